Context: an optimization exercise on an open-source flow, tuned for small area. The choices shown serve that exercise and are no tape-out recipe.
Function was checked by simulation only, so behaviour that the tests miss may differ from the original.
Order is by start time. A run may have started before the one above it ended, and the first run may already hold edits.
Some runs may be left out. An edit can pass the tests and still lose a function that they never use.

[design.v]
module sine_generator #(
    parameter DATA_WIDTH = 16,
    parameter PHASE_WIDTH = 32,
    parameter LUT_ADDR_WIDTH = 8             
)(
    input  wire                         clk,
    input  wire                         rst_n,
    input  wire                         enable,
    input  wire [PHASE_WIDTH-1:0]       freq_increment,
    input  wire [DATA_WIDTH-1:0]        modulation_index,
    output reg  signed [DATA_WIDTH-1:0] sine_out,
    output wire [LUT_ADDR_WIDTH-1:0]    phase
);
    reg [PHASE_WIDTH-1:0] phase_acc;
    assign phase = phase_acc[PHASE_WIDTH-1:PHASE_WIDTH-LUT_ADDR_WIDTH];
    reg signed [DATA_WIDTH-1:0] sine_lut [0:(1<<LUT_ADDR_WIDTH)-1];
    wire signed [2*DATA_WIDTH-1:0] sine_scaled;
    initial begin
        $readmemh("sine_lut.hex", sine_lut);
    end
    assign sine_scaled = sine_lut[phase] * $signed(modulation_index);
    always @(posedge clk or negedge rst_n) begin
        if (!rst_n) begin
            phase_acc <= 0;
            sine_out <= 0;
        end else begin
            if (enable) begin
                phase_acc <= phase_acc + freq_increment;
                sine_out <= sine_scaled >>> (DATA_WIDTH - 1);
            end else begin
                phase_acc <= 0;
                sine_out <= 0;
            end
        end
    end
endmodule
module carrier_generator #(
    parameter CARRIER_WIDTH = 16,            
    parameter COUNTER_WIDTH = 16             
)(
    input  wire                         clk,
    input  wire                         rst_n,
    input  wire                         enable,
    input  wire [COUNTER_WIDTH-1:0]     freq_div,       
    output reg  signed [CARRIER_WIDTH-1:0]  carrier1,       
    output reg  signed [CARRIER_WIDTH-1:0]  carrier2,       
    output reg                          sync_pulse      
);
    localparam signed CARRIER_MAX = (1 << (CARRIER_WIDTH-1)) - 1;   
    localparam signed CARRIER_MIN = -(1 << (CARRIER_WIDTH-1));      
    localparam signed CARRIER_MID = 0;
    reg [COUNTER_WIDTH-1:0] counter;
    reg counter_dir;                         
    reg prev_dir;                            
    reg [CARRIER_WIDTH-1:0] carrier_unsigned;
    always @(posedge clk or negedge rst_n) begin
        if (!rst_n) begin
            counter <= 0;
            counter_dir <= 0;
            prev_dir <= 0;
            carrier_unsigned <= 0;
            carrier1 <= CARRIER_MIN;
            carrier2 <= CARRIER_MID;
            sync_pulse <= 0;
        end else begin
            if (enable) begin
                if (counter >= freq_div - 1) begin
                    counter <= 0;
                    if (counter_dir == 0) begin
                        counter_dir <= 1;
                        carrier_unsigned <= (1 << (CARRIER_WIDTH-1)) - 1;   
                    end else begin
                        counter_dir <= 0;
                        carrier_unsigned <= 0;   
                    end
                end else begin
                    counter <= counter + 1;
                    if (counter_dir == 0) begin
                        carrier_unsigned <= carrier_unsigned + 1;
                    end else begin
                        carrier_unsigned <= carrier_unsigned - 1;
                    end
                end
                carrier1 <= $signed(carrier_unsigned) + CARRIER_MIN;
                carrier2 <= $signed(carrier_unsigned);
                prev_dir <= counter_dir;
                sync_pulse <= (prev_dir == 0) && (counter_dir == 1);
            end else begin
                counter <= 0;
                counter_dir <= 0;
                carrier_unsigned <= 0;
                carrier1 <= CARRIER_MIN;
                carrier2 <= CARRIER_MID;
                sync_pulse <= 0;
            end
        end
    end
endmodule
module pwm_comparator #(
    parameter DATA_WIDTH = 16,               
    parameter DEADTIME_WIDTH = 8             
)(
    input  wire                         clk,
    input  wire                         rst_n,
    input  wire                         enable,
    input  wire signed [DATA_WIDTH-1:0] reference,
    input  wire signed [DATA_WIDTH-1:0] carrier,
    input  wire [DEADTIME_WIDTH-1:0]    deadtime,
    output reg                          pwm_high,
    output reg                          pwm_low
);
    reg pwm_raw;                             
    reg pwm_raw_prev;                        
    reg [DEADTIME_WIDTH-1:0] deadtime_counter;
    reg deadtime_active;                     
    wire rising_edge;
    wire falling_edge;
    assign rising_edge = pwm_raw && !pwm_raw_prev;
    assign falling_edge = !pwm_raw && pwm_raw_prev;
    always @(posedge clk or negedge rst_n) begin
        if (!rst_n) begin
            pwm_raw <= 0;
            pwm_raw_prev <= 0;
            deadtime_counter <= 0;
            deadtime_active <= 0;
            pwm_high <= 0;
            pwm_low <= 0;
        end else begin
            if (enable) begin
                pwm_raw <= (reference > carrier) ? 1'b1 : 1'b0;
                pwm_raw_prev <= pwm_raw;
                if (rising_edge || falling_edge) begin
                    deadtime_active <= 1;
                    deadtime_counter <= deadtime;
                    pwm_high <= 0;
                    pwm_low <= 0;
                end else if (deadtime_active) begin
                    if (deadtime_counter > 0) begin
                        deadtime_counter <= deadtime_counter - 1;
                        pwm_high <= 0;
                        pwm_low <= 0;
                    end else begin
                        deadtime_active <= 0;
                        pwm_high <= pwm_raw;
                        pwm_low <= ~pwm_raw;
                    end
                end else begin
                    pwm_high <= pwm_raw;
                    pwm_low <= ~pwm_raw;
                end
            end else begin
                pwm_raw <= 0;
                pwm_raw_prev <= 0;
                deadtime_counter <= 0;
                deadtime_active <= 0;
                pwm_high <= 0;
                pwm_low <= 0;
            end
        end
    end
endmodule
module inverter_5level_top #(
    parameter DATA_WIDTH = 16,
    parameter PHASE_WIDTH = 32,
    parameter DEADTIME_WIDTH = 8,
    parameter CARRIER_DIV_WIDTH = 16
)(
    input  wire                         clk,
    input  wire                         rst_n,
    input  wire                         enable,
    input  wire [PHASE_WIDTH-1:0]       freq_50hz,           
    input  wire [DATA_WIDTH-1:0]        modulation_index,    
    input  wire [DEADTIME_WIDTH-1:0]    deadtime_cycles,     
    input  wire [CARRIER_DIV_WIDTH-1:0] carrier_freq_div,    
    output wire                         pwm1_ch1_high,       
    output wire                         pwm1_ch1_low,        
    output wire                         pwm1_ch2_high,       
    output wire                         pwm1_ch2_low,        
    output wire                         pwm2_ch1_high,       
    output wire                         pwm2_ch1_low,        
    output wire                         pwm2_ch2_high,       
    output wire                         pwm2_ch2_low,        
    output wire                         sync_pulse,
    output wire                         fault
);
    wire signed [DATA_WIDTH-1:0] sine_ref;
    wire signed [DATA_WIDTH-1:0] carrier1;
    wire signed [DATA_WIDTH-1:0] carrier2;
    sine_generator #(
        .DATA_WIDTH     (DATA_WIDTH),
        .PHASE_WIDTH    (PHASE_WIDTH)
    ) sine_gen (
        .clk                (clk),
        .rst_n              (rst_n),
        .enable             (enable),
        .freq_increment     (freq_50hz),
        .modulation_index   (modulation_index),
        .sine_out           (sine_ref),
        .phase              ()                   
    );
    carrier_generator #(
        .CARRIER_WIDTH  (DATA_WIDTH),
        .COUNTER_WIDTH  (CARRIER_DIV_WIDTH)
    ) carrier_gen (
        .clk            (clk),
        .rst_n          (rst_n),
        .enable         (enable),
        .freq_div       (carrier_freq_div),
        .carrier1       (carrier1),
        .carrier2       (carrier2),
        .sync_pulse     (sync_pulse)
    );
    pwm_comparator #(
        .DATA_WIDTH         (DATA_WIDTH),
        .DEADTIME_WIDTH     (DEADTIME_WIDTH)
    ) pwm1_ch1 (
        .clk        (clk),
        .rst_n      (rst_n),
        .enable     (enable),
        .reference  (sine_ref),
        .carrier    (carrier1),
        .deadtime   (deadtime_cycles),
        .pwm_high   (pwm1_ch1_high),
        .pwm_low    (pwm1_ch1_low)
    );
    pwm_comparator #(
        .DATA_WIDTH         (DATA_WIDTH),
        .DEADTIME_WIDTH     (DEADTIME_WIDTH)
    ) pwm1_ch2 (
        .clk        (clk),
        .rst_n      (rst_n),
        .enable     (enable),
        .reference  (sine_ref),
        .carrier    (carrier1),
        .deadtime   (deadtime_cycles),
        .pwm_high   (pwm1_ch2_high),
        .pwm_low    (pwm1_ch2_low)
    );
    pwm_comparator #(
        .DATA_WIDTH         (DATA_WIDTH),
        .DEADTIME_WIDTH     (DEADTIME_WIDTH)
    ) pwm2_ch1 (
        .clk        (clk),
        .rst_n      (rst_n),
        .enable     (enable),
        .reference  (sine_ref),
        .carrier    (carrier2),
        .deadtime   (deadtime_cycles),
        .pwm_high   (pwm2_ch1_high),
        .pwm_low    (pwm2_ch1_low)
    );
    pwm_comparator #(
        .DATA_WIDTH         (DATA_WIDTH),
        .DEADTIME_WIDTH     (DEADTIME_WIDTH)
    ) pwm2_ch2 (
        .clk        (clk),
        .rst_n      (rst_n),
        .enable     (enable),
        .reference  (sine_ref),
        .carrier    (carrier2),
        .deadtime   (deadtime_cycles),
        .pwm_high   (pwm2_ch2_high),
        .pwm_low    (pwm2_ch2_low)
    );
    assign fault = 1'b0;
endmodule
[sine_lut.hex]
0000
0324
0647
096a
0c8b
0fab
12c7
15e1
18f8
1c0b
1f19
2223
2527
2826
2b1e
2e10
30fb
33de
36b9
398c
3c56
3f16
41cd
447a
471c
49b3
4c3f
4ebf
5133
539a
55f4
5842
5a81
5cb3
5ed6
60eb
62f1
64e7
66ce
68a5
6a6c
6c23
6dc9
6f5e
70e1
7254
73b5
7503
7640
776b
7883
7989
7a7c
7b5c
7c29
7ce2
7d89
7e1c
7e9c
7f08
7f61
7fa6
7fd7
7ff5
7fff
7ff5
7fd7
7fa6
7f61
7f08
7e9c
7e1c
7d89
7ce2
7c29
7b5c
7a7c
7989
7883
776b
7640
7503
73b5
7254
70e1
6f5e
6dc9
6c23
6a6c
68a5
66ce
64e7
62f1
60eb
5ed6
5cb3
5a81
5842
55f4
539a
5133
4ebf
4c3f
49b3
471c
447a
41cd
3f16
3c56
398c
36b9
33de
30fb
2e10
2b1e
2826
2527
2223
1f19
1c0b
18f8
15e1
12c7
0fab
0c8b
096a
0647
0324
0000
fcdc
f9b9
f696
f375
f055
ed39
ea1f
e708
e3f5
e0e7
dddd
dad9
d7da
d4e2
d1f0
cf05
cc22
c947
c674
c3aa
c0ea
be33
bb86
b8e4
b64d
b3c1
b141
aecd
ac66
aa0c
a7be
a57f
a34d
a12a
9f15
9d0f
9b19
9932
975b
9594
93dd
9237
90a2
8f1f
8dac
8c4b
8afd
89c0
8895
877d
8677
8584
84a4
83d7
831e
8277
81e4
8164
80f8
809f
805a
8029
800b
8001
800b
8029
805a
809f
80f8
8164
81e4
8277
831e
83d7
84a4
8584
8677
877d
8895
89c0
8afd
8c4b
8dac
8f1f
90a2
9237
93dd
9594
975b
9932
9b19
9d0f
9f15
a12a
a34d
a57f
a7be
aa0c
ac66
aecd
b141
b3c1
b64d
b8e4
bb86
be33
c0ea
c3aa
c674
c947
cc22
cf05
d1f0
d4e2
d7da
dad9
dddd
e0e7
e3f5
e708
ea1f
ed39
f055
f375
f696
f9b9
fcdc
[run.sh]
#!/bin/bash
# synth_recipe.tcl (not shown) runs the flow's synth.tcl, then flattens the netlist and writes it again
# the make line also repeats each setting of config.mk as NAME=value (left out here)
make -C /OpenROAD-flow-scripts/flow DESIGN_CONFIG=/design/flow/config.mk WORK_HOME=/design/flow/orfs CLKGATE_MAP_FILE= SYNTH_SCRIPT=/design/flow/synth_recipe.tcl finish
[config.mk]
export PLATFORM = sky130hd
export DESIGN_NAME = inverter_5level_top
export DESIGN_NICKNAME = inverter_5level_top
export VERILOG_FILES = /design/flow/design.v
export SDC_FILE = /design/flow/constraint.sdc
export NUM_CORES = 4
export LEC_CHECK = 0
export CAP_MARGIN = 20
export CORE_MARGIN = 2
export CORE_UTILIZATION = 40
export SLEW_MARGIN = 20
[constraint.sdc]
create_clock -name core_clock -period 10.0 [get_ports {clk}]
set_input_delay 2.0000 -clock core_clock [delete_from_list [all_inputs] [get_ports {clk}]]
set_output_delay 2.0000 -clock core_clock [all_outputs]
set_load 0.01 [all_outputs]
==> results of run 1 <==
[worst max-delay path: cells and delay by family, from the launching register on]
| kind | cells | cell delay, ps |
|---|---|---|
| flip-flops | 1 | 400 |
| buffers and inverters | 8 | 1080 |
| AND/OR/NAND/NOR | 5 | 1220 |
| AO/OA/AOI/OAI | 12 | 2320 |
| adder cells (fa/ha/maj) | 9 | 4300 |
[cell families after synthesis]
family	count (synthesis)	synth area share [%]
AO/OA/AOI/OAI	588	16.9
multiplexers	14	0.978
XOR/XNOR	114	4.51
other	1	0.0169
flip-flops	148	16.7
adder cells (fa/ha/maj)	439	33.5
AND/OR/NAND/NOR	851	18.5
buffers and inverters	494	8.73
[metal layers]
| metal | part of all wire (%) | global-route usage, % | up-vias |
|---|---|---|---|
| li1 | - | - | 8853 |
| met1 | 42 | 31.7 | 9487 |
| met2 | 48 | 40.8 | 677 |
| met3 | 5.6 | 2.86 | 171 |
| met4 | 4.6 | 10.4 | 0 |
| met5 | 0 | 0 | - |
[area by class of cell]
cell class / instances / area share [%]
antenna: 1 / 0.0103
clock buffer: 20 / 1.80
clock inverter: 12 / 0.546
inverter: 357 / 5.51
multi-input combinational: 2007 / 67.9
sequential: 148 / 15.3
tap: 704 / 3.63
timing repair buffer: 145 / 5.32
[Yosys cell counts (15+ instances only)]
library cell               count
sky130_fd_sc_hd__and2_1      133
sky130_fd_sc_hd__o31ai_1      16
sky130_fd_sc_hd__ha_1        182
sky130_fd_sc_hd__o21ai_0     127
sky130_fd_sc_hd__a21oi_1     199
sky130_fd_sc_hd__o211ai_1     20
sky130_fd_sc_hd__clkbuf_1     81
sky130_fd_sc_hd__nor2_1      189
sky130_fd_sc_hd__nand2_1     280
sky130_fd_sc_hd__buf_2        38
sky130_fd_sc_hd__inv_1       353
sky130_fd_sc_hd__nor2b_1      29
sky130_fd_sc_hd__fa_1        257
sky130_fd_sc_hd__a211oi_1     32
sky130_fd_sc_hd__a21o_1       37
sky130_fd_sc_hd__nand3_1      41
sky130_fd_sc_hd__and3_1       15
sky130_fd_sc_hd__xor2_1       36
sky130_fd_sc_hd__dfrtp_1     147
sky130_fd_sc_hd__nand2b_1     39
sky130_fd_sc_hd__xnor2_1      78
sky130_fd_sc_hd__a31oi_1      20
sky130_fd_sc_hd__nor3_1       49
[flip-flops by register name, summed over array words and instances, names as in the netlist, 8 cells and up]
signal and count:
carrier_gen.carrier1 16, carrier_gen.carrier_unsigned 16, carrier_gen.counter 16, pwm1_ch1.deadtime_counter 8, pwm1_ch2.deadtime_counter 8, pwm2_ch1.deadtime_counter 8
pwm2_ch2.deadtime_counter 8, sine_gen.phase_acc 32, sine_gen.sine_out 16
[how the worst max path moves through the flow]
stage                       endpoint  cells after the start
2_1_floorplan  sine_gen.sine_out[15]                     36
3_3_place_gp   sine_gen.sine_out[15]                     32
3_5_place_dp   sine_gen.sine_out[15]                     32
4_1_cts        sine_gen.sine_out[15]                     32
5_1_grt        sine_gen.sine_out[15]                     34
6_report       sine_gen.sine_out[15]                     34
[metrics by stage]
step	util [%]	hold WS (ps)
floorplan	-	402
global placement	43.2	417
detailed placement	43.2	417
CTS	44.3	442
global route	44.3	458
finish	44.3	439
[what timing repair did]
action | CTS | global route
resized for setup | 0 | 1
endpoints found under the setup margin | 0 | 1
setup buffers | 0 | 0
==> results_dict.tcl, run 1 <==
set metrics [dict create \
    status "finished clean" \
    startpoint "sine_gen.phase_acc[25]" \
    syn-instance-count 2649 \
    hold_bufs_at_cts 0 \
    detail_route.vias_per_cell 5.65 \
    antenna_violations_before_repair 1 \
    dpl_worst_slack_ps 621 \
    final_area_um2 24300 \
    mostFrequentLayoutCell "sky130_fd_sc_hd__inv_1" \
    fill_cells 5544 \
    worst-setup-path-type "register to register" \
    yosys_register_bits 148 \
    chipHeight_um 239 \
    regArea_um2 3710 \
    grt_max_degree 86 \
    path_clk_slew_ps 60 \
    finalCriticalPeriod_ps 9410 \
    floorplan.die.width_um 239 \
    hold_start "carrier_gen.prev_dir" \
    whs_endpoint "carrier_gen.sync_pulse" \
    average_cell_area_after_synthesis_um2 8.36 \
    number_of_enable_type_register_cells_in_the_synthesized_netlist 0 \
    relSlewSlack_pct 26.2 \
    critical-path-slowest-cell "sky130_fd_sc_hd__ha_1" \
    synthesized_net_count 3163 \
    final-max-slew-violation-count 0 \
    critical_path.reg2reg.startpoint "sine_gen.phase_acc[25]" \
    crit-reg2reg-capture "sine_gen.sine_out[15]" \
    layout_setup_ws_ps 591 \
    cts_h_tree_lvls 4 \
    synth.distinct_cells 92 \
    yosys_warnings 3 \
    synthToLayoutAreaGrowth_pct 9.77 \
    holdPathStages 1 \
    worst_setup_path_start_kind "register" \
    routed-via-count 19188 \
    post-place-cells 3361 \
    initialDrtViolationCount 1598 \
    max-clock-path-buffers 2 \
    skew_ps 8.98 \
    floorplan.io_pins 85 \
    floorplan.core_area_um2 54900 \
    gp_congestion 1.03 \
    post_route_cells_drive_above_1_share_pct 5.17 \
    grt_setup_unrepaired "no" \
    tightest_slew_ps 1090 \
    grt_first_pass_wirelength_mm 109 \
    clock_tree.root_cell "sky130_fd_sc_hd__clkbuf_16" \
    grt_usage_pct 24.3 \
    post_synth_instance_area_um2 22100 \
    route.detailed.wl_per_inst_um 19.9 \
    dp_hpwl_mm 51.8 \
    total_number_of_clock_tree_sinks 148 \
    grt_overflow 0 \
    fin_tns_setup_ps 0 \
    maxCapViolations 0 \
    postRouteAntennaNets 0 \
    finalNetCount 3190 \
    cts_made_buffers 17 \
    finalHoldViolations 0 \
    number_of_input_and_output_port_buffers_inserted 83 \
    grt_pass1_vias 19557 \
    fp-row-count 86 \
    initial_core_util_pct 40.3 \
    fin_crit_sh_pct 94.1 \
    cp_data_arrival_time_ps 9750 \
    die_area_um2 57200 \
    multi_input_comb_area_um2 16500 \
    required_time_reported_for_the_critical_path_endpoint_ps 10340 \
    reg2reg_setup_slack_ps 590 \
    finalNonFillerCells 3394 \
    insertion_delay_ps 430 \
    critical_path.endpoint_type "register" \
    postSynth.asyncResetShare_pct 100 \
    wirelength_mm 67.6 \
    fmax_mhz 106 \
    synth_top_flop_cell "sky130_fd_sc_hd__dfrtp_1" \
    drc_errors 0 \
    worst-r2r-cell-count 34 \
    yosys.area.top_type "sky130_fd_sc_hd__fa_1" \
    crit_path_max_fanout 15 \
    yosys.area.top_type_share_pct 23.2 \
    worstHoldPathType "register to register" \
    drt_pre_antenna_iters 5 \
    tritoncts "built" \
    synth_sequential_area_ratio_pct 16.7 \
    commonest_cells_after_routing_fill_and_taps_aside "sky130_fd_sc_hd__inv_1 (353), sky130_fd_sc_hd__nand2_1 (280), sky130_fd_sc_hd__fa_1 (257), sky130_fd_sc_hd__a21oi_1 (199), sky130_fd_sc_hd__nor2_1 (189)" \
    max_stage_delay_ps 600 \
    synthTopCellsByArea "sky130_fd_sc_hd__fa_1 (23%), sky130_fd_sc_hd__dfrtp_1 (17%), sky130_fd_sc_hd__ha_1 (10%)" \
    placed_cell_area_um2 23700 \
    setup_viol 0 \
]
Power of run 1 is not shown: default switching activity piles up to over one toggle a cycle in this logic, so the estimate is an artifact.
==> inputs of run 2 (changes only) <==
==> design.v (replaced) <==
module sine_generator (
    input  wire               clk,
    input  wire               rst_n,
    input  wire               enable,
    input  wire        [31:0] freq_increment,
    input  wire        [15:0] modulation_index,
    output wire signed [15:0] t_out,
    output wire               s_out
);
    reg [31:0] phase_acc;
    always @(posedge clk or negedge rst_n) begin
        if (!rst_n)
            phase_acc <= 32'd0;
        else if (enable)
            phase_acc <= phase_acc + freq_increment;
        else
            phase_acc <= 32'd0;
    end
    wire [7:0] p = phase_acc[31:24];
    wire [6:0] idx = p[6] ? (7'd64 - {1'b0, p[5:0]}) : {1'b0, p[5:0]};
    reg [14:0] quarter;
    always @(*) begin
        case (idx)
            7'd0: quarter = 15'd0;
            7'd1: quarter = 15'd804;
            7'd2: quarter = 15'd1607;
            7'd3: quarter = 15'd2410;
            7'd4: quarter = 15'd3211;
            7'd5: quarter = 15'd4011;
            7'd6: quarter = 15'd4807;
            7'd7: quarter = 15'd5601;
            7'd8: quarter = 15'd6392;
            7'd9: quarter = 15'd7179;
            7'd10: quarter = 15'd7961;
            7'd11: quarter = 15'd8739;
            7'd12: quarter = 15'd9511;
            7'd13: quarter = 15'd10278;
            7'd14: quarter = 15'd11038;
            7'd15: quarter = 15'd11792;
            7'd16: quarter = 15'd12539;
            7'd17: quarter = 15'd13278;
            7'd18: quarter = 15'd14009;
            7'd19: quarter = 15'd14732;
            7'd20: quarter = 15'd15446;
            7'd21: quarter = 15'd16150;
            7'd22: quarter = 15'd16845;
            7'd23: quarter = 15'd17530;
            7'd24: quarter = 15'd18204;
            7'd25: quarter = 15'd18867;
            7'd26: quarter = 15'd19519;
            7'd27: quarter = 15'd20159;
            7'd28: quarter = 15'd20787;
            7'd29: quarter = 15'd21402;
            7'd30: quarter = 15'd22004;
            7'd31: quarter = 15'd22594;
            7'd32: quarter = 15'd23169;
            7'd33: quarter = 15'd23731;
            7'd34: quarter = 15'd24278;
            7'd35: quarter = 15'd24811;
            7'd36: quarter = 15'd25329;
            7'd37: quarter = 15'd25831;
            7'd38: quarter = 15'd26318;
            7'd39: quarter = 15'd26789;
            7'd40: quarter = 15'd27244;
            7'd41: quarter = 15'd27683;
            7'd42: quarter = 15'd28105;
            7'd43: quarter = 15'd28510;
            7'd44: quarter = 15'd28897;
            7'd45: quarter = 15'd29268;
            7'd46: quarter = 15'd29621;
            7'd47: quarter = 15'd29955;
            7'd48: quarter = 15'd30272;
            7'd49: quarter = 15'd30571;
            7'd50: quarter = 15'd30851;
            7'd51: quarter = 15'd31113;
            7'd52: quarter = 15'd31356;
            7'd53: quarter = 15'd31580;
            7'd54: quarter = 15'd31785;
            7'd55: quarter = 15'd31970;
            7'd56: quarter = 15'd32137;
            7'd57: quarter = 15'd32284;
            7'd58: quarter = 15'd32412;
            7'd59: quarter = 15'd32520;
            7'd60: quarter = 15'd32609;
            7'd61: quarter = 15'd32678;
            7'd62: quarter = 15'd32727;
            7'd63: quarter = 15'd32757;
            7'd64: quarter = 15'd32767;
            default: quarter = 15'd0;
        endcase
    end
    wire signed [31:0] m = $signed({1'b0, quarter}) * $signed(modulation_index)
                         + $signed({17'd0, {15{p[7]}}});
    assign t_out = m[30:15];
    assign s_out = p[7];
endmodule
module carrier_generator (
    input  wire        clk,
    input  wire        rst_n,
    input  wire        enable,
    input  wire [15:0] freq_div,
    output wire [15:0] cu,
    output reg         sync_pulse
);
    reg [15:0] counter;
    reg        counter_dir;
    reg        prev_dir;
    wire wrap = (freq_div != 16'd0) && (counter >= freq_div - 16'd1);
    always @(posedge clk or negedge rst_n) begin
        if (!rst_n) begin
            counter     <= 16'd0;
            counter_dir <= 1'b0;
            prev_dir    <= 1'b0;
            sync_pulse  <= 1'b0;
        end else if (enable) begin
            if (wrap) begin
                counter     <= 16'd0;
                counter_dir <= ~counter_dir;
            end else begin
                counter     <= counter + 16'd1;
            end
            prev_dir   <= counter_dir;
            sync_pulse <= ~prev_dir & counter_dir;
        end else begin
            counter     <= 16'd0;
            counter_dir <= 1'b0;
            sync_pulse  <= 1'b0;
        end
    end
    assign cu = counter_dir ? {counter[15], ~counter[14:0]} : counter;
endmodule
module pwm_comparator #(
    parameter RESET_CMP = 1'b0
)(
    input  wire       clk,
    input  wire       rst_n,
    input  wire       enable,
    input  wire       cmp_next,
    input  wire [7:0] deadtime,
    output wire       pwm_high,
    output wire       pwm_low
);
    reg       cmp;
    reg       pwm_raw;
    reg       pwm_raw_prev;
    reg [7:0] deadtime_counter;
    reg       out_en;
    always @(posedge clk or negedge rst_n) begin
        if (!rst_n) begin
            cmp              <= RESET_CMP;
            pwm_raw          <= 1'b0;
            pwm_raw_prev     <= 1'b0;
            deadtime_counter <= 8'd0;
            out_en           <= 1'b0;
        end else if (enable) begin
            cmp          <= cmp_next;
            pwm_raw      <= cmp;
            pwm_raw_prev <= pwm_raw;
            if (pwm_raw != pwm_raw_prev) begin
                deadtime_counter <= deadtime;
                out_en           <= 1'b0;
            end else if (deadtime_counter != 8'd0) begin
                deadtime_counter <= deadtime_counter - 8'd1;
                out_en           <= 1'b0;
            end else begin
                out_en           <= 1'b1;
            end
        end else begin
            cmp              <= RESET_CMP;
            pwm_raw          <= 1'b0;
            pwm_raw_prev     <= 1'b0;
            deadtime_counter <= 8'd0;
            out_en           <= 1'b0;
        end
    end
    assign pwm_high = out_en & pwm_raw_prev;
    assign pwm_low  = out_en & ~pwm_raw_prev;
endmodule
module inverter_5level_top #(
    parameter DATA_WIDTH = 16,
    parameter PHASE_WIDTH = 32,
    parameter DEADTIME_WIDTH = 8,
    parameter CARRIER_DIV_WIDTH = 16
)(
    input  wire                         clk,
    input  wire                         rst_n,
    input  wire                         enable,
    input  wire [PHASE_WIDTH-1:0]       freq_50hz,
    input  wire [DATA_WIDTH-1:0]        modulation_index,
    input  wire [DEADTIME_WIDTH-1:0]    deadtime_cycles,
    input  wire [CARRIER_DIV_WIDTH-1:0] carrier_freq_div,
    output wire                         pwm1_ch1_high,
    output wire                         pwm1_ch1_low,
    output wire                         pwm1_ch2_high,
    output wire                         pwm1_ch2_low,
    output wire                         pwm2_ch1_high,
    output wire                         pwm2_ch1_low,
    output wire                         pwm2_ch2_high,
    output wire                         pwm2_ch2_low,
    output wire                         sync_pulse,
    output wire                         fault
);
    wire signed [15:0] t;
    wire               s;
    wire        [15:0] cu;
    sine_generator sine_gen (
        .clk            (clk),
        .rst_n          (rst_n),
        .enable         (enable),
        .freq_increment (freq_50hz),
        .modulation_index (modulation_index),
        .t_out          (t),
        .s_out          (s)
    );
    carrier_generator carrier_gen (
        .clk        (clk),
        .rst_n      (rst_n),
        .enable     (enable),
        .freq_div   (carrier_freq_div),
        .cu         (cu),
        .sync_pulse (sync_pulse)
    );
    wire signed [15:0] c2 = cu ^ {16{s}};
    wire signed [15:0] c1 = c2 ^ 16'h8000;
    wire cmp1 = s ^ (t > c1);
    wire cmp2 = s ^ (t > c2);
    wire h1, l1, h2, l2;
    pwm_comparator #(.RESET_CMP(1'b1)) pwm1 (
        .clk (clk), .rst_n (rst_n), .enable (enable),
        .cmp_next (cmp1), .deadtime (deadtime_cycles),
        .pwm_high (h1), .pwm_low (l1)
    );
    pwm_comparator #(.RESET_CMP(1'b0)) pwm2 (
        .clk (clk), .rst_n (rst_n), .enable (enable),
        .cmp_next (cmp2), .deadtime (deadtime_cycles),
        .pwm_high (h2), .pwm_low (l2)
    );
    assign pwm1_ch1_high = h1;
    assign pwm1_ch1_low  = l1;
    assign pwm1_ch2_high = h1;
    assign pwm1_ch2_low  = l1;
    assign pwm2_ch1_high = h2;
    assign pwm2_ch1_low  = l2;
    assign pwm2_ch2_high = h2;
    assign pwm2_ch2_low  = l2;
    assign fault = 1'b0;
endmodule
removed: sine_lut.hex
==> run 2 against run 1 <==
  * Still clean
  * Core utilization grew 4.7 points
  * Synthesized area shrank 29%
  * Wire length shrank 39%
  * Sequential share of layout area shrank 5.3 points
  * Global-route usage shrank 3.2 points
  * Synthesized cell count shrank 30%
  * Fmax shrank 2.8%
  * Critical path depth grew 8
  * Hold slack gained 3.3 ps
  * Sequential cell count shrank 73
  * Clock skew shrank 1.6 ps
  * Critical endpoint is now pwm1.cmp
==> results_dict.tcl, run 2 <==
set metrics [dict create \
    finalHoldViolations 0 \
    antenna_violations_before_repair 0 \
    synth_xor_xnor_area_share_pct 5.77 \
    yosys_warnings 4 \
    grt_pass1_vias 14462 \
    grt_max_degree 76 \
    holdPathStages 1 \
    max_stage_delay_ps 550 \
    critical-path-slowest-cell "sky130_fd_sc_hd__fa_1" \
    fill_cells 3794 \
    initial_core_util_pct 40.5 \
    finalNetCount 2495 \
    synth_adder_area_share_pct 39.7 \
    crit_path_frequent_cell "sky130_fd_sc_hd__buf_4" \
    tightest_slew_ps 935 \
    final-max-slew-violation-count 0 \
    initialDrtViolationCount 605 \
    grt_setup_unrepaired "yes" \
    worstHoldPathType "register to register" \
    syn-instance-count 1842 \
    detail_route.vias_per_cell 5.23 \
    relSlewSlack_pct 37.6 \
    maxCapViolations 0 \
    chipHeight_um 202 \
    insertion_delay_ps 340 \
    netlist_top_cells_count "sky130_fd_sc_hd__inv_1 (273), sky130_fd_sc_hd__fa_1 (194), sky130_fd_sc_hd__ha_1 (185)" \
    synthToLayoutAreaGrowth_pct 21.0 \
    grt_overflow 0 \
    drc_errors 0 \
    post_synth_instance_area_um2 15600 \
    area_fraction_in_and_or_nand_and_nor_cells_after_synthesis_pct 19.1 \
    diodes 0 \
    tritoncts "built" \
    synthesized_net_count 2296 \
    cts_h_tree_lvls 3 \
    yosys.area.top_type "sky130_fd_sc_hd__fa_1" \
    die_area_um2 40600 \
    fin_tns_setup_ps 0 \
    placed_cell_area_um2 18100 \
    mostFrequentLayoutCell "sky130_fd_sc_hd__inv_1" \
    floorplan.die.width_um 202 \
    grt_usage_pct 21.1 \
    number_of_input_and_output_port_buffers_inserted 83 \
    synth_top_flop_cell "sky130_fd_sc_hd__dfrtp_1" \
    floorplan.io_pins 85 \
    status "finished clean" \
    worst_setup_path_start_kind "register" \
    synth_sequential_area_ratio_pct 12.0 \
    total_number_of_clock_tree_sinks 75 \
    max-clock-path-buffers 2 \
    floorplan.core_area_um2 38600 \
    grt_first_pass_wirelength_mm 70.3 \
    cp_data_arrival_time_ps 9950 \
    fin_crit_sh_pct 96.8 \
    dp_hpwl_mm 34.2 \
    top_register "sine_gen.phase_acc" \
    reg2reg_setup_slack_ps 320 \
    skew_ps 7.42 \
    yosys.area.top_type_share_pct 24.9 \
    route.detailed.wl_per_inst_um 16.2 \
    postRouteAntennaNets 0 \
    hold_ws_ps 442 \
    synthTopCellsByArea "sky130_fd_sc_hd__fa_1 (25%), sky130_fd_sc_hd__ha_1 (15%), sky130_fd_sc_hd__dfrtp_1 (12%)" \
    gp_congestion 0.889 \
    post_route_cells_drive_above_1_share_pct 14.0 \
    commonest_cells_after_routing_fill_and_taps_aside "sky130_fd_sc_hd__inv_1 (269), sky130_fd_sc_hd__fa_1 (193), sky130_fd_sc_hd__ha_1 (180), sky130_fd_sc_hd__buf_4 (173), sky130_fd_sc_hd__nor2_1 (159)" \
    average_cell_area_after_synthesis_um2 8.47 \
    drt_pre_antenna_iters 6 \
    routed-via-count 13403 \
    postSynth.asyncResetShare_pct 100 \
    fmax_mhz 103 \
    wirelength_mm 41.5 \
    clock_tree.root_cell "sky130_fd_sc_hd__clkbuf_16" \
    critical_path.endpoint_type "register" \
    synth_top_family_by_area "adder cells" \
    final_area_um2 18900 \
    area_fraction_in_compound_gates_after_synthesis_pct 13.6 \
    top_regs "sine_gen.phase_acc x32, carrier_gen.counter x16" \
    largest_register_ffs 32 \
    finalCriticalPeriod_ps 9680 \
    required_time_reported_for_the_critical_path_endpoint_ps 10270 \
    cts_made_buffers 9 \
    yosys_register_bits 75 \
    path_clk_slew_ps 60 \
    post_synth_mux_area_share_pct 0.802 \
    worst-setup-path-type "register to register" \
    yosys.cell_count.top_type "sky130_fd_sc_hd__inv_1" \
    fp-row-count 72 \
    worst-r2r-cell-count 42 \
    setup_viol 0 \
    number_of_enable_type_register_cells_in_the_synthesized_netlist 0 \
    crit_path_max_fanout 7 \
    synth.distinct_cells 82 \
]
run 2: changes by cell type in the layout (fill, tap and decap cells not counted), sizes merged, moves of 63 or more:
cell   before  now
fa        257  194
buf        64  186
dfrtp     147   74
o21ai     128   65
nand2     281  154
a21oi     201   74
inv       356  276
run 2: metrics by stage:
stage	std cells	setup slack, ps	util, %
2_1_floorplan	1842	12.8	-
3_3_place_gp	2533	-473	47.0
3_5_place_dp	2533	-482	47.0
4_1_cts	2552	32.7	48.0
5_1_grt	2564	-80.7	49.0
6_report	2564	317	49.0
run 2: kinds of logic (layout without fill, tap and decap cells):
| family | Yosys count | after routing |
|---|---|---|
| buf+inv | 355 | 559 |
| compound gates | 313 | 313 |
| fa+ha+maj | 379 | 379 |
| xor+xnor | 99 | 99 |
| mux | 11 | 11 |
| other cells | 1 | 1 |
| simple gates | 609 | 609 |
| flops | 75 | 75 |
run 2: worst paths after layout:
kind                                        startpoint                      end
max in group asynchronous                        rst_n   sine_gen.phase_acc[13]
worst max register to register  sine_gen.phase_acc[24]                 pwm1.cmp
worst min-delay path              carrier_gen.prev_dir   carrier_gen.sync_pulse
worst max-delay path            sine_gen.phase_acc[24]                 pwm1.cmp
min in group asynchronous                        rst_n  carrier_gen.counter_dir
worst min register to register    carrier_gen.prev_dir   carrier_gen.sync_pulse
run 2: what timing repair did:
action | 4_1_cts | 5_1_grt
hold endpoints to repair | 0 | 0
buffers inserted | 3 | 12
pin swaps | 6 | 35
setup endpoints to repair | 2 | 2
hold buffers | 0 | 0
resized for setup | 13 | 61
run 2: critical path, delay by kind of cell (launching register included):
| family | cells | cell delay (ps) |
|---|---|---|
| AO/OA/AOI/OAI | 14 | 2740 |
| adder cells (fa/ha/maj) | 9 | 3380 |
| buffers and inverters | 11 | 1190 |
| multiplexers | 1 | 220 |
| flip-flops | 1 | 430 |
| AND/OR/NAND/NOR | 7 | 1630 |
run 2: per-layer routing:
| layer | vias up | routed length (um) | share of wire, % | GRT usage (%) |
|---|---|---|---|---|
| li1 | 6464 | - | - | - |
| met1 | 6569 | 17900 | 43 | 26.4 |
| met2 | 302 | 20900 | 50 | 38.3 |
| met3 | 68 | 1620 | 3.9 | 1.73 |
| met4 | 0 | 1120 | 2.7 | 6.70 |
| met5 | - | 0 | 0 | 0 |
run 2: area by class of cell:
| class | count | area (um2) | area share, % |
|---|---|---|---|
| well taps | 518 | 648 | 3.43 |
| repair buffers | 268 | 2360 | 12.5 |
| clock buffers | 11 | 243 | 1.29 |
| flip-flops and latches | 75 | 1880 | 9.95 |
| inverters | 275 | 1030 | 5.48 |
| clock inverters | 5 | 85.1 | 0.451 |
| multi-input cells | 1412 | 12600 | 66.9 |
Power of run 2 is left out for the same reason.
==> inputs of run 3 (changes only) <==
--- a/design.v
+++ b/design.v
@@ -1,10 +1,11 @@
 module sine_generator (
-    input  wire               clk,
-    input  wire               rst_n,
-    input  wire               enable,
-    input  wire        [31:0] freq_increment,
-    input  wire        [15:0] modulation_index,
-    output wire signed [15:0] t_out,
-    output wire               s_out
+    input  wire        clk,
+    input  wire        rst_n,
+    input  wire        enable,
+    input  wire [31:0] freq_increment,
+    input  wire [15:0] modulation_index,
+    input  wire [15:0] cu,
+    output wire        cmp1,
+    output wire        cmp2
 );
     reg [31:0] phase_acc;
@@ -18,80 +19,516 @@
     end
     wire [7:0] p = phase_acc[31:24];
+    wire       s = p[7];
     wire [6:0] idx = p[6] ? (7'd64 - {1'b0, p[5:0]}) : {1'b0, p[5:0]};
-    reg [14:0] quarter;
+    reg [23:0] dg;
     always @(*) begin
         case (idx)
-            7'd0: quarter = 15'd0;
-            7'd1: quarter = 15'd804;
-            7'd2: quarter = 15'd1607;
-            7'd3: quarter = 15'd2410;
-            7'd4: quarter = 15'd3211;
-            7'd5: quarter = 15'd4011;
-            7'd6: quarter = 15'd4807;
-            7'd7: quarter = 15'd5601;
-            7'd8: quarter = 15'd6392;
-            7'd9: quarter = 15'd7179;
-            7'd10: quarter = 15'd7961;
-            7'd11: quarter = 15'd8739;
-            7'd12: quarter = 15'd9511;
-            7'd13: quarter = 15'd10278;
-            7'd14: quarter = 15'd11038;
-            7'd15: quarter = 15'd11792;
-            7'd16: quarter = 15'd12539;
-            7'd17: quarter = 15'd13278;
-            7'd18: quarter = 15'd14009;
-            7'd19: quarter = 15'd14732;
-            7'd20: quarter = 15'd15446;
-            7'd21: quarter = 15'd16150;
-            7'd22: quarter = 15'd16845;
-            7'd23: quarter = 15'd17530;
-            7'd24: quarter = 15'd18204;
-            7'd25: quarter = 15'd18867;
-            7'd26: quarter = 15'd19519;
-            7'd27: quarter = 15'd20159;
-            7'd28: quarter = 15'd20787;
-            7'd29: quarter = 15'd21402;
-            7'd30: quarter = 15'd22004;
-            7'd31: quarter = 15'd22594;
-            7'd32: quarter = 15'd23169;
-            7'd33: quarter = 15'd23731;
-            7'd34: quarter = 15'd24278;
-            7'd35: quarter = 15'd24811;
-            7'd36: quarter = 15'd25329;
-            7'd37: quarter = 15'd25831;
-            7'd38: quarter = 15'd26318;
-            7'd39: quarter = 15'd26789;
-            7'd40: quarter = 15'd27244;
-            7'd41: quarter = 15'd27683;
-            7'd42: quarter = 15'd28105;
-            7'd43: quarter = 15'd28510;
-            7'd44: quarter = 15'd28897;
-            7'd45: quarter = 15'd29268;
-            7'd46: quarter = 15'd29621;
-            7'd47: quarter = 15'd29955;
-            7'd48: quarter = 15'd30272;
-            7'd49: quarter = 15'd30571;
-            7'd50: quarter = 15'd30851;
-            7'd51: quarter = 15'd31113;
-            7'd52: quarter = 15'd31356;
-            7'd53: quarter = 15'd31580;
-            7'd54: quarter = 15'd31785;
-            7'd55: quarter = 15'd31970;
-            7'd56: quarter = 15'd32137;
-            7'd57: quarter = 15'd32284;
-            7'd58: quarter = 15'd32412;
-            7'd59: quarter = 15'd32520;
-            7'd60: quarter = 15'd32609;
-            7'd61: quarter = 15'd32678;
-            7'd62: quarter = 15'd32727;
-            7'd63: quarter = 15'd32757;
-            7'd64: quarter = 15'd32767;
-            default: quarter = 15'd0;
+            7'd0: dg = 24'h000000;
+            7'd1: dg = 24'h221004;
+            7'd2: dg = 24'h280112;
+            7'd3: dg = 24'h180027;
+            7'd4: dg = 24'h442308;
+            7'd5: dg = 24'h400f00;
+            7'd6: dg = 24'h601902;
+            7'd7: dg = 24'h610814;
+            7'd8: dg = 24'h500422;
+            7'd9: dg = 24'h042340;
+            7'd10: dg = 24'h051042;
+            7'd11: dg = 24'h020154;
+            7'd12: dg = 24'h300146;
+            7'd13: dg = 24'h020065;
+            7'd14: dg = 24'h807205;
+            7'd15: dg = 24'h846010;
+            7'd16: dg = 24'h904300;
+            7'd17: dg = 24'ha04a05;
+            7'd18: dg = 24'h815c22;
+            7'd19: dg = 24'h944228;
+            7'd20: dg = 24'h8e2001;
+            7'd21: dg = 24'h861001;
+            7'd22: dg = 24'h850a10;
+            7'd23: dg = 24'ha0040b;
+            7'd24: dg = 24'h801224;
+            7'd25: dg = 24'h820d30;
+            7'd26: dg = 24'hc82100;
+            7'd27: dg = 24'hc01900;
+            7'd28: dg = 24'hda0500;
+            7'd29: dg = 24'he4100b;
+            7'd30: dg = 24'he20410;
+            7'd31: dg = 24'hc80021;
+            7'd32: dg = 24'hc10038;
+            7'd33: dg = 24'h922d40;
+            7'd34: dg = 24'h861841;
+            7'd35: dg = 24'h900740;
+            7'd36: dg = 24'ha11440;
+            7'd37: dg = 24'hb00946;
+            7'd38: dg = 24'h841a61;
+            7'd39: dg = 24'h83006c;
+            7'd40: dg = 24'h800678;
+            7'd41: dg = 24'h026184;
+            7'd42: dg = 24'h016892;
+            7'd43: dg = 24'h085285;
+            7'd44: dg = 24'h114884;
+            7'd45: dg = 24'h0e4090;
+            7'd46: dg = 24'h234c80;
+            7'd47: dg = 24'h324180;
+            7'd48: dg = 24'h284090;
+            7'd49: dg = 24'h0057a8;
+            7'd50: dg = 24'h0241a8;
+            7'd51: dg = 24'h1140aa;
+            7'd52: dg = 24'h0042b8;
+            7'd53: dg = 24'h083284;
+            7'd54: dg = 24'h012086;
+            7'd55: dg = 24'h102885;
+            7'd56: dg = 24'h11208a;
+            7'd57: dg = 24'h002294;
+            7'd58: dg = 24'h00229c;
+            7'd59: dg = 24'h001082;
+            7'd60: dg = 24'h091084;
+            7'd61: dg = 24'h02108d;
+            7'd62: dg = 24'h040982;
+            7'd63: dg = 24'h030480;
+            7'd64: dg = 24'h000180;
+            default: dg = 24'h000000;
         endcase
     end
-    wire signed [31:0] m = $signed({1'b0, quarter}) * $signed(modulation_index)
-                         + $signed({17'd0, {15{p[7]}}});
-    assign t_out = m[30:15];
-    assign s_out = p[7];
+    wire [7:0] dg_p1 = dg[23:16];
+    wire [7:0] dg_n1 = dg[15:8];
+    wire [7:0] dg_p2 = dg[7:0];
+    wire [15:0] m = modulation_index;
+    wire [15:0] nc = ~(cu ^ {16{s}});
+    wire pp0_0 = (dg_p1[0] & m[0]) | (dg_n1[0] & ~m[0]);
+    wire pp0_1 = (dg_p1[0] & m[1]) | (dg_n1[0] & ~m[1]) | (dg_p2[0] & m[0]);
+    wire pp0_2 = (dg_p1[0] & m[2]) | (dg_n1[0] & ~m[2]) | (dg_p2[0] & m[1]);
+    wire pp0_3 = (dg_p1[0] & m[3]) | (dg_n1[0] & ~m[3]) | (dg_p2[0] & m[2]);
+    wire pp0_4 = (dg_p1[0] & m[4]) | (dg_n1[0] & ~m[4]) | (dg_p2[0] & m[3]);
+    wire pp0_5 = (dg_p1[0] & m[5]) | (dg_n1[0] & ~m[5]) | (dg_p2[0] & m[4]);
+    wire pp0_6 = (dg_p1[0] & m[6]) | (dg_n1[0] & ~m[6]) | (dg_p2[0] & m[5]);
+    wire pp0_7 = (dg_p1[0] & m[7]) | (dg_n1[0] & ~m[7]) | (dg_p2[0] & m[6]);
+    wire pp0_8 = (dg_p1[0] & m[8]) | (dg_n1[0] & ~m[8]) | (dg_p2[0] & m[7]);
+    wire pp0_9 = (dg_p1[0] & m[9]) | (dg_n1[0] & ~m[9]) | (dg_p2[0] & m[8]);
+    wire pp0_10 = (dg_p1[0] & m[10]) | (dg_n1[0] & ~m[10]) | (dg_p2[0] & m[9]);
+    wire pp0_11 = (dg_p1[0] & m[11]) | (dg_n1[0] & ~m[11]) | (dg_p2[0] & m[10]);
+    wire pp0_12 = (dg_p1[0] & m[12]) | (dg_n1[0] & ~m[12]) | (dg_p2[0] & m[11]);
+    wire pp0_13 = (dg_p1[0] & m[13]) | (dg_n1[0] & ~m[13]) | (dg_p2[0] & m[12]);
+    wire pp0_14 = (dg_p1[0] & m[14]) | (dg_n1[0] & ~m[14]) | (dg_p2[0] & m[13]);
+    wire pp0_15 = (dg_p1[0] & m[15]) | (dg_n1[0] & ~m[15]) | (dg_p2[0] & m[14]);
+    wire pp0_16 = (dg_p1[0] & m[15]) | (dg_n1[0] & ~m[15]) | (dg_p2[0] & m[15]);
+    wire pp1_0 = (dg_p1[1] & m[0]) | (dg_n1[1] & ~m[0]);
+    wire pp1_1 = (dg_p1[1] & m[1]) | (dg_n1[1] & ~m[1]) | (dg_p2[1] & m[0]);
+    wire pp1_2 = (dg_p1[1] & m[2]) | (dg_n1[1] & ~m[2]) | (dg_p2[1] & m[1]);
+    wire pp1_3 = (dg_p1[1] & m[3]) | (dg_n1[1] & ~m[3]) | (dg_p2[1] & m[2]);
+    wire pp1_4 = (dg_p1[1] & m[4]) | (dg_n1[1] & ~m[4]) | (dg_p2[1] & m[3]);
+    wire pp1_5 = (dg_p1[1] & m[5]) | (dg_n1[1] & ~m[5]) | (dg_p2[1] & m[4]);
+    wire pp1_6 = (dg_p1[1] & m[6]) | (dg_n1[1] & ~m[6]) | (dg_p2[1] & m[5]);
+    wire pp1_7 = (dg_p1[1] & m[7]) | (dg_n1[1] & ~m[7]) | (dg_p2[1] & m[6]);
+    wire pp1_8 = (dg_p1[1] & m[8]) | (dg_n1[1] & ~m[8]) | (dg_p2[1] & m[7]);
+    wire pp1_9 = (dg_p1[1] & m[9]) | (dg_n1[1] & ~m[9]) | (dg_p2[1] & m[8]);
+    wire pp1_10 = (dg_p1[1] & m[10]) | (dg_n1[1] & ~m[10]) | (dg_p2[1] & m[9]);
+    wire pp1_11 = (dg_p1[1] & m[11]) | (dg_n1[1] & ~m[11]) | (dg_p2[1] & m[10]);
+    wire pp1_12 = (dg_p1[1] & m[12]) | (dg_n1[1] & ~m[12]) | (dg_p2[1] & m[11]);
+    wire pp1_13 = (dg_p1[1] & m[13]) | (dg_n1[1] & ~m[13]) | (dg_p2[1] & m[12]);
+    wire pp1_14 = (dg_p1[1] & m[14]) | (dg_n1[1] & ~m[14]) | (dg_p2[1] & m[13]);
+    wire pp1_15 = (dg_p1[1] & m[15]) | (dg_n1[1] & ~m[15]) | (dg_p2[1] & m[14]);
+    wire pp1_16 = (dg_p1[1] & m[15]) | (dg_n1[1] & ~m[15]) | (dg_p2[1] & m[15]);
+    wire pp2_0 = (dg_p1[2] & m[0]) | (dg_n1[2] & ~m[0]);
+    wire pp2_1 = (dg_p1[2] & m[1]) | (dg_n1[2] & ~m[1]) | (dg_p2[2] & m[0]);
+    wire pp2_2 = (dg_p1[2] & m[2]) | (dg_n1[2] & ~m[2]) | (dg_p2[2] & m[1]);
+    wire pp2_3 = (dg_p1[2] & m[3]) | (dg_n1[2] & ~m[3]) | (dg_p2[2] & m[2]);
+    wire pp2_4 = (dg_p1[2] & m[4]) | (dg_n1[2] & ~m[4]) | (dg_p2[2] & m[3]);
+    wire pp2_5 = (dg_p1[2] & m[5]) | (dg_n1[2] & ~m[5]) | (dg_p2[2] & m[4]);
+    wire pp2_6 = (dg_p1[2] & m[6]) | (dg_n1[2] & ~m[6]) | (dg_p2[2] & m[5]);
+    wire pp2_7 = (dg_p1[2] & m[7]) | (dg_n1[2] & ~m[7]) | (dg_p2[2] & m[6]);
+    wire pp2_8 = (dg_p1[2] & m[8]) | (dg_n1[2] & ~m[8]) | (dg_p2[2] & m[7]);
+    wire pp2_9 = (dg_p1[2] & m[9]) | (dg_n1[2] & ~m[9]) | (dg_p2[2] & m[8]);
+    wire pp2_10 = (dg_p1[2] & m[10]) | (dg_n1[2] & ~m[10]) | (dg_p2[2] & m[9]);
+    wire pp2_11 = (dg_p1[2] & m[11]) | (dg_n1[2] & ~m[11]) | (dg_p2[2] & m[10]);
+    wire pp2_12 = (dg_p1[2] & m[12]) | (dg_n1[2] & ~m[12]) | (dg_p2[2] & m[11]);
+    wire pp2_13 = (dg_p1[2] & m[13]) | (dg_n1[2] & ~m[13]) | (dg_p2[2] & m[12]);
+    wire pp2_14 = (dg_p1[2] & m[14]) | (dg_n1[2] & ~m[14]) | (dg_p2[2] & m[13]);
+    wire pp2_15 = (dg_p1[2] & m[15]) | (dg_n1[2] & ~m[15]) | (dg_p2[2] & m[14]);
+    wire pp2_16 = (dg_p1[2] & m[15]) | (dg_n1[2] & ~m[15]) | (dg_p2[2] & m[15]);
+    wire pp3_0 = (dg_p1[3] & m[0]) | (dg_n1[3] & ~m[0]);
+    wire pp3_1 = (dg_p1[3] & m[1]) | (dg_n1[3] & ~m[1]) | (dg_p2[3] & m[0]);
+    wire pp3_2 = (dg_p1[3] & m[2]) | (dg_n1[3] & ~m[2]) | (dg_p2[3] & m[1]);
+    wire pp3_3 = (dg_p1[3] & m[3]) | (dg_n1[3] & ~m[3]) | (dg_p2[3] & m[2]);
+    wire pp3_4 = (dg_p1[3] & m[4]) | (dg_n1[3] & ~m[4]) | (dg_p2[3] & m[3]);
+    wire pp3_5 = (dg_p1[3] & m[5]) | (dg_n1[3] & ~m[5]) | (dg_p2[3] & m[4]);
+    wire pp3_6 = (dg_p1[3] & m[6]) | (dg_n1[3] & ~m[6]) | (dg_p2[3] & m[5]);
+    wire pp3_7 = (dg_p1[3] & m[7]) | (dg_n1[3] & ~m[7]) | (dg_p2[3] & m[6]);
+    wire pp3_8 = (dg_p1[3] & m[8]) | (dg_n1[3] & ~m[8]) | (dg_p2[3] & m[7]);
+    wire pp3_9 = (dg_p1[3] & m[9]) | (dg_n1[3] & ~m[9]) | (dg_p2[3] & m[8]);
+    wire pp3_10 = (dg_p1[3] & m[10]) | (dg_n1[3] & ~m[10]) | (dg_p2[3] & m[9]);
+    wire pp3_11 = (dg_p1[3] & m[11]) | (dg_n1[3] & ~m[11]) | (dg_p2[3] & m[10]);
+    wire pp3_12 = (dg_p1[3] & m[12]) | (dg_n1[3] & ~m[12]) | (dg_p2[3] & m[11]);
+    wire pp3_13 = (dg_p1[3] & m[13]) | (dg_n1[3] & ~m[13]) | (dg_p2[3] & m[12]);
+    wire pp3_14 = (dg_p1[3] & m[14]) | (dg_n1[3] & ~m[14]) | (dg_p2[3] & m[13]);
+    wire pp3_15 = (dg_p1[3] & m[15]) | (dg_n1[3] & ~m[15]) | (dg_p2[3] & m[14]);
+    wire pp3_16 = (dg_p1[3] & m[15]) | (dg_n1[3] & ~m[15]) | (dg_p2[3] & m[15]);
+    wire pp4_0 = (dg_p1[4] & m[0]) | (dg_n1[4] & ~m[0]);
+    wire pp4_1 = (dg_p1[4] & m[1]) | (dg_n1[4] & ~m[1]) | (dg_p2[4] & m[0]);
+    wire pp4_2 = (dg_p1[4] & m[2]) | (dg_n1[4] & ~m[2]) | (dg_p2[4] & m[1]);
+    wire pp4_3 = (dg_p1[4] & m[3]) | (dg_n1[4] & ~m[3]) | (dg_p2[4] & m[2]);
+    wire pp4_4 = (dg_p1[4] & m[4]) | (dg_n1[4] & ~m[4]) | (dg_p2[4] & m[3]);
+    wire pp4_5 = (dg_p1[4] & m[5]) | (dg_n1[4] & ~m[5]) | (dg_p2[4] & m[4]);
+    wire pp4_6 = (dg_p1[4] & m[6]) | (dg_n1[4] & ~m[6]) | (dg_p2[4] & m[5]);
+    wire pp4_7 = (dg_p1[4] & m[7]) | (dg_n1[4] & ~m[7]) | (dg_p2[4] & m[6]);
+    wire pp4_8 = (dg_p1[4] & m[8]) | (dg_n1[4] & ~m[8]) | (dg_p2[4] & m[7]);
+    wire pp4_9 = (dg_p1[4] & m[9]) | (dg_n1[4] & ~m[9]) | (dg_p2[4] & m[8]);
+    wire pp4_10 = (dg_p1[4] & m[10]) | (dg_n1[4] & ~m[10]) | (dg_p2[4] & m[9]);
+    wire pp4_11 = (dg_p1[4] & m[11]) | (dg_n1[4] & ~m[11]) | (dg_p2[4] & m[10]);
+    wire pp4_12 = (dg_p1[4] & m[12]) | (dg_n1[4] & ~m[12]) | (dg_p2[4] & m[11]);
+    wire pp4_13 = (dg_p1[4] & m[13]) | (dg_n1[4] & ~m[13]) | (dg_p2[4] & m[12]);
+    wire pp4_14 = (dg_p1[4] & m[14]) | (dg_n1[4] & ~m[14]) | (dg_p2[4] & m[13]);
+    wire pp4_15 = (dg_p1[4] & m[15]) | (dg_n1[4] & ~m[15]) | (dg_p2[4] & m[14]);
+    wire pp4_16 = (dg_p1[4] & m[15]) | (dg_n1[4] & ~m[15]) | (dg_p2[4] & m[15]);
+    wire pp5_0 = (dg_p1[5] & m[0]) | (dg_n1[5] & ~m[0]);
+    wire pp5_1 = (dg_p1[5] & m[1]) | (dg_n1[5] & ~m[1]) | (dg_p2[5] & m[0]);
+    wire pp5_2 = (dg_p1[5] & m[2]) | (dg_n1[5] & ~m[2]) | (dg_p2[5] & m[1]);
+    wire pp5_3 = (dg_p1[5] & m[3]) | (dg_n1[5] & ~m[3]) | (dg_p2[5] & m[2]);
+    wire pp5_4 = (dg_p1[5] & m[4]) | (dg_n1[5] & ~m[4]) | (dg_p2[5] & m[3]);
+    wire pp5_5 = (dg_p1[5] & m[5]) | (dg_n1[5] & ~m[5]) | (dg_p2[5] & m[4]);
+    wire pp5_6 = (dg_p1[5] & m[6]) | (dg_n1[5] & ~m[6]) | (dg_p2[5] & m[5]);
+    wire pp5_7 = (dg_p1[5] & m[7]) | (dg_n1[5] & ~m[7]) | (dg_p2[5] & m[6]);
+    wire pp5_8 = (dg_p1[5] & m[8]) | (dg_n1[5] & ~m[8]) | (dg_p2[5] & m[7]);
+    wire pp5_9 = (dg_p1[5] & m[9]) | (dg_n1[5] & ~m[9]) | (dg_p2[5] & m[8]);
+    wire pp5_10 = (dg_p1[5] & m[10]) | (dg_n1[5] & ~m[10]) | (dg_p2[5] & m[9]);
+    wire pp5_11 = (dg_p1[5] & m[11]) | (dg_n1[5] & ~m[11]) | (dg_p2[5] & m[10]);
+    wire pp5_12 = (dg_p1[5] & m[12]) | (dg_n1[5] & ~m[12]) | (dg_p2[5] & m[11]);
+    wire pp5_13 = (dg_p1[5] & m[13]) | (dg_n1[5] & ~m[13]) | (dg_p2[5] & m[12]);
+    wire pp5_14 = (dg_p1[5] & m[14]) | (dg_n1[5] & ~m[14]) | (dg_p2[5] & m[13]);
+    wire pp5_15 = (dg_p1[5] & m[15]) | (dg_n1[5] & ~m[15]) | (dg_p2[5] & m[14]);
+    wire pp5_16 = (dg_p1[5] & m[15]) | (dg_n1[5] & ~m[15]) | (dg_p2[5] & m[15]);
+    wire pp6_0 = (dg_p1[6] & m[0]) | (dg_n1[6] & ~m[0]);
+    wire pp6_1 = (dg_p1[6] & m[1]) | (dg_n1[6] & ~m[1]) | (dg_p2[6] & m[0]);
+    wire pp6_2 = (dg_p1[6] & m[2]) | (dg_n1[6] & ~m[2]) | (dg_p2[6] & m[1]);
+    wire pp6_3 = (dg_p1[6] & m[3]) | (dg_n1[6] & ~m[3]) | (dg_p2[6] & m[2]);
+    wire pp6_4 = (dg_p1[6] & m[4]) | (dg_n1[6] & ~m[4]) | (dg_p2[6] & m[3]);
+    wire pp6_5 = (dg_p1[6] & m[5]) | (dg_n1[6] & ~m[5]) | (dg_p2[6] & m[4]);
+    wire pp6_6 = (dg_p1[6] & m[6]) | (dg_n1[6] & ~m[6]) | (dg_p2[6] & m[5]);
+    wire pp6_7 = (dg_p1[6] & m[7]) | (dg_n1[6] & ~m[7]) | (dg_p2[6] & m[6]);
+    wire pp6_8 = (dg_p1[6] & m[8]) | (dg_n1[6] & ~m[8]) | (dg_p2[6] & m[7]);
+    wire pp6_9 = (dg_p1[6] & m[9]) | (dg_n1[6] & ~m[9]) | (dg_p2[6] & m[8]);
+    wire pp6_10 = (dg_p1[6] & m[10]) | (dg_n1[6] & ~m[10]) | (dg_p2[6] & m[9]);
+    wire pp6_11 = (dg_p1[6] & m[11]) | (dg_n1[6] & ~m[11]) | (dg_p2[6] & m[10]);
+    wire pp6_12 = (dg_p1[6] & m[12]) | (dg_n1[6] & ~m[12]) | (dg_p2[6] & m[11]);
+    wire pp6_13 = (dg_p1[6] & m[13]) | (dg_n1[6] & ~m[13]) | (dg_p2[6] & m[12]);
+    wire pp6_14 = (dg_p1[6] & m[14]) | (dg_n1[6] & ~m[14]) | (dg_p2[6] & m[13]);
+    wire pp6_15 = (dg_p1[6] & m[15]) | (dg_n1[6] & ~m[15]) | (dg_p2[6] & m[14]);
+    wire pp6_16 = (dg_p1[6] & m[15]) | (dg_n1[6] & ~m[15]) | (dg_p2[6] & m[15]);
+    wire pp7_0 = (dg_p1[7] & m[0]) | (dg_n1[7] & ~m[0]);
+    wire pp7_1 = (dg_p1[7] & m[1]) | (dg_n1[7] & ~m[1]) | (dg_p2[7] & m[0]);
+    wire pp7_2 = (dg_p1[7] & m[2]) | (dg_n1[7] & ~m[2]) | (dg_p2[7] & m[1]);
+    wire pp7_3 = (dg_p1[7] & m[3]) | (dg_n1[7] & ~m[3]) | (dg_p2[7] & m[2]);
+    wire pp7_4 = (dg_p1[7] & m[4]) | (dg_n1[7] & ~m[4]) | (dg_p2[7] & m[3]);
+    wire pp7_5 = (dg_p1[7] & m[5]) | (dg_n1[7] & ~m[5]) | (dg_p2[7] & m[4]);
+    wire pp7_6 = (dg_p1[7] & m[6]) | (dg_n1[7] & ~m[6]) | (dg_p2[7] & m[5]);
+    wire pp7_7 = (dg_p1[7] & m[7]) | (dg_n1[7] & ~m[7]) | (dg_p2[7] & m[6]);
+    wire pp7_8 = (dg_p1[7] & m[8]) | (dg_n1[7] & ~m[8]) | (dg_p2[7] & m[7]);
+    wire pp7_9 = (dg_p1[7] & m[9]) | (dg_n1[7] & ~m[9]) | (dg_p2[7] & m[8]);
+    wire pp7_10 = (dg_p1[7] & m[10]) | (dg_n1[7] & ~m[10]) | (dg_p2[7] & m[9]);
+    wire pp7_11 = (dg_p1[7] & m[11]) | (dg_n1[7] & ~m[11]) | (dg_p2[7] & m[10]);
+    wire pp7_12 = (dg_p1[7] & m[12]) | (dg_n1[7] & ~m[12]) | (dg_p2[7] & m[11]);
+    wire pp7_13 = (dg_p1[7] & m[13]) | (dg_n1[7] & ~m[13]) | (dg_p2[7] & m[12]);
+    wire pp7_14 = (dg_p1[7] & m[14]) | (dg_n1[7] & ~m[14]) | (dg_p2[7] & m[13]);
+    wire pp7_15 = (dg_p1[7] & m[15]) | (dg_n1[7] & ~m[15]) | (dg_p2[7] & m[14]);
+    wire pp7_16 = (dg_p1[7] & m[15]) | (dg_n1[7] & ~m[15]) | (dg_p2[7] & m[15]);
+    wire hs1 = pp0_14 ^ pp1_12;
+    wire hc2 = pp0_14 & pp1_12;
+    wire hs3 = pp0_15 ^ pp1_13;
+    wire hc4 = pp0_15 & pp1_13;
+    wire fs5 = ~pp0_16 ^ pp1_14 ^ pp2_12;
+    wire fc6 = (~pp0_16 & pp1_14) | (~pp0_16 & pp2_12) | (pp1_14 & pp2_12);
+    wire hs7 = pp1_15 ^ pp2_13;
+    wire hc8 = pp1_15 & pp2_13;
+    wire hs9 = pp0_8 ^ pp1_6;
+    wire hc10 = pp0_8 & pp1_6;
+    wire hs11 = pp0_9 ^ pp1_7;
+    wire hc12 = pp0_9 & pp1_7;
+    wire fs13 = pp0_10 ^ pp1_8 ^ pp2_6;
+    wire fc14 = (pp0_10 & pp1_8) | (pp0_10 & pp2_6) | (pp1_8 & pp2_6);
+    wire hs15 = pp3_4 ^ pp4_2;
+    wire hc16 = pp3_4 & pp4_2;
+    wire fs17 = pp0_11 ^ pp1_9 ^ pp2_7;
+    wire fc18 = (pp0_11 & pp1_9) | (pp0_11 & pp2_7) | (pp1_9 & pp2_7);
+    wire hs19 = pp3_5 ^ pp4_3;
+    wire hc20 = pp3_5 & pp4_3;
+    wire fs21 = pp0_12 ^ pp1_10 ^ pp2_8;
+    wire fc22 = (pp0_12 & pp1_10) | (pp0_12 & pp2_8) | (pp1_10 & pp2_8);
+    wire fs23 = pp3_6 ^ pp4_4 ^ pp5_2;
+    wire fc24 = (pp3_6 & pp4_4) | (pp3_6 & pp5_2) | (pp4_4 & pp5_2);
+    wire hs25 = pp6_0 ^ dg_n1[6];
+    wire hc26 = pp6_0 & dg_n1[6];
+    wire fs27 = pp0_13 ^ pp1_11 ^ pp2_9;
+    wire fc28 = (pp0_13 & pp1_11) | (pp0_13 & pp2_9) | (pp1_11 & pp2_9);
+    wire fs29 = pp3_7 ^ pp4_5 ^ pp5_3;
+    wire fc30 = (pp3_7 & pp4_5) | (pp3_7 & pp5_3) | (pp4_5 & pp5_3);
+    wire hs31 = pp6_1 ^ s;
+    wire hc32 = pp6_1 & s;
+    wire fs33 = hs1 ^ pp2_10 ^ pp3_8;
+    wire fc34 = (hs1 & pp2_10) | (hs1 & pp3_8) | (pp2_10 & pp3_8);
+    wire fs35 = pp4_6 ^ pp5_4 ^ pp6_2;
+    wire fc36 = (pp4_6 & pp5_4) | (pp4_6 & pp6_2) | (pp5_4 & pp6_2);
+    wire fs37 = pp7_0 ^ dg_n1[7] ^ s;
+    wire fc38 = (pp7_0 & dg_n1[7]) | (pp7_0 & s) | (dg_n1[7] & s);
+    wire fs39 = hc2 ^ hs3 ^ pp2_11;
+    wire fc40 = (hc2 & hs3) | (hc2 & pp2_11) | (hs3 & pp2_11);
+    wire fs41 = pp3_9 ^ pp4_7 ^ pp5_5;
+    wire fc42 = (pp3_9 & pp4_7) | (pp3_9 & pp5_5) | (pp4_7 & pp5_5);
+    wire fs43 = pp6_3 ^ pp7_1 ^ nc[0];
+    wire fc44 = (pp6_3 & pp7_1) | (pp6_3 & nc[0]) | (pp7_1 & nc[0]);
+    wire fs45 = hc4 ^ fs5 ^ pp3_10;
+    wire fc46 = (hc4 & fs5) | (hc4 & pp3_10) | (fs5 & pp3_10);
+    wire fs47 = pp4_8 ^ pp5_6 ^ pp6_4;
+    wire fc48 = (pp4_8 & pp5_6) | (pp4_8 & pp6_4) | (pp5_6 & pp6_4);
+    wire fs49 = pp7_2 ^ nc[1] ^ 1'b1;
+    wire fc50 = (pp7_2 & nc[1]) | (pp7_2 & 1'b1) | (nc[1] & 1'b1);
+    wire fs51 = fc6 ^ hs7 ^ pp3_11;
+    wire fc52 = (fc6 & hs7) | (fc6 & pp3_11) | (hs7 & pp3_11);
+    wire fs53 = pp4_9 ^ pp5_7 ^ pp6_5;
+    wire fc54 = (pp4_9 & pp5_7) | (pp4_9 & pp6_5) | (pp5_7 & pp6_5);
+    wire fs55 = pp7_3 ^ nc[2] ^ 1'b1;
+    wire fc56 = (pp7_3 & nc[2]) | (pp7_3 & 1'b1) | (nc[2] & 1'b1);
+    wire fs57 = hc8 ^ ~pp1_16 ^ pp2_14;
+    wire fc58 = (hc8 & ~pp1_16) | (hc8 & pp2_14) | (~pp1_16 & pp2_14);
+    wire fs59 = pp3_12 ^ pp4_10 ^ pp5_8;
+    wire fc60 = (pp3_12 & pp4_10) | (pp3_12 & pp5_8) | (pp4_10 & pp5_8);
+    wire fs61 = pp6_6 ^ pp7_4 ^ nc[3];
+    wire fc62 = (pp6_6 & pp7_4) | (pp6_6 & nc[3]) | (pp7_4 & nc[3]);
+    wire fs63 = pp2_15 ^ pp3_13 ^ pp4_11;
+    wire fc64 = (pp2_15 & pp3_13) | (pp2_15 & pp4_11) | (pp3_13 & pp4_11);
+    wire fs65 = pp5_9 ^ pp6_7 ^ pp7_5;
+    wire fc66 = (pp5_9 & pp6_7) | (pp5_9 & pp7_5) | (pp6_7 & pp7_5);
+    wire hs67 = nc[4] ^ 1'b1;
+    wire hc68 = nc[4] & 1'b1;
+    wire fs69 = ~pp2_16 ^ pp3_14 ^ pp4_12;
+    wire fc70 = (~pp2_16 & pp3_14) | (~pp2_16 & pp4_12) | (pp3_14 & pp4_12);
+    wire fs71 = pp5_10 ^ pp6_8 ^ pp7_6;
+    wire fc72 = (pp5_10 & pp6_8) | (pp5_10 & pp7_6) | (pp6_8 & pp7_6);
+    wire fs73 = pp3_15 ^ pp4_13 ^ pp5_11;
+    wire fc74 = (pp3_15 & pp4_13) | (pp3_15 & pp5_11) | (pp4_13 & pp5_11);
+    wire hs75 = pp6_9 ^ pp7_7;
+    wire hc76 = pp6_9 & pp7_7;
+    wire fs77 = ~pp3_16 ^ pp4_14 ^ pp5_12;
+    wire fc78 = (~pp3_16 & pp4_14) | (~pp3_16 & pp5_12) | (pp4_14 & pp5_12);
+    wire hs79 = pp4_15 ^ pp5_13;
+    wire hc80 = pp4_15 & pp5_13;
+    wire hs81 = pp0_4 ^ pp1_2;
+    wire hc82 = pp0_4 & pp1_2;
+    wire hs83 = pp0_5 ^ pp1_3;
+    wire hc84 = pp0_5 & pp1_3;
+    wire fs85 = pp0_6 ^ pp1_4 ^ pp2_2;
+    wire fc86 = (pp0_6 & pp1_4) | (pp0_6 & pp2_2) | (pp1_4 & pp2_2);
+    wire hs87 = pp3_0 ^ dg_n1[3];
+    wire hc88 = pp3_0 & dg_n1[3];
+    wire fs89 = pp0_7 ^ pp1_5 ^ pp2_3;
+    wire fc90 = (pp0_7 & pp1_5) | (pp0_7 & pp2_3) | (pp1_5 & pp2_3);
+    wire hs91 = pp3_1 ^ s;
+    wire hc92 = pp3_1 & s;
+    wire fs93 = hs9 ^ pp2_4 ^ pp3_2;
+    wire fc94 = (hs9 & pp2_4) | (hs9 & pp3_2) | (pp2_4 & pp3_2);
+    wire fs95 = pp4_0 ^ dg_n1[4] ^ s;
+    wire fc96 = (pp4_0 & dg_n1[4]) | (pp4_0 & s) | (dg_n1[4] & s);
+    wire fs97 = hc10 ^ hs11 ^ pp2_5;
+    wire fc98 = (hc10 & hs11) | (hc10 & pp2_5) | (hs11 & pp2_5);
+    wire fs99 = pp3_3 ^ pp4_1 ^ s;
+    wire fc100 = (pp3_3 & pp4_1) | (pp3_3 & s) | (pp4_1 & s);
+    wire fs101 = hc12 ^ fs13 ^ hs15;
+    wire fc102 = (hc12 & fs13) | (hc12 & hs15) | (fs13 & hs15);
+    wire fs103 = pp5_0 ^ dg_n1[5] ^ s;
+    wire fc104 = (pp5_0 & dg_n1[5]) | (pp5_0 & s) | (dg_n1[5] & s);
+    wire fs105 = fc14 ^ hc16 ^ fs17;
+    wire fc106 = (fc14 & hc16) | (fc14 & fs17) | (hc16 & fs17);
+    wire fs107 = hs19 ^ pp5_1 ^ s;
+    wire fc108 = (hs19 & pp5_1) | (hs19 & s) | (pp5_1 & s);
+    wire fs109 = fc18 ^ hc20 ^ fs21;
+    wire fc110 = (fc18 & hc20) | (fc18 & fs21) | (hc20 & fs21);
+    wire fs111 = fs23 ^ hs25 ^ s;
+    wire fc112 = (fs23 & hs25) | (fs23 & s) | (hs25 & s);
+    wire fs113 = fc22 ^ fc24 ^ hc26;
+    wire fc114 = (fc22 & fc24) | (fc22 & hc26) | (fc24 & hc26);
+    wire fs115 = fs27 ^ fs29 ^ hs31;
+    wire fc116 = (fs27 & fs29) | (fs27 & hs31) | (fs29 & hs31);
+    wire fs117 = fc28 ^ fc30 ^ hc32;
+    wire fc118 = (fc28 & fc30) | (fc28 & hc32) | (fc30 & hc32);
+    wire fs119 = fs33 ^ fs35 ^ fs37;
+    wire fc120 = (fs33 & fs35) | (fs33 & fs37) | (fs35 & fs37);
+    wire fs121 = fc34 ^ fc36 ^ fc38;
+    wire fc122 = (fc34 & fc36) | (fc34 & fc38) | (fc36 & fc38);
+    wire fs123 = fs39 ^ fs41 ^ fs43;
+    wire fc124 = (fs39 & fs41) | (fs39 & fs43) | (fs41 & fs43);
+    wire fs125 = fc40 ^ fc42 ^ fc44;
+    wire fc126 = (fc40 & fc42) | (fc40 & fc44) | (fc42 & fc44);
+    wire fs127 = fs45 ^ fs47 ^ fs49;
+    wire fc128 = (fs45 & fs47) | (fs45 & fs49) | (fs47 & fs49);
+    wire fs129 = fc46 ^ fc48 ^ fc50;
+    wire fc130 = (fc46 & fc48) | (fc46 & fc50) | (fc48 & fc50);
+    wire fs131 = fs51 ^ fs53 ^ fs55;
+    wire fc132 = (fs51 & fs53) | (fs51 & fs55) | (fs53 & fs55);
+    wire fs133 = fc52 ^ fc54 ^ fc56;
+    wire fc134 = (fc52 & fc54) | (fc52 & fc56) | (fc54 & fc56);
+    wire fs135 = fs57 ^ fs59 ^ fs61;
+    wire fc136 = (fs57 & fs59) | (fs57 & fs61) | (fs59 & fs61);
+    wire fs137 = fc58 ^ fc60 ^ fc62;
+    wire fc138 = (fc58 & fc60) | (fc58 & fc62) | (fc60 & fc62);
+    wire fs139 = fs63 ^ fs65 ^ hs67;
+    wire fc140 = (fs63 & fs65) | (fs63 & hs67) | (fs65 & hs67);
+    wire fs141 = fc64 ^ fc66 ^ hc68;
+    wire fc142 = (fc64 & fc66) | (fc64 & hc68) | (fc66 & hc68);
+    wire fs143 = fs69 ^ fs71 ^ nc[5];
+    wire fc144 = (fs69 & fs71) | (fs69 & nc[5]) | (fs71 & nc[5]);
+    wire fs145 = fc70 ^ fc72 ^ fs73;
+    wire fc146 = (fc70 & fc72) | (fc70 & fs73) | (fc72 & fs73);
+    wire fs147 = hs75 ^ nc[6] ^ 1'b1;
+    wire fc148 = (hs75 & nc[6]) | (hs75 & 1'b1) | (nc[6] & 1'b1);
+    wire fs149 = fc74 ^ hc76 ^ fs77;
+    wire fc150 = (fc74 & hc76) | (fc74 & fs77) | (hc76 & fs77);
+    wire fs151 = pp6_10 ^ pp7_8 ^ nc[7];
+    wire fc152 = (pp6_10 & pp7_8) | (pp6_10 & nc[7]) | (pp7_8 & nc[7]);
+    wire fs153 = fc78 ^ hs79 ^ pp6_11;
+    wire fc154 = (fc78 & hs79) | (fc78 & pp6_11) | (hs79 & pp6_11);
+    wire fs155 = pp7_9 ^ nc[8] ^ 1'b1;
+    wire fc156 = (pp7_9 & nc[8]) | (pp7_9 & 1'b1) | (nc[8] & 1'b1);
+    wire fs157 = hc80 ^ ~pp4_16 ^ pp5_14;
+    wire fc158 = (hc80 & ~pp4_16) | (hc80 & pp5_14) | (~pp4_16 & pp5_14);
+    wire fs159 = pp6_12 ^ pp7_10 ^ nc[9];
+    wire fc160 = (pp6_12 & pp7_10) | (pp6_12 & nc[9]) | (pp7_10 & nc[9]);
+    wire fs161 = pp5_15 ^ pp6_13 ^ pp7_11;
+    wire fc162 = (pp5_15 & pp6_13) | (pp5_15 & pp7_11) | (pp6_13 & pp7_11);
+    wire hs163 = nc[10] ^ 1'b1;
+    wire hc164 = nc[10] & 1'b1;
+    wire fs165 = ~pp5_16 ^ pp6_14 ^ pp7_12;
+    wire fc166 = (~pp5_16 & pp6_14) | (~pp5_16 & pp7_12) | (pp6_14 & pp7_12);
+    wire hs167 = pp6_15 ^ pp7_13;
+    wire hc168 = pp6_15 & pp7_13;
+    wire hs169 = pp0_2 ^ pp1_0;
+    wire hc170 = pp0_2 & pp1_0;
+    wire hs171 = pp0_3 ^ pp1_1;
+    wire hc172 = pp0_3 & pp1_1;
+    wire fs173 = hs81 ^ pp2_0 ^ dg_n1[2];
+    wire fc174 = (hs81 & pp2_0) | (hs81 & dg_n1[2]) | (pp2_0 & dg_n1[2]);
+    wire fs175 = hc82 ^ hs83 ^ pp2_1;
+    wire fc176 = (hc82 & hs83) | (hc82 & pp2_1) | (hs83 & pp2_1);
+    wire fs177 = hc84 ^ fs85 ^ hs87;
+    wire fc178 = (hc84 & fs85) | (hc84 & hs87) | (fs85 & hs87);
+    wire fs179 = fc86 ^ hc88 ^ fs89;
+    wire fc180 = (fc86 & hc88) | (fc86 & fs89) | (hc88 & fs89);
+    wire fs181 = fc90 ^ hc92 ^ fs93;
+    wire fc182 = (fc90 & hc92) | (fc90 & fs93) | (hc92 & fs93);
+    wire fs183 = fc94 ^ fc96 ^ fs97;
+    wire fc184 = (fc94 & fc96) | (fc94 & fs97) | (fc96 & fs97);
+    wire fs185 = fc98 ^ fc100 ^ fs101;
+    wire fc186 = (fc98 & fc100) | (fc98 & fs101) | (fc100 & fs101);
+    wire fs187 = fc102 ^ fc104 ^ fs105;
+    wire fc188 = (fc102 & fc104) | (fc102 & fs105) | (fc104 & fs105);
+    wire fs189 = fc106 ^ fc108 ^ fs109;
+    wire fc190 = (fc106 & fc108) | (fc106 & fs109) | (fc108 & fs109);
+    wire fs191 = fc110 ^ fc112 ^ fs113;
+    wire fc192 = (fc110 & fc112) | (fc110 & fs113) | (fc112 & fs113);
+    wire fs193 = fc114 ^ fc116 ^ fs117;
+    wire fc194 = (fc114 & fc116) | (fc114 & fs117) | (fc116 & fs117);
+    wire fs195 = fc118 ^ fc120 ^ fs121;
+    wire fc196 = (fc118 & fc120) | (fc118 & fs121) | (fc120 & fs121);
+    wire fs197 = fc122 ^ fc124 ^ fs125;
+    wire fc198 = (fc122 & fc124) | (fc122 & fs125) | (fc124 & fs125);
+    wire fs199 = fc126 ^ fc128 ^ fs129;
+    wire fc200 = (fc126 & fc128) | (fc126 & fs129) | (fc128 & fs129);
+    wire fs201 = fc130 ^ fc132 ^ fs133;
+    wire fc202 = (fc130 & fc132) | (fc130 & fs133) | (fc132 & fs133);
+    wire fs203 = fc134 ^ fc136 ^ fs137;
+    wire fc204 = (fc134 & fc136) | (fc134 & fs137) | (fc136 & fs137);
+    wire fs205 = fc138 ^ fc140 ^ fs141;
+    wire fc206 = (fc138 & fc140) | (fc138 & fs141) | (fc140 & fs141);
+    wire fs207 = fc142 ^ fc144 ^ fs145;
+    wire fc208 = (fc142 & fc144) | (fc142 & fs145) | (fc144 & fs145);
+    wire fs209 = fc146 ^ fc148 ^ fs149;
+    wire fc210 = (fc146 & fc148) | (fc146 & fs149) | (fc148 & fs149);
+    wire fs211 = fc150 ^ fc152 ^ fs153;
+    wire fc212 = (fc150 & fc152) | (fc150 & fs153) | (fc152 & fs153);
+    wire fs213 = fc154 ^ fc156 ^ fs157;
+    wire fc214 = (fc154 & fc156) | (fc154 & fs157) | (fc156 & fs157);
+    wire fs215 = fc158 ^ fc160 ^ fs161;
+    wire fc216 = (fc158 & fc160) | (fc158 & fs161) | (fc160 & fs161);
+    wire fs217 = fc162 ^ hc164 ^ fs165;
+    wire fc218 = (fc162 & hc164) | (fc162 & fs165) | (hc164 & fs165);
+    wire fs219 = fc166 ^ hs167 ^ nc[12];
+    wire fc220 = (fc166 & hs167) | (fc166 & nc[12]) | (hs167 & nc[12]);
+    wire fs221 = hc168 ^ ~pp6_16 ^ pp7_14;
+    wire fc222 = (hc168 & ~pp6_16) | (hc168 & pp7_14) | (~pp6_16 & pp7_14);
+    wire hs223 = pp7_15 ^ nc[14];
+    wire hc224 = pp7_15 & nc[14];
+    wire hs225 = pp0_0 ^ dg_n1[0];
+    wire hc226 = pp0_0 & dg_n1[0];
+    wire hs227 = pp0_1 ^ s;
+    wire hc228 = pp0_1 & s;
+    wire fs229 = hs169 ^ dg_n1[1] ^ s;
+    wire fc230 = (hs169 & dg_n1[1]) | (hs169 & s) | (dg_n1[1] & s);
+    wire fs231 = hc170 ^ hs171 ^ s;
+    wire fc232 = (hc170 & hs171) | (hc170 & s) | (hs171 & s);
+    wire fs233 = hc172 ^ fs173 ^ s;
+    wire fc234 = (hc172 & fs173) | (hc172 & s) | (fs173 & s);
+    wire fs235 = fc174 ^ fs175 ^ s;
+    wire fc236 = (fc174 & fs175) | (fc174 & s) | (fs175 & s);
+    wire fs237 = fc176 ^ fs177 ^ s;
+    wire fc238 = (fc176 & fs177) | (fc176 & s) | (fs177 & s);
+    wire fs239 = fc178 ^ fs179 ^ hs91;
+    wire fc240 = (fc178 & fs179) | (fc178 & hs91) | (fs179 & hs91);
+    wire fs241 = fc180 ^ fs181 ^ fs95;
+    wire fc242 = (fc180 & fs181) | (fc180 & fs95) | (fs181 & fs95);
+    wire fs243 = fc182 ^ fs183 ^ fs99;
+    wire fc244 = (fc182 & fs183) | (fc182 & fs99) | (fs183 & fs99);
+    wire fs245 = fc184 ^ fs185 ^ fs103;
+    wire fc246 = (fc184 & fs185) | (fc184 & fs103) | (fs185 & fs103);
+    wire fs247 = fc186 ^ fs187 ^ fs107;
+    wire fc248 = (fc186 & fs187) | (fc186 & fs107) | (fs187 & fs107);
+    wire fs249 = fc188 ^ fs189 ^ fs111;
+    wire fc250 = (fc188 & fs189) | (fc188 & fs111) | (fs189 & fs111);
+    wire fs251 = fc190 ^ fs191 ^ fs115;
+    wire fc252 = (fc190 & fs191) | (fc190 & fs115) | (fs191 & fs115);
+    wire fs253 = fc192 ^ fs193 ^ fs119;
+    wire fc254 = (fc192 & fs193) | (fc192 & fs119) | (fs193 & fs119);
+    wire fs255 = fc194 ^ fs195 ^ fs123;
+    wire fc256 = (fc194 & fs195) | (fc194 & fs123) | (fs195 & fs123);
+    wire fs257 = fc196 ^ fs197 ^ fs127;
+    wire fc258 = (fc196 & fs197) | (fc196 & fs127) | (fs197 & fs127);
+    wire fs259 = fc198 ^ fs199 ^ fs131;
+    wire fc260 = (fc198 & fs199) | (fc198 & fs131) | (fs199 & fs131);
+    wire fs261 = fc200 ^ fs201 ^ fs135;
+    wire fc262 = (fc200 & fs201) | (fc200 & fs135) | (fs201 & fs135);
+    wire fs263 = fc202 ^ fs203 ^ fs139;
+    wire fc264 = (fc202 & fs203) | (fc202 & fs139) | (fs203 & fs139);
+    wire fs265 = fc204 ^ fs205 ^ fs143;
+    wire fc266 = (fc204 & fs205) | (fc204 & fs143) | (fs205 & fs143);
+    wire fs267 = fc206 ^ fs207 ^ fs147;
+    wire fc268 = (fc206 & fs207) | (fc206 & fs147) | (fs207 & fs147);
+    wire fs269 = fc208 ^ fs209 ^ fs151;
+    wire fc270 = (fc208 & fs209) | (fc208 & fs151) | (fs209 & fs151);
+    wire fs271 = fc210 ^ fs211 ^ fs155;
+    wire fc272 = (fc210 & fs211) | (fc210 & fs155) | (fs211 & fs155);
+    wire fs273 = fc212 ^ fs213 ^ fs159;
+    wire fc274 = (fc212 & fs213) | (fc212 & fs159) | (fs213 & fs159);
+    wire fs275 = fc214 ^ fs215 ^ hs163;
+    wire fc276 = (fc214 & fs215) | (fc214 & hs163) | (fs215 & hs163);
+    wire fs277 = fc216 ^ fs217 ^ nc[11];
+    wire fc278 = (fc216 & fs217) | (fc216 & nc[11]) | (fs217 & nc[11]);
+    wire fs279 = fc218 ^ fs219 ^ 1'b1;
+    wire fc280 = (fc218 & fs219) | (fc218 & 1'b1) | (fs219 & 1'b1);
+    wire fs281 = fc220 ^ fs221 ^ nc[13];
+    wire fc282 = (fc220 & fs221) | (fc220 & nc[13]) | (fs221 & nc[13]);
+    wire fs283 = fc222 ^ hs223 ^ 1'b1;
+    wire fc284 = (fc222 & hs223) | (fc222 & 1'b1) | (hs223 & 1'b1);
+    wire fs285 = hc224 ^ ~pp7_16 ^ 1'b1;
+    wire fc286 = (hc224 & ~pp7_16) | (hc224 & 1'b1) | (~pp7_16 & 1'b1);
+    wire [31:0] ra = {fc286, fc284, fc282, fc280, fc278, fc276, fc274, fc272, fc270, fc268, fc266, fc264, fc262, fc260, fc258, fc256, fc254, fc252, fc250, fc248, fc246, fc244, fc242, fc240, fc238, fc236, fc234, fc232, fc230, hc228, hc226, hs225};
+    wire [31:0] rb = {1'b0, fs285, fs283, fs281, fs279, fs277, fs275, fs273, fs271, fs269, fs267, fs265, fs263, fs261, fs259, fs257, fs255, fs253, fs251, fs249, fs247, fs245, fs243, fs241, fs239, fs237, fs235, fs233, fs231, fs229, hs227, s};
+    wire [30:0] low = {1'b0, ra[29:0]} + {1'b0, rb[29:0]};
+    wire        k30 = low[30];
+    wire        e2 = ~nc[15];
+    wire        e1 = nc[15];
+    wire [1:0]  t2 = ra[30] + rb[30] + e2 + k30;
+    wire [1:0]  t1 = ra[30] + rb[30] + e1 + k30;
+    wire        d31_2 = ra[31] ^ rb[31] ^ t2[1];
+    wire        d31_1 = ra[31] ^ rb[31] ^ t1[1];
+    assign cmp2 = ~(s ^ d31_2);
+    assign cmp1 = ~(s ^ d31_1);
 endmodule
 module carrier_generator (
@@ -201,16 +638,6 @@
     output wire                         fault
 );
-    wire signed [15:0] t;
-    wire               s;
-    wire        [15:0] cu;
-    sine_generator sine_gen (
-        .clk            (clk),
-        .rst_n          (rst_n),
-        .enable         (enable),
-        .freq_increment (freq_50hz),
-        .modulation_index (modulation_index),
-        .t_out          (t),
-        .s_out          (s)
-    );
+    wire [15:0] cu;
+    wire        cmp1, cmp2;
     carrier_generator carrier_gen (
         .clk        (clk),
@@ -221,8 +648,14 @@
         .sync_pulse (sync_pulse)
     );
-    wire signed [15:0] c2 = cu ^ {16{s}};
-    wire signed [15:0] c1 = c2 ^ 16'h8000;
-    wire cmp1 = s ^ (t > c1);
-    wire cmp2 = s ^ (t > c2);
+    sine_generator sine_gen (
+        .clk              (clk),
+        .rst_n            (rst_n),
+        .enable           (enable),
+        .freq_increment   (freq_50hz),
+        .modulation_index (modulation_index),
+        .cu               (cu),
+        .cmp1             (cmp1),
+        .cmp2             (cmp2)
+    );
     wire h1, l1, h2, l2;
     pwm_comparator #(.RESET_CMP(1'b1)) pwm1 (
==> run 3 against run 2 <==
  * Non-clock buffer count fell by 142
  * Core utilization fell by 3.3 points
  * Die area fell by 18%
  * Sequential share of layout area rose by 3.1 points
  * Cell count fell by 21%
  * Hold slack got worse by 7.4 ps
  * Largest cell class unchanged
  * Setup slack improved by 880 ps
  * Wire length fell by 13%
  * First-iteration DRC count rose by 49%
==> results_dict.tcl, run 3 <==
set metrics [dict create \
    cts_h_tree_lvls 3 \
    critical_path.reg2reg.startpoint "sine_gen.phase_acc[24]" \
    skew_ps 8.88 \
    synth_sequential_area_ratio_pct 14.7 \
    fp-row-count 65 \
    average_cell_area_after_synthesis_um2 8.14 \
    tightest_slew_ps 986 \
    finalHoldViolations 0 \
    yosys_warnings 4 \
    synthToLayoutAreaGrowth_pct 12.4 \
    fin_tns_setup_ps 0 \
    dpl_worst_slack_ps 1100 \
    syn-instance-count 1571 \
    finalNetCount 1913 \
    grt_max_degree 76 \
    top_register "sine_gen.phase_acc" \
    number_of_enable_type_register_cells_in_the_synthesized_netlist 0 \
    yosys.area.top_type "sky130_fd_sc_hd__fa_1" \
    yosys.cell_count.top_type "sky130_fd_sc_hd__nor2_1" \
    initialDrtViolationCount 900 \
    maxCapViolations 0 \
    finalNonFillerCells 2013 \
    worst-setup-path-type "register to register" \
    total_number_of_clock_tree_sinks 75 \
    critical-path-slowest-cell "sky130_fd_sc_hd__fa_1" \
    finalCriticalPeriod_ps 8810 \
    whs_endpoint "carrier_gen.sync_pulse" \
    wirelength_mm 36.2 \
    antenna_violations_before_repair 0 \
    post_route_cells_drive_above_1_share_pct 5.90 \
    synth_top_flop_cell "sky130_fd_sc_hd__dfrtp_1" \
    final-max-slew-violation-count 0 \
    max-clock-path-buffers 2 \
    postRouteAntennaNets 0 \
    insertion_delay_ps 340 \
    hold_bufs_at_cts 0 \
    gp_congestion 0.897 \
    drt_pre_antenna_iters 7 \
    grt_setup_unrepaired "no" \
    tritoncts "built" \
    drc_errors 0 \
    crit_path_frequent_cell "sky130_fd_sc_hd__inv_1" \
    die_area_um2 33400 \
    relSlewSlack_pct 34.1 \
    synthesized_net_count 1878 \
    status "finished clean" \
    grt_pass1_vias 11315 \
    diodes 0 \
    post_cts.resized_instances 0 \
    grt_usage_pct 22.5 \
    floorplan.io_pins 85 \
    fmax_mhz 114 \
    floorplan.die.width_um 183 \
    commonest_cells_after_routing_fill_and_taps_aside "sky130_fd_sc_hd__nor2_1 (192), sky130_fd_sc_hd__inv_1 (174), sky130_fd_sc_hd__ha_1 (119), sky130_fd_sc_hd__fa_1 (113), sky130_fd_sc_hd__nand2_1 (111)" \
    post_synth_instance_area_um2 12800 \
    detail_route.vias_per_cell 5.74 \
    dp_hpwl_mm 27.5 \
    synth.distinct_cells 74 \
    number_of_input_and_output_port_buffers_inserted 83 \
    placed_cell_area_um2 14000 \
    mostFrequentLayoutCell "sky130_fd_sc_hd__nor2_1" \
    synthTopCellsByArea "sky130_fd_sc_hd__fa_1 (18%), sky130_fd_sc_hd__dfrtp_1 (14%), sky130_fd_sc_hd__ha_1 (12%)" \
    postSynth.asyncResetShare_pct 100 \
    chipHeight_um 183 \
    grt_first_pass_wirelength_mm 60.6 \
    worst-r2r-cell-count 35 \
    hold_start "carrier_gen.prev_dir" \
    max_stage_delay_ps 520 \
    grt_overflow 0 \
    floorplan.core_area_um2 31500 \
    reg2reg_setup_slack_ps 1190 \
    worst_setup_path_start_kind "register" \
    final_area_um2 14400 \
    routed-via-count 11548 \
    layout_setup_ws_ps 1190 \
    setup_viol 0 \
    critical_path.endpoint_type "register" \
    cp_data_arrival_time_ps 9020 \
    holdPathStages 1 \
    post-place-cells 1996 \
    largest_register_ffs 32 \
    yosys_register_bits 75 \
    top_regs "sine_gen.phase_acc x32, carrier_gen.counter x16" \
    fin_crit_sh_pct 88.1 \
    required_time_reported_for_the_critical_path_endpoint_ps 10220 \
    worstHoldPathType "register to register" \
    path_clk_slew_ps 70 \
    crit-reg2reg-capture "pwm2.cmp" \
    netlist_top_cells_count "sky130_fd_sc_hd__nor2_1 (192), sky130_fd_sc_hd__inv_1 (174), sky130_fd_sc_hd__ha_1 (119)" \
    route.detailed.wl_per_inst_um 18.0 \
    crit_path_max_fanout 16 \
    initial_core_util_pct 40.6 \
    cts_made_buffers 9 \
    yosys.area.top_type_share_pct 17.7 \
    postCtsSetupRepairBufs 0 \
    clock_tree.root_cell "sky130_fd_sc_hd__clkbuf_16" \
]
==> run 3: cell count changes after synthesis, moves of 33 or more <==
cell and delta:
sky130_fd_sc_hd__nand2_1 -41, sky130_fd_sc_hd__inv_1 -99, sky130_fd_sc_hd__and2_1 -77, sky130_fd_sc_hd__a221oi_1 +33, sky130_fd_sc_hd__fa_1 -81, sky130_fd_sc_hd__o21ai_0 +34
sky130_fd_sc_hd__ha_1 -66, sky130_fd_sc_hd__a221o_1 +50
==> run 3: cells by family (layout without fill, tap and decap cells) <==
family                     Yosys count  after routing  synth area share, %
xor gates and xnor gates            95             95                 6.63
DFF                                 75             75                 14.7
adders and majority gates          232            232                 29.3
buffers and inverters              277            317                 8.58
AOI/OAI and AO/OA                  432            432                 24.1
muxes                                5              5                0.401
other                                1              1               0.0293
and+or+nand+nor                    454            454                 16.2
==> run 3: worst max-delay path: cells and delay by family (launching register included) <==
family | cells | cell delay, ps
flops | 1 | 320
fa+ha+maj | 9 | 3740
xor+xnor | 1 | 150
buf+inv | 8 | 1200
simple gates | 8 | 1210
compound gates | 9 | 2030
==> run 3: area by class of cell <==
type,instances,area (um2)
fillers,3158,17100
multi-input cells,1219,9860
flip-flops and latches,75,1880
repair buffers,126,1170
inverters,175,657
well taps,402,503
clock buffers,9,225
clock inverters,7,73.8
==> run 3: stage by stage <==
stage                     hold WS [ps]  util (%)
final                              434      45.6
after global routing               443      45.6
after CTS                          428      45.5
after detailed placement           414      44.6
after global placement             416      44.6
after floorplan                    402         -
==> run 3: routing by layer <==
| layer | part of all wire [%] | vias to the layer above | GRT usage (%) |
|---|---|---|---|
| li1 | - | 5563 | - |
| met1 | 46 | 5546 | 32.7 |
| met2 | 46 | 383 | 36.1 |
| met3 | 5.7 | 56 | 1.81 |
| met4 | 2.3 | 0 | 6.23 |
| met5 | 0 | - | 0 |
==> run 3: worst max path at each step <==
stage	startpoint	end	slack, ps
4_1_cts	sine_gen.phase_acc[24]	pwm2.cmp	1120
3_5_place_dp	sine_gen.phase_acc[24]	pwm2.cmp	1100
6_report	sine_gen.phase_acc[24]	pwm2.cmp	1190
3_3_place_gp	sine_gen.phase_acc[24]	pwm2.cmp	1350
2_1_floorplan	sine_gen.phase_acc[24]	pwm2.cmp	2020
5_1_grt	sine_gen.phase_acc[24]	pwm2.cmp	520
Power of run 3 is left out for the same reason.
==> inputs of run 4 (changes only) <==
==> design.v (replaced) <==
module sine_generator (
    input  wire        clk,
    input  wire        rst_n,
    input  wire        enable,
    input  wire [31:0] freq_increment,
    input  wire [15:0] modulation_index,
    input  wire [15:0] cu,
    output wire        cmp1,
    output wire        cmp2
);
    reg [11:0] ph_low;
    reg [11:0] ph_mid;
    reg        ph_cy;
    reg [7:0]  ph_top;
    wire [11:0] f0 = freq_increment[11:0];
    wire [11:0] f1 = freq_increment[23:12];
    wire [7:0]  f2 = freq_increment[31:24];
    wire [12:0] c0;
    wire [11:0] s0;
    wire [12:0] c1;
    wire [11:0] s1;
    wire [8:0]  c2;
    wire [7:0]  s2;
    assign c0[0] = 1'b0;
    assign c1[0] = ph_cy;
    assign c2[0] = 1'b0;
    genvar gi;
    generate
        for (gi = 0; gi < 12; gi = gi + 1) begin : g_low
            assign s0[gi]   = ph_low[gi] ^ f0[gi] ^ c0[gi];
            assign c0[gi+1] = (ph_low[gi] & f0[gi]) | (ph_low[gi] & c0[gi]) | (f0[gi] & c0[gi]);
            assign s1[gi]   = ph_mid[gi] ^ f1[gi] ^ c1[gi];
            assign c1[gi+1] = (ph_mid[gi] & f1[gi]) | (ph_mid[gi] & c1[gi]) | (f1[gi] & c1[gi]);
        end
        for (gi = 0; gi < 8; gi = gi + 1) begin : g_top
            assign s2[gi]   = ph_top[gi] ^ f2[gi] ^ c2[gi];
            assign c2[gi+1] = (ph_top[gi] & f2[gi]) | (ph_top[gi] & c2[gi]) | (f2[gi] & c2[gi]);
        end
    endgenerate
    wire k_now  = ph_cy & (&ph_mid);
    wire k_next = c0[12] & (&s1);
    wire inc    = k_now ? k_next : (c1[12] | k_next);
    wire [7:0] run;
    assign run[0] = inc;
    generate
        for (gi = 1; gi < 8; gi = gi + 1) begin : g_inc
            assign run[gi] = run[gi-1] & s2[gi-1];
        end
    endgenerate
    wire [7:0] top_next = s2 ^ run;
    always @(posedge clk or negedge rst_n) begin
        if (!rst_n) begin
            ph_low <= 12'd0;
            ph_mid <= 12'd0;
            ph_cy  <= 1'b0;
            ph_top <= 8'd0;
        end else if (enable) begin
            ph_low <= s0;
            ph_mid <= s1;
            ph_cy  <= c0[12];
            ph_top <= top_next;
        end else begin
            ph_low <= 12'd0;
            ph_mid <= 12'd0;
            ph_cy  <= 1'b0;
            ph_top <= 8'd0;
        end
    end
    wire [7:0] p = ph_top;
    wire       s = p[7];
    wire [6:0] idx = p[6] ? (7'd64 - {1'b0, p[5:0]}) : {1'b0, p[5:0]};
    reg [23:0] dg;
    reg [6:0]  zt;
    always @(*) begin
        case (idx)
            7'd0: {zt, dg} = 31'h7f000000;
            7'd1: {zt, dg} = 31'h06221004;
            7'd2: {zt, dg} = 31'h00280112;
            7'd3: {zt, dg} = 31'h02180027;
            7'd4: {zt, dg} = 31'h00442308;
            7'd5: {zt, dg} = 31'h00400f00;
            7'd6: {zt, dg} = 31'h00601902;
            7'd7: {zt, dg} = 31'h00610814;
            7'd8: {zt, dg} = 31'h0e500422;
            7'd9: {zt, dg} = 31'h00042340;
            7'd10: {zt, dg} = 31'h00051042;
            7'd11: {zt, dg} = 31'h00020154;
            7'd12: {zt, dg} = 31'h00300146;
            7'd13: {zt, dg} = 31'h02020065;
            7'd14: {zt, dg} = 31'h02807205;
            7'd15: {zt, dg} = 31'h1e846010;
            7'd16: {zt, dg} = 31'h00904300;
            7'd17: {zt, dg} = 31'h02a04a05;
            7'd18: {zt, dg} = 31'h00815c22;
            7'd19: {zt, dg} = 31'h06944228;
            7'd20: {zt, dg} = 31'h028e2001;
            7'd21: {zt, dg} = 31'h02861001;
            7'd22: {zt, dg} = 31'h00850a10;
            7'd23: {zt, dg} = 31'h02a0040b;
            7'd24: {zt, dg} = 31'h06801224;
            7'd25: {zt, dg} = 31'h00820d30;
            7'd26: {zt, dg} = 31'h00c82100;
            7'd27: {zt, dg} = 31'h00c01900;
            7'd28: {zt, dg} = 31'h00da0500;
            7'd29: {zt, dg} = 31'h02e4100b;
            7'd30: {zt, dg} = 31'h06e20410;
            7'd31: {zt, dg} = 31'h02c80021;
            7'd32: {zt, dg} = 31'h00c10038;
            7'd33: {zt, dg} = 31'h00922d40;
            7'd34: {zt, dg} = 31'h02861841;
            7'd35: {zt, dg} = 31'h00900740;
            7'd36: {zt, dg} = 31'h00a11440;
            7'd37: {zt, dg} = 31'h00b00946;
            7'd38: {zt, dg} = 31'h02841a61;
            7'd39: {zt, dg} = 31'h0083006c;
            7'd40: {zt, dg} = 31'h06800678;
            7'd41: {zt, dg} = 31'h00026184;
            7'd42: {zt, dg} = 31'h00016892;
            7'd43: {zt, dg} = 31'h02085285;
            7'd44: {zt, dg} = 31'h00114884;
            7'd45: {zt, dg} = 31'h060e4090;
            7'd46: {zt, dg} = 31'h00234c80;
            7'd47: {zt, dg} = 31'h00324180;
            7'd48: {zt, dg} = 31'h7e284090;
            7'd49: {zt, dg} = 31'h000057a8;
            7'd50: {zt, dg} = 31'h000241a8;
            7'd51: {zt, dg} = 31'h001140aa;
            7'd52: {zt, dg} = 31'h060042b8;
            7'd53: {zt, dg} = 31'h06083284;
            7'd54: {zt, dg} = 31'h00012086;
            7'd55: {zt, dg} = 31'h02102885;
            7'd56: {zt, dg} = 31'h0011208a;
            7'd57: {zt, dg} = 31'h06002294;
            7'd58: {zt, dg} = 31'h0600229c;
            7'd59: {zt, dg} = 31'h0e001082;
            7'd60: {zt, dg} = 31'h00091084;
            7'd61: {zt, dg} = 31'h0202108d;
            7'd62: {zt, dg} = 31'h00040982;
            7'd63: {zt, dg} = 31'h00030480;
            7'd64: {zt, dg} = 31'h00000180;
            default: {zt, dg} = 31'h00000000;
        endcase
    end
    wire [7:0] dg_p1 = dg[23:16];
    wire [7:0] dg_n1 = dg[15:8];
    wire [7:0] dg_p2 = dg[7:0];
    wire [15:0] m = modulation_index;
    wire [15:0] cx = cu ^ {16{s}};
    wire [7:0]  dn1n = ~dg_n1;
    wire z = zt[0] | (m[14:0] == 15'd0) |
             (zt[1] & (m[13:0] == 14'd0)) |
             (zt[2] & (m[12:0] == 13'd0)) |
             (zt[3] & (m[11:0] == 12'd0)) |
             (zt[4] & (m[10:0] == 11'd0)) |
             (zt[5] & (m[9:0] == 10'd0)) |
             (zt[6] & (m[8:0] == 9'd0));
    wire szn = ~(s & ~z);
    wire pn0_0 = ~((dg_p1[0] & m[0]) | (dg_n1[0] & ~m[0]));
    wire pn0_1 = ~((dg_p1[0] & m[1]) | (dg_n1[0] & ~m[1]) | (dg_p2[0] & m[0]));
    wire pn0_2 = ~((dg_p1[0] & m[2]) | (dg_n1[0] & ~m[2]) | (dg_p2[0] & m[1]));
    wire pn0_3 = ~((dg_p1[0] & m[3]) | (dg_n1[0] & ~m[3]) | (dg_p2[0] & m[2]));
    wire pn0_4 = ~((dg_p1[0] & m[4]) | (dg_n1[0] & ~m[4]) | (dg_p2[0] & m[3]));
    wire pn0_5 = ~((dg_p1[0] & m[5]) | (dg_n1[0] & ~m[5]) | (dg_p2[0] & m[4]));
    wire pn0_6 = ~((dg_p1[0] & m[6]) | (dg_n1[0] & ~m[6]) | (dg_p2[0] & m[5]));
    wire pn0_7 = ~((dg_p1[0] & m[7]) | (dg_n1[0] & ~m[7]) | (dg_p2[0] & m[6]));
    wire pn0_8 = ~((dg_p1[0] & m[8]) | (dg_n1[0] & ~m[8]) | (dg_p2[0] & m[7]));
    wire pn0_9 = ~((dg_p1[0] & m[9]) | (dg_n1[0] & ~m[9]) | (dg_p2[0] & m[8]));
    wire pn0_10 = ~((dg_p1[0] & m[10]) | (dg_n1[0] & ~m[10]) | (dg_p2[0] & m[9]));
    wire pn0_11 = ~((dg_p1[0] & m[11]) | (dg_n1[0] & ~m[11]) | (dg_p2[0] & m[10]));
    wire pn0_12 = ~((dg_p1[0] & m[12]) | (dg_n1[0] & ~m[12]) | (dg_p2[0] & m[11]));
    wire pn0_13 = ~((dg_p1[0] & m[13]) | (dg_n1[0] & ~m[13]) | (dg_p2[0] & m[12]));
    wire pn0_14 = ~((dg_p1[0] & m[14]) | (dg_n1[0] & ~m[14]) | (dg_p2[0] & m[13]));
    wire pn0_15 = ~((dg_p1[0] & m[15]) | (dg_n1[0] & ~m[15]) | (dg_p2[0] & m[14]));
    wire pt0 = (dg_p1[0] & m[15]) | (dg_n1[0] & ~m[15]) | (dg_p2[0] & m[15]);
    wire pn1_0 = ~((dg_p1[1] & m[0]) | (dg_n1[1] & ~m[0]));
    wire pn1_1 = ~((dg_p1[1] & m[1]) | (dg_n1[1] & ~m[1]) | (dg_p2[1] & m[0]));
    wire pn1_2 = ~((dg_p1[1] & m[2]) | (dg_n1[1] & ~m[2]) | (dg_p2[1] & m[1]));
    wire pn1_3 = ~((dg_p1[1] & m[3]) | (dg_n1[1] & ~m[3]) | (dg_p2[1] & m[2]));
    wire pn1_4 = ~((dg_p1[1] & m[4]) | (dg_n1[1] & ~m[4]) | (dg_p2[1] & m[3]));
    wire pn1_5 = ~((dg_p1[1] & m[5]) | (dg_n1[1] & ~m[5]) | (dg_p2[1] & m[4]));
    wire pn1_6 = ~((dg_p1[1] & m[6]) | (dg_n1[1] & ~m[6]) | (dg_p2[1] & m[5]));
    wire pn1_7 = ~((dg_p1[1] & m[7]) | (dg_n1[1] & ~m[7]) | (dg_p2[1] & m[6]));
    wire pn1_8 = ~((dg_p1[1] & m[8]) | (dg_n1[1] & ~m[8]) | (dg_p2[1] & m[7]));
    wire pn1_9 = ~((dg_p1[1] & m[9]) | (dg_n1[1] & ~m[9]) | (dg_p2[1] & m[8]));
    wire pn1_10 = ~((dg_p1[1] & m[10]) | (dg_n1[1] & ~m[10]) | (dg_p2[1] & m[9]));
    wire pn1_11 = ~((dg_p1[1] & m[11]) | (dg_n1[1] & ~m[11]) | (dg_p2[1] & m[10]));
    wire pn1_12 = ~((dg_p1[1] & m[12]) | (dg_n1[1] & ~m[12]) | (dg_p2[1] & m[11]));
    wire pn1_13 = ~((dg_p1[1] & m[13]) | (dg_n1[1] & ~m[13]) | (dg_p2[1] & m[12]));
    wire pn1_14 = ~((dg_p1[1] & m[14]) | (dg_n1[1] & ~m[14]) | (dg_p2[1] & m[13]));
    wire pn1_15 = ~((dg_p1[1] & m[15]) | (dg_n1[1] & ~m[15]) | (dg_p2[1] & m[14]));
    wire pt1 = (dg_p1[1] & m[15]) | (dg_n1[1] & ~m[15]) | (dg_p2[1] & m[15]);
    wire pn2_0 = ~((dg_p1[2] & m[0]) | (dg_n1[2] & ~m[0]));
    wire pn2_1 = ~((dg_p1[2] & m[1]) | (dg_n1[2] & ~m[1]) | (dg_p2[2] & m[0]));
    wire pn2_2 = ~((dg_p1[2] & m[2]) | (dg_n1[2] & ~m[2]) | (dg_p2[2] & m[1]));
    wire pn2_3 = ~((dg_p1[2] & m[3]) | (dg_n1[2] & ~m[3]) | (dg_p2[2] & m[2]));
    wire pn2_4 = ~((dg_p1[2] & m[4]) | (dg_n1[2] & ~m[4]) | (dg_p2[2] & m[3]));
    wire pn2_5 = ~((dg_p1[2] & m[5]) | (dg_n1[2] & ~m[5]) | (dg_p2[2] & m[4]));
    wire pn2_6 = ~((dg_p1[2] & m[6]) | (dg_n1[2] & ~m[6]) | (dg_p2[2] & m[5]));
    wire pn2_7 = ~((dg_p1[2] & m[7]) | (dg_n1[2] & ~m[7]) | (dg_p2[2] & m[6]));
    wire pn2_8 = ~((dg_p1[2] & m[8]) | (dg_n1[2] & ~m[8]) | (dg_p2[2] & m[7]));
    wire pn2_9 = ~((dg_p1[2] & m[9]) | (dg_n1[2] & ~m[9]) | (dg_p2[2] & m[8]));
    wire pn2_10 = ~((dg_p1[2] & m[10]) | (dg_n1[2] & ~m[10]) | (dg_p2[2] & m[9]));
    wire pn2_11 = ~((dg_p1[2] & m[11]) | (dg_n1[2] & ~m[11]) | (dg_p2[2] & m[10]));
    wire pn2_12 = ~((dg_p1[2] & m[12]) | (dg_n1[2] & ~m[12]) | (dg_p2[2] & m[11]));
    wire pn2_13 = ~((dg_p1[2] & m[13]) | (dg_n1[2] & ~m[13]) | (dg_p2[2] & m[12]));
    wire pn2_14 = ~((dg_p1[2] & m[14]) | (dg_n1[2] & ~m[14]) | (dg_p2[2] & m[13]));
    wire pn2_15 = ~((dg_p1[2] & m[15]) | (dg_n1[2] & ~m[15]) | (dg_p2[2] & m[14]));
    wire pt2 = (dg_p1[2] & m[15]) | (dg_n1[2] & ~m[15]) | (dg_p2[2] & m[15]);
    wire pn3_0 = ~((dg_p1[3] & m[0]) | (dg_n1[3] & ~m[0]));
    wire pn3_1 = ~((dg_p1[3] & m[1]) | (dg_n1[3] & ~m[1]) | (dg_p2[3] & m[0]));
    wire pn3_2 = ~((dg_p1[3] & m[2]) | (dg_n1[3] & ~m[2]) | (dg_p2[3] & m[1]));
    wire pn3_3 = ~((dg_p1[3] & m[3]) | (dg_n1[3] & ~m[3]) | (dg_p2[3] & m[2]));
    wire pn3_4 = ~((dg_p1[3] & m[4]) | (dg_n1[3] & ~m[4]) | (dg_p2[3] & m[3]));
    wire pn3_5 = ~((dg_p1[3] & m[5]) | (dg_n1[3] & ~m[5]) | (dg_p2[3] & m[4]));
    wire pn3_6 = ~((dg_p1[3] & m[6]) | (dg_n1[3] & ~m[6]) | (dg_p2[3] & m[5]));
    wire pn3_7 = ~((dg_p1[3] & m[7]) | (dg_n1[3] & ~m[7]) | (dg_p2[3] & m[6]));
    wire pn3_8 = ~((dg_p1[3] & m[8]) | (dg_n1[3] & ~m[8]) | (dg_p2[3] & m[7]));
    wire pn3_9 = ~((dg_p1[3] & m[9]) | (dg_n1[3] & ~m[9]) | (dg_p2[3] & m[8]));
    wire pn3_10 = ~((dg_p1[3] & m[10]) | (dg_n1[3] & ~m[10]) | (dg_p2[3] & m[9]));
    wire pn3_11 = ~((dg_p1[3] & m[11]) | (dg_n1[3] & ~m[11]) | (dg_p2[3] & m[10]));
    wire pn3_12 = ~((dg_p1[3] & m[12]) | (dg_n1[3] & ~m[12]) | (dg_p2[3] & m[11]));
    wire pn3_13 = ~((dg_p1[3] & m[13]) | (dg_n1[3] & ~m[13]) | (dg_p2[3] & m[12]));
    wire pn3_14 = ~((dg_p1[3] & m[14]) | (dg_n1[3] & ~m[14]) | (dg_p2[3] & m[13]));
    wire pn3_15 = ~((dg_p1[3] & m[15]) | (dg_n1[3] & ~m[15]) | (dg_p2[3] & m[14]));
    wire pt3 = (dg_p1[3] & m[15]) | (dg_n1[3] & ~m[15]) | (dg_p2[3] & m[15]);
    wire pn4_0 = ~((dg_p1[4] & m[0]) | (dg_n1[4] & ~m[0]));
    wire pn4_1 = ~((dg_p1[4] & m[1]) | (dg_n1[4] & ~m[1]) | (dg_p2[4] & m[0]));
    wire pn4_2 = ~((dg_p1[4] & m[2]) | (dg_n1[4] & ~m[2]) | (dg_p2[4] & m[1]));
    wire pn4_3 = ~((dg_p1[4] & m[3]) | (dg_n1[4] & ~m[3]) | (dg_p2[4] & m[2]));
    wire pn4_4 = ~((dg_p1[4] & m[4]) | (dg_n1[4] & ~m[4]) | (dg_p2[4] & m[3]));
    wire pn4_5 = ~((dg_p1[4] & m[5]) | (dg_n1[4] & ~m[5]) | (dg_p2[4] & m[4]));
    wire pn4_6 = ~((dg_p1[4] & m[6]) | (dg_n1[4] & ~m[6]) | (dg_p2[4] & m[5]));
    wire pn4_7 = ~((dg_p1[4] & m[7]) | (dg_n1[4] & ~m[7]) | (dg_p2[4] & m[6]));
    wire pn4_8 = ~((dg_p1[4] & m[8]) | (dg_n1[4] & ~m[8]) | (dg_p2[4] & m[7]));
    wire pn4_9 = ~((dg_p1[4] & m[9]) | (dg_n1[4] & ~m[9]) | (dg_p2[4] & m[8]));
    wire pn4_10 = ~((dg_p1[4] & m[10]) | (dg_n1[4] & ~m[10]) | (dg_p2[4] & m[9]));
    wire pn4_11 = ~((dg_p1[4] & m[11]) | (dg_n1[4] & ~m[11]) | (dg_p2[4] & m[10]));
    wire pn4_12 = ~((dg_p1[4] & m[12]) | (dg_n1[4] & ~m[12]) | (dg_p2[4] & m[11]));
    wire pn4_13 = ~((dg_p1[4] & m[13]) | (dg_n1[4] & ~m[13]) | (dg_p2[4] & m[12]));
    wire pn4_14 = ~((dg_p1[4] & m[14]) | (dg_n1[4] & ~m[14]) | (dg_p2[4] & m[13]));
    wire pn4_15 = ~((dg_p1[4] & m[15]) | (dg_n1[4] & ~m[15]) | (dg_p2[4] & m[14]));
    wire pt4 = (dg_p1[4] & m[15]) | (dg_n1[4] & ~m[15]) | (dg_p2[4] & m[15]);
    wire pn5_0 = ~((dg_p1[5] & m[0]) | (dg_n1[5] & ~m[0]));
    wire pn5_1 = ~((dg_p1[5] & m[1]) | (dg_n1[5] & ~m[1]) | (dg_p2[5] & m[0]));
    wire pn5_2 = ~((dg_p1[5] & m[2]) | (dg_n1[5] & ~m[2]) | (dg_p2[5] & m[1]));
    wire pn5_3 = ~((dg_p1[5] & m[3]) | (dg_n1[5] & ~m[3]) | (dg_p2[5] & m[2]));
    wire pn5_4 = ~((dg_p1[5] & m[4]) | (dg_n1[5] & ~m[4]) | (dg_p2[5] & m[3]));
    wire pn5_5 = ~((dg_p1[5] & m[5]) | (dg_n1[5] & ~m[5]) | (dg_p2[5] & m[4]));
    wire pn5_6 = ~((dg_p1[5] & m[6]) | (dg_n1[5] & ~m[6]) | (dg_p2[5] & m[5]));
    wire pn5_7 = ~((dg_p1[5] & m[7]) | (dg_n1[5] & ~m[7]) | (dg_p2[5] & m[6]));
    wire pn5_8 = ~((dg_p1[5] & m[8]) | (dg_n1[5] & ~m[8]) | (dg_p2[5] & m[7]));
    wire pn5_9 = ~((dg_p1[5] & m[9]) | (dg_n1[5] & ~m[9]) | (dg_p2[5] & m[8]));
    wire pn5_10 = ~((dg_p1[5] & m[10]) | (dg_n1[5] & ~m[10]) | (dg_p2[5] & m[9]));
    wire pn5_11 = ~((dg_p1[5] & m[11]) | (dg_n1[5] & ~m[11]) | (dg_p2[5] & m[10]));
    wire pn5_12 = ~((dg_p1[5] & m[12]) | (dg_n1[5] & ~m[12]) | (dg_p2[5] & m[11]));
    wire pn5_13 = ~((dg_p1[5] & m[13]) | (dg_n1[5] & ~m[13]) | (dg_p2[5] & m[12]));
    wire pn5_14 = ~((dg_p1[5] & m[14]) | (dg_n1[5] & ~m[14]) | (dg_p2[5] & m[13]));
    wire pn5_15 = ~((dg_p1[5] & m[15]) | (dg_n1[5] & ~m[15]) | (dg_p2[5] & m[14]));
    wire pt5 = (dg_p1[5] & m[15]) | (dg_n1[5] & ~m[15]) | (dg_p2[5] & m[15]);
    wire pn6_0 = ~((dg_p1[6] & m[0]) | (dg_n1[6] & ~m[0]));
    wire pn6_1 = ~((dg_p1[6] & m[1]) | (dg_n1[6] & ~m[1]) | (dg_p2[6] & m[0]));
    wire pn6_2 = ~((dg_p1[6] & m[2]) | (dg_n1[6] & ~m[2]) | (dg_p2[6] & m[1]));
    wire pn6_3 = ~((dg_p1[6] & m[3]) | (dg_n1[6] & ~m[3]) | (dg_p2[6] & m[2]));
    wire pn6_4 = ~((dg_p1[6] & m[4]) | (dg_n1[6] & ~m[4]) | (dg_p2[6] & m[3]));
    wire pn6_5 = ~((dg_p1[6] & m[5]) | (dg_n1[6] & ~m[5]) | (dg_p2[6] & m[4]));
    wire pn6_6 = ~((dg_p1[6] & m[6]) | (dg_n1[6] & ~m[6]) | (dg_p2[6] & m[5]));
    wire pn6_7 = ~((dg_p1[6] & m[7]) | (dg_n1[6] & ~m[7]) | (dg_p2[6] & m[6]));
    wire pn6_8 = ~((dg_p1[6] & m[8]) | (dg_n1[6] & ~m[8]) | (dg_p2[6] & m[7]));
    wire pn6_9 = ~((dg_p1[6] & m[9]) | (dg_n1[6] & ~m[9]) | (dg_p2[6] & m[8]));
    wire pn6_10 = ~((dg_p1[6] & m[10]) | (dg_n1[6] & ~m[10]) | (dg_p2[6] & m[9]));
    wire pn6_11 = ~((dg_p1[6] & m[11]) | (dg_n1[6] & ~m[11]) | (dg_p2[6] & m[10]));
    wire pn6_12 = ~((dg_p1[6] & m[12]) | (dg_n1[6] & ~m[12]) | (dg_p2[6] & m[11]));
    wire pn6_13 = ~((dg_p1[6] & m[13]) | (dg_n1[6] & ~m[13]) | (dg_p2[6] & m[12]));
    wire pn6_14 = ~((dg_p1[6] & m[14]) | (dg_n1[6] & ~m[14]) | (dg_p2[6] & m[13]));
    wire pn6_15 = ~((dg_p1[6] & m[15]) | (dg_n1[6] & ~m[15]) | (dg_p2[6] & m[14]));
    wire pt6 = (dg_p1[6] & m[15]) | (dg_n1[6] & ~m[15]) | (dg_p2[6] & m[15]);
    wire pn7_0 = ~((dg_p1[7] & m[0]) | (dg_n1[7] & ~m[0]));
    wire pn7_1 = ~((dg_p1[7] & m[1]) | (dg_n1[7] & ~m[1]) | (dg_p2[7] & m[0]));
    wire pn7_2 = ~((dg_p1[7] & m[2]) | (dg_n1[7] & ~m[2]) | (dg_p2[7] & m[1]));
    wire pn7_3 = ~((dg_p1[7] & m[3]) | (dg_n1[7] & ~m[3]) | (dg_p2[7] & m[2]));
    wire pn7_4 = ~((dg_p1[7] & m[4]) | (dg_n1[7] & ~m[4]) | (dg_p2[7] & m[3]));
    wire pn7_5 = ~((dg_p1[7] & m[5]) | (dg_n1[7] & ~m[5]) | (dg_p2[7] & m[4]));
    wire pn7_6 = ~((dg_p1[7] & m[6]) | (dg_n1[7] & ~m[6]) | (dg_p2[7] & m[5]));
    wire pn7_7 = ~((dg_p1[7] & m[7]) | (dg_n1[7] & ~m[7]) | (dg_p2[7] & m[6]));
    wire pn7_8 = ~((dg_p1[7] & m[8]) | (dg_n1[7] & ~m[8]) | (dg_p2[7] & m[7]));
    wire pn7_9 = ~((dg_p1[7] & m[9]) | (dg_n1[7] & ~m[9]) | (dg_p2[7] & m[8]));
    wire pn7_10 = ~((dg_p1[7] & m[10]) | (dg_n1[7] & ~m[10]) | (dg_p2[7] & m[9]));
    wire pn7_11 = ~((dg_p1[7] & m[11]) | (dg_n1[7] & ~m[11]) | (dg_p2[7] & m[10]));
    wire pn7_12 = ~((dg_p1[7] & m[12]) | (dg_n1[7] & ~m[12]) | (dg_p2[7] & m[11]));
    wire pn7_13 = ~((dg_p1[7] & m[13]) | (dg_n1[7] & ~m[13]) | (dg_p2[7] & m[12]));
    wire pn7_14 = ~((dg_p1[7] & m[14]) | (dg_n1[7] & ~m[14]) | (dg_p2[7] & m[13]));
    wire pn7_15 = ~((dg_p1[7] & m[15]) | (dg_n1[7] & ~m[15]) | (dg_p2[7] & m[14]));
    wire pt7 = (dg_p1[7] & m[15]) | (dg_n1[7] & ~m[15]) | (dg_p2[7] & m[15]);
    wire hs1 = ~(pn0_15 ^ pn1_13);
    wire hc2 = pn0_15 | pn1_13;
    wire fs3 = pt0 ^ pn1_14 ^ pn2_12;
    wire fc4 = (pt0 & pn1_14) | (pt0 & pn2_12) | (pn1_14 & pn2_12);
    wire hs5 = ~(pn1_15 ^ pn2_13);
    wire hc6 = pn1_15 | pn2_13;
    wire hs7 = ~(pn0_10 ^ pn1_8);
    wire hc8 = pn0_10 | pn1_8;
    wire hs9 = ~(pn0_11 ^ pn1_9);
    wire hc10 = pn0_11 | pn1_9;
    wire fs11 = pn0_12 ^ pn1_10 ^ pn2_8;
    wire fc12 = (pn0_12 & pn1_10) | (pn0_12 & pn2_8) | (pn1_10 & pn2_8);
    wire hs13 = ~(pn3_6 ^ pn4_4);
    wire hc14 = pn3_6 | pn4_4;
    wire fs15 = pn0_13 ^ pn1_11 ^ pn2_9;
    wire fc16 = (pn0_13 & pn1_11) | (pn0_13 & pn2_9) | (pn1_11 & pn2_9);
    wire hs17 = ~(pn3_7 ^ pn4_5);
    wire hc18 = pn3_7 | pn4_5;
    wire fs19 = pn0_14 ^ pn1_12 ^ pn2_10;
    wire fc20 = (pn0_14 & pn1_12) | (pn0_14 & pn2_10) | (pn1_12 & pn2_10);
    wire fs21 = pn3_8 ^ pn4_6 ^ pn5_4;
    wire fc22 = (pn3_8 & pn4_6) | (pn3_8 & pn5_4) | (pn4_6 & pn5_4);
    wire hs23 = ~(pn6_2 ^ pn7_0);
    wire hc24 = pn6_2 | pn7_0;
    wire fs25 = hs1 ^ pn2_11 ^ pn3_9;
    wire fc26 = (hs1 & pn2_11) | (hs1 & pn3_9) | (pn2_11 & pn3_9);
    wire fs27 = pn4_7 ^ pn5_5 ^ pn6_3;
    wire fc28 = (pn4_7 & pn5_5) | (pn4_7 & pn6_3) | (pn5_5 & pn6_3);
    wire fs29 = pn7_1 ^ szn ^ cx[0];
    wire fc30 = (pn7_1 & szn) | (pn7_1 & cx[0]) | (szn & cx[0]);
    wire fs31 = hc2 ^ fs3 ^ pn3_10;
    wire fc32 = (hc2 & fs3) | (hc2 & pn3_10) | (fs3 & pn3_10);
    wire fs33 = pn4_8 ^ pn5_6 ^ pn6_4;
    wire fc34 = (pn4_8 & pn5_6) | (pn4_8 & pn6_4) | (pn5_6 & pn6_4);
    wire fs35 = pn7_2 ^ cx[1] ^ 1'b0;
    wire fc36 = (pn7_2 & cx[1]) | (pn7_2 & 1'b0) | (cx[1] & 1'b0);
    wire fs37 = fc4 ^ hs5 ^ pn3_11;
    wire fc38 = (fc4 & hs5) | (fc4 & pn3_11) | (hs5 & pn3_11);
    wire fs39 = pn4_9 ^ pn5_7 ^ pn6_5;
    wire fc40 = (pn4_9 & pn5_7) | (pn4_9 & pn6_5) | (pn5_7 & pn6_5);
    wire fs41 = pn7_3 ^ cx[2] ^ 1'b0;
    wire fc42 = (pn7_3 & cx[2]) | (pn7_3 & 1'b0) | (cx[2] & 1'b0);
    wire fs43 = hc6 ^ pt1 ^ pn2_14;
    wire fc44 = (hc6 & pt1) | (hc6 & pn2_14) | (pt1 & pn2_14);
    wire fs45 = pn3_12 ^ pn4_10 ^ pn5_8;
    wire fc46 = (pn3_12 & pn4_10) | (pn3_12 & pn5_8) | (pn4_10 & pn5_8);
    wire fs47 = pn6_6 ^ pn7_4 ^ cx[3];
    wire fc48 = (pn6_6 & pn7_4) | (pn6_6 & cx[3]) | (pn7_4 & cx[3]);
    wire fs49 = pn2_15 ^ pn3_13 ^ pn4_11;
    wire fc50 = (pn2_15 & pn3_13) | (pn2_15 & pn4_11) | (pn3_13 & pn4_11);
    wire fs51 = pn5_9 ^ pn6_7 ^ pn7_5;
    wire fc52 = (pn5_9 & pn6_7) | (pn5_9 & pn7_5) | (pn6_7 & pn7_5);
    wire hs53 = ~(cx[4] ^ 1'b0);
    wire hc54 = cx[4] | 1'b0;
    wire fs55 = pt2 ^ pn3_14 ^ pn4_12;
    wire fc56 = (pt2 & pn3_14) | (pt2 & pn4_12) | (pn3_14 & pn4_12);
    wire fs57 = pn5_10 ^ pn6_8 ^ pn7_6;
    wire fc58 = (pn5_10 & pn6_8) | (pn5_10 & pn7_6) | (pn6_8 & pn7_6);
    wire fs59 = pn3_15 ^ pn4_13 ^ pn5_11;
    wire fc60 = (pn3_15 & pn4_13) | (pn3_15 & pn5_11) | (pn4_13 & pn5_11);
    wire hs61 = ~(pn6_9 ^ pn7_7);
    wire hc62 = pn6_9 | pn7_7;
    wire fs63 = pt3 ^ pn4_14 ^ pn5_12;
    wire fc64 = (pt3 & pn4_14) | (pt3 & pn5_12) | (pn4_14 & pn5_12);
    wire hs65 = ~(pn4_15 ^ pn5_13);
    wire hc66 = pn4_15 | pn5_13;
    wire hs67 = ~(pn0_6 ^ pn1_4);
    wire hc68 = pn0_6 | pn1_4;
    wire hs69 = ~(pn0_7 ^ pn1_5);
    wire hc70 = pn0_7 | pn1_5;
    wire fs71 = pn0_8 ^ pn1_6 ^ pn2_4;
    wire fc72 = (pn0_8 & pn1_6) | (pn0_8 & pn2_4) | (pn1_6 & pn2_4);
    wire hs73 = ~(pn3_2 ^ pn4_0);
    wire hc74 = pn3_2 | pn4_0;
    wire fs75 = pn0_9 ^ pn1_7 ^ pn2_5;
    wire fc76 = (pn0_9 & pn1_7) | (pn0_9 & pn2_5) | (pn1_7 & pn2_5);
    wire hs77 = ~(pn3_3 ^ pn4_1);
    wire hc78 = pn3_3 | pn4_1;
    wire fs79 = hs7 ^ pn2_6 ^ pn3_4;
    wire fc80 = (hs7 & pn2_6) | (hs7 & pn3_4) | (pn2_6 & pn3_4);
    wire fs81 = pn4_2 ^ pn5_0 ^ dn1n[5];
    wire fc82 = (pn4_2 & pn5_0) | (pn4_2 & dn1n[5]) | (pn5_0 & dn1n[5]);
    wire fs83 = hc8 ^ hs9 ^ pn2_7;
    wire fc84 = (hc8 & hs9) | (hc8 & pn2_7) | (hs9 & pn2_7);
    wire fs85 = pn3_5 ^ pn4_3 ^ pn5_1;
    wire fc86 = (pn3_5 & pn4_3) | (pn3_5 & pn5_1) | (pn4_3 & pn5_1);
    wire fs87 = hc10 ^ fs11 ^ hs13;
    wire fc88 = (hc10 & fs11) | (hc10 & hs13) | (fs11 & hs13);
    wire fs89 = pn5_2 ^ pn6_0 ^ dn1n[6];
    wire fc90 = (pn5_2 & pn6_0) | (pn5_2 & dn1n[6]) | (pn6_0 & dn1n[6]);
    wire fs91 = fc12 ^ hc14 ^ fs15;
    wire fc92 = (fc12 & hc14) | (fc12 & fs15) | (hc14 & fs15);
    wire fs93 = hs17 ^ pn5_3 ^ pn6_1;
    wire fc94 = (hs17 & pn5_3) | (hs17 & pn6_1) | (pn5_3 & pn6_1);
    wire fs95 = fc16 ^ hc18 ^ fs19;
    wire fc96 = (fc16 & hc18) | (fc16 & fs19) | (hc18 & fs19);
    wire fs97 = fs21 ^ hs23 ^ dn1n[7];
    wire fc98 = (fs21 & hs23) | (fs21 & dn1n[7]) | (hs23 & dn1n[7]);
    wire fs99 = fc20 ^ fc22 ^ hc24;
    wire fc100 = (fc20 & fc22) | (fc20 & hc24) | (fc22 & hc24);
    wire fs101 = fs25 ^ fs27 ^ fs29;
    wire fc102 = (fs25 & fs27) | (fs25 & fs29) | (fs27 & fs29);
    wire fs103 = fc26 ^ fc28 ^ fc30;
    wire fc104 = (fc26 & fc28) | (fc26 & fc30) | (fc28 & fc30);
    wire fs105 = fs31 ^ fs33 ^ fs35;
    wire fc106 = (fs31 & fs33) | (fs31 & fs35) | (fs33 & fs35);
    wire fs107 = fc32 ^ fc34 ^ fc36;
    wire fc108 = (fc32 & fc34) | (fc32 & fc36) | (fc34 & fc36);
    wire fs109 = fs37 ^ fs39 ^ fs41;
    wire fc110 = (fs37 & fs39) | (fs37 & fs41) | (fs39 & fs41);
    wire fs111 = fc38 ^ fc40 ^ fc42;
    wire fc112 = (fc38 & fc40) | (fc38 & fc42) | (fc40 & fc42);
    wire fs113 = fs43 ^ fs45 ^ fs47;
    wire fc114 = (fs43 & fs45) | (fs43 & fs47) | (fs45 & fs47);
    wire fs115 = fc44 ^ fc46 ^ fc48;
    wire fc116 = (fc44 & fc46) | (fc44 & fc48) | (fc46 & fc48);
    wire fs117 = fs49 ^ fs51 ^ hs53;
    wire fc118 = (fs49 & fs51) | (fs49 & hs53) | (fs51 & hs53);
    wire fs119 = fc50 ^ fc52 ^ hc54;
    wire fc120 = (fc50 & fc52) | (fc50 & hc54) | (fc52 & hc54);
    wire fs121 = fs55 ^ fs57 ^ cx[5];
    wire fc122 = (fs55 & fs57) | (fs55 & cx[5]) | (fs57 & cx[5]);
    wire fs123 = fc56 ^ fc58 ^ fs59;
    wire fc124 = (fc56 & fc58) | (fc56 & fs59) | (fc58 & fs59);
    wire fs125 = hs61 ^ cx[6] ^ 1'b0;
    wire fc126 = (hs61 & cx[6]) | (hs61 & 1'b0) | (cx[6] & 1'b0);
    wire fs127 = fc60 ^ hc62 ^ fs63;
    wire fc128 = (fc60 & hc62) | (fc60 & fs63) | (hc62 & fs63);
    wire fs129 = pn6_10 ^ pn7_8 ^ cx[7];
    wire fc130 = (pn6_10 & pn7_8) | (pn6_10 & cx[7]) | (pn7_8 & cx[7]);
    wire fs131 = fc64 ^ hs65 ^ pn6_11;
    wire fc132 = (fc64 & hs65) | (fc64 & pn6_11) | (hs65 & pn6_11);
    wire fs133 = pn7_9 ^ cx[8] ^ 1'b0;
    wire fc134 = (pn7_9 & cx[8]) | (pn7_9 & 1'b0) | (cx[8] & 1'b0);
    wire fs135 = hc66 ^ pt4 ^ pn5_14;
    wire fc136 = (hc66 & pt4) | (hc66 & pn5_14) | (pt4 & pn5_14);
    wire fs137 = pn6_12 ^ pn7_10 ^ cx[9];
    wire fc138 = (pn6_12 & pn7_10) | (pn6_12 & cx[9]) | (pn7_10 & cx[9]);
    wire fs139 = pn5_15 ^ pn6_13 ^ pn7_11;
    wire fc140 = (pn5_15 & pn6_13) | (pn5_15 & pn7_11) | (pn6_13 & pn7_11);
    wire hs141 = ~(cx[10] ^ 1'b0);
    wire hc142 = cx[10] | 1'b0;
    wire fs143 = pt5 ^ pn6_14 ^ pn7_12;
    wire fc144 = (pt5 & pn6_14) | (pt5 & pn7_12) | (pn6_14 & pn7_12);
    wire hs145 = ~(pn6_15 ^ pn7_13);
    wire hc146 = pn6_15 | pn7_13;
    wire hs147 = ~(pn0_4 ^ pn1_2);
    wire hc148 = pn0_4 | pn1_2;
    wire hs149 = ~(pn0_5 ^ pn1_3);
    wire hc150 = pn0_5 | pn1_3;
    wire fs151 = hs67 ^ pn2_2 ^ pn3_0;
    wire fc152 = (hs67 & pn2_2) | (hs67 & pn3_0) | (pn2_2 & pn3_0);
    wire fs153 = hc68 ^ hs69 ^ pn2_3;
    wire fc154 = (hc68 & hs69) | (hc68 & pn2_3) | (hs69 & pn2_3);
    wire fs155 = hc70 ^ fs71 ^ hs73;
    wire fc156 = (hc70 & fs71) | (hc70 & hs73) | (fs71 & hs73);
    wire fs157 = fc72 ^ hc74 ^ fs75;
    wire fc158 = (fc72 & hc74) | (fc72 & fs75) | (hc74 & fs75);
    wire fs159 = fc76 ^ hc78 ^ fs79;
    wire fc160 = (fc76 & hc78) | (fc76 & fs79) | (hc78 & fs79);
    wire fs161 = fc80 ^ fc82 ^ fs83;
    wire fc162 = (fc80 & fc82) | (fc80 & fs83) | (fc82 & fs83);
    wire fs163 = fc84 ^ fc86 ^ fs87;
    wire fc164 = (fc84 & fc86) | (fc84 & fs87) | (fc86 & fs87);
    wire fs165 = fc88 ^ fc90 ^ fs91;
    wire fc166 = (fc88 & fc90) | (fc88 & fs91) | (fc90 & fs91);
    wire fs167 = fc92 ^ fc94 ^ fs95;
    wire fc168 = (fc92 & fc94) | (fc92 & fs95) | (fc94 & fs95);
    wire fs169 = fc96 ^ fc98 ^ fs99;
    wire fc170 = (fc96 & fc98) | (fc96 & fs99) | (fc98 & fs99);
    wire fs171 = fc100 ^ fc102 ^ fs103;
    wire fc172 = (fc100 & fc102) | (fc100 & fs103) | (fc102 & fs103);
    wire fs173 = fc104 ^ fc106 ^ fs107;
    wire fc174 = (fc104 & fc106) | (fc104 & fs107) | (fc106 & fs107);
    wire fs175 = fc108 ^ fc110 ^ fs111;
    wire fc176 = (fc108 & fc110) | (fc108 & fs111) | (fc110 & fs111);
    wire fs177 = fc112 ^ fc114 ^ fs115;
    wire fc178 = (fc112 & fc114) | (fc112 & fs115) | (fc114 & fs115);
    wire fs179 = fc116 ^ fc118 ^ fs119;
    wire fc180 = (fc116 & fc118) | (fc116 & fs119) | (fc118 & fs119);
    wire fs181 = fc120 ^ fc122 ^ fs123;
    wire fc182 = (fc120 & fc122) | (fc120 & fs123) | (fc122 & fs123);
    wire fs183 = fc124 ^ fc126 ^ fs127;
    wire fc184 = (fc124 & fc126) | (fc124 & fs127) | (fc126 & fs127);
    wire fs185 = fc128 ^ fc130 ^ fs131;
    wire fc186 = (fc128 & fc130) | (fc128 & fs131) | (fc130 & fs131);
    wire fs187 = fc132 ^ fc134 ^ fs135;
    wire fc188 = (fc132 & fc134) | (fc132 & fs135) | (fc134 & fs135);
    wire fs189 = fc136 ^ fc138 ^ fs139;
    wire fc190 = (fc136 & fc138) | (fc136 & fs139) | (fc138 & fs139);
    wire fs191 = fc140 ^ hc142 ^ fs143;
    wire fc192 = (fc140 & hc142) | (fc140 & fs143) | (hc142 & fs143);
    wire fs193 = fc144 ^ hs145 ^ cx[12];
    wire fc194 = (fc144 & hs145) | (fc144 & cx[12]) | (hs145 & cx[12]);
    wire fs195 = hc146 ^ pt6 ^ pn7_14;
    wire fc196 = (hc146 & pt6) | (hc146 & pn7_14) | (pt6 & pn7_14);
    wire hs197 = ~(pn7_15 ^ cx[14]);
    wire hc198 = pn7_15 | cx[14];
    wire hs199 = ~(pn0_2 ^ pn1_0);
    wire hc200 = pn0_2 | pn1_0;
    wire hs201 = ~(pn0_3 ^ pn1_1);
    wire hc202 = pn0_3 | pn1_1;
    wire fs203 = hs147 ^ pn2_0 ^ dn1n[2];
    wire fc204 = (hs147 & pn2_0) | (hs147 & dn1n[2]) | (pn2_0 & dn1n[2]);
    wire fs205 = hc148 ^ hs149 ^ pn2_1;
    wire fc206 = (hc148 & hs149) | (hc148 & pn2_1) | (hs149 & pn2_1);
    wire fs207 = hc150 ^ fs151 ^ dn1n[3];
    wire fc208 = (hc150 & fs151) | (hc150 & dn1n[3]) | (fs151 & dn1n[3]);
    wire fs209 = fc152 ^ fs153 ^ pn3_1;
    wire fc210 = (fc152 & fs153) | (fc152 & pn3_1) | (fs153 & pn3_1);
    wire fs211 = fc154 ^ fs155 ^ dn1n[4];
    wire fc212 = (fc154 & fs155) | (fc154 & dn1n[4]) | (fs155 & dn1n[4]);
    wire fs213 = fc156 ^ fs157 ^ hs77;
    wire fc214 = (fc156 & fs157) | (fc156 & hs77) | (fs157 & hs77);
    wire fs215 = fc158 ^ fs159 ^ fs81;
    wire fc216 = (fc158 & fs159) | (fc158 & fs81) | (fs159 & fs81);
    wire fs217 = fc160 ^ fs161 ^ fs85;
    wire fc218 = (fc160 & fs161) | (fc160 & fs85) | (fs161 & fs85);
    wire fs219 = fc162 ^ fs163 ^ fs89;
    wire fc220 = (fc162 & fs163) | (fc162 & fs89) | (fs163 & fs89);
    wire fs221 = fc164 ^ fs165 ^ fs93;
    wire fc222 = (fc164 & fs165) | (fc164 & fs93) | (fs165 & fs93);
    wire fs223 = fc166 ^ fs167 ^ fs97;
    wire fc224 = (fc166 & fs167) | (fc166 & fs97) | (fs167 & fs97);
    wire fs225 = fc168 ^ fs169 ^ fs101;
    wire fc226 = (fc168 & fs169) | (fc168 & fs101) | (fs169 & fs101);
    wire fs227 = fc170 ^ fs171 ^ fs105;
    wire fc228 = (fc170 & fs171) | (fc170 & fs105) | (fs171 & fs105);
    wire fs229 = fc172 ^ fs173 ^ fs109;
    wire fc230 = (fc172 & fs173) | (fc172 & fs109) | (fs173 & fs109);
    wire fs231 = fc174 ^ fs175 ^ fs113;
    wire fc232 = (fc174 & fs175) | (fc174 & fs113) | (fs175 & fs113);
    wire fs233 = fc176 ^ fs177 ^ fs117;
    wire fc234 = (fc176 & fs177) | (fc176 & fs117) | (fs177 & fs117);
    wire fs235 = fc178 ^ fs179 ^ fs121;
    wire fc236 = (fc178 & fs179) | (fc178 & fs121) | (fs179 & fs121);
    wire fs237 = fc180 ^ fs181 ^ fs125;
    wire fc238 = (fc180 & fs181) | (fc180 & fs125) | (fs181 & fs125);
    wire fs239 = fc182 ^ fs183 ^ fs129;
    wire fc240 = (fc182 & fs183) | (fc182 & fs129) | (fs183 & fs129);
    wire fs241 = fc184 ^ fs185 ^ fs133;
    wire fc242 = (fc184 & fs185) | (fc184 & fs133) | (fs185 & fs133);
    wire fs243 = fc186 ^ fs187 ^ fs137;
    wire fc244 = (fc186 & fs187) | (fc186 & fs137) | (fs187 & fs137);
    wire fs245 = fc188 ^ fs189 ^ hs141;
    wire fc246 = (fc188 & fs189) | (fc188 & hs141) | (fs189 & hs141);
    wire fs247 = fc190 ^ fs191 ^ cx[11];
    wire fc248 = (fc190 & fs191) | (fc190 & cx[11]) | (fs191 & cx[11]);
    wire fs249 = fc192 ^ fs193 ^ 1'b0;
    wire fc250 = (fc192 & fs193) | (fc192 & 1'b0) | (fs193 & 1'b0);
    wire fs251 = fc194 ^ fs195 ^ cx[13];
    wire fc252 = (fc194 & fs195) | (fc194 & cx[13]) | (fs195 & cx[13]);
    wire fs253 = fc196 ^ hs197 ^ 1'b0;
    wire fc254 = (fc196 & hs197) | (fc196 & 1'b0) | (hs197 & 1'b0);
    wire fs255 = hc198 ^ pt7 ^ 1'b0;
    wire fc256 = (hc198 & pt7) | (hc198 & 1'b0) | (pt7 & 1'b0);
    wire [31:0] ra = {fc256, fc254, fc252, fc250, fc248, fc246, fc244, fc242, fc240, fc238, fc236, fc234, fc232, fc230, fc228, fc226, fc224, fc222, fc220, fc218, fc216, fc214, fc212, fc210, fc208, fc206, fc204, hc202, hc200, hs199, pn0_1, pn0_0};
    wire [31:0] rb = {1'b1, fs255, fs253, fs251, fs249, fs247, fs245, fs243, fs241, fs239, fs237, fs235, fs233, fs231, fs229, fs227, fs225, fs223, fs221, fs219, fs217, fs215, fs213, fs211, fs209, fs207, fs205, fs203, hs201, dn1n[1], 1'b1, dn1n[0]};
    wire [29:0] cg = ~(ra[29:0] | rb[29:0]);
    wire [29:0] cp = ~(ra[29:0] & rb[29:0]);
    wire tg0_0 = cg[1] | (cp[1] & cg[0]);
    wire tg0_1 = cg[3] | (cp[3] & cg[2]);
    wire tp0_1 = cp[3] & cp[2];
    wire tg0_2 = cg[5] | (cp[5] & cg[4]);
    wire tp0_2 = cp[5] & cp[4];
    wire tg0_3 = cg[7] | (cp[7] & cg[6]);
    wire tp0_3 = cp[7] & cp[6];
    wire tg0_4 = cg[9] | (cp[9] & cg[8]);
    wire tp0_4 = cp[9] & cp[8];
    wire tg0_5 = cg[11] | (cp[11] & cg[10]);
    wire tp0_5 = cp[11] & cp[10];
    wire tg0_6 = cg[13] | (cp[13] & cg[12]);
    wire tp0_6 = cp[13] & cp[12];
    wire tg0_7 = cg[15] | (cp[15] & cg[14]);
    wire tp0_7 = cp[15] & cp[14];
    wire tg0_8 = cg[17] | (cp[17] & cg[16]);
    wire tp0_8 = cp[17] & cp[16];
    wire tg0_9 = cg[19] | (cp[19] & cg[18]);
    wire tp0_9 = cp[19] & cp[18];
    wire tg0_10 = cg[21] | (cp[21] & cg[20]);
    wire tp0_10 = cp[21] & cp[20];
    wire tg0_11 = cg[23] | (cp[23] & cg[22]);
    wire tp0_11 = cp[23] & cp[22];
    wire tg0_12 = cg[25] | (cp[25] & cg[24]);
    wire tp0_12 = cp[25] & cp[24];
    wire tg0_13 = cg[27] | (cp[27] & cg[26]);
    wire tp0_13 = cp[27] & cp[26];
    wire tg0_14 = cg[29] | (cp[29] & cg[28]);
    wire tp0_14 = cp[29] & cp[28];
    wire tg1_0 = tg0_1 | (tp0_1 & tg0_0);
    wire tg1_1 = tg0_3 | (tp0_3 & tg0_2);
    wire tp1_1 = tp0_3 & tp0_2;
    wire tg1_2 = tg0_5 | (tp0_5 & tg0_4);
    wire tp1_2 = tp0_5 & tp0_4;
    wire tg1_3 = tg0_7 | (tp0_7 & tg0_6);
    wire tp1_3 = tp0_7 & tp0_6;
    wire tg1_4 = tg0_9 | (tp0_9 & tg0_8);
    wire tp1_4 = tp0_9 & tp0_8;
    wire tg1_5 = tg0_11 | (tp0_11 & tg0_10);
    wire tp1_5 = tp0_11 & tp0_10;
    wire tg1_6 = tg0_13 | (tp0_13 & tg0_12);
    wire tp1_6 = tp0_13 & tp0_12;
    wire tg2_0 = tg1_1 | (tp1_1 & tg1_0);
    wire tg2_1 = tg1_3 | (tp1_3 & tg1_2);
    wire tp2_1 = tp1_3 & tp1_2;
    wire tg2_2 = tg1_5 | (tp1_5 & tg1_4);
    wire tp2_2 = tp1_5 & tp1_4;
    wire tg2_3 = tg0_14 | (tp0_14 & tg1_6);
    wire tp2_3 = tp0_14 & tp1_6;
    wire tg3_0 = tg2_1 | (tp2_1 & tg2_0);
    wire tg3_1 = tg2_3 | (tp2_3 & tg2_2);
    wire tp3_1 = tp2_3 & tp2_2;
    wire tg4_0 = tg3_1 | (tp3_1 & tg3_0);
    wire        k30 = tg4_0;
    wire        e2 = cx[15];
    wire        e1 = ~cx[15];
    wire [1:0]  t2 = (~ra[30]) + (~rb[30]) + e2 + k30;
    wire [1:0]  t1 = (~ra[30]) + (~rb[30]) + e1 + k30;
    wire        d31_2 = ra[31] ^ rb[31] ^ t2[1];
    wire        d31_1 = ra[31] ^ rb[31] ^ t1[1];
    assign cmp2 = ~(s ^ d31_2);
    assign cmp1 = ~(s ^ d31_1);
endmodule
module carrier_generator (
    input  wire        clk,
    input  wire        rst_n,
    input  wire        enable,
    input  wire [15:0] freq_div,
    output wire [15:0] cu,
    output reg         sync_pulse
);
    reg [15:0] counter;
    reg        counter_dir;
    reg        prev_dir;
    wire [16:0] cnt_inc;
    assign cnt_inc[0] = 1'b1;
    wire [15:0] cnt_plus1;
    genvar gi;
    generate
        for (gi = 0; gi < 16; gi = gi + 1) begin : g_inc
            assign cnt_plus1[gi]  = counter[gi] ^ cnt_inc[gi];
            assign cnt_inc[gi+1]  = counter[gi] & cnt_inc[gi];
        end
    endgenerate
    wire wrap = (|freq_div) && (cnt_inc[16] || (cnt_plus1 >= freq_div));
    always @(posedge clk or negedge rst_n) begin
        if (!rst_n) begin
            counter     <= 16'd0;
            counter_dir <= 1'b0;
            prev_dir    <= 1'b0;
            sync_pulse  <= 1'b0;
        end else if (enable) begin
            if (wrap) begin
                counter     <= 16'd0;
                counter_dir <= ~counter_dir;
            end else begin
                counter     <= cnt_plus1;
            end
            prev_dir   <= counter_dir;
            sync_pulse <= ~prev_dir & counter_dir;
        end else begin
            counter     <= 16'd0;
            counter_dir <= 1'b0;
            sync_pulse  <= 1'b0;
        end
    end
    assign cu = counter_dir ? {counter[15], ~counter[14:0]} : counter;
endmodule
module pwm_comparator #(
    parameter RESET_CMP = 1'b0
)(
    input  wire       clk,
    input  wire       rst_n,
    input  wire       enable,
    input  wire       cmp_next,
    input  wire [7:0] deadtime,
    output wire       pwm_high,
    output wire       pwm_low
);
    reg       cmp;
    reg       pwm_raw;
    reg       pwm_raw_prev;
    reg [7:0] deadtime_counter;
    reg       out_en;
    always @(posedge clk or negedge rst_n) begin
        if (!rst_n) begin
            cmp              <= RESET_CMP;
            pwm_raw          <= 1'b0;
            pwm_raw_prev     <= 1'b0;
            deadtime_counter <= 8'd0;
            out_en           <= 1'b0;
        end else if (enable) begin
            cmp          <= cmp_next;
            pwm_raw      <= cmp;
            pwm_raw_prev <= pwm_raw;
            if (pwm_raw != pwm_raw_prev) begin
                deadtime_counter <= deadtime;
                out_en           <= 1'b0;
            end else if (deadtime_counter != 8'd0) begin
                deadtime_counter <= deadtime_counter - 8'd1;
                out_en           <= 1'b0;
            end else begin
                out_en           <= 1'b1;
            end
        end else begin
            cmp              <= RESET_CMP;
            pwm_raw          <= 1'b0;
            pwm_raw_prev     <= 1'b0;
            deadtime_counter <= 8'd0;
            out_en           <= 1'b0;
        end
    end
    assign pwm_high = out_en & pwm_raw_prev;
    assign pwm_low  = out_en & ~pwm_raw_prev;
endmodule
module inverter_5level_top #(
    parameter DATA_WIDTH = 16,
    parameter PHASE_WIDTH = 32,
    parameter DEADTIME_WIDTH = 8,
    parameter CARRIER_DIV_WIDTH = 16
)(
    input  wire                         clk,
    input  wire                         rst_n,
    input  wire                         enable,
    input  wire [PHASE_WIDTH-1:0]       freq_50hz,
    input  wire [DATA_WIDTH-1:0]        modulation_index,
    input  wire [DEADTIME_WIDTH-1:0]    deadtime_cycles,
    input  wire [CARRIER_DIV_WIDTH-1:0] carrier_freq_div,
    output wire                         pwm1_ch1_high,
    output wire                         pwm1_ch1_low,
    output wire                         pwm1_ch2_high,
    output wire                         pwm1_ch2_low,
    output wire                         pwm2_ch1_high,
    output wire                         pwm2_ch1_low,
    output wire                         pwm2_ch2_high,
    output wire                         pwm2_ch2_low,
    output wire                         sync_pulse,
    output wire                         fault
);
    wire [15:0] cu;
    wire        cmp1, cmp2;
    carrier_generator carrier_gen (
        .clk        (clk),
        .rst_n      (rst_n),
        .enable     (enable),
        .freq_div   (carrier_freq_div),
        .cu         (cu),
        .sync_pulse (sync_pulse)
    );
    sine_generator sine_gen (
        .clk              (clk),
        .rst_n            (rst_n),
        .enable           (enable),
        .freq_increment   (freq_50hz),
        .modulation_index (modulation_index),
        .cu               (cu),
        .cmp1             (cmp1),
        .cmp2             (cmp2)
    );
    wire h1, l1, h2, l2;
    pwm_comparator #(.RESET_CMP(1'b1)) pwm1 (
        .clk (clk), .rst_n (rst_n), .enable (enable),
        .cmp_next (cmp1), .deadtime (deadtime_cycles),
        .pwm_high (h1), .pwm_low (l1)
    );
    pwm_comparator #(.RESET_CMP(1'b0)) pwm2 (
        .clk (clk), .rst_n (rst_n), .enable (enable),
        .cmp_next (cmp2), .deadtime (deadtime_cycles),
        .pwm_high (h2), .pwm_low (l2)
    );
    assign pwm1_ch1_high = h1;
    assign pwm1_ch1_low  = l1;
    assign pwm1_ch2_high = h1;
    assign pwm1_ch2_low  = l1;
    assign pwm2_ch1_high = h2;
    assign pwm2_ch1_low  = l2;
    assign pwm2_ch2_high = h2;
    assign pwm2_ch2_low  = l2;
    assign fault = 1'b0;
endmodule
==> run 4 against run 3 <==
  * Still clean
  * Synthesized cell count fell by 7.1%
  * Non-clock buffer count grew 17
  * Core utilization decreased by 0.26 points
  * Count of clock-buffer cells in the layout is the same
  * Fmax decreased by 8.1%
  * Global-route usage shrank 0.074 points
  * Clock skew grew 0.70 ps
==> results_dict.tcl, run 4 <==
set metrics [dict create \
    area_fraction_in_and_or_nand_and_nor_cells_after_synthesis_pct 15.5 \
    post-route-util_pct 45.4 \
    post_cts.resized_instances 0 \
    worst_setup_path_start_kind "input port" \
    max_stage_delay_ps 490 \
    crit_path_max_fanout 2 \
    worstHoldPathType "register to register" \
    synth_adder_area_share_pct 29.1 \
    grt_pass1_vias 11203 \
    post_synth_instance_area_um2 12300 \
    crit-reg2reg-capture "pwm2.cmp" \
    detail_route.vias_per_cell 5.92 \
    total_number_of_clock_tree_sinks 76 \
    cp_data_arrival_time_ps 9760 \
    synthTopCellsByArea "sky130_fd_sc_hd__fa_1 (21%), sky130_fd_sc_hd__dfrtp_1 (15%), sky130_fd_sc_hd__ha_1 (8.1%)" \
    area_fraction_in_compound_gates_after_synthesis_pct 24.8 \
    initial_core_util_pct 40.4 \
    top_register "carrier_gen.counter" \
    relSlewSlack_pct 34.2 \
    synth_sequential_area_ratio_pct 15.4 \
    required_time_reported_for_the_critical_path_endpoint_ps 10180 \
    synth.distinct_cells 88 \
    initialDrtViolationCount 1302 \
    tritoncts "built" \
    clock_tree.root_cell "sky130_fd_sc_hd__clkbuf_16" \
    dp_hpwl_mm 27.3 \
    synthesized_net_count 1743 \
    mostFrequentLayoutCell "sky130_fd_sc_hd__nor2_1" \
    worst-path-stages 27 \
    wirelength_mm 36.0 \
    diodes 0 \
    grt_setup_unrepaired "no" \
    fill_cells 2955 \
    crit_path_frequent_cell "sky130_fd_sc_hd__fa_1" \
    post_synth_mux_area_share_pct 0.852 \
    routed-via-count 11211 \
    synth_xor_xnor_area_share_pct 3.63 \
    floorplan.io_pins 85 \
    synth_top_flop_cell "sky130_fd_sc_hd__dfrtp_1" \
    synth_top_family_by_area "adder cells" \
    synthToLayoutAreaGrowth_pct 12.2 \
    tightest_slew_ps 988 \
    grt_usage_pct 22.4 \
    finalHoldViolations 0 \
    grt_max_degree 77 \
    path_clk_slew_ps 60 \
    reg2reg_setup_slack_ps 1250 \
    floorplan.core_area_um2 30500 \
    worst-r2r-cell-count 33 \
    hold_bufs_at_cts 0 \
    skew_ps 9.58 \
    cts_h_tree_lvls 3 \
    finalNetCount 1776 \
    worst-setup-path-type "input port to register" \
    grt_util_met2_pct 37.1 \
    grt_first_pass_wirelength_mm 59.7 \
    yosys_register_bits 76 \
    average_cell_area_after_synthesis_um2 8.45 \
    status "finished clean" \
    postSynth.asyncResetShare_pct 100 \
    yosys.area.top_type "sky130_fd_sc_hd__fa_1" \
    postCtsSetupRepairBufs 0 \
    grt_overflow 0 \
    largest_register_ffs 16 \
    fmax_mhz 104 \
    fp-row-count 64 \
    chipHeight_um 180 \
    floorplan.die.width_um 180 \
    drc_errors 0 \
    finalCriticalPeriod_ps 9580 \
    setup_viol 0 \
    post_route_cells_drive_above_1_share_pct 7.95 \
    critical_path.endpoint_type "register" \
    yosys.cell_count.top_type "sky130_fd_sc_hd__nor2_1" \
    antenna_violations_before_repair 0 \
    fin_crit_sh_pct 95.8 \
    holdPathStages 1 \
    startpoint "freq_50hz[12]" \
    syn-instance-count 1460 \
    top_regs "carrier_gen.counter x16, sine_gen.ph_low x12, sine_gen.ph_mid x12" \
    maxCapViolations 0 \
    yosys_warnings 4 \
    number_of_enable_type_register_cells_in_the_synthesized_netlist 0 \
    yosys.area.top_type_share_pct 20.8 \
    worstSetupEndpoint "sine_gen.ph_top[7]" \
    drt_pre_antenna_iters 6 \
    number_of_input_and_output_port_buffers_inserted 83 \
    globalRouteMet1Util_pct 31.1 \
    max-clock-path-buffers 2 \
    critical-path-slowest-cell "sky130_fd_sc_hd__clkdlybuf4s50_1" \
    critical_path.reg2reg.startpoint "sine_gen.ph_top[1]" \
    cts_made_buffers 9 \
    die_area_um2 32300 \
    final-max-slew-violation-count 0 \
    postRouteAntennaNets 0 \
    route.detailed.wl_per_inst_um 19.0 \
    top_usage_layer "met2" \
    use_met3_pct 2.07 \
    critical_path_buf_inv_count 3 \
    insertion_delay_ps 340 \
    worst_path_dominant_cell_family "adder cells" \
    commonest_cells_after_routing_fill_and_taps_aside "sky130_fd_sc_hd__nor2_1 (195), sky130_fd_sc_hd__inv_1 (185), sky130_fd_sc_hd__fa_1 (124), sky130_fd_sc_hd__nand2_1 (86), sky130_fd_sc_hd__clkdlybuf4s50_1 (81)" \
    gp_congestion 0.956 \
    netlist_top_cells_count "sky130_fd_sc_hd__nor2_1 (195), sky130_fd_sc_hd__inv_1 (185), sky130_fd_sc_hd__fa_1 (128)" \
]
run 4: cell types whose count changed in the layout (fill, tap and decap cells not counted), moves of 15 or more:
| cell | delta |
|---|---|
| sky130_fd_sc_hd__xnor2_1 | -23 |
| sky130_fd_sc_hd__ha_1 | -39 |
| sky130_fd_sc_hd__o21ai_0 | -51 |
| sky130_fd_sc_hd__xor2_1 | -28 |
| sky130_fd_sc_hd__buf_4 | +17 |
| sky130_fd_sc_hd__nand2_1 | -25 |
| sky130_fd_sc_hd__a22oi_1 | -15 |
| sky130_fd_sc_hd__a21oi_1 | -17 |
run 4: per-layer routing:
metal,vias to the layer above,share of wire [%],wire [um]
li1,5199,-,-
met5,-,0,0
met3,68,5.4,1940
met4,0,2.4,859
met2,465,48,17200
met1,5479,44,16000
run 4: worst register-to-register path: cells and delay by family, from the launching register on:
family	cells	cell delay (ps)
buffers and inverters	6	720
multiplexers	1	410
AND/OR/NAND/NOR	5	480
XOR/XNOR	1	170
adder cells (fa/ha/maj)	7	3120
AO/OA/AOI/OAI	13	3150
flip-flops	1	530
run 4: layout make-up:
class	instances	area, um2	area share [%]
repair buffers	143	1280	9.23
well taps	396	495	3.58
clock buffers	9	225	1.63
clock inverters	6	65.1	0.470
flip-flops and latches	76	1900	13.7
multi-input cells	1075	9170	66.3
inverters	188	706	5.10
run 4: worst min path at each step:
stage	endpoint	start	slack, ps
finish	pwm2.pwm_raw	pwm2.cmp	460
global route	pwm2.pwm_raw	pwm2.cmp	510
CTS	pwm2.pwm_raw	pwm2.cmp	470
detailed placement	pwm2.pwm_raw	pwm2.cmp	450
global placement	pwm2.pwm_raw	pwm2.cmp	470
floorplan	pwm2.pwm_raw	pwm2.cmp	430
run 4: cell families after synthesis:
| logic type | count (synthesis) |
|---|---|
| buf+inv | 309 |
| simple gates | 420 |
| mux | 10 |
| xor+xnor | 43 |
| other cells | 1 |
| compound gates | 390 |
| flops | 76 |
| fa+ha+maj | 211 |
run 4: through the flow:
| stage | std cells | instance area, um2 | TNS (ps) | hold slack, ps | worst slack [ps] |
|---|---|---|---|---|---|
| after floorplan | 1460 | 12300 | 0 | 434 | 709 |
| final | 1893 | 13800 | 0 | 462 | 417 |
| after global routing | 1893 | 13800 | 0 | 512 | 40.6 |
| after detailed placement | 1877 | 13500 | -280 | 453 | -236 |
| after global placement | 1877 | 13500 | -119 | 473 | -119 |
| after CTS | 1892 | 13800 | 0 | 471 | 109 |
Power of run 4 is left out for the same reason.
==> inputs of run 5 (changes only) <==
==> flow/run.sh (new file) <==
#!/bin/bash
# Own layout flow: the standard flow (standard.sh) with two changes:
#  - synthesis maps logic with an area-oriented ABC script (flow/abc_area.script)
#    instead of ORFS's speed script; registers are mapped as before (dfflibmap
#    runs before ABC), so their names and cells match the standard synthesis;
#  - port buffers are sky130_fd_sc_hd__buf_1 (every port still gets one).
# Each tool's output is in orfs/logs/...; make's own output goes to flow_make.log.
set -euo pipefail
here=$(pwd)
rm -rf "$here/scripts_area"
cp -r "$FLOW_HOME/scripts" "$here/scripts_area"
cp "$here/flow/abc_area.script" "$here/scripts_area/abc_area.script"
bash standard.sh \
  SCRIPTS_DIR="$here/scripts_area" \
  ABC_AREA=1 \
  BUFFER_PORTS_ARGS="-buffer_cell sky130_fd_sc_hd__buf_1" \
  finish > "$here/flow_make.log" 2>&1
==> flow/abc_area.script (new file) <==
strash
&get -n
&deepsyn -T 60
&put
dch
map -a
topo
stime -c
==> standard.sh (new file) <==
#!/bin/bash
# synth_recipe.tcl (not shown) runs the flow's synth.tcl, then flattens the netlist and writes it again
# the make line also repeats each setting of config.mk as NAME=value (left out here)
make -C /OpenROAD-flow-scripts/flow DESIGN_CONFIG=/design/flow/config.mk WORK_HOME=/design/flow/orfs CLKGATE_MAP_FILE= SYNTH_SCRIPT=/design/flow/synth_recipe.tcl "${@:-finish}"
removed: run.sh
==> run 5 against run 4 <==
  * Setup slack gained 360 ps
  * Still clean on timing, DRC and antenna
  * Via count shrank 8.7%
  * Critical endpoint is now pwm2.cmp
  * First-iteration DRC count shrank 20%
==> results_dict.tcl, run 5 <==
set metrics [dict create \
    drt_pre_antenna_iters 16 \
    route.detailed.wl_per_inst_um 18.1 \
    yosys.area.top_type "sky130_fd_sc_hd__fa_1" \
    number_of_enable_type_register_cells_in_the_synthesized_netlist 0 \
    fp-row-count 59 \
    chipHeight_um 167 \
    max-clock-path-buffers 2 \
    critical_path.reg2reg.startpoint "sine_gen.ph_top[0]" \
    crit_path_frequent_cell "sky130_fd_sc_hd__clkinv_1" \
    finalCriticalPeriod_ps 9230 \
    floorplan.die.width_um 167 \
    postSynth.asyncResetShare_pct 100 \
    postRouteAntennaNets 0 \
    clock_tree.root_cell "sky130_fd_sc_hd__clkbuf_16" \
    post_route_cells_drive_above_1_share_pct 5.25 \
    fin_crit_sh_pct 92.3 \
    tightest_slew_ps 961 \
    gp_congestion 0.988 \
    worst-setup-path-type "register to register" \
    synthToLayoutAreaGrowth_pct 13.3 \
    insertion_delay_ps 340 \
    max_stage_delay_ps 540 \
    tritoncts "built" \
    finalHoldViolations 0 \
    synth_sequential_area_ratio_pct 17.8 \
    final-max-slew-violation-count 0 \
    average_cell_area_after_synthesis_um2 7.96 \
    yosys.cell_count.top_type "sky130_fd_sc_hd__clkinv_1" \
    floorplan.core_area_um2 26100 \
    top_register "carrier_gen.counter" \
    syn-instance-count 1342 \
    critical-path-slowest-cell "sky130_fd_sc_hd__fa_1" \
    cts_made_buffers 9 \
    synth_top_flop_cell "sky130_fd_sc_hd__dfrtp_1" \
    floorplan.io_pins 85 \
    worst_setup_path_start_kind "register" \
    hold_start "carrier_gen.prev_dir" \
    whs_endpoint "carrier_gen.sync_pulse" \
    critical_path_buf_inv_count 11 \
    layout_setup_ws_ps 772 \
    synthesized_net_count 1625 \
    detail_route.vias_per_cell 5.61 \
    holdPathStages 1 \
    yosys.area.top_type_share_pct 24.0 \
    required_time_reported_for_the_critical_path_endpoint_ps 10240 \
    dpl_worst_slack_ps 434 \
    total_number_of_clock_tree_sinks 76 \
    initialDrtViolationCount 1044 \
    yosys_register_bits 76 \
    post_synth_instance_area_um2 10700 \
    crit_path_max_fanout 9 \
    finalNetCount 1765 \
    top_regs "carrier_gen.counter x16, sine_gen.ph_low x12, sine_gen.ph_mid x12" \
    grt_overflow 0 \
    skew_ps 6.34 \
    wirelength_mm 33.0 \
    post-place-cells 1804 \
    worst-r2r-cell-count 42 \
    synthTopCellsByArea "sky130_fd_sc_hd__fa_1 (24%), sky130_fd_sc_hd__dfrtp_1 (18%), sky130_fd_sc_hd__clkinv_1 (11%)" \
    grt_usage_pct 24.5 \
    setup_viol 0 \
    dp_hpwl_mm 26.6 \
    status "finished clean" \
    initial_core_util_pct 40.9 \
    mostFrequentLayoutCell "sky130_fd_sc_hd__clkinv_1" \
    routed-via-count 10235 \
    relSlewSlack_pct 36.0 \
    reg2reg_setup_slack_ps 770 \
    grt_first_pass_wirelength_mm 55.0 \
    maxCapViolations 0 \
    largest_register_ffs 16 \
    hold_ws_ps 425 \
    path_clk_slew_ps 60 \
    die_area_um2 28000 \
    yosys_warnings 4 \
    critical_path.endpoint_type "register" \
    number_of_input_and_output_port_buffers_inserted 83 \
    commonest_cells_after_routing_fill_and_taps_aside "sky130_fd_sc_hd__clkinv_1 (312), sky130_fd_sc_hd__nor2_1 (170), sky130_fd_sc_hd__nand2_1 (146), sky130_fd_sc_hd__fa_1 (128), sky130_fd_sc_hd__buf_1 (82)" \
    fill_cells 2669 \
    finalNonFillerCells 1823 \
    grt_pass1_vias 10584 \
    worstHoldPathType "register to register" \
    grt_max_degree 77 \
    synth.distinct_cells 38 \
    fmax_mhz 108 \
    cts_h_tree_lvls 3 \
    antenna_violations_before_repair 0 \
    crit-reg2reg-capture "pwm2.cmp" \
    hold_bufs_at_cts 0 \
    cp_data_arrival_time_ps 9470 \
    worst_path_dominant_cell_family "adder cells" \
    netlist_top_cells_count "sky130_fd_sc_hd__clkinv_1 (312), sky130_fd_sc_hd__nor2_1 (170), sky130_fd_sc_hd__nand2_1 (146)" \
    post-route-util_pct 46.3 \
    drc_errors 0 \
]
-- run 5: cell count changes in the layout (fill, tap and decap cells not counted), moves of 21 or more --
cell | previous run | this run
sky130_fd_sc_hd__o22ai_1 | 15 | 49
sky130_fd_sc_hd__inv_1 | 185 | 0
sky130_fd_sc_hd__a221o_1 | 65 | 0
sky130_fd_sc_hd__o221ai_1 | 9 | 54
sky130_fd_sc_hd__clkdlybuf4s50_1 | 81 | 0
sky130_fd_sc_hd__nand2_1 | 86 | 146
sky130_fd_sc_hd__a211oi_1 | 21 | 0
sky130_fd_sc_hd__nor2_1 | 195 | 170
sky130_fd_sc_hd__clkinv_1 | 1 | 312
sky130_fd_sc_hd__o21ai_0 | 44 | 69
sky130_fd_sc_hd__a221oi_1 | 47 | 21
sky130_fd_sc_hd__buf_1 | 0 | 82
-- run 5: logic make-up after synthesis --
family,Yosys count,share of synthesized area [%]
other cells,1,0.0351
xor+xnor,27,2.21
buf+inv,317,11.3
fa+ha+maj,208,33.3
simple gates,383,14.6
compound gates,330,20.7
flops,76,17.8
-- run 5: worst max path at each step --
| stage | startpoint | to | cells past startpoint |
|---|---|---|---|
| 5_1_grt | sine_gen.ph_top[0] | pwm2.cmp | 42 |
| 6_report | sine_gen.ph_top[0] | pwm2.cmp | 42 |
| 3_5_place_dp | freq_50hz[12] | sine_gen.ph_top[7] | 29 |
| 4_1_cts | sine_gen.ph_top[0] | pwm2.cmp | 40 |
| 3_3_place_gp | freq_50hz[12] | sine_gen.ph_top[7] | 29 |
| 2_1_floorplan | freq_50hz[12] | sine_gen.ph_top[7] | 28 |
-- run 5: layer usage --
layer / global-route usage (%) / wire (um) / up-vias
li1: - / - / 4811
met1: 32.0 / 13800 / 4880
met2: 40.3 / 15300 / 442
met3: 3.17 / 2440 / 102
met4: 12.2 / 1440 / 0
met5: 0 / 0 / -
-- run 5: repair_timing --
item	4_1_cts	5_1_grt
endpoints found under the setup margin	0	2
endpoints found under the hold margin	0	0
gates resized for setup	0	1
setup buffers	0	2
-- run 5: layout make-up --
cell class	instances	area [um2]	share of cell area, %
clock buffers	9	225	1.86
flip-flops and latches	76	1900	15.7
repair buffers	134	698	5.76
diodes	1	2.50	0.0207
inverters	312	1170	9.67
clock inverters	7	91.3	0.754
multi-input cells	949	7600	62.8
well taps	335	419	3.46
-- run 5: per-stage QoR --
stage,setup TNS [ps],instance area [um2]
CTS,0,12100
finish,0,12100
global route,-31.5,12100
detailed placement,0,11800
global placement,0,11800
floorplan,0,10700
Power of run 5 is left out for the same reason.
==> inputs of run 6 (changes only) <==
--- a/design.v
+++ b/design.v
@@ -636,5 +636,12 @@
         end
     endgenerate
-    wire wrap = (|freq_div) && (cnt_inc[16] || (cnt_plus1 >= freq_div));
+    wire [16:0] ge;
+    assign ge[0] = 1'b1;
+    generate
+        for (gi = 0; gi < 16; gi = gi + 1) begin : g_ge
+            assign ge[gi+1] = (cnt_plus1[gi] & ~freq_div[gi]) | (ge[gi] & (cnt_plus1[gi] | ~freq_div[gi]));
+        end
+    endgenerate
+    wire wrap = (|freq_div) && (cnt_inc[16] || ge[16]);
     always @(posedge clk or negedge rst_n) begin
         if (!rst_n) begin
@@ -676,4 +683,17 @@
     reg [7:0] deadtime_counter;
     reg       out_en;
+    wire       edge_seen = pwm_raw ^ pwm_raw_prev;
+    wire       dt_zero   = ~|deadtime_counter;
+    wire [8:0] borrow;
+    wire [7:0] dt_dec;
+    assign borrow[0] = 1'b1;
+    genvar gi;
+    generate
+        for (gi = 0; gi < 8; gi = gi + 1) begin : g_dec
+            assign dt_dec[gi]   = deadtime_counter[gi] ^ borrow[gi];
+            assign borrow[gi+1] = borrow[gi] & ~deadtime_counter[gi];
+        end
+    endgenerate
+    wire [7:0] dt_next = edge_seen ? deadtime : (dt_zero ? 8'd0 : dt_dec);
     always @(posedge clk or negedge rst_n) begin
         if (!rst_n) begin
@@ -683,23 +703,10 @@
             deadtime_counter <= 8'd0;
             out_en           <= 1'b0;
-        end else if (enable) begin
-            cmp          <= cmp_next;
-            pwm_raw      <= cmp;
-            pwm_raw_prev <= pwm_raw;
-            if (pwm_raw != pwm_raw_prev) begin
-                deadtime_counter <= deadtime;
-                out_en           <= 1'b0;
-            end else if (deadtime_counter != 8'd0) begin
-                deadtime_counter <= deadtime_counter - 8'd1;
-                out_en           <= 1'b0;
-            end else begin
-                out_en           <= 1'b1;
-            end
         end else begin
-            cmp              <= RESET_CMP;
-            pwm_raw          <= 1'b0;
-            pwm_raw_prev     <= 1'b0;
-            deadtime_counter <= 8'd0;
-            out_en           <= 1'b0;
+            cmp              <= enable ? cmp_next : RESET_CMP;
+            pwm_raw          <= enable & cmp;
+            pwm_raw_prev     <= enable & pwm_raw;
+            deadtime_counter <= enable ? dt_next : 8'd0;
+            out_en           <= enable & ~edge_seen & dt_zero;
         end
     end
--- a/config.mk
+++ b/config.mk
@@ -9,3 +9,4 @@
 export CORE_MARGIN = 2
 export CORE_UTILIZATION = 40
+export CTS_BUF_LIST = sky130_fd_sc_hd__clkbuf_8
 export SLEW_MARGIN = 20
==> run 6 against run 5 <==
  * Setup slack improved by 20 ps
  * Register-to-register slack better by 150 ps
  * Die area down 1.5%
  * Via count is 0.21% higher
  * Synthesized cell count down 0.97%
  * Still clean on timing, DRC and antenna
  * Count of clock-buffer cells in the layout rose by 2
  * Sequential cell count did not move
  * Sequential share of layout area up 0.16 points
  * Core utilization is essentially flat
  * Critical path depth fell by 15
  * Cell area decreased by 0.94%
==> results_dict.tcl, run 6 <==
set metrics [dict create \
    status "finished clean" \
    die_area_um2 27600 \
    synth_top_flop_cell "sky130_fd_sc_hd__dfrtp_1" \
    cts_h_tree_lvls 3 \
    syn-instance-count 1329 \
    synthToLayoutAreaGrowth_pct 14.0 \
    finalCriticalPeriod_ps 9210 \
    grt_pass1_vias 10603 \
    dp_hpwl_mm 26.8 \
    grt_overflow 0 \
    skew_ps 5.48 \
    chipHeight_um 166 \
    synth.distinct_cells 38 \
    largest_register_ffs 16 \
    average_cell_area_after_synthesis_um2 7.92 \
    layout_setup_ws_ps 792 \
    fp-row-count 59 \
    synth_top_family_by_area "adder cells" \
    path_clk_slew_ps 80 \
    worst-setup-path-type "input port to register" \
    netlist_top_cells_count "sky130_fd_sc_hd__clkinv_1 (309), sky130_fd_sc_hd__nor2_1 (181), sky130_fd_sc_hd__nand2_1 (164)" \
    yosys.area.top_type_share_pct 24.3 \
    synth_xor_xnor_area_share_pct 1.66 \
    number_of_input_and_output_port_buffers_inserted 83 \
    mostFrequentLayoutCell "sky130_fd_sc_hd__clkinv_1" \
    routed-via-count 10256 \
    post_synth_mux_area_share_pct 0 \
    postSynth.asyncResetShare_pct 100 \
    diodes 0 \
    clock_tree.root_cell "sky130_fd_sc_hd__clkbuf_8" \
    postRouteAntennaNets 0 \
    grt_setup_unrepaired "no" \
    drc_errors 0 \
    fill_cells 2624 \
    tritoncts "built" \
    grt_usage_pct 24.8 \
    worst_setup_path_start_kind "input port" \
    initialDrtViolationCount 955 \
    drt_pre_antenna_iters 7 \
    setup_viol 0 \
    synth_sequential_area_ratio_pct 18.1 \
    yosys_register_bits 76 \
    floorplan.core_area_um2 25900 \
    post_synth_instance_area_um2 10500 \
    grt_first_pass_wirelength_mm 55.5 \
    area_fraction_in_and_or_nand_and_nor_cells_after_synthesis_pct 16.0 \
    floorplan.die.width_um 166 \
    final-max-slew-violation-count 0 \
    synthesized_net_count 1605 \
    tightest_slew_ps 957 \
    fmax_mhz 109 \
    cp_data_arrival_time_ps 9480 \
    route.detailed.wl_per_inst_um 18.1 \
    yosys.area.top_type "sky130_fd_sc_hd__fa_1" \
    area_fraction_in_compound_gates_after_synthesis_pct 19.8 \
    fin_crit_sh_pct 92.1 \
    total_number_of_clock_tree_sinks 76 \
    yosys_warnings 4 \
    cts_made_buffers 9 \
    gp_congestion 1.02 \
    top_register "carrier_gen.counter" \
    dpl_worst_slack_ps 367 \
    detail_route.vias_per_cell 5.60 \
    number_of_enable_type_register_cells_in_the_synthesized_netlist 0 \
    grt_max_degree 77 \
    initial_core_util_pct 40.6 \
    required_time_reported_for_the_critical_path_endpoint_ps 10280 \
    insertion_delay_ps 350 \
    critical_path.endpoint_type "register" \
    antenna_violations_before_repair 0 \
    synth_adder_area_share_pct 33.0 \
    max-clock-path-buffers 2 \
    maxCapViolations 0 \
    synthTopCellsByArea "sky130_fd_sc_hd__fa_1 (24%), sky130_fd_sc_hd__dfrtp_1 (18%), sky130_fd_sc_hd__clkinv_1 (11%)" \
    worstHoldPathType "register to register" \
    finalHoldViolations 0 \
    floorplan.io_pins 85 \
    multi_input_comb_area_um2 7430 \
    relSlewSlack_pct 36.2 \
    yosys.cell_count.top_type "sky130_fd_sc_hd__clkinv_1" \
    commonest_cells_after_routing_fill_and_taps_aside "sky130_fd_sc_hd__clkinv_1 (307), sky130_fd_sc_hd__nor2_1 (181), sky130_fd_sc_hd__nand2_1 (164), sky130_fd_sc_hd__fa_1 (128), sky130_fd_sc_hd__buf_1 (82)" \
    regArea_um2 1900 \
    post_route_cells_drive_above_1_share_pct 6.88 \
    top_regs "carrier_gen.counter x16, sine_gen.ph_low x12, sine_gen.ph_mid x12" \
    crit_path_max_fanout 2 \
    wirelength_mm 33.3 \
    finalNetCount 1769 \
    hold_bufs_at_cts 0 \
    fin_tns_setup_ps 0 \
]
run 6: changes by cell type in the layout (fill, tap and decap cells not counted), moves of 5 or more:
cell / change
sky130_fd_sc_hd__o21ai_0: -15
sky130_fd_sc_hd__clkbuf_16: -9
sky130_fd_sc_hd__buf_4: +24
sky130_fd_sc_hd__o221ai_1: +16
sky130_fd_sc_hd__ha_1: -7
sky130_fd_sc_hd__a221oi_1: +6
sky130_fd_sc_hd__o21a_1: -17
sky130_fd_sc_hd__clkbuf_8: +11
sky130_fd_sc_hd__clkinv_1: -5
sky130_fd_sc_hd__nand2_1: +18
sky130_fd_sc_hd__nor2_1: +11
sky130_fd_sc_hd__a22oi_1: -10
run 6: final cells by class:
class,instances,share of cell area [%]
Tap cell,335,3.49
Multi-Input combinational cell,939,61.9
Clock buffer,11,1.26
Timing Repair Buffer,158,7.32
Sequential cell,76,15.9
Inverter,309,9.70
Clock inverter,5,0.417
run 6: kinds of logic after synthesis:
family | count (synthesis)
buf+inv | 314
fa+ha+maj | 201
flops | 76
xor+xnor | 20
simple gates | 415
compound gates | 302
other cells | 1
run 6: worst max-delay path, cell delays in order:
cell and delay, ps:
sky130_fd_sc_hd__buf_1 70, sky130_fd_sc_hd__ha_1 140, sky130_fd_sc_hd__clkinv_1 80, sky130_fd_sc_hd__fa_1 450
sky130_fd_sc_hd__fa_1 460, sky130_fd_sc_hd__fa_1 460, sky130_fd_sc_hd__fa_1 470, sky130_fd_sc_hd__fa_1 460
sky130_fd_sc_hd__fa_1 460, sky130_fd_sc_hd__fa_1 470, sky130_fd_sc_hd__fa_1 460, sky130_fd_sc_hd__fa_1 460
sky130_fd_sc_hd__fa_1 450, sky130_fd_sc_hd__fa_1 460, sky130_fd_sc_hd__nor4_1 180, sky130_fd_sc_hd__nand4_1 130
sky130_fd_sc_hd__o41ai_1 300, sky130_fd_sc_hd__ha_1 210, sky130_fd_sc_hd__ha_1 150, sky130_fd_sc_hd__ha_1 150
sky130_fd_sc_hd__ha_1 150, sky130_fd_sc_hd__ha_1 150, sky130_fd_sc_hd__ha_1 150, sky130_fd_sc_hd__ha_1 150
sky130_fd_sc_hd__xnor2_1 130, sky130_fd_sc_hd__o21ai_0 110, sky130_fd_sc_hd__a21oi_1 140
run 6: per-stage QoR:
stage          std cells  area (um2)  util [%]  hold slack (ps)
6_report            1833       12000      46.3              443
5_1_grt             1833       12000      46.3              469
4_1_cts             1833       12000      46.3              449
3_5_place_dp        1817       11800      45.5              434
3_3_place_gp        1817       11800      45.5              434
2_1_floorplan       1329       10500         -              402
run 6: path summary, 6_finish.rpt:
kind                                            from                  endpoint  slack [ps]  cells past startpoint
worst max-delay path                    freq_50hz[0]        sine_gen.ph_top[7]         790                     27
worst min-delay path            carrier_gen.prev_dir    carrier_gen.sync_pulse         440                      1
worst max register to register    sine_gen.ph_top[0]                  pwm2.cmp         920                     45
worst min register to register  carrier_gen.prev_dir    carrier_gen.sync_pulse         440                      1
max in group asynchronous                      rst_n        sine_gen.ph_top[0]        7420                      2
min in group asynchronous                      rst_n  pwm1.deadtime_counter[0]        1900                      2
run 6: metal layers:
layer	wire length (um)	part of all wire [%]	global-route usage, %
met3	2620	7.9	4.58
met5	0	0	0
met1	14100	42	32.8
met2	15400	46	40.3
met4	1110	3.3	9.68
run 6: timing repair:
action                     4_1_cts  5_1_grt
gates resized for setup          0        2
setup buffers                    0        0
setup endpoints to repair        0        2
Power of run 6 is left out for the same reason.
==> inputs of run 7 (changes only) <==
--- a/config.mk
+++ b/config.mk
@@ -10,3 +10,4 @@
 export CORE_UTILIZATION = 40
 export CTS_BUF_LIST = sky130_fd_sc_hd__clkbuf_8
+export GPL_TIMING_DRIVEN = 0
 export SLEW_MARGIN = 20
==> run 7 against run 6 <==
  * Still clean on timing, DRC and antenna
  * Sequential cell count did not move
  * Die area did not move
  * Synthesized area did not move
  * Wire length fell by 2.2%
  * Clock skew rose by 3.3 ps
  * Synthesized cell count did not move
  * Critical endpoint unchanged
  * Highest routed layer unchanged
==> results_dict.tcl, run 7 <==
set metrics [dict create \
    fin_crit_sh_pct 93.8 \
    commonest_cells_after_routing_fill_and_taps_aside "sky130_fd_sc_hd__clkinv_1 (298), sky130_fd_sc_hd__nor2_1 (169), sky130_fd_sc_hd__nand2_1 (162), sky130_fd_sc_hd__fa_1 (128), sky130_fd_sc_hd__buf_1 (82)" \
    grt_pass1_vias 10054 \
    initialDrtViolationCount 956 \
    postSynth.asyncResetShare_pct 100 \
    critical_path.reg2reg.startpoint "sine_gen.ph_top[0]" \
    yosys_warnings 4 \
    wirelength_mm 32.5 \
    placed_cell_area_um2 11400 \
    grt_util_met2_pct 40.0 \
    worstHoldPathType "register to register" \
    postRouteAntennaNets 0 \
    floorplan.io_pins 85 \
    maxCapViolations 0 \
    finalHoldViolations 0 \
    grt_usage_pct 23.9 \
    critical_path.endpoint_type "register" \
    dp_hpwl_mm 25.6 \
    required_time_reported_for_the_critical_path_endpoint_ps 10260 \
    final-max-slew-violation-count 0 \
    drt_pre_antenna_iters 5 \
    syn-instance-count 1329 \
    route.detailed.wl_per_inst_um 18.3 \
    use_met3_pct 3.24 \
    grt_max_degree 33 \
    post_synth_instance_area_um2 10500 \
    synth_top_flop_cell "sky130_fd_sc_hd__dfrtp_1" \
    hold_bufs_at_cts 0 \
    fmax_mhz 107 \
    finalNetCount 1708 \
    hold_start "carrier_gen.prev_dir" \
    clock_tree.root_cell "sky130_fd_sc_hd__clkbuf_8" \
    tritoncts "built" \
    whs_endpoint "carrier_gen.sync_pulse" \
    chipHeight_um 166 \
    initial_core_util_pct 40.6 \
    yosys.area.top_type "sky130_fd_sc_hd__fa_1" \
    crit-reg2reg-capture "pwm2.cmp" \
    synth_sequential_area_ratio_pct 18.1 \
    finalCriticalPeriod_ps 9380 \
    floorplan.core_area_um2 25900 \
    setup_viol 0 \
    worst_setup_path_start_kind "input port" \
    post-route-util_pct 45.3 \
    synth.distinct_cells 38 \
    top_usage_layer "met2" \
    gp_congestion 0.980 \
    reg2reg_setup_slack_ps 820 \
    number_of_input_and_output_port_buffers_inserted 83 \
    cts_h_tree_lvls 3 \
    routed-via-count 10061 \
    grt_setup_unrepaired "no" \
    yosys_register_bits 76 \
    tightest_slew_ps 1020 \
    worst-r2r-cell-count 40 \
    dpl_worst_slack_ps -379 \
    netlist_top_cells_count "sky130_fd_sc_hd__clkinv_1 (309), sky130_fd_sc_hd__nor2_1 (181), sky130_fd_sc_hd__nand2_1 (164)" \
    total_number_of_clock_tree_sinks 76 \
    mostFrequentLayoutCell "sky130_fd_sc_hd__clkinv_1" \
    floorplan.die.width_um 166 \
    post_route_cells_drive_above_1_share_pct 4.94 \
    cts_made_buffers 9 \
    yosys.cell_count.top_type "sky130_fd_sc_hd__clkinv_1" \
    skew_ps 8.79 \
    layout_setup_ws_ps 621 \
    antenna_violations_before_repair 0 \
    synthToLayoutAreaGrowth_pct 11.6 \
    holdPathStages 1 \
    crit_path_max_fanout 2 \
    path_clk_slew_ps 80 \
    synthTopCellsByArea "sky130_fd_sc_hd__fa_1 (24%), sky130_fd_sc_hd__dfrtp_1 (18%), sky130_fd_sc_hd__clkinv_1 (11%)" \
    insertion_delay_ps 350 \
    largest_register_ffs 16 \
    fp-row-count 59 \
    diodes 0 \
    average_cell_area_after_synthesis_um2 7.92 \
    top_register "carrier_gen.counter" \
    detail_route.vias_per_cell 5.68 \
    worst-setup-path-type "input port to register" \
    yosys.area.top_type_share_pct 24.3 \
    hold_ws_ps 432 \
    status "finished clean" \
    die_area_um2 27600 \
    max-clock-path-buffers 2 \
    globalRouteMet1Util_pct 32.5 \
    relSlewSlack_pct 31.9 \
    drc_errors 0 \
    cp_data_arrival_time_ps 9640 \
    final_area_um2 11700 \
    top_regs "carrier_gen.counter x16, sine_gen.ph_low x12, sine_gen.ph_mid x12" \
    synthesized_net_count 1605 \
    grt_first_pass_wirelength_mm 53.3 \
    grt_overflow 0 \
    number_of_enable_type_register_cells_in_the_synthesized_netlist 0 \
]
==> run 7: worst max-delay path by stage <==
stage                            start                 end  slack (ps)
floorplan                freq_50hz[12]  sine_gen.ph_top[7]         870
global placement    sine_gen.ph_top[0]            pwm2.cmp       -1310
detailed placement  sine_gen.ph_top[0]            pwm2.cmp        -380
CTS                 sine_gen.ph_top[0]            pwm2.cmp           3
global route        sine_gen.ph_top[0]            pwm2.cmp          30
finish                   freq_50hz[12]  sine_gen.ph_top[7]         620
==> run 7: kinds of logic after synthesis <==
group           share of synthesized area [%]
compound gates                           19.8
xor+xnor                                 1.66
fa+ha+maj                                33.0
buf+inv                                  11.4
flops                                    18.1
other cells                            0.0356
simple gates                             16.0
==> run 7: what timing repair did <==
| item | in CTS | in global routing |
|---|---|---|
| setup endpoints to repair | 2 | 2 |
| buffers inserted | 0 | 3 |
| cloned | 0 | 0 |
| resized for setup | 9 | 29 |
| pin swaps | 0 | 0 |
==> run 7: critical path: stages <==
cell and delay (ps):
sky130_fd_sc_hd__buf_1 120, sky130_fd_sc_hd__fa_1 190, sky130_fd_sc_hd__clkinv_1 90, sky130_fd_sc_hd__fa_1 470
sky130_fd_sc_hd__fa_1 490, sky130_fd_sc_hd__fa_1 480, sky130_fd_sc_hd__fa_1 470, sky130_fd_sc_hd__fa_1 460
sky130_fd_sc_hd__fa_1 480, sky130_fd_sc_hd__fa_1 480, sky130_fd_sc_hd__fa_1 470, sky130_fd_sc_hd__fa_1 460
sky130_fd_sc_hd__fa_1 440, sky130_fd_sc_hd__clkinv_1 80, sky130_fd_sc_hd__fa_1 420, sky130_fd_sc_hd__nand4_1 130
sky130_fd_sc_hd__o41ai_1 80, sky130_fd_sc_hd__ha_1 230, sky130_fd_sc_hd__ha_1 200, sky130_fd_sc_hd__ha_1 200
sky130_fd_sc_hd__ha_1 200, sky130_fd_sc_hd__ha_1 200, sky130_fd_sc_hd__ha_1 200, sky130_fd_sc_hd__ha_1 190
sky130_fd_sc_hd__xnor2_1 170, sky130_fd_sc_hd__o21ai_0 110, sky130_fd_sc_hd__a21oi_1 150
==> run 7: metal layers <==
layer | wire, um | share of wire, %
met4 | 780 | 2.4
met1 | 13900 | 43
met5 | 0 | 0
met3 | 2550 | 7.8
met2 | 15300 | 47
==> run 7: per-stage QoR <==
step | setup TNS (ps) | std cells
2_1_floorplan | 0 | 1329
3_3_place_gp | -2560 | 1747
3_5_place_dp | -683 | 1753
4_1_cts | 0 | 1769
5_1_grt | 0 | 1772
6_report | 0 | 1772
==> run 7: layout make-up <==
cell class / count / area [um2]
plain buffers: 5 / 37.5
fillers: 2664 / 14200
inverters: 309 / 1210
flip-flops and latches: 76 / 1900
repair buffers: 92 / 440
clock inverters: 6 / 65.1
well taps: 335 / 419
clock buffers: 10 / 138
multi-input cells: 939 / 7530
Power of run 7 is left out for the same reason.
==> inputs of run 8 (changes only) <==
==> design.v (replaced) <==
module sine_generator (
    input  wire        clk,
    input  wire        rst_n,
    input  wire        enable,
    input  wire [31:0] freq_increment,
    input  wire [15:0] modulation_index,
    input  wire [15:0] cu,
    output wire        cmp1,
    output wire        cmp2
);
    reg [11:0] ph_low;
    reg [11:0] ph_mid;
    reg        ph_cy;
    reg [7:0]  ph_top;
    wire [11:0] f0 = freq_increment[11:0];
    wire [11:0] f1 = freq_increment[23:12];
    wire [7:0]  f2 = freq_increment[31:24];
    wire [12:0] c0;
    wire [11:0] s0;
    wire [12:0] c1;
    wire [11:0] s1;
    wire [8:0]  c2;
    wire [7:0]  s2;
    assign c0[0] = 1'b0;
    assign c1[0] = ph_cy;
    assign c2[0] = 1'b0;
    genvar gi;
    generate
        for (gi = 0; gi < 12; gi = gi + 1) begin : g_low
            assign s0[gi]   = ph_low[gi] ^ f0[gi] ^ c0[gi];
            assign c0[gi+1] = (ph_low[gi] & f0[gi]) | (ph_low[gi] & c0[gi]) | (f0[gi] & c0[gi]);
            assign s1[gi]   = ph_mid[gi] ^ f1[gi] ^ c1[gi];
            assign c1[gi+1] = (ph_mid[gi] & f1[gi]) | (ph_mid[gi] & c1[gi]) | (f1[gi] & c1[gi]);
        end
        for (gi = 0; gi < 8; gi = gi + 1) begin : g_top
            assign s2[gi]   = ph_top[gi] ^ f2[gi] ^ c2[gi];
            assign c2[gi+1] = (ph_top[gi] & f2[gi]) | (ph_top[gi] & c2[gi]) | (f2[gi] & c2[gi]);
        end
    endgenerate
    wire k_now  = ph_cy & (&ph_mid);
    wire k_next = c0[12] & (&s1);
    wire inc    = k_now ? k_next : (c1[12] | k_next);
    wire [7:0] run;
    assign run[0] = inc;
    generate
        for (gi = 1; gi < 8; gi = gi + 1) begin : g_inc
            assign run[gi] = run[gi-1] & s2[gi-1];
        end
    endgenerate
    wire [7:0] top_next = s2 ^ run;
    always @(posedge clk or negedge rst_n) begin
        if (!rst_n) begin
            ph_low <= 12'd0;
            ph_mid <= 12'd0;
            ph_cy  <= 1'b0;
            ph_top <= 8'd0;
        end else if (enable) begin
            ph_low <= s0;
            ph_mid <= s1;
            ph_cy  <= c0[12];
            ph_top <= top_next;
        end else begin
            ph_low <= 12'd0;
            ph_mid <= 12'd0;
            ph_cy  <= 1'b0;
            ph_top <= 8'd0;
        end
    end
    wire [7:0] p = ph_top;
    wire       s = p[7];
    wire [6:0] idx = p[6] ? (7'd64 - {1'b0, p[5:0]}) : {1'b0, p[5:0]};
    reg [23:0] dg;
    reg [6:0]  zt;
    always @(*) begin
        case (idx)
            7'd0: {zt, dg} = 31'h7f000000;
            7'd1: {zt, dg} = 31'h06221004;
            7'd2: {zt, dg} = 31'h00280112;
            7'd3: {zt, dg} = 31'h02180027;
            7'd4: {zt, dg} = 31'h00442308;
            7'd5: {zt, dg} = 31'h00400f00;
            7'd6: {zt, dg} = 31'h00601902;
            7'd7: {zt, dg} = 31'h00610814;
            7'd8: {zt, dg} = 31'h0e500422;
            7'd9: {zt, dg} = 31'h00042340;
            7'd10: {zt, dg} = 31'h00051042;
            7'd11: {zt, dg} = 31'h00020154;
            7'd12: {zt, dg} = 31'h00300146;
            7'd13: {zt, dg} = 31'h02020065;
            7'd14: {zt, dg} = 31'h02807205;
            7'd15: {zt, dg} = 31'h1e846010;
            7'd16: {zt, dg} = 31'h00904300;
            7'd17: {zt, dg} = 31'h02a04a05;
            7'd18: {zt, dg} = 31'h00815c22;
            7'd19: {zt, dg} = 31'h06944228;
            7'd20: {zt, dg} = 31'h028e2001;
            7'd21: {zt, dg} = 31'h02861001;
            7'd22: {zt, dg} = 31'h00850a10;
            7'd23: {zt, dg} = 31'h02a0040b;
            7'd24: {zt, dg} = 31'h06801224;
            7'd25: {zt, dg} = 31'h00820d30;
            7'd26: {zt, dg} = 31'h00c82100;
            7'd27: {zt, dg} = 31'h00c01900;
            7'd28: {zt, dg} = 31'h00da0500;
            7'd29: {zt, dg} = 31'h02e4100b;
            7'd30: {zt, dg} = 31'h06e20410;
            7'd31: {zt, dg} = 31'h02c80021;
            7'd32: {zt, dg} = 31'h00c10038;
            7'd33: {zt, dg} = 31'h00922d40;
            7'd34: {zt, dg} = 31'h02861841;
            7'd35: {zt, dg} = 31'h00900740;
            7'd36: {zt, dg} = 31'h00a11440;
            7'd37: {zt, dg} = 31'h00b00946;
            7'd38: {zt, dg} = 31'h02841a61;
            7'd39: {zt, dg} = 31'h0083006c;
            7'd40: {zt, dg} = 31'h06800678;
            7'd41: {zt, dg} = 31'h00026184;
            7'd42: {zt, dg} = 31'h00016892;
            7'd43: {zt, dg} = 31'h02085285;
            7'd44: {zt, dg} = 31'h00114884;
            7'd45: {zt, dg} = 31'h060e4090;
            7'd46: {zt, dg} = 31'h00234c80;
            7'd47: {zt, dg} = 31'h00324180;
            7'd48: {zt, dg} = 31'h7e284090;
            7'd49: {zt, dg} = 31'h000057a8;
            7'd50: {zt, dg} = 31'h000241a8;
            7'd51: {zt, dg} = 31'h001140aa;
            7'd52: {zt, dg} = 31'h060042b8;
            7'd53: {zt, dg} = 31'h06083284;
            7'd54: {zt, dg} = 31'h00012086;
            7'd55: {zt, dg} = 31'h02102885;
            7'd56: {zt, dg} = 31'h0011208a;
            7'd57: {zt, dg} = 31'h06002294;
            7'd58: {zt, dg} = 31'h0600229c;
            7'd59: {zt, dg} = 31'h0e001082;
            7'd60: {zt, dg} = 31'h00091084;
            7'd61: {zt, dg} = 31'h0202108d;
            7'd62: {zt, dg} = 31'h00040982;
            7'd63: {zt, dg} = 31'h00030480;
            7'd64: {zt, dg} = 31'h00000180;
            default: {zt, dg} = 31'h00000000;
        endcase
    end
    wire [7:0] dg_p1 = dg[23:16];
    wire [7:0] dg_n1 = dg[15:8];
    wire [7:0] dg_p2 = dg[7:0];
    wire [15:0] m = modulation_index;
    wire [15:0] cx = cu ^ {16{s}};
    wire [15:0] ncx = ~cx;
    wire [7:0]  dn1n = dg_n1;
    wire z = zt[0] | (m[14:0] == 15'd0) |
             (zt[1] & (m[13:0] == 14'd0)) |
             (zt[2] & (m[12:0] == 13'd0)) |
             (zt[3] & (m[11:0] == 12'd0)) |
             (zt[4] & (m[10:0] == 11'd0)) |
             (zt[5] & (m[9:0] == 10'd0)) |
             (zt[6] & (m[8:0] == 9'd0));
    wire szn = (s & ~z);
    wire pn0_0 = ((dg_p1[0] & m[0]) | (dg_n1[0] & ~m[0]));
    wire pn0_1 = ((dg_p1[0] & m[1]) | (dg_n1[0] & ~m[1]) | (dg_p2[0] & m[0]));
    wire pn0_2 = ((dg_p1[0] & m[2]) | (dg_n1[0] & ~m[2]) | (dg_p2[0] & m[1]));
    wire pn0_3 = ((dg_p1[0] & m[3]) | (dg_n1[0] & ~m[3]) | (dg_p2[0] & m[2]));
    wire pn0_4 = ((dg_p1[0] & m[4]) | (dg_n1[0] & ~m[4]) | (dg_p2[0] & m[3]));
    wire pn0_5 = ((dg_p1[0] & m[5]) | (dg_n1[0] & ~m[5]) | (dg_p2[0] & m[4]));
    wire pn0_6 = ((dg_p1[0] & m[6]) | (dg_n1[0] & ~m[6]) | (dg_p2[0] & m[5]));
    wire pn0_7 = ((dg_p1[0] & m[7]) | (dg_n1[0] & ~m[7]) | (dg_p2[0] & m[6]));
    wire pn0_8 = ((dg_p1[0] & m[8]) | (dg_n1[0] & ~m[8]) | (dg_p2[0] & m[7]));
    wire pn0_9 = ((dg_p1[0] & m[9]) | (dg_n1[0] & ~m[9]) | (dg_p2[0] & m[8]));
    wire pn0_10 = ((dg_p1[0] & m[10]) | (dg_n1[0] & ~m[10]) | (dg_p2[0] & m[9]));
    wire pn0_11 = ((dg_p1[0] & m[11]) | (dg_n1[0] & ~m[11]) | (dg_p2[0] & m[10]));
    wire pn0_12 = ((dg_p1[0] & m[12]) | (dg_n1[0] & ~m[12]) | (dg_p2[0] & m[11]));
    wire pn0_13 = ((dg_p1[0] & m[13]) | (dg_n1[0] & ~m[13]) | (dg_p2[0] & m[12]));
    wire pn0_14 = ((dg_p1[0] & m[14]) | (dg_n1[0] & ~m[14]) | (dg_p2[0] & m[13]));
    wire pn0_15 = ((dg_p1[0] & m[15]) | (dg_n1[0] & ~m[15]) | (dg_p2[0] & m[14]));
    wire pt0 = ~((dg_p1[0] & m[15]) | (dg_n1[0] & ~m[15]) | (dg_p2[0] & m[15]));
    wire pn1_0 = ((dg_p1[1] & m[0]) | (dg_n1[1] & ~m[0]));
    wire pn1_1 = ((dg_p1[1] & m[1]) | (dg_n1[1] & ~m[1]) | (dg_p2[1] & m[0]));
    wire pn1_2 = ((dg_p1[1] & m[2]) | (dg_n1[1] & ~m[2]) | (dg_p2[1] & m[1]));
    wire pn1_3 = ((dg_p1[1] & m[3]) | (dg_n1[1] & ~m[3]) | (dg_p2[1] & m[2]));
    wire pn1_4 = ((dg_p1[1] & m[4]) | (dg_n1[1] & ~m[4]) | (dg_p2[1] & m[3]));
    wire pn1_5 = ((dg_p1[1] & m[5]) | (dg_n1[1] & ~m[5]) | (dg_p2[1] & m[4]));
    wire pn1_6 = ((dg_p1[1] & m[6]) | (dg_n1[1] & ~m[6]) | (dg_p2[1] & m[5]));
    wire pn1_7 = ((dg_p1[1] & m[7]) | (dg_n1[1] & ~m[7]) | (dg_p2[1] & m[6]));
    wire pn1_8 = ((dg_p1[1] & m[8]) | (dg_n1[1] & ~m[8]) | (dg_p2[1] & m[7]));
    wire pn1_9 = ((dg_p1[1] & m[9]) | (dg_n1[1] & ~m[9]) | (dg_p2[1] & m[8]));
    wire pn1_10 = ((dg_p1[1] & m[10]) | (dg_n1[1] & ~m[10]) | (dg_p2[1] & m[9]));
    wire pn1_11 = ((dg_p1[1] & m[11]) | (dg_n1[1] & ~m[11]) | (dg_p2[1] & m[10]));
    wire pn1_12 = ((dg_p1[1] & m[12]) | (dg_n1[1] & ~m[12]) | (dg_p2[1] & m[11]));
    wire pn1_13 = ((dg_p1[1] & m[13]) | (dg_n1[1] & ~m[13]) | (dg_p2[1] & m[12]));
    wire pn1_14 = ((dg_p1[1] & m[14]) | (dg_n1[1] & ~m[14]) | (dg_p2[1] & m[13]));
    wire pn1_15 = ((dg_p1[1] & m[15]) | (dg_n1[1] & ~m[15]) | (dg_p2[1] & m[14]));
    wire pt1 = ~((dg_p1[1] & m[15]) | (dg_n1[1] & ~m[15]) | (dg_p2[1] & m[15]));
    wire pn2_0 = ((dg_p1[2] & m[0]) | (dg_n1[2] & ~m[0]));
    wire pn2_1 = ((dg_p1[2] & m[1]) | (dg_n1[2] & ~m[1]) | (dg_p2[2] & m[0]));
    wire pn2_2 = ((dg_p1[2] & m[2]) | (dg_n1[2] & ~m[2]) | (dg_p2[2] & m[1]));
    wire pn2_3 = ((dg_p1[2] & m[3]) | (dg_n1[2] & ~m[3]) | (dg_p2[2] & m[2]));
    wire pn2_4 = ((dg_p1[2] & m[4]) | (dg_n1[2] & ~m[4]) | (dg_p2[2] & m[3]));
    wire pn2_5 = ((dg_p1[2] & m[5]) | (dg_n1[2] & ~m[5]) | (dg_p2[2] & m[4]));
    wire pn2_6 = ((dg_p1[2] & m[6]) | (dg_n1[2] & ~m[6]) | (dg_p2[2] & m[5]));
    wire pn2_7 = ((dg_p1[2] & m[7]) | (dg_n1[2] & ~m[7]) | (dg_p2[2] & m[6]));
    wire pn2_8 = ((dg_p1[2] & m[8]) | (dg_n1[2] & ~m[8]) | (dg_p2[2] & m[7]));
    wire pn2_9 = ((dg_p1[2] & m[9]) | (dg_n1[2] & ~m[9]) | (dg_p2[2] & m[8]));
    wire pn2_10 = ((dg_p1[2] & m[10]) | (dg_n1[2] & ~m[10]) | (dg_p2[2] & m[9]));
    wire pn2_11 = ((dg_p1[2] & m[11]) | (dg_n1[2] & ~m[11]) | (dg_p2[2] & m[10]));
    wire pn2_12 = ((dg_p1[2] & m[12]) | (dg_n1[2] & ~m[12]) | (dg_p2[2] & m[11]));
    wire pn2_13 = ((dg_p1[2] & m[13]) | (dg_n1[2] & ~m[13]) | (dg_p2[2] & m[12]));
    wire pn2_14 = ((dg_p1[2] & m[14]) | (dg_n1[2] & ~m[14]) | (dg_p2[2] & m[13]));
    wire pn2_15 = ((dg_p1[2] & m[15]) | (dg_n1[2] & ~m[15]) | (dg_p2[2] & m[14]));
    wire pt2 = ~((dg_p1[2] & m[15]) | (dg_n1[2] & ~m[15]) | (dg_p2[2] & m[15]));
    wire pn3_0 = ((dg_p1[3] & m[0]) | (dg_n1[3] & ~m[0]));
    wire pn3_1 = ((dg_p1[3] & m[1]) | (dg_n1[3] & ~m[1]) | (dg_p2[3] & m[0]));
    wire pn3_2 = ((dg_p1[3] & m[2]) | (dg_n1[3] & ~m[2]) | (dg_p2[3] & m[1]));
    wire pn3_3 = ((dg_p1[3] & m[3]) | (dg_n1[3] & ~m[3]) | (dg_p2[3] & m[2]));
    wire pn3_4 = ((dg_p1[3] & m[4]) | (dg_n1[3] & ~m[4]) | (dg_p2[3] & m[3]));
    wire pn3_5 = ((dg_p1[3] & m[5]) | (dg_n1[3] & ~m[5]) | (dg_p2[3] & m[4]));
    wire pn3_6 = ((dg_p1[3] & m[6]) | (dg_n1[3] & ~m[6]) | (dg_p2[3] & m[5]));
    wire pn3_7 = ((dg_p1[3] & m[7]) | (dg_n1[3] & ~m[7]) | (dg_p2[3] & m[6]));
    wire pn3_8 = ((dg_p1[3] & m[8]) | (dg_n1[3] & ~m[8]) | (dg_p2[3] & m[7]));
    wire pn3_9 = ((dg_p1[3] & m[9]) | (dg_n1[3] & ~m[9]) | (dg_p2[3] & m[8]));
    wire pn3_10 = ((dg_p1[3] & m[10]) | (dg_n1[3] & ~m[10]) | (dg_p2[3] & m[9]));
    wire pn3_11 = ((dg_p1[3] & m[11]) | (dg_n1[3] & ~m[11]) | (dg_p2[3] & m[10]));
    wire pn3_12 = ((dg_p1[3] & m[12]) | (dg_n1[3] & ~m[12]) | (dg_p2[3] & m[11]));
    wire pn3_13 = ((dg_p1[3] & m[13]) | (dg_n1[3] & ~m[13]) | (dg_p2[3] & m[12]));
    wire pn3_14 = ((dg_p1[3] & m[14]) | (dg_n1[3] & ~m[14]) | (dg_p2[3] & m[13]));
    wire pn3_15 = ((dg_p1[3] & m[15]) | (dg_n1[3] & ~m[15]) | (dg_p2[3] & m[14]));
    wire pt3 = ~((dg_p1[3] & m[15]) | (dg_n1[3] & ~m[15]) | (dg_p2[3] & m[15]));
    wire pn4_0 = ((dg_p1[4] & m[0]) | (dg_n1[4] & ~m[0]));
    wire pn4_1 = ((dg_p1[4] & m[1]) | (dg_n1[4] & ~m[1]) | (dg_p2[4] & m[0]));
    wire pn4_2 = ((dg_p1[4] & m[2]) | (dg_n1[4] & ~m[2]) | (dg_p2[4] & m[1]));
    wire pn4_3 = ((dg_p1[4] & m[3]) | (dg_n1[4] & ~m[3]) | (dg_p2[4] & m[2]));
    wire pn4_4 = ((dg_p1[4] & m[4]) | (dg_n1[4] & ~m[4]) | (dg_p2[4] & m[3]));
    wire pn4_5 = ((dg_p1[4] & m[5]) | (dg_n1[4] & ~m[5]) | (dg_p2[4] & m[4]));
    wire pn4_6 = ((dg_p1[4] & m[6]) | (dg_n1[4] & ~m[6]) | (dg_p2[4] & m[5]));
    wire pn4_7 = ((dg_p1[4] & m[7]) | (dg_n1[4] & ~m[7]) | (dg_p2[4] & m[6]));
    wire pn4_8 = ((dg_p1[4] & m[8]) | (dg_n1[4] & ~m[8]) | (dg_p2[4] & m[7]));
    wire pn4_9 = ((dg_p1[4] & m[9]) | (dg_n1[4] & ~m[9]) | (dg_p2[4] & m[8]));
    wire pn4_10 = ((dg_p1[4] & m[10]) | (dg_n1[4] & ~m[10]) | (dg_p2[4] & m[9]));
    wire pn4_11 = ((dg_p1[4] & m[11]) | (dg_n1[4] & ~m[11]) | (dg_p2[4] & m[10]));
    wire pn4_12 = ((dg_p1[4] & m[12]) | (dg_n1[4] & ~m[12]) | (dg_p2[4] & m[11]));
    wire pn4_13 = ((dg_p1[4] & m[13]) | (dg_n1[4] & ~m[13]) | (dg_p2[4] & m[12]));
    wire pn4_14 = ((dg_p1[4] & m[14]) | (dg_n1[4] & ~m[14]) | (dg_p2[4] & m[13]));
    wire pn4_15 = ((dg_p1[4] & m[15]) | (dg_n1[4] & ~m[15]) | (dg_p2[4] & m[14]));
    wire pt4 = ~((dg_p1[4] & m[15]) | (dg_n1[4] & ~m[15]) | (dg_p2[4] & m[15]));
    wire pn5_0 = ((dg_p1[5] & m[0]) | (dg_n1[5] & ~m[0]));
    wire pn5_1 = ((dg_p1[5] & m[1]) | (dg_n1[5] & ~m[1]) | (dg_p2[5] & m[0]));
    wire pn5_2 = ((dg_p1[5] & m[2]) | (dg_n1[5] & ~m[2]) | (dg_p2[5] & m[1]));
    wire pn5_3 = ((dg_p1[5] & m[3]) | (dg_n1[5] & ~m[3]) | (dg_p2[5] & m[2]));
    wire pn5_4 = ((dg_p1[5] & m[4]) | (dg_n1[5] & ~m[4]) | (dg_p2[5] & m[3]));
    wire pn5_5 = ((dg_p1[5] & m[5]) | (dg_n1[5] & ~m[5]) | (dg_p2[5] & m[4]));
    wire pn5_6 = ((dg_p1[5] & m[6]) | (dg_n1[5] & ~m[6]) | (dg_p2[5] & m[5]));
    wire pn5_7 = ((dg_p1[5] & m[7]) | (dg_n1[5] & ~m[7]) | (dg_p2[5] & m[6]));
    wire pn5_8 = ((dg_p1[5] & m[8]) | (dg_n1[5] & ~m[8]) | (dg_p2[5] & m[7]));
    wire pn5_9 = ((dg_p1[5] & m[9]) | (dg_n1[5] & ~m[9]) | (dg_p2[5] & m[8]));
    wire pn5_10 = ((dg_p1[5] & m[10]) | (dg_n1[5] & ~m[10]) | (dg_p2[5] & m[9]));
    wire pn5_11 = ((dg_p1[5] & m[11]) | (dg_n1[5] & ~m[11]) | (dg_p2[5] & m[10]));
    wire pn5_12 = ((dg_p1[5] & m[12]) | (dg_n1[5] & ~m[12]) | (dg_p2[5] & m[11]));
    wire pn5_13 = ((dg_p1[5] & m[13]) | (dg_n1[5] & ~m[13]) | (dg_p2[5] & m[12]));
    wire pn5_14 = ((dg_p1[5] & m[14]) | (dg_n1[5] & ~m[14]) | (dg_p2[5] & m[13]));
    wire pn5_15 = ((dg_p1[5] & m[15]) | (dg_n1[5] & ~m[15]) | (dg_p2[5] & m[14]));
    wire pt5 = ~((dg_p1[5] & m[15]) | (dg_n1[5] & ~m[15]) | (dg_p2[5] & m[15]));
    wire pn6_0 = ((dg_p1[6] & m[0]) | (dg_n1[6] & ~m[0]));
    wire pn6_1 = ((dg_p1[6] & m[1]) | (dg_n1[6] & ~m[1]) | (dg_p2[6] & m[0]));
    wire pn6_2 = ((dg_p1[6] & m[2]) | (dg_n1[6] & ~m[2]) | (dg_p2[6] & m[1]));
    wire pn6_3 = ((dg_p1[6] & m[3]) | (dg_n1[6] & ~m[3]) | (dg_p2[6] & m[2]));
    wire pn6_4 = ((dg_p1[6] & m[4]) | (dg_n1[6] & ~m[4]) | (dg_p2[6] & m[3]));
    wire pn6_5 = ((dg_p1[6] & m[5]) | (dg_n1[6] & ~m[5]) | (dg_p2[6] & m[4]));
    wire pn6_6 = ((dg_p1[6] & m[6]) | (dg_n1[6] & ~m[6]) | (dg_p2[6] & m[5]));
    wire pn6_7 = ((dg_p1[6] & m[7]) | (dg_n1[6] & ~m[7]) | (dg_p2[6] & m[6]));
    wire pn6_8 = ((dg_p1[6] & m[8]) | (dg_n1[6] & ~m[8]) | (dg_p2[6] & m[7]));
    wire pn6_9 = ((dg_p1[6] & m[9]) | (dg_n1[6] & ~m[9]) | (dg_p2[6] & m[8]));
    wire pn6_10 = ((dg_p1[6] & m[10]) | (dg_n1[6] & ~m[10]) | (dg_p2[6] & m[9]));
    wire pn6_11 = ((dg_p1[6] & m[11]) | (dg_n1[6] & ~m[11]) | (dg_p2[6] & m[10]));
    wire pn6_12 = ((dg_p1[6] & m[12]) | (dg_n1[6] & ~m[12]) | (dg_p2[6] & m[11]));
    wire pn6_13 = ((dg_p1[6] & m[13]) | (dg_n1[6] & ~m[13]) | (dg_p2[6] & m[12]));
    wire pn6_14 = ((dg_p1[6] & m[14]) | (dg_n1[6] & ~m[14]) | (dg_p2[6] & m[13]));
    wire pn6_15 = ((dg_p1[6] & m[15]) | (dg_n1[6] & ~m[15]) | (dg_p2[6] & m[14]));
    wire pt6 = ~((dg_p1[6] & m[15]) | (dg_n1[6] & ~m[15]) | (dg_p2[6] & m[15]));
    wire pn7_0 = ((dg_p1[7] & m[0]) | (dg_n1[7] & ~m[0]));
    wire pn7_1 = ((dg_p1[7] & m[1]) | (dg_n1[7] & ~m[1]) | (dg_p2[7] & m[0]));
    wire pn7_2 = ((dg_p1[7] & m[2]) | (dg_n1[7] & ~m[2]) | (dg_p2[7] & m[1]));
    wire pn7_3 = ((dg_p1[7] & m[3]) | (dg_n1[7] & ~m[3]) | (dg_p2[7] & m[2]));
    wire pn7_4 = ((dg_p1[7] & m[4]) | (dg_n1[7] & ~m[4]) | (dg_p2[7] & m[3]));
    wire pn7_5 = ((dg_p1[7] & m[5]) | (dg_n1[7] & ~m[5]) | (dg_p2[7] & m[4]));
    wire pn7_6 = ((dg_p1[7] & m[6]) | (dg_n1[7] & ~m[6]) | (dg_p2[7] & m[5]));
    wire pn7_7 = ((dg_p1[7] & m[7]) | (dg_n1[7] & ~m[7]) | (dg_p2[7] & m[6]));
    wire pn7_8 = ((dg_p1[7] & m[8]) | (dg_n1[7] & ~m[8]) | (dg_p2[7] & m[7]));
    wire pn7_9 = ((dg_p1[7] & m[9]) | (dg_n1[7] & ~m[9]) | (dg_p2[7] & m[8]));
    wire pn7_10 = ((dg_p1[7] & m[10]) | (dg_n1[7] & ~m[10]) | (dg_p2[7] & m[9]));
    wire pn7_11 = ((dg_p1[7] & m[11]) | (dg_n1[7] & ~m[11]) | (dg_p2[7] & m[10]));
    wire pn7_12 = ((dg_p1[7] & m[12]) | (dg_n1[7] & ~m[12]) | (dg_p2[7] & m[11]));
    wire pn7_13 = ((dg_p1[7] & m[13]) | (dg_n1[7] & ~m[13]) | (dg_p2[7] & m[12]));
    wire pn7_14 = ((dg_p1[7] & m[14]) | (dg_n1[7] & ~m[14]) | (dg_p2[7] & m[13]));
    wire pn7_15 = ((dg_p1[7] & m[15]) | (dg_n1[7] & ~m[15]) | (dg_p2[7] & m[14]));
    wire pt7 = ~((dg_p1[7] & m[15]) | (dg_n1[7] & ~m[15]) | (dg_p2[7] & m[15]));
    wire hs1, hc2;
    assign {hc2, hs1} = pn0_15 + pn1_13;
    wire fs3, fc4;
    assign {fc4, fs3} = 1'b1 + pt0 + pn1_14;
    wire hs5, hc6;
    assign {hc6, hs5} = 1'b1 + pn1_15;
    wire hs7, hc8;
    assign {hc8, hs7} = pn0_10 + pn1_8;
    wire hs9, hc10;
    assign {hc10, hs9} = pn0_11 + pn1_9;
    wire fs11, fc12;
    assign {fc12, fs11} = pn0_12 + pn1_10 + pn2_8;
    wire hs13, hc14;
    assign {hc14, hs13} = pn3_6 + pn4_4;
    wire fs15, fc16;
    assign {fc16, fs15} = pn0_13 + pn1_11 + pn2_9;
    wire hs17, hc18;
    assign {hc18, hs17} = pn3_7 + pn4_5;
    wire fs19, fc20;
    assign {fc20, fs19} = pn0_14 + pn1_12 + pn2_10;
    wire fs21, fc22;
    assign {fc22, fs21} = pn3_8 + pn4_6 + pn5_4;
    wire hs23, hc24;
    assign {hc24, hs23} = pn6_2 + pn7_0;
    wire fs25, fc26;
    assign {fc26, fs25} = hs1 + pn2_11 + pn3_9;
    wire fs27, fc28;
    assign {fc28, fs27} = pn4_7 + pn5_5 + pn6_3;
    wire fs29, fc30;
    assign {fc30, fs29} = pn7_1 + szn + ncx[0];
    wire fs31, fc32;
    assign {fc32, fs31} = hc2 + fs3 + pn2_12;
    wire fs33, fc34;
    assign {fc34, fs33} = pn3_10 + pn4_8 + pn5_6;
    wire fs35, fc36;
    assign {fc36, fs35} = pn6_4 + pn7_2 + ncx[1];
    wire fs37, fc38;
    assign {fc38, fs37} = fc4 + hs5 + pn2_13;
    wire fs39, fc40;
    assign {fc40, fs39} = pn3_11 + pn4_9 + pn5_7;
    wire fs41, fc42;
    assign {fc42, fs41} = pn6_5 + pn7_3 + ncx[2];
    wire fs43, fc44;
    assign {fc44, fs43} = hc6 + pt1 + pn2_14;
    wire fs45, fc46;
    assign {fc46, fs45} = pn3_12 + pn4_10 + pn5_8;
    wire fs47, fc48;
    assign {fc48, fs47} = pn6_6 + pn7_4 + ncx[3];
    wire fs49, fc50;
    assign {fc50, fs49} = 1'b1 + pn2_15 + pn3_13;
    wire fs51, fc52;
    assign {fc52, fs51} = pn4_11 + pn5_9 + pn6_7;
    wire hs53, hc54;
    assign {hc54, hs53} = pn7_5 + ncx[4];
    wire fs55, fc56;
    assign {fc56, fs55} = pt2 + pn3_14 + pn4_12;
    wire fs57, fc58;
    assign {fc58, fs57} = pn5_10 + pn6_8 + pn7_6;
    wire fs59, fc60;
    assign {fc60, fs59} = 1'b1 + pn3_15 + pn4_13;
    wire hs61, hc62;
    assign {hc62, hs61} = pn5_11 + pn6_9;
    wire fs63, fc64;
    assign {fc64, fs63} = pt3 + pn4_14 + pn5_12;
    wire hs65, hc66;
    assign {hc66, hs65} = 1'b1 + pn4_15;
    wire hs67, hc68;
    assign {hc68, hs67} = pn0_6 + pn1_4;
    wire hs69, hc70;
    assign {hc70, hs69} = pn0_7 + pn1_5;
    wire fs71, fc72;
    assign {fc72, fs71} = pn0_8 + pn1_6 + pn2_4;
    wire hs73, hc74;
    assign {hc74, hs73} = pn3_2 + pn4_0;
    wire fs75, fc76;
    assign {fc76, fs75} = pn0_9 + pn1_7 + pn2_5;
    wire hs77, hc78;
    assign {hc78, hs77} = pn3_3 + pn4_1;
    wire fs79, fc80;
    assign {fc80, fs79} = hs7 + pn2_6 + pn3_4;
    wire fs81, fc82;
    assign {fc82, fs81} = pn4_2 + pn5_0 + dn1n[5];
    wire fs83, fc84;
    assign {fc84, fs83} = hc8 + hs9 + pn2_7;
    wire fs85, fc86;
    assign {fc86, fs85} = pn3_5 + pn4_3 + pn5_1;
    wire fs87, fc88;
    assign {fc88, fs87} = hc10 + fs11 + hs13;
    wire fs89, fc90;
    assign {fc90, fs89} = pn5_2 + pn6_0 + dn1n[6];
    wire fs91, fc92;
    assign {fc92, fs91} = fc12 + hc14 + fs15;
    wire fs93, fc94;
    assign {fc94, fs93} = hs17 + pn5_3 + pn6_1;
    wire fs95, fc96;
    assign {fc96, fs95} = fc16 + hc18 + fs19;
    wire fs97, fc98;
    assign {fc98, fs97} = fs21 + hs23 + dn1n[7];
    wire fs99, fc100;
    assign {fc100, fs99} = fc20 + fc22 + hc24;
    wire fs101, fc102;
    assign {fc102, fs101} = fs25 + fs27 + fs29;
    wire fs103, fc104;
    assign {fc104, fs103} = fc26 + fc28 + fc30;
    wire fs105, fc106;
    assign {fc106, fs105} = fs31 + fs33 + fs35;
    wire fs107, fc108;
    assign {fc108, fs107} = fc32 + fc34 + fc36;
    wire fs109, fc110;
    assign {fc110, fs109} = fs37 + fs39 + fs41;
    wire fs111, fc112;
    assign {fc112, fs111} = fc38 + fc40 + fc42;
    wire fs113, fc114;
    assign {fc114, fs113} = fs43 + fs45 + fs47;
    wire fs115, fc116;
    assign {fc116, fs115} = fc44 + fc46 + fc48;
    wire fs117, fc118;
    assign {fc118, fs117} = fs49 + fs51 + hs53;
    wire fs119, fc120;
    assign {fc120, fs119} = fc50 + fc52 + hc54;
    wire fs121, fc122;
    assign {fc122, fs121} = fs55 + fs57 + ncx[5];
    wire fs123, fc124;
    assign {fc124, fs123} = fc56 + fc58 + fs59;
    wire fs125, fc126;
    assign {fc126, fs125} = hs61 + pn7_7 + ncx[6];
    wire fs127, fc128;
    assign {fc128, fs127} = fc60 + hc62 + fs63;
    wire fs129, fc130;
    assign {fc130, fs129} = pn6_10 + pn7_8 + ncx[7];
    wire fs131, fc132;
    assign {fc132, fs131} = fc64 + hs65 + pn5_13;
    wire fs133, fc134;
    assign {fc134, fs133} = pn6_11 + pn7_9 + ncx[8];
    wire fs135, fc136;
    assign {fc136, fs135} = hc66 + pt4 + pn5_14;
    wire fs137, fc138;
    assign {fc138, fs137} = pn6_12 + pn7_10 + ncx[9];
    wire fs139, fc140;
    assign {fc140, fs139} = 1'b1 + pn5_15 + pn6_13;
    wire hs141, hc142;
    assign {hc142, hs141} = pn7_11 + ncx[10];
    wire fs143, fc144;
    assign {fc144, fs143} = pt5 + pn6_14 + pn7_12;
    wire hs145, hc146;
    assign {hc146, hs145} = 1'b1 + pn6_15;
    wire hs147, hc148;
    assign {hc148, hs147} = pn0_4 + pn1_2;
    wire hs149, hc150;
    assign {hc150, hs149} = pn0_5 + pn1_3;
    wire fs151, fc152;
    assign {fc152, fs151} = hs67 + pn2_2 + pn3_0;
    wire fs153, fc154;
    assign {fc154, fs153} = hc68 + hs69 + pn2_3;
    wire fs155, fc156;
    assign {fc156, fs155} = hc70 + fs71 + hs73;
    wire fs157, fc158;
    assign {fc158, fs157} = fc72 + hc74 + fs75;
    wire fs159, fc160;
    assign {fc160, fs159} = fc76 + hc78 + fs79;
    wire fs161, fc162;
    assign {fc162, fs161} = fc80 + fc82 + fs83;
    wire fs163, fc164;
    assign {fc164, fs163} = fc84 + fc86 + fs87;
    wire fs165, fc166;
    assign {fc166, fs165} = fc88 + fc90 + fs91;
    wire fs167, fc168;
    assign {fc168, fs167} = fc92 + fc94 + fs95;
    wire fs169, fc170;
    assign {fc170, fs169} = fc96 + fc98 + fs99;
    wire fs171, fc172;
    assign {fc172, fs171} = fc100 + fc102 + fs103;
    wire fs173, fc174;
    assign {fc174, fs173} = fc104 + fc106 + fs107;
    wire fs175, fc176;
    assign {fc176, fs175} = fc108 + fc110 + fs111;
    wire fs177, fc178;
    assign {fc178, fs177} = fc112 + fc114 + fs115;
    wire fs179, fc180;
    assign {fc180, fs179} = fc116 + fc118 + fs119;
    wire fs181, fc182;
    assign {fc182, fs181} = fc120 + fc122 + fs123;
    wire fs183, fc184;
    assign {fc184, fs183} = fc124 + fc126 + fs127;
    wire fs185, fc186;
    assign {fc186, fs185} = fc128 + fc130 + fs131;
    wire fs187, fc188;
    assign {fc188, fs187} = fc132 + fc134 + fs135;
    wire fs189, fc190;
    assign {fc190, fs189} = fc136 + fc138 + fs139;
    wire fs191, fc192;
    assign {fc192, fs191} = fc140 + hc142 + fs143;
    wire fs193, fc194;
    assign {fc194, fs193} = fc144 + hs145 + pn7_13;
    wire fs195, fc196;
    assign {fc196, fs195} = hc146 + pt6 + pn7_14;
    wire hs197, hc198;
    assign {hc198, hs197} = 1'b1 + pn7_15;
    wire hs199, hc200;
    assign {hc200, hs199} = pn0_2 + pn1_0;
    wire hs201, hc202;
    assign {hc202, hs201} = pn0_3 + pn1_1;
    wire fs203, fc204;
    assign {fc204, fs203} = hs147 + pn2_0 + dn1n[2];
    wire fs205, fc206;
    assign {fc206, fs205} = hc148 + hs149 + pn2_1;
    wire fs207, fc208;
    assign {fc208, fs207} = hc150 + fs151 + dn1n[3];
    wire fs209, fc210;
    assign {fc210, fs209} = fc152 + fs153 + pn3_1;
    wire fs211, fc212;
    assign {fc212, fs211} = fc154 + fs155 + dn1n[4];
    wire fs213, fc214;
    assign {fc214, fs213} = fc156 + fs157 + hs77;
    wire fs215, fc216;
    assign {fc216, fs215} = fc158 + fs159 + fs81;
    wire fs217, fc218;
    assign {fc218, fs217} = fc160 + fs161 + fs85;
    wire fs219, fc220;
    assign {fc220, fs219} = fc162 + fs163 + fs89;
    wire fs221, fc222;
    assign {fc222, fs221} = fc164 + fs165 + fs93;
    wire fs223, fc224;
    assign {fc224, fs223} = fc166 + fs167 + fs97;
    wire fs225, fc226;
    assign {fc226, fs225} = fc168 + fs169 + fs101;
    wire fs227, fc228;
    assign {fc228, fs227} = fc170 + fs171 + fs105;
    wire fs229, fc230;
    assign {fc230, fs229} = fc172 + fs173 + fs109;
    wire fs231, fc232;
    assign {fc232, fs231} = fc174 + fs175 + fs113;
    wire fs233, fc234;
    assign {fc234, fs233} = fc176 + fs177 + fs117;
    wire fs235, fc236;
    assign {fc236, fs235} = fc178 + fs179 + fs121;
    wire fs237, fc238;
    assign {fc238, fs237} = fc180 + fs181 + fs125;
    wire fs239, fc240;
    assign {fc240, fs239} = fc182 + fs183 + fs129;
    wire fs241, fc242;
    assign {fc242, fs241} = fc184 + fs185 + fs133;
    wire fs243, fc244;
    assign {fc244, fs243} = fc186 + fs187 + fs137;
    wire fs245, fc246;
    assign {fc246, fs245} = fc188 + fs189 + hs141;
    wire fs247, fc248;
    assign {fc248, fs247} = fc190 + fs191 + ncx[11];
    wire fs249, fc250;
    assign {fc250, fs249} = fc192 + fs193 + ncx[12];
    wire fs251, fc252;
    assign {fc252, fs251} = fc194 + fs195 + ncx[13];
    wire fs253, fc254;
    assign {fc254, fs253} = fc196 + hs197 + ncx[14];
    wire fs255, fc256;
    assign {fc256, fs255} = hc198 + 1'b1 + pt7;
    wire [31:0] ra = {fc256, fc254, fc252, fc250, fc248, fc246, fc244, fc242, fc240, fc238, fc236, fc234, fc232, fc230, fc228, fc226, fc224, fc222, fc220, fc218, fc216, fc214, fc212, fc210, fc208, fc206, fc204, hc202, hc200, hs199, pn0_1, pn0_0};
    wire [31:0] rb = {1'b0, fs255, fs253, fs251, fs249, fs247, fs245, fs243, fs241, fs239, fs237, fs235, fs233, fs231, fs229, fs227, fs225, fs223, fs221, fs219, fs217, fs215, fs213, fs211, fs209, fs207, fs205, fs203, hs201, dn1n[1], 1'b0, dn1n[0]};
    wire [29:0] cg = ra[29:0] & rb[29:0];
    wire [29:0] cp = ra[29:0] | rb[29:0];
    wire tg0_0 = cg[1] | (cp[1] & cg[0]);
    wire tg0_1 = cg[3] | (cp[3] & cg[2]);
    wire tp0_1 = cp[3] & cp[2];
    wire tg0_2 = cg[5] | (cp[5] & cg[4]);
    wire tp0_2 = cp[5] & cp[4];
    wire tg0_3 = cg[7] | (cp[7] & cg[6]);
    wire tp0_3 = cp[7] & cp[6];
    wire tg0_4 = cg[9] | (cp[9] & cg[8]);
    wire tp0_4 = cp[9] & cp[8];
    wire tg0_5 = cg[11] | (cp[11] & cg[10]);
    wire tp0_5 = cp[11] & cp[10];
    wire tg0_6 = cg[13] | (cp[13] & cg[12]);
    wire tp0_6 = cp[13] & cp[12];
    wire tg0_7 = cg[15] | (cp[15] & cg[14]);
    wire tp0_7 = cp[15] & cp[14];
    wire tg0_8 = cg[17] | (cp[17] & cg[16]);
    wire tp0_8 = cp[17] & cp[16];
    wire tg0_9 = cg[19] | (cp[19] & cg[18]);
    wire tp0_9 = cp[19] & cp[18];
    wire tg0_10 = cg[21] | (cp[21] & cg[20]);
    wire tp0_10 = cp[21] & cp[20];
    wire tg0_11 = cg[23] | (cp[23] & cg[22]);
    wire tp0_11 = cp[23] & cp[22];
    wire tg0_12 = cg[25] | (cp[25] & cg[24]);
    wire tp0_12 = cp[25] & cp[24];
    wire tg0_13 = cg[27] | (cp[27] & cg[26]);
    wire tp0_13 = cp[27] & cp[26];
    wire tg0_14 = cg[29] | (cp[29] & cg[28]);
    wire tp0_14 = cp[29] & cp[28];
    wire tg1_0 = tg0_1 | (tp0_1 & tg0_0);
    wire tg1_1 = tg0_3 | (tp0_3 & tg0_2);
    wire tp1_1 = tp0_3 & tp0_2;
    wire tg1_2 = tg0_5 | (tp0_5 & tg0_4);
    wire tp1_2 = tp0_5 & tp0_4;
    wire tg1_3 = tg0_7 | (tp0_7 & tg0_6);
    wire tp1_3 = tp0_7 & tp0_6;
    wire tg1_4 = tg0_9 | (tp0_9 & tg0_8);
    wire tp1_4 = tp0_9 & tp0_8;
    wire tg1_5 = tg0_11 | (tp0_11 & tg0_10);
    wire tp1_5 = tp0_11 & tp0_10;
    wire tg1_6 = tg0_13 | (tp0_13 & tg0_12);
    wire tp1_6 = tp0_13 & tp0_12;
    wire tg2_0 = tg1_1 | (tp1_1 & tg1_0);
    wire tg2_1 = tg1_3 | (tp1_3 & tg1_2);
    wire tp2_1 = tp1_3 & tp1_2;
    wire tg2_2 = tg1_5 | (tp1_5 & tg1_4);
    wire tp2_2 = tp1_5 & tp1_4;
    wire tg2_3 = tg0_14 | (tp0_14 & tg1_6);
    wire tp2_3 = tp0_14 & tp1_6;
    wire tg3_0 = tg2_1 | (tp2_1 & tg2_0);
    wire tg3_1 = tg2_3 | (tp2_3 & tg2_2);
    wire tp3_1 = tp2_3 & tp2_2;
    wire tg4_0 = tg3_1 | (tp3_1 & tg3_0);
    wire        k30 = tg4_0;
    wire        e2 = cx[15];
    wire        e1 = ~cx[15];
    wire        a30 = ra[30];
    wire        b30 = rb[30];
    wire [1:0]  t2 = a30 + b30 + e2 + k30;
    wire [1:0]  t1 = a30 + b30 + e1 + k30;
    wire        d31_2 = ra[31] ^ rb[31] ^ t2[1];
    wire        d31_1 = ra[31] ^ rb[31] ^ t1[1];
    assign cmp2 = ~(s ^ d31_2);
    assign cmp1 = ~(s ^ d31_1);
endmodule
module carrier_generator (
    input  wire        clk,
    input  wire        rst_n,
    input  wire        enable,
    input  wire [15:0] freq_div,
    output wire [15:0] cu,
    output reg         sync_pulse
);
    reg [15:0] counter;
    reg        counter_dir;
    reg        prev_dir;
    wire [16:0] cnt_inc;
    assign cnt_inc[0] = 1'b1;
    wire [15:0] cnt_plus1;
    genvar gi;
    generate
        for (gi = 0; gi < 16; gi = gi + 1) begin : g_inc
            assign cnt_plus1[gi]  = counter[gi] ^ cnt_inc[gi];
            assign cnt_inc[gi+1]  = counter[gi] & cnt_inc[gi];
        end
    endgenerate
    wire [16:0] ge;
    assign ge[0] = 1'b1;
    generate
        for (gi = 0; gi < 16; gi = gi + 1) begin : g_ge
            assign ge[gi+1] = (cnt_plus1[gi] & ~freq_div[gi]) | (ge[gi] & (cnt_plus1[gi] | ~freq_div[gi]));
        end
    endgenerate
    wire wrap = (|freq_div) && (cnt_inc[16] || ge[16]);
    always @(posedge clk or negedge rst_n) begin
        if (!rst_n) begin
            counter     <= 16'd0;
            counter_dir <= 1'b0;
            prev_dir    <= 1'b0;
            sync_pulse  <= 1'b0;
        end else if (enable) begin
            if (wrap) begin
                counter     <= 16'd0;
                counter_dir <= ~counter_dir;
            end else begin
                counter     <= cnt_plus1;
            end
            prev_dir   <= counter_dir;
            sync_pulse <= ~prev_dir & counter_dir;
        end else begin
            counter     <= 16'd0;
            counter_dir <= 1'b0;
            sync_pulse  <= 1'b0;
        end
    end
    assign cu = counter_dir ? {counter[15], ~counter[14:0]} : counter;
endmodule
module pwm_comparator #(
    parameter RESET_CMP = 1'b0
)(
    input  wire       clk,
    input  wire       rst_n,
    input  wire       enable,
    input  wire       cmp_next,
    input  wire [7:0] deadtime,
    output wire       pwm_high,
    output wire       pwm_low
);
    reg       cmp;
    reg       pwm_raw;
    reg       pwm_raw_prev;
    reg [7:0] deadtime_counter;
    reg       out_en;
    wire       edge_seen = pwm_raw ^ pwm_raw_prev;
    wire       dt_zero   = ~|deadtime_counter;
    wire [8:0] borrow;
    wire [7:0] dt_dec;
    assign borrow[0] = 1'b1;
    genvar gi;
    generate
        for (gi = 0; gi < 8; gi = gi + 1) begin : g_dec
            assign dt_dec[gi]   = deadtime_counter[gi] ^ borrow[gi];
            assign borrow[gi+1] = borrow[gi] & ~deadtime_counter[gi];
        end
    endgenerate
    wire [7:0] dt_next = edge_seen ? deadtime : (dt_zero ? 8'd0 : dt_dec);
    always @(posedge clk or negedge rst_n) begin
        if (!rst_n) begin
            cmp              <= RESET_CMP;
            pwm_raw          <= 1'b0;
            pwm_raw_prev     <= 1'b0;
            deadtime_counter <= 8'd0;
            out_en           <= 1'b0;
        end else begin
            cmp              <= enable ? cmp_next : RESET_CMP;
            pwm_raw          <= enable & cmp;
            pwm_raw_prev     <= enable & pwm_raw;
            deadtime_counter <= enable ? dt_next : 8'd0;
            out_en           <= enable & ~edge_seen & dt_zero;
        end
    end
    assign pwm_high = out_en & pwm_raw_prev;
    assign pwm_low  = out_en & ~pwm_raw_prev;
endmodule
module inverter_5level_top #(
    parameter DATA_WIDTH = 16,
    parameter PHASE_WIDTH = 32,
    parameter DEADTIME_WIDTH = 8,
    parameter CARRIER_DIV_WIDTH = 16
)(
    input  wire                         clk,
    input  wire                         rst_n,
    input  wire                         enable,
    input  wire [PHASE_WIDTH-1:0]       freq_50hz,
    input  wire [DATA_WIDTH-1:0]        modulation_index,
    input  wire [DEADTIME_WIDTH-1:0]    deadtime_cycles,
    input  wire [CARRIER_DIV_WIDTH-1:0] carrier_freq_div,
    output wire                         pwm1_ch1_high,
    output wire                         pwm1_ch1_low,
    output wire                         pwm1_ch2_high,
    output wire                         pwm1_ch2_low,
    output wire                         pwm2_ch1_high,
    output wire                         pwm2_ch1_low,
    output wire                         pwm2_ch2_high,
    output wire                         pwm2_ch2_low,
    output wire                         sync_pulse,
    output wire                         fault
);
    wire [15:0] cu;
    wire        cmp1, cmp2;
    carrier_generator carrier_gen (
        .clk        (clk),
        .rst_n      (rst_n),
        .enable     (enable),
        .freq_div   (carrier_freq_div),
        .cu         (cu),
        .sync_pulse (sync_pulse)
    );
    sine_generator sine_gen (
        .clk              (clk),
        .rst_n            (rst_n),
        .enable           (enable),
        .freq_increment   (freq_50hz),
        .modulation_index (modulation_index),
        .cu               (cu),
        .cmp1             (cmp1),
        .cmp2             (cmp2)
    );
    wire h1, l1, h2, l2;
    pwm_comparator #(.RESET_CMP(1'b1)) pwm1 (
        .clk (clk), .rst_n (rst_n), .enable (enable),
        .cmp_next (cmp1), .deadtime (deadtime_cycles),
        .pwm_high (h1), .pwm_low (l1)
    );
    pwm_comparator #(.RESET_CMP(1'b0)) pwm2 (
        .clk (clk), .rst_n (rst_n), .enable (enable),
        .cmp_next (cmp2), .deadtime (deadtime_cycles),
        .pwm_high (h2), .pwm_low (l2)
    );
    assign pwm1_ch1_high = h1;
    assign pwm1_ch1_low  = l1;
    assign pwm1_ch2_high = h1;
    assign pwm1_ch2_low  = l1;
    assign pwm2_ch1_high = h2;
    assign pwm2_ch1_low  = l2;
    assign pwm2_ch2_high = h2;
    assign pwm2_ch2_low  = l2;
    assign fault = 1'b0;
endmodule
--- a/flow/run.sh
+++ b/flow/run.sh
@@ -1,7 +1,9 @@
 #!/bin/bash
-# Own layout flow: the standard flow (standard.sh) with two changes:
+# Own layout flow: the standard flow (standard.sh) with these changes:
 #  - synthesis maps logic with an area-oriented ABC script (flow/abc_area.script)
 #    instead of ORFS's speed script; registers are mapped as before (dfflibmap
 #    runs before ABC), so their names and cells match the standard synthesis;
+#  - Yosys's synth runs without its internal ABC pass (SYNTH_ARGS=-noabc), so
+#    the adders written in the RTL reach extract_fa as written;
 #  - port buffers are sky130_fd_sc_hd__buf_1 (every port still gets one).
 # Each tool's output is in orfs/logs/...; make's own output goes to flow_make.log.
@@ -14,4 +16,5 @@
   SCRIPTS_DIR="$here/scripts_area" \
   ABC_AREA=1 \
+  SYNTH_ARGS=-noabc \
   BUFFER_PORTS_ARGS="-buffer_cell sky130_fd_sc_hd__buf_1" \
   finish > "$here/flow_make.log" 2>&1
==> run 8 against run 7 <==
  * Count of clock-buffer cells in the layout increased by 1
  * Cell count decreased by 5.1%
  * Cell area decreased by 0.92%
  * Clock skew increased by 4.5 ps
  * Setup slack got worse by 140 ps
==> results_dict.tcl, run 8 <==
set metrics [dict create \
    status "finished clean" \
    hold_start "carrier_gen.prev_dir" \
    die_area_um2 26600 \
    netlist_top_cells_count "sky130_fd_sc_hd__clkinv_1 (219), sky130_fd_sc_hd__nor2_1 (168), sky130_fd_sc_hd__nand2_1 (142)" \
    antenna_violations_before_repair 0 \
    worst-r2r-cell-count 42 \
    floorplan.core_area_um2 25000 \
    post-route-util_pct 46.5 \
    gp_congestion 0.958 \
    yosys.area.top_type_share_pct 25.7 \
    total_number_of_clock_tree_sinks 76 \
    top_usage_layer "met2" \
    worst_path_dominant_cell_family "compound AO/OA/AOI/OAI gates" \
    number_of_input_and_output_port_buffers_inserted 83 \
    clock_tree.root_cell "sky130_fd_sc_hd__clkbuf_8" \
    yosys.area.top_type "sky130_fd_sc_hd__fa_1" \
    worst_setup_path_start_kind "register" \
    fmax_mhz 105 \
    grt_pass1_vias 9852 \
    syn-instance-count 1224 \
    dp_hpwl_mm 24.1 \
    crit_path_max_fanout 13 \
    drt_pre_antenna_iters 8 \
    synthesized_net_count 1494 \
    path_clk_slew_ps 90 \
    tritoncts "built" \
    commonest_cells_after_routing_fill_and_taps_aside "sky130_fd_sc_hd__clkinv_1 (206), sky130_fd_sc_hd__nor2_1 (155), sky130_fd_sc_hd__nand2_1 (136), sky130_fd_sc_hd__fa_1 (130), sky130_fd_sc_hd__buf_1 (82)" \
    cts_made_buffers 9 \
    average_cell_area_after_synthesis_um2 8.27 \
    use_met3_pct 3.50 \
    post_route_cells_drive_above_1_share_pct 7.85 \
    cp_data_arrival_time_ps 9770 \
    grt_overflow 0 \
    worstHoldPathType "register to register" \
    finalCriticalPeriod_ps 9520 \
    tightest_slew_ps 1010 \
    insertion_delay_ps 360 \
    skew_ps 13.3 \
    crit_path_frequent_cell "sky130_fd_sc_hd__fa_1" \
    critical_path.endpoint_type "register" \
    reg2reg_setup_slack_ps 480 \
    wirelength_mm 31.2 \
    synthToLayoutAreaGrowth_pct 14.9 \
    number_of_enable_type_register_cells_in_the_synthesized_netlist 0 \
    max_stage_delay_ps 520 \
    relSlewSlack_pct 32.4 \
    finalNetCount 1616 \
    globalRouteMet1Util_pct 32.5 \
    cts_h_tree_lvls 3 \
    yosys_register_bits 76 \
    synthTopCellsByArea "sky130_fd_sc_hd__fa_1 (26%), sky130_fd_sc_hd__dfrtp_1 (19%), sky130_fd_sc_hd__clkinv_1 (8.1%)" \
    worst-setup-path-type "register to register" \
    synth_top_flop_cell "sky130_fd_sc_hd__dfrtp_1" \
    setup_viol 0 \
    postRouteAntennaNets 0 \
    initialDrtViolationCount 793 \
    grt_first_pass_wirelength_mm 51.6 \
    postSynth.asyncResetShare_pct 100 \
    critical_path.reg2reg.startpoint "sine_gen.ph_top[0]" \
    max-clock-path-buffers 2 \
    route.detailed.wl_per_inst_um 18.5 \
    hold_bufs_at_cts 0 \
    maxCapViolations 0 \
    top_regs "carrier_gen.counter x16, sine_gen.ph_low x12, sine_gen.ph_mid x12" \
    critical-path-slowest-cell "sky130_fd_sc_hd__fa_1" \
    whs_endpoint "carrier_gen.sync_pulse" \
    chipHeight_um 163 \
    fin_crit_sh_pct 95.2 \
    crit-reg2reg-capture "pwm1.cmp" \
    top_register "carrier_gen.counter" \
    final-max-slew-violation-count 0 \
    finalHoldViolations 0 \
    largest_register_ffs 16 \
    grt_util_met2_pct 39.7 \
    holdPathStages 1 \
    grt_max_degree 30 \
    required_time_reported_for_the_critical_path_endpoint_ps 10250 \
    synth_sequential_area_ratio_pct 18.8 \
    synth.distinct_cells 39 \
    critical_path_buf_inv_count 8 \
    floorplan.io_pins 85 \
    detail_route.vias_per_cell 5.79 \
    floorplan.die.width_um 163 \
    initial_core_util_pct 40.4 \
    yosys_warnings 4 \
    yosys.cell_count.top_type "sky130_fd_sc_hd__clkinv_1" \
    drc_errors 0 \
    diodes 0 \
    post_synth_instance_area_um2 10100 \
    mostFrequentLayoutCell "sky130_fd_sc_hd__clkinv_1" \
    grt_usage_pct 24.3 \
    fp-row-count 58 \
    routed-via-count 9734 \
    worst-path-stages 42 \
]
==> run 8: worst max-delay path by stage <==
stage	from	endpoint	slack [ps]
CTS	sine_gen.ph_top[0]	pwm1.cmp	50
floorplan	sine_gen.ph_top[0]	pwm1.cmp	100
finish	sine_gen.ph_top[0]	pwm1.cmp	480
global placement	sine_gen.ph_top[0]	pwm1.cmp	-4200
global route	sine_gen.ph_top[0]	pwm1.cmp	-60
detailed placement	sine_gen.ph_top[0]	pwm1.cmp	-1770
==> run 8: kinds of logic (layout without fill, tap and decap cells) <==
kind of cell	Yosys count	count (layout)	share of synthesized area, %
and+or+nand+nor	374	374	14.9
AOI/OAI and AO/OA	334	334	22.3
buffers and inverters	224	351	8.49
adders and majority gates	195	195	33.7
DFF	76	76	18.8
xor gates and xnor gates	20	20	1.73
other	1	1	0.0370
==> run 8: cell type report <==
type	count	area [um2]
Inverter	219	861
Clock inverter	5	83.8
Clock buffer	11	151
Sequential cell	76	1900
Timing Repair Buffer	111	592
Fill cell	2497	13400
Multi-Input combinational cell	924	7600
Buffer	5	37.5
Tap cell	330	413
==> run 8: metrics by stage <==
stage	hold WS (ps)	instance area, um2	worst slack (ps)	setup TNS (ps)	instances
5_1_grt	498	11600	-59.2	-69.7	1681
4_1_cts	475	11500	45.5	0	1670
2_1_floorplan	410	10100	96.0	0	1224
3_3_place_gp	427	10900	-4200	-8330	1637
6_report	460	11600	482	0	1681
3_5_place_dp	431	11100	-1770	-3470	1648
==> run 8: timing repair <==
item | CTS | global route
endpoints found under the setup margin | 2 | 2
gates resized for setup | 31 | 27
pin swaps | 5 | 5
endpoints found under the hold margin | 0 | 0
buffers inserted | 6 | 11
==> run 8: layer usage <==
layer,routed length (um),vias up
met5,0,-
met2,14500,473
met3,2320,84
met4,1200,0
met1,13100,4647
li1,-,4530
==> run 8: worst reg2reg max path: cells and delay by family (launching register included) <==
| family | cells | cell delay, ps |
|---|---|---|
| simple gates | 8 | 1510 |
| flops | 1 | 490 |
| fa+ha+maj | 6 | 2640 |
| buf+inv | 8 | 1430 |
| compound gates | 20 | 3340 |
Power of run 8 is left out for the same reason.
==> inputs of run 9 (changes only) <==
==> flow/abc_area.script (replaced) <==
strash
&get -n
&deepsyn -T 60
&b
&put
dch
map -a
topo
stime -c
--- a/config.mk
+++ b/config.mk
@@ -8,5 +8,5 @@
 export CAP_MARGIN = 20
 export CORE_MARGIN = 2
-export CORE_UTILIZATION = 40
+export CORE_UTILIZATION = 55
 export CTS_BUF_LIST = sky130_fd_sc_hd__clkbuf_8
 export GPL_TIMING_DRIVEN = 0
==> run 9 against run 8 <==
  * Still clean on timing, DRC and antenna
  * Register-to-register slack better by 330 ps
  * Core utilization grew 16 points
  * Wire length barely moved
  * Setup slack improved by 38 ps
  * Fmax up 0.40%
  * First-iteration DRC count grew 9.5%
  * Hold slack got worse by 29 ps
  * Non-clock buffer count shrank 7
  * Highest routed layer unchanged
==> results_dict.tcl, run 9 <==
set metrics [dict create \
    status "finished clean" \
    synth_top_flop_cell "sky130_fd_sc_hd__dfrtp_1" \
    yosys.area.top_type "sky130_fd_sc_hd__fa_1" \
    syn-instance-count 1265 \
    wirelength_mm 31.1 \
    total_number_of_clock_tree_sinks 76 \
    post_route_cells_drive_above_1_share_pct 6.86 \
    postSynth.asyncResetShare_pct 100 \
    yosys_register_bits 76 \
    dr.max_layer_used "met4" \
    initial_core_util_pct 56.3 \
    yosys.area.top_type_share_pct 25.6 \
    postRouteAntennaNets 0 \
    antenna_violations_before_repair 0 \
    wl_met3_mm 2.84 \
    crit_path_max_fanout 2 \
    synthTopCellsByArea "sky130_fd_sc_hd__fa_1 (26%), sky130_fd_sc_hd__dfrtp_1 (18%), sky130_fd_sc_hd__clkinv_1 (8.0%)" \
    worstHoldPathType "register to register" \
    route.detailed.wl_per_inst_um 19.3 \
    worst_setup_path_start_kind "input port" \
    setup_viol 0 \
    drc_errors 0 \
    dp_hpwl_mm 24.3 \
    fp-row-count 49 \
    yosys.cell_count.top_type "sky130_fd_sc_hd__clkinv_1" \
    chipHeight_um 140 \
    fin_crit_sh_pct 94.8 \
    finalCriticalPeriod_ps 9480 \
    top_register "carrier_gen.counter" \
    top_regs "carrier_gen.counter x16, sine_gen.ph_low x12, sine_gen.ph_mid x12" \
    routed-via-count 10003 \
    clock_tree.root_cell "sky130_fd_sc_hd__clkbuf_8" \
    post-place-cells 1590 \
    worst-setup-path-type "input port to register" \
    finalNonFillerCells 1614 \
    grt_max_degree 31 \
    cts_h_tree_lvls 3 \
    die_area_um2 19600 \
    yosys_warnings 4 \
    relSlewSlack_pct 35.8 \
    initialDrtViolationCount 868 \
    number_of_enable_type_register_cells_in_the_synthesized_netlist 0 \
    post_synth_instance_area_um2 10200 \
    mostFrequentLayoutCell "sky130_fd_sc_hd__clkinv_1" \
    cts_made_buffers 9 \
    grt_pass1_vias 10108 \
    max-clock-path-buffers 2 \
    grt_usage_pct 32.9 \
    finalHoldViolations 0 \
    detail_route.wirelength.met1_mm 12.2 \
    cp_data_arrival_time_ps 9760 \
    grt_overflow 0 \
    tritoncts "built" \
    average_cell_area_after_synthesis_um2 8.04 \
    synth.distinct_cells 38 \
    floorplan.die.width_um 140 \
    floorplan.core_area_um2 18100 \
    tightest_slew_ps 963 \
    gp_congestion 0.987 \
    final-max-slew-violation-count 0 \
    hold_ws_ps 431 \
    drt_pre_antenna_iters 23 \
    required_time_reported_for_the_critical_path_endpoint_ps 10280 \
    number_of_input_and_output_port_buffers_inserted 83 \
    grt_first_pass_wirelength_mm 51.5 \
    critical_path.endpoint_type "register" \
    skew_ps 6.00 \
    detail_route.vias_per_cell 6.20 \
    synthesized_net_count 1535 \
    netlist_top_cells_count "sky130_fd_sc_hd__clkinv_1 (218), sky130_fd_sc_hd__nor2_1 (201), sky130_fd_sc_hd__nand2_1 (136)" \
    synth_sequential_area_ratio_pct 18.7 \
    commonest_cells_after_routing_fill_and_taps_aside "sky130_fd_sc_hd__clkinv_1 (206), sky130_fd_sc_hd__nor2_1 (188), sky130_fd_sc_hd__fa_1 (130), sky130_fd_sc_hd__nand2_1 (129), sky130_fd_sc_hd__o21ai_0 (115)" \
    met2RoutedLength_mm 14.6 \
    path_clk_slew_ps 70 \
    largest_register_ffs 16 \
    finalNetCount 1650 \
    maxCapViolations 0 \
    synthToLayoutAreaGrowth_pct 11.7 \
    insertion_delay_ps 350 \
    fmax_mhz 105 \
    diodes 0 \
    floorplan.io_pins 85 \
]
==> run 9: cell count changes in the layout (fill, tap and decap cells not counted), sizes merged, moves of 7 or more <==
cell	change
buf	-7
o21ai	+41
o22ai	+16
o221ai	-22
nor2	+33
a22oi	-11
==> run 9: what timing repair did <==
item                                    in CTS  in global routing
resized for setup                           17                 26
endpoints found under the setup margin       2                  3
setup buffers                                0                  8
pin swaps                                    1                  3
hold buffers                                 0                  0
==> run 9: final timing paths <==
kind                                       from                  endpoint  slack, ps  depth (start not counted)
setup / recovery                  freq_50hz[12]        sine_gen.ph_top[7]        520                         27
hold / removal             carrier_gen.prev_dir    carrier_gen.sync_pulse        430                          1
setup reg to reg             sine_gen.ph_top[0]                  pwm2.cmp        810                         42
hold reg to reg            carrier_gen.prev_dir    carrier_gen.sync_pulse        430                          1
max in group asynchronous                 rst_n        sine_gen.ph_top[0]       7630                          3
min in group asynchronous                 rst_n  pwm1.deadtime_counter[7]       1600                          1
==> run 9: layout make-up <==
type,instances,area (um2)
repair buffers,104,548
multi-input cells,966,7560
clock inverters,6,63.8
well taps,229,287
clock buffers,10,138
plain buffers,5,37.5
inverters,218,837
fillers,1618,6720
flip-flops and latches,76,1900
==> run 9: layer usage <==
| layer | vias up | global-route usage (%) |
|---|---|---|
| met3 | 106 | 6.05 |
| li1 | 4581 | - |
| met4 | 0 | 14.9 |
| met1 | 4769 | 42.9 |
| met2 | 547 | 53.9 |
| met5 | - | 0 |
==> run 9: logic make-up (layout without fill, tap and decap cells) <==
group           count (synthesis)  in the layout  share of synthesized area, %
other cells                     1              1                        0.0369
buf+inv                       223            343                          8.41
xor+xnor                       22             22                          1.89
flops                          76             76                          18.7
fa+ha+maj                     195            195                          33.6
simple gates                  405            405                          16.1
compound gates                343            343                          21.3
==> run 9: critical path, cell delays in order <==
cell,delay (ps)
sky130_fd_sc_hd__buf_1,90
sky130_fd_sc_hd__fa_1,470
sky130_fd_sc_hd__fa_1,440
sky130_fd_sc_hd__fa_1,430
sky130_fd_sc_hd__fa_1,430
sky130_fd_sc_hd__fa_1,430
sky130_fd_sc_hd__fa_1,430
sky130_fd_sc_hd__fa_1,440
sky130_fd_sc_hd__fa_1,440
sky130_fd_sc_hd__fa_1,440
sky130_fd_sc_hd__fa_1,420
sky130_fd_sc_hd__fa_1,420
sky130_fd_sc_hd__fa_1,530
sky130_fd_sc_hd__clkinv_1,80
sky130_fd_sc_hd__nor4_1,300
sky130_fd_sc_hd__nand4_1,150
sky130_fd_sc_hd__o41ai_2,280
sky130_fd_sc_hd__ha_1,210
sky130_fd_sc_hd__ha_1,160
sky130_fd_sc_hd__ha_1,150
sky130_fd_sc_hd__ha_1,150
sky130_fd_sc_hd__ha_1,150
sky130_fd_sc_hd__ha_1,160
sky130_fd_sc_hd__ha_1,160
sky130_fd_sc_hd__xnor2_1,140
sky130_fd_sc_hd__o21ai_0,110
sky130_fd_sc_hd__a21oi_1,140
==> run 9: through the flow <==
stage | setup slack, ps | instance area [um2] | util [%] | setup TNS (ps)
finish | 520 | 11400 | 62.9 | 0
global route | -12.0 | 11400 | 62.9 | -12.0
CTS | 17.1 | 11200 | 62.0 | 0
detailed placement | -1300 | 11000 | 60.6 | -2510
global placement | -3310 | 10800 | 59.6 | -6540
floorplan | 548 | 10200 | - | 0
Power of run 9 is left out for the same reason.
==> inputs of run 10 (changes only) <==
--- a/config.mk
+++ b/config.mk
@@ -8,5 +8,5 @@
 export CAP_MARGIN = 20
 export CORE_MARGIN = 2
-export CORE_UTILIZATION = 55
+export CORE_UTILIZATION = 40
 export CTS_BUF_LIST = sky130_fd_sc_hd__clkbuf_8
 export GPL_TIMING_DRIVEN = 0
==> run 10 against run 9 <==
  * Core utilization shrank 17 points
  * First-iteration DRC count grew 2.2%
  * Setup slack lost 42 ps
==> results_dict.tcl, run 10 <==
set metrics [dict create \
    routed-via-count 9819 \
    fmax_mhz 105 \
    startpoint "freq_50hz[12]" \
    required_time_reported_for_the_critical_path_endpoint_ps 10270 \
    initial_core_util_pct 40.4 \
    cts_h_tree_lvls 3 \
    worst-setup-path-type "input port to register" \
    die_area_um2 26600 \
    floorplan.die.width_um 163 \
    fp-row-count 58 \
    critical_path.reg2reg.startpoint "sine_gen.ph_top[0]" \
    number_of_input_and_output_port_buffers_inserted 83 \
    hold_bufs_at_cts 0 \
    max-clock-path-buffers 2 \
    synthTopCellsByArea "sky130_fd_sc_hd__fa_1 (26%), sky130_fd_sc_hd__dfrtp_1 (19%), sky130_fd_sc_hd__ha_1 (8.0%)" \
    post_synth_instance_area_um2 10100 \
    number_of_enable_type_register_cells_in_the_synthesized_netlist 0 \
    path_clk_slew_ps 70 \
    critical_path.endpoint_type "register" \
    synth_adder_area_share_pct 33.8 \
    synth_xor_xnor_area_share_pct 1.90 \
    antenna_violations_before_repair 0 \
    fin_crit_sh_pct 95.2 \
    drt_pre_antenna_iters 5 \
    worstHoldPathType "register to register" \
    area_fraction_in_and_or_nand_and_nor_cells_after_synthesis_pct 16.4 \
    netlist_top_cells_count "sky130_fd_sc_hd__clkinv_1 (200), sky130_fd_sc_hd__nand2_1 (171), sky130_fd_sc_hd__nor2_1 (160)" \
    maxCapViolations 0 \
    syn-instance-count 1224 \
    yosys_register_bits 76 \
    tightest_slew_ps 1030 \
    clock_tree.root_cell "sky130_fd_sc_hd__clkbuf_8" \
    critical-path-slowest-cell "sky130_fd_sc_hd__fa_1" \
    synth.distinct_cells 41 \
    yosys.area.top_type "sky130_fd_sc_hd__fa_1" \
    post_synth_mux_area_share_pct 0 \
    crit-reg2reg-capture "pwm2.cmp" \
    detail_route.vias_per_cell 5.87 \
    grt_overflow 0 \
    grt_first_pass_wirelength_mm 51.0 \
    placed_cell_area_um2 11000 \
    worst-r2r-cell-count 40 \
    total_number_of_clock_tree_sinks 76 \
    synth_top_family_by_area "adder cells" \
    grt_setup_unrepaired "yes" \
    diodes 0 \
    synth_top_flop_cell "sky130_fd_sc_hd__dfrtp_1" \
    average_cell_area_after_synthesis_um2 8.27 \
    largest_register_ffs 16 \
    postSynth.asyncResetShare_pct 100 \
    finalNonFillerCells 1673 \
    max_stage_delay_ps 530 \
    dp_hpwl_mm 24.1 \
    yosys_warnings 4 \
    commonest_cells_after_routing_fill_and_taps_aside "sky130_fd_sc_hd__clkinv_1 (190), sky130_fd_sc_hd__nand2_1 (168), sky130_fd_sc_hd__nor2_1 (152), sky130_fd_sc_hd__fa_1 (130), sky130_fd_sc_hd__buf_1 (82)" \
    final_area_um2 11400 \
    synthesized_net_count 1494 \
    relSlewSlack_pct 31.2 \
    mostFrequentLayoutCell "sky130_fd_sc_hd__clkinv_1" \
    top_regs "carrier_gen.counter x16, sine_gen.ph_low x12, sine_gen.ph_mid x12" \
    tritoncts "built" \
    post_route_cells_drive_above_1_share_pct 6.25 \
    crit_path_max_fanout 2 \
    area_fraction_in_compound_gates_after_synthesis_pct 21.3 \
    insertion_delay_ps 350 \
    grt_max_degree 42 \
    route.detailed.wl_per_inst_um 18.5 \
    skew_ps 8.22 \
    finalHoldViolations 0 \
    synthToLayoutAreaGrowth_pct 12.4 \
    yosys.cell_count.top_type "sky130_fd_sc_hd__clkinv_1" \
    floorplan.core_area_um2 25000 \
    drc_errors 0 \
    chipHeight_um 163 \
    wirelength_mm 30.9 \
    cp_data_arrival_time_ps 9790 \
    post-place-cells 1645 \
    status "finished clean" \
    finalCriticalPeriod_ps 9520 \
    final-max-slew-violation-count 0 \
    reg2reg_setup_slack_ps 670 \
    worstSetupEndpoint "sine_gen.ph_top[7]" \
    gp_congestion 1.05 \
    hold_ws_ps 432 \
    fin_tns_setup_ps 0 \
    top_register "carrier_gen.counter" \
    cts_made_buffers 9 \
    crit_path_frequent_cell "sky130_fd_sc_hd__fa_1" \
    finalNetCount 1609 \
    fill_cells 2501 \
    yosys.area.top_type_share_pct 25.7 \
    synth_sequential_area_ratio_pct 18.8 \
    worst_setup_path_start_kind "input port" \
    postRouteAntennaNets 0 \
    setup_viol 0 \
    grt_usage_pct 24.1 \
    grt_pass1_vias 9916 \
    initialDrtViolationCount 887 \
    floorplan.io_pins 85 \
]
run 10: area by class of cell:
cell class,instances,area (um2),area share (%)
Buffer,5,37.5,0.330
Clock buffer,10,138,1.21
Clock inverter,5,52.6,0.462
Inverter,200,771,6.78
Multi-Input combinational cell,943,7540,66.3
Sequential cell,76,1900,16.7
Tap cell,330,413,3.63
Timing Repair Buffer,104,520,4.58
run 10: layer usage:
metal / global-route usage [%] / share of wire, %
met3: 4.09 / 8.1
met2: 40.7 / 47
met4: 9.33 / 3.2
met5: 0 / 0
met1: 31.0 / 42
run 10: logic make-up after synthesis:
logic type / after synthesis
AND/OR/NAND/NOR: 406
AO/OA/AOI/OAI: 319
buffers and inverters: 205
adder cells (fa/ha/maj): 195
flip-flops: 76
XOR/XNOR: 22
other: 1
run 10: metrics by stage:
stage | util, % | worst slack, ps
6_report | 45.4 | 478
5_1_grt | 45.4 | -70.5
4_1_cts | 44.7 | 107
3_5_place_dp | 43.8 | -828
3_3_place_gp | 43.3 | -2870
2_1_floorplan | - | 742
run 10: what timing repair did:
action,in CTS,in global routing
endpoints found under the setup margin,2,3
resized for setup,12,19
buffers inserted,0,13
endpoints found under the hold margin,0,0
pin swaps,0,3
run 10: how the worst min path moves through the flow:
stage / start / endpoint / slack [ps] / depth (start not counted)
6_report: carrier_gen.prev_dir / carrier_gen.sync_pulse / 430 / 1
3_5_place_dp: carrier_gen.prev_dir / carrier_gen.sync_pulse / 430 / 1
4_1_cts: carrier_gen.prev_dir / carrier_gen.sync_pulse / 440 / 1
3_3_place_gp: carrier_gen.prev_dir / carrier_gen.sync_pulse / 420 / 1
2_1_floorplan: carrier_gen.prev_dir / carrier_gen.sync_pulse / 410 / 1
5_1_grt: carrier_gen.prev_dir / carrier_gen.sync_pulse / 450 / 1
run 10: worst max-delay path: cells and delay by family:
kind            cells  cell delay, ps
buf+inv             2             170
simple gates        2             460
compound gates      3             530
xor+xnor            1             210
fa+ha+maj          19            6400
Power of run 10 is left out for the same reason.
==> inputs of run 11 (changes only) <==
--- a/config.mk
+++ b/config.mk
@@ -10,4 +10,6 @@
 export CORE_UTILIZATION = 40
 export CTS_BUF_LIST = sky130_fd_sc_hd__clkbuf_8
+export CTS_CLUSTER_DIAMETER = 100
+export CTS_CLUSTER_SIZE = 30
 export GPL_TIMING_DRIVEN = 0
 export SLEW_MARGIN = 20
==> run 11 against run 10 <==
  * Still clean on timing, DRC and antenna
  * Register-to-register slack worse by 30 ps
  * Wire length grew 3.1%
  * Setup slack better by 27 ps
  * Via count about the same
  * First-iteration DRC count down 6.5%
  * Critical path type unchanged
  * Critical endpoint unchanged
==> results_dict.tcl, run 11 <==
set metrics [dict create \
    status "finished clean" \
    antenna_violations_before_repair 0 \
    drt_pre_antenna_iters 5 \
    required_time_reported_for_the_critical_path_endpoint_ps 10270 \
    finalNetCount 1652 \
    average_cell_area_after_synthesis_um2 8.04 \
    crit-reg2reg-capture "pwm2.cmp" \
    tritoncts "built" \
    initial_core_util_pct 40.5 \
    fp-row-count 58 \
    synthTopCellsByArea "sky130_fd_sc_hd__fa_1 (26%), sky130_fd_sc_hd__dfrtp_1 (18%), sky130_fd_sc_hd__clkinv_1 (8.0%)" \
    finalCriticalPeriod_ps 9490 \
    post-place-cells 1689 \
    syn-instance-count 1265 \
    detail_route.vias_per_cell 5.72 \
    max_stage_delay_ps 520 \
    dp_hpwl_mm 24.9 \
    worstHoldPathType "register to register" \
    final-max-slew-violation-count 0 \
    clock_tree.root_cell "sky130_fd_sc_hd__clkbuf_8" \
    post_synth_instance_area_um2 10200 \
    worst_setup_path_start_kind "input port" \
    critical-path-slowest-cell "sky130_fd_sc_hd__fa_1" \
    whs_endpoint "carrier_gen.sync_pulse" \
    postRouteAntennaNets 0 \
    maxCapViolations 0 \
    netlist_top_cells_count "sky130_fd_sc_hd__clkinv_1 (218), sky130_fd_sc_hd__nor2_1 (201), sky130_fd_sc_hd__nand2_1 (136)" \
    drc_errors 0 \
    wirelength_mm 31.9 \
    chipHeight_um 164 \
    synthesized_net_count 1535 \
    critical_path.reg2reg.startpoint "sine_gen.ph_top[0]" \
    setup_viol 0 \
    gp_congestion 0.985 \
    synth.distinct_cells 38 \
    floorplan.die.width_um 164 \
    yosys_register_bits 76 \
    yosys.area.top_type "sky130_fd_sc_hd__fa_1" \
    fmax_mhz 105 \
    yosys.area.top_type_share_pct 25.6 \
    grt_first_pass_wirelength_mm 52.1 \
    crit_path_frequent_cell "sky130_fd_sc_hd__fa_1" \
    grt_pass1_vias 9829 \
    grt_overflow 0 \
    reg2reg_setup_slack_ps 640 \
    hold_bufs_at_cts 0 \
    max-clock-path-buffers 2 \
    yosys.cell_count.top_type "sky130_fd_sc_hd__clkinv_1" \
    critical_path.endpoint_type "register" \
    routed-via-count 9822 \
    post_route_cells_drive_above_1_share_pct 6.49 \
    mostFrequentLayoutCell "sky130_fd_sc_hd__clkinv_1" \
    holdPathStages 1 \
    floorplan.io_pins 85 \
    relSlewSlack_pct 36.6 \
    fin_crit_sh_pct 94.9 \
    number_of_input_and_output_port_buffers_inserted 83 \
    cp_data_arrival_time_ps 9770 \
    commonest_cells_after_routing_fill_and_taps_aside "sky130_fd_sc_hd__clkinv_1 (206), sky130_fd_sc_hd__nor2_1 (192), sky130_fd_sc_hd__fa_1 (130), sky130_fd_sc_hd__nand2_1 (129), sky130_fd_sc_hd__o21ai_0 (115)" \
    number_of_enable_type_register_cells_in_the_synthesized_netlist 0 \
    floorplan.core_area_um2 25100 \
    cts_made_buffers 9 \
    die_area_um2 26700 \
    fin_tns_setup_ps 0 \
    synth_top_flop_cell "sky130_fd_sc_hd__dfrtp_1" \
    yosys_warnings 4 \
    hold_start "carrier_gen.prev_dir" \
    top_regs "carrier_gen.counter x16, sine_gen.ph_low x12, sine_gen.ph_mid x12" \
    cts_h_tree_lvls 3 \
    skew_ps 8.74 \
    top_register "carrier_gen.counter" \
    finalNonFillerCells 1716 \
    synthToLayoutAreaGrowth_pct 13.0 \
    postSynth.asyncResetShare_pct 100 \
    synth_sequential_area_ratio_pct 18.7 \
    initialDrtViolationCount 829 \
    largest_register_ffs 16 \
    insertion_delay_ps 340 \
    total_number_of_clock_tree_sinks 76 \
    path_clk_slew_ps 70 \
    grt_max_degree 29 \
    finalHoldViolations 0 \
    fill_cells 2626 \
    grt_setup_unrepaired "no" \
    worst-r2r-cell-count 47 \
    diodes 0 \
    grt_usage_pct 24.7 \
    route.detailed.wl_per_inst_um 18.6 \
    tightest_slew_ps 951 \
    worst-setup-path-type "input port to register" \
    crit_path_max_fanout 2 \
]
run 11: cell types whose count changed in the layout (fill, tap and decap cells not counted), sizes merged, moves of 5 or more:
| cell | delta |
|---|---|
| clkinv | +13 |
| o21ai | +41 |
| nand2 | -35 |
| a22oi | +13 |
| o221ai | -36 |
| a31oi | -6 |
| nor2 | +41 |
| o22ai | +15 |
| o2111ai | -5 |
run 11: cells by family (layout without fill, tap and decap cells):
logic type,Yosys count,count (layout),synth area share (%)
flip-flops,76,76,18.7
other,1,1,0.0369
AO/OA/AOI/OAI,343,343,21.3
buffers and inverters,223,344,8.41
adder cells (fa/ha/maj),195,195,33.6
XOR/XNOR,22,22,1.89
AND/OR/NAND/NOR,405,405,16.1
run 11: worst max-delay path: cells and delay by family:
kind	cells	cell delay, ps
AOI/OAI and AO/OA	3	550
xor gates and xnor gates	1	150
adders and majority gates	19	6400
buffers and inverters	2	170
and+or+nand+nor	2	490
run 11: worst max path at each step:
stage	to	start	cells past startpoint	slack, ps
after floorplan	pwm2.cmp	sine_gen.ph_top[0]	35	550
after global placement	pwm2.cmp	sine_gen.ph_top[0]	43	-4040
after detailed placement	pwm2.cmp	sine_gen.ph_top[0]	45	-1340
after CTS	pwm2.cmp	sine_gen.ph_top[0]	42	60
after global routing	pwm2.cmp	sine_gen.ph_top[0]	45	8
final	sine_gen.ph_top[7]	freq_50hz[12]	27	510
run 11: metal layers:
layer  part of all wire (%)  GRT usage (%)  routed length [um]
met1                     42           33.0               13400
met2                     47           40.7               14900
met3                    7.2           3.50                2300
met4                    4.1           9.13                1300
met5                      0              0                   0
run 11: what timing repair did:
item / CTS / global route
pin swaps: 1 / 4
buffers inserted: 0 / 12
setup endpoints to repair: 2 / 3
resized for setup: 17 / 23
run 11: layout make-up:
| class | count | area, um2 | area share, % |
|---|---|---|---|
| flip-flops and latches | 76 | 1900 | 16.6 |
| repair buffers | 106 | 547 | 4.75 |
| clock buffers | 12 | 165 | 1.44 |
| multi-input cells | 966 | 7550 | 65.7 |
| clock inverters | 3 | 37.5 | 0.326 |
| well taps | 330 | 413 | 3.59 |
| inverters | 218 | 845 | 7.34 |
| plain buffers | 5 | 37.5 | 0.326 |
run 11: through the flow:
| step | utilization (%) | area [um2] | hold WS (ps) | worst slack (ps) |
|---|---|---|---|---|
| 2_1_floorplan | - | 10200 | 410 | 548 |
| 4_1_cts | 45.2 | 11300 | 443 | 60.0 |
| 6_report | 45.8 | 11500 | 442 | 505 |
| 5_1_grt | 45.8 | 11500 | 465 | 8.17 |
| 3_5_place_dp | 44.2 | 11100 | 433 | -1340 |
| 3_3_place_gp | 43.4 | 10900 | 417 | -4040 |
Power of run 11 is left out for the same reason.
==> inputs of run 12 (changes only) <==
--- a/config.mk
+++ b/config.mk
@@ -6,10 +6,8 @@
 export NUM_CORES = 4
 export LEC_CHECK = 0
-export CAP_MARGIN = 20
+export CAP_MARGIN = 0
 export CORE_MARGIN = 2
 export CORE_UTILIZATION = 40
 export CTS_BUF_LIST = sky130_fd_sc_hd__clkbuf_8
-export CTS_CLUSTER_DIAMETER = 100
-export CTS_CLUSTER_SIZE = 30
 export GPL_TIMING_DRIVEN = 0
-export SLEW_MARGIN = 20
+export SLEW_MARGIN = 0
==> run 12 against run 11 <==
  * Cell area decreased by 0.62%
  * Via count decreased by 0.63%
  * Global-route usage increased by 0.087 points
  * First-iteration DRC count increased by 6.9%
  * Cell count decreased by 0.35%
  * Register-to-register slack improved by 90 ps
  * Wire length decreased by 0.38%
==> results_dict.tcl, run 12 <==
set metrics [dict create \
    commonest_cells_after_routing_fill_and_taps_aside "sky130_fd_sc_hd__clkinv_1 (209), sky130_fd_sc_hd__nor2_1 (193), sky130_fd_sc_hd__fa_1 (130), sky130_fd_sc_hd__nand2_1 (129), sky130_fd_sc_hd__o21ai_0 (115)" \
    netlist_top_cells_count "sky130_fd_sc_hd__clkinv_1 (218), sky130_fd_sc_hd__nor2_1 (201), sky130_fd_sc_hd__nand2_1 (136)" \
    grt_overflow 0 \
    clock_tree.root_cell "sky130_fd_sc_hd__clkbuf_8" \
    cts_h_tree_lvls 3 \
    floorplan.core_area_um2 25100 \
    use_met3_pct 3.43 \
    fp-row-count 58 \
    yosys.area.top_type "sky130_fd_sc_hd__fa_1" \
    globalRouteMet1Util_pct 32.8 \
    chipHeight_um 164 \
    cts_made_buffers 9 \
    cp_data_arrival_time_ps 9750 \
    regArea_um2 1900 \
    max-clock-path-buffers 2 \
    critical_path.endpoint_type "register" \
    yosys.cell_count.top_type "sky130_fd_sc_hd__clkinv_1" \
    die_area_um2 26700 \
    gp_congestion 0.985 \
    synthesized_net_count 1535 \
    finalNetCount 1646 \
    worstHoldPathType "register to register" \
    hold_bufs_at_cts 0 \
    synthToLayoutAreaGrowth_pct 12.3 \
    synth_top_flop_cell "sky130_fd_sc_hd__dfrtp_1" \
    grt_first_pass_wirelength_mm 52.1 \
    status "finished clean" \
    finalCriticalPeriod_ps 9480 \
    top_usage_layer "met2" \
    post_route_cells_drive_above_1_share_pct 5.72 \
    fill_cells 2592 \
    skew_ps 9.86 \
    drc_errors 0 \
    setup_viol 0 \
    number_of_enable_type_register_cells_in_the_synthesized_netlist 0 \
    multi_input_comb_area_um2 7570 \
    total_number_of_clock_tree_sinks 76 \
    antenna_violations_before_repair 0 \
    route.detailed.wl_per_inst_um 18.6 \
    grt_usage_pct 24.7 \
    synthTopCellsByArea "sky130_fd_sc_hd__fa_1 (26%), sky130_fd_sc_hd__dfrtp_1 (18%), sky130_fd_sc_hd__clkinv_1 (8.0%)" \
    fmax_mhz 105 \
    largest_register_ffs 16 \
    reg2reg_setup_slack_ps 730 \
    tritoncts "built" \
    finalHoldViolations 0 \
    relSlewSlack_pct 14.8 \
    postSynth.asyncResetShare_pct 100 \
    wirelength_mm 31.7 \
    drt_pre_antenna_iters 6 \
    yosys.area.top_type_share_pct 25.6 \
    floorplan.io_pins 85 \
    path_clk_slew_ps 70 \
    syn-instance-count 1265 \
    floorplan.die.width_um 164 \
    crit_path_max_fanout 2 \
    grt_max_degree 42 \
    routed-via-count 9760 \
    dp_hpwl_mm 24.9 \
    worst_setup_path_start_kind "input port" \
    top_register "carrier_gen.counter" \
    post_synth_instance_area_um2 10200 \
    grt_pass1_vias 9887 \
    initialDrtViolationCount 886 \
    average_cell_area_after_synthesis_um2 8.04 \
    diodes 0 \
    mostFrequentLayoutCell "sky130_fd_sc_hd__clkinv_1" \
    insertion_delay_ps 350 \
    detail_route.vias_per_cell 5.71 \
    grt_util_met2_pct 41.7 \
    number_of_input_and_output_port_buffers_inserted 83 \
    top_regs "carrier_gen.counter x16, sine_gen.ph_low x12, sine_gen.ph_mid x12" \
    yosys_register_bits 76 \
    fin_crit_sh_pct 94.8 \
    maxCapViolations 0 \
    postRouteAntennaNets 0 \
    hold_ws_ps 439 \
    final-max-slew-violation-count 0 \
    synth.distinct_cells 38 \
    yosys_warnings 4 \
    tightest_slew_ps 1270 \
    worst-setup-path-type "input port to register" \
    required_time_reported_for_the_critical_path_endpoint_ps 10270 \
    initial_core_util_pct 40.5 \
    synth_sequential_area_ratio_pct 18.7 \
]
[run 12: worst paths after layout]
check	from	depth (start not counted)	endpoint
min in group asynchronous	rst_n	1	pwm2.deadtime_counter[6]
max in group asynchronous	rst_n	3	pwm1.cmp
hold reg to reg	carrier_gen.prev_dir	1	carrier_gen.sync_pulse
hold / removal	carrier_gen.prev_dir	1	carrier_gen.sync_pulse
setup reg to reg	sine_gen.ph_top[0]	43	pwm2.cmp
setup / recovery	freq_50hz[12]	27	sine_gen.ph_top[7]
[run 12: critical path: stages]
cell	delay, ps
sky130_fd_sc_hd__buf_1	90
sky130_fd_sc_hd__fa_1	440
sky130_fd_sc_hd__fa_1	430
sky130_fd_sc_hd__fa_1	430
sky130_fd_sc_hd__fa_1	420
sky130_fd_sc_hd__fa_1	420
sky130_fd_sc_hd__fa_1	440
sky130_fd_sc_hd__fa_1	440
sky130_fd_sc_hd__fa_1	440
sky130_fd_sc_hd__fa_1	430
sky130_fd_sc_hd__fa_1	450
sky130_fd_sc_hd__fa_1	430
sky130_fd_sc_hd__fa_1	510
sky130_fd_sc_hd__clkinv_1	80
sky130_fd_sc_hd__nor4_1	330
sky130_fd_sc_hd__nand4_1	170
sky130_fd_sc_hd__o41ai_2	300
sky130_fd_sc_hd__ha_1	210
sky130_fd_sc_hd__ha_1	140
sky130_fd_sc_hd__ha_1	150
sky130_fd_sc_hd__ha_1	150
sky130_fd_sc_hd__ha_1	150
sky130_fd_sc_hd__ha_1	150
sky130_fd_sc_hd__ha_1	160
sky130_fd_sc_hd__xnor2_1	140
sky130_fd_sc_hd__o21ai_0	120
sky130_fd_sc_hd__a21oi_1	130
[run 12: metrics by stage]
stage | cell area, um2 | setup WS (ps) | cells | TNS, ps | utilization (%)
after global routing | 11400 | -1.15 | 1710 | -1.15 | 45.5
after floorplan | 10200 | 548 | 1265 | 0 | -
after global placement | 10900 | -4040 | 1678 | -8020 | 43.4
after detailed placement | 11000 | -2290 | 1686 | -4560 | 43.8
final | 11400 | 518 | 1710 | 0 | 45.5
after CTS | 11300 | 55.9 | 1704 | 0 | 45.1
[run 12: logic make-up (layout without fill, tap and decap cells)]
family,after synthesis,after routing,share of synthesized area [%]
simple gates,405,405,16.1
compound gates,343,343,21.3
fa+ha+maj,195,195,33.6
xor+xnor,22,22,1.89
other cells,1,1,0.0369
flops,76,76,18.7
buf+inv,223,338,8.41
[run 12: what timing repair did]
action                                  CTS  global route
gates resized for setup                  25            20
buffers inserted                          3             6
pin swaps                                 2             2
endpoints found under the setup margin    2             3
[run 12: routing by layer]
layer / up-vias / share of wire, %
li1: 4575 / -
met1: 4629 / 42
met2: 481 / 47
met3: 75 / 7.5
met4: 0 / 3.2
met5: - / 0
[run 12: final cells by class]
cell class                      instances  share of cell area, %
Multi-Input combinational cell        966                   66.2
Sequential cell                        76                   16.7
Inverter                              218                   7.29
Timing Repair Buffer                  100                   4.11
Tap cell                              330                   3.61
Clock buffer                           12                   1.44
Clock inverter                          3                  0.328
Buffer                                  5                  0.328
Power of run 12 is left out for the same reason.
==> inputs of run 13 (changes only) <==
--- a/config.mk
+++ b/config.mk
@@ -9,5 +9,5 @@
 export CORE_MARGIN = 2
 export CORE_UTILIZATION = 40
-export CTS_BUF_LIST = sky130_fd_sc_hd__clkbuf_8
+export CTS_BUF_LIST = sky130_fd_sc_hd__clkbuf_4 sky130_fd_sc_hd__clkbuf_8
 export GPL_TIMING_DRIVEN = 0
 export SLEW_MARGIN = 0
==> run 13 against run 12 <==
  * Still clean on timing, DRC and antenna
  * Hold slack barely moved
  * Core utilization barely moved
  * Synthesized cell count did not move
  * Sequential share of layout area barely moved
  * Via count rose by 0.26%
  * Wire length barely moved
  * Cell count did not move
  * Critical endpoint unchanged
  * Largest cell class unchanged
==> results_dict.tcl, run 13 <==
set metrics [dict create \
    largest_register_ffs 16 \
    tightest_slew_ps 1270 \
    hold_bufs_at_cts 0 \
    chipHeight_um 164 \
    finalNetCount 1646 \
    route.detailed.wl_per_inst_um 18.5 \
    fin_crit_sh_pct 94.8 \
    grt_first_pass_wirelength_mm 52.2 \
    floorplan.io_pins 85 \
    finalNonFillerCells 1710 \
    top_register "carrier_gen.counter" \
    floorplan.die.width_um 164 \
    drc_errors 0 \
    number_of_enable_type_register_cells_in_the_synthesized_netlist 0 \
    clock_tree.root_cell "sky130_fd_sc_hd__clkbuf_8" \
    fill_cells 2593 \
    initial_core_util_pct 40.5 \
    diodes 0 \
    critical_path.endpoint_type "register" \
    synth_top_flop_cell "sky130_fd_sc_hd__dfrtp_1" \
    tritoncts "built" \
    worst_setup_path_start_kind "input port" \
    path_clk_slew_ps 70 \
    synth.distinct_cells 38 \
    total_number_of_clock_tree_sinks 76 \
    critical-path-slowest-cell "sky130_fd_sc_hd__fa_1" \
    antenna_violations_before_repair 0 \
    synthTopCellsByArea "sky130_fd_sc_hd__fa_1 (26%), sky130_fd_sc_hd__dfrtp_1 (18%), sky130_fd_sc_hd__clkinv_1 (8.0%)" \
    drt_pre_antenna_iters 6 \
    postSynth.asyncResetShare_pct 100 \
    status "finished clean" \
    detail_route.vias_per_cell 5.72 \
    worstHoldPathType "register to register" \
    setup_viol 0 \
    netlist_top_cells_count "sky130_fd_sc_hd__clkinv_1 (218), sky130_fd_sc_hd__nor2_1 (201), sky130_fd_sc_hd__nand2_1 (136)" \
    floorplan.core_area_um2 25100 \
    relSlewSlack_pct 15.0 \
    synthToLayoutAreaGrowth_pct 12.4 \
    grt_pass1_vias 9889 \
    finalCriticalPeriod_ps 9480 \
    post_route_cells_drive_above_1_share_pct 5.87 \
    syn-instance-count 1265 \
    finalHoldViolations 0 \
    worst-setup-path-type "input port to register" \
    insertion_delay_ps 340 \
    crit_path_max_fanout 2 \
    dp_hpwl_mm 24.9 \
    hold_ws_ps 439 \
    required_time_reported_for_the_critical_path_endpoint_ps 10270 \
    post_synth_instance_area_um2 10200 \
    grt_max_degree 42 \
    yosys_register_bits 76 \
    skew_ps 9.78 \
    fmax_mhz 105 \
    fin_tns_setup_ps 0 \
    wirelength_mm 31.7 \
    cp_data_arrival_time_ps 9750 \
    multi_input_comb_area_um2 7570 \
    die_area_um2 26700 \
    cts_h_tree_lvls 3 \
    maxCapViolations 0 \
    grt_overflow 0 \
    yosys.area.top_type "sky130_fd_sc_hd__fa_1" \
    final-max-slew-violation-count 0 \
    initialDrtViolationCount 779 \
    gp_congestion 0.985 \
    fp-row-count 58 \
    yosys.cell_count.top_type "sky130_fd_sc_hd__clkinv_1" \
    yosys.area.top_type_share_pct 25.6 \
    postRouteAntennaNets 0 \
    grt_usage_pct 24.7 \
    cts_made_buffers 9 \
    commonest_cells_after_routing_fill_and_taps_aside "sky130_fd_sc_hd__clkinv_1 (209), sky130_fd_sc_hd__nor2_1 (193), sky130_fd_sc_hd__fa_1 (130), sky130_fd_sc_hd__nand2_1 (129), sky130_fd_sc_hd__o21ai_0 (115)" \
    max_stage_delay_ps 510 \
    mostFrequentLayoutCell "sky130_fd_sc_hd__clkinv_1" \
    number_of_input_and_output_port_buffers_inserted 83 \
    regArea_um2 1900 \
    average_cell_area_after_synthesis_um2 8.04 \
    top_regs "carrier_gen.counter x16, sine_gen.ph_low x12, sine_gen.ph_mid x12" \
    synth_sequential_area_ratio_pct 18.7 \
    crit_path_frequent_cell "sky130_fd_sc_hd__fa_1" \
    max-clock-path-buffers 2 \
    yosys_warnings 4 \
    synthesized_net_count 1535 \
    post-place-cells 1686 \
    routed-via-count 9785 \
]
run 13: final cells by class:
cell class / count / share of cell area [%]
multi-input cells: 966 / 66.2
plain buffers: 5 / 0.328
well taps: 330 / 3.61
inverters: 218 / 7.29
clock buffers: 14 / 1.58
clock inverters: 1 / 0.263
flip-flops and latches: 76 / 16.7
repair buffers: 100 / 4.10
run 13: path summary, 6_finish.rpt:
path                                      start                       end  slack, ps  cells past startpoint
max                               freq_50hz[12]        sine_gen.ph_top[7]        520                     27
min reg2reg                carrier_gen.prev_dir    carrier_gen.sync_pulse        440                      1
min                        carrier_gen.prev_dir    carrier_gen.sync_pulse        440                      1
max reg2reg                  sine_gen.ph_top[0]                  pwm2.cmp        730                     43
max in group asynchronous                 rst_n                  pwm1.cmp       7580                      3
min in group asynchronous                 rst_n  pwm2.deadtime_counter[6]       1600                      1
run 13: through the flow:
| stage | setup slack (ps) | utilization [%] | instance area, um2 |
|---|---|---|---|
| 3_3_place_gp | -4040 | 43.4 | 10900 |
| 3_5_place_dp | -2290 | 43.8 | 11000 |
| 5_1_grt | -1.15 | 45.6 | 11400 |
| 4_1_cts | 55.9 | 45.1 | 11300 |
| 2_1_floorplan | 548 | - | 10200 |
| 6_report | 516 | 45.6 | 11400 |
run 13: cell families (layout without fill, tap and decap cells):
group           Yosys count  in the layout  share of synthesized area, %
simple gates            405            405                          16.1
compound gates          343            343                          21.3
buf+inv                 223            338                          8.41
fa+ha+maj               195            195                          33.6
flops                    76             76                          18.7
xor+xnor                 22             22                          1.89
other cells               1              1                        0.0369
run 13: worst max-delay path: cells and delay by family:
| kind | cells | cell delay (ps) |
|---|---|---|
| compound gates | 3 | 550 |
| xor+xnor | 1 | 140 |
| fa+ha+maj | 19 | 6390 |
| buf+inv | 2 | 170 |
| simple gates | 2 | 500 |
run 13: per-layer routing:
layer	routed length, um	track usage [%]	up-vias
met2	15100	41.7	432
li1	-	-	4578
met4	1030	8.33	0
met5	0	0	-
met3	2090	3.43	80
met1	13500	32.8	4695
run 13: what timing repair did:
item / CTS / global route
pin swaps: 2 / 2
setup buffers: 3 / 6
setup endpoints to repair: 2 / 3
gates resized for setup: 25 / 20
Power of run 13 is left out for the same reason.
==> inputs of run 14 (changes only) <==
--- a/design.v
+++ b/design.v
@@ -294,17 +294,17 @@
     wire pt7 = ~((dg_p1[7] & m[15]) | (dg_n1[7] & ~m[15]) | (dg_p2[7] & m[15]));
     wire hs1, hc2;
-    assign {hc2, hs1} = pn0_15 + pn1_13;
+    assign {hc2, hs1} = ncx[0] + szn;
     wire fs3, fc4;
-    assign {fc4, fs3} = 1'b1 + pt0 + pn1_14;
+    assign {fc4, fs3} = 1'b1 + ncx[1] + pt0;
     wire hs5, hc6;
-    assign {hc6, hs5} = 1'b1 + pn1_15;
+    assign {hc6, hs5} = 1'b1 + ncx[2];
     wire hs7, hc8;
-    assign {hc8, hs7} = pn0_10 + pn1_8;
+    assign {hc8, hs7} = dn1n[5] + pn0_10;
     wire hs9, hc10;
     assign {hc10, hs9} = pn0_11 + pn1_9;
     wire fs11, fc12;
-    assign {fc12, fs11} = pn0_12 + pn1_10 + pn2_8;
+    assign {fc12, fs11} = dn1n[6] + pn0_12 + pn1_10;
     wire hs13, hc14;
-    assign {hc14, hs13} = pn3_6 + pn4_4;
+    assign {hc14, hs13} = pn2_8 + pn3_6;
     wire fs15, fc16;
     assign {fc16, fs15} = pn0_13 + pn1_11 + pn2_9;
@@ -312,59 +312,59 @@
     assign {hc18, hs17} = pn3_7 + pn4_5;
     wire fs19, fc20;
-    assign {fc20, fs19} = pn0_14 + pn1_12 + pn2_10;
+    assign {fc20, fs19} = dn1n[7] + pn0_14 + pn1_12;
     wire fs21, fc22;
-    assign {fc22, fs21} = pn3_8 + pn4_6 + pn5_4;
+    assign {fc22, fs21} = pn2_10 + pn3_8 + pn4_6;
     wire hs23, hc24;
-    assign {hc24, hs23} = pn6_2 + pn7_0;
+    assign {hc24, hs23} = pn5_4 + pn6_2;
     wire fs25, fc26;
-    assign {fc26, fs25} = hs1 + pn2_11 + pn3_9;
+    assign {fc26, fs25} = hs1 + pn0_15 + pn1_13;
     wire fs27, fc28;
-    assign {fc28, fs27} = pn4_7 + pn5_5 + pn6_3;
+    assign {fc28, fs27} = pn2_11 + pn3_9 + pn4_7;
     wire fs29, fc30;
-    assign {fc30, fs29} = pn7_1 + szn + ncx[0];
+    assign {fc30, fs29} = pn5_5 + pn6_3 + pn7_1;
     wire fs31, fc32;
-    assign {fc32, fs31} = hc2 + fs3 + pn2_12;
+    assign {fc32, fs31} = hc2 + pn1_14 + pn2_12;
     wire fs33, fc34;
     assign {fc34, fs33} = pn3_10 + pn4_8 + pn5_6;
     wire fs35, fc36;
-    assign {fc36, fs35} = pn6_4 + pn7_2 + ncx[1];
+    assign {fc36, fs35} = pn6_4 + pn7_2 + fs3;
     wire fs37, fc38;
-    assign {fc38, fs37} = fc4 + hs5 + pn2_13;
+    assign {fc38, fs37} = hs5 + pn1_15 + pn2_13;
     wire fs39, fc40;
     assign {fc40, fs39} = pn3_11 + pn4_9 + pn5_7;
     wire fs41, fc42;
-    assign {fc42, fs41} = pn6_5 + pn7_3 + ncx[2];
+    assign {fc42, fs41} = pn6_5 + pn7_3 + fc4;
     wire fs43, fc44;
-    assign {fc44, fs43} = hc6 + pt1 + pn2_14;
+    assign {fc44, fs43} = ncx[3] + hc6 + pt1;
     wire fs45, fc46;
-    assign {fc46, fs45} = pn3_12 + pn4_10 + pn5_8;
+    assign {fc46, fs45} = pn2_14 + pn3_12 + pn4_10;
     wire fs47, fc48;
-    assign {fc48, fs47} = pn6_6 + pn7_4 + ncx[3];
+    assign {fc48, fs47} = pn5_8 + pn6_6 + pn7_4;
     wire fs49, fc50;
-    assign {fc50, fs49} = 1'b1 + pn2_15 + pn3_13;
+    assign {fc50, fs49} = 1'b1 + ncx[4] + pn2_15;
     wire fs51, fc52;
-    assign {fc52, fs51} = pn4_11 + pn5_9 + pn6_7;
+    assign {fc52, fs51} = pn3_13 + pn4_11 + pn5_9;
     wire hs53, hc54;
-    assign {hc54, hs53} = pn7_5 + ncx[4];
+    assign {hc54, hs53} = pn6_7 + pn7_5;
     wire fs55, fc56;
-    assign {fc56, fs55} = pt2 + pn3_14 + pn4_12;
+    assign {fc56, fs55} = ncx[5] + pt2 + pn3_14;
     wire fs57, fc58;
-    assign {fc58, fs57} = pn5_10 + pn6_8 + pn7_6;
+    assign {fc58, fs57} = pn4_12 + pn5_10 + pn6_8;
     wire fs59, fc60;
-    assign {fc60, fs59} = 1'b1 + pn3_15 + pn4_13;
+    assign {fc60, fs59} = 1'b1 + ncx[6] + pn3_15;
     wire hs61, hc62;
-    assign {hc62, hs61} = pn5_11 + pn6_9;
+    assign {hc62, hs61} = pn4_13 + pn5_11;
     wire fs63, fc64;
-    assign {fc64, fs63} = pt3 + pn4_14 + pn5_12;
+    assign {fc64, fs63} = ncx[7] + pt3 + pn4_14;
     wire hs65, hc66;
-    assign {hc66, hs65} = 1'b1 + pn4_15;
+    assign {hc66, hs65} = 1'b1 + ncx[8];
     wire hs67, hc68;
-    assign {hc68, hs67} = pn0_6 + pn1_4;
+    assign {hc68, hs67} = dn1n[3] + pn0_6;
     wire hs69, hc70;
     assign {hc70, hs69} = pn0_7 + pn1_5;
     wire fs71, fc72;
-    assign {fc72, fs71} = pn0_8 + pn1_6 + pn2_4;
+    assign {fc72, fs71} = dn1n[4] + pn0_8 + pn1_6;
     wire hs73, hc74;
-    assign {hc74, hs73} = pn3_2 + pn4_0;
+    assign {hc74, hs73} = pn2_4 + pn3_2;
     wire fs75, fc76;
     assign {fc76, fs75} = pn0_9 + pn1_7 + pn2_5;
@@ -372,25 +372,25 @@
     assign {hc78, hs77} = pn3_3 + pn4_1;
     wire fs79, fc80;
-    assign {fc80, fs79} = hs7 + pn2_6 + pn3_4;
+    assign {fc80, fs79} = pn1_8 + pn2_6 + pn3_4;
     wire fs81, fc82;
-    assign {fc82, fs81} = pn4_2 + pn5_0 + dn1n[5];
+    assign {fc82, fs81} = pn4_2 + pn5_0 + hs7;
     wire fs83, fc84;
-    assign {fc84, fs83} = hc8 + hs9 + pn2_7;
+    assign {fc84, fs83} = pn2_7 + pn3_5 + pn4_3;
     wire fs85, fc86;
-    assign {fc86, fs85} = pn3_5 + pn4_3 + pn5_1;
+    assign {fc86, fs85} = pn5_1 + hc8 + hs9;
     wire fs87, fc88;
-    assign {fc88, fs87} = hc10 + fs11 + hs13;
+    assign {fc88, fs87} = pn4_4 + pn5_2 + pn6_0;
     wire fs89, fc90;
-    assign {fc90, fs89} = pn5_2 + pn6_0 + dn1n[6];
+    assign {fc90, fs89} = hc10 + hs13 + fs11;
     wire fs91, fc92;
-    assign {fc92, fs91} = fc12 + hc14 + fs15;
+    assign {fc92, fs91} = pn5_3 + pn6_1 + hc14;
     wire fs93, fc94;
-    assign {fc94, fs93} = hs17 + pn5_3 + pn6_1;
+    assign {fc94, fs93} = hs17 + fc12 + fs15;
     wire fs95, fc96;
-    assign {fc96, fs95} = fc16 + hc18 + fs19;
+    assign {fc96, fs95} = pn7_0 + hc18 + hs23;
     wire fs97, fc98;
-    assign {fc98, fs97} = fs21 + hs23 + dn1n[7];
+    assign {fc98, fs97} = fc16 + fs19 + fs21;
     wire fs99, fc100;
-    assign {fc100, fs99} = fc20 + fc22 + hc24;
+    assign {fc100, fs99} = hc24 + fc20 + fc22;
     wire fs101, fc102;
     assign {fc102, fs101} = fs25 + fs27 + fs29;
@@ -400,65 +400,65 @@
     assign {fc106, fs105} = fs31 + fs33 + fs35;
     wire fs107, fc108;
-    assign {fc108, fs107} = fc32 + fc34 + fc36;
+    assign {fc108, fs107} = fc32 + fc34 + fs37;
     wire fs109, fc110;
-    assign {fc110, fs109} = fs37 + fs39 + fs41;
+    assign {fc110, fs109} = fs39 + fc36 + fs41;
     wire fs111, fc112;
-    assign {fc112, fs111} = fc38 + fc40 + fc42;
+    assign {fc112, fs111} = fc38 + fc40 + fs43;
     wire fs113, fc114;
-    assign {fc114, fs113} = fs43 + fs45 + fs47;
+    assign {fc114, fs113} = fs45 + fs47 + fc42;
     wire fs115, fc116;
-    assign {fc116, fs115} = fc44 + fc46 + fc48;
+    assign {fc116, fs115} = hs53 + fc44 + fc46;
     wire fs117, fc118;
-    assign {fc118, fs117} = fs49 + fs51 + hs53;
+    assign {fc118, fs117} = fc48 + fs49 + fs51;
     wire fs119, fc120;
-    assign {fc120, fs119} = fc50 + fc52 + hc54;
+    assign {fc120, fs119} = pn7_6 + hc54 + fc50;
     wire fs121, fc122;
-    assign {fc122, fs121} = fs55 + fs57 + ncx[5];
+    assign {fc122, fs121} = fc52 + fs55 + fs57;
     wire fs123, fc124;
-    assign {fc124, fs123} = fc56 + fc58 + fs59;
+    assign {fc124, fs123} = pn6_9 + pn7_7 + hs61;
     wire fs125, fc126;
-    assign {fc126, fs125} = hs61 + pn7_7 + ncx[6];
+    assign {fc126, fs125} = fc56 + fc58 + fs59;
     wire fs127, fc128;
-    assign {fc128, fs127} = fc60 + hc62 + fs63;
+    assign {fc128, fs127} = pn5_12 + pn6_10 + pn7_8;
     wire fs129, fc130;
-    assign {fc130, fs129} = pn6_10 + pn7_8 + ncx[7];
+    assign {fc130, fs129} = hc62 + fc60 + fs63;
     wire fs131, fc132;
-    assign {fc132, fs131} = fc64 + hs65 + pn5_13;
+    assign {fc132, fs131} = hs65 + pn4_15 + pn5_13;
     wire fs133, fc134;
-    assign {fc134, fs133} = pn6_11 + pn7_9 + ncx[8];
+    assign {fc134, fs133} = pn6_11 + pn7_9 + fc64;
     wire fs135, fc136;
-    assign {fc136, fs135} = hc66 + pt4 + pn5_14;
+    assign {fc136, fs135} = ncx[9] + hc66 + pt4;
     wire fs137, fc138;
-    assign {fc138, fs137} = pn6_12 + pn7_10 + ncx[9];
+    assign {fc138, fs137} = pn5_14 + pn6_12 + pn7_10;
     wire fs139, fc140;
-    assign {fc140, fs139} = 1'b1 + pn5_15 + pn6_13;
+    assign {fc140, fs139} = 1'b1 + ncx[10] + pn5_15;
     wire hs141, hc142;
-    assign {hc142, hs141} = pn7_11 + ncx[10];
+    assign {hc142, hs141} = pn6_13 + pn7_11;
     wire fs143, fc144;
-    assign {fc144, fs143} = pt5 + pn6_14 + pn7_12;
+    assign {fc144, fs143} = ncx[11] + pt5 + pn6_14;
     wire hs145, hc146;
-    assign {hc146, hs145} = 1'b1 + pn6_15;
+    assign {hc146, hs145} = 1'b1 + ncx[12];
     wire hs147, hc148;
-    assign {hc148, hs147} = pn0_4 + pn1_2;
+    assign {hc148, hs147} = dn1n[2] + pn0_4;
     wire hs149, hc150;
     assign {hc150, hs149} = pn0_5 + pn1_3;
     wire fs151, fc152;
-    assign {fc152, fs151} = hs67 + pn2_2 + pn3_0;
+    assign {fc152, fs151} = pn1_4 + pn2_2 + pn3_0;
     wire fs153, fc154;
-    assign {fc154, fs153} = hc68 + hs69 + pn2_3;
+    assign {fc154, fs153} = pn2_3 + pn3_1 + hc68;
     wire fs155, fc156;
-    assign {fc156, fs155} = hc70 + fs71 + hs73;
+    assign {fc156, fs155} = pn4_0 + hc70 + hs73;
     wire fs157, fc158;
-    assign {fc158, fs157} = fc72 + hc74 + fs75;
+    assign {fc158, fs157} = hc74 + hs77 + fc72;
     wire fs159, fc160;
-    assign {fc160, fs159} = fc76 + hc78 + fs79;
+    assign {fc160, fs159} = hc78 + fc76 + fs79;
     wire fs161, fc162;
-    assign {fc162, fs161} = fc80 + fc82 + fs83;
+    assign {fc162, fs161} = fc80 + fs83 + fc82;
     wire fs163, fc164;
-    assign {fc164, fs163} = fc84 + fc86 + fs87;
+    assign {fc164, fs163} = fc84 + fs87 + fc86;
     wire fs165, fc166;
-    assign {fc166, fs165} = fc88 + fc90 + fs91;
+    assign {fc166, fs165} = fc88 + fs91 + fc90;
     wire fs167, fc168;
-    assign {fc168, fs167} = fc92 + fc94 + fs95;
+    assign {fc168, fs167} = fc92 + fs95 + fc94;
     wire fs169, fc170;
     assign {fc170, fs169} = fc96 + fc98 + fs99;
@@ -466,89 +466,89 @@
     assign {fc172, fs171} = fc100 + fc102 + fs103;
     wire fs173, fc174;
-    assign {fc174, fs173} = fc104 + fc106 + fs107;
+    assign {fc174, fs173} = fc104 + fs107 + fc106;
     wire fs175, fc176;
-    assign {fc176, fs175} = fc108 + fc110 + fs111;
+    assign {fc176, fs175} = fc108 + fs111 + fc110;
     wire fs177, fc178;
-    assign {fc178, fs177} = fc112 + fc114 + fs115;
+    assign {fc178, fs177} = fc112 + fs115 + fs117;
     wire fs179, fc180;
     assign {fc180, fs179} = fc116 + fc118 + fs119;
     wire fs181, fc182;
-    assign {fc182, fs181} = fc120 + fc122 + fs123;
+    assign {fc182, fs181} = fs123 + fc120 + fc122;
     wire fs183, fc184;
-    assign {fc184, fs183} = fc124 + fc126 + fs127;
+    assign {fc184, fs183} = fs127 + fc124 + fc126;
     wire fs185, fc186;
-    assign {fc186, fs185} = fc128 + fc130 + fs131;
+    assign {fc186, fs185} = fc128 + fs131 + fc130;
     wire fs187, fc188;
-    assign {fc188, fs187} = fc132 + fc134 + fs135;
+    assign {fc188, fs187} = fc132 + fs135 + fs137;
     wire fs189, fc190;
-    assign {fc190, fs189} = fc136 + fc138 + fs139;
+    assign {fc190, fs189} = hs141 + fc136 + fc138;
     wire fs191, fc192;
-    assign {fc192, fs191} = fc140 + hc142 + fs143;
+    assign {fc192, fs191} = pn7_12 + hc142 + fc140;
     wire fs193, fc194;
-    assign {fc194, fs193} = fc144 + hs145 + pn7_13;
+    assign {fc194, fs193} = hs145 + pn6_15 + pn7_13;
     wire fs195, fc196;
-    assign {fc196, fs195} = hc146 + pt6 + pn7_14;
+    assign {fc196, fs195} = ncx[13] + hc146 + pt6;
     wire hs197, hc198;
-    assign {hc198, hs197} = 1'b1 + pn7_15;
+    assign {hc198, hs197} = 1'b1 + ncx[14];
     wire hs199, hc200;
-    assign {hc200, hs199} = pn0_2 + pn1_0;
+    assign {hc200, hs199} = dn1n[1] + pn0_2;
     wire hs201, hc202;
     assign {hc202, hs201} = pn0_3 + pn1_1;
     wire fs203, fc204;
-    assign {fc204, fs203} = hs147 + pn2_0 + dn1n[2];
+    assign {fc204, fs203} = pn1_2 + pn2_0 + hs147;
     wire fs205, fc206;
-    assign {fc206, fs205} = hc148 + hs149 + pn2_1;
+    assign {fc206, fs205} = pn2_1 + hc148 + hs149;
     wire fs207, fc208;
-    assign {fc208, fs207} = hc150 + fs151 + dn1n[3];
+    assign {fc208, fs207} = hc150 + hs67 + fs151;
     wire fs209, fc210;
-    assign {fc210, fs209} = fc152 + fs153 + pn3_1;
+    assign {fc210, fs209} = hs69 + fc152 + fs153;
     wire fs211, fc212;
-    assign {fc212, fs211} = fc154 + fs155 + dn1n[4];
+    assign {fc212, fs211} = fs71 + fc154 + fs155;
     wire fs213, fc214;
-    assign {fc214, fs213} = fc156 + fs157 + hs77;
+    assign {fc214, fs213} = fs75 + fc156 + fs157;
     wire fs215, fc216;
-    assign {fc216, fs215} = fc158 + fs159 + fs81;
+    assign {fc216, fs215} = fs81 + fc158 + fs159;
     wire fs217, fc218;
-    assign {fc218, fs217} = fc160 + fs161 + fs85;
+    assign {fc218, fs217} = fs85 + fc160 + fs161;
     wire fs219, fc220;
-    assign {fc220, fs219} = fc162 + fs163 + fs89;
+    assign {fc220, fs219} = fs89 + fc162 + fs163;
     wire fs221, fc222;
-    assign {fc222, fs221} = fc164 + fs165 + fs93;
+    assign {fc222, fs221} = fs93 + fc164 + fs165;
     wire fs223, fc224;
-    assign {fc224, fs223} = fc166 + fs167 + fs97;
+    assign {fc224, fs223} = fs97 + fc166 + fs167;
     wire fs225, fc226;
-    assign {fc226, fs225} = fc168 + fs169 + fs101;
+    assign {fc226, fs225} = fs101 + fc168 + fs169;
     wire fs227, fc228;
     assign {fc228, fs227} = fc170 + fs171 + fs105;
     wire fs229, fc230;
-    assign {fc230, fs229} = fc172 + fs173 + fs109;
+    assign {fc230, fs229} = fc172 + fs109 + fs173;
     wire fs231, fc232;
-    assign {fc232, fs231} = fc174 + fs175 + fs113;
+    assign {fc232, fs231} = fs113 + fc174 + fs175;
     wire fs233, fc234;
-    assign {fc234, fs233} = fc176 + fs177 + fs117;
+    assign {fc234, fs233} = fc114 + fs177 + fc176;
     wire fs235, fc236;
-    assign {fc236, fs235} = fc178 + fs179 + fs121;
+    assign {fc236, fs235} = fs121 + fc178 + fs179;
     wire fs237, fc238;
-    assign {fc238, fs237} = fc180 + fs181 + fs125;
+    assign {fc238, fs237} = fs125 + fc180 + fs181;
     wire fs239, fc240;
-    assign {fc240, fs239} = fc182 + fs183 + fs129;
+    assign {fc240, fs239} = fs129 + fc182 + fs183;
     wire fs241, fc242;
-    assign {fc242, fs241} = fc184 + fs185 + fs133;
+    assign {fc242, fs241} = fs133 + fc184 + fs185;
     wire fs243, fc244;
-    assign {fc244, fs243} = fc186 + fs187 + fs137;
+    assign {fc244, fs243} = fc134 + fs187 + fc186;
     wire fs245, fc246;
-    assign {fc246, fs245} = fc188 + fs189 + hs141;
+    assign {fc246, fs245} = fs139 + fc188 + fs189;
     wire fs247, fc248;
-    assign {fc248, fs247} = fc190 + fs191 + ncx[11];
+    assign {fc248, fs247} = fs143 + fc190 + fs191;
     wire fs249, fc250;
-    assign {fc250, fs249} = fc192 + fs193 + ncx[12];
+    assign {fc250, fs249} = fc144 + fs193 + fc192;
     wire fs251, fc252;
-    assign {fc252, fs251} = fc194 + fs195 + ncx[13];
+    assign {fc252, fs251} = pn7_14 + fc194 + fs195;
     wire fs253, fc254;
-    assign {fc254, fs253} = fc196 + hs197 + ncx[14];
+    assign {fc254, fs253} = hs197 + pn7_15 + fc196;
     wire fs255, fc256;
-    assign {fc256, fs255} = hc198 + 1'b1 + pt7;
-    wire [31:0] ra = {fc256, fc254, fc252, fc250, fc248, fc246, fc244, fc242, fc240, fc238, fc236, fc234, fc232, fc230, fc228, fc226, fc224, fc222, fc220, fc218, fc216, fc214, fc212, fc210, fc208, fc206, fc204, hc202, hc200, hs199, pn0_1, pn0_0};
-    wire [31:0] rb = {1'b0, fs255, fs253, fs251, fs249, fs247, fs245, fs243, fs241, fs239, fs237, fs235, fs233, fs231, fs229, fs227, fs225, fs223, fs221, fs219, fs217, fs215, fs213, fs211, fs209, fs207, fs205, fs203, hs201, dn1n[1], 1'b0, dn1n[0]};
+    assign {fc256, fs255} = 1'b1 + hc198 + pt7;
+    wire [31:0] ra = {fc256, fc254, fc252, fc250, fc248, fc246, fc244, fc242, fc240, fc238, fc236, fc234, fc232, fc230, fc228, fc226, fc224, fc222, fc220, fc218, fc216, fc214, fc212, fc210, fc208, fc206, fc204, hc202, hc200, hs199, pn0_1, dn1n[0]};
+    wire [31:0] rb = {1'b0, fs255, fs253, fs251, fs249, fs247, fs245, fs243, fs241, fs239, fs237, fs235, fs233, fs231, fs229, fs227, fs225, fs223, fs221, fs219, fs217, fs215, fs213, fs211, fs209, fs207, fs205, fs203, hs201, pn1_0, 1'b0, pn0_0};
     wire [29:0] cg = ra[29:0] & rb[29:0];
     wire [29:0] cp = ra[29:0] | rb[29:0];
--- a/config.mk
+++ b/config.mk
@@ -9,5 +9,5 @@
 export CORE_MARGIN = 2
 export CORE_UTILIZATION = 40
-export CTS_BUF_LIST = sky130_fd_sc_hd__clkbuf_4 sky130_fd_sc_hd__clkbuf_8
+export CTS_BUF_LIST = sky130_fd_sc_hd__clkbuf_8
 export GPL_TIMING_DRIVEN = 0
 export SLEW_MARGIN = 0
==> run 14 against run 13 <==
  * Still clean on timing, DRC and antenna
  * Synthesized cell count shrank 6.6%
  * Non-clock buffer count increased by 7
  * Fmax fell by 0.48%
  * Count of clock-buffer cells in the layout decreased by 4
  * Synthesized area down 1.9%
  * Wire length increased by 1.2%
  * Cell count is 4.7% lower
  * Cell area decreased by 0.32%
  * Setup slack worse by 45 ps
  * Global-route usage rose by 0.21 points
  * Critical endpoint is now pwm2.cmp
  * Highest routed layer unchanged
==> results_dict.tcl, run 14 <==
set metrics [dict create \
    tightest_slew_ps 1230 \
    fin_crit_sh_pct 95.3 \
    largest_register_ffs 16 \
    skew_ps 10.5 \
    finalCriticalPeriod_ps 9530 \
    synthesized_net_count 1455 \
    path_clk_slew_ps 80 \
    synth_top_flop_cell "sky130_fd_sc_hd__dfrtp_1" \
    top_register "carrier_gen.counter" \
    floorplan.die.width_um 162 \
    tritoncts "built" \
    grt_pass1_vias 9615 \
    yosys.area.top_type_share_pct 26.1 \
    syn-instance-count 1182 \
    gp_congestion 0.971 \
    hold_start "carrier_gen.prev_dir" \
    cts_made_buffers 9 \
    hold_bufs_at_cts 0 \
    cp_data_arrival_time_ps 9760 \
    post_route_cells_drive_above_1_share_pct 7.82 \
    chipHeight_um 162 \
    route.detailed.wl_per_inst_um 19.7 \
    synthToLayoutAreaGrowth_pct 14.2 \
    critical-path-slowest-cell "sky130_fd_sc_hd__fa_1" \
    initialDrtViolationCount 936 \
    number_of_enable_type_register_cells_in_the_synthesized_netlist 0 \
    yosys.area.top_type "sky130_fd_sc_hd__fa_1" \
    crit_path_frequent_cell "sky130_fd_sc_hd__nor2_1" \
    synth_sequential_area_ratio_pct 19.1 \
    status "finished clean" \
    worst_setup_path_start_kind "register" \
    worst-r2r-cell-count 46 \
    mostFrequentLayoutCell "sky130_fd_sc_hd__clkinv_1" \
    clock_tree.root_cell "sky130_fd_sc_hd__clkbuf_8" \
    crit_path_max_fanout 16 \
    final-max-slew-violation-count 0 \
    netlist_top_cells_count "sky130_fd_sc_hd__clkinv_1 (190), sky130_fd_sc_hd__nand2_1 (168), sky130_fd_sc_hd__nor2_1 (162)" \
    multi_input_comb_area_um2 7540 \
    post_synth_instance_area_um2 9980 \
    detail_route.vias_per_cell 5.85 \
    grt_usage_pct 25.0 \
    max_stage_delay_ps 520 \
    setup_viol 0 \
    critical_path.endpoint_type "register" \
    insertion_delay_ps 360 \
    synth_top_family_by_area "adder cells" \
    worstHoldPathType "register to register" \
    maxCapViolations 0 \
    placed_cell_area_um2 10800 \
    postRouteAntennaNets 0 \
    fill_cells 2449 \
    floorplan.io_pins 85 \
    average_cell_area_after_synthesis_um2 8.45 \
    yosys_warnings 4 \
    yosys_register_bits 76 \
    wirelength_mm 32.1 \
    final_area_um2 11400 \
    finalHoldViolations 0 \
    grt_max_degree 42 \
    crit-reg2reg-capture "pwm2.cmp" \
    initial_core_util_pct 40.9 \
    drt_pre_antenna_iters 6 \
    number_of_input_and_output_port_buffers_inserted 83 \
    area_fraction_in_compound_gates_after_synthesis_pct 21.1 \
    grt_overflow 0 \
    synth_adder_area_share_pct 34.7 \
    synth_xor_xnor_area_share_pct 2.11 \
    reg2reg_setup_slack_ps 470 \
    required_time_reported_for_the_critical_path_endpoint_ps 10230 \
    routed-via-count 9532 \
    total_number_of_clock_tree_sinks 76 \
    whs_endpoint "carrier_gen.sync_pulse" \
    worst-setup-path-type "register to register" \
    critical_path.reg2reg.startpoint "sine_gen.ph_top[0]" \
    fp-row-count 57 \
    commonest_cells_after_routing_fill_and_taps_aside "sky130_fd_sc_hd__clkinv_1 (178), sky130_fd_sc_hd__nand2_1 (165), sky130_fd_sc_hd__nor2_1 (152), sky130_fd_sc_hd__fa_1 (130), sky130_fd_sc_hd__o221ai_1 (98)" \
    dp_hpwl_mm 24.7 \
    antenna_violations_before_repair 0 \
    holdPathStages 1 \
    max-clock-path-buffers 2 \
    synth.distinct_cells 39 \
    fmax_mhz 105 \
    synthTopCellsByArea "sky130_fd_sc_hd__fa_1 (26%), sky130_fd_sc_hd__dfrtp_1 (19%), sky130_fd_sc_hd__o221ai_1 (8.6%)" \
    diodes 0 \
    drc_errors 0 \
    top_regs "carrier_gen.counter x16, sine_gen.ph_low x12, sine_gen.ph_mid x12" \
    post_synth_mux_area_share_pct 0 \
    yosys.cell_count.top_type "sky130_fd_sc_hd__clkinv_1" \
    regArea_um2 1910 \
    cts_h_tree_lvls 3 \
    relSlewSlack_pct 17.6 \
    die_area_um2 26200 \
    grt_first_pass_wirelength_mm 51.8 \
    finalNetCount 1573 \
    fin_tns_setup_ps 0 \
    area_fraction_in_and_or_nand_and_nor_cells_after_synthesis_pct 15.5 \
    postSynth.asyncResetShare_pct 100 \
    floorplan.core_area_um2 24400 \
]
==> run 14: changes by cell type in the layout (fill, tap and decap cells not counted), moves of 4 or more <==
cell	delta
sky130_fd_sc_hd__buf_4	+7
sky130_fd_sc_hd__xnor2_1	+5
sky130_fd_sc_hd__a31oi_1	+6
sky130_fd_sc_hd__nor2_1	-41
sky130_fd_sc_hd__clkinv_1	-31
sky130_fd_sc_hd__a221oi_1	-8
sky130_fd_sc_hd__o22ai_1	-10
sky130_fd_sc_hd__o221ai_1	+63
sky130_fd_sc_hd__o21ai_0	-69
sky130_fd_sc_hd__nor3_1	-6
sky130_fd_sc_hd__nor2_2	+4
sky130_fd_sc_hd__nand3_1	-8
sky130_fd_sc_hd__a22oi_1	-29
sky130_fd_sc_hd__nand2_1	+36
==> run 14: stage by stage <==
step	worst slack (ps)	hold slack (ps)	cells	util [%]
floorplan	69.2	408	1182	-
global placement	-4190	416	1589	43.9
detailed placement	-3070	424	1595	44.3
CTS	76.8	436	1620	46.0
global route	-121	468	1629	46.7
finish	470	433	1629	46.7
==> run 14: worst max-delay path: cells and delay by family (launching register included) <==
kind                       cells  cell delay, ps
DFF                            1             440
AOI/OAI and AO/OA             20            3260
and+or+nand+nor               12            1700
adders and majority gates      7            2910
buffers and inverters          7            1060
==> run 14: timing repair <==
item | in CTS | in global routing
resized for setup | 24 | 31
gates cloned | 0 | 0
endpoints found under the setup margin | 2 | 3
pin swaps | 3 | 5
setup buffers | 9 | 9
==> run 14: area by class of cell <==
| type | instances | share of cell area (%) |
|---|---|---|
| Multi-Input combinational cell | 911 | 66.1 |
| Sequential cell | 76 | 16.7 |
| Inverter | 190 | 6.41 |
| Timing Repair Buffer | 107 | 4.65 |
| Tap cell | 324 | 3.56 |
| Clock buffer | 10 | 1.21 |
| Clock inverter | 6 | 0.977 |
| Buffer | 5 | 0.329 |
==> run 14: cell families (layout without fill, tap and decap cells) <==
group | Yosys count | in the layout
DFF | 76 | 76
and+or+nand+nor | 386 | 386
other | 1 | 1
adders and majority gates | 199 | 199
xor gates and xnor gates | 24 | 24
AOI/OAI and AO/OA | 301 | 301
buffers and inverters | 195 | 318
==> run 14: worst max path at each step <==
| stage | slack, ps | to | start |
|---|---|---|---|
| after floorplan | 70 | pwm2.cmp | sine_gen.ph_top[0] |
| after global placement | -4190 | pwm2.cmp | sine_gen.ph_top[0] |
| after detailed placement | -3070 | pwm2.cmp | sine_gen.ph_top[0] |
| after CTS | 80 | pwm2.cmp | sine_gen.ph_top[0] |
| after global routing | -120 | pwm2.cmp | sine_gen.ph_top[0] |
| final | 470 | pwm2.cmp | sine_gen.ph_top[0] |
==> run 14: routing by layer <==
layer,global-route usage (%),vias up,routed length [um]
li1,-,4395,-
met1,33.3,4597,13500
met2,41.2,445,15100
met3,3.45,95,2220
met4,10.0,0,1280
met5,0,-,0
Power of run 14 is left out for the same reason.

## port drivers added, routing unchanged
How much do the figures lean on ideal ports? The routed layouts below were timed once more, with nothing changed but the port constraints. Step 1: set_driving_cell puts a clkbuf_16 on clk and a buf_2 on each other input, an assumption about the parent block. Step 2 moves the port delays by t, midway between the first and last clock arrival at a register: inputs arrive t later, outputs are due t later. That takes back most of the time a late clock gives input paths. a / b / c = no drivers / after step 1 / after step 2; a / b = the first two.
| run | t (ns) | setup WS [ns] | worst setup path at the end | slew at the worst register clock pin (ns) | cell pins on the clock port's net |
|---|---|---|---|---|---|
| run 1 | 0.471 | 0.591 / 0.591 / 0.591 | register to register | 0.07 / 0.07 | 1 |
| run 2 | 0.378 | 0.317 / 0.317 / 0.096 | input to register | 0.06 / 0.06 | 1 |
| run 3 | 0.378 | 1.194 / 1.194 / 1.194 | register to register | 0.07 / 0.07 | 1 |
| run 4 | 0.373 | 0.417 / 0.429 / 0.056 | input to register | 0.06 / 0.06 | 1 |
| run 5 | 0.378 | 0.772 / 0.772 / 0.464 | input to register | 0.06 / 0.06 | 1 |
| run 6 | 0.378 | 0.792 / 0.799 / 0.422 | input to register | 0.08 / 0.08 | 1 |
| run 7 | 0.370 | 0.621 / 0.630 / 0.259 | input to register | 0.08 / 0.08 | 1 |
| run 8 | 0.388 | 0.482 / 0.482 / 0.153 | input to register | 0.09 / 0.09 | 1 |
| run 9 | 0.383 | 0.520 / 0.523 / 0.140 | input to register | 0.08 / 0.08 | 1 |
| run 10 | 0.378 | 0.478 / 0.486 / 0.108 | input to register | 0.08 / 0.08 | 1 |
| run 11 | 0.370 | 0.505 / 0.517 / 0.146 | input to register | 0.07 / 0.07 | 1 |
| run 12 | 0.374 | 0.518 / 0.528 / 0.154 | input to register | 0.08 / 0.08 | 1 |
| run 13 | 0.372 | 0.516 / 0.526 / 0.154 | input to register | 0.08 / 0.08 | 1 |
| run 14 | 0.390 | 0.470 / 0.471 / 0.187 | input to register | 0.09 / 0.09 | 1 |
After both steps setup and hold are still met in every run listed. For run 9, which loses most, drivers alone change the setup slack by +0.003 ns; drivers and shift together by -0.380 ns.
